What follows belongs to an exercise in optimizing a design on an open flow for small area and a short achievable clock period; a production flow would make more cautious choices. RTL that was checked went through simulation tests only; none was proved equivalent to the original. Order is by start time. A run may have started before the one above it ended, and the first run may already hold edits. The series may have gaps, and a smaller design here may also do less where the tests do not look. Only the layout flow was run in runs 1 to 6 and 11; the RTL was not checked for function there.

## design/flow/run.sh

```bash
#!/bin/bash
# synth_recipe.tcl (not shown) runs the flow's synth.tcl, then flattens the netlist and writes it again
# the make line also repeats each setting of config.mk as NAME=value (left out here)
make -C /OpenROAD-flow-scripts/flow DESIGN_CONFIG=/design/flow/config.mk WORK_HOME=/design/flow/orfs CLKGATE_MAP_FILE= SYNTH_SCRIPT=/design/flow/synth_recipe.tcl finish
```

## design/flow/config.mk

```make
export PLATFORM = sky130hd
export DESIGN_NAME = cic_decim
export DESIGN_NICKNAME = cic_decim
export VERILOG_FILES = /design/flow/design.v
export SDC_FILE = /design/flow/constraint.sdc
export NUM_CORES = 4
export LEC_CHECK = 0
export ABC_CLOCK_PERIOD_IN_PS = 2000
export CAP_MARGIN = 20
export CORE_MARGIN = 2
export CORE_UTILIZATION = 40
export SETUP_SLACK_MARGIN = 1.8
export SLEW_MARGIN = 20
```

## design/flow/constraint.sdc

```tcl
create_clock -name core_clock -period 4.0 [get_ports {clk_i}]
set_input_delay 0.8000 -clock core_clock [delete_from_list [all_inputs] [get_ports {clk_i}]]
set_output_delay 0.8000 -clock core_clock [all_outputs]
set_load 0.01 [all_outputs]
```

## design/flow/design.v

```verilog
module cic_decim
  (
    input             clk_i,
    input             rst_i,
    input             en_i,
    input      [15:0] data_i,
    output     [15:0] data_o,
    input             act_i,
    input             act_out_i,
    output            val_o
  );
  localparam W = 51;
  reg        rst_r, en_r, act_r, ao_r;
  reg [15:0] din_r;
  always @(posedge clk_i) begin
    rst_r <= rst_i;
    en_r  <= en_i;
    act_r <= act_i;
    ao_r  <= act_out_i;
    din_r <= data_i;
  end
  reg [W-1:0] i0, i1, i2, i3, i4;
  reg         a0, a1, a2, a3, a4;
  reg [W-1:0] d00, d01, d10, d11, d20, d21, d30, d31, d40, d41;
  reg [W-1:0] p0, p1, p2, p3;
  reg [15:0]  p4;
  reg         c0, c1, c2, c3;
  reg         vint;
  wire          g   = en_r & act_r;
  wire          upd = en_r & ao_r & a4;
  wire [W-1:0]  xin = {{(W-16){din_r[15]}}, din_r};
  always @(posedge clk_i) begin
    if (rst_r) begin
      i0 <= 0; i1 <= 0; i2 <= 0; i3 <= 0; i4 <= 0;
    end else begin
      i0 <= i0 + ({W{g}} & xin);
      i1 <= i1 + ({W{g}} & i0);
      i2 <= i2 + ({W{g}} & i1);
      i3 <= i3 + ({W{g}} & i2);
      i4 <= i4 + ({W{g}} & i3);
    end
  end
  always @(posedge clk_i) begin
    if (rst_r) begin
      a0 <= 1'b0; a1 <= 1'b0; a2 <= 1'b0; a3 <= 1'b0; a4 <= 1'b0;
    end else if (g) begin
      a0 <= 1'b1; a1 <= a0; a2 <= a1; a3 <= a2; a4 <= a3;
    end else if (en_r & ao_r) begin
      a4 <= 1'b0;
    end
  end
  wire [W-1:0] s0 = i4 - d01;
  wire [W-1:0] s1 = p0 - d11;
  wire [W-1:0] s2 = p1 - d21;
  wire [W-1:0] s3 = p2 - d31;
  wire [W-1:0] s4 = p3 - d41;
  always @(posedge clk_i) begin
    if (rst_r) begin
      d00 <= 0; d01 <= 0; d10 <= 0; d11 <= 0; d20 <= 0;
      d21 <= 0; d30 <= 0; d31 <= 0; d40 <= 0; d41 <= 0;
      p0 <= 0; p1 <= 0; p2 <= 0; p3 <= 0;
      c0 <= 1'b0; c1 <= 1'b0; c2 <= 1'b0; c3 <= 1'b0;
    end else if (upd) begin
      d00 <= i4; d01 <= d00;
      d10 <= p0; d11 <= d10;
      d20 <= p1; d21 <= d20;
      d30 <= p2; d31 <= d30;
      d40 <= p3; d41 <= d40;
      p0 <= s0; p1 <= s1; p2 <= s2; p3 <= s3;
      c0 <= 1'b1; c1 <= c0; c2 <= c1; c3 <= c2;
    end
  end
  wire [15:0] p4_cur  = rst_r ? 16'd0 : upd ? s4[W-1:W-16] : p4;
  wire        val_cur = rst_r ? 1'b0 : en_r ? (upd & c3) : vint;
  always @(posedge clk_i) begin
    p4   <= p4_cur;
    vint <= val_cur;
  end
  reg [15:0] dout;
  reg        vout;
  always @(posedge clk_i) begin
    if (rst_i) begin
      dout <= 16'd0;
      vout <= 1'b0;
    end else if (en_i) begin
      dout <= p4_cur;
      vout <= val_cur;
    end
  end
  assign data_o = dout;
  assign val_o  = vout;
endmodule
```

==> results.rst, run 1 <==
.. list-table::
   :header-rows: 1

   * - Metric
     - Value
   * - Run status
     - timing/DRC/antenna clean
   * - Remaining max-slew budget at the tightest pin
     - 0.234
   * - Sinks on the clock net
     - 1032
   * - Die Span Y
     - 397 µm
   * - Largest clock skew in the final design
     - 55.1 ps
   * - Number of global-route vias before repair
     - 59100
   * - IO Port Bufs
     - 37
   * - Finish-stage setup viols
     - 0
   * - Final max-slew violation count
     - 0
   * - Global-route wire length before repair
     - 323000 µm
   * - WL met2
     - 117000 µm
   * - Sum of met3 wire segment lengths after detailed routing
     - 13700 µm
   * - Rows
     - 144
   * - Detailed-router iteration count before antenna repair
     - 8
   * - Highest metal layer with signal wires
     - met4
   * - Global placer's final weighted congestion
     - 0.866
   * - Initial Utilization
     - 0.402
   * - H-Tree Level Count
     - 3
   * - Transition at the pin with the smallest max-transition slack
     - 1150 ps
   * - Maximum number of pins on one net before global-route repair
     - 134
   * - Share of synthesized area occupied by flip-flops and latches
     - 0.335
   * - Startpoint Class
     - flip-flop
   * - Clock buffers created by TritonCTS
     - 115
   * - Area of the die
     - 157000 µm²
   * - Reg2reg path depth
     - 14
   * - Cells after synthesis
     - 8241
   * - Filler Cell Count
     - 12200
   * - Number of buffers added to fix hold violations after cts
     - 0
   * - FFs w/ async S/R, synth
     - 0
   * - Hold depth
     - 2
   * - Top delay family on crit path
     - compound AO/OA/AOI/OAI gates
   * - Critical path depth in cells
     - 14
   * - Share of the synthesized area in the top cell type
     - 0.335
   * - Final ANT Viol Nets
     - 0
   * - Total routing resource utilization after global routing
     - 0.251
   * - Dominant synthesized flop cell
     - sky130_fd_sc_hd__dfxtp_1
   * - Upper clock frequency limit
     - 276 MHz
   * - Synthesized netlist net count
     - 8735
   * - Total half-perimeter wirelength after legalization and detailed placement
     - 124000 µm
   * - Peak fanout along the critical path
     - 8
   * - Fraction of layout cells with a size suffix above 1
     - 0.388
   * - Most common cell in the netlist
     - sky130_fd_sc_hd__nand2_1
   * - Longest Clk Path Bufs
     - 3
   * - Cell-by-cell listing of the critical path
     - buf_16 -> and3_4 -> ha_4 -> inv_2 -> fa_2 -> nor2b_4 -> o31a_1 -> o21ai_2 -> nand4_1 -> or4b_4 -> a211oi_4 -> a21boi_2 -> o21a_1 -> a311o_1
   * - Category of the most critical setup path
     - reg -> reg
   * - Antenna Cells
     - 0
   * - Total congestion overflow after global routing
     - 0
   * - Die extent in x
     - 397 µm
   * - Number of synthesized flops with an enable pin
     - 0
   * - WP buf/inv
     - 2
   * - Cell chosen for the clock root
     - sky130_fd_sc_hd__clkbuf_16
   * - Slowest cell on the critical path
     - sky130_fd_sc_hd__or4b_4
   * - Detail-routed via count per cell
     - 5.85
   * - Clock insertion delay at the later pin of the skew report
     - 790 ps
   * - I/O pin count
     - 38
   * - Area Overhead vs Synth
     - 53.1%
   * - Commonest cells post-synth
     - 1636 x sky130_fd_sc_hd__nand2_1, 1113 x sky130_fd_sc_hd__a21oi_1, 1032 x sky130_fd_sc_hd__dfxtp_1, 534 x sky130_fd_sc_hd__nor2_1, 464 x sky130_fd_sc_hd__ha_1
   * - Cell Area, Synth
     - 61700 µm²
   * - Post-DR wirelength/cell
     - 21.9 µm
   * - Most area-hungry cell type in the Yosys netlist
     - sky130_fd_sc_hd__dfxtp_1
   * - Fin. Hold Viols
     - 0
   * - Clock-pin slew on the worst setup and hold paths
     - 60 ps
   * - M1 wire length
     - 99400 µm
   * - Drt initial violations
     - 4718
   * - WP data required
     - 4630 ps
   * - Period Utilization, post-route
     - 0.905
   * - Net count reported at finish
     - 9398
   * - Arrival time at the worst endpoint
     - 4250 ps
   * - Drt total wl
     - 241000 µm
   * - Antenna violations before repair
     - 2
   * - Delay of the slowest cell on the worst path
     - 510 ps
   * - Final-layout setup total negative slack
     - 0 ps
   * - Total number of vias
     - 64600
   * - CTS tree
     - yes
   * - Yosys reg bits
     - 1032
   * - Count of maximum capacitance violations
     - 0
   * - Minimum clock period after layout
     - 3620 ps
   * - Setup crit end kind
     - flip-flop
   * - Top area cells in the synthesized netlist
     - sky130_fd_sc_hd__dfxtp_1 33%, sky130_fd_sc_hd__nand2_1 9.9%, sky130_fd_sc_hd__ha_1 9.4%
   * - Setup repair after global routing missed its margin
     - true
   * - Distinct cell type count after synthesis
     - 101
   * - DRC violations left
     - 0
   * - CORE AREA
     - 154000 µm²
   * - Class of the tightest hold or removal check
     - reg -> reg
   * - Average cell area after synthesis
     - 7.49 µm²
   * - Synth warnings
     - 1
[stage by stage]
stage / instances / area, µm² / setup slack (ps) / hold WS, ps / utilization
finish: 11000 / 94500 / 378 / 422 / 0.615
detailed placement: 9916 / 65700 / 142 / 435 / 0.427
global route: 11000 / 94500 / 216 / 424 / 0.615
floorplan: 8241 / 64100 / 616 / 425 / -
CTS: 10600 / 82400 / 478 / 422 / 0.536
global placement: 9916 / 65700 / 184 / 428 / 0.427
[registers in the layout, summed over array words and instances, names as in the netlist, 51 cells and up]
| name | flops |
|---|---|
| d31 | 51 |
| p2 | 51 |
| p1 | 51 |
| p3 | 51 |
| d21 | 51 |
| i0 | 51 |
| d01 | 51 |
| i3 | 51 |
| d30 | 51 |
| p0 | 51 |
| d40 | 51 |
| d11 | 51 |
| d00 | 51 |
| d41 | 51 |
| i1 | 51 |
| d20 | 51 |
| i4 | 51 |
| d10 | 51 |
| i2 | 51 |
[tightest hold or removal path, stage by stage (launching register included)]
cell	delay (ps)
sky130_fd_sc_hd__dfxtp_1	310
sky130_fd_sc_hd__nand2_2	50
sky130_fd_sc_hd__a21oi_1	40
[worst paths after layout]
check | slack [ps] | from | to
min | 420 | d00[48] | d01[48]
min reg2reg | 420 | d00[48] | d01[48]
max reg2reg | 380 | en_r | i4[46]
max | 380 | en_r | i4[46]
[cell families after synthesis]
family          count (synthesis)  share of synthesized area
simple gates                 3149                      0.229
buf+inv                       854                     0.0521
xor+xnor                      382                     0.0542
compound gates               2313                      0.227
mux                            38                    0.00632
fa+ha+maj                     473                     0.0970
flops                        1032                      0.335
[layout make-up]
cell class / instances / area, µm² / share of cell area
Clock buffer: 153 / 3260 / 0.0345
Clock inverter: 63 / 908 / 0.00961
Inverter: 380 / 1430 / 0.0152
Multi-Input combinational cell: 6358 / 51300 / 0.542
Sequential cell: 1032 / 20800 / 0.221
Tap cell: 2044 / 2560 / 0.0271
Timing Repair Buffer: 1017 / 14200 / 0.151
[repair_timing]
| item | CTS | global route |
|---|---|---|
| resized for setup | 1500 | 1826 |
| gates cloned | 109 | 117 |
| pin swaps | 529 | 660 |
| setup buffers | 385 | 304 |
| setup endpoints to repair | 1000 | 988 |
[metal layers]
metal  track usage  vias to the layer above
li1              -                    30200
met1         0.319                    31600
met2         0.440                     2191
met4        0.0830                        0
met5             0                        -
met3        0.0283                      695
[cell usage in the layout (no fill, tap or decap), types with 99 or more instances in the layout]
cell and n:
sky130_fd_sc_hd__nand2_1 1024, sky130_fd_sc_hd__dfxtp_1 922, sky130_fd_sc_hd__a21oi_1 650, sky130_fd_sc_hd__nor2_1 478
sky130_fd_sc_hd__a21oi_2 430, sky130_fd_sc_hd__buf_4 412, sky130_fd_sc_hd__nand2_4 347, sky130_fd_sc_hd__inv_1 339
sky130_fd_sc_hd__nand2_2 262, sky130_fd_sc_hd__a21o_1 219, sky130_fd_sc_hd__ha_1 213, sky130_fd_sc_hd__buf_6 208
sky130_fd_sc_hd__clkbuf_16 199, sky130_fd_sc_hd__ha_4 197, sky130_fd_sc_hd__and3_1 192, sky130_fd_sc_hd__xnor2_1 154
sky130_fd_sc_hd__xor2_1 142, sky130_fd_sc_hd__buf_16 132, sky130_fd_sc_hd__o21ai_0 125, sky130_fd_sc_hd__nand3_1 115
sky130_fd_sc_hd__buf_12 110, sky130_fd_sc_hd__o21ai_1 108, sky130_fd_sc_hd__o21ai_2 99
Power of run 1 is not shown: the default activity estimate is doubtful for this run.
==> inputs of run 2 (changes only) <==
--- a/design/flow/config.mk
+++ b/design/flow/config.mk
@@ -6,8 +6,6 @@
 export NUM_CORES = 4
 export LEC_CHECK = 0
-export ABC_CLOCK_PERIOD_IN_PS = 2000
 export CAP_MARGIN = 20
 export CORE_MARGIN = 2
 export CORE_UTILIZATION = 40
-export SETUP_SLACK_MARGIN = 1.8
 export SLEW_MARGIN = 20
==> run 2 against run 1 <==
Compared with the run above: still clean; setup slack worse by 310 ps; clock skew increased by 40 ps; clock-buffer cell count grew 14; critical path depth grew 1; via count fell by 14%; critical path type unchanged.
==> results.rst, run 2 <==
.. list-table::
   :header-rows: 1

   * - Metric
     - Value
   * - WP buf/inv
     - 3
   * - Global-route wire length before repair
     - 271000 µm
   * - Synth warnings
     - 1
   * - Global placer's final weighted congestion
     - 0.917
   * - Fin. Hold Viols
     - 0
   * - Number of global-route vias before repair
     - 52700
   * - Commonest cells post-synth
     - 1636 x sky130_fd_sc_hd__nand2_1, 1113 x sky130_fd_sc_hd__a21oi_1, 1032 x sky130_fd_sc_hd__dfxtp_1, 534 x sky130_fd_sc_hd__nor2_1, 464 x sky130_fd_sc_hd__ha_1
   * - Post-DR wirelength/cell
     - 16.2 µm
   * - Total half-perimeter wirelength after legalization and detailed placement
     - 122000 µm
   * - Hold depth
     - 2
   * - Setup repair after global routing missed its margin
     - true
   * - Cell-by-cell listing of the critical path
     - buf_2 -> and3_1 -> ha_1 -> nor2b_1 -> o2111ai_1 -> a21bo_2 -> nand3b_4 -> o311ai_4 -> a2111oi_2 -> buf_4 -> or4_1 -> a31oi_2 -> buf_4 -> o21bai_1 -> mux2_2
   * - Longest Clk Path Bufs
     - 3
   * - H-Tree Level Count
     - 3
   * - Peak fanout along the critical path
     - 9
   * - Run status
     - timing/DRC/antenna clean
   * - Most area-hungry cell type in the Yosys netlist
     - sky130_fd_sc_hd__dfxtp_1
   * - Clock insertion delay at the later pin of the skew report
     - 780 ps
   * - Transition at the pin with the smallest max-transition slack
     - 911 ps
   * - WP data required
     - 4610 ps
   * - WHS
     - 397 ps
   * - Area share of fa/ha/maj cells after synthesis
     - 0.0970
   * - Final max-slew violation count
     - 0
   * - Dominant synthesized flop cell
     - sky130_fd_sc_hd__dfxtp_1
   * - Largest clock skew in the final design
     - 94.7 ps
   * - Top area cells in the synthesized netlist
     - sky130_fd_sc_hd__dfxtp_1 33%, sky130_fd_sc_hd__nand2_1 9.9%, sky130_fd_sc_hd__ha_1 9.4%
   * - Cells after synthesis
     - 8241
   * - IO Port Bufs
     - 37
   * - Synthesized netlist net count
     - 8735
   * - Initial Utilization
     - 0.402
   * - Dominant combinational cell family by area after synthesis
     - simple AND/OR/NAND/NOR gates
   * - Die extent in x
     - 397 µm
   * - Share of the synthesized area in compound gates (AO/OA/AOI/OAI)
     - 0.227
   * - Clock buffers created by TritonCTS
     - 117
   * - Leading cell types in the layout, fill and taps excluded
     - 1635 x sky130_fd_sc_hd__nand2_1, 1112 x sky130_fd_sc_hd__a21oi_1, 1029 x sky130_fd_sc_hd__dfxtp_1
   * - Slowest cell on the critical path
     - sky130_fd_sc_hd__or4_1
   * - Period Utilization, post-route
     - 0.982
   * - Area of the die
     - 157000 µm²
   * - Die Span Y
     - 397 µm
   * - Antenna Cells
     - 0
   * - Drt initial violations
     - 3045
   * - Top delay family on crit path
     - compound AO/OA/AOI/OAI gates
   * - Number of synthesized flops with an enable pin
     - 0
   * - Arrival time at the worst endpoint
     - 4540 ps
   * - Startpoint Class
     - flip-flop
   * - Category of the most critical setup path
     - reg -> reg
   * - Parity-gate share of the synthesized area counting xor and xnor cells
     - 0.0542
   * - Final design area excluding fillers
     - 68900 µm²
   * - Fraction of layout cells with a size suffix above 1
     - 0.0601
   * - Cell Area, Synth
     - 61700 µm²
   * - Cell chosen for the clock root
     - sky130_fd_sc_hd__clkbuf_16
   * - Critical path depth in cells
     - 15
   * - Area Overhead vs Synth
     - 11.6%
   * - Count of maximum capacitance violations
     - 0
   * - Net count reported at finish
     - 8609
   * - Leading cell type in the layout, fill and taps excluded
     - sky130_fd_sc_hd__nand2_1
   * - Upper clock frequency limit
     - 255 MHz
   * - Final ANT Viol Nets
     - 0
   * - Reg2reg path depth
     - 15
   * - FFs w/ async S/R, synth
     - 0
   * - CTS tree
     - yes
   * - Drt total wl
     - 167000 µm
   * - Share of cell area taken by muxes after synthesis
     - 0.00632
   * - Detailed-router iteration count before antenna repair
     - 6
   * - Class of the tightest hold or removal check
     - reg -> reg
   * - Share of the synthesized area in the top cell type
     - 0.335
   * - Sinks on the clock net
     - 1032
   * - Finish-stage setup viols
     - 0
   * - Distinct cell type count after synthesis
     - 101
   * - Most common cell in the netlist
     - sky130_fd_sc_hd__nand2_1
   * - Simple-Gate Fraction of Synth Area
     - 0.229
   * - Antenna violations before repair
     - 1
   * - Total number of vias
     - 55400
   * - Share of synthesized area occupied by flip-flops and latches
     - 0.335
   * - CORE AREA
     - 154000 µm²
   * - Clock-pin slew on the worst setup and hold paths
     - 60 ps
   * - Crit-path most repeated cell
     - sky130_fd_sc_hd__buf_4
   * - Total congestion overflow after global routing
     - 0
   * - I/O pin count
     - 38
   * - Setup crit end kind
     - flip-flop
   * - Rows
     - 144
   * - Yosys reg bits
     - 1032
   * - Remaining max-slew budget at the tightest pin
     - 0.391
   * - Area after DPL
     - 64500 µm²
   * - Average cell area after synthesis
     - 7.49 µm²
   * - Final-layout setup total negative slack
     - 0 ps
   * - Maximum number of pins on one net before global-route repair
     - 145
   * - Detail-routed via count per cell
     - 5.40
   * - Filler Cell Count
     - 15500
   * - Total routing resource utilization after global routing
     - 0.206
   * - DRC violations left
     - 0
   * - Delay of the slowest cell on the worst path
     - 550 ps
   * - Minimum clock period after layout
     - 3930 ps
-- run 2: cell counts after synthesis --
Identical to the previous run, type by type.
-- run 2: kinds of logic after synthesis --
group / Yosys count
DFF: 1032
AOI/OAI and AO/OA: 2313
and+or+nand+nor: 3149
muxes: 38
xor gates and xnor gates: 382
adders and majority gates: 473
buffers and inverters: 854
-- run 2: cell type report --
type,instances,area [µm²],area share
Multi-Input combinational cell,6355,38000,0.552
Inverter,380,1430,0.0207
Tap cell,2044,2560,0.0371
Clock buffer,167,3420,0.0496
Timing Repair Buffer,229,2120,0.0308
Clock inverter,51,678,0.00984
Sequential cell,1032,20700,0.300
-- run 2: tightest hold or removal path: cells and delay by family (launching register included) --
| kind | cells | cell delay (ps) |
|---|---|---|
| simple gates | 1 | 50 |
| compound gates | 1 | 50 |
| flops | 1 | 310 |
-- run 2: through the flow --
step,util,setup slack [ps],instances
finish,0.448,71.2,10300
global route,0.448,-91.4,10300
CTS,0.447,0.256,10200
detailed placement,0.420,-159,10000
global placement,0.420,-231,10000
floorplan,-,150,8241
-- run 2: worst paths after layout --
| path | start | to | slack (ps) |
|---|---|---|---|
| hold reg to reg | d30[0] | d31[0] | 400 |
| hold / removal | d30[0] | d31[0] | 400 |
| setup / recovery | act_r | i3[44] | 70 |
| setup reg to reg | act_r | i3[44] | 70 |
-- run 2: what timing repair did --
item / CTS / global route
setup endpoints to repair: 10 / 53
setup buffers: 0 / 10
gates resized for setup: 8 / 37
pin swaps: 1 / 12
cloned: 0 / 1
hold buffers: 0 / 0
-- run 2: routing by layer --
layer / track usage / routed length [µm] / vias to the layer above
li1: - / - / 28400
met2: 0.367 / 81100 / 953
met5: 0 / 0 / -
met4: 0.0852 / 7280 / 0
met1: 0.251 / 73000 / 25700
met3: 0.0226 / 5270 / 330
Power of run 2 is not shown: the default activity estimate is doubtful for this run.
==> inputs of run 3 (changes only) <==
==> design/flow/design.v (replaced) <==
module cic_decim
  (
    input             clk_i,
    input             rst_i,
    input             en_i,
    input      [15:0] data_i,
    output     [15:0] data_o,
    input             act_i,
    input             act_out_i,
    output            val_o
  );
  localparam W  = 51;
  localparam H  = 25;           
  localparam WH = W - H;        
  wire g   = en_i & act_i;
  reg  a0, a1, a2, a3, a4;
  wire upd = en_i & act_out_i & a4;
  wire [H-1:0] xl = {{(H-16){data_i[15]}}, data_i};
  reg  [H-1:0] li0, li1, li2, li3, li4;
  wire [H:0]   si0 = {1'b0, li0} + {1'b0, {H{g}} & xl};
  wire [H:0]   si1 = {1'b0, li1} + {1'b0, {H{g}} & li0};
  wire [H:0]   si2 = {1'b0, li2} + {1'b0, {H{g}} & li1};
  wire [H:0]   si3 = {1'b0, li3} + {1'b0, {H{g}} & li2};
  wire [H:0]   si4 = {1'b0, li4} + {1'b0, {H{g}} & li3};
  always @(posedge clk_i) begin
    if (rst_i) begin
      li0 <= 0; li1 <= 0; li2 <= 0; li3 <= 0; li4 <= 0;
    end else begin
      li0 <= si0[H-1:0]; li1 <= si1[H-1:0]; li2 <= si2[H-1:0];
      li3 <= si3[H-1:0]; li4 <= si4[H-1:0];
    end
  end
  always @(posedge clk_i) begin
    if (rst_i) begin
      a0 <= 1'b0; a1 <= 1'b0; a2 <= 1'b0; a3 <= 1'b0; a4 <= 1'b0;
    end else if (g) begin
      a0 <= 1'b1; a1 <= a0; a2 <= a1; a3 <= a2; a4 <= a3;
    end else if (en_i & act_out_i) begin
      a4 <= 1'b0;
    end
  end
  reg  [H-1:0] ld00, ld01, ld10, ld11, ld20, ld21, ld30, ld31, ld40, ld41;
  reg  [H-1:0] lp0, lp1, lp2, lp3;
  reg          c0, c1, c2, c3, vint;
  wire [H:0]   sc0 = {1'b0, li4} + {1'b0, ~ld01} + 1'b1;
  wire [H:0]   sc1 = {1'b0, lp0} + {1'b0, ~ld11} + 1'b1;
  wire [H:0]   sc2 = {1'b0, lp1} + {1'b0, ~ld21} + 1'b1;
  wire [H:0]   sc3 = {1'b0, lp2} + {1'b0, ~ld31} + 1'b1;
  wire [H:0]   sc4 = {1'b0, lp3} + {1'b0, ~ld41} + 1'b1;
  always @(posedge clk_i) begin
    if (rst_i) begin
      ld00 <= 0; ld01 <= 0; ld10 <= 0; ld11 <= 0; ld20 <= 0;
      ld21 <= 0; ld30 <= 0; ld31 <= 0; ld40 <= 0; ld41 <= 0;
      lp0 <= 0; lp1 <= 0; lp2 <= 0; lp3 <= 0;
      c0 <= 1'b0; c1 <= 1'b0; c2 <= 1'b0; c3 <= 1'b0;
    end else if (upd) begin
      ld00 <= li4; ld01 <= ld00;
      ld10 <= lp0; ld11 <= ld10;
      ld20 <= lp1; ld21 <= ld20;
      ld30 <= lp2; ld31 <= ld30;
      ld40 <= lp3; ld41 <= ld40;
      lp0 <= sc0[H-1:0]; lp1 <= sc1[H-1:0];
      lp2 <= sc2[H-1:0]; lp3 <= sc3[H-1:0];
      c0 <= 1'b1; c1 <= c0; c2 <= c1; c3 <= c2;
    end
  end
  always @(posedge clk_i) begin
    if (rst_i)     vint <= 1'b0;
    else if (en_i) vint <= upd & c3;
  end
  reg rst_r, g_r, upd_r, sgn_r;
  reg ki0, ki1, ki2, ki3, ki4, kc0, kc1, kc2, kc3, kc4;
  always @(posedge clk_i) begin
    rst_r <= rst_i;
    g_r   <= g;
    upd_r <= upd;
    sgn_r <= data_i[15];
    ki0 <= si0[H]; ki1 <= si1[H]; ki2 <= si2[H]; ki3 <= si3[H]; ki4 <= si4[H];
    kc0 <= sc0[H]; kc1 <= sc1[H]; kc2 <= sc2[H]; kc3 <= sc3[H]; kc4 <= sc4[H];
  end
  reg  [WH-1:0] hi0, hi1, hi2, hi3, hi4;
  always @(posedge clk_i) begin
    if (rst_r) begin
      hi0 <= 0; hi1 <= 0; hi2 <= 0; hi3 <= 0; hi4 <= 0;
    end else begin
      hi0 <= hi0 + ({WH{g_r & sgn_r}}) + ki0;
      hi1 <= hi1 + ({WH{g_r}} & hi0) + ki1;
      hi2 <= hi2 + ({WH{g_r}} & hi1) + ki2;
      hi3 <= hi3 + ({WH{g_r}} & hi2) + ki3;
      hi4 <= hi4 + ({WH{g_r}} & hi3) + ki4;
    end
  end
  reg  [WH-1:0] hd00, hd01, hd10, hd11, hd20, hd21, hd30, hd31, hd40, hd41;
  reg  [WH-1:0] hp0, hp1, hp2, hp3;
  reg  [15:0]   hp4;
  wire [WH-1:0] hs4 = hp3 + ~hd41 + kc4;
  always @(posedge clk_i) begin
    if (rst_r) begin
      hd00 <= 0; hd01 <= 0; hd10 <= 0; hd11 <= 0; hd20 <= 0;
      hd21 <= 0; hd30 <= 0; hd31 <= 0; hd40 <= 0; hd41 <= 0;
      hp0 <= 0; hp1 <= 0; hp2 <= 0; hp3 <= 0;
    end else if (upd_r) begin
      hd00 <= hi4; hd01 <= hd00;
      hd10 <= hp0; hd11 <= hd10;
      hd20 <= hp1; hd21 <= hd20;
      hd30 <= hp2; hd31 <= hd30;
      hd40 <= hp3; hd41 <= hd40;
      hp0 <= hi4 + ~hd01 + kc0;
      hp1 <= hp0 + ~hd11 + kc1;
      hp2 <= hp1 + ~hd21 + kc2;
      hp3 <= hp2 + ~hd31 + kc3;
    end
  end
  wire [15:0] p4_cur = rst_r ? 16'd0 : upd_r ? hs4[WH-1:WH-16] : hp4;
  always @(posedge clk_i) hp4 <= p4_cur;
  reg [15:0] dout;
  reg        vout;
  always @(posedge clk_i) begin
    if (rst_i) begin
      dout <= 16'd0;
      vout <= 1'b0;
    end else if (en_i) begin
      dout <= p4_cur;
      vout <= vint;
    end
  end
  assign data_o = dout;
  assign val_o  = vout;
endmodule
==> run 3 against run 2 <==
Compared with the run above: register-to-register slack gained 280 ps; critical path depth shrank 1; clock skew shrank 54 ps; final area shrank 8.1%; area after synthesis shrank 7.9%; clock-buffer cell count shrank 1; utilization is essentially flat; global-route usage shrank 4.3 points; synthesized cell count shrank 16%; sequential share of layout area grew 2.4 points; flip-flop and latch count shrank 6; non-clock buffer count shrank 87; highest routed layer unchanged.
==> results.rst, run 3 <==
.. list-table::
   :header-rows: 1

   * - Metric
     - Value
   * - Run status
     - timing/DRC/antenna clean
   * - Sinks on the clock net
     - 1026
   * - Share of the synthesized area in compound gates (AO/OA/AOI/OAI)
     - 0.174
   * - Longest Clk Path Bufs
     - 3
   * - Area Overhead vs Synth
     - 11.4%
   * - Upper clock frequency limit
     - 274 MHz
   * - Detailed-router iteration count before antenna repair
     - 5
   * - Commonest cells post-synth
     - 1026 x sky130_fd_sc_hd__dfxtp_1, 863 x sky130_fd_sc_hd__nand2_1, 790 x sky130_fd_sc_hd__nor2_1, 666 x sky130_fd_sc_hd__a21oi_1, 490 x sky130_fd_sc_hd__ha_1
   * - Startpoint Class
     - flip-flop
   * - Simple-Gate Fraction of Synth Area
     - 0.194
   * - Area of the die
     - 145000 µm²
   * - Cell Area, Synth
     - 56800 µm²
   * - Leading cell types in the layout, fill and taps excluded
     - 1023 x sky130_fd_sc_hd__dfxtp_1, 863 x sky130_fd_sc_hd__nand2_1, 790 x sky130_fd_sc_hd__nor2_1
   * - Slowest cell on the critical path
     - sky130_fd_sc_hd__a311oi_1
   * - Total congestion overflow after global routing
     - 0
   * - Worst-case register-to-register setup slack
     - 350 ps
   * - Rows
     - 138
   * - Transition at the pin with the smallest max-transition slack
     - 1080 ps
   * - Class of the tightest hold or removal check
     - in -> reg
   * - Hold depth
     - 2
   * - Cells after synthesis
     - 6911
   * - FFs w/ async S/R, synth
     - 0
   * - CTS tree
     - yes
   * - Die extent in x
     - 381 µm
   * - Drt initial violations
     - 2371
   * - Final ANT Viol Nets
     - 0
   * - Clock buffers created by TritonCTS
     - 113
   * - Finish-stage setup viols
     - 0
   * - Detail-routed via count per cell
     - 5.12
   * - Share of synthesized area occupied by flip-flops and latches
     - 0.361
   * - Cell-by-cell listing of the critical path
     - inv_1 -> fa_1 -> inv_1 -> fa_1 -> nor2b_1 -> o21a_1 -> o21ai_1 -> a21oi_1 -> a311oi_1 -> o31ai_1 -> buf_4 -> a41oi_1 -> mux2_1 -> a311o_1
   * - Area share of fa/ha/maj cells after synthesis
     - 0.117
   * - DRC violations left
     - 0
   * - Cell chosen for the clock root
     - sky130_fd_sc_hd__clkbuf_16
   * - H-Tree Level Count
     - 3
   * - Final max-slew violation count
     - 0
   * - Synthesized netlist net count
     - 7449
   * - Average cell area after synthesis
     - 8.22 µm²
   * - Fraction of layout cells with a size suffix above 1
     - 0.0487
   * - Number of synthesized flops with an enable pin
     - 0
   * - Parity-gate share of the synthesized area counting xor and xnor cells
     - 0.0505
   * - Die Span Y
     - 381 µm
   * - Number of gates resized after CTS
     - 0
   * - Yosys reg bits
     - 1026
   * - End-of-flow core utilization
     - 0.448
   * - Post-DR wirelength/cell
     - 13.6 µm
   * - Number of buffers added to fix hold violations after cts
     - 0
   * - Maximum number of pins on one net before global-route repair
     - 194
   * - WP data required
     - 4600 ps
   * - CORE AREA
     - 141000 µm²
   * - Initial Utilization
     - 0.402
   * - Clock insertion delay at the later pin of the skew report
     - 740 ps
   * - Most area-hungry cell type in the Yosys netlist
     - sky130_fd_sc_hd__dfxtp_1
   * - Fin. Hold Viols
     - 0
   * - Share of the synthesized area in the top cell type
     - 0.361
   * - Peak fanout along the critical path
     - 4
   * - Net count reported at finish
     - 7403
   * - Drt total wl
     - 121000 µm
   * - Share of cell area taken by muxes after synthesis
     - 0.0577
   * - Minimum clock period after layout
     - 3650 ps
   * - Setup crit end kind
     - flip-flop
   * - Global-route wire length before repair
     - 206000 µm
   * - Arrival time at the worst endpoint
     - 4250 ps
   * - Filler Cell Count
     - 14100
   * - Clock-pin slew on the worst setup and hold paths
     - 60 ps
   * - Remaining max-slew budget at the tightest pin
     - 0.277
   * - Total number of vias
     - 45300
   * - Top area cells in the synthesized netlist
     - sky130_fd_sc_hd__dfxtp_1 36%, sky130_fd_sc_hd__ha_1 11%, sky130_fd_sc_hd__a21oi_1 5.9%
   * - Setup repair after global routing missed its margin
     - false
   * - Category of the most critical setup path
     - reg -> reg
   * - Period Utilization, post-route
     - 0.911
   * - Distinct cell type count after synthesis
     - 78
   * - Global placer's final weighted congestion
     - 0.825
   * - Count of maximum capacitance violations
     - 0
   * - Reg2reg path depth
     - 14
   * - Leading cell type in the layout, fill and taps excluded
     - sky130_fd_sc_hd__dfxtp_1
   * - Most common cell in the netlist
     - sky130_fd_sc_hd__dfxtp_1
   * - I/O pin count
     - 38
   * - Delay of the slowest cell on the worst path
     - 620 ps
   * - Antenna violations before repair
     - 1
   * - Number of global-route vias before repair
     - 43100
   * - Synth warnings
     - 1
   * - Total half-perimeter wirelength after legalization and detailed placement
     - 85300 µm
   * - Total routing resource utilization after global routing
     - 0.163
   * - IO Port Bufs
     - 37
   * - Largest clock skew in the final design
     - 40.4 ps
   * - Setup Buffers After CTS
     - 0
   * - Dominant combinational cell family by area after synthesis
     - simple AND/OR/NAND/NOR gates
   * - Dominant synthesized flop cell
     - sky130_fd_sc_hd__dfxtp_1
-- run 3: layout make-up --
cell class	instances	area, µm²	share of cell area
antenna	1	2.50	0.0000395
clock buffer	166	3310	0.0523
clock inverter	41	587	0.00927
inverter	373	1410	0.0222
multi-input combinational	5209	33800	0.533
sequential	1026	20500	0.324
tap	1890	2360	0.0373
timing repair buffer	142	1340	0.0212
-- run 3: worst max-delay path: cells and delay by family (launching register included) --
kind | cells | cell delay (ps)
and+or+nand+nor | 1 | 60
muxes | 1 | 350
adders and majority gates | 2 | 630
DFF | 1 | 320
buffers and inverters | 3 | 320
AOI/OAI and AO/OA | 7 | 1820
-- run 3: kinds of logic after synthesis --
logic type / count (synthesis)
xor gates and xnor gates: 328
DFF: 1026
muxes: 327
buffers and inverters: 676
adders and majority gates: 517
AOI/OAI and AO/OA: 1597
and+or+nand+nor: 2440
-- run 3: through the flow --
step / hold WS (ps) / setup WS (ps) / instances / area [µm²] / setup TNS [ps]
6_report: 422 / 354 / 8848 / 63300 / 0
5_1_grt: 401 / 121 / 8847 / 63300 / 0
4_1_cts: 384 / 317 / 8847 / 63300 / 0
3_5_place_dp: 442 / -128 / 8640 / 59400 / -316
3_3_place_gp: 435 / -165 / 8640 / 59400 / -205
2_1_floorplan: 432 / 98.7 / 6911 / 56800 / 0
-- run 3: metal layers --
metal  vias up  wire [µm]  track usage
li1      23900          -            -
met1     20800      57700        0.210
met2       470      56600        0.284
met3       182       3510       0.0227
met4         0       2870       0.0461
met5         -          0            0
-- run 3: path summary, 6_finish.rpt --
check | endpoint | from
max | hp1[22] | hd11[0]
min | vout | rst_i
max reg2reg | hp1[22] | hd11[0]
min reg2reg | ld11[6] | ld10[6]
Power of run 3 is not shown: the default activity estimate is doubtful for this run.
==> inputs of run 4 (changes only) <==
==> design/flow/design.v (replaced) <==
module cic_slice #(parameter WS = 17)
  (
    input               clk,
    input               rst,       
    input               g,         
    input               upd,       
    input      [WS-1:0] x,         
    input      [4:0]    ki,        
    input      [4:0]    kc,        
    output     [4:0]    ko_i,      
    output     [4:0]    ko_c,      
    output     [WS-1:0] q_p2, q_p3, q_d31, q_d40, q_d41
  );
  reg  [WS-1:0] i0, i1, i2, i3, i4;
  wire [WS-1:0] gm = {WS{g}};
  wire [WS:0]   si0 = {1'b0, i0} + {1'b0, gm & x}  + ki[0];
  wire [WS:0]   si1 = {1'b0, i1} + {1'b0, gm & i0} + ki[1];
  wire [WS:0]   si2 = {1'b0, i2} + {1'b0, gm & i1} + ki[2];
  wire [WS:0]   si3 = {1'b0, i3} + {1'b0, gm & i2} + ki[3];
  wire [WS:0]   si4 = {1'b0, i4} + {1'b0, gm & i3} + ki[4];
  always @(posedge clk) begin
    if (rst) begin
      i0 <= 0; i1 <= 0; i2 <= 0; i3 <= 0; i4 <= 0;
    end else begin
      i0 <= si0[WS-1:0]; i1 <= si1[WS-1:0]; i2 <= si2[WS-1:0];
      i3 <= si3[WS-1:0]; i4 <= si4[WS-1:0];
    end
  end
  reg  [WS-1:0] d00, d01, d10, d11, d20, d21, d30, d31, d40, d41;
  reg  [WS-1:0] p0, p1, p2, p3;
  wire [WS:0]   sc0 = {1'b0, i4} + {1'b0, ~d01} + kc[0];
  wire [WS:0]   sc1 = {1'b0, p0} + {1'b0, ~d11} + kc[1];
  wire [WS:0]   sc2 = {1'b0, p1} + {1'b0, ~d21} + kc[2];
  wire [WS:0]   sc3 = {1'b0, p2} + {1'b0, ~d31} + kc[3];
  wire [WS:0]   sc4 = {1'b0, p3} + {1'b0, ~d41} + kc[4];
  always @(posedge clk) begin
    if (rst) begin
      d00 <= 0; d01 <= 0; d10 <= 0; d11 <= 0; d20 <= 0;
      d21 <= 0; d30 <= 0; d31 <= 0; d40 <= 0; d41 <= 0;
      p0 <= 0; p1 <= 0; p2 <= 0; p3 <= 0;
    end else if (upd) begin
      d00 <= i4; d01 <= d00;
      d10 <= p0; d11 <= d10;
      d20 <= p1; d21 <= d20;
      d30 <= p2; d31 <= d30;
      d40 <= p3; d41 <= d40;
      p0 <= sc0[WS-1:0]; p1 <= sc1[WS-1:0];
      p2 <= sc2[WS-1:0]; p3 <= sc3[WS-1:0];
    end
  end
  assign ko_i  = {si4[WS], si3[WS], si2[WS], si1[WS], si0[WS]};
  assign ko_c  = {sc4[WS], sc3[WS], sc2[WS], sc1[WS], sc0[WS]};
  assign q_p2  = p2;
  assign q_p3  = p3;
  assign q_d31 = d31;
  assign q_d40 = d40;
  assign q_d41 = d41;
endmodule
module cic_decim
  (
    input             clk_i,
    input             rst_i,
    input             en_i,
    input      [15:0] data_i,
    output     [15:0] data_o,
    input             act_i,
    input             act_out_i,
    output            val_o
  );
  localparam WS = 17;
  wire g   = en_i & act_i;
  reg  a0, a1, a2, a3, a4;
  wire upd = en_i & act_out_i & a4;
  reg  c0, c1, c2, c3, vint;
  always @(posedge clk_i) begin
    if (rst_i) begin
      a0 <= 1'b0; a1 <= 1'b0; a2 <= 1'b0; a3 <= 1'b0; a4 <= 1'b0;
    end else if (g) begin
      a0 <= 1'b1; a1 <= a0; a2 <= a1; a3 <= a2; a4 <= a3;
    end else if (en_i & act_out_i) begin
      a4 <= 1'b0;
    end
  end
  always @(posedge clk_i) begin
    if (rst_i) begin
      c0 <= 1'b0; c1 <= 1'b0; c2 <= 1'b0; c3 <= 1'b0;
    end else if (upd) begin
      c0 <= 1'b1; c1 <= c0; c2 <= c1; c3 <= c2;
    end
  end
  always @(posedge clk_i) begin
    if (rst_i)     vint <= 1'b0;
    else if (en_i) vint <= upd & c3;
  end
  reg rst_1, g_1, upd_1, sgn_1;
  reg rst_2, g_2, upd_2, sgn_2;
  always @(posedge clk_i) begin
    rst_1 <= rst_i; g_1 <= g;   upd_1 <= upd;   sgn_1 <= data_i[15];
    rst_2 <= rst_1; g_2 <= g_1; upd_2 <= upd_1; sgn_2 <= sgn_1;
  end
  wire [4:0]    koi_a, koc_a, koi_b, koc_b, koi_c, koc_c;
  reg  [4:0]    kri_a, krc_a, kri_b, krc_b;
  wire [WS-1:0] a_p2, a_p3, a_d31, a_d40, a_d41;
  wire [WS-1:0] b_p2, b_p3, b_d31, b_d40, b_d41;
  wire [WS-1:0] c_p2, c_p3, c_d31, c_d40, c_d41;
  cic_slice #(WS) sa (
    .clk(clk_i), .rst(rst_i), .g(g), .upd(upd),
    .x({data_i[15], data_i}), .ki(5'b00000), .kc(5'b11111),
    .ko_i(koi_a), .ko_c(koc_a),
    .q_p2(a_p2), .q_p3(a_p3), .q_d31(a_d31), .q_d40(a_d40), .q_d41(a_d41));
  cic_slice #(WS) sb (
    .clk(clk_i), .rst(rst_1), .g(g_1), .upd(upd_1),
    .x({WS{sgn_1}}), .ki(kri_a), .kc(krc_a),
    .ko_i(koi_b), .ko_c(koc_b),
    .q_p2(b_p2), .q_p3(b_p3), .q_d31(b_d31), .q_d40(b_d40), .q_d41(b_d41));
  cic_slice #(WS) sc (
    .clk(clk_i), .rst(rst_2), .g(g_2), .upd(upd_2),
    .x({WS{sgn_2}}), .ki(kri_b), .kc(krc_b),
    .ko_i(koi_c), .ko_c(koc_c),
    .q_p2(c_p2), .q_p3(c_p3), .q_d31(c_d31), .q_d40(c_d40), .q_d41(c_d41));
  always @(posedge clk_i) begin
    kri_a <= koi_a; krc_a <= koc_a;
    kri_b <= koi_b; krc_b <= koc_b;
  end
  wire       kb4_now = koc_b[4];     
  wire       kb3_old = krc_b[3];     
  wire       kb4_old = krc_b[4];     
  reg  [15:0] p4c;                   
  wire [WS-1:0] z_sum = c_p3 + ~c_d41 + kb4_old;
  wire [15:0]   z     = rst_2 ? 16'd0 : upd_2 ? z_sum[WS-1:1] : p4c;
  wire [WS-1:0] t_a  = c_p2;
  wire [WS-1:0] t_b  = ~c_d31;
  wire [WS-1:0] t_c  = ~c_d40;
  wire [WS-1:0] cs_s = t_a ^ t_b ^ t_c;
  wire [WS-1:0] cs_c = {(t_a[WS-2:0] & t_b[WS-2:0]) | (t_a[WS-2:0] & t_c[WS-2:0]) |
                        (t_b[WS-2:0] & t_c[WS-2:0]), kb3_old};
  wire [WS-1:0] u_a  = upd_2 ? cs_s : c_p3;
  wire [WS-1:0] u_b  = upd_2 ? cs_c : ~c_d41;
  wire [WS-1:0] y0   = u_a + u_b;
  wire [WS-1:0] y1   = u_a + u_b + 1'b1;
  wire [15:0]   y    = rst_2 ? 16'd0 :
                       kb4_now ? y1[WS-1:1] : y0[WS-1:1];
  wire [15:0] p4_now = rst_1 ? 16'd0 : upd_1 ? y : z;
  always @(posedge clk_i) p4c <= z;
  reg [15:0] dout;
  reg        vout;
  always @(posedge clk_i) begin
    if (rst_i) begin
      dout <= 16'd0;
      vout <= 1'b0;
    end else if (en_i) begin
      dout <= p4_now;
      vout <= vint;
    end
  end
  assign data_o = dout;
  assign val_o  = vout;
endmodule
==> run 4 against run 3 <==
Compared with the run above: still clean on timing, DRC and antenna; synthesized cell count fell by 1.2%; critical path depth fell by 1; area after synthesis rose by 1.3%; final area rose by 1.3%; hold slack got worse by 57 ps; critical endpoint is now dout[6]; largest cell class unchanged.
==> results.rst, run 4 <==
.. list-table::
   :header-rows: 1

   * - Metric
     - Value
   * - Run status
     - timing/DRC/antenna clean
   * - WP buf/inv
     - 1
   * - Total routing resource utilization after global routing
     - 0.157
   * - Cell-by-cell listing of the critical path
     - inv_1 -> fa_1 -> a21oi_1 -> ha_1 -> fa_1 -> a21o_1 -> a21oi_1 -> xnor2_1 -> and3_1 -> nand4_1 -> or3_1 -> a41oi_1 -> o21ai_1
   * - Drt total wl
     - 117000 µm
   * - Peak fanout along the critical path
     - 7
   * - WHS
     - 366 ps
   * - Global placer's final weighted congestion
     - 0.856
   * - Area of the die
     - 147000 µm²
   * - Top area cells in the synthesized netlist
     - sky130_fd_sc_hd__dfxtp_1 36%, sky130_fd_sc_hd__ha_1 11%, sky130_fd_sc_hd__mux2i_1 7.3%
   * - Final max-slew violation count
     - 0
   * - Fin. Hold Viols
     - 0
   * - R2r endpoint
     - dout[6]
   * - Category of the most critical setup path
     - reg -> reg
   * - CTS tree
     - yes
   * - Synthesized netlist net count
     - 7407
   * - Cells after synthesis
     - 6825
   * - Top delay family on crit path
     - adder cells
   * - Class of the tightest hold or removal check
     - reg -> reg
   * - Leading cell type in the layout, fill and taps excluded
     - sky130_fd_sc_hd__dfxtp_1
   * - Slowest cell on the critical path
     - sky130_fd_sc_hd__fa_1
   * - Cell Area, Synth
     - 57600 µm²
   * - Delay of the slowest cell on the worst path
     - 540 ps
   * - Area Overhead vs Synth
     - 11.5%
   * - Fraction of layout cells with a size suffix above 1
     - 0.0481
   * - Number of synthesized flops with an enable pin
     - 0
   * - Pre-CTS setup slack
     - 57.5 ps
   * - Clock insertion delay at the later pin of the skew report
     - 730 ps
   * - Die Span Y
     - 383 µm
   * - Share of the synthesized area in the top cell type
     - 0.362
   * - Terminating pin of the worst hold path
     - sgn_2
   * - Final ANT Viol Nets
     - 0
   * - Upper clock frequency limit
     - 258 MHz
   * - FFs w/ async S/R, synth
     - 0
   * - R2r startpoint
     - sc.p2[0]
   * - WP data required
     - 4620 ps
   * - Crit path setup slack, layout
     - 131 ps
   * - Transition at the pin with the smallest max-transition slack
     - 963 ps
   * - Antenna violations before repair
     - 1
   * - Share of synthesized area occupied by flip-flops and latches
     - 0.362
   * - Remaining max-slew budget at the tightest pin
     - 0.358
   * - Longest Clk Path Bufs
     - 3
   * - Die extent in x
     - 383 µm
   * - Startpoint Class
     - flip-flop
   * - Most area-hungry cell type in the Yosys netlist
     - sky130_fd_sc_hd__dfxtp_1
   * - Largest clock skew in the final design
     - 34.2 ps
   * - Dominant synthesized flop cell
     - sky130_fd_sc_hd__dfxtp_1
   * - Setup crit end kind
     - flip-flop
   * - Minimum clock period after layout
     - 3870 ps
   * - Drt initial violations
     - 2210
   * - Period Utilization, post-route
     - 0.967
   * - Count of maximum capacitance violations
     - 0
   * - Synth warnings
     - 2
   * - Initial Utilization
     - 0.402
   * - Clock buffers created by TritonCTS
     - 117
   * - Net count reported at finish
     - 7337
   * - Most common cell in the netlist
     - sky130_fd_sc_hd__dfxtp_1
   * - Global-route wire length before repair
     - 200000 µm
   * - Filler Cell Count
     - 14100
   * - Number of buffers added to fix hold violations after cts
     - 0
   * - Commonest cells post-synth
     - 1040 x sky130_fd_sc_hd__dfxtp_1, 799 x sky130_fd_sc_hd__nor2_1, 729 x sky130_fd_sc_hd__nand2_1, 498 x sky130_fd_sc_hd__ha_1, 492 x sky130_fd_sc_hd__a21oi_1
   * - Final cell count without fillers
     - 8760
   * - Cell chosen for the clock root
     - sky130_fd_sc_hd__clkbuf_16
   * - Post-DR wirelength/cell
     - 13.4 µm
   * - Leading cell types in the layout, fill and taps excluded
     - 1034 x sky130_fd_sc_hd__dfxtp_1, 799 x sky130_fd_sc_hd__nor2_1, 729 x sky130_fd_sc_hd__nand2_1
   * - I/O pin count
     - 38
   * - Detailed-router iteration count before antenna repair
     - 6
   * - Finish-stage setup viols
     - 0
   * - Maximum number of pins on one net before global-route repair
     - 211
   * - Hold depth
     - 0
   * - Reg2reg path depth
     - 13
   * - Detail-routed via count per cell
     - 5.15
   * - Start point of the worst min-delay path
     - sgn_1
   * - Worst-case register-to-register setup slack
     - 130 ps
   * - Antenna Cells
     - 0
   * - Arrival time at the worst endpoint
     - 4480 ps
   * - Total half-perimeter wirelength after legalization and detailed placement
     - 81200 µm
   * - H-Tree Level Count
     - 3
   * - Rows
     - 139
   * - Average cell area after synthesis
     - 8.43 µm²
   * - Total congestion overflow after global routing
     - 0
   * - Yosys reg bits
     - 1040
   * - CORE AREA
     - 143000 µm²
   * - Sinks on the clock net
     - 1040
   * - Distinct cell type count after synthesis
     - 85
   * - Number of global-route vias before repair
     - 42500
   * - Total number of vias
     - 45100
   * - Number of placed instances with taps included
     - 8538
   * - Clock-pin slew on the worst setup and hold paths
     - 60 ps
   * - IO Port Bufs
     - 37
   * - DRC violations left
     - 0
[run 4: changes by cell type after synthesis, moves of 45 or more]
cell,before,now
sky130_fd_sc_hd__nor3_1,106,187
sky130_fd_sc_hd__xor2_1,147,101
sky130_fd_sc_hd__o21a_1,81,36
sky130_fd_sc_hd__a21oi_1,666,492
sky130_fd_sc_hd__inv_1,372,463
sky130_fd_sc_hd__nand2_1,863,729
sky130_fd_sc_hd__mux2i_1,320,417
[run 4: timing repair]
action,CTS,global route
resized for setup,0,5
endpoints found under the hold margin,0,0
endpoints found under the setup margin,0,3
setup buffers,0,1
[run 4: worst max path at each step]
| stage | from | to | slack (ps) | cells past startpoint |
|---|---|---|---|---|
| after floorplan | upd_2 | dout[15] | 30 | 16 |
| after global placement | sc.p2[0] | dout[15] | 120 | 14 |
| after detailed placement | en_i | sa.i1[16] | 60 | 15 |
| after CTS | sc.p2[0] | dout[14] | 50 | 14 |
| after global routing | sc.p2[0] | dout[6] | -10 | 13 |
| final | sc.p2[0] | dout[6] | 130 | 13 |
[run 4: layout make-up]
class | instances | area [µm²] | share of cell area
well taps | 1903 | 2380 | 0.0371
clock inverters | 47 | 747 | 0.0116
multi-input cells | 5031 | 33900 | 0.529
clock buffers | 174 | 3460 | 0.0540
inverters | 466 | 1750 | 0.0273
repair buffers | 99 | 1040 | 0.0163
flip-flops and latches | 1040 | 20800 | 0.325
[run 4: cells by family (layout without fill, tap and decap cells)]
| logic type | count (synthesis) | count (layout) | share of synthesized area |
|---|---|---|---|
| multiplexers | 423 | 423 | 0.0737 |
| XOR/XNOR | 302 | 302 | 0.0461 |
| flip-flops | 1040 | 1040 | 0.362 |
| AO/OA/AOI/OAI | 1301 | 1301 | 0.145 |
| buffers and inverters | 754 | 786 | 0.0492 |
| adder cells (fa/ha/maj) | 561 | 561 | 0.130 |
| AND/OR/NAND/NOR | 2444 | 2444 | 0.194 |
[run 4: layer usage]
layer  GRT usage  vias to the layer above  share of wire
li1            -                    23400              -
met1       0.205                    21000           0.48
met2       0.269                      471           0.47
met3      0.0236                      172          0.030
met4      0.0405                        0          0.023
met5           0                        -              0
[run 4: metrics by stage]
stage | util | setup TNS [ps] | cell area (µm²)
floorplan | - | 0 | 57600
global placement | 0.419 | 0 | 59900
detailed placement | 0.419 | 0 | 59900
CTS | 0.448 | 0 | 64100
global route | 0.448 | -10.2 | 64200
finish | 0.448 | 0 | 64200
Power of run 4 is not shown: the default activity estimate is doubtful for this run.
==> inputs of run 5 (changes only) <==
--- a/design/flow/config.mk
+++ b/design/flow/config.mk
@@ -9,3 +9,4 @@
 export CORE_MARGIN = 2
 export CORE_UTILIZATION = 40
+export SETUP_SLACK_MARGIN = 1.0
 export SLEW_MARGIN = 20
==> run 5 against run 4 <==
Compared with the run above: sequential share of layout area shrank 0.92 points; clock-buffer cell count shrank 10; cell count grew 0.73%; synthesized cell count is the same; critical path type unchanged; highest routed layer unchanged.
==> results.rst, run 5 <==
.. list-table::
   :header-rows: 1

   * - Metric
     - Value
   * - Run status
     - timing/DRC/antenna clean
   * - Setup repair after global routing missed its margin
     - true
   * - WP data required
     - 4610 ps
   * - Synthesized netlist net count
     - 7407
   * - I/O pin count
     - 38
   * - Longest Clk Path Bufs
     - 3
   * - Distinct cell type count after synthesis
     - 85
   * - Area Overhead vs Synth
     - 14.9%
   * - Net count reported at finish
     - 7402
   * - Fraction of layout cells with a size suffix above 1
     - 0.0906
   * - Total routing resource utilization after global routing
     - 0.160
   * - Detail-routed via count per cell
     - 5.16
   * - Synth warnings
     - 2
   * - Largest clock skew in the final design
     - 51.9 ps
   * - Delay of the slowest cell on the worst path
     - 560 ps
   * - Cell-by-cell listing of the critical path
     - fa_1 -> a21oi_2 -> ha_2 -> fa_2 -> a21o_4 -> a221oi_4 -> xnor2_2 -> nand3_2 -> a211oi_4 -> nand4_1 -> nor2_1 -> xnor2_1 -> a221o_1
   * - Remaining max-slew budget at the tightest pin
     - 0.314
   * - Clock-pin slew on the worst setup and hold paths
     - 60 ps
   * - Leading cell types in the layout, fill and taps excluded
     - 1025 x sky130_fd_sc_hd__dfxtp_1, 797 x sky130_fd_sc_hd__nor2_1, 719 x sky130_fd_sc_hd__nand2_1
   * - Leading cell type in the layout, fill and taps excluded
     - sky130_fd_sc_hd__dfxtp_1
   * - Global-route wire length before repair
     - 205000 µm
   * - Slowest cell on the critical path
     - sky130_fd_sc_hd__fa_1
   * - Share of synthesized area occupied by flip-flops and latches
     - 0.362
   * - Clock insertion delay at the later pin of the skew report
     - 740 ps
   * - Yosys reg bits
     - 1040
   * - Category of the most critical setup path
     - reg -> reg
   * - Total half-perimeter wirelength after legalization and detailed placement
     - 82000 µm
   * - Total number of vias
     - 45500
   * - Cells after synthesis
     - 6825
   * - Final max-slew violation count
     - 0
   * - Die Span Y
     - 383 µm
   * - Commonest cells post-synth
     - 1040 x sky130_fd_sc_hd__dfxtp_1, 799 x sky130_fd_sc_hd__nor2_1, 729 x sky130_fd_sc_hd__nand2_1, 498 x sky130_fd_sc_hd__ha_1, 492 x sky130_fd_sc_hd__a21oi_1
   * - Post-DR wirelength/cell
     - 13.7 µm
   * - Transition at the pin with the smallest max-transition slack
     - 1020 ps
   * - CORE AREA
     - 143000 µm²
   * - Startpoint Class
     - flip-flop
   * - Detailed-router iteration count before antenna repair
     - 5
   * - Number of synthesized flops with an enable pin
     - 0
   * - Antenna violations before repair
     - 1
   * - Global placer's final weighted congestion
     - 0.857
   * - Sinks on the clock net
     - 1040
   * - Initial Utilization
     - 0.402
   * - Number of placed instances with taps included
     - 8540
   * - Cell chosen for the clock root
     - sky130_fd_sc_hd__clkbuf_16
   * - FFs w/ async S/R, synth
     - 0
   * - Drt initial violations
     - 2081
   * - Upper clock frequency limit
     - 284 MHz
   * - Top area cells in the synthesized netlist
     - sky130_fd_sc_hd__dfxtp_1 36%, sky130_fd_sc_hd__ha_1 11%, sky130_fd_sc_hd__mux2i_1 7.3%
   * - Clock buffers created by TritonCTS
     - 116
   * - Rows
     - 139
   * - Class of the tightest hold or removal check
     - reg -> reg
   * - DRC violations left
     - 0
   * - Antenna Cells
     - 0
   * - H-Tree Level Count
     - 3
   * - Final ANT Viol Nets
     - 0
   * - Total congestion overflow after global routing
     - 0
   * - Peak fanout along the critical path
     - 4
   * - Number of global-route vias before repair
     - 43300
   * - Share of the synthesized area in the top cell type
     - 0.362
   * - Fin. Hold Viols
     - 0
   * - Filler Cell Count
     - 13800
   * - Minimum clock period after layout
     - 3520 ps
   * - Area of the die
     - 147000 µm²
   * - End-of-flow core utilization
     - 0.462
   * - Maximum number of pins on one net before global-route repair
     - 170
   * - Count of maximum capacitance violations
     - 0
   * - Final-layout setup total negative slack
     - 0 ps
   * - Most common cell in the netlist
     - sky130_fd_sc_hd__dfxtp_1
   * - Arrival time at the worst endpoint
     - 4130 ps
   * - Die extent in x
     - 383 µm
   * - Dominant synthesized flop cell
     - sky130_fd_sc_hd__dfxtp_1
   * - CTS tree
     - yes
   * - IO Port Bufs
     - 37
   * - Final cell count without fillers
     - 8824
   * - Setup crit end kind
     - flip-flop
   * - Number of buffers added to fix hold violations after cts
     - 0
   * - Finish-stage setup viols
     - 0
   * - Average cell area after synthesis
     - 8.43 µm²
   * - Cell Area, Synth
     - 57600 µm²
   * - Period Utilization, post-route
     - 0.880
   * - Most area-hungry cell type in the Yosys netlist
     - sky130_fd_sc_hd__dfxtp_1
   * - Drt total wl
     - 121000 µm
## run 5: area by class of cell
class	count	area [µm²]	area share
Clock buffer	164	3380	0.0512
Clock inverter	55	902	0.0136
Inverter	466	1760	0.0266
Multi-Input combinational cell	5031	35200	0.533
Sequential cell	1040	20900	0.315
Tap cell	1903	2380	0.0360
Timing Repair Buffer	165	1610	0.0244
## run 5: stage by stage
| step | setup slack [ps] | cell area [µm²] | hold slack, ps |
|---|---|---|---|
| finish | 478 | 66100 | 412 |
| global route | 314 | 66100 | 422 |
| CTS | 587 | 65000 | 408 |
| detailed placement | 268 | 60200 | 442 |
| global placement | 393 | 60200 | 435 |
| floorplan | 676 | 58100 | 331 |
## run 5: routing by layer
layer / vias up / wire length [µm] / GRT usage
met4: 0 / 2950 / 0.0424
met3: 181 / 3710 / 0.0239
met1: 21300 / 57500 / 0.208
li1: 23500 / - / -
met2: 485 / 57100 / 0.277
met5: - / 0 / 0
## run 5: cell families (layout without fill, tap and decap cells)
kind of cell,Yosys count,count (layout),share of synthesized area
buffers and inverters,754,850,0.0492
and+or+nand+nor,2444,2444,0.194
adders and majority gates,561,561,0.130
muxes,423,423,0.0737
AOI/OAI and AO/OA,1301,1301,0.145
xor gates and xnor gates,302,302,0.0461
DFF,1040,1040,0.362
## run 5: final timing paths
path,endpoint,cells after the start,slack [ps],from
worst max-delay path,dout[13],13,480,sc.d40[0]
worst min-delay path,sgn_2,0,410,sgn_1
worst max register to register,dout[13],13,480,sc.d40[0]
worst min register to register,sgn_2,0,410,sgn_1
## run 5: critical path, delay by kind of cell, from the launching register on
| kind | cells | cell delay (ps) |
|---|---|---|
| adder cells (fa/ha/maj) | 3 | 1160 |
| XOR/XNOR | 2 | 260 |
| AO/OA/AOI/OAI | 5 | 1150 |
| AND/OR/NAND/NOR | 3 | 550 |
| flip-flops | 1 | 330 |
## run 5: repair_timing
action / CTS / global route
cloned: 0 / 1
pin swaps: 38 / 92
setup endpoints to repair: 117 / 155
hold endpoints to repair: 0 / 0
setup buffers: 22 / 41
gates resized for setup: 90 / 184
Power of run 5 is not shown: the default activity estimate is doubtful for this run.
==> inputs of run 6 (changes only) <==
--- a/design/flow/config.mk
+++ b/design/flow/config.mk
@@ -9,4 +9,4 @@
 export CORE_MARGIN = 2
 export CORE_UTILIZATION = 40
-export SETUP_SLACK_MARGIN = 1.0
+export SETUP_SLACK_MARGIN = 1.4
 export SLEW_MARGIN = 20
==> run 6 against run 5 <==
Compared with the run above: still clean on timing, DRC and antenna; die area unchanged; via count up 2.4%; final area increased by 6.2%; sequential share of layout area decreased by 1.8 points; clock-buffer cell count is 1 lower; routed wire length up 5.0%; hold slack gained 29 ps; flip-flop and latch count unchanged; critical path type unchanged; largest cell class unchanged; highest routed layer unchanged.
==> results.rst, run 6 <==
.. list-table::
   :header-rows: 1

   * - Metric
     - Value
   * - Most common cell in the netlist
     - sky130_fd_sc_hd__dfxtp_1
   * - Slowest cell on the critical path
     - sky130_fd_sc_hd__fa_1
   * - Initial Utilization
     - 0.402
   * - Detailed-router iteration count before antenna repair
     - 5
   * - R2r endpoint
     - dout[13]
   * - Dominant synthesized flop cell
     - sky130_fd_sc_hd__dfxtp_1
   * - Share of synthesized area occupied by flip-flops and latches
     - 0.362
   * - Distinct cell type count after synthesis
     - 85
   * - Top delay family on crit path
     - compound AO/OA/AOI/OAI gates
   * - Post-DR wirelength/cell
     - 14.1 µm
   * - Area after DPL
     - 60400 µm²
   * - Top area cells in the synthesized netlist
     - sky130_fd_sc_hd__dfxtp_1 36%, sky130_fd_sc_hd__ha_1 11%, sky130_fd_sc_hd__mux2i_1 7.3%
   * - Yosys reg bits
     - 1040
   * - Share of the synthesized area in the top cell type
     - 0.362
   * - Setup repair after global routing missed its margin
     - true
   * - Number of placed instances with taps included
     - 8540
   * - Start point of the worst min-delay path
     - sa.d00[4]
   * - DRC violations left
     - 0
   * - Commonest cells post-synth
     - 1040 x sky130_fd_sc_hd__dfxtp_1, 799 x sky130_fd_sc_hd__nor2_1, 729 x sky130_fd_sc_hd__nand2_1, 498 x sky130_fd_sc_hd__ha_1, 492 x sky130_fd_sc_hd__a21oi_1
   * - Run status
     - timing/DRC/antenna clean
   * - Total half-perimeter wirelength after legalization and detailed placement
     - 81600 µm
   * - Leading cell type in the layout, fill and taps excluded
     - sky130_fd_sc_hd__dfxtp_1
   * - Class of the tightest hold or removal check
     - reg -> reg
   * - I/O pin count
     - 38
   * - Finish-stage setup viols
     - 0
   * - Longest Clk Path Bufs
     - 3
   * - WP buf/inv
     - 2
   * - Global-route wire length before repair
     - 210000 µm
   * - Hold depth
     - 2
   * - H-Tree Level Count
     - 3
   * - Die extent in x
     - 383 µm
   * - End-of-flow core utilization
     - 0.491
   * - Period Utilization, post-route
     - 0.874
   * - Minimum clock period after layout
     - 3500 ps
   * - Arrival time at the worst endpoint
     - 4110 ps
   * - Reg2reg path depth
     - 14
   * - CORE AREA
     - 143000 µm²
   * - Cells after synthesis
     - 6825
   * - Upper clock frequency limit
     - 286 MHz
   * - Final max-slew violation count
     - 0
   * - Peak fanout along the critical path
     - 5
   * - Terminating pin of the worst hold path
     - sa.d01[4]
   * - Fin. Hold Viols
     - 0
   * - Remaining max-slew budget at the tightest pin
     - 0.338
   * - FFs w/ async S/R, synth
     - 0
   * - Antenna Cells
     - 0
   * - R2r startpoint
     - sc.d31[9]
   * - Net count reported at finish
     - 7579
   * - Worst-case register-to-register setup slack
     - 500 ps
   * - Most area-hungry cell type in the Yosys netlist
     - sky130_fd_sc_hd__dfxtp_1
   * - Average cell area after synthesis
     - 8.43 µm²
   * - Category of the most critical setup path
     - reg -> reg
   * - Area Overhead vs Synth
     - 22.0%
   * - Transition at the pin with the smallest max-transition slack
     - 994 ps
   * - Rows
     - 139
   * - Number of buffers added to fix hold violations after cts
     - 0
   * - Clock insertion delay at the later pin of the skew report
     - 730 ps
   * - Number of synthesized flops with an enable pin
     - 0
   * - IO Port Bufs
     - 37
   * - Cell-by-cell listing of the critical path
     - inv_1 -> fa_1 -> nand2_1 -> nand2_1 -> ha_2 -> inv_2 -> or3_1 -> a222oi_1 -> a31oi_2 -> a211oi_4 -> nand4_1 -> nor2_1 -> xnor2_1 -> a221o_1
   * - Crit-path most repeated cell
     - sky130_fd_sc_hd__nand2_1
   * - Delay of the slowest cell on the worst path
     - 460 ps
   * - Startpoint Class
     - flip-flop
   * - Drt initial violations
     - 1889
   * - Total number of vias
     - 46600
   * - Total routing resource utilization after global routing
     - 0.165
   * - Count of maximum capacitance violations
     - 0
   * - Cell Area, Synth
     - 57600 µm²
   * - Number of global-route vias before repair
     - 44000
   * - Largest clock skew in the final design
     - 41.8 ps
   * - Leading cell types in the layout, fill and taps excluded
     - 985 x sky130_fd_sc_hd__dfxtp_1, 793 x sky130_fd_sc_hd__nor2_1, 710 x sky130_fd_sc_hd__nand2_1
   * - Clock buffers created by TritonCTS
     - 118
   * - Area of the die
     - 147000 µm²
   * - Final ANT Viol Nets
     - 0
   * - Drt total wl
     - 127000 µm
   * - Cell chosen for the clock root
     - sky130_fd_sc_hd__clkbuf_16
   * - Final cell count without fillers
     - 9002
   * - Setup crit end kind
     - flip-flop
   * - Sinks on the clock net
     - 1040
   * - Die Span Y
     - 383 µm
   * - Clock-pin slew on the worst setup and hold paths
     - 60 ps
   * - Detail-routed via count per cell
     - 5.18
   * - Final design area excluding fillers
     - 70200 µm²
   * - Total congestion overflow after global routing
     - 0
   * - WP data required
     - 4610 ps
   * - CTS tree
     - yes
   * - Antenna violations before repair
     - 1
   * - Final-layout setup total negative slack
     - 0 ps
   * - Fraction of layout cells with a size suffix above 1
     - 0.169
   * - Synthesized netlist net count
     - 7407
   * - Global placer's final weighted congestion
     - 0.849
   * - Synth warnings
     - 2
   * - Maximum number of pins on one net before global-route repair
     - 206
run 6: cell counts after synthesis:
Identical to the previous run, type by type.
run 6: worst max path at each step:
stage / startpoint / endpoint / slack [ps] / cells past startpoint
5_1_grt: sc.d31[8] / dout[13] / 300 / 14
6_report: sc.d31[9] / dout[13] / 500 / 14
3_5_place_dp: en_i / sa.i4[16] / 330 / 15
2_1_floorplan: upd_2 / dout[13] / 680 / 17
4_1_cts: sc.d31[5] / dout[13] / 560 / 14
3_3_place_gp: en_i / sa.i4[16] / 390 / 15
run 6: cell families after synthesis:
group | Yosys count | share of synthesized area
xor gates and xnor gates | 302 | 0.0461
DFF | 1040 | 0.362
muxes | 423 | 0.0737
AOI/OAI and AO/OA | 1301 | 0.145
and+or+nand+nor | 2444 | 0.194
adders and majority gates | 561 | 0.130
buffers and inverters | 754 | 0.0492
run 6: worst min-delay path, delay by kind of cell, from the launching register on:
family           cells  cell delay [ps]
flip-flops           1              310
AO/OA/AOI/OAI        1               50
AND/OR/NAND/NOR      1               50
run 6: what timing repair did:
action / 4_1_cts / 5_1_grt
endpoints found under the setup margin: 208 / 211
setup buffers: 120 / 109
pin swaps: 250 / 312
cloned: 7 / 3
resized for setup: 388 / 419
run 6: routing by layer:
metal  vias up  share of wire  GRT usage
met5         -              0          0
met2       487           0.48      0.284
met3       188          0.031     0.0259
met1     22000           0.46      0.213
li1      23900              -          -
met4         0          0.023     0.0452
run 6: metrics by stage:
stage / worst slack, ps / hold slack [ps]
6_report: 503 / 441
5_1_grt: 296 / 414
3_5_place_dp: 327 / 443
4_1_cts: 559 / 446
3_3_place_gp: 393 / 435
2_1_floorplan: 676 / 350
run 6: cell type report:
| type | count | area (µm²) |
|---|---|---|
| clock inverters | 59 | 832 |
| well taps | 1903 | 2380 |
| multi-input cells | 5031 | 37500 |
| clock buffers | 163 | 3440 |
| repair buffers | 340 | 3420 |
| fillers | 13400 | 72900 |
| inverters | 466 | 1770 |
| flip-flops and latches | 1040 | 20900 |
Power of run 6 is not shown: the default activity estimate is doubtful for this run.
==> inputs of run 7 (changes only) <==
--- a/design/flow/design.v
+++ b/design/flow/design.v
@@ -13,25 +13,24 @@
   );
   reg  [WS-1:0] i0, i1, i2, i3, i4;
-  wire [WS-1:0] gm = {WS{g}};
-  wire [WS:0]   si0 = {1'b0, i0} + {1'b0, gm & x}  + ki[0];
-  wire [WS:0]   si1 = {1'b0, i1} + {1'b0, gm & i0} + ki[1];
-  wire [WS:0]   si2 = {1'b0, i2} + {1'b0, gm & i1} + ki[2];
-  wire [WS:0]   si3 = {1'b0, i3} + {1'b0, gm & i2} + ki[3];
-  wire [WS:0]   si4 = {1'b0, i4} + {1'b0, gm & i3} + ki[4];
+  wire [WS+1:0] si0 = {1'b0, i0, 1'b1} + {1'b0, x,  ki[0]};
+  wire [WS+1:0] si1 = {1'b0, i1, 1'b1} + {1'b0, i0, ki[1]};
+  wire [WS+1:0] si2 = {1'b0, i2, 1'b1} + {1'b0, i1, ki[2]};
+  wire [WS+1:0] si3 = {1'b0, i3, 1'b1} + {1'b0, i2, ki[3]};
+  wire [WS+1:0] si4 = {1'b0, i4, 1'b1} + {1'b0, i3, ki[4]};
   always @(posedge clk) begin
     if (rst) begin
       i0 <= 0; i1 <= 0; i2 <= 0; i3 <= 0; i4 <= 0;
-    end else begin
-      i0 <= si0[WS-1:0]; i1 <= si1[WS-1:0]; i2 <= si2[WS-1:0];
-      i3 <= si3[WS-1:0]; i4 <= si4[WS-1:0];
+    end else if (g) begin
+      i0 <= si0[WS:1]; i1 <= si1[WS:1]; i2 <= si2[WS:1];
+      i3 <= si3[WS:1]; i4 <= si4[WS:1];
     end
   end
   reg  [WS-1:0] d00, d01, d10, d11, d20, d21, d30, d31, d40, d41;
   reg  [WS-1:0] p0, p1, p2, p3;
-  wire [WS:0]   sc0 = {1'b0, i4} + {1'b0, ~d01} + kc[0];
-  wire [WS:0]   sc1 = {1'b0, p0} + {1'b0, ~d11} + kc[1];
-  wire [WS:0]   sc2 = {1'b0, p1} + {1'b0, ~d21} + kc[2];
-  wire [WS:0]   sc3 = {1'b0, p2} + {1'b0, ~d31} + kc[3];
-  wire [WS:0]   sc4 = {1'b0, p3} + {1'b0, ~d41} + kc[4];
+  wire [WS+1:0] sc0 = {1'b0, i4, 1'b1} + {1'b0, ~d01, kc[0]};
+  wire [WS+1:0] sc1 = {1'b0, p0, 1'b1} + {1'b0, ~d11, kc[1]};
+  wire [WS+1:0] sc2 = {1'b0, p1, 1'b1} + {1'b0, ~d21, kc[2]};
+  wire [WS+1:0] sc3 = {1'b0, p2, 1'b1} + {1'b0, ~d31, kc[3]};
+  wire [WS+1:0] sc4 = {1'b0, p3, 1'b1} + {1'b0, ~d41, kc[4]};
   always @(posedge clk) begin
     if (rst) begin
@@ -45,10 +44,10 @@
       d30 <= p2; d31 <= d30;
       d40 <= p3; d41 <= d40;
-      p0 <= sc0[WS-1:0]; p1 <= sc1[WS-1:0];
-      p2 <= sc2[WS-1:0]; p3 <= sc3[WS-1:0];
+      p0 <= sc0[WS:1]; p1 <= sc1[WS:1];
+      p2 <= sc2[WS:1]; p3 <= sc3[WS:1];
     end
   end
-  assign ko_i  = {si4[WS], si3[WS], si2[WS], si1[WS], si0[WS]};
-  assign ko_c  = {sc4[WS], sc3[WS], sc2[WS], sc1[WS], sc0[WS]};
+  assign ko_i  = {si4[WS+1], si3[WS+1], si2[WS+1], si1[WS+1], si0[WS+1]};
+  assign ko_c  = {sc4[WS+1], sc3[WS+1], sc2[WS+1], sc1[WS+1], sc0[WS+1]};
   assign q_p2  = p2;
   assign q_p3  = p3;
@@ -127,5 +126,6 @@
   wire       kb4_old = krc_b[4];     
   reg  [15:0] p4c;                   
-  wire [WS-1:0] z_sum = c_p3 + ~c_d41 + kb4_old;
+  wire [WS+1:0] z_t   = {1'b0, c_p3, 1'b1} + {1'b0, ~c_d41, kb4_old};
+  wire [WS-1:0] z_sum = z_t[WS:1];
   wire [15:0]   z     = rst_2 ? 16'd0 : upd_2 ? z_sum[WS-1:1] : p4c;
   wire [WS-1:0] t_a  = c_p2;
@@ -138,5 +138,6 @@
   wire [WS-1:0] u_b  = upd_2 ? cs_c : ~c_d41;
   wire [WS-1:0] y0   = u_a + u_b;
-  wire [WS-1:0] y1   = u_a + u_b + 1'b1;
+  wire [WS+1:0] y1_t = {1'b0, u_a, 1'b1} + {1'b0, u_b, 1'b1};
+  wire [WS-1:0] y1   = y1_t[WS:1];
   wire [15:0]   y    = rst_2 ? 16'd0 :
                        kb4_now ? y1[WS-1:1] : y0[WS-1:1];
--- a/design/flow/config.mk
+++ b/design/flow/config.mk
@@ -9,4 +9,3 @@
 export CORE_MARGIN = 2
 export CORE_UTILIZATION = 40
-export SETUP_SLACK_MARGIN = 1.4
 export SLEW_MARGIN = 20
==> run 7 against run 6 <==
Compared with the run above: area after synthesis is essentially flat; first-iteration DRC count grew 7.5%; routed wire length is 8.6% lower; clock-buffer cell count down 6; die area hardly changed; flip-flop and latch count unchanged; critical path type unchanged; non-clock buffer count fell by 242.
==> results.rst, run 7 <==
.. list-table::
   :header-rows: 1

   * - Metric
     - Value
   * - Run status
     - timing/DRC/antenna clean
   * - Global-route wire length before repair
     - 200000 µm
   * - Total congestion overflow after global routing
     - 0
   * - WP data required
     - 4630 ps
   * - CTS tree
     - yes
   * - Initial Utilization
     - 0.402
   * - Maximum number of pins on one net before global-route repair
     - 128
   * - Dominant synthesized flop cell
     - sky130_fd_sc_hd__dfxtp_1
   * - Transition at the pin with the smallest max-transition slack
     - 1030 ps
   * - Number of gates resized after CTS
     - 0
   * - Most common cell in the netlist
     - sky130_fd_sc_hd__dfxtp_1
   * - Area of the die
     - 147000 µm²
   * - Clock insertion delay at the later pin of the skew report
     - 760 ps
   * - Pre-CTS setup slack
     - 158 ps
   * - Number of buffers added to fix hold violations after cts
     - 0
   * - Final design area excluding fillers
     - 63900 µm²
   * - Filler Cell Count
     - 14100
   * - Share of the synthesized area in the top cell type
     - 0.362
   * - Area after DPL
     - 59800 µm²
   * - Area Overhead vs Synth
     - 11.1%
   * - I/O pin count
     - 38
   * - Distinct cell type count after synthesis
     - 72
   * - Peak fanout along the critical path
     - 41
   * - Average cell area after synthesis
     - 8.42 µm²
   * - H-Tree Level Count
     - 3
   * - Category of the most critical setup path
     - reg -> reg
   * - Yosys reg bits
     - 1040
   * - FFs w/ async S/R, synth
     - 0
   * - Period Utilization, post-route
     - 0.879
   * - Commonest cells post-synth
     - 1040 x sky130_fd_sc_hd__dfxtp_1, 845 x sky130_fd_sc_hd__nand2_1, 797 x sky130_fd_sc_hd__nor2_1, 615 x sky130_fd_sc_hd__a21oi_1, 514 x sky130_fd_sc_hd__ha_1
   * - Largest clock skew in the final design
     - 66.1 ps
   * - Longest Clk Path Bufs
     - 3
   * - Rows
     - 139
   * - Total half-perimeter wirelength after legalization and detailed placement
     - 79200 µm
   * - Final ANT Viol Nets
     - 0
   * - Total number of vias
     - 44900
   * - Setup repair after global routing missed its margin
     - false
   * - Share of synthesized area occupied by flip-flops and latches
     - 0.362
   * - Cell chosen for the clock root
     - sky130_fd_sc_hd__clkbuf_16
   * - Remaining max-slew budget at the tightest pin
     - 0.310
   * - Die extent in x
     - 383 µm
   * - Cells after synthesis
     - 6832
   * - Detail-routed via count per cell
     - 5.12
   * - Minimum clock period after layout
     - 3520 ps
   * - Synthesized netlist net count
     - 7412
   * - Post-DR wirelength/cell
     - 13.3 µm
   * - IO Port Bufs
     - 37
   * - Finish-stage setup viols
     - 0
   * - Die Span Y
     - 383 µm
   * - Global placer's final weighted congestion
     - 0.810
   * - Final max-slew violation count
     - 0
   * - Most area-hungry cell type in the Yosys netlist
     - sky130_fd_sc_hd__dfxtp_1
   * - Top area cells in the synthesized netlist
     - sky130_fd_sc_hd__dfxtp_1 36%, sky130_fd_sc_hd__ha_1 11%, sky130_fd_sc_hd__mux2i_1 8.9%
   * - Clock-pin slew on the worst setup and hold paths
     - 60 ps
   * - Antenna violations before repair
     - 0
   * - Net count reported at finish
     - 7330
   * - Class of the tightest hold or removal check
     - reg -> reg
   * - Leading cell types in the layout, fill and taps excluded
     - 1034 x sky130_fd_sc_hd__dfxtp_1, 844 x sky130_fd_sc_hd__nand2_1, 797 x sky130_fd_sc_hd__nor2_1
   * - Upper clock frequency limit
     - 284 MHz
   * - Antenna Cells
     - 0
   * - Detailed-router iteration count before antenna repair
     - 5
   * - DRC violations left
     - 0
   * - Synth warnings
     - 2
   * - Number of global-route vias before repair
     - 42600
   * - Clock buffers created by TritonCTS
     - 113
   * - Setup Buffers After CTS
     - 0
   * - Total routing resource utilization after global routing
     - 0.156
   * - Startpoint Class
     - flip-flop
   * - Sinks on the clock net
     - 1040
   * - Fraction of layout cells with a size suffix above 1
     - 0.0467
   * - Drt total wl
     - 116000 µm
   * - End-of-flow core utilization
     - 0.446
   * - Leading cell type in the layout, fill and taps excluded
     - sky130_fd_sc_hd__dfxtp_1
   * - Number of synthesized flops with an enable pin
     - 0
   * - CORE AREA
     - 143000 µm²
   * - Setup crit end kind
     - flip-flop
   * - Crit path setup slack, layout
     - 484 ps
   * - Count of maximum capacitance violations
     - 0
   * - Cell Area, Synth
     - 57500 µm²
   * - Arrival time at the worst endpoint
     - 4150 ps
   * - Drt initial violations
     - 2030
   * - Fin. Hold Viols
     - 0
   * - Final-layout setup total negative slack
     - 0 ps
[run 7: cell types whose count changed after synthesis, moves of 22 or more]
cell | before | now
sky130_fd_sc_hd__nand2_1 | 729 | 845
sky130_fd_sc_hd__nor2b_1 | 87 | 65
sky130_fd_sc_hd__mux2i_1 | 417 | 513
sky130_fd_sc_hd__nor3_1 | 187 | 128
sky130_fd_sc_hd__and2_1 | 151 | 22
sky130_fd_sc_hd__inv_1 | 463 | 417
sky130_fd_sc_hd__a21oi_1 | 492 | 615
sky130_fd_sc_hd__and3_1 | 139 | 58
sky130_fd_sc_hd__o21ai_1 | 33 | 2
sky130_fd_sc_hd__a31oi_1 | 38 | 81
[run 7: cells by family after synthesis]
kind of cell               Yosys count  share of synthesized area
and+or+nand+nor                   2249                      0.171
adders and majority gates          559                      0.127
DFF                               1040                      0.362
buffers and inverters              717                     0.0468
AOI/OAI and AO/OA                 1421                      0.153
muxes                              526                     0.0918
xor gates and xnor gates           320                     0.0487
[run 7: worst paths after layout]
path               from    endpoint  slack (ps)  depth (start not counted)
max               upd_2    dout[15]         480                         13
min reg2reg  sa.d00[14]  sa.d01[14]         410                          2
max reg2reg       upd_2    dout[15]         480                         13
min          sa.d00[14]  sa.d01[14]         410                          2
[run 7: per-layer routing]
metal	wire (µm)	global-route usage	vias to the layer above
li1	-	-	23500
met1	56500	0.202	20900
met2	54700	0.273	352
met3	2890	0.0231	143
met4	2220	0.0383	0
met5	0	0	-
[run 7: stage by stage]
| stage | hold WS [ps] | instances |
|---|---|---|
| floorplan | 329 | 6832 |
| global placement | 436 | 8538 |
| detailed placement | 443 | 8538 |
| CTS | 389 | 8754 |
| global route | 420 | 8754 |
| finish | 408 | 8754 |
[run 7: cell type report]
| cell class | instances | area, µm² | share of cell area |
|---|---|---|---|
| clock buffers | 157 | 3290 | 0.0516 |
| clock inverters | 59 | 749 | 0.0117 |
| inverters | 422 | 1590 | 0.0249 |
| multi-input cells | 5075 | 34000 | 0.533 |
| flip-flops and latches | 1040 | 20800 | 0.326 |
| well taps | 1903 | 2380 | 0.0373 |
| repair buffers | 98 | 996 | 0.0156 |
[run 7: worst max-delay path, cell delays in order (launching register included)]
cell                       delay (ps)
sky130_fd_sc_hd__dfxtp_4          690
sky130_fd_sc_hd__buf_4            290
sky130_fd_sc_hd__nand2b_1         150
sky130_fd_sc_hd__nand2_1           80
sky130_fd_sc_hd__ha_1             380
sky130_fd_sc_hd__a21oi_1          160
sky130_fd_sc_hd__nor2b_1           50
sky130_fd_sc_hd__o21ai_0          160
sky130_fd_sc_hd__nand2_1           70
sky130_fd_sc_hd__a21oi_1          350
sky130_fd_sc_hd__o21ai_0          210
sky130_fd_sc_hd__o41ai_1          390
sky130_fd_sc_hd__mux2i_1          130
sky130_fd_sc_hd__a211o_1          270
Power of run 7 is not shown: the default activity estimate is doubtful for this run.
==> inputs of run 8 (changes only) <==
--- a/design/flow/config.mk
+++ b/design/flow/config.mk
@@ -9,3 +9,4 @@
 export CORE_MARGIN = 2
 export CORE_UTILIZATION = 40
+export SETUP_SLACK_MARGIN = 1.5
 export SLEW_MARGIN = 20
==> run 8 against run 7 <==
Compared with the run above: final area rose by 9.1%; utilization rose by 4.1 points; area after synthesis did not move; die area did not move.
==> results.rst, run 8 <==
.. list-table::
   :header-rows: 1

   * - Metric
     - Value
   * - Upper clock frequency limit
     - 333 MHz
   * - Arrival time at the worst endpoint
     - 3630 ps
   * - Total half-perimeter wirelength after legalization and detailed placement
     - 79400 µm
   * - Yosys reg bits
     - 1040
   * - Most area-hungry cell type in the Yosys netlist
     - sky130_fd_sc_hd__dfxtp_1
   * - Cell-by-cell listing of the critical path
     - ha_4 -> a211oi_4 -> o21bai_2 -> o41a_4 -> a2111o_1 -> and4_4 -> o32a_4 -> a21oi_2 -> xor2_1 -> o21ai_1 -> a211o_1
   * - Cells after synthesis
     - 6832
   * - Antenna violations before repair
     - 1
   * - Clock-pin slew on the worst setup and hold paths
     - 60 ps
   * - Period Utilization, post-route
     - 0.751
   * - Cell chosen for the clock root
     - sky130_fd_sc_hd__clkbuf_16
   * - Final max-slew violation count
     - 0
   * - Rows
     - 139
   * - Number of global-route vias before repair
     - 43800
   * - Leading cell type in the layout, fill and taps excluded
     - sky130_fd_sc_hd__dfxtp_1
   * - Synth warnings
     - 2
   * - Number of buffers added to fix hold violations after cts
     - 0
   * - Sinks on the clock net
     - 1040
   * - Startpoint Class
     - flip-flop
   * - Peak fanout along the critical path
     - 4
   * - Pre-CTS setup slack
     - 430 ps
   * - WHS
     - 387 ps
   * - Most common cell in the netlist
     - sky130_fd_sc_hd__dfxtp_1
   * - Distinct cell type count after synthesis
     - 72
   * - Run status
     - timing/DRC/antenna clean
   * - Drt total wl
     - 125000 µm
   * - Final ANT Viol Nets
     - 0
   * - Commonest cells post-synth
     - 1040 x sky130_fd_sc_hd__dfxtp_1, 845 x sky130_fd_sc_hd__nand2_1, 797 x sky130_fd_sc_hd__nor2_1, 615 x sky130_fd_sc_hd__a21oi_1, 514 x sky130_fd_sc_hd__ha_1
   * - Clock buffers created by TritonCTS
     - 115
   * - IO Port Bufs
     - 37
   * - Delay of the slowest cell on the worst path
     - 420 ps
   * - Maximum number of pins on one net before global-route repair
     - 202
   * - Cell Area, Synth
     - 57500 µm²
   * - Final-layout setup total negative slack
     - 0 ps
   * - Remaining max-slew budget at the tightest pin
     - 0.289
   * - WP buf/inv
     - 0
   * - CTS tree
     - yes
   * - Class of the tightest hold or removal check
     - in -> reg
   * - Transition at the pin with the smallest max-transition slack
     - 1070 ps
   * - Longest Clk Path Bufs
     - 3
   * - Number of synthesized flops with an enable pin
     - 0
   * - Fraction of layout cells with a size suffix above 1
     - 0.170
   * - Die Span Y
     - 383 µm
   * - Area of the die
     - 147000 µm²
   * - WP data required
     - 4630 ps
   * - Minimum clock period after layout
     - 3010 ps
   * - Total congestion overflow after global routing
     - 0
   * - Finish-stage setup viols
     - 0
   * - Share of the synthesized area in the top cell type
     - 0.362
   * - H-Tree Level Count
     - 3
   * - Detailed-router iteration count before antenna repair
     - 5
   * - DRC violations left
     - 0
   * - Area Overhead vs Synth
     - 21.2%
   * - Setup repair after global routing missed its margin
     - true
   * - Total routing resource utilization after global routing
     - 0.162
   * - Synthesized netlist net count
     - 7412
   * - Top area cells in the synthesized netlist
     - sky130_fd_sc_hd__dfxtp_1 36%, sky130_fd_sc_hd__ha_1 11%, sky130_fd_sc_hd__mux2i_1 8.9%
   * - Detail-routed via count per cell
     - 5.16
   * - Slowest cell on the critical path
     - sky130_fd_sc_hd__a2111o_1
   * - Clock insertion delay at the later pin of the skew report
     - 750 ps
   * - Die extent in x
     - 383 µm
   * - Leading cell types in the layout, fill and taps excluded
     - 947 x sky130_fd_sc_hd__dfxtp_1, 835 x sky130_fd_sc_hd__nand2_1, 793 x sky130_fd_sc_hd__nor2_1
   * - Net count reported at finish
     - 7624
   * - Global-route wire length before repair
     - 207000 µm
   * - Global placer's final weighted congestion
     - 0.811
   * - Post-DR wirelength/cell
     - 13.8 µm
   * - I/O pin count
     - 38
   * - Category of the most critical setup path
     - reg -> reg
   * - Largest clock skew in the final design
     - 47.3 ps
   * - Antenna Cells
     - 0
   * - Total number of vias
     - 46700
   * - Dominant synthesized flop cell
     - sky130_fd_sc_hd__dfxtp_1
   * - Initial Utilization
     - 0.402
   * - Count of maximum capacitance violations
     - 0
   * - FFs w/ async S/R, synth
     - 0
   * - Average cell area after synthesis
     - 8.42 µm²
   * - Drt initial violations
     - 1943
   * - Setup crit end kind
     - flip-flop
   * - Share of synthesized area occupied by flip-flops and latches
     - 0.362
   * - Top delay family on crit path
     - compound AO/OA/AOI/OAI gates
   * - Fin. Hold Viols
     - 0
   * - CORE AREA
     - 143000 µm²
   * - Crit path setup slack, layout
     - 994 ps
[run 8: cell families (layout without fill, tap and decap cells)]
logic type	after synthesis	count (layout)	synth area share
fa+ha+maj	559	559	0.127
compound gates	1421	1421	0.153
flops	1040	1040	0.362
simple gates	2249	2249	0.171
mux	526	526	0.0918
xor+xnor	320	320	0.0487
buf+inv	717	1028	0.0468
[run 8: cell type report]
type / instances / area, µm²
clock buffers: 154 / 3330
clock inverters: 62 / 752
fillers: 13400 / 73400
inverters: 422 / 1620
multi-input cells: 5075 / 37200
flip-flops and latches: 1040 / 21000
well taps: 1903 / 2380
repair buffers: 390 / 3390
[run 8: what timing repair did]
| item | CTS | global route |
|---|---|---|
| buffers inserted | 177 | 126 |
| hold endpoints to repair | 0 | 0 |
| gates resized for setup | 436 | 388 |
| endpoints found under the setup margin | 218 | 209 |
| pin swaps | 303 | 409 |
[run 8: final timing paths]
| check | cells after the start | slack (ps) | to | from |
|---|---|---|---|---|
| setup reg to reg | 11 | 990 | dout[15] | sc.p3[0] |
| setup / recovery | 11 | 990 | dout[15] | sc.p3[0] |
| hold reg to reg | 2 | 420 | sa.d01[5] | sa.d00[5] |
| hold / removal | 2 | 390 | sa.p0[8] | rst_i |
[run 8: worst register-to-register path, delay by kind of cell (launching register included)]
family	cells	cell delay, ps
AO/OA/AOI/OAI	8	1970
flip-flops	1	390
XOR/XNOR	1	150
AND/OR/NAND/NOR	1	180
adder cells (fa/ha/maj)	1	230
[run 8: per-stage QoR]
step / util / cell area [µm²] / std cells
finish: 0.487 / 69700 / 9046
global route: 0.487 / 69700 / 9046
CTS: 0.468 / 67000 / 8920
detailed placement: 0.419 / 60000 / 8527
global placement: 0.419 / 60000 / 8527
floorplan: - / 57900 / 6832
[run 8: routing by layer]
layer / GRT usage / routed length [µm]
met1: 0.207 / 58300
met2: 0.282 / 60100
met3: 0.0259 / 3520
met4: 0.0457 / 2880
met5: 0 / 0
Power of run 8 is not shown: the default activity estimate is doubtful for this run.
==> inputs of run 9 (changes only) <==
--- a/design/flow/config.mk
+++ b/design/flow/config.mk
@@ -9,4 +9,4 @@
 export CORE_MARGIN = 2
 export CORE_UTILIZATION = 40
-export SETUP_SLACK_MARGIN = 1.5
+export SETUP_SLACK_MARGIN = 2.0
 export SLEW_MARGIN = 20
==> run 9 against run 8 <==
Compared with the run above: cell count up 1.5%; via count up 1.2%; first-iteration DRC count down 0.87%.
==> results.rst, run 9 <==
.. list-table::
   :header-rows: 1

   * - Metric
     - Value
   * - Cells after synthesis
     - 6832
   * - Total congestion overflow after global routing
     - 0
   * - Share of the synthesized area in compound gates (AO/OA/AOI/OAI)
     - 0.153
   * - Total half-perimeter wirelength after legalization and detailed placement
     - 78700 µm
   * - Drt initial violations
     - 1926
   * - Leading cell types in the layout, fill and taps excluded
     - 931 x sky130_fd_sc_hd__dfxtp_1, 834 x sky130_fd_sc_hd__nand2_1, 787 x sky130_fd_sc_hd__nor2_1
   * - Dominant combinational cell family by area after synthesis
     - simple AND/OR/NAND/NOR gates
   * - Number of global-route vias before repair
     - 44900
   * - Global-route wire length before repair
     - 211000 µm
   * - Parity-gate share of the synthesized area counting xor and xnor cells
     - 0.0487
   * - Area Overhead vs Synth
     - 26.4%
   * - Share of cell area taken by muxes after synthesis
     - 0.0918
   * - Antenna Cells
     - 0
   * - Synth warnings
     - 2
   * - Final max-slew violation count
     - 0
   * - Finish-stage setup viols
     - 0
   * - Antenna violations before repair
     - 2
   * - FFs w/ async S/R, synth
     - 0
   * - Drt total wl
     - 127000 µm
   * - IO Port Bufs
     - 37
   * - CTS tree
     - yes
   * - Largest clock skew in the final design
     - 18.2 ps
   * - Area of the die
     - 147000 µm²
   * - Fraction of layout cells with a size suffix above 1
     - 0.217
   * - Maximum number of pins on one net before global-route repair
     - 161
   * - Fin. Hold Viols
     - 0
   * - Rows
     - 139
   * - I/O pin count
     - 38
   * - Total routing resource utilization after global routing
     - 0.165
   * - Synthesized netlist net count
     - 7412
   * - Area share of fa/ha/maj cells after synthesis
     - 0.127
   * - Average cell area after synthesis
     - 8.42 µm²
   * - Cell chosen for the clock root
     - sky130_fd_sc_hd__clkbuf_16
   * - Filler Cell Count
     - 13200
   * - Number of placed instances with taps included
     - 8526
   * - Detail-routed via count per cell
     - 5.15
   * - Run status
     - timing/DRC/antenna clean
   * - WHS
     - 413 ps
   * - Initial Utilization
     - 0.402
   * - Die extent in x
     - 383 µm
   * - Remaining max-slew budget at the tightest pin
     - 0.451
   * - Clock buffers created by TritonCTS
     - 113
   * - Dominant synthesized flop cell
     - sky130_fd_sc_hd__dfxtp_1
   * - Cell-by-cell listing of the critical path
     - inv_2 -> ha_4 -> a211oi_4 -> o21bai_2 -> o41a_4 -> a2111o_1 -> and4_4 -> o32a_4 -> a21oi_2 -> xor2_1 -> o21ai_1 -> a211o_1
   * - Peak fanout along the critical path
     - 3
   * - Top area cells in the synthesized netlist
     - sky130_fd_sc_hd__dfxtp_1 36%, sky130_fd_sc_hd__ha_1 11%, sky130_fd_sc_hd__mux2i_1 8.9%
   * - Yosys reg bits
     - 1040
   * - Upper clock frequency limit
     - 325 MHz
   * - Final-layout setup total negative slack
     - 0 ps
   * - Simple-Gate Fraction of Synth Area
     - 0.171
   * - Final ANT Viol Nets
     - 0
   * - Distinct cell type count after synthesis
     - 72
   * - Arrival time at the worst endpoint
     - 3680 ps
   * - Category of the most critical setup path
     - reg -> reg
   * - Slowest cell on the critical path
     - sky130_fd_sc_hd__a2111o_1
   * - Transition at the pin with the smallest max-transition slack
     - 817 ps
   * - Commonest cells post-synth
     - 1040 x sky130_fd_sc_hd__dfxtp_1, 845 x sky130_fd_sc_hd__nand2_1, 797 x sky130_fd_sc_hd__nor2_1, 615 x sky130_fd_sc_hd__a21oi_1, 514 x sky130_fd_sc_hd__ha_1
   * - Number of synthesized flops with an enable pin
     - 0
   * - Most area-hungry cell type in the Yosys netlist
     - sky130_fd_sc_hd__dfxtp_1
   * - Share of the synthesized area in the top cell type
     - 0.362
   * - Share of synthesized area occupied by flip-flops and latches
     - 0.362
   * - WP data required
     - 4610 ps
   * - Number of buffers added to fix hold violations after cts
     - 0
   * - Net count reported at finish
     - 7762
   * - Setup crit end kind
     - flip-flop
   * - Most common cell in the netlist
     - sky130_fd_sc_hd__dfxtp_1
   * - Final cell count without fillers
     - 9181
   * - Total number of vias
     - 47300
   * - Setup repair after global routing missed its margin
     - true
   * - Clock-pin slew on the worst setup and hold paths
     - 60 ps
   * - Startpoint Class
     - flip-flop
   * - CORE AREA
     - 143000 µm²
   * - Clock insertion delay at the later pin of the skew report
     - 720 ps
   * - Period Utilization, post-route
     - 0.769
   * - Cell Area, Synth
     - 57500 µm²
   * - H-Tree Level Count
     - 3
   * - Delay of the slowest cell on the worst path
     - 410 ps
   * - Leading cell type in the layout, fill and taps excluded
     - sky130_fd_sc_hd__dfxtp_1
   * - Count of maximum capacitance violations
     - 0
   * - Minimum clock period after layout
     - 3080 ps
   * - Die Span Y
     - 383 µm
   * - Post-DR wirelength/cell
     - 13.9 µm
   * - Sinks on the clock net
     - 1040
   * - Detailed-router iteration count before antenna repair
     - 7
   * - Class of the tightest hold or removal check
     - in -> reg
   * - DRC violations left
     - 0
   * - Longest Clk Path Bufs
     - 3
   * - Global placer's final weighted congestion
     - 0.811
==> run 9: kinds of logic after synthesis <==
family	after synthesis
and+or+nand+nor	2249
AOI/OAI and AO/OA	1421
DFF	1040
buffers and inverters	717
adders and majority gates	559
muxes	526
xor gates and xnor gates	320
==> run 9: repair_timing <==
action                     CTS  global route
resized for setup          563           407
pin swaps                  463           414
cloned                       3             0
setup endpoints to repair  694           447
buffers inserted           293           148
==> run 9: worst paths after layout <==
check,endpoint,startpoint,cells past startpoint,slack (ps)
max,dout[15],sc.d41[0],12,920
min,rst_1,rst_i,1,410
min reg2reg,sa.d11[1],sa.d10[1],2,450
max reg2reg,dout[15],sc.d41[0],12,920
==> run 9: layout make-up <==
type / instances / area [µm²] / area share
tap: 1903 / 2380 / 0.0328
timing repair buffer: 530 / 5040 / 0.0694
clock inverter: 45 / 637 / 0.00876
clock buffer: 166 / 3300 / 0.0454
sequential: 1040 / 21100 / 0.290
multi-input combinational: 5075 / 38600 / 0.531
inverter: 422 / 1640 / 0.0226
==> run 9: layer usage <==
metal	global-route usage	share of wire
met3	0.0240	0.026
met4	0.0431	0.023
met1	0.208	0.46
met5	0	0.000079
met2	0.293	0.50
==> run 9: critical path, delay by kind of cell (launching register included) <==
| kind | cells | cell delay [ps] |
|---|---|---|
| XOR/XNOR | 1 | 160 |
| buffers and inverters | 1 | 60 |
| adder cells (fa/ha/maj) | 1 | 220 |
| AND/OR/NAND/NOR | 1 | 180 |
| AO/OA/AOI/OAI | 8 | 1980 |
| flip-flops | 1 | 340 |
==> run 9: stage by stage <==
stage          utilization  cell area [µm²]  worst slack [ps]
2_1_floorplan            -            59000               993
3_3_place_gp         0.427            61100               386
3_5_place_dp         0.427            61100               385
4_1_cts              0.487            69700               942
5_1_grt              0.508            72700               803
6_report             0.508            72700               924
Power of run 9 is not shown: the default activity estimate is doubtful for this run.
==> inputs of run 10 (changes only) <==
--- a/design/flow/config.mk
+++ b/design/flow/config.mk
@@ -9,4 +9,4 @@
 export CORE_MARGIN = 2
 export CORE_UTILIZATION = 40
-export SETUP_SLACK_MARGIN = 2.0
+export SETUP_SLACK_MARGIN = 1.0
 export SLEW_MARGIN = 20
==> run 10 against run 9 <==
Compared with the run above: largest cell class unchanged; maximum frequency is 1.4% higher; critical path type unchanged; setup slack better by 42 ps; area after synthesis stayed put; highest routed layer is now met4; register-to-register slack better by 40 ps.
==> results.rst, run 10 <==
.. list-table::
   :header-rows: 1

   * - Metric
     - Value
   * - Run status
     - timing/DRC/antenna clean
   * - Distinct cell type count after synthesis
     - 72
   * - Synth warnings
     - 2
   * - Cell Area, Synth
     - 57500 µm²
   * - Count of maximum capacitance violations
     - 0
   * - Finish-stage setup viols
     - 0
   * - I/O pin count
     - 38
   * - Synthesized netlist net count
     - 7412
   * - Share of the synthesized area in the top cell type
     - 0.362
   * - Post-DR wirelength/cell
     - 13.4 µm
   * - Cell chosen for the clock root
     - sky130_fd_sc_hd__clkbuf_16
   * - Dominant synthesized flop cell
     - sky130_fd_sc_hd__dfxtp_1
   * - Global-route wire length before repair
     - 198000 µm
   * - Net count reported at finish
     - 7372
   * - End-of-flow core utilization
     - 0.456
   * - Die extent in x
     - 383 µm
   * - Number of global-route vias before repair
     - 42200
   * - Minimum clock period after layout
     - 3030 ps
   * - Share of synthesized area occupied by flip-flops and latches
     - 0.362
   * - Class of the tightest hold or removal check
     - in -> reg
   * - IO Port Bufs
     - 37
   * - Clock insertion delay at the later pin of the skew report
     - 760 ps
   * - Leading cell type in the layout, fill and taps excluded
     - sky130_fd_sc_hd__dfxtp_1
   * - Initial Utilization
     - 0.402
   * - Final max-slew violation count
     - 0
   * - Longest Clk Path Bufs
     - 3
   * - Global placer's final weighted congestion
     - 0.816
   * - Drt total wl
     - 118000 µm
   * - WP data required
     - 4630 ps
   * - Category of the most critical setup path
     - reg -> reg
   * - Total number of vias
     - 45200
   * - Total congestion overflow after global routing
     - 0
   * - Die Span Y
     - 383 µm
   * - Top area cells in the synthesized netlist
     - sky130_fd_sc_hd__dfxtp_1 36%, sky130_fd_sc_hd__ha_1 11%, sky130_fd_sc_hd__mux2i_1 8.9%
   * - Total half-perimeter wirelength after legalization and detailed placement
     - 78000 µm
   * - Yosys reg bits
     - 1040
   * - Average cell area after synthesis
     - 8.42 µm²
   * - Setup crit end kind
     - flip-flop
   * - DRC violations left
     - 0
   * - Antenna Cells
     - 0
   * - Most common cell in the netlist
     - sky130_fd_sc_hd__dfxtp_1
   * - Final cell count without fillers
     - 8791
   * - Detail-routed via count per cell
     - 5.14
   * - Most area-hungry cell type in the Yosys netlist
     - sky130_fd_sc_hd__dfxtp_1
   * - Drt initial violations
     - 1913
   * - Number of buffers added to fix hold violations after cts
     - 0
   * - CTS tree
     - yes
   * - Upper clock frequency limit
     - 330 MHz
   * - Filler Cell Count
     - 13900
   * - Area Overhead vs Synth
     - 13.4%
   * - Antenna violations before repair
     - 0
   * - Area of the die
     - 147000 µm²
   * - CORE AREA
     - 143000 µm²
   * - Total routing resource utilization after global routing
     - 0.155
   * - Clock-pin slew on the worst setup and hold paths
     - 60 ps
   * - Number of synthesized flops with an enable pin
     - 0
   * - Setup repair after global routing missed its margin
     - true
   * - Worst-case register-to-register setup slack
     - 970 ps
   * - Detailed-router iteration count before antenna repair
     - 7
   * - Final ANT Viol Nets
     - 0
   * - Leading cell types in the layout, fill and taps excluded
     - 1006 x sky130_fd_sc_hd__dfxtp_1, 843 x sky130_fd_sc_hd__nand2_1, 796 x sky130_fd_sc_hd__nor2_1
   * - Peak fanout along the critical path
     - 3
   * - Fraction of layout cells with a size suffix above 1
     - 0.0775
   * - Startpoint Class
     - flip-flop
   * - Clock buffers created by TritonCTS
     - 115
   * - Commonest cells post-synth
     - 1040 x sky130_fd_sc_hd__dfxtp_1, 845 x sky130_fd_sc_hd__nand2_1, 797 x sky130_fd_sc_hd__nor2_1, 615 x sky130_fd_sc_hd__a21oi_1, 514 x sky130_fd_sc_hd__ha_1
   * - Maximum number of pins on one net before global-route repair
     - 184
   * - Transition at the pin with the smallest max-transition slack
     - 962 ps
   * - Largest clock skew in the final design
     - 56.1 ps
   * - FFs w/ async S/R, synth
     - 0
   * - Sinks on the clock net
     - 1040
   * - Final-layout setup total negative slack
     - 0 ps
   * - Remaining max-slew budget at the tightest pin
     - 0.359
   * - Period Utilization, post-route
     - 0.758
   * - Cells after synthesis
     - 6832
   * - H-Tree Level Count
     - 3
   * - Fin. Hold Viols
     - 0
   * - Arrival time at the worst endpoint
     - 3670 ps
   * - Number of placed instances with taps included
     - 8529
   * - Rows
     - 139
[run 10: metal layers]
layer | wire (µm) | global-route usage | up-vias
met5 | 0 | 0 | -
met4 | 2770 | 0.0427 | 0
met3 | 3610 | 0.0258 | 157
met2 | 55200 | 0.265 | 377
met1 | 56200 | 0.199 | 21100
li1 | - | - | 23600
[run 10: metrics by stage]
| step | hold WS [ps] | setup WS [ps] | area, µm² |
|---|---|---|---|
| 6_report | 358 | 966 | 65200 |
| 5_1_grt | 301 | 840 | 65200 |
| 4_1_cts | 285 | 963 | 64200 |
| 3_5_place_dp | 445 | 279 | 59900 |
| 3_3_place_gp | 435 | 215 | 59900 |
| 2_1_floorplan | 329 | 926 | 57700 |
[run 10: worst paths after layout]
path | start | end | depth (start not counted)
max reg2reg | sc.d41[0] | dout[15] | 12
min reg2reg | sa.d00[14] | sa.d01[14] | 2
max | sc.d41[0] | dout[15] | 12
min | rst_i | rst_1 | 1
[run 10: worst max-delay path, stage by stage, from the launching register on]
cell and delay, ps:
sky130_fd_sc_hd__dfxtp_2 340, sky130_fd_sc_hd__inv_2 50, sky130_fd_sc_hd__ha_4 220, sky130_fd_sc_hd__a211oi_4 230, sky130_fd_sc_hd__o21bai_2 140, sky130_fd_sc_hd__o41a_4 380
sky130_fd_sc_hd__a2111o_1 420, sky130_fd_sc_hd__and4_4 180, sky130_fd_sc_hd__o32a_4 330, sky130_fd_sc_hd__a21oi_2 130, sky130_fd_sc_hd__xor2_1 150, sky130_fd_sc_hd__o21ai_1 100
sky130_fd_sc_hd__a211o_1 270
[run 10: kinds of logic after synthesis]
group,Yosys count,synth area share
multiplexers,526,0.0918
AND/OR/NAND/NOR,2249,0.171
flip-flops,1040,0.362
XOR/XNOR,320,0.0487
buffers and inverters,717,0.0468
adder cells (fa/ha/maj),559,0.127
AO/OA/AOI/OAI,1421,0.153
[run 10: timing repair]
item,4_1_cts,5_1_grt
pin swaps,24,88
setup endpoints to repair,37,91
buffers inserted,16,32
gates resized for setup,58,195
gates cloned,0,1
[run 10: area by class of cell]
cell class | instances | area [µm²] | share of cell area
Clock buffer | 164 | 3330 | 0.0511
Clock inverter | 49 | 701 | 0.0107
Inverter | 422 | 1590 | 0.0244
Multi-Input combinational cell | 5075 | 34900 | 0.536
Sequential cell | 1040 | 20900 | 0.320
Tap cell | 1903 | 2380 | 0.0365
Timing Repair Buffer | 138 | 1370 | 0.0211
Power of run 10 is not shown: the default activity estimate is doubtful for this run.
==> inputs of run 11 (changes only) <==
--- a/design/flow/design.v
+++ b/design/flow/design.v
@@ -126,7 +126,8 @@
   wire       kb4_old = krc_b[4];     
   reg  [15:0] p4c;                   
-  wire [WS+1:0] z_t   = {1'b0, c_p3, 1'b1} + {1'b0, ~c_d41, kb4_old};
-  wire [WS-1:0] z_sum = z_t[WS:1];
-  wire [15:0]   z     = rst_2 ? 16'd0 : upd_2 ? z_sum[WS-1:1] : p4c;
+  wire [WS+1:0] a0_t = {1'b0, c_p3, 1'b1} + {1'b0, ~c_d41, 1'b0};
+  wire [WS+1:0] a1_t = {1'b0, c_p3, 1'b1} + {1'b0, ~c_d41, 1'b1};
+  wire [15:0]   ra0   = a0_t[WS:2];
+  wire [15:0]   ra1   = a1_t[WS:2];
   wire [WS-1:0] t_a  = c_p2;
   wire [WS-1:0] t_b  = ~c_d31;
@@ -135,11 +136,11 @@
   wire [WS-1:0] cs_c = {(t_a[WS-2:0] & t_b[WS-2:0]) | (t_a[WS-2:0] & t_c[WS-2:0]) |
                         (t_b[WS-2:0] & t_c[WS-2:0]), kb3_old};
-  wire [WS-1:0] u_a  = upd_2 ? cs_s : c_p3;
-  wire [WS-1:0] u_b  = upd_2 ? cs_c : ~c_d41;
-  wire [WS-1:0] y0   = u_a + u_b;
-  wire [WS+1:0] y1_t = {1'b0, u_a, 1'b1} + {1'b0, u_b, 1'b1};
-  wire [WS-1:0] y1   = y1_t[WS:1];
+  wire [WS+1:0] b0_t = {1'b0, cs_s, 1'b1} + {1'b0, cs_c, 1'b0};
+  wire [WS+1:0] b1_t = {1'b0, cs_s, 1'b1} + {1'b0, cs_c, 1'b1};
+  wire [15:0]   rb0   = b0_t[WS:2];
+  wire [15:0]   rb1   = b1_t[WS:2];
+  wire [15:0]   z    = rst_2 ? 16'd0 : upd_2 ? (kb4_old ? ra1 : ra0) : p4c;
   wire [15:0]   y    = rst_2 ? 16'd0 :
-                       kb4_now ? y1[WS-1:1] : y0[WS-1:1];
+                       upd_2 ? (kb4_now ? rb1 : rb0) : (kb4_now ? ra1 : ra0);
   wire [15:0] p4_now = rst_1 ? 16'd0 : upd_1 ? y : z;
   always @(posedge clk_i) p4c <= z;
--- a/design/flow/config.mk
+++ b/design/flow/config.mk
@@ -9,4 +9,4 @@
 export CORE_MARGIN = 2
 export CORE_UTILIZATION = 40
-export SETUP_SLACK_MARGIN = 1.0
+export SETUP_SLACK_MARGIN = 1.2
 export SLEW_MARGIN = 20
==> run 11 against run 10 <==
Compared with the run above: first-iteration DRC count up 23%; largest cell class unchanged; die area up 4.0%; global-route usage up 1.2 points; non-clock buffer count up 22; critical path type unchanged; clock skew up 10 ps; highest routed layer unchanged; via count up 7.7%.
==> results.rst, run 11 <==
.. list-table::
   :header-rows: 1

   * - Metric
     - Value
   * - Run status
     - timing/DRC/antenna clean
   * - Number of global-route vias before repair
     - 44800
   * - Fraction of layout cells with a size suffix above 1
     - 0.0953
   * - Peak fanout along the critical path
     - 4
   * - Final max-slew violation count
     - 0
   * - Commonest cells post-synth
     - 1040 x sky130_fd_sc_hd__dfxtp_1, 886 x sky130_fd_sc_hd__nor2_1, 802 x sky130_fd_sc_hd__nand2_1, 588 x sky130_fd_sc_hd__a21oi_1, 513 x sky130_fd_sc_hd__ha_1
   * - FFs w/ async S/R, synth
     - 0
   * - Synth warnings
     - 2
   * - Most common cell in the netlist
     - sky130_fd_sc_hd__dfxtp_1
   * - CORE AREA
     - 148000 µm²
   * - Total congestion overflow after global routing
     - 0
   * - Cell-by-cell listing of the critical path
     - inv_2 -> fa_1 -> nand2b_4 -> fa_2 -> nor2b_4 -> a41o_1 -> a311oi_4 -> nor3_4 -> nand3b_1 -> mux2_4 -> o211ai_1
   * - Setup crit end kind
     - flip-flop
   * - Global placer's final weighted congestion
     - 0.893
   * - Sinks on the clock net
     - 1040
   * - Cell chosen for the clock root
     - sky130_fd_sc_hd__clkbuf_16
   * - Drt initial violations
     - 2353
   * - Setup repair after global routing missed its margin
     - true
   * - Global-route wire length before repair
     - 219000 µm
   * - Maximum number of pins on one net before global-route repair
     - 184
   * - WP buf/inv
     - 1
   * - Class of the tightest hold or removal check
     - in -> reg
   * - Distinct cell type count after synthesis
     - 88
   * - Net count reported at finish
     - 7742
   * - Initial Utilization
     - 0.404
   * - Worst-case register-to-register setup slack
     - 1050 ps
   * - Longest Clk Path Bufs
     - 3
   * - Antenna Cells
     - 0
   * - WP data required
     - 4630 ps
   * - Pre-CTS setup slack
     - 474 ps
   * - Arrival time at the worst endpoint
     - 3580 ps
   * - Fin. Hold Viols
     - 0
   * - Cells after synthesis
     - 7201
   * - Clock buffers created by TritonCTS
     - 115
   * - Total number of vias
     - 48700
   * - Post-DR wirelength/cell
     - 14.3 µm
   * - Die Span Y
     - 391 µm
   * - Final-layout setup total negative slack
     - 0 ps
   * - Number of buffers added to fix hold violations after cts
     - 0
   * - Total routing resource utilization after global routing
     - 0.167
   * - Total half-perimeter wirelength after legalization and detailed placement
     - 88200 µm
   * - H-Tree Level Count
     - 3
   * - Dominant synthesized flop cell
     - sky130_fd_sc_hd__dfxtp_1
   * - Rows
     - 141
   * - Final ANT Viol Nets
     - 0
   * - Finish-stage setup viols
     - 0
   * - Die extent in x
     - 391 µm
   * - Detailed-router iteration count before antenna repair
     - 6
   * - Crit path setup slack, layout
     - 1050 ps
   * - DRC violations left
     - 0
   * - Filler Cell Count
     - 14500
   * - Leading cell type in the layout, fill and taps excluded
     - sky130_fd_sc_hd__dfxtp_1
   * - Largest clock skew in the final design
     - 66.2 ps
   * - Minimum clock period after layout
     - 2950 ps
   * - Transition at the pin with the smallest max-transition slack
     - 1170 ps
   * - Clock-pin slew on the worst setup and hold paths
     - 60 ps
   * - Category of the most critical setup path
     - reg -> reg
   * - Yosys reg bits
     - 1040
   * - Area Overhead vs Synth
     - 14.2%
   * - Top delay family on crit path
     - adder cells
   * - Leading cell types in the layout, fill and taps excluded
     - 993 x sky130_fd_sc_hd__dfxtp_1, 884 x sky130_fd_sc_hd__nor2_1, 801 x sky130_fd_sc_hd__nand2_1
   * - Share of synthesized area occupied by flip-flops and latches
     - 0.348
   * - Top area cells in the synthesized netlist
     - sky130_fd_sc_hd__dfxtp_1 35%, sky130_fd_sc_hd__ha_1 11%, sky130_fd_sc_hd__mux2i_1 8.5%
   * - Detail-routed via count per cell
     - 5.30
   * - Register Area
     - 20900 µm²
   * - Multi-input logic area
     - 37800 µm²
   * - Period Utilization, post-route
     - 0.737
   * - Most area-hungry cell type in the Yosys netlist
     - sky130_fd_sc_hd__dfxtp_1
   * - Antenna violations before repair
     - 1
   * - Number of synthesized flops with an enable pin
     - 0
   * - CTS tree
     - yes
   * - IO Port Bufs
     - 37
   * - Remaining max-slew budget at the tightest pin
     - 0.223
   * - Synthesized netlist net count
     - 7782
   * - Count of maximum capacitance violations
     - 0
   * - Slowest cell on the critical path
     - sky130_fd_sc_hd__fa_1
   * - Area of the die
     - 153000 µm²
   * - I/O pin count
     - 38
   * - Drt total wl
     - 132000 µm
   * - Upper clock frequency limit
     - 339 MHz
   * - Startpoint Class
     - flip-flop
   * - Average cell area after synthesis
     - 8.31 µm²
   * - Share of the synthesized area in the top cell type
     - 0.348
   * - Clock insertion delay at the later pin of the skew report
     - 770 ps
   * - Delay of the slowest cell on the worst path
     - 490 ps
   * - Cell Area, Synth
     - 59900 µm²
## run 11: cell count changes in the layout (fill, tap and decap cells not counted), sizes merged, moves of 23 or more
cell	before	now
nand3	115	178
a21oi	616	590
buf	101	124
nor3	128	179
a211oi	60	100
o21a	31	65
o21ai	198	232
nand2	845	802
xor2	113	81
xnor2	207	230
nor2	797	886
## run 11: through the flow
| step | cells | hold WS (ps) | cell area, µm² | utilization |
|---|---|---|---|---|
| 6_report | 9191 | 268 | 68400 | 0.461 |
| 5_1_grt | 9191 | 213 | 68400 | 0.461 |
| 4_1_cts | 9143 | 199 | 67000 | 0.452 |
| 3_5_place_dp | 8893 | 442 | 62000 | 0.418 |
| 3_3_place_gp | 8893 | 435 | 62000 | 0.418 |
| 2_1_floorplan | 7201 | 329 | 59900 | - |
## run 11: area by class of cell
class                           count  area share
Sequential cell                  1040       0.306
Clock buffer                      159      0.0483
Multi-Input combinational cell   5414       0.553
Inverter                          430      0.0238
Timing Repair Buffer              160      0.0214
Tap cell                         1930      0.0353
Clock inverter                     58      0.0123
## run 11: layer usage
| layer | GRT usage | vias up | routed length [µm] |
|---|---|---|---|
| met2 | 0.275 | 535 | 60400 |
| met3 | 0.0251 | 190 | 3990 |
| li1 | - | 25200 | - |
| met5 | 0 | - | 0 |
| met1 | 0.226 | 22800 | 64500 |
| met4 | 0.0444 | 0 | 2890 |
## run 11: worst paths after layout
path,from,endpoint,cells past startpoint
hold / removal,rst_i,rst_1,1
setup reg to reg,sc.p2[0],dout[9],11
setup / recovery,sc.p2[0],dout[9],11
hold reg to reg,sa.i4[0],sa.d00[0],2
## run 11: cell families after synthesis
kind of cell,synth area share
simple gates,0.180
compound gates,0.170
flops,0.348
buf+inv,0.0469
fa+ha+maj,0.123
mux,0.0863
xor+xnor,0.0455
## run 11: timing repair
item / CTS / global route
setup endpoints to repair: 63 / 118
setup buffers: 33 / 47
pin swaps: 78 / 151
gates resized for setup: 153 / 258
Power of run 11 is not shown: the default activity estimate is doubtful for this run.
==> inputs of run 12 (changes only) <==
--- a/design/flow/design.v
+++ b/design/flow/design.v
@@ -126,8 +126,7 @@
   wire       kb4_old = krc_b[4];     
   reg  [15:0] p4c;                   
-  wire [WS+1:0] a0_t = {1'b0, c_p3, 1'b1} + {1'b0, ~c_d41, 1'b0};
-  wire [WS+1:0] a1_t = {1'b0, c_p3, 1'b1} + {1'b0, ~c_d41, 1'b1};
-  wire [15:0]   ra0   = a0_t[WS:2];
-  wire [15:0]   ra1   = a1_t[WS:2];
+  wire [WS+1:0] z_t   = {1'b0, c_p3, 1'b1} + {1'b0, ~c_d41, kb4_old};
+  wire [WS-1:0] z_sum = z_t[WS:1];
+  wire [15:0]   z     = rst_2 ? 16'd0 : upd_2 ? z_sum[WS-1:1] : p4c;
   wire [WS-1:0] t_a  = c_p2;
   wire [WS-1:0] t_b  = ~c_d31;
@@ -136,11 +135,11 @@
   wire [WS-1:0] cs_c = {(t_a[WS-2:0] & t_b[WS-2:0]) | (t_a[WS-2:0] & t_c[WS-2:0]) |
                         (t_b[WS-2:0] & t_c[WS-2:0]), kb3_old};
-  wire [WS+1:0] b0_t = {1'b0, cs_s, 1'b1} + {1'b0, cs_c, 1'b0};
-  wire [WS+1:0] b1_t = {1'b0, cs_s, 1'b1} + {1'b0, cs_c, 1'b1};
-  wire [15:0]   rb0   = b0_t[WS:2];
-  wire [15:0]   rb1   = b1_t[WS:2];
-  wire [15:0]   z    = rst_2 ? 16'd0 : upd_2 ? (kb4_old ? ra1 : ra0) : p4c;
+  wire [WS-1:0] u_a  = upd_2 ? cs_s : c_p3;
+  wire [WS-1:0] u_b  = upd_2 ? cs_c : ~c_d41;
+  wire [WS-1:0] y0   = u_a + u_b;
+  wire [WS+1:0] y1_t = {1'b0, u_a, 1'b1} + {1'b0, u_b, 1'b1};
+  wire [WS-1:0] y1   = y1_t[WS:1];
   wire [15:0]   y    = rst_2 ? 16'd0 :
-                       upd_2 ? (kb4_now ? rb1 : rb0) : (kb4_now ? ra1 : ra0);
+                       kb4_now ? y1[WS-1:1] : y0[WS-1:1];
   wire [15:0] p4_now = rst_1 ? 16'd0 : upd_1 ? y : z;
   always @(posedge clk_i) p4c <= z;
--- a/design/flow/config.mk
+++ b/design/flow/config.mk
@@ -8,5 +8,5 @@
 export CAP_MARGIN = 20
 export CORE_MARGIN = 2
-export CORE_UTILIZATION = 40
-export SETUP_SLACK_MARGIN = 1.2
+export CORE_UTILIZATION = 55
+export SETUP_SLACK_MARGIN = 1.0
 export SLEW_MARGIN = 20
==> run 12 against run 11 <==
Compared with the run above: routed wire length shrank 8.5%; critical path depth grew 1; hold slack better by 180 ps; sequential share of layout area up 1.8 points; first-iteration DRC count is 6.9% higher; critical path type unchanged; highest routed layer unchanged.
==> results.rst, run 12 <==
.. list-table::
   :header-rows: 1

   * - Metric
     - Value
   * - Class of the tightest hold or removal check
     - reg -> reg
   * - Antenna Cells
     - 0
   * - Setup crit end kind
     - flip-flop
   * - Setup repair after global routing missed its margin
     - true
   * - Yosys reg bits
     - 1040
   * - Net count reported at finish
     - 7379
   * - Distinct cell type count after synthesis
     - 72
   * - Rows
     - 118
   * - Period Utilization, post-route
     - 0.791
   * - Detailed-router iteration count before antenna repair
     - 5
   * - Leading cell types in the layout, fill and taps excluded
     - 1010 x sky130_fd_sc_hd__dfxtp_1, 843 x sky130_fd_sc_hd__nand2_1, 796 x sky130_fd_sc_hd__nor2_1
   * - WP data required
     - 4590 ps
   * - Post-DR wirelength/cell
     - 14.6 µm
   * - Remaining max-slew budget at the tightest pin
     - 0.325
   * - Detail-routed via count per cell
     - 5.44
   * - Average cell area after synthesis
     - 8.42 µm²
   * - H-Tree Level Count
     - 3
   * - Most common cell in the netlist
     - sky130_fd_sc_hd__dfxtp_1
   * - Start point of the worst min-delay path
     - sa.d30[9]
   * - Fin. Hold Viols
     - 0
   * - Final max-slew violation count
     - 0
   * - Minimum clock period after layout
     - 3160 ps
   * - CORE AREA
     - 104000 µm²
   * - Leading cell type in the layout, fill and taps excluded
     - sky130_fd_sc_hd__dfxtp_1
   * - Category of the most critical setup path
     - reg -> reg
   * - Multi-input logic area
     - 35000 µm²
   * - Filler Cell Count
     - 9311
   * - End-of-flow core utilization
     - 0.623
   * - Area Overhead vs Synth
     - 12.2%
   * - Die extent in x
     - 327 µm
   * - Register Area
     - 20900 µm²
   * - Clock insertion delay at the later pin of the skew report
     - 700 ps
   * - Dominant combinational cell family by area after synthesis
     - simple AND/OR/NAND/NOR gates
   * - Global-route wire length before repair
     - 201000 µm
   * - Area of the die
     - 107000 µm²
   * - I/O pin count
     - 38
   * - Clock buffers created by TritonCTS
     - 115
   * - Arrival time at the worst endpoint
     - 3750 ps
   * - Total half-perimeter wirelength after legalization and detailed placement
     - 81000 µm
   * - R2r startpoint
     - sc.d41[0]
   * - Area share of fa/ha/maj cells after synthesis
     - 0.127
   * - Final-layout setup total negative slack
     - 0 ps
   * - Crit path setup slack, layout
     - 836 ps
   * - Run status
     - timing/DRC/antenna clean
   * - Count of maximum capacitance violations
     - 0
   * - Clock-pin slew on the worst setup and hold paths
     - 60 ps
   * - Fraction of layout cells with a size suffix above 1
     - 0.0790
   * - Top area cells in the synthesized netlist
     - sky130_fd_sc_hd__dfxtp_1 36%, sky130_fd_sc_hd__ha_1 11%, sky130_fd_sc_hd__mux2i_1 8.9%
   * - Upper clock frequency limit
     - 316 MHz
   * - Synthesized netlist net count
     - 7412
   * - Antenna violations before repair
     - 5
   * - CP startpoint
     - sc.d41[0]
   * - Startpoint Class
     - flip-flop
   * - Share of the synthesized area in compound gates (AO/OA/AOI/OAI)
     - 0.153
   * - Simple-Gate Fraction of Synth Area
     - 0.171
   * - Final ANT Viol Nets
     - 0
   * - Cell Area, Synth
     - 57500 µm²
   * - Most area-hungry cell type in the Yosys netlist
     - sky130_fd_sc_hd__dfxtp_1
   * - Share of cell area taken by muxes after synthesis
     - 0.0918
   * - Peak fanout along the critical path
     - 4
   * - Die Span Y
     - 327 µm
   * - Drt initial violations
     - 2515
   * - Finish-stage setup viols
     - 0
   * - Parity-gate share of the synthesized area counting xor and xnor cells
     - 0.0487
   * - Maximum number of pins on one net before global-route repair
     - 204
   * - DRC violations left
     - 0
   * - WHS
     - 446 ps
   * - CTS tree
     - yes
   * - Dominant synthesized flop cell
     - sky130_fd_sc_hd__dfxtp_1
   * - Synth warnings
     - 2
   * - Longest Clk Path Bufs
     - 3
   * - Number of synthesized flops with an enable pin
     - 0
   * - IO Port Bufs
     - 37
   * - Pre-CTS setup slack
     - 311 ps
   * - FFs w/ async S/R, synth
     - 0
   * - Global placer's final weighted congestion
     - 0.809
   * - Largest clock skew in the final design
     - 26.4 ps
   * - Transition at the pin with the smallest max-transition slack
     - 1010 ps
   * - Total number of vias
     - 45000
   * - Commonest cells post-synth
     - 1040 x sky130_fd_sc_hd__dfxtp_1, 845 x sky130_fd_sc_hd__nand2_1, 797 x sky130_fd_sc_hd__nor2_1, 615 x sky130_fd_sc_hd__a21oi_1, 514 x sky130_fd_sc_hd__ha_1
   * - Share of synthesized area occupied by flip-flops and latches
     - 0.362
   * - Drt total wl
     - 121000 µm
   * - Total congestion overflow after global routing
     - 0
   * - Total routing resource utilization after global routing
     - 0.218
   * - Number of buffers added to fix hold violations after cts
     - 0
   * - Cells after synthesis
     - 6832
   * - Sinks on the clock net
     - 1040
   * - Cell chosen for the clock root
     - sky130_fd_sc_hd__clkbuf_16
   * - Initial Utilization
     - 0.555
   * - Number of global-route vias before repair
     - 41600
   * - Share of the synthesized area in the top cell type
     - 0.362
[run 12: changes by cell type after synthesis, moves of 34 or more]
cell,change
sky130_fd_sc_hd__o21a_1,-34
sky130_fd_sc_hd__nand3_1,-63
sky130_fd_sc_hd__a211oi_1,-39
sky130_fd_sc_hd__nand2_1,+43
sky130_fd_sc_hd__nor2_1,-89
sky130_fd_sc_hd__nor3_1,-48
[run 12: per-layer routing]
| layer | share of wire | vias to the layer above | global-route usage | wire length [µm] |
|---|---|---|---|---|
| li1 | - | 23600 | - | - |
| met1 | 0.51 | 20800 | 0.309 | 61300 |
| met2 | 0.45 | 438 | 0.353 | 54100 |
| met3 | 0.026 | 141 | 0.0261 | 3080 |
| met4 | 0.017 | 0 | 0.0465 | 2090 |
| met5 | 0 | - | 0 | 0 |
[run 12: final cells by class]
| class | count | area share |
|---|---|---|
| multi-input combinational | 5075 | 0.543 |
| clock inverter | 48 | 0.00960 |
| clock buffer | 160 | 0.0515 |
| sequential | 1040 | 0.324 |
| tap | 1380 | 0.0268 |
| timing repair buffer | 145 | 0.0214 |
| inverter | 422 | 0.0247 |
[run 12: final timing paths]
kind,end,slack [ps],cells after the start
max,dout[15],840,12
min,sa.d31[9],450,2
max reg2reg,dout[15],840,12
min reg2reg,sa.d31[9],450,2
[run 12: kinds of logic (layout without fill, tap and decap cells)]
group / after synthesis / in the layout
and+or+nand+nor: 2249 / 2249
adders and majority gates: 559 / 559
DFF: 1040 / 1040
AOI/OAI and AO/OA: 1421 / 1421
xor gates and xnor gates: 320 / 320
buffers and inverters: 717 / 775
muxes: 526 / 526
[run 12: critical path: stages (launching register included)]
cell,delay (ps)
sky130_fd_sc_hd__dfxtp_2,340
sky130_fd_sc_hd__inv_2,50
sky130_fd_sc_hd__ha_4,220
sky130_fd_sc_hd__a211oi_4,280
sky130_fd_sc_hd__o21bai_4,110
sky130_fd_sc_hd__o41a_4,400
sky130_fd_sc_hd__a2111o_1,450
sky130_fd_sc_hd__and4_4,190
sky130_fd_sc_hd__o32a_4,330
sky130_fd_sc_hd__a21oi_2,130
sky130_fd_sc_hd__xor2_1,200
sky130_fd_sc_hd__o21ai_2,90
sky130_fd_sc_hd__a211o_1,260
[run 12: per-stage QoR]
step           cell area, µm²  instances
4_1_cts                 63600       8235
3_5_place_dp            59200       8010
5_1_grt                 64500       8270
2_1_floorplan           57700       6832
6_report                64500       8270
3_3_place_gp            59200       8010
[run 12: timing repair]
item                                    4_1_cts  5_1_grt
endpoints found under the setup margin       45       98
pin swaps                                    32       83
cloned                                        0        1
setup buffers                                17       34
resized for setup                            86      184
hold endpoints to repair                      0        0
Power of run 12 is not shown: the default activity estimate is doubtful for this run.
==> inputs of run 13 (changes only) <==
--- a/design/flow/config.mk
+++ b/design/flow/config.mk
@@ -8,5 +8,5 @@
 export CAP_MARGIN = 20
 export CORE_MARGIN = 2
-export CORE_UTILIZATION = 55
+export CORE_UTILIZATION = 70
 export SETUP_SLACK_MARGIN = 1.0
 export SLEW_MARGIN = 20
==> run 13 against run 12 <==
Compared with the run above: routed wire length grew 1.4%; critical path type unchanged; still clean on timing, DRC and antenna; via count increased by 2.7%; non-clock buffer count shrank 7; highest routed layer is now met5.
==> results.rst, run 13 <==
.. list-table::
   :header-rows: 1

   * - Metric
     - Value
   * - Leading cell type in the layout, fill and taps excluded
     - sky130_fd_sc_hd__dfxtp_1
   * - Transition at the pin with the smallest max-transition slack
     - 1070 ps
   * - Setup repair after global routing missed its margin
     - true
   * - Clock buffers created by TritonCTS
     - 106
   * - Total congestion overflow after global routing
     - 0
   * - R2r startpoint
     - sc.p3[0]
   * - FFs w/ async S/R, synth
     - 0
   * - Net count reported at finish
     - 7363
   * - Minimum clock period after layout
     - 3120 ps
   * - Category of the most critical setup path
     - reg -> reg
   * - H-Tree Level Count
     - 3
   * - Distinct cell type count after synthesis
     - 72
   * - Setup crit end kind
     - flip-flop
   * - Drt initial violations
     - 2531
   * - Most common cell in the netlist
     - sky130_fd_sc_hd__dfxtp_1
   * - Final cell count without fillers
     - 7944
   * - Start point of the worst min-delay path
     - sa.d40[13]
   * - Number of buffers added to fix hold violations after cts
     - 0
   * - Total routing resource utilization after global routing
     - 0.278
   * - Synth warnings
     - 2
   * - Synthesized netlist net count
     - 7412
   * - Initial Utilization
     - 0.704
   * - Total half-perimeter wirelength after legalization and detailed placement
     - 82200 µm
   * - Die extent in x
     - 291 µm
   * - Top area cells in the synthesized netlist
     - sky130_fd_sc_hd__dfxtp_1 36%, sky130_fd_sc_hd__ha_1 11%, sky130_fd_sc_hd__mux2i_1 8.9%
   * - Area Overhead vs Synth
     - 10.9%
   * - Final ANT Viol Nets
     - 0
   * - CP startpoint
     - sc.p3[0]
   * - Startpoint Class
     - flip-flop
   * - Most area-hungry cell type in the Yosys netlist
     - sky130_fd_sc_hd__dfxtp_1
   * - Cell Area, Synth
     - 57500 µm²
   * - Detail-routed via count per cell
     - 5.82
   * - Post-DR wirelength/cell
     - 15.4 µm
   * - Period Utilization, post-route
     - 0.779
   * - Final max-slew violation count
     - 0
   * - Average cell area after synthesis
     - 8.42 µm²
   * - CTS tree
     - yes
   * - Leading cell types in the layout, fill and taps excluded
     - 996 x sky130_fd_sc_hd__dfxtp_1, 842 x sky130_fd_sc_hd__nand2_1, 794 x sky130_fd_sc_hd__nor2_1
   * - Number of placed instances with taps included
     - 7701
   * - I/O pin count
     - 38
   * - Reg2reg path depth
     - 11
   * - Upper clock frequency limit
     - 321 MHz
   * - Longest Clk Path Bufs
     - 3
   * - Cells after synthesis
     - 6832
   * - Share of the synthesized area in the top cell type
     - 0.362
   * - Clock-pin slew on the worst setup and hold paths
     - 60 ps
   * - Pre-CTS setup slack
     - 290 ps
   * - Hold depth
     - 2
   * - Class of the tightest hold or removal check
     - reg -> reg
   * - DRC violations left
     - 0
   * - Die Span Y
     - 291 µm
   * - Remaining max-slew budget at the tightest pin
     - 0.285
   * - Maximum number of pins on one net before global-route repair
     - 160
   * - Cell chosen for the clock root
     - sky130_fd_sc_hd__clkbuf_16
   * - WP data required
     - 4560 ps
   * - Fin. Hold Viols
     - 0
   * - Run status
     - timing/DRC/antenna clean
   * - End-of-flow core utilization
     - 0.781
   * - Antenna violations before repair
     - 6
   * - Drt total wl
     - 122000 µm
   * - Count of maximum capacitance violations
     - 0
   * - Largest clock skew in the final design
     - 24.1 ps
   * - Peak fanout along the critical path
     - 4
   * - Share of synthesized area occupied by flip-flops and latches
     - 0.362
   * - Final-layout setup total negative slack
     - 0 ps
   * - Global-route wire length before repair
     - 203000 µm
   * - Commonest cells post-synth
     - 1040 x sky130_fd_sc_hd__dfxtp_1, 845 x sky130_fd_sc_hd__nand2_1, 797 x sky130_fd_sc_hd__nor2_1, 615 x sky130_fd_sc_hd__a21oi_1, 514 x sky130_fd_sc_hd__ha_1
   * - Clock insertion delay at the later pin of the skew report
     - 670 ps
   * - Number of global-route vias before repair
     - 43200
   * - IO Port Bufs
     - 37
   * - Fraction of layout cells with a size suffix above 1
     - 0.0781
   * - Rows
     - 105
   * - Arrival time at the worst endpoint
     - 3680 ps
   * - Number of synthesized flops with an enable pin
     - 0
   * - Finish-stage setup viols
     - 0
   * - CORE AREA
     - 81700 µm²
   * - Sinks on the clock net
     - 1040
   * - Crit path setup slack, layout
     - 883 ps
   * - Detailed-router iteration count before antenna repair
     - 6
   * - Area of the die
     - 84500 µm²
   * - Global placer's final weighted congestion
     - 0.853
   * - Yosys reg bits
     - 1040
   * - Dominant synthesized flop cell
     - sky130_fd_sc_hd__dfxtp_1
   * - Total number of vias
     - 46200
## run 13: cell counts after synthesis
Identical to the previous run, type by type.
## run 13: area by class of cell
class | count | area, µm²
clock buffer | 142 | 3020
clock inverter | 56 | 674
tap | 1070 | 1340
sequential | 1040 | 20900
antenna | 1 | 2.50
timing repair buffer | 138 | 1350
multi-input combinational | 5075 | 34900
inverter | 422 | 1590
fill | 5927 | 17900
## run 13: cell families (layout without fill, tap and decap cells)
kind of cell | Yosys count | after routing | synth area share
AND/OR/NAND/NOR | 2249 | 2249 | 0.171
AO/OA/AOI/OAI | 1421 | 1421 | 0.153
flip-flops | 1040 | 1040 | 0.362
buffers and inverters | 717 | 758 | 0.0468
adder cells (fa/ha/maj) | 559 | 559 | 0.127
multiplexers | 526 | 526 | 0.0918
XOR/XNOR | 320 | 320 | 0.0487
other | 0 | 1 | 0
## run 13: critical path, cell delays in order (launching register included)
cell and delay, ps:
sky130_fd_sc_hd__dfxtp_2 410, sky130_fd_sc_hd__ha_4 230, sky130_fd_sc_hd__a211oi_4 210, sky130_fd_sc_hd__o21bai_2 120, sky130_fd_sc_hd__o41a_4 380, sky130_fd_sc_hd__a2111o_1 440, sky130_fd_sc_hd__and4_4 190, sky130_fd_sc_hd__o32a_4 320
sky130_fd_sc_hd__a21oi_2 130, sky130_fd_sc_hd__xor2_1 200, sky130_fd_sc_hd__o21ai_2 90, sky130_fd_sc_hd__a211o_1 270
## run 13: layer usage
| metal | GRT usage | wire [µm] | vias to the layer above |
|---|---|---|---|
| li1 | - | - | 23600 |
| met1 | 0.368 | 56500 | 21800 |
| met2 | 0.475 | 58300 | 653 |
| met3 | 0.0405 | 4820 | 175 |
| met4 | 0.0718 | 2520 | 8 |
| met5 | 0 | 56 | - |
## run 13: timing repair
item	4_1_cts	5_1_grt
endpoints found under the setup margin	53	92
pin swaps	33	92
resized for setup	80	197
endpoints found under the hold margin	0	0
gates cloned	1	0
buffers inserted	15	28
## run 13: worst paths after layout
kind                              endpoint  slack (ps)
worst max register to register    dout[15]         880
worst min-delay path            sa.d41[13]         430
worst max-delay path              dout[15]         880
worst min register to register  sa.d41[13]         430
## run 13: per-stage QoR
stage,hold slack [ps],instance area [µm²]
CTS,431,63000
detailed placement,442,58800
global route,452,63800
global placement,435,58800
floorplan,329,57700
finish,428,63800
Power of run 13 is not shown: the default activity estimate is doubtful for this run.
==> inputs of run 14 (changes only) <==
--- a/design/flow/design.v
+++ b/design/flow/design.v
@@ -10,4 +10,5 @@
     output     [4:0]    ko_i,      
     output     [4:0]    ko_c,      
+    output     [WS-1:0] q_p1, q_d21, q_d30,
     output     [WS-1:0] q_p2, q_p3, q_d31, q_d40, q_d41
   );
@@ -50,4 +51,7 @@
   assign ko_i  = {si4[WS+1], si3[WS+1], si2[WS+1], si1[WS+1], si0[WS+1]};
   assign ko_c  = {sc4[WS+1], sc3[WS+1], sc2[WS+1], sc1[WS+1], sc0[WS+1]};
+  assign q_p1  = p1;
+  assign q_d21 = d21;
+  assign q_d30 = d30;
   assign q_p2  = p2;
   assign q_p3  = p3;
@@ -103,8 +107,10 @@
   wire [WS-1:0] b_p2, b_p3, b_d31, b_d40, b_d41;
   wire [WS-1:0] c_p2, c_p3, c_d31, c_d40, c_d41;
+  wire [WS-1:0] a_p1, a_d21, a_d30, b_p1, b_d21, b_d30, c_p1, c_d21, c_d30;
   cic_slice #(WS) sa (
     .clk(clk_i), .rst(rst_i), .g(g), .upd(upd),
     .x({data_i[15], data_i}), .ki(5'b00000), .kc(5'b11111),
     .ko_i(koi_a), .ko_c(koc_a),
+    .q_p1(a_p1), .q_d21(a_d21), .q_d30(a_d30),
     .q_p2(a_p2), .q_p3(a_p3), .q_d31(a_d31), .q_d40(a_d40), .q_d41(a_d41));
   cic_slice #(WS) sb (
@@ -112,4 +118,5 @@
     .x({WS{sgn_1}}), .ki(kri_a), .kc(krc_a),
     .ko_i(koi_b), .ko_c(koc_b),
+    .q_p1(b_p1), .q_d21(b_d21), .q_d30(b_d30),
     .q_p2(b_p2), .q_p3(b_p3), .q_d31(b_d31), .q_d40(b_d40), .q_d41(b_d41));
   cic_slice #(WS) sc (
@@ -117,4 +124,5 @@
     .x({WS{sgn_2}}), .ki(kri_b), .kc(krc_b),
     .ko_i(koi_c), .ko_c(koc_c),
+    .q_p1(c_p1), .q_d21(c_d21), .q_d30(c_d30),
     .q_p2(c_p2), .q_p3(c_p3), .q_d31(c_d31), .q_d40(c_d40), .q_d41(c_d41));
   always @(posedge clk_i) begin
@@ -126,20 +134,47 @@
   wire       kb4_old = krc_b[4];     
   reg  [15:0] p4c;                   
-  wire [WS+1:0] z_t   = {1'b0, c_p3, 1'b1} + {1'b0, ~c_d41, kb4_old};
-  wire [WS-1:0] z_sum = z_t[WS:1];
-  wire [15:0]   z     = rst_2 ? 16'd0 : upd_2 ? z_sum[WS-1:1] : p4c;
-  wire [WS-1:0] t_a  = c_p2;
-  wire [WS-1:0] t_b  = ~c_d31;
-  wire [WS-1:0] t_c  = ~c_d40;
-  wire [WS-1:0] cs_s = t_a ^ t_b ^ t_c;
-  wire [WS-1:0] cs_c = {(t_a[WS-2:0] & t_b[WS-2:0]) | (t_a[WS-2:0] & t_c[WS-2:0]) |
-                        (t_b[WS-2:0] & t_c[WS-2:0]), kb3_old};
-  wire [WS-1:0] u_a  = upd_2 ? cs_s : c_p3;
-  wire [WS-1:0] u_b  = upd_2 ? cs_c : ~c_d41;
-  wire [WS-1:0] y0   = u_a + u_b;
-  wire [WS+1:0] y1_t = {1'b0, u_a, 1'b1} + {1'b0, u_b, 1'b1};
-  wire [WS-1:0] y1   = y1_t[WS:1];
+  wire [WS+1:0] a0_t = {1'b0, c_p3, 1'b1} + {1'b0, ~c_d41, 1'b0};
+  wire [WS+1:0] a1_t = {1'b0, c_p3, 1'b1} + {1'b0, ~c_d41, 1'b1};
+  wire [15:0]   ra0   = a0_t[WS:2];
+  wire [15:0]   ra1   = a1_t[WS:2];
+  wire          kc2   = krc_b[2];      
+  wire [WS-1:0] f_a   = c_p1;
+  wire [WS-1:0] f_b   = ~c_d21;
+  wire [WS-1:0] f_c   = ~c_d30;
+  wire [WS-1:0] f_d   = ~c_p3;
+  wire [WS-1:0] f1_s  = f_a ^ f_b ^ f_c;
+  wire [WS-1:0] f1_m  = {(f_a[WS-2:0] & f_b[WS-2:0]) | (f_a[WS-2:0] & f_c[WS-2:0]) |
+                         (f_b[WS-2:0] & f_c[WS-2:0]), kc2};
+  wire [WS-1:0] f2_s  = f1_s ^ f1_m ^ f_d;
+  wire [WS-2:0] f2_m  = (f1_s[WS-2:0] & f1_m[WS-2:0]) | (f1_s[WS-2:0] & f_d[WS-2:0]) |
+                        (f1_m[WS-2:0] & f_d[WS-2:0]);
+  wire [WS-1:0] t_a   = c_p2;
+  wire [WS-1:0] t_b   = ~c_d31;
+  wire [WS-1:0] t_c   = ~c_d40;
+  wire [WS-1:0] t_s   = t_a ^ t_b ^ t_c;
+  wire [WS-2:0] t_m   = (t_a[WS-2:0] & t_b[WS-2:0]) | (t_a[WS-2:0] & t_c[WS-2:0]) |
+                        (t_b[WS-2:0] & t_c[WS-2:0]);
+  reg  [WS-1:0] cs_s;
+  reg  [WS-2:0] cs_m;
+  always @(posedge clk_i) begin
+    if (rst_2) begin
+      cs_s <= {WS{1'b0}};
+      cs_m <= {(WS-1){1'b1}};
+    end else if (upd_2) begin
+      cs_s <= f2_s;
+      cs_m <= f2_m;
+    end else begin
+      cs_s <= t_s;
+      cs_m <= t_m;
+    end
+  end
+  wire [WS-1:0] cs_c = {cs_m, kb3_old};
+  wire [WS+1:0] b0_t = {1'b0, cs_s, 1'b1} + {1'b0, cs_c, 1'b0};
+  wire [WS+1:0] b1_t = {1'b0, cs_s, 1'b1} + {1'b0, cs_c, 1'b1};
+  wire [15:0]   rb0   = b0_t[WS:2];
+  wire [15:0]   rb1   = b1_t[WS:2];
+  wire [15:0]   z    = rst_2 ? 16'd0 : upd_2 ? (kb4_old ? ra1 : ra0) : p4c;
   wire [15:0]   y    = rst_2 ? 16'd0 :
-                       kb4_now ? y1[WS-1:1] : y0[WS-1:1];
+                       upd_2 ? (kb4_now ? rb1 : rb0) : (kb4_now ? ra1 : ra0);
   wire [15:0] p4_now = rst_1 ? 16'd0 : upd_1 ? y : z;
   always @(posedge clk_i) p4c <= z;
--- a/design/flow/config.mk
+++ b/design/flow/config.mk
@@ -8,5 +8,5 @@
 export CAP_MARGIN = 20
 export CORE_MARGIN = 2
-export CORE_UTILIZATION = 70
+export CORE_UTILIZATION = 40
 export SETUP_SLACK_MARGIN = 1.0
 export SLEW_MARGIN = 20
==> run 14 against run 13 <==
Compared with the run above: still clean; register-to-register slack worse by 30 ps; maximum frequency down 0.99%; clock-buffer cell count up 27.
==> results.rst, run 14 <==
.. list-table::
   :header-rows: 1

   * - Metric
     - Value
   * - Most common cell in the netlist
     - sky130_fd_sc_hd__dfxtp_1
   * - Worst-case register-to-register setup slack
     - 850 ps
   * - Post-DR wirelength/cell
     - 14.3 µm
   * - Fin. Hold Viols
     - 0
   * - Total routing resource utilization after global routing
     - 0.169
   * - Multi-input logic area
     - 37400 µm²
   * - R2r startpoint
     - sb.d41[12]
   * - Count of maximum capacitance violations
     - 0
   * - I/O pin count
     - 38
   * - Remaining max-slew budget at the tightest pin
     - 0.302
   * - CTS tree
     - yes
   * - Clock-pin slew on the worst setup and hold paths
     - 60 ps
   * - Yosys reg bits
     - 1073
   * - Drt total wl
     - 135000 µm
   * - Number of global-route vias before repair
     - 46600
   * - Total congestion overflow after global routing
     - 0
   * - Area of the die
     - 156000 µm²
   * - Average cell area after synthesis
     - 8.30 µm²
   * - Sinks on the clock net
     - 1073
   * - Synthesized netlist net count
     - 7988
   * - Reg2reg path depth
     - 13
   * - FFs w/ async S/R, synth
     - 0
   * - Top area cells in the synthesized netlist
     - sky130_fd_sc_hd__dfxtp_1 35%, sky130_fd_sc_hd__ha_1 10%, sky130_fd_sc_hd__mux2i_1 7.9%
   * - Net count reported at finish
     - 7922
   * - Initial Utilization
     - 0.403
   * - Leading cell type in the layout, fill and taps excluded
     - sky130_fd_sc_hd__dfxtp_1
   * - Most area-hungry cell type in the Yosys netlist
     - sky130_fd_sc_hd__dfxtp_1
   * - Register Area
     - 21500 µm²
   * - Area Overhead vs Synth
     - 12.7%
   * - Cell chosen for the clock root
     - sky130_fd_sc_hd__clkbuf_16
   * - Global-route wire length before repair
     - 229000 µm
   * - Share of synthesized area occupied by flip-flops and latches
     - 0.351
   * - Setup crit end kind
     - flip-flop
   * - Drt initial violations
     - 2561
   * - Antenna Cells
     - 0
   * - Filler Cell Count
     - 14900
   * - WP data required
     - 4610 ps
   * - Longest Clk Path Bufs
     - 3
   * - Arrival time at the worst endpoint
     - 3760 ps
   * - Final ANT Viol Nets
     - 0
   * - Terminating pin of the worst hold path
     - sa.d31[9]
   * - Clock buffers created by TritonCTS
     - 119
   * - Dominant synthesized flop cell
     - sky130_fd_sc_hd__dfxtp_1
   * - Total number of vias
     - 49200
   * - DRC violations left
     - 0
   * - Number of buffers added to fix hold violations after cts
     - 0
   * - Die Span Y
     - 395 µm
   * - Antenna violations before repair
     - 0
   * - R2r endpoint
     - dout[10]
   * - Setup repair after global routing missed its margin
     - true
   * - Commonest cells post-synth
     - 1073 x sky130_fd_sc_hd__dfxtp_1, 897 x sky130_fd_sc_hd__nor2_1, 815 x sky130_fd_sc_hd__nand2_1, 652 x sky130_fd_sc_hd__a21oi_1
   * - Finish-stage setup viols
     - 0
   * - Largest clock skew in the final design
     - 31.3 ps
   * - Synth warnings
     - 2
   * - Detailed-router iteration count before antenna repair
     - 6
   * - Distinct cell type count after synthesis
     - 87
   * - H-Tree Level Count
     - 3
   * - Clock insertion delay at the later pin of the skew report
     - 740 ps
   * - Number of synthesized flops with an enable pin
     - 0
   * - Run status
     - timing/DRC/antenna clean
   * - CORE AREA
     - 152000 µm²
   * - Startpoint Class
     - flip-flop
   * - Fraction of layout cells with a size suffix above 1
     - 0.0753
   * - Period Utilization, post-route
     - 0.787
   * - Class of the tightest hold or removal check
     - reg -> reg
   * - Hold depth
     - 2
   * - IO Port Bufs
     - 37
   * - Share of the synthesized area in the top cell type
     - 0.351
   * - Final max-slew violation count
     - 0
   * - Upper clock frequency limit
     - 318 MHz
   * - Pre-CTS setup slack
     - 222 ps
   * - Maximum number of pins on one net before global-route repair
     - 180
   * - Cell Area, Synth
     - 61200 µm²
   * - Transition at the pin with the smallest max-transition slack
     - 1050 ps
   * - Final-layout setup total negative slack
     - 0 ps
   * - Cells after synthesis
     - 7375
   * - Die extent in x
     - 395 µm
   * - Leading cell types in the layout, fill and taps excluded
     - 1040 x sky130_fd_sc_hd__dfxtp_1, 896 x sky130_fd_sc_hd__nor2_1, 814 x sky130_fd_sc_hd__nand2_1
   * - Crit path setup slack, layout
     - 852 ps
   * - Peak fanout along the critical path
     - 6
   * - Rows
     - 143
   * - Start point of the worst min-delay path
     - sa.d30[9]
   * - Detail-routed via count per cell
     - 5.22
   * - Total half-perimeter wirelength after legalization and detailed placement
     - 92400 µm
   * - Global placer's final weighted congestion
     - 0.869
   * - Minimum clock period after layout
     - 3150 ps
   * - Category of the most critical setup path
     - reg -> reg
run 14: cell type report:
cell class,instances,share of cell area
multi-input combinational,5450,0.543
tap,2030,0.0368
sequential,1073,0.312
timing repair buffer,146,0.0207
clock inverter,52,0.00884
clock buffer,169,0.0500
inverter,519,0.0283
run 14: metrics by stage:
step	instance area [µm²]	hold WS, ps	util	instances
2_1_floorplan	61200	350	-	7375
3_3_place_gp	63600	435	0.419	9175
3_5_place_dp	63600	445	0.419	9175
4_1_cts	68100	372	0.448	9410
5_1_grt	68900	409	0.454	9439
6_report	68900	441	0.454	9439
run 14: cell families after synthesis:
family	share of synthesized area
compound gates	0.167
xor+xnor	0.0414
fa+ha+maj	0.131
buf+inv	0.0524
flops	0.351
mux	0.0818
simple gates	0.176
run 14: worst max path at each step:
stage | startpoint | to | slack [ps] | cells past startpoint
floorplan | data_i[0] | sa.i0[16] | 1040 | 13
global placement | data_i[0] | sa.i0[16] | 140 | 14
detailed placement | data_i[0] | sa.i0[16] | 220 | 14
CTS | sc.p3[6] | dout[10] | 890 | 10
global route | sb.d41[6] | dout[10] | 690 | 13
finish | sb.d41[12] | dout[10] | 850 | 13
run 14: per-layer routing:
layer  track usage  up-vias  share of wire  routed length [µm]
li1              -    25500              -                   -
met1         0.222    23000           0.47               64200
met2         0.290      546           0.47               63900
met3        0.0235      186          0.032                4340
met4        0.0440        0          0.022                3010
met5             0        -              0                   0
run 14: critical path: stages (launching register included):
cell                        delay (ps)
sky130_fd_sc_hd__dfxtp_1           320
sky130_fd_sc_hd__inv_1              70
sky130_fd_sc_hd__ha_4              220
sky130_fd_sc_hd__and4_1            210
sky130_fd_sc_hd__a21o_1            170
sky130_fd_sc_hd__o21ai_2           220
sky130_fd_sc_hd__o211ai_4          180
sky130_fd_sc_hd__buf_4             180
sky130_fd_sc_hd__o2111ai_2         200
sky130_fd_sc_hd__a31oi_2           150
sky130_fd_sc_hd__or4_4             480
sky130_fd_sc_hd__a31oi_4           230
sky130_fd_sc_hd__o41ai_1            80
sky130_fd_sc_hd__or3_1             310
run 14: timing repair:
action / 4_1_cts / 5_1_grt
resized for setup: 88 / 212
setup buffers: 14 / 29
endpoints found under the setup margin: 52 / 129
hold endpoints to repair: 0 / 0
pin swaps: 30 / 93
Power of run 14 is not shown: the default activity estimate is doubtful for this run.
==> inputs of run 15 (changes only) <==
--- a/design/flow/config.mk
+++ b/design/flow/config.mk
@@ -9,4 +9,4 @@
 export CORE_MARGIN = 2
 export CORE_UTILIZATION = 40
-export SETUP_SLACK_MARGIN = 1.0
+export SETUP_SLACK_MARGIN = 1.3
 export SLEW_MARGIN = 20
==> run 15 against run 14 <==
Compared with the run above: hold slack lost 49 ps; global-route usage rose by 0.35 points; utilization grew 1.9 points; routed wire length is 3.6% higher; cell count increased by 1.8%; non-clock buffer count increased by 160; die area is the same; area after synthesis unchanged; setup slack got worse by 7.9 ps; flip-flop and latch count stayed put; register-to-register slack about the same; clock skew increased by 23 ps; critical path type unchanged; critical endpoint is now dout[13]; largest cell class unchanged.
==> results.rst, run 15 <==
.. list-table::
   :header-rows: 1

   * - Metric
     - Value
   * - Area of the die
     - 156000 µm²
   * - Cell Area, Synth
     - 61200 µm²
   * - H-Tree Level Count
     - 3
   * - Upper clock frequency limit
     - 317 MHz
   * - Number of synthesized flops with an enable pin
     - 0
   * - Detailed-router iteration count before antenna repair
     - 7
   * - Maximum number of pins on one net before global-route repair
     - 181
   * - Synthesized netlist net count
     - 7988
   * - Transition at the pin with the smallest max-transition slack
     - 981 ps
   * - Minimum clock period after layout
     - 3160 ps
   * - Share of the synthesized area in the top cell type
     - 0.351
   * - Clock insertion delay at the later pin of the skew report
     - 750 ps
   * - WP data required
     - 4650 ps
   * - Fin. Hold Viols
     - 0
   * - Category of the most critical setup path
     - reg -> reg
   * - Period Utilization, post-route
     - 0.789
   * - WHS
     - 391 ps
   * - Global-route wire length before repair
     - 233000 µm
   * - Crit-path most repeated cell
     - sky130_fd_sc_hd__a211oi_4
   * - Global placer's final weighted congestion
     - 0.876
   * - I/O pin count
     - 38
   * - Number of buffers added to fix hold violations after cts
     - 0
   * - Share of synthesized area occupied by flip-flops and latches
     - 0.351
   * - Arrival time at the worst endpoint
     - 3810 ps
   * - Final-layout setup total negative slack
     - 0 ps
   * - Net count reported at finish
     - 8084
   * - Average cell area after synthesis
     - 8.30 µm²
   * - Class of the tightest hold or removal check
     - in -> reg
   * - Leading cell types in the layout, fill and taps excluded
     - 1011 x sky130_fd_sc_hd__dfxtp_1, 894 x sky130_fd_sc_hd__nor2_1, 812 x sky130_fd_sc_hd__nand2_1
   * - Yosys reg bits
     - 1073
   * - Slowest cell on the critical path
     - sky130_fd_sc_hd__or4_1
   * - Area Overhead vs Synth
     - 17.5%
   * - Die extent in x
     - 395 µm
   * - Commonest cells post-synth
     - 1073 x sky130_fd_sc_hd__dfxtp_1, 897 x sky130_fd_sc_hd__nor2_1, 815 x sky130_fd_sc_hd__nand2_1, 652 x sky130_fd_sc_hd__a21oi_1
   * - Total half-perimeter wirelength after legalization and detailed placement
     - 92600 µm
   * - Cell-by-cell listing of the critical path
     - inv_2 -> ha_4 -> a21oi_1 -> o21ai_1 -> a211oi_4 -> o211ai_4 -> buf_12 -> buf_6 -> a211oi_4 -> o21ba_4 -> a311o_2 -> o22ai_4 -> or4_1 -> nand3_1
   * - Most area-hungry cell type in the Yosys netlist
     - sky130_fd_sc_hd__dfxtp_1
   * - Share of the synthesized area in compound gates (AO/OA/AOI/OAI)
     - 0.167
   * - Remaining max-slew budget at the tightest pin
     - 0.346
   * - Drt total wl
     - 140000 µm
   * - Antenna violations before repair
     - 1
   * - Drt initial violations
     - 2381
   * - Share of cell area taken by muxes after synthesis
     - 0.0818
   * - Delay of the slowest cell on the worst path
     - 480 ps
   * - Dominant synthesized flop cell
     - sky130_fd_sc_hd__dfxtp_1
   * - Startpoint Class
     - flip-flop
   * - Top area cells in the synthesized netlist
     - sky130_fd_sc_hd__dfxtp_1 35%, sky130_fd_sc_hd__ha_1 10%, sky130_fd_sc_hd__mux2i_1 7.9%
   * - Leading cell type in the layout, fill and taps excluded
     - sky130_fd_sc_hd__dfxtp_1
   * - Count of maximum capacitance violations
     - 0
   * - Number of global-route vias before repair
     - 48000
   * - Finish-stage setup viols
     - 0
   * - Cell chosen for the clock root
     - sky130_fd_sc_hd__clkbuf_16
   * - Total routing resource utilization after global routing
     - 0.173
   * - CTS tree
     - yes
   * - Total number of vias
     - 50400
   * - Final ANT Viol Nets
     - 0
   * - Post-DR wirelength/cell
     - 14.6 µm
   * - Setup crit end kind
     - flip-flop
   * - DRC violations left
     - 0
   * - Final max-slew violation count
     - 0
   * - Area share of fa/ha/maj cells after synthesis
     - 0.131
   * - Longest Clk Path Bufs
     - 3
   * - Synth warnings
     - 2
   * - Clock-pin slew on the worst setup and hold paths
     - 60 ps
   * - Clock buffers created by TritonCTS
     - 121
   * - Rows
     - 143
   * - IO Port Bufs
     - 37
   * - CORE AREA
     - 152000 µm²
   * - Initial Utilization
     - 0.403
   * - FFs w/ async S/R, synth
     - 0
   * - Simple-Gate Fraction of Synth Area
     - 0.176
   * - Total congestion overflow after global routing
     - 0
   * - Detail-routed via count per cell
     - 5.24
   * - Setup repair after global routing missed its margin
     - true
   * - Fraction of layout cells with a size suffix above 1
     - 0.134
   * - Distinct cell type count after synthesis
     - 87
   * - Peak fanout along the critical path
     - 4
   * - Run status
     - timing/DRC/antenna clean
   * - Dominant combinational cell family by area after synthesis
     - simple AND/OR/NAND/NOR gates
   * - Die Span Y
     - 395 µm
   * - Largest clock skew in the final design
     - 54.4 ps
   * - Sinks on the clock net
     - 1073
   * - Cells after synthesis
     - 7375
   * - Most common cell in the netlist
     - sky130_fd_sc_hd__dfxtp_1
   * - Parity-gate share of the synthesized area counting xor and xnor cells
     - 0.0414
[run 15: changes by cell type in the layout (fill, tap and decap cells not counted), sizes merged, moves of 4 or more]
cell,before,now
clkinvlp,6,12
buf,110,270
clkdlybuf4s50,36,32
clkbuf,169,165
clkinv,32,36
[run 15: cell families after synthesis]
group	Yosys count
and+or+nand+nor	2461
muxes	497
AOI/OAI and AO/OA	1610
buffers and inverters	852
xor gates and xnor gates	289
adders and majority gates	593
DFF	1073
[run 15: worst max-delay path: cells and delay by family (launching register included)]
kind	cells	cell delay (ps)
fa+ha+maj	1	210
compound gates	8	1620
flops	1	330
simple gates	2	570
buf+inv	3	330
[run 15: area by class of cell]
class / count / area (µm²)
Sequential cell: 1073 / 21600
Inverter: 519 / 1970
Timing Repair Buffer: 306 / 2680
Antenna cell: 3 / 7.51
Tap cell: 2030 / 2540
Clock inverter: 60 / 689
Fill cell: 14500 / 80000
Clock buffer: 165 / 3480
Multi-Input combinational cell: 5450 / 38900
[run 15: repair_timing]
action | in CTS | in global routing
endpoints found under the setup margin | 174 | 190
buffers inserted | 143 | 68
gates resized for setup | 358 | 362
pin swaps | 187 | 310
[run 15: metrics by stage]
stage	area, µm²	utilization	cells	setup WS [ps]
global placement	63600	0.418	9167	328
global route	71900	0.473	9604	731
CTS	70000	0.461	9535	814
finish	71900	0.473	9606	844
floorplan	61300	-	7375	1130
detailed placement	63600	0.418	9167	291
[run 15: path summary, 6_finish.rpt]
check / startpoint / end / slack [ps] / cells past startpoint
worst max-delay path: sb.d41[6] / dout[13] / 840 / 14
worst min-delay path: rst_i / dout[5] / 390 / 2
worst max register to register: sb.d41[6] / dout[13] / 840 / 14
worst min register to register: sa.d10[1] / sa.d11[1] / 450 / 2
[run 15: layer usage]
| layer | up-vias | track usage | wire (µm) |
|---|---|---|---|
| li1 | 25800 | - | - |
| met5 | - | 0 | 0 |
| met2 | 552 | 0.303 | 68400 |
| met1 | 23900 | 0.223 | 65200 |
| met3 | 179 | 0.0243 | 4130 |
| met4 | 0 | 0.0392 | 2660 |
Power of run 15 is not shown: the default activity estimate is doubtful for this run.
==> inputs of run 16 (changes only) <==
==> design/flow/flow/run.sh (new file) <==
#!/bin/bash
# The standard layout (standard.sh), except that synthesis maps the logic with
# ABC under a delay target (flow/abc_map.script) instead of ORFS's default ABC
# script.  Everything else in synthesis is the standard script
# (synth_recipe.tcl: synth -nofsm -noshare, flatten, renames), so the registers
# are the standard synthesis's.
set -euo pipefail
here=$(pwd)
export MY_ABC_SCRIPT=$here/flow/abc_map.script

# ORFS's synth.tcl with only the abc call's script changed (and its -D dropped)
sed 's|log_cmd abc {\*}\$abc_args$|set abc_args [lreplace $abc_args 1 1 $::env(MY_ABC_SCRIPT)]; set di [lsearch $abc_args -D]; if {$di >= 0} { set abc_args [lreplace $abc_args $di [expr {$di+1}]] }; log_cmd abc {*}$abc_args|' \
  "$FLOW_HOME/scripts/synth.tcl" > my_orfs_synth.tcl
grep -q MY_ABC_SCRIPT my_orfs_synth.tcl

# The standard flow's synthesis script, sourcing the changed synth.tcl
sed "s|source \$::env(SCRIPTS_DIR)/synth.tcl|source $here/my_orfs_synth.tcl|" synth_recipe.tcl > my_synth.tcl
grep -q my_orfs_synth.tcl my_synth.tcl

# The standard layout, with that synthesis script
sed "s|SYNTH_SCRIPT=[^ ]*|SYNTH_SCRIPT=$here/my_synth.tcl|" standard.sh > my_standard.sh
grep -q my_synth.tcl my_standard.sh

bash my_standard.sh > make.log 2>&1
==> design/flow/flow/abc_map.script (new file) <==
strash
dch -f
map -D 1200
topo
buffer -p
upsize -D 1200
dnsize -D 1200
stime -p
==> design/flow/standard.sh (new file) <==
#!/bin/bash
# synth_recipe.tcl (not shown) runs the flow's synth.tcl, then flattens the netlist and writes it again
# the make line also repeats each setting of config.mk as NAME=value (left out here)
make -C /OpenROAD-flow-scripts/flow DESIGN_CONFIG=/design/flow/config.mk WORK_HOME=/design/flow/orfs CLKGATE_MAP_FILE= SYNTH_SCRIPT=/design/flow/synth_recipe.tcl "${@:-finish}"
--- a/design/flow/config.mk
+++ b/design/flow/config.mk
@@ -9,4 +9,4 @@
 export CORE_MARGIN = 2
 export CORE_UTILIZATION = 40
-export SETUP_SLACK_MARGIN = 1.3
+export SETUP_SLACK_MARGIN = 1.0
 export SLEW_MARGIN = 20
removed: design/flow/run.sh
==> run 16 against run 15 <==
Compared with the run above: via count down 4.2%; area after synthesis down 3.7%; critical path type unchanged; critical endpoint is now dout[10]; routed wire length down 6.8%.
==> results.rst, run 16 <==
.. list-table::
   :header-rows: 1

   * - Metric
     - Value
   * - Detail-routed via count per cell
     - 5.15
   * - Area share of fa/ha/maj cells after synthesis
     - 0.136
   * - Cell-by-cell listing of the critical path
     - ha_1 -> a21oi_1 -> o21ai_1 -> a21oi_2 -> o21ai_0 -> nand2_1 -> nand3_1 -> nand3_1 -> nand2_1 -> o22ai_1 -> nand2_1 -> a21oi_1
   * - Crit-path most repeated cell
     - sky130_fd_sc_hd__nand2_1
   * - Cells after synthesis
     - 7530
   * - Die extent in x
     - 388 µm
   * - Share of the synthesized area in compound gates (AO/OA/AOI/OAI)
     - 0.264
   * - Total congestion overflow after global routing
     - 0
   * - Setup crit end kind
     - flip-flop
   * - Final ANT Viol Nets
     - 0
   * - Post-DR wirelength/cell
     - 13.9 µm
   * - Run status
     - timing/DRC/antenna clean
   * - Leading cell types in the layout, fill and taps excluded
     - 1347 x sky130_fd_sc_hd__a21oi_1, 1066 x sky130_fd_sc_hd__dfxtp_1, 944 x sky130_fd_sc_hd__o21ai_0
   * - Category of the most critical setup path
     - reg -> reg
   * - Share of synthesized area occupied by flip-flops and latches
     - 0.365
   * - Number of synthesized flops with an enable pin
     - 0
   * - Clock-pin slew on the worst setup and hold paths
     - 60 ps
   * - Upper clock frequency limit
     - 351 MHz
   * - Yosys reg bits
     - 1073
   * - Arrival time at the worst endpoint
     - 3490 ps
   * - I/O pin count
     - 38
   * - Final max-slew violation count
     - 0
   * - Die Span Y
     - 388 µm
   * - Area Overhead vs Synth
     - 9.70%
   * - Share of the synthesized area in the top cell type
     - 0.365
   * - CTS tree
     - yes
   * - Synth warnings
     - 2
   * - Commonest cells post-synth
     - 1347 x sky130_fd_sc_hd__a21oi_1, 1073 x sky130_fd_sc_hd__dfxtp_1, 944 x sky130_fd_sc_hd__o21ai_0, 816 x sky130_fd_sc_hd__nand2_1, 755 x sky130_fd_sc_hd__inv_1
   * - Clock insertion delay at the later pin of the skew report
     - 720 ps
   * - Remaining max-slew budget at the tightest pin
     - 0.263
   * - Distinct cell type count after synthesis
     - 72
   * - Period Utilization, post-route
     - 0.712
   * - Final-layout setup total negative slack
     - 0 ps
   * - Dominant combinational cell family by area after synthesis
     - compound AO/OA/AOI/OAI gates
   * - Detailed-router iteration count before antenna repair
     - 5
   * - Minimum clock period after layout
     - 2850 ps
   * - Total number of vias
     - 48300
   * - Final design area excluding fillers
     - 64600 µm²
   * - Antenna Cells
     - 0
   * - Count of maximum capacitance violations
     - 0
   * - Parity-gate share of the synthesized area counting xor and xnor cells
     - 0.0569
   * - IO Port Bufs
     - 37
   * - Sinks on the clock net
     - 1073
   * - CORE AREA
     - 146000 µm²
   * - Area of the die
     - 150000 µm²
   * - Fraction of layout cells with a size suffix above 1
     - 0.0499
   * - DRC violations left
     - 0
   * - Drt total wl
     - 131000 µm
   * - Net count reported at finish
     - 7980
   * - Peak fanout along the critical path
     - 6
   * - Class of the tightest hold or removal check
     - reg -> reg
   * - Antenna violations before repair
     - 0
   * - Clock buffers created by TritonCTS
     - 114
   * - Cell chosen for the clock root
     - sky130_fd_sc_hd__clkbuf_16
   * - Initial Utilization
     - 0.404
   * - Slowest cell on the critical path
     - sky130_fd_sc_hd__dfxtp_1
   * - Leading cell type in the layout, fill and taps excluded
     - sky130_fd_sc_hd__a21oi_1
   * - Global placer's final weighted congestion
     - 0.883
   * - Startpoint Class
     - flip-flop
   * - WP data required
     - 4640 ps
   * - Fin. Hold Viols
     - 0
   * - Most common cell in the netlist
     - sky130_fd_sc_hd__a21oi_1
   * - Average cell area after synthesis
     - 7.82 µm²
   * - Delay of the slowest cell on the worst path
     - 440 ps
   * - Synthesized netlist net count
     - 8143
   * - Rows
     - 140
   * - Setup repair after global routing missed its margin
     - false
   * - Area after DPL
     - 60800 µm²
   * - Drt initial violations
     - 2631
   * - Transition at the pin with the smallest max-transition slack
     - 1110 ps
   * - Number of global-route vias before repair
     - 45200
   * - H-Tree Level Count
     - 3
   * - Most area-hungry cell type in the Yosys netlist
     - sky130_fd_sc_hd__dfxtp_1
   * - Largest clock skew in the final design
     - 27.1 ps
   * - Longest Clk Path Bufs
     - 3
   * - Top area cells in the synthesized netlist
     - sky130_fd_sc_hd__dfxtp_1 36%, sky130_fd_sc_hd__a21oi_1 11%, sky130_fd_sc_hd__ha_1 11%
   * - Simple-Gate Fraction of Synth Area
     - 0.106
   * - Dominant synthesized flop cell
     - sky130_fd_sc_hd__dfxtp_1
   * - Final cell count without fillers
     - 9375
   * - Total half-perimeter wirelength after legalization and detailed placement
     - 89900 µm
   * - Cell Area, Synth
     - 58900 µm²
   * - Number of buffers added to fix hold violations after cts
     - 0
   * - Share of cell area taken by muxes after synthesis
     - 0
   * - FFs w/ async S/R, synth
     - 0
   * - Finish-stage setup viols
     - 0
   * - Global-route wire length before repair
     - 220000 µm
   * - Number of placed instances with taps included
     - 9164
   * - Maximum number of pins on one net before global-route repair
     - 260
   * - Total routing resource utilization after global routing
     - 0.170
   * - End-of-flow core utilization
     - 0.443
run 16: changes by cell type in the layout (fill, tap and decap cells not counted), sizes merged, moves of 52 or more:
cell and change:
buf -227, a21o -149, or3 -64, nor2b -56
inv +239, nor3 -142, nor2 -461, and3 -52
o21ai +815, a21oi +710, mux2i -486, xor2 +208
xnor2 -114
run 16: routing by layer:
layer | global-route usage | up-vias | share of wire
met5 | 0 | - | 0
met4 | 0.0486 | 0 | 0.025
met3 | 0.0227 | 215 | 0.031
met2 | 0.285 | 541 | 0.46
met1 | 0.228 | 22000 | 0.49
li1 | - | 25500 | -
run 16: critical path: cells and delay by family (launching register included):
kind,cells,cell delay (ps)
AO/OA/AOI/OAI,6,1460
AND/OR/NAND/NOR,5,490
flip-flops,1,440
adder cells (fa/ha/maj),1,400
run 16: area by class of cell:
| cell class | count | area, µm² |
|---|---|---|
| clock buffers | 171 | 3430 |
| clock inverters | 36 | 363 |
| fillers | 14500 | 81300 |
| inverters | 762 | 2900 |
| multi-input cells | 5337 | 33200 |
| flip-flops and latches | 1073 | 21500 |
| well taps | 1917 | 2400 |
| repair buffers | 79 | 843 |
run 16: worst paths after layout:
path                   from         to  slack [ps]  depth (start not counted)
setup / recovery   sc.p3[6]   dout[10]        1150                         12
hold / removal    sa.d30[0]  sa.d30[0]         450                          2
setup reg to reg   sc.p3[6]   dout[10]        1150                         12
hold reg to reg   sa.d30[0]  sa.d30[0]         450                          2
run 16: repair_timing:
action / 4_1_cts / 5_1_grt
buffers inserted: 0 / 4
pin swaps: 0 / 1
resized for setup: 1 / 2
setup endpoints to repair: 9 / 9
hold endpoints to repair: 0 / 0
run 16: kinds of logic after synthesis:
logic type	Yosys count
AND/OR/NAND/NOR	1535
XOR/XNOR	383
flip-flops	1073
adder cells (fa/ha/maj)	592
buffers and inverters	1120
AO/OA/AOI/OAI	2827
run 16: stage by stage:
step                      hold WS [ps]  worst slack [ps]
after global routing               469              1030
final                              452              1150
after CTS                          456              1160
after detailed placement           447               701
after floorplan                    329              1380
after global placement             438               694
Power of run 16 is not shown: the default activity estimate is doubtful for this run.
==> inputs of run 17 (changes only) <==
==> design/flow/design.v: back to that of run 7 <==
==> run 17 against run 16 <==
Compared with the run above: still clean on timing, DRC and antenna; routed wire length fell by 4.8%; final area fell by 3.4%; utilization rose by 0.53 points; maximum frequency fell by 1.6%; setup slack got worse by 45 ps; hold slack improved by 1.1 ps; clock skew rose by 21 ps; die area fell by 4.8%; critical path type unchanged.
==> results.rst, run 17 <==
.. list-table::
   :header-rows: 1

   * - Metric
     - Value
   * - Yosys reg bits
     - 1040
   * - Number of buffers added to fix hold violations after cts
     - 0
   * - Startpoint Class
     - flip-flop
   * - H-Tree Level Count
     - 3
   * - I/O pin count
     - 38
   * - Clock insertion delay at the later pin of the skew report
     - 750 ps
   * - Leading cell type in the layout, fill and taps excluded
     - sky130_fd_sc_hd__a21oi_1
   * - Detail-routed via count per cell
     - 5.14
   * - Final max-slew violation count
     - 0
   * - Remaining max-slew budget at the tightest pin
     - 0.305
   * - Synth warnings
     - 2
   * - Finish-stage setup viols
     - 0
   * - WP data required
     - 4630 ps
   * - Drt total wl
     - 125000 µm
   * - Final cell count without fillers
     - 9081
   * - Minimum clock period after layout
     - 2890 ps
   * - Commonest cells post-synth
     - 1308 x sky130_fd_sc_hd__a21oi_1, 1040 x sky130_fd_sc_hd__dfxtp_1, 950 x sky130_fd_sc_hd__o21ai_0, 839 x sky130_fd_sc_hd__nand2_1, 683 x sky130_fd_sc_hd__inv_1
   * - Detailed-router iteration count before antenna repair
     - 5
   * - DRC violations left
     - 0
   * - Upper clock frequency limit
     - 345 MHz
   * - Cell chosen for the clock root
     - sky130_fd_sc_hd__clkbuf_16
   * - Number of synthesized flops with an enable pin
     - 0
   * - Final-layout setup total negative slack
     - 0 ps
   * - CORE AREA
     - 139000 µm²
   * - Total number of vias
     - 46700
   * - Cell Area, Synth
     - 56000 µm²
   * - Setup repair after global routing missed its margin
     - true
   * - Global-route wire length before repair
     - 210000 µm
   * - Share of the synthesized area in the top cell type
     - 0.372
   * - Die extent in x
     - 378 µm
   * - Class of the tightest hold or removal check
     - reg -> reg
   * - Number of placed instances with taps included
     - 8855
   * - Total congestion overflow after global routing
     - 0
   * - Most common cell in the netlist
     - sky130_fd_sc_hd__a21oi_1
   * - Area Overhead vs Synth
     - 11.5%
   * - Total half-perimeter wirelength after legalization and detailed placement
     - 84100 µm
   * - Number of global-route vias before repair
     - 43700
   * - End-of-flow core utilization
     - 0.448
   * - Most area-hungry cell type in the Yosys netlist
     - sky130_fd_sc_hd__dfxtp_1
   * - Total routing resource utilization after global routing
     - 0.171
   * - Multi-input logic area
     - 31500 µm²
   * - Setup crit end kind
     - flip-flop
   * - WHS
     - 453 ps
   * - Net count reported at finish
     - 7687
   * - Longest Clk Path Bufs
     - 3
   * - Leading cell types in the layout, fill and taps excluded
     - 1297 x sky130_fd_sc_hd__a21oi_1, 1033 x sky130_fd_sc_hd__dfxtp_1, 938 x sky130_fd_sc_hd__o21ai_0
   * - Sinks on the clock net
     - 1040
   * - Run status
     - timing/DRC/antenna clean
   * - IO Port Bufs
     - 37
   * - Filler Cell Count
     - 13800
   * - Clock-pin slew on the worst setup and hold paths
     - 60 ps
   * - Fraction of layout cells with a size suffix above 1
     - 0.0458
   * - Largest clock skew in the final design
     - 48.1 ps
   * - Dominant synthesized flop cell
     - sky130_fd_sc_hd__dfxtp_1
   * - Register Area
     - 20800 µm²
   * - Arrival time at the worst endpoint
     - 3520 ps
   * - Category of the most critical setup path
     - reg -> reg
   * - Count of maximum capacitance violations
     - 0
   * - Fin. Hold Viols
     - 0
   * - Transition at the pin with the smallest max-transition slack
     - 1040 ps
   * - Global placer's final weighted congestion
     - 0.882
   * - Drt initial violations
     - 2509
   * - FFs w/ async S/R, synth
     - 0
   * - Final ANT Viol Nets
     - 0
   * - Initial Utilization
     - 0.402
   * - Die Span Y
     - 378 µm
   * - Maximum number of pins on one net before global-route repair
     - 255
   * - Period Utilization, post-route
     - 0.724
   * - Top area cells in the synthesized netlist
     - sky130_fd_sc_hd__dfxtp_1 37%, sky130_fd_sc_hd__a21oi_1 12%, sky130_fd_sc_hd__ha_1 11%
   * - Rows
     - 137
   * - Synthesized netlist net count
     - 7821
   * - Antenna Cells
     - 0
   * - Clock buffers created by TritonCTS
     - 117
   * - Peak fanout along the critical path
     - 5
   * - Antenna violations before repair
     - 3
   * - Cells after synthesis
     - 7241
   * - Average cell area after synthesis
     - 7.74 µm²
   * - Share of synthesized area occupied by flip-flops and latches
     - 0.372
   * - Post-DR wirelength/cell
     - 13.7 µm
   * - Area of the die
     - 143000 µm²
   * - Distinct cell type count after synthesis
     - 59
   * - CTS tree
     - yes
## run 17: changes by cell type after synthesis, moves of 34 or more
cell	before	now
sky130_fd_sc_hd__a21oi_1	1347	1308
sky130_fd_sc_hd__xor2_1	285	243
sky130_fd_sc_hd__o21ai_1	81	36
sky130_fd_sc_hd__nor2_1	431	466
sky130_fd_sc_hd__nand3_1	197	141
sky130_fd_sc_hd__fa_1	79	45
sky130_fd_sc_hd__inv_1	755	683
## run 17: repair_timing
action	4_1_cts	5_1_grt
gates cloned	0	3
setup endpoints to repair	13	15
gates resized for setup	15	61
setup buffers	0	6
pin swaps	0	8
## run 17: cell type report
cell class,count,area share
Timing Repair Buffer,89,0.0156
Clock inverter,43,0.0117
Sequential cell,1040,0.334
Clock buffer,174,0.0545
Inverter,686,0.0420
Tap cell,1876,0.0376
Multi-Input combinational cell,5173,0.505
## run 17: worst paths after layout
check	to	cells past startpoint	slack, ps	start
worst min-delay path	sa.d41[0]	2	450	sa.d41[0]
worst max-delay path	dout[5]	13	1110	sc.d31[0]
worst min register to register	sa.d41[0]	2	450	sa.d41[0]
worst max register to register	dout[5]	13	1110	sc.d31[0]
## run 17: cell families after synthesis
| family | count (synthesis) | share of synthesized area |
|---|---|---|
| AOI/OAI and AO/OA | 2698 | 0.260 |
| xor gates and xnor gates | 370 | 0.0578 |
| adders and majority gates | 559 | 0.131 |
| buffers and inverters | 1028 | 0.0693 |
| DFF | 1040 | 0.372 |
| and+or+nand+nor | 1546 | 0.111 |
## run 17: layer usage
| metal | up-vias | share of wire | track usage |
|---|---|---|---|
| li1 | 24600 | - | - |
| met1 | 21400 | 0.49 | 0.226 |
| met2 | 440 | 0.46 | 0.291 |
| met3 | 177 | 0.028 | 0.0236 |
| met4 | 2 | 0.024 | 0.0458 |
| met5 | - | 0.00010 | 0 |
## run 17: worst max-delay path: stages (launching register included)
cell                       delay (ps)
sky130_fd_sc_hd__dfxtp_1          300
sky130_fd_sc_hd__inv_1             90
sky130_fd_sc_hd__fa_1             510
sky130_fd_sc_hd__nand2_1           80
sky130_fd_sc_hd__a21boi_1         140
sky130_fd_sc_hd__nand2_1          100
sky130_fd_sc_hd__inv_1             80
sky130_fd_sc_hd__fa_2             450
sky130_fd_sc_hd__o21ai_1          340
sky130_fd_sc_hd__and2_1           200
sky130_fd_sc_hd__o21ai_2           60
sky130_fd_sc_hd__a32o_1           240
sky130_fd_sc_hd__a22oi_1          140
sky130_fd_sc_hd__nor2_1            50
## run 17: stage by stage
step	worst slack, ps	instance area [µm²]
2_1_floorplan	986	56000
3_3_place_gp	511	58000
3_5_place_dp	525	58000
4_1_cts	946	62100
5_1_grt	869	62500
6_report	1110	62500
Power of run 17 is not shown: the default activity estimate is doubtful for this run.
==> inputs of run 18 (changes only) <==
--- a/design/flow/config.mk
+++ b/design/flow/config.mk
@@ -9,4 +9,4 @@
 export CORE_MARGIN = 2
 export CORE_UTILIZATION = 40
-export SETUP_SLACK_MARGIN = 1.0
+export SETUP_SLACK_MARGIN = 1.5
 export SLEW_MARGIN = 20
==> run 18 against run 17 <==
Compared with the run above: still clean; die area stayed put; critical path depth is 1 higher; clock-buffer cell count is 13 lower; setup slack better by 73 ps; flip-flop and latch count stayed put; hold slack worse by 2.3 ps; area after synthesis stayed put; critical path type unchanged; highest routed layer is now met4.
==> results.rst, run 18 <==
.. list-table::
   :header-rows: 1

   * - Metric
     - Value
   * - Remaining max-slew budget at the tightest pin
     - 0.353
   * - Filler Cell Count
     - 13700
   * - H-Tree Level Count
     - 3
   * - Most common cell in the netlist
     - sky130_fd_sc_hd__a21oi_1
   * - Drt total wl
     - 126000 µm
   * - Run status
     - timing/DRC/antenna clean
   * - Number of buffers added to fix hold violations after cts
     - 0
   * - Area Overhead vs Synth
     - 15.2%
   * - Antenna Cells
     - 0
   * - Rows
     - 137
   * - Share of synthesized area occupied by flip-flops and latches
     - 0.372
   * - Worst-case register-to-register setup slack
     - 1180 ps
   * - DRC violations left
     - 0
   * - Maximum number of pins on one net before global-route repair
     - 255
   * - Setup crit end kind
     - flip-flop
   * - Setup repair after global routing missed its margin
     - true
   * - Initial Utilization
     - 0.402
   * - Startpoint Class
     - flip-flop
   * - Period Utilization, post-route
     - 0.705
   * - Top area cells in the synthesized netlist
     - sky130_fd_sc_hd__dfxtp_1 37%, sky130_fd_sc_hd__a21oi_1 12%, sky130_fd_sc_hd__ha_1 11%
   * - Detail-routed via count per cell
     - 5.17
   * - Global-route wire length before repair
     - 213000 µm
   * - Count of maximum capacitance violations
     - 0
   * - Post-DR wirelength/cell
     - 13.8 µm
   * - Detailed-router iteration count before antenna repair
     - 5
   * - Distinct cell type count after synthesis
     - 59
   * - Total number of vias
     - 47400
   * - Antenna violations before repair
     - 0
   * - Reg2reg path depth
     - 14
   * - Class of the tightest hold or removal check
     - reg -> reg
   * - CP startpoint
     - sc.p2[0]
   * - Minimum clock period after layout
     - 2820 ps
   * - Cell chosen for the clock root
     - sky130_fd_sc_hd__clkbuf_16
   * - Transition at the pin with the smallest max-transition slack
     - 970 ps
   * - Dominant synthesized flop cell
     - sky130_fd_sc_hd__dfxtp_1
   * - CTS tree
     - yes
   * - Clock-pin slew on the worst setup and hold paths
     - 60 ps
   * - Cell Area, Synth
     - 56000 µm²
   * - Share of the synthesized area in the top cell type
     - 0.372
   * - R2r startpoint
     - sc.p2[0]
   * - Total congestion overflow after global routing
     - 0
   * - Total half-perimeter wirelength after legalization and detailed placement
     - 82400 µm
   * - Number of global-route vias before repair
     - 44200
   * - Leading cell type in the layout, fill and taps excluded
     - sky130_fd_sc_hd__a21oi_1
   * - Fin. Hold Viols
     - 0
   * - Number of synthesized flops with an enable pin
     - 0
   * - Clock insertion delay at the later pin of the skew report
     - 740 ps
   * - Yosys reg bits
     - 1040
   * - Die extent in x
     - 378 µm
   * - R2r endpoint
     - dout[11]
   * - Leading cell types in the layout, fill and taps excluded
     - 1250 x sky130_fd_sc_hd__a21oi_1, 1003 x sky130_fd_sc_hd__dfxtp_1, 885 x sky130_fd_sc_hd__o21ai_0
   * - Peak fanout along the critical path
     - 4
   * - Area of the die
     - 143000 µm²
   * - Most area-hungry cell type in the Yosys netlist
     - sky130_fd_sc_hd__dfxtp_1
   * - CORE AREA
     - 139000 µm²
   * - Upper clock frequency limit
     - 354 MHz
   * - Multi-input logic area
     - 32900 µm²
   * - Longest Clk Path Bufs
     - 3
   * - Final ANT Viol Nets
     - 0
   * - IO Port Bufs
     - 37
   * - Final max-slew violation count
     - 0
   * - Total routing resource utilization after global routing
     - 0.172
   * - Sinks on the clock net
     - 1040
   * - Synthesized netlist net count
     - 7821
   * - Net count reported at finish
     - 7765
   * - Die Span Y
     - 378 µm
   * - Clock buffers created by TritonCTS
     - 114
   * - Synth warnings
     - 2
   * - Final-layout setup total negative slack
     - 0 ps
   * - Cells after synthesis
     - 7241
   * - WP data required
     - 4660 ps
   * - Commonest cells post-synth
     - 1308 x sky130_fd_sc_hd__a21oi_1, 1040 x sky130_fd_sc_hd__dfxtp_1, 950 x sky130_fd_sc_hd__o21ai_0, 839 x sky130_fd_sc_hd__nand2_1, 683 x sky130_fd_sc_hd__inv_1
   * - Largest clock skew in the final design
     - 37.2 ps
   * - Finish-stage setup viols
     - 0
   * - Fraction of layout cells with a size suffix above 1
     - 0.0954
   * - I/O pin count
     - 38
   * - Capturing element of the worst setup path
     - dout[11]
   * - FFs w/ async S/R, synth
     - 0
   * - Average cell area after synthesis
     - 7.74 µm²
   * - Drt initial violations
     - 2432
   * - Global placer's final weighted congestion
     - 0.903
   * - Arrival time at the worst endpoint
     - 3480 ps
   * - Register Area
     - 20900 µm²
   * - Category of the most critical setup path
     - reg -> reg
[run 18: what timing repair did]
| action | 4_1_cts | 5_1_grt |
|---|---|---|
| gates resized for setup | 139 | 260 |
| setup endpoints to repair | 59 | 141 |
| buffers inserted | 36 | 54 |
| gates cloned | 3 | 0 |
| pin swaps | 68 | 118 |
[run 18: how the worst min path moves through the flow]
| stage | startpoint | end | slack, ps | depth (start not counted) |
|---|---|---|---|---|
| after floorplan | g_1 | g_2 | 330 | 0 |
| after global routing | sc.d10[10] | sc.d10[10] | 470 | 2 |
| after global placement | sa.d10[0] | sa.d10[0] | 440 | 2 |
| final | sa.d30[0] | sa.d30[0] | 450 | 2 |
| after detailed placement | sa.d30[0] | sa.d30[0] | 450 | 2 |
| after CTS | sa.d30[0] | sa.d30[0] | 460 | 2 |
[run 18: final cells by class]
cell class	count	share of cell area
clock buffers	161	0.0521
clock inverters	52	0.0127
inverters	686	0.0408
multi-input cells	5173	0.509
flip-flops and latches	1040	0.323
well taps	1876	0.0364
repair buffers	169	0.0253
repair inverters	1	0.000136
[run 18: cells by family after synthesis]
logic type      after synthesis  synth area share
compound gates             2698             0.260
simple gates               1546             0.111
flops                      1040             0.372
buf+inv                    1028            0.0693
fa+ha+maj                   559             0.131
xor+xnor                    370            0.0578
[run 18: stage by stage]
stage / utilization / hold slack, ps / setup slack [ps] / cells / cell area (µm²)
after CTS: 0.453 / 456 / 1170 / 9104 / 63100
final: 0.463 / 451 / 1180 / 9158 / 64600
after global routing: 0.463 / 470 / 1050 / 9158 / 64600
after floorplan: - / 329 / 1420 / 7241 / 56400
after detailed placement: 0.418 / 447 / 725 / 8852 / 58200
after global placement: 0.418 / 439 / 689 / 8852 / 58200
[run 18: worst max-delay path, stage by stage, from the launching register on]
cell                        delay, ps
sky130_fd_sc_hd__dfxtp_4          350
sky130_fd_sc_hd__fa_1             550
sky130_fd_sc_hd__nand2_2           70
sky130_fd_sc_hd__a21boi_4         140
sky130_fd_sc_hd__nand2_2          100
sky130_fd_sc_hd__inv_2             50
sky130_fd_sc_hd__fa_2             390
sky130_fd_sc_hd__o21ai_4          220
sky130_fd_sc_hd__a21o_1           170
sky130_fd_sc_hd__nor2_1            40
sky130_fd_sc_hd__o21ai_1          170
sky130_fd_sc_hd__o2111ai_2        170
sky130_fd_sc_hd__nand2_1          140
sky130_fd_sc_hd__a22oi_2           60
sky130_fd_sc_hd__nor2_1           110
[run 18: routing by layer]
layer,up-vias,track usage,routed length (µm)
li1,24800,-,-
met4,0,0.0448,2760
met3,187,0.0245,3460
met2,461,0.289,58000
met1,21900,0.231,61800
met5,-,0,0
Power of run 18 is not shown: the default activity estimate is doubtful for this run.
==> inputs of run 19 (changes only) <==
==> design/flow/design.v: back to that of run 14 <==
==> run 19 against run 18 <==
Compared with the run above: setup slack better by 390 ps; cell count is 3.4% higher; flip-flop and latch count up 33; first-iteration DRC count grew 4.7%; sequential share of layout area is 0.097 points lower; register-to-register slack improved by 390 ps; non-clock buffer count decreased by 14; clock skew up 1.7 ps; utilization decreased by 0.52 points; critical path type unchanged; clock-buffer cell count is 2 higher; routed wire length rose by 5.7%; critical endpoint is now dout[13].
==> results.rst, run 19 <==
.. list-table::
   :header-rows: 1

   * - Metric
     - Value
   * - Run status
     - timing/DRC/antenna clean
   * - M1 wire length
     - 64000 µm
   * - Final ANT Viol Nets
     - 0
   * - Maximum number of pins on one net before global-route repair
     - 260
   * - Top area cells in the synthesized netlist
     - sky130_fd_sc_hd__dfxtp_1 36%, sky130_fd_sc_hd__a21oi_1 11%, sky130_fd_sc_hd__ha_1 11%
   * - Final-layout setup total negative slack
     - 0 ps
   * - Global placer's final weighted congestion
     - 0.886
   * - Fin. Hold Viols
     - 0
   * - Longest Clk Path Bufs
     - 3
   * - Category of the most critical setup path
     - reg -> reg
   * - Sum of met3 wire segment lengths after detailed routing
     - 4110 µm
   * - Number of global-route vias before repair
     - 45900
   * - Number of synthesized flops with an enable pin
     - 0
   * - Share of synthesized area occupied by flip-flops and latches
     - 0.365
   * - FFs w/ async S/R, synth
     - 0
   * - Die Span Y
     - 388 µm
   * - Hold depth
     - 2
   * - Dominant synthesized flop cell
     - sky130_fd_sc_hd__dfxtp_1
   * - I/O pin count
     - 38
   * - Share of the synthesized area in the top cell type
     - 0.365
   * - Yosys reg bits
     - 1073
   * - Peak fanout along the critical path
     - 4
   * - Setup repair after global routing missed its margin
     - true
   * - Initial Utilization
     - 0.404
   * - Detail-routed via count per cell
     - 5.17
   * - Final cell count without fillers
     - 9469
   * - DRC violations left
     - 0
   * - Leading cell types in the layout, fill and taps excluded
     - 1301 x sky130_fd_sc_hd__a21oi_1, 1039 x sky130_fd_sc_hd__dfxtp_1, 933 x sky130_fd_sc_hd__o21ai_0
   * - Area of the die
     - 150000 µm²
   * - Leading cell type in the layout, fill and taps excluded
     - sky130_fd_sc_hd__a21oi_1
   * - Final max-slew violation count
     - 0
   * - Upper clock frequency limit
     - 412 MHz
   * - Total congestion overflow after global routing
     - 0
   * - Most area-hungry cell type in the Yosys netlist
     - sky130_fd_sc_hd__dfxtp_1
   * - Clock buffers created by TritonCTS
     - 116
   * - Setup crit end kind
     - flip-flop
   * - Cell Area, Synth
     - 58900 µm²
   * - Final design area excluding fillers
     - 66900 µm²
   * - H-Tree Level Count
     - 3
   * - Cells after synthesis
     - 7530
   * - Die extent in x
     - 388 µm
   * - WP data required
     - 4590 ps
   * - WL met2
     - 62100 µm
   * - R2r startpoint
     - sc.p3[0]
   * - CTS tree
     - yes
   * - Crit-path most repeated cell
     - sky130_fd_sc_hd__nand3_1
   * - Global-route wire length before repair
     - 221000 µm
   * - Total number of vias
     - 48900
   * - Post-DR wirelength/cell
     - 14.1 µm
   * - Total routing resource utilization after global routing
     - 0.171
   * - Remaining max-slew budget at the tightest pin
     - 0.367
   * - Finish-stage setup viols
     - 0
   * - Net count reported at finish
     - 8062
   * - Drt total wl
     - 133000 µm
   * - Filler Cell Count
     - 14200
   * - Delay of the slowest cell on the worst path
     - 400 ps
   * - R2r endpoint
     - dout[13]
   * - Register Area
     - 21600 µm²
   * - Transition at the pin with the smallest max-transition slack
     - 950 ps
   * - Clock insertion delay at the later pin of the skew report
     - 740 ps
   * - Slowest cell on the critical path
     - sky130_fd_sc_hd__dfxtp_1
   * - Clock-pin slew on the worst setup and hold paths
     - 60 ps
   * - Sinks on the clock net
     - 1073
   * - Most common cell in the netlist
     - sky130_fd_sc_hd__a21oi_1
   * - Startpoint Class
     - flip-flop
   * - Cell-by-cell listing of the critical path
     - inv_2 -> nor2_2 -> fa_2 -> inv_1 -> o211ai_1 -> nand2_1 -> nand3_1 -> nand2_1 -> nand3_1 -> nand3_1 -> nand3_1 -> o22ai_1 -> a22oi_1 -> nor2_1
   * - Start point of the worst min-delay path
     - sa.d41[13]
   * - Worst-case register-to-register setup slack
     - 1570 ps
   * - Drt initial violations
     - 2546
   * - Area Overhead vs Synth
     - 13.5%
   * - Period Utilization, post-route
     - 0.607
   * - Rows
     - 140
   * - Detailed-router iteration count before antenna repair
     - 6
   * - Commonest cells post-synth
     - 1347 x sky130_fd_sc_hd__a21oi_1, 1073 x sky130_fd_sc_hd__dfxtp_1, 944 x sky130_fd_sc_hd__o21ai_0, 816 x sky130_fd_sc_hd__nand2_1, 755 x sky130_fd_sc_hd__inv_1
   * - IO Port Bufs
     - 37
   * - Synth warnings
     - 2
   * - Highest metal layer with signal wires
     - met4
   * - Class of the tightest hold or removal check
     - reg -> reg
   * - Average cell area after synthesis
     - 7.82 µm²
   * - Cell chosen for the clock root
     - sky130_fd_sc_hd__clkbuf_16
   * - WHS
     - 452 ps
   * - Synthesized netlist net count
     - 8143
   * - Minimum clock period after layout
     - 2430 ps
   * - Largest clock skew in the final design
     - 38.9 ps
   * - Antenna violations before repair
     - 7
   * - Area after DPL
     - 60800 µm²
   * - Arrival time at the worst endpoint
     - 3020 ps
   * - CORE AREA
     - 146000 µm²
   * - Distinct cell type count after synthesis
     - 72
   * - Reg2reg path depth
     - 14
   * - Total half-perimeter wirelength after legalization and detailed placement
     - 89500 µm
   * - Fraction of layout cells with a size suffix above 1
     - 0.0915
   * - Multi-input logic area
     - 34400 µm²
   * - Terminating pin of the worst hold path
     - sa.d41[13]
   * - Number of placed instances with taps included
     - 9162
   * - Count of maximum capacitance violations
     - 0
[run 19: cell count changes after synthesis, moves of 27 or more]
cell	before	now
sky130_fd_sc_hd__nor2_1	466	431
sky130_fd_sc_hd__a21oi_1	1308	1347
sky130_fd_sc_hd__o21ai_2	28	55
sky130_fd_sc_hd__xor2_1	243	285
sky130_fd_sc_hd__fa_1	45	79
sky130_fd_sc_hd__inv_1	683	755
sky130_fd_sc_hd__dfxtp_1	1040	1073
sky130_fd_sc_hd__nand3_1	141	197
sky130_fd_sc_hd__o21ai_1	36	81
sky130_fd_sc_hd__xnor2_1	127	98
[run 19: final cells by class]
| cell class | instances | share of cell area |
|---|---|---|
| antenna | 1 | 0.0000374 |
| multi-input combinational | 5341 | 0.515 |
| clock buffer | 163 | 0.0507 |
| sequential | 1073 | 0.322 |
| inverter | 762 | 0.0433 |
| timing repair buffer | 155 | 0.0220 |
| tap | 1917 | 0.0359 |
| clock inverter | 57 | 0.0109 |
[run 19: logic make-up after synthesis]
family | after synthesis | share of synthesized area
flip-flops | 1073 | 0.365
adder cells (fa/ha/maj) | 592 | 0.136
AO/OA/AOI/OAI | 2827 | 0.264
AND/OR/NAND/NOR | 1535 | 0.106
XOR/XNOR | 383 | 0.0569
buffers and inverters | 1120 | 0.0724
[run 19: worst max-delay path by stage]
stage	startpoint	end	slack (ps)	depth (start not counted)
after floorplan	data_i[0]	sa.i0[16]	1480	12
after global placement	data_i[0]	sa.i0[16]	790	13
after detailed placement	data_i[0]	sa.i0[16]	800	13
after CTS	sb.d41[12]	dout[4]	1480	14
after global routing	sc.d41[8]	dout[9]	1430	13
final	sc.p3[0]	dout[13]	1570	14
[run 19: per-layer routing]
layer	vias up	GRT usage
met5	-	0
met4	0	0.0438
met3	213	0.0235
met2	553	0.290
met1	22400	0.227
li1	25700	-
[run 19: per-stage QoR]
stage | utilization | setup WS [ps]
finish | 0.458 | 1570
global route | 0.458 | 1430
CTS | 0.448 | 1480
detailed placement | 0.417 | 801
global placement | 0.417 | 795
floorplan | - | 1480
[run 19: critical path: cells and delay by family, from the launching register on]
kind | cells | cell delay (ps)
adders and majority gates | 1 | 270
buffers and inverters | 2 | 190
and+or+nand+nor | 8 | 840
AOI/OAI and AO/OA | 3 | 580
DFF | 1 | 400
[run 19: repair_timing]
action / 4_1_cts / 5_1_grt
setup buffers: 18 / 64
gates resized for setup: 76 / 237
hold buffers: 0 / 0
gates cloned: 2 / 2
endpoints found under the setup margin: 52 / 101
pin swaps: 19 / 104
Power of run 19 is not shown: the default activity estimate is doubtful for this run.
==> inputs of run 20 (changes only) <==
--- a/design/flow/config.mk
+++ b/design/flow/config.mk
@@ -9,4 +9,4 @@
 export CORE_MARGIN = 2
 export CORE_UTILIZATION = 40
-export SETUP_SLACK_MARGIN = 1.5
+export SETUP_SLACK_MARGIN = 1.9
 export SLEW_MARGIN = 20
==> run 20 against run 19 <==
Compared with the run above: still clean on timing, DRC and antenna; register-to-register slack improved by 90 ps; final area increased by 12%; flip-flop and latch count unchanged; setup slack improved by 88 ps; utilization increased by 5.3 points; critical path depth increased by 1; area after synthesis unchanged; die area unchanged; first-iteration DRC count increased by 0.27%; maximum frequency increased by 3.8%.
==> results.rst, run 20 <==
.. list-table::
   :header-rows: 1

   * - Metric
     - Value
   * - Most common cell in the netlist
     - sky130_fd_sc_hd__a21oi_1
   * - Share of the synthesized area in the top cell type
     - 0.365
   * - Total routing resource utilization after global routing
     - 0.180
   * - Cell Area, Synth
     - 58900 µm²
   * - WL met2
     - 70600 µm
   * - Dominant combinational cell family by area after synthesis
     - compound AO/OA/AOI/OAI gates
   * - Distinct cell type count after synthesis
     - 72
   * - Slowest cell on the critical path
     - sky130_fd_sc_hd__dfxtp_1
   * - Register Area
     - 21900 µm²
   * - Maximum number of pins on one net before global-route repair
     - 260
   * - Drt initial violations
     - 2553
   * - Leading cell type in the layout, fill and taps excluded
     - sky130_fd_sc_hd__a21oi_1
   * - H-Tree Level Count
     - 3
   * - Average cell area after synthesis
     - 7.82 µm²
   * - Post-DR wirelength/cell
     - 14.9 µm
   * - Commonest cells post-synth
     - 1347 x sky130_fd_sc_hd__a21oi_1, 1073 x sky130_fd_sc_hd__dfxtp_1, 944 x sky130_fd_sc_hd__o21ai_0, 816 x sky130_fd_sc_hd__nand2_1, 755 x sky130_fd_sc_hd__inv_1
   * - Antenna violations before repair
     - 2
   * - Class of the tightest hold or removal check
     - reg -> reg
   * - DRC violations left
     - 0
   * - Number of placed instances with taps included
     - 9158
   * - Arrival time at the worst endpoint
     - 3030 ps
   * - Global-route wire length before repair
     - 233000 µm
   * - Share of synthesized area occupied by flip-flops and latches
     - 0.365
   * - Detailed-router iteration count before antenna repair
     - 6
   * - Sum of met3 wire segment lengths after detailed routing
     - 4630 µm
   * - Most area-hungry cell type in the Yosys netlist
     - sky130_fd_sc_hd__dfxtp_1
   * - Fin. Hold Viols
     - 0
   * - WHS
     - 439 ps
   * - Period Utilization, post-route
     - 0.585
   * - Peak fanout along the critical path
     - 7
   * - Final-layout setup total negative slack
     - 0 ps
   * - Total half-perimeter wirelength after legalization and detailed placement
     - 88300 µm
   * - Finish-stage setup viols
     - 0
   * - Clock insertion delay at the later pin of the skew report
     - 750 ps
   * - Initial Utilization
     - 0.404
   * - Highest metal layer with signal wires
     - met4
   * - Yosys reg bits
     - 1073
   * - Simple-Gate Fraction of Synth Area
     - 0.106
   * - Detail-routed via count per cell
     - 5.24
   * - Synthesized netlist net count
     - 8143
   * - Final cell count without fillers
     - 9784
   * - Number of buffers added to fix hold violations after cts
     - 0
   * - Transition at the pin with the smallest max-transition slack
     - 1090 ps
   * - M1 wire length
     - 66400 µm
   * - Clock buffers created by TritonCTS
     - 116
   * - Drt total wl
     - 145000 µm
   * - CTS tree
     - yes
   * - Filler Cell Count
     - 13200
   * - FFs w/ async S/R, synth
     - 0
   * - Rows
     - 140
   * - Minimum clock period after layout
     - 2340 ps
   * - Sinks on the clock net
     - 1073
   * - Die extent in x
     - 388 µm
   * - Upper clock frequency limit
     - 427 MHz
   * - Cell-by-cell listing of the critical path
     - ha_4 -> nand2_4 -> nor3_4 -> nand2_2 -> buf_6 -> a31o_4 -> buf_12 -> nand2_8 -> buf_4 -> nand3_2 -> nand3_2 -> nand2_2 -> o21ai_2 -> nand2_1 -> a21oi_2
   * - Dominant synthesized flop cell
     - sky130_fd_sc_hd__dfxtp_1
   * - Clock-pin slew on the worst setup and hold paths
     - 70 ps
   * - Setup repair after global routing missed its margin
     - true
   * - CORE AREA
     - 146000 µm²
   * - Setup crit end kind
     - flip-flop
   * - Top area cells in the synthesized netlist
     - sky130_fd_sc_hd__dfxtp_1 36%, sky130_fd_sc_hd__a21oi_1 11%, sky130_fd_sc_hd__ha_1 11%
   * - Synth warnings
     - 2
   * - Net count reported at finish
     - 8385
   * - Count of maximum capacitance violations
     - 0
   * - Largest clock skew in the final design
     - 38.5 ps
   * - Category of the most critical setup path
     - reg -> reg
   * - Final max-slew violation count
     - 0
   * - Leading cell types in the layout, fill and taps excluded
     - 1195 x sky130_fd_sc_hd__a21oi_1, 894 x sky130_fd_sc_hd__o21ai_0, 884 x sky130_fd_sc_hd__dfxtp_1
   * - Startpoint Class
     - flip-flop
   * - WP data required
     - 4690 ps
   * - IO Port Bufs
     - 37
   * - Area of the die
     - 150000 µm²
   * - Delay of the slowest cell on the worst path
     - 350 ps
   * - Cell chosen for the clock root
     - sky130_fd_sc_hd__clkbuf_16
   * - Run status
     - timing/DRC/antenna clean
   * - Longest Clk Path Bufs
     - 3
   * - Cells after synthesis
     - 7530
   * - Multi-input logic area
     - 39200 µm²
   * - Number of synthesized flops with an enable pin
     - 0
   * - Share of cell area taken by muxes after synthesis
     - 0
   * - Die Span Y
     - 388 µm
   * - Share of the synthesized area in compound gates (AO/OA/AOI/OAI)
     - 0.264
   * - Total congestion overflow after global routing
     - 0
   * - Number of global-route vias before repair
     - 48400
   * - I/O pin count
     - 38
   * - Remaining max-slew budget at the tightest pin
     - 0.276
   * - Final ANT Viol Nets
     - 0
   * - Total number of vias
     - 51300
   * - Fraction of layout cells with a size suffix above 1
     - 0.233
   * - Area Overhead vs Synth
     - 26.5%
   * - End-of-flow core utilization
     - 0.511
   * - Area share of fa/ha/maj cells after synthesis
     - 0.136
   * - Parity-gate share of the synthesized area counting xor and xnor cells
     - 0.0569
   * - Global placer's final weighted congestion
     - 0.866
## run 20: routing by layer
layer | up-vias | global-route usage
li1 | 26300 | -
met1 | 24000 | 0.229
met2 | 673 | 0.316
met3 | 264 | 0.0244
met4 | 0 | 0.0519
met5 | - | 0
## run 20: final timing paths
check | from | endpoint | slack, ps | depth (start not counted)
max | sb.p3[3] | dout[12] | 1660 | 15
min | sc.d00[16] | sc.d01[16] | 440 | 2
min reg2reg | sc.d00[16] | sc.d01[16] | 440 | 2
max reg2reg | sb.p3[3] | dout[12] | 1660 | 15
## run 20: what timing repair did
item / CTS / global route
cloned: 5 / 4
setup endpoints to repair: 235 / 474
resized for setup: 896 / 619
buffers inserted: 230 / 174
pin swaps: 333 / 467
## run 20: kinds of logic after synthesis
| family | after synthesis |
|---|---|
| buf+inv | 1120 |
| fa+ha+maj | 592 |
| flops | 1073 |
| xor+xnor | 383 |
| simple gates | 1535 |
| compound gates | 2827 |
## run 20: metrics by stage
step | cell area (µm²) | worst slack (ps)
2_1_floorplan | 59100 | 1530
3_3_place_gp | 60900 | 790
3_5_place_dp | 60900 | 812
4_1_cts | 70400 | 1620
5_1_grt | 74600 | 1520
6_report | 74600 | 1660
## run 20: layout make-up
| type | instances | area share |
|---|---|---|
| sequential | 1073 | 0.293 |
| timing repair buffer | 478 | 0.0551 |
| inverter | 762 | 0.0397 |
| tap | 1917 | 0.0322 |
| clock inverter | 39 | 0.00817 |
| clock buffer | 173 | 0.0462 |
| antenna | 1 | 0.0000336 |
| multi-input combinational | 5341 | 0.525 |
## run 20: critical path: cells and delay by family, from the launching register on
kind / cells / cell delay [ps]
AOI/OAI and AO/OA: 3 / 520
DFF: 1 / 350
buffers and inverters: 3 / 400
adders and majority gates: 1 / 280
and+or+nand+nor: 8 / 740
Power of run 20 is not shown: the default activity estimate is doubtful for this run.
==> inputs of run 21 (changes only) <==
==> design/flow/flow/abc_map.script (replaced) <==
strash
dch -f
map -D 1000
topo
buffer -p
upsize -D 1000
dnsize -D 1000
stime -p
--- a/design/flow/config.mk
+++ b/design/flow/config.mk
@@ -9,4 +9,4 @@
 export CORE_MARGIN = 2
 export CORE_UTILIZATION = 40
-export SETUP_SLACK_MARGIN = 1.9
+export SETUP_SLACK_MARGIN = 1.5
 export SLEW_MARGIN = 20
==> run 21 against run 20 <==
Compared with the run above: still clean on timing, DRC and antenna; first-iteration DRC count rose by 0.67%; flip-flop and latch count did not move; register-to-register slack got worse by 50 ps; routed wire length fell by 0.42%; critical path type is now reg -> out; critical endpoint is now data_o[10]; highest routed layer is now met5.
==> results.rst, run 21 <==
.. list-table::
   :header-rows: 1

   * - Metric
     - Value
   * - Commonest cells post-synth
     - 1417 x sky130_fd_sc_hd__a21oi_1, 1073 x sky130_fd_sc_hd__dfxtp_1, 1009 x sky130_fd_sc_hd__o21ai_0, 966 x sky130_fd_sc_hd__nand2_1, 854 x sky130_fd_sc_hd__inv_1
   * - Initial Utilization
     - 0.404
   * - DRC violations left
     - 0
   * - Clock-pin slew on the worst setup and hold paths
     - 60 ps
   * - Share of synthesized area occupied by flip-flops and latches
     - 0.354
   * - CORE AREA
     - 150000 µm²
   * - Maximum number of pins on one net before global-route repair
     - 259
   * - Final ANT Viol Nets
     - 0
   * - Area Overhead vs Synth
     - 11.9%
   * - Total number of vias
     - 51500
   * - Share of cell area taken by muxes after synthesis
     - 0
   * - Filler Cell Count
     - 15100
   * - Largest clock skew in the final design
     - 86.6 ps
   * - Leading cell types in the layout, fill and taps excluded
     - 1395 x sky130_fd_sc_hd__a21oi_1, 1047 x sky130_fd_sc_hd__dfxtp_1, 988 x sky130_fd_sc_hd__o21ai_0
   * - Sinks on the clock net
     - 1073
   * - Fraction of layout cells with a size suffix above 1
     - 0.0683
   * - Yosys reg bits
     - 1073
   * - Arrival time at the worst endpoint
     - 1630 ps
   * - Die extent in x
     - 394 µm
   * - Category of the most critical setup path
     - reg -> out
   * - Average cell area after synthesis
     - 7.61 µm²
   * - Share of the synthesized area in compound gates (AO/OA/AOI/OAI)
     - 0.258
   * - Drt initial violations
     - 2570
   * - Fin. Hold Viols
     - 0
   * - I/O pin count
     - 38
   * - Synthesized netlist net count
     - 8593
   * - Leading cell type in the layout, fill and taps excluded
     - sky130_fd_sc_hd__a21oi_1
   * - Final max-slew violation count
     - 0
   * - Area of the die
     - 155000 µm²
   * - IO Port Bufs
     - 37
   * - Dominant synthesized flop cell
     - sky130_fd_sc_hd__dfxtp_1
   * - Cell Area, Synth
     - 60700 µm²
   * - WP buf/inv
     - 1
   * - Period Utilization, post-route
     - 0.607
   * - Most common cell in the netlist
     - sky130_fd_sc_hd__a21oi_1
   * - Worst-case register-to-register setup slack
     - 1610 ps
   * - Number of global-route vias before repair
     - 48500
   * - Detail-routed via count per cell
     - 5.16
   * - Total congestion overflow after global routing
     - 0
   * - Die Span Y
     - 394 µm
   * - Finish-stage setup viols
     - 0
   * - Terminating pin of the worst hold path
     - sa.d41[0]
   * - Rows
     - 142
   * - Cells after synthesis
     - 7980
   * - Longest Clk Path Bufs
     - 3
   * - Multi-input logic area
     - 35400 µm²
   * - Total half-perimeter wirelength after legalization and detailed placement
     - 101000 µm
   * - Global-route wire length before repair
     - 240000 µm
   * - Drt total wl
     - 145000 µm
   * - Top area cells in the synthesized netlist
     - sky130_fd_sc_hd__dfxtp_1 35%, sky130_fd_sc_hd__a21oi_1 12%, sky130_fd_sc_hd__ha_1 11%
   * - R2r startpoint
     - cs_s[8]
   * - Setup crit end kind
     - primary output
   * - R2r endpoint
     - dout[12]
   * - Count of maximum capacitance violations
     - 0
   * - Area share of fa/ha/maj cells after synthesis
     - 0.132
   * - Register Area
     - 21500 µm²
   * - Top delay family on crit path
     - buffers and inverters
   * - Number of synthesized flops with an enable pin
     - 0
   * - Total routing resource utilization after global routing
     - 0.181
   * - Slowest cell on the critical path
     - sky130_fd_sc_hd__clkdlybuf4s50_1
   * - Number of buffers added to fix hold violations after cts
     - 0
   * - Class of the tightest hold or removal check
     - reg -> reg
   * - Distinct cell type count after synthesis
     - 63
   * - Transition at the pin with the smallest max-transition slack
     - 1050 ps
   * - Remaining max-slew budget at the tightest pin
     - 0.299
   * - Parity-gate share of the synthesized area counting xor and xnor cells
     - 0.0575
   * - FFs w/ async S/R, synth
     - 0
   * - Simple-Gate Fraction of Synth Area
     - 0.122
   * - Net count reported at finish
     - 8462
   * - Cell-by-cell listing of the critical path
     - clkdlybuf4s50_1
   * - H-Tree Level Count
     - 3
   * - Detailed-router iteration count before antenna repair
     - 5
   * - Hold depth
     - 2
   * - Most area-hungry cell type in the Yosys netlist
     - sky130_fd_sc_hd__dfxtp_1
   * - Startpoint Class
     - flip-flop
   * - Reg2reg path depth
     - 11
   * - Clock insertion delay at the later pin of the skew report
     - 790 ps
   * - Global placer's final weighted congestion
     - 0.866
   * - Minimum clock period after layout
     - 2430 ps
   * - Upper clock frequency limit
     - 412 MHz
   * - Delay of the slowest cell on the worst path
     - 540 ps
   * - Clock buffers created by TritonCTS
     - 117
   * - Synth warnings
     - 2
   * - Share of the synthesized area in the top cell type
     - 0.354
   * - Cell chosen for the clock root
     - sky130_fd_sc_hd__clkbuf_16
   * - Final-layout setup total negative slack
     - 0 ps
   * - Post-DR wirelength/cell
     - 14.5 µm
   * - WP data required
     - 3200 ps
   * - Run status
     - timing/DRC/antenna clean
   * - Setup repair after global routing missed its margin
     - true
   * - Dominant combinational cell family by area after synthesis
     - compound AO/OA/AOI/OAI gates
   * - Antenna violations before repair
     - 2
   * - Peak fanout along the critical path
     - 2
   * - Start point of the worst min-delay path
     - sa.d41[0]
   * - CTS tree
     - yes
-- run 21: changes by cell type after synthesis, moves of 17 or more --
cell,change
sky130_fd_sc_hd__o211ai_1,-22
sky130_fd_sc_hd__o221ai_1,+21
sky130_fd_sc_hd__a211oi_1,-17
sky130_fd_sc_hd__inv_1,+99
sky130_fd_sc_hd__xor2_1,+31
sky130_fd_sc_hd__nor3_1,+22
sky130_fd_sc_hd__o21ai_1,-33
sky130_fd_sc_hd__nand4_1,+39
sky130_fd_sc_hd__nor2_1,+32
sky130_fd_sc_hd__o21ai_0,+65
sky130_fd_sc_hd__nand2_1,+150
sky130_fd_sc_hd__clkbuf_1,+18
sky130_fd_sc_hd__a21oi_1,+70
-- run 21: timing repair --
action,4_1_cts,5_1_grt
setup buffers,6,30
endpoints found under the setup margin,47,81
hold endpoints to repair,0,0
gates resized for setup,57,173
pin swaps,6,42
gates cloned,1,1
-- run 21: area by class of cell --
class | count | share of cell area
clock inverters | 47 | 0.0109
flip-flops and latches | 1073 | 0.317
well taps | 2016 | 0.0371
inverters | 857 | 0.0480
diodes | 1 | 0.0000368
repair buffers | 113 | 0.0162
multi-input cells | 5687 | 0.521
clock buffers | 172 | 0.0503
-- run 21: how the worst max path moves through the flow --
stage                    start    endpoint  cells past startpoint  slack [ps]
floorplan            data_i[0]   sa.i0[16]                     11        1500
global placement     data_i[0]   sa.i0[16]                     12         770
detailed placement   data_i[0]   sa.i0[16]                     12         760
CTS                 sb.d41[16]     dout[6]                     13        1480
global route             sgn_1   sb.i0[15]                     14        1440
finish                dout[10]  data_o[10]                      1        1570
-- run 21: metrics by stage --
stage                     setup slack (ps)   util  cell area (µm²)  cells  hold WS, ps
after global routing                  1440  0.452            67900   9965          469
after CTS                             1480  0.446            67000   9934          453
after global placement                 765  0.417            62700   9708          434
after detailed placement               762  0.417            62700   9708          444
after floorplan                       1500      -            60700   7980          329
final                                 1570  0.452            67900   9966          450
-- run 21: kinds of logic (layout without fill, tap and decap cells) --
group / Yosys count / after routing
AO/OA/AOI/OAI: 2891 / 2892
AND/OR/NAND/NOR: 1803 / 1804
buffers and inverters: 1222 / 1189
flip-flops: 1073 / 1073
adder cells (fa/ha/maj): 592 / 592
XOR/XNOR: 399 / 399
other: 0 / 1
-- run 21: per-layer routing --
metal  wire length, µm  track usage  up-vias
met1             68100        0.236    23600
met5                 7            0        -
met3              5380       0.0296      217
met2             67900        0.309      639
li1                  -            -    27100
met4              3350       0.0484        2
Power of run 21 is not shown: the default activity estimate is doubtful for this run.
==> inputs of run 22 (changes only) <==
==> design/flow/flow/abc_map.script (replaced) <==
strash
dch -f
map -D 1400
topo
buffer -p
upsize -D 1400
dnsize -D 1400
stime -p
==> run 22 against run 21 <==
Compared with the run above: via count is 6.7% lower; critical path depth is 14 higher; maximum frequency is 8.7% lower; global-route usage is 0.85 points lower; area after synthesis is 5.1% lower; die area is 5.0% lower; sequential share of layout area is 0.37 points higher; critical endpoint is now dout[8].
==> results.rst, run 22 <==
.. list-table::
   :header-rows: 1

   * - Metric
     - Value
   * - Arrival time at the worst endpoint
     - 3250 ps
   * - Most area-hungry cell type in the Yosys netlist
     - sky130_fd_sc_hd__dfxtp_1
   * - Filler Cell Count
     - 14100
   * - Share of synthesized area occupied by flip-flops and latches
     - 0.373
   * - Sinks on the clock net
     - 1073
   * - Top area cells in the synthesized netlist
     - sky130_fd_sc_hd__dfxtp_1 37%, sky130_fd_sc_hd__a21oi_1 12%, sky130_fd_sc_hd__ha_1 11%
   * - WP data required
     - 4590 ps
   * - Detail-routed via count per cell
     - 5.14
   * - Antenna violations before repair
     - 0
   * - Final max-slew violation count
     - 0
   * - Cells after synthesis
     - 7357
   * - WHS
     - 454 ps
   * - Multi-input logic area
     - 34600 µm²
   * - Finish-stage setup viols
     - 0
   * - Number of synthesized flops with an enable pin
     - 0
   * - H-Tree Level Count
     - 3
   * - I/O pin count
     - 38
   * - Clock buffers created by TritonCTS
     - 117
   * - Start point of the worst min-delay path
     - sa.d10[0]
   * - Area Overhead vs Synth
     - 17.0%
   * - CTS tree
     - yes
   * - Run status
     - timing/DRC/antenna clean
   * - Fraction of layout cells with a size suffix above 1
     - 0.127
   * - Total half-perimeter wirelength after legalization and detailed placement
     - 85300 µm
   * - Longest Clk Path Bufs
     - 3
   * - Startpoint Class
     - flip-flop
   * - DRC violations left
     - 0
   * - Drt total wl
     - 132000 µm
   * - Final ANT Viol Nets
     - 0
   * - Global-route wire length before repair
     - 218000 µm
   * - Cell chosen for the clock root
     - sky130_fd_sc_hd__clkbuf_16
   * - Drt initial violations
     - 2389
   * - Fin. Hold Viols
     - 0
   * - Minimum clock period after layout
     - 2660 ps
   * - Area of the die
     - 147000 µm²
   * - Setup crit end kind
     - flip-flop
   * - Met1 Usage GRT
     - 0.225
   * - Detailed-router iteration count before antenna repair
     - 6
   * - Clock-pin slew on the worst setup and hold paths
     - 60 ps
   * - Class of the tightest hold or removal check
     - reg -> reg
   * - Total number of vias
     - 48000
   * - Share of the synthesized area in the top cell type
     - 0.373
   * - Clock insertion delay at the later pin of the skew report
     - 740 ps
   * - Net count reported at finish
     - 7942
   * - CP startpoint
     - sb.p3[10]
   * - Final-layout setup total negative slack
     - 0 ps
   * - Peak fanout along the critical path
     - 6
   * - R2r startpoint
     - sb.p3[10]
   * - Count of maximum capacitance violations
     - 0
   * - Synth warnings
     - 2
   * - Total routing resource utilization after global routing
     - 0.173
   * - Transition at the pin with the smallest max-transition slack
     - 1030 ps
   * - Upper clock frequency limit
     - 376 MHz
   * - Setup repair after global routing missed its margin
     - true
   * - Post-DR wirelength/cell
     - 14.2 µm
   * - Total congestion overflow after global routing
     - 0
   * - Category of the most critical setup path
     - reg -> reg
   * - GR Layer Usage met3
     - 0.0223
   * - Leading cell types in the layout, fill and taps excluded
     - 1250 x sky130_fd_sc_hd__a21oi_1, 988 x sky130_fd_sc_hd__dfxtp_1, 900 x sky130_fd_sc_hd__o21ai_0
   * - Die extent in x
     - 384 µm
   * - Largest clock skew in the final design
     - 42.8 ps
   * - Period Utilization, post-route
     - 0.665
   * - IO Port Bufs
     - 37
   * - Remaining max-slew budget at the tightest pin
     - 0.310
   * - Rows
     - 139
   * - Synthesized netlist net count
     - 7970
   * - Met2 capacity usage during global routing
     - 0.298
   * - Global placer's final weighted congestion
     - 0.857
   * - Register Area
     - 21600 µm²
   * - Cell Area, Synth
     - 57600 µm²
   * - CORE AREA
     - 143000 µm²
   * - FFs w/ async S/R, synth
     - 0
   * - Distinct cell type count after synthesis
     - 52
   * - Leading cell type in the layout, fill and taps excluded
     - sky130_fd_sc_hd__a21oi_1
   * - Average cell area after synthesis
     - 7.84 µm²
   * - Dominant synthesized flop cell
     - sky130_fd_sc_hd__dfxtp_1
   * - Die Span Y
     - 384 µm
   * - Initial Utilization
     - 0.402
   * - Number of global-route vias before repair
     - 44900
   * - Most crowded layer after global routing
     - met2
   * - Number of buffers added to fix hold violations after cts
     - 0
   * - Commonest cells post-synth
     - 1326 x sky130_fd_sc_hd__a21oi_1, 1073 x sky130_fd_sc_hd__dfxtp_1, 974 x sky130_fd_sc_hd__o21ai_0, 780 x sky130_fd_sc_hd__nand2_1, 753 x sky130_fd_sc_hd__inv_1
   * - Most common cell in the netlist
     - sky130_fd_sc_hd__a21oi_1
   * - Maximum number of pins on one net before global-route repair
     - 255
   * - Yosys reg bits
     - 1073
run 22: changes by cell type in the layout (fill, tap and decap cells not counted), sizes merged, moves of 29 or more:
cell,change
inv,-99
xnor2,+34
nand2,-184
o31ai,-29
nor2,-46
o21ai,-59
buf,+100
a21oi,-108
a21boi,-35
a211oi,+30
nand4,-55
run 22: worst max-delay path: stages (launching register included):
cell                       delay [ps]
sky130_fd_sc_hd__dfxtp_2          340
sky130_fd_sc_hd__ha_4             240
sky130_fd_sc_hd__a21o_1           180
sky130_fd_sc_hd__a221oi_4         270
sky130_fd_sc_hd__o221ai_2         150
sky130_fd_sc_hd__nor2_4           280
sky130_fd_sc_hd__buf_6            170
sky130_fd_sc_hd__buf_6            120
sky130_fd_sc_hd__buf_16           130
sky130_fd_sc_hd__nand2_1           60
sky130_fd_sc_hd__o21ai_2           60
sky130_fd_sc_hd__o21ai_0           90
sky130_fd_sc_hd__a21oi_1          170
sky130_fd_sc_hd__o22ai_1          100
sky130_fd_sc_hd__nand2_1          120
sky130_fd_sc_hd__a21oi_1           60
run 22: worst paths after layout:
path | to | slack [ps] | cells past startpoint
setup / recovery | dout[8] | 1340 | 15
hold / removal | sa.d10[0] | 450 | 2
setup reg to reg | dout[8] | 1340 | 15
hold reg to reg | sa.d10[0] | 450 | 2
run 22: area by class of cell:
cell class / count / share of cell area
sequential: 1073 / 0.321
multi-input combinational: 5166 / 0.513
clock buffer: 166 / 0.0506
timing repair buffer: 214 / 0.0294
inverter: 756 / 0.0428
timing repair inverter: 1 / 0.000111
clock inverter: 52 / 0.00774
antenna: 2 / 0.0000742
tap: 1903 / 0.0353
run 22: per-layer routing:
layer  share of wire  vias to the layer above  wire length (µm)
met2            0.48                      520             63300
met1            0.47                    22300             62100
li1                -                    25000                 -
met4           0.027                        0              3580
met3           0.026                      192              3440
met5               0                        -                 0
run 22: timing repair:
action	4_1_cts	5_1_grt
buffers inserted	32	103
resized for setup	242	474
pin swaps	62	223
cloned	4	1
setup endpoints to repair	107	123
run 22: cell families after synthesis:
logic type               Yosys count  share of synthesized area
AO/OA/AOI/OAI                   2680                      0.248
adder cells (fa/ha/maj)          592                      0.139
XOR/XNOR                         423                     0.0643
flip-flops                      1073                      0.373
AND/OR/NAND/NOR                 1471                      0.103
buffers and inverters           1118                     0.0732
run 22: through the flow:
step,setup slack [ps],std cells,util,instance area (µm²)
6_report,1340,9333,0.471,67400
5_1_grt,1180,9331,0.470,67400
4_1_cts,1310,9227,0.451,64700
2_1_floorplan,1400,7357,-,57700
3_5_place_dp,670,8973,0.416,59600
3_3_place_gp,648,8973,0.416,59600
Power of run 22 is not shown: the default activity estimate is doubtful for this run.
==> inputs of run 23 (changes only) <==
==> design/flow/flow/abc_map.script (replaced) <==
strash
dch -f
map -D 1200
topo
buffer -p
upsize -D 1200
dnsize -D 1200
stime -p
--- a/design/flow/config.mk
+++ b/design/flow/config.mk
@@ -9,4 +9,6 @@
 export CORE_MARGIN = 2
 export CORE_UTILIZATION = 40
+export CTS_CLUSTER_DIAMETER = 80
+export CTS_CLUSTER_SIZE = 24
 export SETUP_SLACK_MARGIN = 1.5
 export SLEW_MARGIN = 20
==> run 23 against run 22 <==
Compared with the run above: still clean on timing, DRC and antenna; final area is 4.2% lower; non-clock buffer count fell by 63; critical path depth down 4.
==> results.rst, run 23 <==
.. list-table::
   :header-rows: 1

   * - Metric
     - Value
   * - Antenna violations before repair
     - 6
   * - Top area cells in the synthesized netlist
     - sky130_fd_sc_hd__dfxtp_1 36%, sky130_fd_sc_hd__a21oi_1 11%, sky130_fd_sc_hd__ha_1 11%
   * - Clock insertion delay at the later pin of the skew report
     - 700 ps
   * - Global-route wire length before repair
     - 219000 µm
   * - Initial Utilization
     - 0.404
   * - Clock-pin slew on the worst setup and hold paths
     - 90 ps
   * - Global placer's final weighted congestion
     - 0.886
   * - Yosys reg bits
     - 1073
   * - Synth warnings
     - 2
   * - CTS tree
     - yes
   * - Setup crit end kind
     - flip-flop
   * - Average cell area after synthesis
     - 7.82 µm²
   * - Minimum clock period after layout
     - 2450 ps
   * - Cell chosen for the clock root
     - sky130_fd_sc_hd__clkbuf_16
   * - Setup repair after global routing missed its margin
     - true
   * - Commonest cells post-synth
     - 1347 x sky130_fd_sc_hd__a21oi_1, 1073 x sky130_fd_sc_hd__dfxtp_1, 944 x sky130_fd_sc_hd__o21ai_0, 816 x sky130_fd_sc_hd__nand2_1, 755 x sky130_fd_sc_hd__inv_1
   * - Fin. Hold Viols
     - 0
   * - CORE AREA
     - 146000 µm²
   * - Die Span Y
     - 388 µm
   * - Final design area excluding fillers
     - 64600 µm²
   * - FFs w/ async S/R, synth
     - 0
   * - Sinks on the clock net
     - 1073
   * - Pre-CTS setup slack
     - 801 ps
   * - DRC violations left
     - 0
   * - Area of the die
     - 150000 µm²
   * - Category of the most critical setup path
     - reg -> reg
   * - Period Utilization, post-route
     - 0.612
   * - IO Port Bufs
     - 37
   * - Final max-slew violation count
     - 0
   * - Detail-routed via count per cell
     - 5.19
   * - Total congestion overflow after global routing
     - 0
   * - Finish-stage setup viols
     - 0
   * - Drt total wl
     - 131000 µm
   * - Longest Clk Path Bufs
     - 3
   * - Rows
     - 140
   * - Run status
     - timing/DRC/antenna clean
   * - Upper clock frequency limit
     - 408 MHz
   * - Net count reported at finish
     - 7998
   * - M1 wire length
     - 64200 µm
   * - Cell-by-cell listing of the critical path
     - ha_1 -> nand2_1 -> o21ai_1 -> o21bai_1 -> nand2_1 -> a21oi_1 -> o21ai_0 -> a21oi_1 -> o22ai_1 -> a22oi_1 -> nor2_1
   * - Number of synthesized flops with an enable pin
     - 0
   * - Synthesized netlist net count
     - 8143
   * - WL met2
     - 61800 µm
   * - Leading cell type in the layout, fill and taps excluded
     - sky130_fd_sc_hd__a21oi_1
   * - Cells after synthesis
     - 7530
   * - Maximum number of pins on one net before global-route repair
     - 260
   * - Area Overhead vs Synth
     - 9.68%
   * - Leading cell types in the layout, fill and taps excluded
     - 1300 x sky130_fd_sc_hd__a21oi_1, 1031 x sky130_fd_sc_hd__dfxtp_1, 934 x sky130_fd_sc_hd__o21ai_0
   * - Count of maximum capacitance violations
     - 0
   * - Number of global-route vias before repair
     - 45400
   * - Total routing resource utilization after global routing
     - 0.168
   * - WHS
     - 457 ps
   * - Remaining max-slew budget at the tightest pin
     - 0.329
   * - Top delay family on crit path
     - compound AO/OA/AOI/OAI gates
   * - Crit path setup slack, layout
     - 1550 ps
   * - Arrival time at the worst endpoint
     - 3010 ps
   * - Dominant synthesized flop cell
     - sky130_fd_sc_hd__dfxtp_1
   * - Startpoint Class
     - flip-flop
   * - I/O pin count
     - 38
   * - Share of synthesized area occupied by flip-flops and latches
     - 0.365
   * - Peak fanout along the critical path
     - 6
   * - Total number of vias
     - 48400
   * - Final ANT Viol Nets
     - 0
   * - Drt initial violations
     - 2596
   * - Transition at the pin with the smallest max-transition slack
     - 1010 ps
   * - Most area-hungry cell type in the Yosys netlist
     - sky130_fd_sc_hd__dfxtp_1
   * - WP data required
     - 4560 ps
   * - Cell Area, Synth
     - 58900 µm²
   * - Clock buffers created by TritonCTS
     - 58
   * - Most common cell in the netlist
     - sky130_fd_sc_hd__a21oi_1
   * - Sum of met3 wire segment lengths after detailed routing
     - 3110 µm
   * - WP buf/inv
     - 0
   * - Die extent in x
     - 388 µm
   * - Distinct cell type count after synthesis
     - 72
   * - Final-layout setup total negative slack
     - 0 ps
   * - Delay of the slowest cell on the worst path
     - 400 ps
   * - Detailed-router iteration count before antenna repair
     - 6
   * - H-Tree Level Count
     - 2
   * - Share of the synthesized area in the top cell type
     - 0.365
   * - Class of the tightest hold or removal check
     - reg -> reg
   * - Slowest cell on the critical path
     - sky130_fd_sc_hd__ha_1
   * - Fraction of layout cells with a size suffix above 1
     - 0.0783
   * - Post-DR wirelength/cell
     - 14.1 µm
   * - Largest clock skew in the final design
     - 29.2 ps
   * - Total half-perimeter wirelength after legalization and detailed placement
     - 89500 µm
   * - Highest metal layer with signal wires
     - met4
   * - Area after DPL
     - 60800 µm²
## run 23: final cells by class
class / count / area (µm²)
clock inverters: 24 / 282
repair buffers: 151 / 1470
well taps: 1917 / 2400
flip-flops and latches: 1073 / 21600
fillers: 14400 / 81300
clock buffers: 72 / 1620
multi-input cells: 5339 / 34400
inverters: 762 / 2900
diodes: 1 / 2.50
## run 23: layer usage
| layer | track usage | vias up |
|---|---|---|
| li1 | - | 25500 |
| met1 | 0.225 | 22300 |
| met2 | 0.291 | 444 |
| met3 | 0.0158 | 147 |
| met4 | 0.0388 | 0 |
| met5 | 0 | - |
## run 23: cell families (layout without fill, tap and decap cells)
logic type	Yosys count	count (layout)	synth area share
AO/OA/AOI/OAI	2827	2827	0.264
AND/OR/NAND/NOR	1535	1537	0.106
buffers and inverters	1120	1009	0.0724
flip-flops	1073	1073	0.365
adder cells (fa/ha/maj)	592	592	0.136
XOR/XNOR	383	383	0.0569
other	0	1	0
## run 23: worst min-delay path: stages, from the launching register on
cell and delay (ps):
sky130_fd_sc_hd__dfxtp_1 310, sky130_fd_sc_hd__inv_1 60, sky130_fd_sc_hd__a21oi_1 50
## run 23: per-stage QoR
stage,instances,utilization
floorplan,7530,-
global placement,9162,0.417
detailed placement,9162,0.417
CTS,9281,0.433
global route,9338,0.443
finish,9339,0.443
## run 23: final timing paths
check,cells after the start,startpoint,slack [ps],end
max,11,cs_m[4],1550,dout[13]
min,2,sa.d41[13],460,sa.d41[13]
min reg2reg,2,sa.d41[13],460,sa.d41[13]
max reg2reg,11,cs_m[4],1550,dout[13]
## run 23: what timing repair did
item / 4_1_cts / 5_1_grt
pin swaps: 21 / 93
gates cloned: 2 / 0
setup buffers: 21 / 57
resized for setup: 74 / 251
setup endpoints to repair: 52 / 102
hold buffers: 0 / 0
Power of run 23 is not shown: the default activity estimate is doubtful for this run.
==> inputs of run 24 (changes only) <==
--- a/design/flow/config.mk
+++ b/design/flow/config.mk
@@ -9,6 +9,6 @@
 export CORE_MARGIN = 2
 export CORE_UTILIZATION = 40
-export CTS_CLUSTER_DIAMETER = 80
-export CTS_CLUSTER_SIZE = 24
-export SETUP_SLACK_MARGIN = 1.5
+export CTS_CLUSTER_DIAMETER = 100
+export CTS_CLUSTER_SIZE = 30
+export SETUP_SLACK_MARGIN = 1.7
 export SLEW_MARGIN = 20
==> run 24 against run 23 <==
Compared with the run above: final area up 5.3%; register-to-register slack barely moved; still clean on timing, DRC and antenna; highest routed layer is now met5; critical path type unchanged; largest cell class unchanged; critical endpoint is now sa.p0[16]; synthesized cell count stayed put; non-clock buffer count increased by 150; setup slack better by 3.8 ps; critical path depth is 1 higher; cell count increased by 1.3%.
==> results.rst, run 24 <==
.. list-table::
   :header-rows: 1

   * - Metric
     - Value
   * - Detail-routed via count per cell
     - 5.20
   * - Upper clock frequency limit
     - 409 MHz
   * - Rows
     - 140
   * - Number of synthesized flops with an enable pin
     - 0
   * - Cell-by-cell listing of the critical path
     - inv_4 -> ha_4 -> fa_2 -> o21ai_4 -> a31oi_4 -> o21ai_2 -> a21boi_2 -> o21ai_2 -> nand4_1 -> o311ai_4 -> o21a_1 -> a21oi_1
   * - CP startpoint
     - sa.i4[0]
   * - Class of the tightest hold or removal check
     - reg -> reg
   * - Area of the die
     - 150000 µm²
   * - Start point of the worst min-delay path
     - sa.d41[5]
   * - H-Tree Level Count
     - 2
   * - Top area cells in the synthesized netlist
     - sky130_fd_sc_hd__dfxtp_1 36%, sky130_fd_sc_hd__a21oi_1 11%, sky130_fd_sc_hd__ha_1 11%
   * - WHS
     - 461 ps
   * - Post-DR wirelength/cell
     - 14.3 µm
   * - Drt initial violations
     - 2602
   * - Most common cell in the netlist
     - sky130_fd_sc_hd__a21oi_1
   * - Distinct cell type count after synthesis
     - 72
   * - Delay of the slowest cell on the worst path
     - 420 ps
   * - Commonest cells post-synth
     - 1347 x sky130_fd_sc_hd__a21oi_1, 1073 x sky130_fd_sc_hd__dfxtp_1, 944 x sky130_fd_sc_hd__o21ai_0, 816 x sky130_fd_sc_hd__nand2_1, 755 x sky130_fd_sc_hd__inv_1
   * - Leading cell type in the layout, fill and taps excluded
     - sky130_fd_sc_hd__a21oi_1
   * - Final max-slew violation count
     - 0
   * - Die extent in x
     - 388 µm
   * - Largest clock skew in the final design
     - 55.6 ps
   * - Yosys reg bits
     - 1073
   * - R2r startpoint
     - sa.i4[0]
   * - Total number of vias
     - 49200
   * - Finish-stage setup viols
     - 0
   * - I/O pin count
     - 38
   * - Transition at the pin with the smallest max-transition slack
     - 1200 ps
   * - Top delay family on crit path
     - compound AO/OA/AOI/OAI gates
   * - Total routing resource utilization after global routing
     - 0.168
   * - Global-route wire length before repair
     - 218000 µm
   * - Run status
     - timing/DRC/antenna clean
   * - Average cell area after synthesis
     - 7.82 µm²
   * - End-of-flow core utilization
     - 0.467
   * - Total congestion overflow after global routing
     - 0
   * - FFs w/ async S/R, synth
     - 0
   * - Setup repair after global routing missed its margin
     - true
   * - Startpoint Class
     - flip-flop
   * - Net count reported at finish
     - 8136
   * - Die Span Y
     - 388 µm
   * - Area Overhead vs Synth
     - 15.5%
   * - Number of global-route vias before repair
     - 45500
   * - WP buf/inv
     - 1
   * - Period Utilization, post-route
     - 0.611
   * - Final design area excluding fillers
     - 68100 µm²
   * - Remaining max-slew budget at the tightest pin
     - 0.198
   * - Terminating pin of the worst hold path
     - sa.d41[5]
   * - Sinks on the clock net
     - 1073
   * - Final ANT Viol Nets
     - 0
   * - Number of buffers added to fix hold violations after cts
     - 0
   * - Detailed-router iteration count before antenna repair
     - 7
   * - Initial Utilization
     - 0.404
   * - Setup crit end kind
     - flip-flop
   * - Peak fanout along the critical path
     - 3
   * - Synth warnings
     - 2
   * - Count of maximum capacitance violations
     - 0
   * - DRC violations left
     - 0
   * - Longest Clk Path Bufs
     - 3
   * - Dominant synthesized flop cell
     - sky130_fd_sc_hd__dfxtp_1
   * - WP data required
     - 4590 ps
   * - Antenna violations before repair
     - 9
   * - Area after DPL
     - 60900 µm²
   * - Clock insertion delay at the later pin of the skew report
     - 690 ps
   * - Global placer's final weighted congestion
     - 0.876
   * - Slowest cell on the critical path
     - sky130_fd_sc_hd__fa_2
   * - Total half-perimeter wirelength after legalization and detailed placement
     - 88900 µm
   * - Fraction of layout cells with a size suffix above 1
     - 0.152
   * - Hold depth
     - 2
   * - Reg2reg path depth
     - 12
   * - Clock buffers created by TritonCTS
     - 46
   * - R2r endpoint
     - sa.p0[16]
   * - Synthesized netlist net count
     - 8143
   * - Leading cell types in the layout, fill and taps excluded
     - 1231 x sky130_fd_sc_hd__a21oi_1, 940 x sky130_fd_sc_hd__dfxtp_1, 916 x sky130_fd_sc_hd__o21ai_0
   * - Share of synthesized area occupied by flip-flops and latches
     - 0.365
   * - Final-layout setup total negative slack
     - 0 ps
   * - Worst-case register-to-register setup slack
     - 1550 ps
   * - Category of the most critical setup path
     - reg -> reg
   * - Drt total wl
     - 135000 µm
   * - IO Port Bufs
     - 37
   * - Clock-pin slew on the worst setup and hold paths
     - 120 ps
   * - Minimum clock period after layout
     - 2450 ps
   * - Maximum number of pins on one net before global-route repair
     - 228
   * - Most area-hungry cell type in the Yosys netlist
     - sky130_fd_sc_hd__dfxtp_1
   * - CORE AREA
     - 146000 µm²
   * - Cell chosen for the clock root
     - sky130_fd_sc_hd__clkbuf_16
   * - Cells after synthesis
     - 7530
   * - Share of the synthesized area in the top cell type
     - 0.365
   * - Crit-path most repeated cell
     - sky130_fd_sc_hd__o21ai_2
   * - Fin. Hold Viols
     - 0
   * - CTS tree
     - yes
   * - Cell Area, Synth
     - 58900 µm²
   * - Arrival time at the worst endpoint
     - 3040 ps
## run 24: how the worst max path moves through the flow
stage / cells after the start / end
2_1_floorplan: 12 / sa.i0[16]
3_3_place_gp: 13 / sa.i0[16]
3_5_place_dp: 13 / sa.i0[16]
4_1_cts: 12 / sa.p0[16]
5_1_grt: 16 / dout[15]
6_report: 12 / sa.p0[16]
## run 24: logic make-up after synthesis
| group | synth area share |
|---|---|
| xor gates and xnor gates | 0.0569 |
| DFF | 0.365 |
| AOI/OAI and AO/OA | 0.264 |
| and+or+nand+nor | 0.106 |
| buffers and inverters | 0.0724 |
| adders and majority gates | 0.136 |
## run 24: cell type report
class,count,area [µm²]
fill,14200,77800
multi-input combinational,5339,36700
sequential,1073,21700
inverter,762,2920
timing repair buffer,301,2810
tap,1917,2400
clock buffer,52,1210
clock inverter,16,298
antenna,2,5.00
## run 24: what timing repair did
item,in CTS,in global routing
gates cloned,4,0
buffers inserted,94,134
setup endpoints to repair,138,146
pin swaps,169,274
resized for setup,414,502
## run 24: per-layer routing
layer,GRT usage,part of all wire,up-vias
li1,-,-,25800
met1,0.221,0.47,22700
met2,0.291,0.47,544
met3,0.0185,0.031,169
met4,0.0468,0.026,6
met5,0,0.00028,-
## run 24: worst reg2reg max path: cells and delay by family, from the launching register on
kind                       cells  cell delay (ps)
AOI/OAI and AO/OA              8             1180
adders and majority gates      2              570
DFF                            1              380
and+or+nand+nor                1              180
buffers and inverters          1               40
## run 24: per-stage QoR
| stage | setup slack, ps | std cells |
|---|---|---|
| CTS | 1560 | 9326 |
| floorplan | 1530 | 7530 |
| finish | 1550 | 9462 |
| global route | 1480 | 9461 |
| global placement | 789 | 9160 |
| detailed placement | 824 | 9160 |
Power of run 24 is not shown: the default activity estimate is doubtful for this run.
==> inputs of run 25 (changes only) <==
--- a/design/flow/config.mk
+++ b/design/flow/config.mk
@@ -11,4 +11,4 @@
 export CTS_CLUSTER_DIAMETER = 100
 export CTS_CLUSTER_SIZE = 30
-export SETUP_SLACK_MARGIN = 1.7
+export SETUP_SLACK_MARGIN = 1.5
 export SLEW_MARGIN = 20
==> run 25 against run 24 <==
Compared with the run above: sequential share of layout area rose by 1.7 points; final area down 5.6%; hold slack got worse by 1.8 ps; die area unchanged; via count decreased by 1.9%; utilization down 2.6 points; critical endpoint is now dout[0]; largest cell class unchanged.
==> results.rst, run 25 <==
.. list-table::
   :header-rows: 1

   * - Metric
     - Value
   * - Run status
     - timing/DRC/antenna clean
   * - Fraction of layout cells with a size suffix above 1
     - 0.0764
   * - Area after DPL
     - 60800 µm²
   * - Count of maximum capacitance violations
     - 0
   * - Detailed-router iteration count before antenna repair
     - 5
   * - Cell Area, Synth
     - 58900 µm²
   * - Startpoint Class
     - flip-flop
   * - Filler Cell Count
     - 14500
   * - Peak fanout along the critical path
     - 6
   * - Maximum number of pins on one net before global-route repair
     - 260
   * - Share of the synthesized area in the top cell type
     - 0.365
   * - Post-DR wirelength/cell
     - 14.1 µm
   * - Fin. Hold Viols
     - 0
   * - Total congestion overflow after global routing
     - 0
   * - Longest Clk Path Bufs
     - 3
   * - IO Port Bufs
     - 37
   * - Total half-perimeter wirelength after legalization and detailed placement
     - 89500 µm
   * - Delay of the slowest cell on the worst path
     - 330 ps
   * - Number of placed instances with taps included
     - 9162
   * - Transition at the pin with the smallest max-transition slack
     - 1040 ps
   * - Synthesized netlist net count
     - 8143
   * - Number of synthesized flops with an enable pin
     - 0
   * - Total number of vias
     - 48300
   * - Arrival time at the worst endpoint
     - 2940 ps
   * - WP buf/inv
     - 4
   * - CTS tree
     - yes
   * - Register Area
     - 21600 µm²
   * - Cell chosen for the clock root
     - sky130_fd_sc_hd__clkbuf_16
   * - Pre-CTS setup slack
     - 801 ps
   * - Die Span Y
     - 388 µm
   * - Final-layout setup total negative slack
     - 0 ps
   * - Finish-stage setup viols
     - 0
   * - Top area cells in the synthesized netlist
     - sky130_fd_sc_hd__dfxtp_1 36%, sky130_fd_sc_hd__a21oi_1 11%, sky130_fd_sc_hd__ha_1 11%
   * - Final cell count without fillers
     - 9315
   * - I/O pin count
     - 38
   * - Class of the tightest hold or removal check
     - reg -> reg
   * - Crit path setup slack, layout
     - 1610 ps
   * - H-Tree Level Count
     - 2
   * - Most area-hungry cell type in the Yosys netlist
     - sky130_fd_sc_hd__dfxtp_1
   * - DRC violations left
     - 0
   * - Drt initial violations
     - 2666
   * - FFs w/ async S/R, synth
     - 0
   * - Yosys reg bits
     - 1073
   * - Slowest cell on the critical path
     - sky130_fd_sc_hd__dfxtp_1
   * - Dominant synthesized flop cell
     - sky130_fd_sc_hd__dfxtp_1
   * - Clock insertion delay at the later pin of the skew report
     - 680 ps
   * - Clock buffers created by TritonCTS
     - 45
   * - Global-route wire length before repair
     - 218000 µm
   * - Detail-routed via count per cell
     - 5.18
   * - Area Overhead vs Synth
     - 9.04%
   * - Drt total wl
     - 131000 µm
   * - Final ANT Viol Nets
     - 0
   * - Remaining max-slew budget at the tightest pin
     - 0.308
   * - Number of global-route vias before repair
     - 45300
   * - Die extent in x
     - 388 µm
   * - Global placer's final weighted congestion
     - 0.886
   * - Setup repair after global routing missed its margin
     - true
   * - WP data required
     - 4540 ps
   * - Multi-input logic area
     - 34400 µm²
   * - Final max-slew violation count
     - 0
   * - Leading cell type in the layout, fill and taps excluded
     - sky130_fd_sc_hd__a21oi_1
   * - Clock-pin slew on the worst setup and hold paths
     - 110 ps
   * - Share of synthesized area occupied by flip-flops and latches
     - 0.365
   * - Cells after synthesis
     - 7530
   * - Commonest cells post-synth
     - 1347 x sky130_fd_sc_hd__a21oi_1, 1073 x sky130_fd_sc_hd__dfxtp_1, 944 x sky130_fd_sc_hd__o21ai_0, 816 x sky130_fd_sc_hd__nand2_1, 755 x sky130_fd_sc_hd__inv_1
   * - Final design area excluding fillers
     - 64200 µm²
   * - Cell-by-cell listing of the critical path
     - inv_1 -> ha_1 -> and2_0 -> and3_4 -> nand2_2 -> a31oi_4 -> buf_12 -> nor2_4 -> buf_6 -> buf_4 -> nand2_1 -> nand3_1 -> a32o_1 -> nand2_1 -> a21oi_1
   * - CORE AREA
     - 146000 µm²
   * - Number of buffers added to fix hold violations after cts
     - 0
   * - Crit-path most repeated cell
     - sky130_fd_sc_hd__nand2_1
   * - Average cell area after synthesis
     - 7.82 µm²
   * - Area of the die
     - 150000 µm²
   * - Upper clock frequency limit
     - 418 MHz
   * - Net count reported at finish
     - 7986
   * - Sinks on the clock net
     - 1073
   * - Leading cell types in the layout, fill and taps excluded
     - 1298 x sky130_fd_sc_hd__a21oi_1, 1027 x sky130_fd_sc_hd__dfxtp_1, 936 x sky130_fd_sc_hd__o21ai_0
   * - Minimum clock period after layout
     - 2390 ps
   * - Initial Utilization
     - 0.404
   * - Period Utilization, post-route
     - 0.598
   * - Distinct cell type count after synthesis
     - 72
   * - Setup crit end kind
     - flip-flop
   * - Largest clock skew in the final design
     - 21.4 ps
   * - Most common cell in the netlist
     - sky130_fd_sc_hd__a21oi_1
   * - Antenna violations before repair
     - 7
   * - Total routing resource utilization after global routing
     - 0.168
   * - Rows
     - 140
   * - Top delay family on crit path
     - simple AND/OR/NAND/NOR gates
   * - Category of the most critical setup path
     - reg -> reg
   * - Synth warnings
     - 2
[run 25: cell counts after synthesis]
Identical to the previous run, type by type.
[run 25: layout make-up]
type,instances,area share
multi-input combinational,5339,0.536
sequential,1073,0.336
inverter,762,0.0452
tap,1917,0.0373
timing repair buffer,152,0.0228
clock buffer,53,0.0191
clock inverter,18,0.00413
antenna,1,0.0000390
[run 25: final timing paths]
path / startpoint / to / slack, ps / cells past startpoint
min reg2reg: sa.d41[13] / sa.d41[13] / 460 / 2
max reg2reg: sb.d41[15] / dout[0] / 1610 / 15
max: sb.d41[15] / dout[0] / 1610 / 15
min: sa.d41[13] / sa.d41[13] / 460 / 2
[run 25: worst register-to-register path, cell delays in order, from the launching register on]
cell and delay, ps:
sky130_fd_sc_hd__dfxtp_1 330, sky130_fd_sc_hd__inv_1 50, sky130_fd_sc_hd__ha_1 280, sky130_fd_sc_hd__and2_0 140, sky130_fd_sc_hd__and3_4 200, sky130_fd_sc_hd__nand2_2 90, sky130_fd_sc_hd__a31oi_4 190, sky130_fd_sc_hd__buf_12 150
sky130_fd_sc_hd__nor2_4 60, sky130_fd_sc_hd__buf_6 130, sky130_fd_sc_hd__buf_4 140, sky130_fd_sc_hd__nand2_1 50, sky130_fd_sc_hd__nand3_1 70, sky130_fd_sc_hd__a32o_1 300, sky130_fd_sc_hd__nand2_1 60, sky130_fd_sc_hd__a21oi_1 50
[run 25: metrics by stage]
step	hold WS, ps	utilization
2_1_floorplan	329	-
3_3_place_gp	438	0.417
3_5_place_dp	448	0.417
4_1_cts	465	0.430
5_1_grt	477	0.440
6_report	460	0.440
[run 25: metal layers]
layer	global-route usage	wire length, µm	up-vias
met5	0	8	-
met4	0.0381	2320	2
met3	0.0153	3430	130
met2	0.290	61400	477
met1	0.225	63900	22200
li1	-	-	25500
[run 25: cell families after synthesis]
family / share of synthesized area
buffers and inverters: 0.0724
adder cells (fa/ha/maj): 0.136
XOR/XNOR: 0.0569
AO/OA/AOI/OAI: 0.264
flip-flops: 0.365
AND/OR/NAND/NOR: 0.106
[run 25: timing repair]
| item | in CTS | in global routing |
|---|---|---|
| cloned | 2 | 0 |
| endpoints found under the setup margin | 52 | 113 |
| gates resized for setup | 74 | 255 |
| pin swaps | 21 | 94 |
| setup buffers | 23 | 56 |
Power of run 25 is not shown: the default activity estimate is doubtful for this run.
==> inputs of run 26 (changes only) <==
--- a/design/flow/config.mk
+++ b/design/flow/config.mk
@@ -8,5 +8,5 @@
 export CAP_MARGIN = 20
 export CORE_MARGIN = 2
-export CORE_UTILIZATION = 40
+export CORE_UTILIZATION = 55
 export CTS_CLUSTER_DIAMETER = 100
 export CTS_CLUSTER_SIZE = 30
==> run 26 against run 25 <==
Compared with the run above: still clean; routed wire length down 0.48%; clock-buffer cell count grew 3; area after synthesis stayed put; final area is 0.71% lower; cell count shrank 5.5%; sequential share of layout area is 0.22 points higher; register-to-register slack got worse by 90 ps; setup slack lost 86 ps; global-route usage up 6.4 points; flip-flop and latch count stayed put; critical path depth is 1 lower; clock skew is 2.3 ps higher.
==> results.rst, run 26 <==
.. list-table::
   :header-rows: 1

   * - Metric
     - Value
   * - Run status
     - timing/DRC/antenna clean
   * - Period Utilization, post-route
     - 0.619
   * - Fin. Hold Viols
     - 0
   * - Share of synthesized area occupied by flip-flops and latches
     - 0.365
   * - Number of synthesized flops with an enable pin
     - 0
   * - Clock buffers created by TritonCTS
     - 47
   * - Global placer's final weighted congestion
     - 0.884
   * - CORE AREA
     - 107000 µm²
   * - Die extent in x
     - 331 µm
   * - Net count reported at finish
     - 7988
   * - Reg2reg path depth
     - 14
   * - Most common cell in the netlist
     - sky130_fd_sc_hd__a21oi_1
   * - Yosys reg bits
     - 1073
   * - Pre-CTS setup slack
     - 707 ps
   * - Area after DPL
     - 60200 µm²
   * - Crit-path most repeated cell
     - sky130_fd_sc_hd__nand2_1
   * - WP data required
     - 4600 ps
   * - CTS tree
     - yes
   * - End-of-flow core utilization
     - 0.598
   * - Number of global-route vias before repair
     - 44800
   * - Average cell area after synthesis
     - 7.82 µm²
   * - Filler Cell Count
     - 9926
   * - Drt initial violations
     - 2659
   * - Most area-hungry cell type in the Yosys netlist
     - sky130_fd_sc_hd__dfxtp_1
   * - Leading cell types in the layout, fill and taps excluded
     - 1305 x sky130_fd_sc_hd__a21oi_1, 1028 x sky130_fd_sc_hd__dfxtp_1, 934 x sky130_fd_sc_hd__o21ai_0
   * - Slowest cell on the critical path
     - sky130_fd_sc_hd__dfxtp_1
   * - Share of the synthesized area in compound gates (AO/OA/AOI/OAI)
     - 0.264
   * - Crit path setup slack, layout
     - 1520 ps
   * - Finish-stage setup viols
     - 0
   * - Antenna Cells
     - 0
   * - Dominant synthesized flop cell
     - sky130_fd_sc_hd__dfxtp_1
   * - Synth warnings
     - 2
   * - Post-DR wirelength/cell
     - 14.8 µm
   * - Clock insertion delay at the later pin of the skew report
     - 680 ps
   * - Detailed-router iteration count before antenna repair
     - 5
   * - I/O pin count
     - 38
   * - Initial Utilization
     - 0.553
   * - Maximum number of pins on one net before global-route repair
     - 260
   * - DRC violations left
     - 0
   * - Rows
     - 120
   * - Antenna violations before repair
     - 0
   * - Simple-Gate Fraction of Synth Area
     - 0.106
   * - Setup repair after global routing missed its margin
     - true
   * - Total routing resource utilization after global routing
     - 0.232
   * - Setup crit end kind
     - flip-flop
   * - Sinks on the clock net
     - 1073
   * - Area Overhead vs Synth
     - 8.26%
   * - Parity-gate share of the synthesized area counting xor and xnor cells
     - 0.0569
   * - Peak fanout along the critical path
     - 6
   * - Commonest cells post-synth
     - 1347 x sky130_fd_sc_hd__a21oi_1, 1073 x sky130_fd_sc_hd__dfxtp_1, 944 x sky130_fd_sc_hd__o21ai_0, 816 x sky130_fd_sc_hd__nand2_1, 755 x sky130_fd_sc_hd__inv_1
   * - Cells after synthesis
     - 7530
   * - Final max-slew violation count
     - 0
   * - Number of buffers added to fix hold violations after cts
     - 0
   * - Longest Clk Path Bufs
     - 3
   * - H-Tree Level Count
     - 2
   * - Top area cells in the synthesized netlist
     - sky130_fd_sc_hd__dfxtp_1 36%, sky130_fd_sc_hd__a21oi_1 11%, sky130_fd_sc_hd__ha_1 11%
   * - Arrival time at the worst endpoint
     - 3080 ps
   * - Cell Area, Synth
     - 58900 µm²
   * - Cell-by-cell listing of the critical path
     - inv_1 -> ha_4 -> nand2_1 -> nor2_2 -> nand2_2 -> a31oi_4 -> nor2_4 -> buf_12 -> buf_4 -> o311ai_1 -> nand2_1 -> o22ai_1 -> a22oi_1 -> nor2_1
   * - Class of the tightest hold or removal check
     - reg -> reg
   * - Count of maximum capacitance violations
     - 0
   * - Detail-routed via count per cell
     - 5.50
   * - IO Port Bufs
     - 37
   * - Leading cell type in the layout, fill and taps excluded
     - sky130_fd_sc_hd__a21oi_1
   * - Final ANT Viol Nets
     - 0
   * - Share of the synthesized area in the top cell type
     - 0.365
   * - Hold depth
     - 2
   * - Total congestion overflow after global routing
     - 0
   * - Share of cell area taken by muxes after synthesis
     - 0
   * - Category of the most critical setup path
     - reg -> reg
   * - Remaining max-slew budget at the tightest pin
     - 0.281
   * - Drt total wl
     - 130000 µm
   * - Area of the die
     - 110000 µm²
   * - Startpoint Class
     - flip-flop
   * - Total half-perimeter wirelength after legalization and detailed placement
     - 89700 µm
   * - Global-route wire length before repair
     - 220000 µm
   * - FFs w/ async S/R, synth
     - 0
   * - Largest clock skew in the final design
     - 23.7 ps
   * - Cell chosen for the clock root
     - sky130_fd_sc_hd__clkbuf_16
   * - Delay of the slowest cell on the worst path
     - 330 ps
   * - Area share of fa/ha/maj cells after synthesis
     - 0.136
   * - Minimum clock period after layout
     - 2480 ps
   * - Transition at the pin with the smallest max-transition slack
     - 1080 ps
   * - Final design area excluding fillers
     - 63800 µm²
   * - Synthesized netlist net count
     - 8143
   * - Die Span Y
     - 331 µm
   * - Final-layout setup total negative slack
     - 0 ps
   * - Upper clock frequency limit
     - 404 MHz
   * - Total number of vias
     - 48400
   * - Distinct cell type count after synthesis
     - 72
   * - Clock-pin slew on the worst setup and hold paths
     - 120 ps
   * - Dominant combinational cell family by area after synthesis
     - compound AO/OA/AOI/OAI gates
   * - Fraction of layout cells with a size suffix above 1
     - 0.0766
-- run 26: per-stage QoR --
| stage | std cells | hold slack [ps] |
|---|---|---|
| floorplan | 7530 | 329 |
| global placement | 8653 | 439 |
| detailed placement | 8653 | 447 |
| global route | 8806 | 477 |
| finish | 8806 | 459 |
| CTS | 8747 | 464 |
-- run 26: cell families (layout without fill, tap and decap cells) --
logic type                 after synthesis  in the layout
adders and majority gates              592            592
and+or+nand+nor                       1535           1535
DFF                                   1073           1073
AOI/OAI and AO/OA                     2827           2827
buffers and inverters                 1120            993
xor gates and xnor gates               383            383
-- run 26: cell type report --
class,count,area [µm²],share of cell area
Multi-Input combinational cell,5337,34500,0.540
Inverter,762,2910,0.0456
Clock buffer,56,1290,0.0203
Sequential cell,1073,21600,0.338
Timing Repair Buffer,154,1520,0.0238
Tap cell,1403,1760,0.0275
Clock inverter,21,277,0.00433
-- run 26: timing repair --
item | 4_1_cts | 5_1_grt
gates cloned | 0 | 2
resized for setup | 82 | 240
setup endpoints to repair | 52 | 98
buffers inserted | 17 | 57
pin swaps | 27 | 82
-- run 26: path summary, 6_finish.rpt --
path,slack [ps],start,endpoint
worst min-delay path,460,sc.d00[16],sc.d01[16]
worst max-delay path,1520,sb.d41[8],dout[11]
worst max register to register,1520,sb.d41[8],dout[11]
worst min register to register,460,sc.d00[16],sc.d01[16]
-- run 26: worst max-delay path: cells and delay by family, from the launching register on --
| kind | cells | cell delay, ps |
|---|---|---|
| simple gates | 6 | 630 |
| buf+inv | 3 | 370 |
| flops | 1 | 330 |
| fa+ha+maj | 1 | 270 |
| compound gates | 4 | 790 |
-- run 26: per-layer routing --
| metal | vias to the layer above | part of all wire | GRT usage |
|---|---|---|---|
| met5 | - | 0 | 0 |
| met3 | 134 | 0.028 | 0.0219 |
| li1 | 25500 | - | - |
| met2 | 547 | 0.45 | 0.382 |
| met4 | 0 | 0.019 | 0.0495 |
| met1 | 22200 | 0.50 | 0.329 |
Power of run 26 is not shown: the default activity estimate is doubtful for this run.
==> inputs of run 27 (changes only) <==
--- a/design/flow/flow/run.sh
+++ b/design/flow/flow/run.sh
@@ -2,7 +2,8 @@
 # The standard layout (standard.sh), except that synthesis maps the logic with
 # ABC under a delay target (flow/abc_map.script) instead of ORFS's default ABC
-# script.  Everything else in synthesis is the standard script
-# (synth_recipe.tcl: synth -nofsm -noshare, flatten, renames), so the registers
-# are the standard synthesis's.
+# script, and leaves the adders to ABC too (no full/half-adder cell extraction).
+# Everything else in synthesis is the standard script (synth_recipe.tcl:
+# synth -nofsm -noshare, flatten, renames), so the registers are the standard
+# synthesis's.
 set -euo pipefail
 here=$(pwd)
@@ -11,6 +12,9 @@
 # ORFS's synth.tcl with only the abc call's script changed (and its -D dropped)
 sed 's|log_cmd abc {\*}\$abc_args$|set abc_args [lreplace $abc_args 1 1 $::env(MY_ABC_SCRIPT)]; set di [lsearch $abc_args -D]; if {$di >= 0} { set abc_args [lreplace $abc_args $di [expr {$di+1}]] }; log_cmd abc {*}$abc_args|' \
-  "$FLOW_HOME/scripts/synth.tcl" > my_orfs_synth.tcl
+  "$FLOW_HOME/scripts/synth.tcl" > my_orfs_synth0.tcl
+# leave the adders' logic to ABC as well: no full/half-adder cell extraction
+sed 's/^  extract_fa {\*}\[dont_use_extract_fa_args\]$/  # extract_fa skipped/' my_orfs_synth0.tcl > my_orfs_synth.tcl
 grep -q MY_ABC_SCRIPT my_orfs_synth.tcl
+grep -q "extract_fa skipped" my_orfs_synth.tcl
 
 # The standard flow's synthesis script, sourcing the changed synth.tcl
==> design/flow/flow/abc_map.script (replaced) <==
strash
dch -f
map -D 1600
topo
buffer -p
upsize -D 1600
dnsize -D 1600
stime -p
--- a/design/flow/config.mk
+++ b/design/flow/config.mk
@@ -8,5 +8,5 @@
 export CAP_MARGIN = 20
 export CORE_MARGIN = 2
-export CORE_UTILIZATION = 55
+export CORE_UTILIZATION = 40
 export CTS_CLUSTER_DIAMETER = 100
 export CTS_CLUSTER_SIZE = 30
==> run 27 against run 26 <==
Compared with the run above: clock-buffer cell count unchanged; setup slack got worse by 280 ps; flip-flop and latch count is the same; final area rose by 3.1%; hold slack got worse by 15 ps; global-route usage fell by 4.6 points; sequential share of layout area shrank 0.97 points; still clean; first-iteration DRC count increased by 14%; utilization down 15 points.
==> results.rst, run 27 <==
.. list-table::
   :header-rows: 1

   * - Metric
     - Value
   * - Clock-pin slew on the worst setup and hold paths
     - 120 ps
   * - Register Area
     - 21600 µm²
   * - Die Span Y
     - 389 µm
   * - Minimum clock period after layout
     - 2760 ps
   * - Global-route wire length before repair
     - 245000 µm
   * - CORE AREA
     - 147000 µm²
   * - Yosys reg bits
     - 1073
   * - FFs w/ async S/R, synth
     - 0
   * - Dominant synthesized flop cell
     - sky130_fd_sc_hd__dfxtp_1
   * - Total congestion overflow after global routing
     - 0
   * - R2r startpoint
     - sb.p3[15]
   * - Post-DR wirelength/cell
     - 13.6 µm
   * - Clock insertion delay at the later pin of the skew report
     - 690 ps
   * - Total half-perimeter wirelength after legalization and detailed placement
     - 99000 µm
   * - Terminating pin of the worst hold path
     - sb.d41[6]
   * - Setup repair after global routing missed its margin
     - true
   * - Average cell area after synthesis
     - 6.64 µm²
   * - I/O pin count
     - 38
   * - Final ANT Viol Nets
     - 0
   * - Largest clock skew in the final design
     - 32.1 ps
   * - Number of synthesized flops with an enable pin
     - 0
   * - Most common cell in the netlist
     - sky130_fd_sc_hd__nor2_1
   * - Number of buffers added to fix hold violations after cts
     - 0
   * - R2r endpoint
     - dout[5]
   * - Longest Clk Path Bufs
     - 3
   * - Startpoint Class
     - flip-flop
   * - Maximum number of pins on one net before global-route repair
     - 202
   * - Run status
     - timing/DRC/antenna clean
   * - Leading cell types in the layout, fill and taps excluded
     - 1673 x sky130_fd_sc_hd__nor2_1, 1099 x sky130_fd_sc_hd__a21oi_1, 1090 x sky130_fd_sc_hd__inv_1
   * - Leading cell type in the layout, fill and taps excluded
     - sky130_fd_sc_hd__nor2_1
   * - Antenna violations before repair
     - 0
   * - Sinks on the clock net
     - 1073
   * - Cell chosen for the clock root
     - sky130_fd_sc_hd__clkbuf_16
   * - Finish-stage setup viols
     - 0
   * - Clock buffers created by TritonCTS
     - 46
   * - Upper clock frequency limit
     - 363 MHz
   * - Class of the tightest hold or removal check
     - reg -> reg
   * - Final max-slew violation count
     - 0
   * - Initial Utilization
     - 0.402
   * - Area of the die
     - 151000 µm²
   * - Remaining max-slew budget at the tightest pin
     - 0.311
   * - Commonest cells post-synth
     - 1777 x sky130_fd_sc_hd__nor2_1, 1155 x sky130_fd_sc_hd__a21oi_1, 1115 x sky130_fd_sc_hd__inv_1, 1083 x sky130_fd_sc_hd__nand2_1, 1073 x sky130_fd_sc_hd__dfxtp_1
   * - Distinct cell type count after synthesis
     - 78
   * - WP data required
     - 4550 ps
   * - Most area-hungry cell type in the Yosys netlist
     - sky130_fd_sc_hd__dfxtp_1
   * - H-Tree Level Count
     - 2
   * - Final-layout setup total negative slack
     - 0 ps
   * - Count of maximum capacitance violations
     - 0
   * - Synthesized netlist net count
     - 8941
   * - Worst-case register-to-register setup slack
     - 1240 ps
   * - Cells after synthesis
     - 8920
   * - DRC violations left
     - 0
   * - Reg2reg path depth
     - 17
   * - Net count reported at finish
     - 8848
   * - Rows
     - 141
   * - Hold depth
     - 2
   * - IO Port Bufs
     - 37
   * - Detail-routed via count per cell
     - 5.15
   * - Transition at the pin with the smallest max-transition slack
     - 1030 ps
   * - Share of the synthesized area in the top cell type
     - 0.363
   * - Detailed-router iteration count before antenna repair
     - 8
   * - Cell Area, Synth
     - 59200 µm²
   * - CTS tree
     - yes
   * - Die extent in x
     - 389 µm
   * - Top area cells in the synthesized netlist
     - sky130_fd_sc_hd__dfxtp_1 36%, sky130_fd_sc_hd__nor2_1 11%, sky130_fd_sc_hd__a21oi_1 9.8%
   * - Fraction of layout cells with a size suffix above 1
     - 0.0950
   * - Drt initial violations
     - 3019
   * - Peak fanout along the critical path
     - 5
   * - Area Overhead vs Synth
     - 11.0%
   * - Period Utilization, post-route
     - 0.689
   * - Total routing resource utilization after global routing
     - 0.185
   * - Share of synthesized area occupied by flip-flops and latches
     - 0.363
   * - Fin. Hold Viols
     - 0
   * - Global placer's final weighted congestion
     - 0.882
   * - Setup crit end kind
     - flip-flop
   * - Total number of vias
     - 55500
   * - Multi-input logic area
     - 33900 µm²
   * - Arrival time at the worst endpoint
     - 3310 ps
   * - Synth warnings
     - 2
   * - Start point of the worst min-delay path
     - sb.d40[6]
   * - Number of global-route vias before repair
     - 51600
   * - Category of the most critical setup path
     - reg -> reg
   * - Antenna Cells
     - 0
   * - Filler Cell Count
     - 15100
   * - Drt total wl
     - 146000 µm
==> run 27: what timing repair did <==
| item | in CTS | in global routing |
|---|---|---|
| resized for setup | 135 | 452 |
| setup buffers | 46 | 87 |
| gates cloned | 5 | 1 |
| endpoints found under the setup margin | 58 | 164 |
| pin swaps | 37 | 139 |
==> run 27: how the worst max path moves through the flow <==
stage / startpoint / to / slack, ps / depth (start not counted)
floorplan: data_i[0] / sa.i0[15] / 1530 / 14
global placement: data_i[0] / sa.i0[15] / 370 / 15
detailed placement: data_i[0] / sa.i0[15] / 450 / 15
CTS: krc_b[3] / dout[15] / 1390 / 13
global route: sb.d41[16] / dout[3] / 1140 / 17
finish: sb.p3[15] / dout[5] / 1240 / 17
==> run 27: per-stage QoR <==
stage          hold WS [ps]  setup slack (ps)  instances  area [µm²]   util
6_report                444              1240      10800       65800  0.446
5_1_grt                 464              1140      10800       65800  0.446
3_5_place_dp            446               455      10600       61200  0.415
2_1_floorplan           329              1530       8920       59200      -
4_1_cts                 446              1390      10700       63500  0.431
3_3_place_gp            440               370      10600       61200  0.415
==> run 27: kinds of logic (layout without fill, tap and decap cells) <==
family / Yosys count / count (layout) / synth area share
AO/OA/AOI/OAI: 2707 / 2707 / 0.262
XOR/XNOR: 458 / 458 / 0.0677
adder cells (fa/ha/maj): 1 / 1 / 0.000169
buffers and inverters: 1496 / 1421 / 0.0955
flip-flops: 1073 / 1073 / 0.363
AND/OR/NAND/NOR: 3185 / 3190 / 0.212
==> run 27: layout make-up <==
type / count / share of cell area
clock inverter: 15 / 0.00369
inverter: 1134 / 0.0656
tap: 1930 / 0.0367
timing repair buffer: 216 / 0.0304
multi-input combinational: 6356 / 0.516
sequential: 1073 / 0.328
clock buffer: 56 / 0.0194
==> run 27: routing by layer <==
metal / vias to the layer above / global-route usage / share of wire
li1: 29100 / - / -
met2: 655 / 0.326 / 0.47
met3: 124 / 0.0148 / 0.027
met5: - / 0 / 0
met4: 0 / 0.0339 / 0.015
met1: 25600 / 0.249 / 0.48
==> run 27: worst max-delay path, stage by stage (launching register included) <==
cell and delay [ps]:
sky130_fd_sc_hd__dfxtp_2 360, sky130_fd_sc_hd__inv_2 40, sky130_fd_sc_hd__or2_1 240, sky130_fd_sc_hd__nand3_2 110, sky130_fd_sc_hd__nor2_4 50, sky130_fd_sc_hd__a211oi_4 320, sky130_fd_sc_hd__o21ai_4 160, sky130_fd_sc_hd__buf_6 150
sky130_fd_sc_hd__buf_6 100, sky130_fd_sc_hd__nor2_4 250, sky130_fd_sc_hd__buf_4 170, sky130_fd_sc_hd__nand2_2 40, sky130_fd_sc_hd__o21ai_0 70, sky130_fd_sc_hd__nand2_1 90, sky130_fd_sc_hd__a21oi_2 160, sky130_fd_sc_hd__o21ai_1 90
sky130_fd_sc_hd__o211ai_1 140, sky130_fd_sc_hd__a21oi_1 80
Power of run 27 is not shown: the default activity estimate is doubtful for this run.
==> inputs of run 28 (changes only) <==
==> design/flow/flow/abc_map.script (replaced) <==
strash
dch -f
map -D 1800
topo
buffer -p
upsize -D 1800
dnsize -D 1800
stime -p
==> run 28 against run 27 <==
Compared with the run above: clock-buffer cell count up 5; setup slack lost 64 ps; critical path depth grew 1; routed wire length down 2.7%; sequential share of layout area fell by 0.73 points; final area is 2.9% higher; die area shrank 2.9%; cell count is 2.2% lower; maximum frequency fell by 2.3%; flip-flop and latch count stayed put; via count shrank 3.1%; hold slack worse by 0.56 ps; largest cell class unchanged.
==> results.rst, run 28 <==
.. list-table::
   :header-rows: 1

   * - Metric
     - Value
   * - Drt total wl
     - 143000 µm
   * - Peak fanout along the critical path
     - 11
   * - Cells after synthesis
     - 8504
   * - Leading cell types in the layout, fill and taps excluded
     - 1526 x sky130_fd_sc_hd__nor2_1, 1013 x sky130_fd_sc_hd__a21oi_1, 1002 x sky130_fd_sc_hd__inv_1
   * - Final ANT Viol Nets
     - 0
   * - Setup crit end kind
     - flip-flop
   * - Commonest cells post-synth
     - 1693 x sky130_fd_sc_hd__nor2_1, 1083 x sky130_fd_sc_hd__a21oi_1, 1073 x sky130_fd_sc_hd__dfxtp_1, 1054 x sky130_fd_sc_hd__inv_1, 982 x sky130_fd_sc_hd__nand2_1
   * - Highest metal layer with signal wires
     - met4
   * - FFs w/ async S/R, synth
     - 0
   * - Run status
     - timing/DRC/antenna clean
   * - Drt initial violations
     - 2796
   * - Crit-path most repeated cell
     - sky130_fd_sc_hd__a21oi_2
   * - Antenna violations before repair
     - 0
   * - Maximum number of pins on one net before global-route repair
     - 251
   * - Rows
     - 139
   * - Total half-perimeter wirelength after legalization and detailed placement
     - 91100 µm
   * - M1 wire length
     - 67400 µm
   * - Share of synthesized area occupied by flip-flops and latches
     - 0.374
   * - Category of the most critical setup path
     - reg -> reg
   * - Average cell area after synthesis
     - 6.76 µm²
   * - Fraction of layout cells with a size suffix above 1
     - 0.158
   * - WP data required
     - 4570 ps
   * - Global-route wire length before repair
     - 234000 µm
   * - Post-DR wirelength/cell
     - 13.5 µm
   * - Transition at the pin with the smallest max-transition slack
     - 1100 ps
   * - Total routing resource utilization after global routing
     - 0.183
   * - Most common cell in the netlist
     - sky130_fd_sc_hd__nor2_1
   * - Total number of vias
     - 53800
   * - Total congestion overflow after global routing
     - 0
   * - Arrival time at the worst endpoint
     - 3400 ps
   * - Final max-slew violation count
     - 0
   * - Final-layout setup total negative slack
     - 0 ps
   * - CTS tree
     - yes
   * - Top delay family on crit path
     - simple AND/OR/NAND/NOR gates
   * - Class of the tightest hold or removal check
     - reg -> reg
   * - Global placer's final weighted congestion
     - 0.869
   * - Synthesized netlist net count
     - 8525
   * - Minimum clock period after layout
     - 2820 ps
   * - Sinks on the clock net
     - 1073
   * - Leading cell type in the layout, fill and taps excluded
     - sky130_fd_sc_hd__nor2_1
   * - Dominant synthesized flop cell
     - sky130_fd_sc_hd__dfxtp_1
   * - Number of buffers added to fix hold violations after cts
     - 0
   * - Sum of met3 wire segment lengths after detailed routing
     - 3400 µm
   * - Top area cells in the synthesized netlist
     - sky130_fd_sc_hd__dfxtp_1 37%, sky130_fd_sc_hd__nor2_1 11%, sky130_fd_sc_hd__a21oi_1 9.4%
   * - Delay of the slowest cell on the worst path
     - 350 ps
   * - Die Span Y
     - 383 µm
   * - Finish-stage setup viols
     - 0
   * - Net count reported at finish
     - 8634
   * - Area after DPL
     - 59400 µm²
   * - CORE AREA
     - 143000 µm²
   * - Upper clock frequency limit
     - 354 MHz
   * - Clock insertion delay at the later pin of the skew report
     - 710 ps
   * - I/O pin count
     - 38
   * - Initial Utilization
     - 0.402
   * - Period Utilization, post-route
     - 0.705
   * - Yosys reg bits
     - 1073
   * - Largest clock skew in the final design
     - 56.2 ps
   * - Detail-routed via count per cell
     - 5.10
   * - Antenna Cells
     - 0
   * - Filler Cell Count
     - 14300
   * - Area Overhead vs Synth
     - 17.7%
   * - Clock-pin slew on the worst setup and hold paths
     - 120 ps
   * - Cell-by-cell listing of the critical path
     - inv_2 -> or2_2 -> nand3b_1 -> buf_4 -> nor2_1 -> nor3_2 -> a21oi_2 -> nor2_2 -> buf_12 -> buf_4 -> nand2_1 -> o21ai_4 -> a21oi_2 -> or2_0 -> a21oi_2 -> o22ai_1 -> a22oi_1 -> nor2_1
   * - Cell chosen for the clock root
     - sky130_fd_sc_hd__clkbuf_16
   * - Slowest cell on the critical path
     - sky130_fd_sc_hd__dfxtp_2
   * - Count of maximum capacitance violations
     - 0
   * - IO Port Bufs
     - 37
   * - Longest Clk Path Bufs
     - 3
   * - Number of synthesized flops with an enable pin
     - 0
   * - Area of the die
     - 147000 µm²
   * - WL met2
     - 69500 µm
   * - Share of the synthesized area in the top cell type
     - 0.374
   * - Remaining max-slew budget at the tightest pin
     - 0.270
   * - Distinct cell type count after synthesis
     - 82
   * - Final design area excluding fillers
     - 67700 µm²
   * - WP buf/inv
     - 4
   * - Setup repair after global routing missed its margin
     - true
   * - Synth warnings
     - 2
   * - Fin. Hold Viols
     - 0
   * - Clock buffers created by TritonCTS
     - 50
   * - Most area-hungry cell type in the Yosys netlist
     - sky130_fd_sc_hd__dfxtp_1
   * - Number of global-route vias before repair
     - 49900
   * - Startpoint Class
     - flip-flop
   * - Die extent in x
     - 383 µm
   * - DRC violations left
     - 0
   * - Cell Area, Synth
     - 57500 µm²
   * - H-Tree Level Count
     - 2
   * - Detailed-router iteration count before antenna repair
     - 6
-- run 28: changes by cell type in the layout (fill, tap and decap cells not counted), moves of 45 or more --
| cell | previous run | this run |
|---|---|---|
| sky130_fd_sc_hd__inv_1 | 1090 | 1002 |
| sky130_fd_sc_hd__dfxtp_1 | 1010 | 965 |
| sky130_fd_sc_hd__nand2_2 | 41 | 110 |
| sky130_fd_sc_hd__nor2_4 | 26 | 79 |
| sky130_fd_sc_hd__a21oi_1 | 1099 | 1013 |
| sky130_fd_sc_hd__nor2_1 | 1673 | 1526 |
| sky130_fd_sc_hd__buf_4 | 147 | 335 |
| sky130_fd_sc_hd__nand2_1 | 1042 | 865 |
-- run 28: worst register-to-register path, cell delays in order, from the launching register on --
cell	delay (ps)
sky130_fd_sc_hd__dfxtp_2	350
sky130_fd_sc_hd__inv_2	40
sky130_fd_sc_hd__or2_2	280
sky130_fd_sc_hd__nand3b_1	170
sky130_fd_sc_hd__buf_4	140
sky130_fd_sc_hd__nor2_1	40
sky130_fd_sc_hd__nor3_2	170
sky130_fd_sc_hd__a21oi_2	100
sky130_fd_sc_hd__nor2_2	170
sky130_fd_sc_hd__buf_12	170
sky130_fd_sc_hd__buf_4	140
sky130_fd_sc_hd__nand2_1	80
sky130_fd_sc_hd__o21ai_4	100
sky130_fd_sc_hd__a21oi_2	70
sky130_fd_sc_hd__or2_0	210
sky130_fd_sc_hd__a21oi_2	120
sky130_fd_sc_hd__o22ai_1	100
sky130_fd_sc_hd__a22oi_1	190
sky130_fd_sc_hd__nor2_1	50
-- run 28: metrics by stage --
stage               utilization  hold slack (ps)  setup slack (ps)  std cells
floorplan                     -              329              1430       8504
global placement          0.415              443               296      10100
detailed placement        0.415              447               380      10100
CTS                       0.444              446              1250      10300
global route              0.473              438               976      10500
finish                    0.473              444              1180      10500
-- run 28: worst paths after layout --
kind / start / cells after the start / slack [ps] / end
worst max-delay path: sb.p3[7] / 18 / 1180 / dout[9]
worst min-delay path: sa.d40[6] / 2 / 440 / sa.d41[6]
worst max register to register: sb.p3[7] / 18 / 1180 / dout[9]
worst min register to register: sa.d40[6] / 2 / 440 / sa.d41[6]
-- run 28: area by class of cell --
| type | instances | area, µm² | share of cell area |
|---|---|---|---|
| clock buffers | 61 | 1390 | 0.0205 |
| clock inverters | 20 | 332 | 0.00490 |
| inverters | 1063 | 4080 | 0.0603 |
| multi-input cells | 6008 | 34200 | 0.505 |
| flip-flops and latches | 1073 | 21700 | 0.321 |
| well taps | 1903 | 2380 | 0.0352 |
| repair buffers | 417 | 3580 | 0.0529 |
-- run 28: timing repair --
item                                   in CTS  in global routing
resized for setup                         412                688
setup endpoints to repair                 140                172
endpoints found under the hold margin       0                  0
setup buffers                             128                203
cloned                                      1                  1
pin swaps                                 151                361
-- run 28: cell families (layout without fill, tap and decap cells) --
| group | count (synthesis) | after routing | share of synthesized area |
|---|---|---|---|
| and+or+nand+nor | 2999 | 2999 | 0.206 |
| AOI/OAI and AO/OA | 2527 | 2527 | 0.253 |
| buffers and inverters | 1423 | 1561 | 0.0940 |
| DFF | 1073 | 1073 | 0.374 |
| xor gates and xnor gates | 479 | 479 | 0.0731 |
| adders and majority gates | 2 | 2 | 0.000370 |
| muxes | 1 | 1 | 0.000174 |
-- run 28: routing by layer --
layer,vias to the layer above,global-route usage
met5,-,0
li1,28200,-
met4,0,0.0398
met1,24900,0.238
met3,128,0.0168
met2,529,0.325
Power of run 28 is not shown: the default activity estimate is doubtful for this run.
==> inputs of run 29 (changes only) <==
==> design/flow/design.v (replaced) <==
module cic_slice #(parameter WS = 17)
  (
    input               clk,
    input               rst,       
    input               g,         
    input               upd,       
    input      [WS-1:0] x,         
    input      [4:0]    ki,        
    input      [4:0]    kc,        
    output     [4:0]    ko_i,      
    output     [4:0]    ko_c,      
    output     [WS-1:0] q_p2, q_p3, q_d31, q_d40, q_d41
  );
  reg  [WS-1:0] i0, i1, i2, i3, i4;
  wire [WS+1:0] si0 = {1'b0, i0, 1'b1} + {1'b0, x,  ki[0]};
  wire [WS+1:0] si1 = {1'b0, i1, 1'b1} + {1'b0, i0, ki[1]};
  wire [WS+1:0] si2 = {1'b0, i2, 1'b1} + {1'b0, i1, ki[2]};
  wire [WS+1:0] si3 = {1'b0, i3, 1'b1} + {1'b0, i2, ki[3]};
  wire [WS+1:0] si4 = {1'b0, i4, 1'b1} + {1'b0, i3, ki[4]};
  always @(posedge clk) begin
    if (rst) begin
      i0 <= 0; i1 <= 0; i2 <= 0; i3 <= 0; i4 <= 0;
    end else if (g) begin
      i0 <= si0[WS:1]; i1 <= si1[WS:1]; i2 <= si2[WS:1];
      i3 <= si3[WS:1]; i4 <= si4[WS:1];
    end
  end
  reg  [WS-1:0] d00, d01, d10, d11, d20, d21, d30, d31, d40, d41;
  reg  [WS-1:0] p0, p1, p2, p3;
  wire [WS+1:0] sc0 = {1'b0, i4, 1'b1} + {1'b0, ~d01, kc[0]};
  wire [WS+1:0] sc1 = {1'b0, p0, 1'b1} + {1'b0, ~d11, kc[1]};
  wire [WS+1:0] sc2 = {1'b0, p1, 1'b1} + {1'b0, ~d21, kc[2]};
  wire [WS+1:0] sc3 = {1'b0, p2, 1'b1} + {1'b0, ~d31, kc[3]};
  wire [WS+1:0] sc4 = {1'b0, p3, 1'b1} + {1'b0, ~d41, kc[4]};
  always @(posedge clk) begin
    if (rst) begin
      d00 <= 0; d01 <= 0; d10 <= 0; d11 <= 0; d20 <= 0;
      d21 <= 0; d30 <= 0; d31 <= 0; d40 <= 0; d41 <= 0;
      p0 <= 0; p1 <= 0; p2 <= 0; p3 <= 0;
    end else if (upd) begin
      d00 <= i4; d01 <= d00;
      d10 <= p0; d11 <= d10;
      d20 <= p1; d21 <= d20;
      d30 <= p2; d31 <= d30;
      d40 <= p3; d41 <= d40;
      p0 <= sc0[WS:1]; p1 <= sc1[WS:1];
      p2 <= sc2[WS:1]; p3 <= sc3[WS:1];
    end
  end
  assign ko_i  = {si4[WS+1], si3[WS+1], si2[WS+1], si1[WS+1], si0[WS+1]};
  assign ko_c  = {sc4[WS+1], sc3[WS+1], sc2[WS+1], sc1[WS+1], sc0[WS+1]};
  assign q_p2  = p2;
  assign q_p3  = p3;
  assign q_d31 = d31;
  assign q_d40 = d40;
  assign q_d41 = d41;
endmodule
module cic_decim
  (
    input             clk_i,
    input             rst_i,
    input             en_i,
    input      [15:0] data_i,
    output     [15:0] data_o,
    input             act_i,
    input             act_out_i,
    output            val_o
  );
  localparam WA = 25;           
  localparam WB = 26;           
  wire g   = en_i & act_i;
  reg  a0, a1, a2, a3, a4;
  wire upd = en_i & act_out_i & a4;
  reg  c0, c1, c2, c3, vint;
  always @(posedge clk_i) begin
    if (rst_i) begin
      a0 <= 1'b0; a1 <= 1'b0; a2 <= 1'b0; a3 <= 1'b0; a4 <= 1'b0;
    end else if (g) begin
      a0 <= 1'b1; a1 <= a0; a2 <= a1; a3 <= a2; a4 <= a3;
    end else if (en_i & act_out_i) begin
      a4 <= 1'b0;
    end
  end
  always @(posedge clk_i) begin
    if (rst_i) begin
      c0 <= 1'b0; c1 <= 1'b0; c2 <= 1'b0; c3 <= 1'b0;
    end else if (upd) begin
      c0 <= 1'b1; c1 <= c0; c2 <= c1; c3 <= c2;
    end
  end
  always @(posedge clk_i) begin
    if (rst_i)     vint <= 1'b0;
    else if (en_i) vint <= upd & c3;
  end
  reg rst_1, g_1, upd_1, sgn_1;
  always @(posedge clk_i) begin
    rst_1 <= rst_i; g_1 <= g; upd_1 <= upd; sgn_1 <= data_i[15];
  end
  wire [4:0]    koi_a, koc_a, koi_b, koc_b;
  reg  [4:0]    kri_a, krc_a;
  wire [WA-1:0] a_p2, a_p3, a_d31, a_d40, a_d41;
  wire [WB-1:0] b_p2, b_p3, b_d31, b_d40, b_d41;
  cic_slice #(WA) sa (
    .clk(clk_i), .rst(rst_i), .g(g), .upd(upd),
    .x({{(WA-16){data_i[15]}}, data_i}), .ki(5'b00000), .kc(5'b11111),
    .ko_i(koi_a), .ko_c(koc_a),
    .q_p2(a_p2), .q_p3(a_p3), .q_d31(a_d31), .q_d40(a_d40), .q_d41(a_d41));
  cic_slice #(WB) sb (
    .clk(clk_i), .rst(rst_1), .g(g_1), .upd(upd_1),
    .x({WB{sgn_1}}), .ki(kri_a), .kc(krc_a),
    .ko_i(koi_b), .ko_c(koc_b),
    .q_p2(b_p2), .q_p3(b_p3), .q_d31(b_d31), .q_d40(b_d40), .q_d41(b_d41));
  always @(posedge clk_i) begin
    kri_a <= koi_a; krc_a <= koc_a;
  end
  reg  [15:0]   p4b;
  wire [WB+1:0] s4_t   = {1'b0, b_p3, 1'b1} + {1'b0, ~b_d41, krc_a[4]};
  wire [15:0]   p4_now = rst_1 ? 16'd0 : upd_1 ? s4_t[WB:WB-15] : p4b;
  always @(posedge clk_i) p4b <= p4_now;
  reg [15:0] dout;
  reg        vout;
  always @(posedge clk_i) begin
    if (rst_i) begin
      dout <= 16'd0;
      vout <= 1'b0;
    end else if (en_i) begin
      dout <= p4_now;
      vout <= vint;
    end
  end
  assign data_o = dout;
  assign val_o  = vout;
endmodule
==> design/flow/flow/abc_map.script (replaced) <==
strash
dch -f
map -D 1600
topo
buffer -p
upsize -D 1600
dnsize -D 1600
stime -p
==> run 29 against run 28 <==
Compared with the run above: synthesized cell count up 3.6%; critical path type unchanged; critical endpoint is now sb.i0[25]; sequential share of layout area up 0.27 points; highest routed layer unchanged; global-route usage rose by 2.2 points.
==> results.rst, run 29 <==
.. list-table::
   :header-rows: 1

   * - Metric
     - Value
   * - Period Utilization, post-route
     - 0.618
   * - Total half-perimeter wirelength after legalization and detailed placement
     - 113000 µm
   * - Setup repair after global routing missed its margin
     - true
   * - Global placer's final weighted congestion
     - 0.911
   * - Final ANT Viol Nets
     - 0
   * - Category of the most critical setup path
     - reg -> reg
   * - Number of global-route vias before repair
     - 50700
   * - Clock buffers created by TritonCTS
     - 50
   * - Total routing resource utilization after global routing
     - 0.205
   * - Hold depth
     - 1
   * - CTS tree
     - yes
   * - Longest Clk Path Bufs
     - 3
   * - Share of synthesized area occupied by flip-flops and latches
     - 0.357
   * - Detailed-router iteration count before antenna repair
     - 6
   * - Critical path depth in cells
     - 14
   * - Remaining max-slew budget at the tightest pin
     - 0.322
   * - Antenna Cells
     - 0
   * - Net count reported at finish
     - 8695
   * - Top area cells in the synthesized netlist
     - sky130_fd_sc_hd__dfxtp_1 36%, sky130_fd_sc_hd__nor2_1 13%, sky130_fd_sc_hd__a21oi_1 11%
   * - Clock insertion delay at the later pin of the skew report
     - 720 ps
   * - WP data required
     - 4620 ps
   * - Synthesized netlist net count
     - 8833
   * - Maximum number of pins on one net before global-route repair
     - 227
   * - H-Tree Level Count
     - 2
   * - Fin. Hold Viols
     - 0
   * - Total congestion overflow after global routing
     - 0
   * - Fraction of layout cells with a size suffix above 1
     - 0.0774
   * - Total number of vias
     - 55200
   * - WP buf/inv
     - 2
   * - IO Port Bufs
     - 37
   * - Die extent in x
     - 383 µm
   * - Dominant synthesized flop cell
     - sky130_fd_sc_hd__dfxtp_1
   * - Run status
     - timing/DRC/antenna clean
   * - Sinks on the clock net
     - 1026
   * - DRC violations left
     - 0
   * - Upper clock frequency limit
     - 405 MHz
   * - Most common cell in the netlist
     - sky130_fd_sc_hd__nor2_1
   * - Filler Cell Count
     - 15000
   * - Count of maximum capacitance violations
     - 0
   * - Drt initial violations
     - 3310
   * - Area of the die
     - 147000 µm²
   * - Die Span Y
     - 383 µm
   * - Cell Area, Synth
     - 57500 µm²
   * - Leading cell type in the layout, fill and taps excluded
     - sky130_fd_sc_hd__nor2_1
   * - Share of the synthesized area in the top cell type
     - 0.357
   * - Detail-routed via count per cell
     - 5.21
   * - Largest clock skew in the final design
     - 54.1 ps
   * - Reg2reg path depth
     - 14
   * - Delay of the slowest cell on the worst path
     - 440 ps
   * - Final max-slew violation count
     - 0
   * - Drt total wl
     - 158000 µm
   * - Clock-pin slew on the worst setup and hold paths
     - 120 ps
   * - Finish-stage setup viols
     - 0
   * - I/O pin count
     - 38
   * - Yosys reg bits
     - 1026
   * - Slowest cell on the critical path
     - sky130_fd_sc_hd__dfxtp_4
   * - Final-layout setup total negative slack
     - 0 ps
   * - Cells after synthesis
     - 8812
   * - FFs w/ async S/R, synth
     - 0
   * - Rows
     - 139
   * - Peak fanout along the critical path
     - 22
   * - Minimum clock period after layout
     - 2470 ps
   * - Number of synthesized flops with an enable pin
     - 0
   * - Area Overhead vs Synth
     - 10.8%
   * - Antenna violations before repair
     - 1
   * - Distinct cell type count after synthesis
     - 63
   * - Arrival time at the worst endpoint
     - 3090 ps
   * - Class of the tightest hold or removal check
     - in -> reg
   * - Cell chosen for the clock root
     - sky130_fd_sc_hd__clkbuf_16
   * - Global-route wire length before repair
     - 256000 µm
   * - Leading cell types in the layout, fill and taps excluded
     - 1825 x sky130_fd_sc_hd__nor2_1, 1183 x sky130_fd_sc_hd__a21oi_1, 982 x sky130_fd_sc_hd__dfxtp_1
   * - Most area-hungry cell type in the Yosys netlist
     - sky130_fd_sc_hd__dfxtp_1
   * - Top delay family on crit path
     - compound AO/OA/AOI/OAI gates
   * - Register Area
     - 20600 µm²
   * - Initial Utilization
     - 0.402
   * - Transition at the pin with the smallest max-transition slack
     - 1020 ps
   * - Setup crit end kind
     - flip-flop
   * - CORE AREA
     - 143000 µm²
   * - Synth warnings
     - 3
   * - Average cell area after synthesis
     - 6.53 µm²
   * - Post-DR wirelength/cell
     - 14.8 µm
   * - Startpoint Class
     - flip-flop
   * - Multi-input logic area
     - 33700 µm²
   * - Commonest cells post-synth
     - 1943 x sky130_fd_sc_hd__nor2_1, 1242 x sky130_fd_sc_hd__a21oi_1, 1026 x sky130_fd_sc_hd__dfxtp_1, 991 x sky130_fd_sc_hd__inv_1, 974 x sky130_fd_sc_hd__nand2_1
   * - Cell-by-cell listing of the critical path
     - buf_12 -> inv_12 -> nor2_4 -> nor2_2 -> a311o_1 -> a21o_1 -> a21oi_2 -> nor3_2 -> a21o_1 -> a21oi_2 -> a21oi_1 -> o21ai_1 -> o21ai_1 -> a21oi_1
-- run 29: cell types whose count changed after synthesis, moves of 15 or more --
cell,previous run,this run
sky130_fd_sc_hd__a211oi_1,218,243
sky130_fd_sc_hd__a21oi_1,1083,1242
sky130_fd_sc_hd__a22oi_1,19,4
sky130_fd_sc_hd__dfxtp_1,1073,1026
sky130_fd_sc_hd__inv_1,1054,991
sky130_fd_sc_hd__nand3_1,180,147
sky130_fd_sc_hd__nor2_1,1693,1943
sky130_fd_sc_hd__nor3_1,38,71
sky130_fd_sc_hd__o211ai_1,58,16
sky130_fd_sc_hd__o21ai_0,773,930
sky130_fd_sc_hd__o21ai_2,25,6
sky130_fd_sc_hd__or2_2,26,2
sky130_fd_sc_hd__xnor2_1,149,202
sky130_fd_sc_hd__xor2_1,329,219
-- run 29: path summary, 6_finish.rpt --
| check | from | endpoint | slack (ps) |
|---|---|---|---|
| max | sgn_1 | sb.i0[25] | 1530 |
| min | rst_i | rst_1 | 280 |
| max reg2reg | sgn_1 | sb.i0[25] | 1530 |
| min reg2reg | sb.d40[9] | sb.d41[9] | 430 |
-- run 29: cell type report --
class,instances,area share
repair buffers,154,0.0233
inverters,1002,0.0599
clock buffers,55,0.0201
multi-input cells,6440,0.529
clock inverters,29,0.00703
flip-flops and latches,1026,0.324
well taps,1903,0.0374
-- run 29: kinds of logic (layout without fill, tap and decap cells) --
family,after synthesis,in the layout,synth area share
AOI/OAI and AO/OA,2805,2805,0.272
and+or+nand+nor,3214,3214,0.218
DFF,1026,1026,0.357
buffers and inverters,1346,1240,0.0887
xor gates and xnor gates,421,421,0.0641
-- run 29: stage by stage --
step                      hold slack [ps]  instances  instance area [µm²]  setup slack, ps   util
after floorplan                       430       8812                57500             1500      -
final                                 279      10600                63700             1530  0.445
after CTS                             228      10500                61800             1470  0.432
after detailed placement              447      10500                59500              557  0.416
after global routing                  234      10600                63700             1380  0.445
after global placement                440      10500                59500              555  0.416
-- run 29: routing by layer --
layer  vias up  GRT usage  wire, µm
met5         -          0         0
met4         0     0.0404      2730
met3       164     0.0308      6720
met2       799      0.329     69600
met1     25300      0.291     78500
li1      28900          -         -
-- run 29: timing repair --
action / 4_1_cts / 5_1_grt
setup buffers: 14 / 60
hold buffers: 0 / 0
gates cloned: 1 / 0
endpoints found under the setup margin: 121 / 201
gates resized for setup: 115 / 413
pin swaps: 25 / 126
Power of run 29 is not shown: the default activity estimate is doubtful for this run.
==> inputs of run 30 (changes only) <==
==> design/flow/flow/abc_map.script (replaced) <==
strash
dch -f
map -D 1400
topo
buffer -p
upsize -D 1400
dnsize -D 1400
stime -p
==> run 30 against run 29 <==
Compared with the run above: routed wire length up 0.49%; sequential share of layout area grew 0.38 points; first-iteration DRC count up 16%; setup slack better by 8.3 ps; hold slack better by 180 ps; highest routed layer is now met5; still clean on timing, DRC and antenna; critical path depth fell by 13; die area increased by 0.70%.
==> results.rst, run 30 <==
.. list-table::
   :header-rows: 1

   * - Metric
     - Value
   * - Final max-slew violation count
     - 0
   * - Reg2reg path depth
     - 10
   * - Slowest cell on the critical path
     - sky130_fd_sc_hd__dfxtp_2
   * - Most crowded layer after global routing
     - met2
   * - Number of global-route vias before repair
     - 51200
   * - Area of the die
     - 148000 µm²
   * - Finish-stage setup viols
     - 0
   * - Run status
     - timing/DRC/antenna clean
   * - Critical path depth in cells
     - 1
   * - Drt initial violations
     - 3839
   * - CTS tree
     - yes
   * - Top delay family on crit path
     - flip-flops
   * - Clock insertion delay at the later pin of the skew report
     - 700 ps
   * - Number of placed instances with taps included
     - 10500
   * - Fin. Hold Viols
     - 0
   * - Area Overhead vs Synth
     - 8.48%
   * - Detailed-router iteration count before antenna repair
     - 6
   * - Filler Cell Count
     - 15100
   * - Cell chosen for the clock root
     - sky130_fd_sc_hd__clkbuf_16
   * - Leading cell type in the layout, fill and taps excluded
     - sky130_fd_sc_hd__nor2_1
   * - Largest clock skew in the final design
     - 42.6 ps
   * - Die extent in x
     - 385 µm
   * - Global placer's final weighted congestion
     - 0.890
   * - Most common cell in the netlist
     - sky130_fd_sc_hd__nor2_1
   * - Distinct cell type count after synthesis
     - 64
   * - IO Port Bufs
     - 37
   * - Maximum number of pins on one net before global-route repair
     - 223
   * - Cell Area, Synth
     - 57900 µm²
   * - Detail-routed via count per cell
     - 5.24
   * - Fraction of layout cells with a size suffix above 1
     - 0.0542
   * - Period Utilization, post-route
     - 0.615
   * - FFs w/ async S/R, synth
     - 0
   * - Share of synthesized area occupied by flip-flops and latches
     - 0.354
   * - H-Tree Level Count
     - 2
   * - I/O pin count
     - 38
   * - Number of buffers added to fix hold violations after cts
     - 0
   * - Crit path setup slack, layout
     - 1540 ps
   * - WP data required
     - 3200 ps
   * - Sinks on the clock net
     - 1026
   * - Post-DR wirelength/cell
     - 14.9 µm
   * - Class of the tightest hold or removal check
     - reg -> reg
   * - Rows
     - 139
   * - Clock buffers created by TritonCTS
     - 48
   * - Total number of vias
     - 55600
   * - Leading cell types in the layout, fill and taps excluded
     - 1865 x sky130_fd_sc_hd__nor2_1, 1118 x sky130_fd_sc_hd__a21oi_1, 1084 x sky130_fd_sc_hd__o21ai_0
   * - Hold depth
     - 1
   * - Upper clock frequency limit
     - 406 MHz
   * - Arrival time at the worst endpoint
     - 1660 ps
   * - WP buf/inv
     - 1
   * - Share of the synthesized area in the top cell type
     - 0.354
   * - Number of synthesized flops with an enable pin
     - 0
   * - Final-layout setup total negative slack
     - 0 ps
   * - Transition at the pin with the smallest max-transition slack
     - 1070 ps
   * - Pre-CTS setup slack
     - 691 ps
   * - Most area-hungry cell type in the Yosys netlist
     - sky130_fd_sc_hd__dfxtp_1
   * - Dominant synthesized flop cell
     - sky130_fd_sc_hd__dfxtp_1
   * - Met1 Usage GRT
     - 0.303
   * - Startpoint Class
     - flip-flop
   * - Cell-by-cell listing of the critical path
     - dlygate4sd2_1
   * - Count of maximum capacitance violations
     - 0
   * - Synth warnings
     - 3
   * - Drt total wl
     - 158000 µm
   * - Initial Utilization
     - 0.403
   * - Total half-perimeter wirelength after legalization and detailed placement
     - 115000 µm
   * - Remaining max-slew budget at the tightest pin
     - 0.286
   * - DRC violations left
     - 0
   * - CORE AREA
     - 144000 µm²
   * - Commonest cells post-synth
     - 1928 x sky130_fd_sc_hd__nor2_1, 1166 x sky130_fd_sc_hd__a21oi_1, 1112 x sky130_fd_sc_hd__o21ai_0, 1026 x sky130_fd_sc_hd__dfxtp_1, 1010 x sky130_fd_sc_hd__inv_1
   * - Final cell count without fillers
     - 10600
   * - WHS
     - 456 ps
   * - Delay of the slowest cell on the worst path
     - 480 ps
   * - Antenna Cells
     - 0
   * - Category of the most critical setup path
     - reg -> out
   * - Met2 capacity usage during global routing
     - 0.332
   * - Total routing resource utilization after global routing
     - 0.207
   * - GR Layer Usage met3
     - 0.0180
   * - Final ANT Viol Nets
     - 0
   * - Global-route wire length before repair
     - 260000 µm
   * - Clock-pin slew on the worst setup and hold paths
     - 110 ps
   * - Net count reported at finish
     - 8713
   * - Setup repair after global routing missed its margin
     - true
   * - Synthesized netlist net count
     - 8892
   * - Cells after synthesis
     - 8871
   * - Setup crit end kind
     - primary output
   * - Minimum clock period after layout
     - 2460 ps
   * - Die Span Y
     - 385 µm
   * - Antenna violations before repair
     - 4
   * - Yosys reg bits
     - 1026
   * - Peak fanout along the critical path
     - 2
   * - Longest Clk Path Bufs
     - 3
   * - Total congestion overflow after global routing
     - 0
   * - Average cell area after synthesis
     - 6.53 µm²
   * - Top area cells in the synthesized netlist
     - sky130_fd_sc_hd__dfxtp_1 35%, sky130_fd_sc_hd__nor2_1 12%, sky130_fd_sc_hd__a21oi_1 10%
==> run 30: changes by cell type after synthesis, sizes merged, moves of 23 or more <==
| cell | previous run | this run |
|---|---|---|
| o21ai | 1006 | 1184 |
| nand2 | 974 | 874 |
| a21oi | 1253 | 1173 |
| xnor2 | 202 | 174 |
| nand3 | 147 | 123 |
| nand4 | 19 | 43 |
| xor2 | 219 | 243 |
| a21o | 18 | 41 |
==> run 30: layout make-up <==
cell class | count | area [µm²] | share of cell area
Clock inverter | 27 | 394 | 0.00627
Timing Repair Buffer | 111 | 1080 | 0.0172
Inverter | 1026 | 3890 | 0.0619
Multi-Input combinational cell | 6479 | 33300 | 0.530
Sequential cell | 1026 | 20600 | 0.328
Tap cell | 1903 | 2380 | 0.0379
Clock buffer | 51 | 1210 | 0.0193
==> run 30: per-stage QoR <==
stage / area [µm²] / utilization
after floorplan: 57900 / -
after global placement: 59900 / 0.417
after detailed placement: 59900 / 0.417
after CTS: 61700 / 0.430
after global routing: 62900 / 0.438
final: 62900 / 0.438
==> run 30: cells by family after synthesis <==
logic type | count (synthesis) | synth area share
buf+inv | 1366 | 0.0891
xor+xnor | 417 | 0.0630
flops | 1026 | 0.354
compound gates | 2954 | 0.283
simple gates | 3108 | 0.211
==> run 30: final timing paths <==
check / startpoint / slack (ps) / endpoint
setup / recovery: dout[11] / 1540 / data_o[11]
hold / removal: sa.d21[24] / 460 / krc_a[2]
setup reg to reg: sa.p0[4] / 1590 / sa.p1[24]
hold reg to reg: sa.d21[24] / 460 / krc_a[2]
==> run 30: repair_timing <==
action | CTS | global route
gates resized for setup | 65 | 269
hold endpoints to repair | 0 | 0
pin swaps | 3 | 39
endpoints found under the setup margin | 64 | 180
setup buffers | 5 | 25
==> run 30: per-layer routing <==
metal  share of wire  wire (µm)  vias to the layer above
met5        0.000082         13                        -
met4           0.017       2700                        2
met3           0.037       5900                      128
met2            0.44      69300                      876
met1            0.51      80300                    25500
li1                -          -                    29100
Power of run 30 is not shown: the default activity estimate is doubtful for this run.
==> inputs of run 31 (changes only) <==
==> design/flow/flow/run.sh (replaced) <==
#!/bin/bash
# The standard layout (standard.sh), except that synthesis maps the logic with
# ABC under a delay target (flow/abc_map.script) instead of ORFS's default ABC
# script.  Everything else in synthesis is the standard script
# (synth_recipe.tcl: synth -nofsm -noshare, flatten, renames), so the registers
# are the standard synthesis's.
set -euo pipefail
here=$(pwd)
export MY_ABC_SCRIPT=$here/flow/abc_map.script

# ORFS's synth.tcl with only the abc call's script changed (and its -D dropped)
sed 's|log_cmd abc {\*}\$abc_args$|set abc_args [lreplace $abc_args 1 1 $::env(MY_ABC_SCRIPT)]; set di [lsearch $abc_args -D]; if {$di >= 0} { set abc_args [lreplace $abc_args $di [expr {$di+1}]] }; log_cmd abc {*}$abc_args|' \
  "$FLOW_HOME/scripts/synth.tcl" > my_orfs_synth.tcl
grep -q MY_ABC_SCRIPT my_orfs_synth.tcl

# The standard flow's synthesis script, sourcing the changed synth.tcl
sed "s|source \$::env(SCRIPTS_DIR)/synth.tcl|source $here/my_orfs_synth.tcl|" synth_recipe.tcl > my_synth.tcl
grep -q my_orfs_synth.tcl my_synth.tcl

# The standard layout, with that synthesis script
sed "s|SYNTH_SCRIPT=[^ ]*|SYNTH_SCRIPT=$here/my_synth.tcl|" standard.sh > my_standard.sh
grep -q my_synth.tcl my_standard.sh

bash my_standard.sh > make.log 2>&1
==> design/flow/flow/abc_map.script (replaced) <==
strash
dch -f
map -D 1200
topo
buffer -p
upsize -D 1200
dnsize -D 1200
stime -p
--- a/design/flow/config.mk
+++ b/design/flow/config.mk
@@ -11,4 +11,4 @@
 export CTS_CLUSTER_DIAMETER = 100
 export CTS_CLUSTER_SIZE = 30
-export SETUP_SLACK_MARGIN = 1.5
+export SETUP_SLACK_MARGIN = 1.7
 export SLEW_MARGIN = 20
==> run 31 against run 30 <==
Compared with the run above: maximum frequency grew 2.5%; synthesized cell count decreased by 14%; still clean on timing, DRC and antenna; area after synthesis decreased by 0.59%; clock-buffer cell count rose by 1; flip-flop and latch count unchanged; routed wire length decreased by 6.9%; setup slack better by 61 ps; critical endpoint is now sa.p0[24]; utilization rose by 2.5 points.
==> results.rst, run 31 <==
.. list-table::
   :header-rows: 1

   * - Metric
     - Value
   * - Synthesized netlist net count
     - 8148
   * - Cell-by-cell listing of the critical path
     - inv_2 -> ha_4 -> inv_2 -> fa_2 -> a31oi_4 -> o21ai_2 -> a21o_1 -> a31oi_4 -> o221ai_2 -> xor2_1 -> a21oi_1
   * - Final ANT Viol Nets
     - 0
   * - Filler Cell Count
     - 14200
   * - Minimum clock period after layout
     - 2400 ps
   * - Net count reported at finish
     - 8114
   * - Run status
     - timing/DRC/antenna clean
   * - Synth warnings
     - 3
   * - Commonest cells post-synth
     - 1342 x sky130_fd_sc_hd__a21oi_1, 1095 x sky130_fd_sc_hd__o21ai_0, 1026 x sky130_fd_sc_hd__dfxtp_1, 893 x sky130_fd_sc_hd__nand2_1, 628 x sky130_fd_sc_hd__nor2_1
   * - Finish-stage setup viols
     - 0
   * - Global placer's final weighted congestion
     - 0.879
   * - Cells after synthesis
     - 7610
   * - Count of maximum capacitance violations
     - 0
   * - Most common cell in the netlist
     - sky130_fd_sc_hd__a21oi_1
   * - Top delay family on crit path
     - compound AO/OA/AOI/OAI gates
   * - WHS
     - 408 ps
   * - H-Tree Level Count
     - 2
   * - I/O pin count
     - 38
   * - Drt total wl
     - 147000 µm
   * - WP data required
     - 4560 ps
   * - Longest Clk Path Bufs
     - 3
   * - Top area cells in the synthesized netlist
     - sky130_fd_sc_hd__dfxtp_1 36%, sky130_fd_sc_hd__a21oi_1 12%, sky130_fd_sc_hd__ha_1 11%
   * - Die extent in x
     - 383 µm
   * - Final max-slew violation count
     - 0
   * - Total number of vias
     - 50700
   * - Share of synthesized area occupied by flip-flops and latches
     - 0.357
   * - Antenna violations before repair
     - 1
   * - Transition at the pin with the smallest max-transition slack
     - 870 ps
   * - Average cell area after synthesis
     - 7.57 µm²
   * - Detail-routed via count per cell
     - 5.33
   * - Clock buffers created by TritonCTS
     - 47
   * - Slowest cell on the critical path
     - sky130_fd_sc_hd__fa_2
   * - Post-DR wirelength/cell
     - 15.5 µm
   * - Setup crit end kind
     - flip-flop
   * - Initial Utilization
     - 0.402
   * - Category of the most critical setup path
     - reg -> reg
   * - Die Span Y
     - 383 µm
   * - Area Overhead vs Synth
     - 15.0%
   * - Cell chosen for the clock root
     - sky130_fd_sc_hd__clkbuf_16
   * - Fraction of layout cells with a size suffix above 1
     - 0.125
   * - Clock-pin slew on the worst setup and hold paths
     - 110 ps
   * - Final-layout setup total negative slack
     - 0 ps
   * - Largest clock skew in the final design
     - 60.9 ps
   * - CTS tree
     - yes
   * - Startpoint Class
     - flip-flop
   * - Dominant synthesized flop cell
     - sky130_fd_sc_hd__dfxtp_1
   * - Share of the synthesized area in the top cell type
     - 0.357
   * - Sinks on the clock net
     - 1026
   * - Arrival time at the worst endpoint
     - 2970 ps
   * - IO Port Bufs
     - 37
   * - Total congestion overflow after global routing
     - 0
   * - Number of synthesized flops with an enable pin
     - 0
   * - Period Utilization, post-route
     - 0.600
   * - Final cell count without fillers
     - 9508
   * - Yosys reg bits
     - 1026
   * - Upper clock frequency limit
     - 417 MHz
   * - Number of placed instances with taps included
     - 9260
   * - Fin. Hold Viols
     - 0
   * - Remaining max-slew budget at the tightest pin
     - 0.420
   * - Delay of the slowest cell on the worst path
     - 410 ps
   * - CORE AREA
     - 143000 µm²
   * - Cell Area, Synth
     - 57600 µm²
   * - Area of the die
     - 147000 µm²
   * - Number of global-route vias before repair
     - 47000
   * - Distinct cell type count after synthesis
     - 65
   * - Rows
     - 139
   * - Most area-hungry cell type in the Yosys netlist
     - sky130_fd_sc_hd__dfxtp_1
   * - FFs w/ async S/R, synth
     - 0
   * - Drt initial violations
     - 3088
   * - Clock insertion delay at the later pin of the skew report
     - 690 ps
   * - Detailed-router iteration count before antenna repair
     - 6
   * - Total half-perimeter wirelength after legalization and detailed placement
     - 102000 µm
   * - Maximum number of pins on one net before global-route repair
     - 186
   * - Leading cell type in the layout, fill and taps excluded
     - sky130_fd_sc_hd__a21oi_1
   * - Leading cell types in the layout, fill and taps excluded
     - 1242 x sky130_fd_sc_hd__a21oi_1, 1037 x sky130_fd_sc_hd__o21ai_0, 941 x sky130_fd_sc_hd__dfxtp_1
   * - Global-route wire length before repair
     - 237000 µm
   * - Class of the tightest hold or removal check
     - in -> reg
   * - Setup repair after global routing missed its margin
     - true
   * - Peak fanout along the critical path
     - 3
   * - Antenna Cells
     - 0
   * - WP buf/inv
     - 2
   * - Total routing resource utilization after global routing
     - 0.188
   * - DRC violations left
     - 0
==> run 31: cell types whose count changed after synthesis, sizes merged, moves of 19 or more <==
cell / previous run / this run
o21ai: 1184 / 1158
ha: 0 / 499
o22ai: 29 / 1
nand2: 874 / 903
nand4: 43 / 105
nor2: 1941 / 629
a21oi: 1173 / 1366
xor2: 243 / 221
a221oi: 32 / 2
xnor2: 174 / 193
a211oi: 240 / 34
inv: 1023 / 559
a21o: 41 / 70
==> run 31: metrics by stage <==
stage           util  setup slack (ps)  cell area [µm²]
6_report       0.462              1600            66300
5_1_grt        0.462              1510            66300
4_1_cts        0.441              1520            63200
3_5_place_dp   0.418               724            59900
3_3_place_gp   0.418               675            59900
2_1_floorplan      -              1620            57700
==> run 31: path summary, 6_finish.rpt <==
| kind | startpoint | to | slack (ps) | depth (start not counted) |
|---|---|---|---|---|
| worst max-delay path | sa.i4[0] | sa.p0[24] | 1600 | 11 |
| worst min register to register | sa.d21[15] | sa.d21[15] | 460 | 2 |
| worst max register to register | sa.i4[0] | sa.p0[24] | 1600 | 11 |
| worst min-delay path | data_i[15] | sgn_1 | 410 | 1 |
==> run 31: final cells by class <==
class | count | area [µm²] | share of cell area
clock buffer | 52 | 1250 | 0.0188
tap | 1903 | 2380 | 0.0359
multi-input combinational | 5693 | 37100 | 0.559
inverter | 559 | 2150 | 0.0325
clock inverter | 26 | 358 | 0.00540
sequential | 1026 | 20700 | 0.312
timing repair buffer | 249 | 2370 | 0.0358
==> run 31: logic make-up (layout without fill, tap and decap cells) <==
kind of cell	count (synthesis)	after routing	synth area share
buf+inv	891	886	0.0582
compound gates	2915	2915	0.276
fa+ha+maj	517	517	0.115
simple gates	1847	1847	0.131
flops	1026	1026	0.357
xor+xnor	414	414	0.0630
==> run 31: metal layers <==
metal / wire (µm) / share of wire / GRT usage / vias to the layer above
li1: - / - / - / 26300
met1: 72800 / 0.49 / 0.262 / 23700
met2: 68000 / 0.46 / 0.314 / 520
met3: 3780 / 0.026 / 0.0178 / 127
met4: 2710 / 0.018 / 0.0412 / 0
met5: 0 / 0 / 0 / -
==> run 31: what timing repair did <==
action,in CTS,in global routing
pin swaps,106,220
setup buffers,75,91
cloned,1,3
endpoints found under the setup margin,225,478
hold buffers,0,0
gates resized for setup,295,490
Power of run 31 is not shown: the default activity estimate is doubtful for this run.
==> inputs of run 32 (changes only) <==
--- a/design/flow/flow/run.sh
+++ b/design/flow/flow/run.sh
@@ -2,7 +2,8 @@
 # The standard layout (standard.sh), except that synthesis maps the logic with
 # ABC under a delay target (flow/abc_map.script) instead of ORFS's default ABC
-# script.  Everything else in synthesis is the standard script
-# (synth_recipe.tcl: synth -nofsm -noshare, flatten, renames), so the registers
-# are the standard synthesis's.
+# script, and leaves the adders to ABC too (no full/half-adder cell extraction).
+# Everything else in synthesis is the standard script (synth_recipe.tcl:
+# synth -nofsm -noshare, flatten, renames), so the registers are the standard
+# synthesis's.
 set -euo pipefail
 here=$(pwd)
@@ -11,6 +12,9 @@
 # ORFS's synth.tcl with only the abc call's script changed (and its -D dropped)
 sed 's|log_cmd abc {\*}\$abc_args$|set abc_args [lreplace $abc_args 1 1 $::env(MY_ABC_SCRIPT)]; set di [lsearch $abc_args -D]; if {$di >= 0} { set abc_args [lreplace $abc_args $di [expr {$di+1}]] }; log_cmd abc {*}$abc_args|' \
-  "$FLOW_HOME/scripts/synth.tcl" > my_orfs_synth.tcl
+  "$FLOW_HOME/scripts/synth.tcl" > my_orfs_synth0.tcl
+# leave the adders' logic to ABC as well: no full/half-adder cell extraction
+sed 's/^  extract_fa {\*}\[dont_use_extract_fa_args\]$/  # extract_fa skipped/' my_orfs_synth0.tcl > my_orfs_synth.tcl
 grep -q MY_ABC_SCRIPT my_orfs_synth.tcl
+grep -q "extract_fa skipped" my_orfs_synth.tcl
 
 # The standard flow's synthesis script, sourcing the changed synth.tcl
==> design/flow/flow/abc_map.script (replaced) <==
strash
dch -f
map -D 1400
topo
buffer -p
upsize -D 1400
dnsize -D 1400
stime -p
==> run 32 against run 31 <==
Compared with the run above: setup slack improved by 17 ps; non-clock buffer count decreased by 14; die area increased by 0.59%; global-route usage grew 2.6 points; critical path depth decreased by 2; critical endpoint is now sb.i0[24]; via count increased by 12%.
==> results.rst, run 32 <==
.. list-table::
   :header-rows: 1

   * - Metric
     - Value
   * - Register Area
     - 20800 µm²
   * - Clock buffers created by TritonCTS
     - 49
   * - Maximum number of pins on one net before global-route repair
     - 178
   * - CP startpoint
     - sgn_1
   * - Minimum clock period after layout
     - 2380 ps
   * - Most area-hungry cell type in the Yosys netlist
     - sky130_fd_sc_hd__dfxtp_1
   * - CTS tree
     - yes
   * - Final max-slew violation count
     - 0
   * - Total number of vias
     - 56900
   * - Cells after synthesis
     - 8871
   * - Count of maximum capacitance violations
     - 0
   * - Capturing element of the worst setup path
     - sb.i0[24]
   * - Reg2reg path depth
     - 9
   * - Detail-routed via count per cell
     - 5.29
   * - Die extent in x
     - 385 µm
   * - Post-DR wirelength/cell
     - 15.5 µm
   * - Setup crit end kind
     - flip-flop
   * - Global-route wire length before repair
     - 268000 µm
   * - Top area cells in the synthesized netlist
     - sky130_fd_sc_hd__dfxtp_1 35%, sky130_fd_sc_hd__nor2_1 12%, sky130_fd_sc_hd__a21oi_1 10%
   * - Clock-pin slew on the worst setup and hold paths
     - 120 ps
   * - Multi-input logic area
     - 35600 µm²
   * - Worst-case register-to-register setup slack
     - 1620 ps
   * - Setup repair after global routing missed its margin
     - true
   * - WP data required
     - 4560 ps
   * - Leading cell types in the layout, fill and taps excluded
     - 1653 x sky130_fd_sc_hd__nor2_1, 1055 x sky130_fd_sc_hd__a21oi_1, 1016 x sky130_fd_sc_hd__o21ai_0
   * - Dominant synthesized flop cell
     - sky130_fd_sc_hd__dfxtp_1
   * - Share of cell area taken by muxes after synthesis
     - 0
   * - Clock insertion delay at the later pin of the skew report
     - 710 ps
   * - Startpoint Class
     - flip-flop
   * - CORE AREA
     - 144000 µm²
   * - Fraction of layout cells with a size suffix above 1
     - 0.134
   * - Final-layout setup total negative slack
     - 0 ps
   * - Detailed-router iteration count before antenna repair
     - 6
   * - Number of global-route vias before repair
     - 52200
   * - Dominant combinational cell family by area after synthesis
     - compound AO/OA/AOI/OAI gates
   * - Initial Utilization
     - 0.403
   * - Total routing resource utilization after global routing
     - 0.214
   * - Class of the tightest hold or removal check
     - reg -> reg
   * - GR Layer Usage met3
     - 0.0236
   * - Fin. Hold Viols
     - 0
   * - Filler Cell Count
     - 14900
   * - Simple-Gate Fraction of Synth Area
     - 0.211
   * - Period Utilization, post-route
     - 0.596
   * - Total half-perimeter wirelength after legalization and detailed placement
     - 117000 µm
   * - Total congestion overflow after global routing
     - 0
   * - Number of buffers added to fix hold violations after cts
     - 0
   * - Remaining max-slew budget at the tightest pin
     - 0.378
   * - Longest Clk Path Bufs
     - 3
   * - Met1 Usage GRT
     - 0.310
   * - R2r startpoint
     - sgn_1
   * - Share of synthesized area occupied by flip-flops and latches
     - 0.354
   * - Share of the synthesized area in compound gates (AO/OA/AOI/OAI)
     - 0.283
   * - H-Tree Level Count
     - 2
   * - DRC violations left
     - 0
   * - Net count reported at finish
     - 8838
   * - Synth warnings
     - 3
   * - Run status
     - timing/DRC/antenna clean
   * - Area of the die
     - 148000 µm²
   * - Sinks on the clock net
     - 1026
   * - Distinct cell type count after synthesis
     - 64
   * - Hold depth
     - 2
   * - Area share of fa/ha/maj cells after synthesis
     - 0
   * - Start point of the worst min-delay path
     - sa.d30[20]
   * - Cell Area, Synth
     - 57900 µm²
   * - Area after DPL
     - 60000 µm²
   * - Arrival time at the worst endpoint
     - 2940 ps
   * - Synthesized netlist net count
     - 8892
   * - Category of the most critical setup path
     - reg -> reg
   * - Most common cell in the netlist
     - sky130_fd_sc_hd__nor2_1
   * - Yosys reg bits
     - 1026
   * - Area Overhead vs Synth
     - 15.0%
   * - Peak fanout along the critical path
     - 6
   * - Drt initial violations
     - 4117
   * - Transition at the pin with the smallest max-transition slack
     - 934 ps
   * - Final design area excluding fillers
     - 66600 µm²
   * - R2r endpoint
     - sb.i0[24]
   * - FFs w/ async S/R, synth
     - 0
   * - Leading cell type in the layout, fill and taps excluded
     - sky130_fd_sc_hd__nor2_1
   * - Cell chosen for the clock root
     - sky130_fd_sc_hd__clkbuf_16
   * - Average cell area after synthesis
     - 6.53 µm²
   * - Share of the synthesized area in the top cell type
     - 0.354
   * - I/O pin count
     - 38
   * - Rows
     - 139
   * - Commonest cells post-synth
     - 1928 x sky130_fd_sc_hd__nor2_1, 1166 x sky130_fd_sc_hd__a21oi_1, 1112 x sky130_fd_sc_hd__o21ai_0, 1026 x sky130_fd_sc_hd__dfxtp_1, 1010 x sky130_fd_sc_hd__inv_1
   * - IO Port Bufs
     - 37
   * - Antenna violations before repair
     - 7
   * - Number of synthesized flops with an enable pin
     - 0
   * - Final ANT Viol Nets
     - 0
   * - Drt total wl
     - 167000 µm
   * - Finish-stage setup viols
     - 0
   * - Parity-gate share of the synthesized area counting xor and xnor cells
     - 0.0630
   * - Upper clock frequency limit
     - 419 MHz
   * - Die Span Y
     - 385 µm
   * - Met2 capacity usage during global routing
     - 0.341
   * - Most crowded layer after global routing
     - met2
   * - Largest clock skew in the final design
     - 46.7 ps
   * - Global placer's final weighted congestion
     - 0.880
[run 32: kinds of logic (layout without fill, tap and decap cells)]
family	Yosys count	after routing
AND/OR/NAND/NOR	3108	3108
AO/OA/AOI/OAI	2954	2954
buffers and inverters	1366	1344
flip-flops	1026	1026
XOR/XNOR	417	417
other	0	2
[run 32: per-layer routing]
| layer | vias to the layer above | routed length (µm) | share of wire |
|---|---|---|---|
| li1 | 29400 | - | - |
| met4 | 2 | 2760 | 0.017 |
| met5 | - | 11 | 0.000066 |
| met1 | 26500 | 83100 | 0.50 |
| met3 | 131 | 6290 | 0.038 |
| met2 | 860 | 74800 | 0.45 |
[run 32: final cells by class]
| cell class | instances | share of cell area |
|---|---|---|
| diodes | 2 | 0.0000751 |
| repair buffers | 235 | 0.0332 |
| inverters | 1026 | 0.0587 |
| clock buffers | 57 | 0.0199 |
| flip-flops and latches | 1026 | 0.312 |
| clock inverters | 26 | 0.00541 |
| multi-input cells | 6479 | 0.535 |
| well taps | 1903 | 0.0357 |
[run 32: through the flow]
stage / utilization / hold WS (ps) / setup slack, ps / instances
after floorplan: - / 426 / 1650 / 8871
after global placement: 0.418 / 440 / 809 / 10500
after detailed placement: 0.418 / 446 / 763 / 10500
after CTS: 0.439 / 463 / 1550 / 10600
after global routing: 0.464 / 476 / 1520 / 10800
final: 0.464 / 457 / 1620 / 10800
[run 32: worst min-delay path by stage]
stage | endpoint | slack [ps]
detailed placement | sa.d20[20] | 450
floorplan | krc_a[2] | 430
CTS | sa.d10[24] | 460
global placement | sa.d40[5] | 440
finish | sa.d31[20] | 460
global route | sa.i0[0] | 480
[run 32: worst max-delay path, cell delays in order (launching register included)]
cell and delay [ps]:
sky130_fd_sc_hd__dfxtp_4 510, sky130_fd_sc_hd__buf_12 150, sky130_fd_sc_hd__buf_12 110, sky130_fd_sc_hd__nor2_1 90, sky130_fd_sc_hd__nor4_4 360, sky130_fd_sc_hd__nand2_1 160, sky130_fd_sc_hd__or4_4 450, sky130_fd_sc_hd__o21ai_4 200
sky130_fd_sc_hd__xnor2_2 120, sky130_fd_sc_hd__a21oi_1 70
[run 32: timing repair]
action	in CTS	in global routing
setup endpoints to repair	223	516
buffers inserted	32	114
pin swaps	53	189
resized for setup	348	821
hold endpoints to repair	0	0
cloned	4	0
Power of run 32 is not shown: the default activity estimate is doubtful for this run.
==> inputs of run 33 (changes only) <==
==> design/flow/flow/run.sh (replaced) <==
#!/bin/bash
# The standard layout (standard.sh), except that synthesis maps the logic with
# ABC under a delay target (flow/abc_map.script) instead of ORFS's default ABC
# script.  Everything else in synthesis is the standard script
# (synth_recipe.tcl: synth -nofsm -noshare, flatten, renames), so the registers
# are the standard synthesis's.
set -euo pipefail
here=$(pwd)
export MY_ABC_SCRIPT=$here/flow/abc_map.script

# ORFS's synth.tcl with only the abc call's script changed (and its -D dropped)
sed 's|log_cmd abc {\*}\$abc_args$|set abc_args [lreplace $abc_args 1 1 $::env(MY_ABC_SCRIPT)]; set di [lsearch $abc_args -D]; if {$di >= 0} { set abc_args [lreplace $abc_args $di [expr {$di+1}]] }; log_cmd abc {*}$abc_args|' \
  "$FLOW_HOME/scripts/synth.tcl" > my_orfs_synth.tcl
grep -q MY_ABC_SCRIPT my_orfs_synth.tcl

# The standard flow's synthesis script, sourcing the changed synth.tcl
sed "s|source \$::env(SCRIPTS_DIR)/synth.tcl|source $here/my_orfs_synth.tcl|" synth_recipe.tcl > my_synth.tcl
grep -q my_orfs_synth.tcl my_synth.tcl

# The standard layout, with that synthesis script
sed "s|SYNTH_SCRIPT=[^ ]*|SYNTH_SCRIPT=$here/my_synth.tcl|" standard.sh > my_standard.sh
grep -q my_synth.tcl my_standard.sh

bash my_standard.sh > make.log 2>&1
==> design/flow/flow/abc_map.script (replaced) <==
strash
dch -f
map -D 1200
topo
buffer -p
upsize -D 1200
dnsize -D 1200
stime -p
--- a/design/flow/config.mk
+++ b/design/flow/config.mk
@@ -11,4 +11,4 @@
 export CTS_CLUSTER_DIAMETER = 100
 export CTS_CLUSTER_SIZE = 30
-export SETUP_SLACK_MARGIN = 1.7
+export SETUP_SLACK_MARGIN = 1.5
 export SLEW_MARGIN = 20
==> run 33 against run 32 <==
Compared with the run above: still clean; final area shrank 6.0%; hold slack lost 44 ps; non-clock buffer count shrank 104; clock-buffer cell count shrank 3; critical path depth shrank 1; area after synthesis shrank 0.59%; cell count shrank 13%.
==> results.rst, run 33 <==
.. list-table::
   :header-rows: 1

   * - Metric
     - Value
   * - Run status
     - timing/DRC/antenna clean
   * - CORE AREA
     - 143000 µm²
   * - Dominant synthesized flop cell
     - sky130_fd_sc_hd__dfxtp_1
   * - H-Tree Level Count
     - 2
   * - Initial Utilization
     - 0.402
   * - Class of the tightest hold or removal check
     - in -> reg
   * - Clock-pin slew on the worst setup and hold paths
     - 110 ps
   * - Longest Clk Path Bufs
     - 3
   * - Setup crit end kind
     - flip-flop
   * - Detailed-router iteration count before antenna repair
     - 5
   * - Pre-CTS setup slack
     - 640 ps
   * - Number of global-route vias before repair
     - 46700
   * - Category of the most critical setup path
     - reg -> reg
   * - Sinks on the clock net
     - 1026
   * - Rows
     - 139
   * - Leading cell types in the layout, fill and taps excluded
     - 1309 x sky130_fd_sc_hd__a21oi_1, 1084 x sky130_fd_sc_hd__o21ai_0, 1001 x sky130_fd_sc_hd__dfxtp_1
   * - Die Span Y
     - 383 µm
   * - Period Utilization, post-route
     - 0.608
   * - Most area-hungry cell type in the Yosys netlist
     - sky130_fd_sc_hd__dfxtp_1
   * - Upper clock frequency limit
     - 411 MHz
   * - Total number of vias
     - 49700
   * - Cells after synthesis
     - 7610
   * - Minimum clock period after layout
     - 2430 ps
   * - Worst-case register-to-register setup slack
     - 1570 ps
   * - Clock buffers created by TritonCTS
     - 47
   * - Synth warnings
     - 3
   * - I/O pin count
     - 38
   * - Clock insertion delay at the later pin of the skew report
     - 690 ps
   * - WP data required
     - 4590 ps
   * - Area Overhead vs Synth
     - 8.68%
   * - IO Port Bufs
     - 37
   * - Final ANT Viol Nets
     - 0
   * - Final design area excluding fillers
     - 62600 µm²
   * - Share of the synthesized area in the top cell type
     - 0.357
   * - Distinct cell type count after synthesis
     - 65
   * - Die extent in x
     - 383 µm
   * - Number of buffers added to fix hold violations after cts
     - 0
   * - Transition at the pin with the smallest max-transition slack
     - 973 ps
   * - Share of synthesized area occupied by flip-flops and latches
     - 0.357
   * - Most common cell in the netlist
     - sky130_fd_sc_hd__a21oi_1
   * - Cell chosen for the clock root
     - sky130_fd_sc_hd__clkbuf_16
   * - Largest clock skew in the final design
     - 60.1 ps
   * - Remaining max-slew budget at the tightest pin
     - 0.351
   * - Drt total wl
     - 142000 µm
   * - Finish-stage setup viols
     - 0
   * - Global-route wire length before repair
     - 236000 µm
   * - Antenna violations before repair
     - 2
   * - Net count reported at finish
     - 7996
   * - Startpoint Class
     - flip-flop
   * - Setup repair after global routing missed its margin
     - true
   * - Arrival time at the worst endpoint
     - 3020 ps
   * - Peak fanout along the critical path
     - 5
   * - Maximum number of pins on one net before global-route repair
     - 182
   * - Drt initial violations
     - 2826
   * - Fin. Hold Viols
     - 0
   * - Cell Area, Synth
     - 57600 µm²
   * - Average cell area after synthesis
     - 7.57 µm²
   * - Area after DPL
     - 59600 µm²
   * - FFs w/ async S/R, synth
     - 0
   * - Leading cell type in the layout, fill and taps excluded
     - sky130_fd_sc_hd__a21oi_1
   * - Commonest cells post-synth
     - 1342 x sky130_fd_sc_hd__a21oi_1, 1095 x sky130_fd_sc_hd__o21ai_0, 1026 x sky130_fd_sc_hd__dfxtp_1, 893 x sky130_fd_sc_hd__nand2_1, 628 x sky130_fd_sc_hd__nor2_1
   * - DRC violations left
     - 0
   * - Number of synthesized flops with an enable pin
     - 0
   * - Synthesized netlist net count
     - 8148
   * - CTS tree
     - yes
   * - Filler Cell Count
     - 14600
   * - Count of maximum capacitance violations
     - 0
   * - Yosys reg bits
     - 1026
   * - Global placer's final weighted congestion
     - 0.865
   * - Fraction of layout cells with a size suffix above 1
     - 0.0608
   * - Area of the die
     - 147000 µm²
   * - Final-layout setup total negative slack
     - 0 ps
   * - Total congestion overflow after global routing
     - 0
   * - Total routing resource utilization after global routing
     - 0.187
   * - Crit path setup slack, layout
     - 1570 ps
   * - Total half-perimeter wirelength after legalization and detailed placement
     - 103000 µm
   * - Final max-slew violation count
     - 0
   * - Top area cells in the synthesized netlist
     - sky130_fd_sc_hd__dfxtp_1 36%, sky130_fd_sc_hd__a21oi_1 12%, sky130_fd_sc_hd__ha_1 11%
   * - Detail-routed via count per cell
     - 5.30
   * - Post-DR wirelength/cell
     - 15.2 µm
[run 33: path summary, 6_finish.rpt]
kind	from	to	cells after the start
setup / recovery	sa.p2[17]	sa.p3[24]	8
hold / removal	data_i[15]	sgn_1	1
setup reg to reg	sa.p2[17]	sa.p3[24]	8
hold reg to reg	sa.d00[0]	sa.d01[0]	2
[run 33: cells by family after synthesis]
group                      synth area share
buffers and inverters                0.0582
xor gates and xnor gates             0.0630
and+or+nand+nor                       0.131
DFF                                   0.357
adders and majority gates             0.115
AOI/OAI and AO/OA                     0.276
[run 33: worst max-delay path, cell delays in order, from the launching register on]
cell	delay, ps
sky130_fd_sc_hd__dfxtp_1	360
sky130_fd_sc_hd__ha_1	370
sky130_fd_sc_hd__a21o_1	220
sky130_fd_sc_hd__a31oi_1	230
sky130_fd_sc_hd__nor2_1	80
sky130_fd_sc_hd__a2111oi_1	560
sky130_fd_sc_hd__o41ai_4	200
sky130_fd_sc_hd__xor2_1	180
sky130_fd_sc_hd__a21oi_1	130
[run 33: through the flow]
| step | util | cells | hold WS, ps |
|---|---|---|---|
| 2_1_floorplan | - | 7610 | 430 |
| 3_3_place_gp | 0.416 | 9259 | 440 |
| 3_5_place_dp | 0.416 | 9259 | 448 |
| 4_1_cts | 0.430 | 9350 | 439 |
| 5_1_grt | 0.437 | 9388 | 389 |
| 6_report | 0.437 | 9390 | 413 |
[run 33: repair_timing]
item / 4_1_cts / 5_1_grt
pin swaps: 32 / 73
setup endpoints to repair: 49 / 163
setup buffers: 15 / 38
resized for setup: 70 / 161
[run 33: cell type report]
cell class                      count  area, µm²  share of cell area
Tap cell                         1903       2380              0.0380
Sequential cell                  1026      20600               0.329
Inverter                          559       2140              0.0342
Clock inverter                     22        315             0.00504
Antenna cell                        2       5.00           0.0000799
Multi-Input combinational cell   5693      34700               0.554
Timing Repair Buffer              131       1250              0.0199
Clock buffer                       54       1240              0.0199
[run 33: layer usage]
metal,wire length (µm),share of wire,up-vias,global-route usage
met5,0,0,-,0
met4,2230,0.016,0,0.0335
met3,3400,0.024,114,0.0197
met2,65600,0.46,451,0.314
met1,71000,0.50,23100,0.261
li1,-,-,26100,-
Power of run 33 is not shown: the default activity estimate is doubtful for this run.
==> inputs of run 34 (changes only) <==
==> design/flow/flow/abc_map.script (replaced) <==
strash
dch -f
map -D 1000
topo
buffer -p
upsize -D 1000
dnsize -D 1000
stime -p
==> run 34 against run 33 <==
Compared with the run above: non-clock buffer count down 42; clock-buffer cell count up 3; utilization down 0.28 points; synthesized cell count grew 6.7%; via count rose by 9.2%; first-iteration DRC count increased by 25%.
==> results.rst, run 34 <==
.. list-table::
   :header-rows: 1

   * - Metric
     - Value
   * - H-Tree Level Count
     - 2
   * - FFs w/ async S/R, synth
     - 0
   * - Total routing resource utilization after global routing
     - 0.204
   * - Clock-pin slew on the worst setup and hold paths
     - 120 ps
   * - Peak fanout along the critical path
     - 4
   * - Class of the tightest hold or removal check
     - in -> reg
   * - Net count reported at finish
     - 8454
   * - Period Utilization, post-route
     - 0.611
   * - Drt initial violations
     - 3531
   * - Initial Utilization
     - 0.404
   * - Global-route wire length before repair
     - 263000 µm
   * - Largest clock skew in the final design
     - 57.6 ps
   * - IO Port Bufs
     - 37
   * - Commonest cells post-synth
     - 1308 x sky130_fd_sc_hd__a21oi_1, 1154 x sky130_fd_sc_hd__o21ai_0, 1033 x sky130_fd_sc_hd__nand2_1, 1026 x sky130_fd_sc_hd__dfxtp_1, 713 x sky130_fd_sc_hd__inv_1
   * - Delay of the slowest cell on the worst path
     - 380 ps
   * - Remaining max-slew budget at the tightest pin
     - 0.377
   * - Start point of the worst min-delay path
     - data_i[15]
   * - Final max-slew violation count
     - 0
   * - Fin. Hold Viols
     - 0
   * - Setup repair after global routing missed its margin
     - true
   * - Total congestion overflow after global routing
     - 0
   * - Run status
     - timing/DRC/antenna clean
   * - Upper clock frequency limit
     - 409 MHz
   * - Arrival time at the worst endpoint
     - 3010 ps
   * - Minimum clock period after layout
     - 2450 ps
   * - R2r startpoint
     - sa.d31[5]
   * - Leading cell types in the layout, fill and taps excluded
     - 1283 x sky130_fd_sc_hd__a21oi_1, 1140 x sky130_fd_sc_hd__o21ai_0, 1032 x sky130_fd_sc_hd__nand2_1
   * - Cells after synthesis
     - 8117
   * - WP data required
     - 4570 ps
   * - Finish-stage setup viols
     - 0
   * - Die extent in x
     - 391 µm
   * - Sinks on the clock net
     - 1026
   * - Slowest cell on the critical path
     - sky130_fd_sc_hd__ha_1
   * - Top area cells in the synthesized netlist
     - sky130_fd_sc_hd__dfxtp_1 34%, sky130_fd_sc_hd__a21oi_1 11%, sky130_fd_sc_hd__ha_1 10%
   * - CP startpoint
     - sa.d31[5]
   * - I/O pin count
     - 38
   * - Number of synthesized flops with an enable pin
     - 0
   * - Number of global-route vias before repair
     - 49900
   * - Category of the most critical setup path
     - reg -> reg
   * - Dominant synthesized flop cell
     - sky130_fd_sc_hd__dfxtp_1
   * - Post-DR wirelength/cell
     - 16.3 µm
   * - Share of the synthesized area in the top cell type
     - 0.343
   * - Transition at the pin with the smallest max-transition slack
     - 934 ps
   * - Total number of vias
     - 54300
   * - Fraction of layout cells with a size suffix above 1
     - 0.0440
   * - Detailed-router iteration count before antenna repair
     - 8
   * - Area Overhead vs Synth
     - 7.49%
   * - Drt total wl
     - 161000 µm
   * - Count of maximum capacitance violations
     - 0
   * - CTS tree
     - yes
   * - Cell Area, Synth
     - 59800 µm²
   * - Global placer's final weighted congestion
     - 0.917
   * - Most area-hungry cell type in the Yosys netlist
     - sky130_fd_sc_hd__dfxtp_1
   * - Total half-perimeter wirelength after legalization and detailed placement
     - 118000 µm
   * - Clock buffers created by TritonCTS
     - 49
   * - Clock insertion delay at the later pin of the skew report
     - 710 ps
   * - Yosys reg bits
     - 1026
   * - Most common cell in the netlist
     - sky130_fd_sc_hd__a21oi_1
   * - Synth warnings
     - 3
   * - CORE AREA
     - 148000 µm²
   * - Synthesized netlist net count
     - 8655
   * - Final ANT Viol Nets
     - 0
   * - Cell-by-cell listing of the critical path
     - inv_1 -> ha_1 -> inv_1 -> nor2_1 -> nand3_1 -> nor2_1 -> nand2_1 -> o221ai_2 -> nand3_1 -> nand2_1 -> a21oi_1 -> o21bai_2
   * - Startpoint Class
     - flip-flop
   * - Die Span Y
     - 391 µm
   * - Share of synthesized area occupied by flip-flops and latches
     - 0.343
   * - Cell chosen for the clock root
     - sky130_fd_sc_hd__clkbuf_16
   * - Leading cell type in the layout, fill and taps excluded
     - sky130_fd_sc_hd__a21oi_1
   * - Antenna violations before repair
     - 2
   * - DRC violations left
     - 0
   * - Setup crit end kind
     - flip-flop
   * - Average cell area after synthesis
     - 7.37 µm²
   * - Maximum number of pins on one net before global-route repair
     - 201
   * - Longest Clk Path Bufs
     - 3
   * - Rows
     - 141
   * - Final-layout setup total negative slack
     - 0 ps
   * - Area of the die
     - 153000 µm²
   * - Detail-routed via count per cell
     - 5.50
   * - Distinct cell type count after synthesis
     - 65
   * - Number of buffers added to fix hold violations after cts
     - 0
## run 34: final cells by class
type | instances | area, µm²
Tap cell | 1930 | 2410
Timing Repair Buffer | 89 | 1030
Sequential cell | 1026 | 20600
Multi-Input combinational cell | 6035 | 35800
Inverter | 715 | 2720
Antenna cell | 1 | 2.50
Fill cell | 15200 | 83900
Clock buffer | 57 | 1320
Clock inverter | 25 | 459
## run 34: kinds of logic (layout without fill, tap and decap cells)
logic type      count (synthesis)  count (layout)  share of synthesized area
compound gates               3139            3139                      0.295
buf+inv                      1056             886                     0.0668
simple gates                 2129            2129                      0.148
fa+ha+maj                     517             517                      0.110
flops                        1026            1026                      0.343
other cells                     0               1                          0
xor+xnor                      250             250                     0.0366
## run 34: critical path, delay by kind of cell (launching register included)
kind            cells  cell delay, ps
simple gates        6             810
compound gates      3             610
flops               1             330
buf+inv             2             180
fa+ha+maj           1             380
## run 34: through the flow
step                hold slack, ps  utilization  instance area, µm²  setup slack, ps  cells
global placement               439        0.418               62000              484   9783
global route                   368        0.434               64300             1440   9877
CTS                            464        0.431               63800             1410   9867
detailed placement             448        0.418               62000              527   9783
floorplan                      430            -               59900             1530   8117
finish                         386        0.434               64300             1550   9878
## run 34: routing by layer
layer / global-route usage / part of all wire / vias up
li1: - / - / 28000
met5: 0 / 0 / -
met4: 0.0366 / 0.017 / 0
met1: 0.290 / 0.49 / 25400
met3: 0.0187 / 0.034 / 130
met2: 0.337 / 0.46 / 763
## run 34: repair_timing
item / 4_1_cts / 5_1_grt
endpoints found under the setup margin: 43 / 99
setup buffers: 2 / 10
pin swaps: 1 / 15
resized for setup: 32 / 98
## run 34: worst paths after layout
check / endpoint / slack, ps / cells after the start
worst max-delay path: krc_a[3] / 1550 / 12
worst min-delay path: sgn_1 / 390 / 1
worst max register to register: krc_a[3] / 1550 / 12
worst min register to register: sa.d31[23] / 460 / 2
Power of run 34 is not shown: the default activity estimate is doubtful for this run.
==> inputs of run 35 (changes only) <==
==> design/flow/flow/abc_map.script (replaced) <==
strash
dch -f
map -D 1200
topo
buffer -p
upsize -D 1200
dnsize -D 1200
stime -p
--- a/design/flow/config.mk
+++ b/design/flow/config.mk
@@ -11,4 +11,4 @@
 export CTS_CLUSTER_DIAMETER = 100
 export CTS_CLUSTER_SIZE = 30
-export SETUP_SLACK_MARGIN = 1.5
+export SETUP_SLACK_MARGIN = 1.6
 export SLEW_MARGIN = 20
==> run 35 against run 34 <==
Compared with the run above: via count is 7.9% lower; critical path depth decreased by 1; die area is 3.7% lower; synthesized cell count fell by 6.2%; still clean; first-iteration DRC count is 15% lower; cell count shrank 4.5%; maximum frequency up 2.0%.
==> results.rst, run 35 <==
.. list-table::
   :header-rows: 1

   * - Metric
     - Value
   * - Net count reported at finish
     - 8044
   * - Maximum number of pins on one net before global-route repair
     - 204
   * - Initial Utilization
     - 0.402
   * - Final ANT Viol Nets
     - 0
   * - Dominant synthesized flop cell
     - sky130_fd_sc_hd__dfxtp_1
   * - Detailed-router iteration count before antenna repair
     - 5
   * - Drt initial violations
     - 2993
   * - Startpoint Class
     - flip-flop
   * - Share of the synthesized area in the top cell type
     - 0.357
   * - CORE AREA
     - 143000 µm²
   * - Count of maximum capacitance violations
     - 0
   * - Average cell area after synthesis
     - 7.57 µm²
   * - Top area cells in the synthesized netlist
     - sky130_fd_sc_hd__dfxtp_1 36%, sky130_fd_sc_hd__a21oi_1 12%, sky130_fd_sc_hd__ha_1 11%
   * - Cell chosen for the clock root
     - sky130_fd_sc_hd__clkbuf_16
   * - Upper clock frequency limit
     - 417 MHz
   * - Run status
     - timing/DRC/antenna clean
   * - Minimum clock period after layout
     - 2400 ps
   * - Clock-pin slew on the worst setup and hold paths
     - 110 ps
   * - R2r startpoint
     - sa.p0[0]
   * - Antenna violations before repair
     - 4
   * - Yosys reg bits
     - 1026
   * - Multi-input logic area
     - 35500 µm²
   * - Global placer's final weighted congestion
     - 0.876
   * - WP data required
     - 4600 ps
   * - CTS tree
     - yes
   * - Class of the tightest hold or removal check
     - in -> reg
   * - Fin. Hold Viols
     - 0
   * - Final cell count without fillers
     - 9438
   * - Die extent in x
     - 383 µm
   * - Total routing resource utilization after global routing
     - 0.188
   * - Finish-stage setup viols
     - 0
   * - Register Area
     - 20600 µm²
   * - Number of placed instances with taps included
     - 9258
   * - Area Overhead vs Synth
     - 11.1%
   * - Peak fanout along the critical path
     - 3
   * - Total half-perimeter wirelength after legalization and detailed placement
     - 103000 µm
   * - Largest clock skew in the final design
     - 73.4 ps
   * - FFs w/ async S/R, synth
     - 0
   * - Longest Clk Path Bufs
     - 3
   * - Leading cell types in the layout, fill and taps excluded
     - 1284 x sky130_fd_sc_hd__a21oi_1, 1062 x sky130_fd_sc_hd__o21ai_0, 981 x sky130_fd_sc_hd__dfxtp_1
   * - Distinct cell type count after synthesis
     - 65
   * - Start point of the worst min-delay path
     - data_i[15]
   * - Transition at the pin with the smallest max-transition slack
     - 1060 ps
   * - Sinks on the clock net
     - 1026
   * - Final-layout setup total negative slack
     - 0 ps
   * - Cell Area, Synth
     - 57600 µm²
   * - Most common cell in the netlist
     - sky130_fd_sc_hd__a21oi_1
   * - Post-DR wirelength/cell
     - 15.3 µm
   * - Commonest cells post-synth
     - 1342 x sky130_fd_sc_hd__a21oi_1, 1095 x sky130_fd_sc_hd__o21ai_0, 1026 x sky130_fd_sc_hd__dfxtp_1, 893 x sky130_fd_sc_hd__nand2_1, 628 x sky130_fd_sc_hd__nor2_1
   * - Setup crit end kind
     - flip-flop
   * - DRC violations left
     - 0
   * - Drt total wl
     - 145000 µm
   * - Total congestion overflow after global routing
     - 0
   * - Most area-hungry cell type in the Yosys netlist
     - sky130_fd_sc_hd__dfxtp_1
   * - Detail-routed via count per cell
     - 5.30
   * - Clock buffers created by TritonCTS
     - 47
   * - Die Span Y
     - 383 µm
   * - CP startpoint
     - sa.p0[0]
   * - Filler Cell Count
     - 14500
   * - Share of synthesized area occupied by flip-flops and latches
     - 0.357
   * - Final max-slew violation count
     - 0
   * - Synthesized netlist net count
     - 8148
   * - Synth warnings
     - 3
   * - Category of the most critical setup path
     - reg -> reg
   * - Area of the die
     - 147000 µm²
   * - Global-route wire length before repair
     - 237000 µm
   * - Number of global-route vias before repair
     - 46600
   * - H-Tree Level Count
     - 2
   * - Fraction of layout cells with a size suffix above 1
     - 0.0860
   * - I/O pin count
     - 38
   * - Setup repair after global routing missed its margin
     - true
   * - Rows
     - 139
   * - Clock insertion delay at the later pin of the skew report
     - 710 ps
   * - Leading cell type in the layout, fill and taps excluded
     - sky130_fd_sc_hd__a21oi_1
   * - IO Port Bufs
     - 37
   * - Number of synthesized flops with an enable pin
     - 0
   * - Remaining max-slew budget at the tightest pin
     - 0.287
   * - Period Utilization, post-route
     - 0.599
   * - Cells after synthesis
     - 7610
   * - Total number of vias
     - 50000
   * - Arrival time at the worst endpoint
     - 3000 ps
## run 35: changes by cell type after synthesis, moves of 34 or more
| cell | before | now |
|---|---|---|
| sky130_fd_sc_hd__inv_1 | 713 | 559 |
| sky130_fd_sc_hd__nand2_1 | 1033 | 893 |
| sky130_fd_sc_hd__xnor2_1 | 88 | 193 |
| sky130_fd_sc_hd__o211ai_1 | 93 | 25 |
| sky130_fd_sc_hd__nand3_1 | 178 | 114 |
| sky130_fd_sc_hd__a21oi_1 | 1308 | 1342 |
| sky130_fd_sc_hd__nand4_1 | 140 | 105 |
| sky130_fd_sc_hd__o21ai_0 | 1154 | 1095 |
| sky130_fd_sc_hd__xor2_1 | 162 | 221 |
| sky130_fd_sc_hd__a31oi_1 | 160 | 71 |
## run 35: timing repair
item,CTS,global route
resized for setup,158,302
pin swaps,60,139
cloned,0,3
setup buffers,42,57
endpoints found under the setup margin,198,229
hold buffers,0,0
## run 35: path summary, 6_finish.rpt
check | endpoint | slack (ps) | cells after the start
worst min-delay path | sgn_1 | 410 | 1
worst max register to register | sa.p1[22] | 1600 | 11
worst min register to register | sa.d20[0] | 460 | 2
worst max-delay path | sa.p1[22] | 1600 | 11
## run 35: layout make-up
class                   count  share of cell area
diodes                      1           0.0000391
clock buffers              54              0.0191
clock inverters            23             0.00534
inverters                 559              0.0335
multi-input cells        5693               0.555
flip-flops and latches   1026               0.322
well taps                1903              0.0372
repair buffers            179              0.0275
## run 35: metal layers
layer	vias up	global-route usage	share of wire
met5	-	0	0
met4	0	0.0358	0.017
met3	129	0.0187	0.026
met2	538	0.312	0.45
met1	23200	0.265	0.50
li1	26200	-	-
## run 35: cell families (layout without fill, tap and decap cells)
kind of cell | count (synthesis) | in the layout | share of synthesized area
adders and majority gates | 517 | 517 | 0.115
and+or+nand+nor | 1847 | 1847 | 0.131
xor gates and xnor gates | 414 | 414 | 0.0630
other | 0 | 1 | 0
buffers and inverters | 891 | 815 | 0.0582
DFF | 1026 | 1026 | 0.357
AOI/OAI and AO/OA | 2915 | 2915 | 0.276
## run 35: through the flow
stage	worst slack (ps)	hold WS [ps]	instance area (µm²)	util
6_report	1600	413	64000	0.447
3_5_place_dp	557	447	59700	0.417
3_3_place_gp	612	438	59700	0.417
5_1_grt	1490	391	64000	0.447
2_1_floorplan	1540	430	57600	-
4_1_cts	1560	460	62300	0.434
## run 35: critical path: stages, from the launching register on
cell                      delay (ps)
sky130_fd_sc_hd__dfxtp_2         350
sky130_fd_sc_hd__inv_2            40
sky130_fd_sc_hd__ha_4            150
sky130_fd_sc_hd__fa_2            340
sky130_fd_sc_hd__o211a_1         280
sky130_fd_sc_hd__o21ai_4         190
sky130_fd_sc_hd__a41oi_2         170
sky130_fd_sc_hd__o21ai_2         250
sky130_fd_sc_hd__nand3_1         120
sky130_fd_sc_hd__nand4_1         130
sky130_fd_sc_hd__xor2_2          200
sky130_fd_sc_hd__a21oi_1          80
Power of run 35 is not shown: the default activity estimate is doubtful for this run.
==> inputs of run 36 (changes only) <==
--- a/design/flow/config.mk
+++ b/design/flow/config.mk
@@ -11,4 +11,4 @@
 export CTS_CLUSTER_DIAMETER = 100
 export CTS_CLUSTER_SIZE = 30
-export SETUP_SLACK_MARGIN = 1.6
+export SETUP_SLACK_MARGIN = 1.4
 export SLEW_MARGIN = 20
==> run 36 against run 35 <==
Compared with the run above: first-iteration DRC count decreased by 3.9%; critical path depth decreased by 10; routed wire length decreased by 2.9%; still clean; cell count decreased by 0.88%; synthesized cell count unchanged; critical path type is now reg -> out; via count decreased by 0.37%; register-to-register slack got worse by 90 ps; highest routed layer is now met5; flip-flop and latch count unchanged; setup slack got worse by 140 ps.
==> results.rst, run 36 <==
.. list-table::
   :header-rows: 1

   * - Metric
     - Value
   * - Run status
     - timing/DRC/antenna clean
   * - Average cell area after synthesis
     - 7.57 µm²
   * - Final ANT Viol Nets
     - 0
   * - Setup repair after global routing missed its margin
     - true
   * - Fraction of layout cells with a size suffix above 1
     - 0.0444
   * - Top delay family on crit path
     - buffers and inverters
   * - Area Overhead vs Synth
     - 7.56%
   * - Crit path setup slack, layout
     - 1470 ps
   * - FFs w/ async S/R, synth
     - 0
   * - Final max-slew violation count
     - 0
   * - IO Port Bufs
     - 37
   * - Share of synthesized area occupied by flip-flops and latches
     - 0.357
   * - Clock buffers created by TritonCTS
     - 47
   * - Sinks on the clock net
     - 1026
   * - R2r startpoint
     - sa.p2[0]
   * - Post-DR wirelength/cell
     - 15.0 µm
   * - Most common cell in the netlist
     - sky130_fd_sc_hd__a21oi_1
   * - Delay of the slowest cell on the worst path
     - 730 ps
   * - Total routing resource utilization after global routing
     - 0.185
   * - Start point of the worst min-delay path
     - sa.d30[0]
   * - R2r endpoint
     - sa.p3[22]
   * - Global placer's final weighted congestion
     - 0.893
   * - Drt total wl
     - 141000 µm
   * - Peak fanout along the critical path
     - 2
   * - Leading cell types in the layout, fill and taps excluded
     - 1327 x sky130_fd_sc_hd__a21oi_1, 1089 x sky130_fd_sc_hd__o21ai_0, 1011 x sky130_fd_sc_hd__dfxtp_1
   * - DRC violations left
     - 0
   * - Pre-CTS setup slack
     - 517 ps
   * - Drt initial violations
     - 2876
   * - Transition at the pin with the smallest max-transition slack
     - 1060 ps
   * - Period Utilization, post-route
     - 0.634
   * - Worst-case register-to-register setup slack
     - 1510 ps
   * - Antenna violations before repair
     - 5
   * - Longest Clk Path Bufs
     - 3
   * - Capturing element of the worst setup path
     - val_o
   * - Commonest cells post-synth
     - 1342 x sky130_fd_sc_hd__a21oi_1, 1095 x sky130_fd_sc_hd__o21ai_0, 1026 x sky130_fd_sc_hd__dfxtp_1, 893 x sky130_fd_sc_hd__nand2_1, 628 x sky130_fd_sc_hd__nor2_1
   * - Clock insertion delay at the later pin of the skew report
     - 700 ps
   * - WHS
     - 447 ps
   * - Final design area excluding fillers
     - 62000 µm²
   * - I/O pin count
     - 38
   * - Category of the most critical setup path
     - reg -> out
   * - Synth warnings
     - 3
   * - CORE AREA
     - 143000 µm²
   * - Maximum number of pins on one net before global-route repair
     - 212
   * - Upper clock frequency limit
     - 395 MHz
   * - Area after DPL
     - 59700 µm²
   * - Die extent in x
     - 383 µm
   * - Area of the die
     - 147000 µm²
   * - Dominant synthesized flop cell
     - sky130_fd_sc_hd__dfxtp_1
   * - Synthesized netlist net count
     - 8148
   * - Die Span Y
     - 383 µm
   * - Finish-stage setup viols
     - 0
   * - Most area-hungry cell type in the Yosys netlist
     - sky130_fd_sc_hd__dfxtp_1
   * - Leading cell type in the layout, fill and taps excluded
     - sky130_fd_sc_hd__a21oi_1
   * - Number of global-route vias before repair
     - 46300
   * - Fin. Hold Viols
     - 0
   * - Cells after synthesis
     - 7610
   * - Largest clock skew in the final design
     - 77.1 ps
   * - WP data required
     - 3200 ps
   * - Minimum clock period after layout
     - 2530 ps
   * - Cell-by-cell listing of the critical path
     - clkdlybuf4s50_1
   * - Distinct cell type count after synthesis
     - 65
   * - Clock-pin slew on the worst setup and hold paths
     - 110 ps
   * - Remaining max-slew budget at the tightest pin
     - 0.293
   * - H-Tree Level Count
     - 2
   * - Cell Area, Synth
     - 57600 µm²
   * - Total number of vias
     - 49800
   * - Initial Utilization
     - 0.402
   * - CP startpoint
     - vout
   * - Net count reported at finish
     - 7959
   * - Final-layout setup total negative slack
     - 0 ps
   * - Reg2reg path depth
     - 12
   * - Setup crit end kind
     - primary output
   * - Startpoint Class
     - flip-flop
   * - Rows
     - 139
   * - Top area cells in the synthesized netlist
     - sky130_fd_sc_hd__dfxtp_1 36%, sky130_fd_sc_hd__a21oi_1 12%, sky130_fd_sc_hd__ha_1 11%
   * - Total half-perimeter wirelength after legalization and detailed placement
     - 103000 µm
   * - Cell chosen for the clock root
     - sky130_fd_sc_hd__clkbuf_16
   * - Global-route wire length before repair
     - 234000 µm
   * - Slowest cell on the critical path
     - sky130_fd_sc_hd__clkdlybuf4s50_1
   * - Total congestion overflow after global routing
     - 0
   * - WP buf/inv
     - 1
   * - Share of the synthesized area in the top cell type
     - 0.357
   * - Detailed-router iteration count before antenna repair
     - 6
   * - Number of synthesized flops with an enable pin
     - 0
   * - CTS tree
     - yes
   * - Detail-routed via count per cell
     - 5.33
   * - Count of maximum capacitance violations
     - 0
   * - Arrival time at the worst endpoint
     - 1730 ps
   * - Class of the tightest hold or removal check
     - reg -> reg
   * - Critical path depth in cells
     - 1
   * - Yosys reg bits
     - 1026
==> run 36: cell count changes in the layout (fill, tap and decap cells not counted), sizes merged, moves of 2 or more <==
cell / before / now
diode: 1 / 3
buf: 139 / 57
dlygate4sd2: 17 / 0
clkdlybuf4s50: 17 / 36
bufinv: 0 / 2
clkbuf: 58 / 51
==> run 36: area by class of cell <==
cell class | instances | area, µm²
inverters | 559 | 2140
multi-input cells | 5693 | 34200
repair buffers | 94 | 1040
well taps | 1903 | 2380
flip-flops and latches | 1026 | 20600
diodes | 3 | 7.51
fillers | 14800 | 81400
clock inverters | 26 | 367
clock buffers | 51 | 1210
==> run 36: how the worst min path moves through the flow <==
stage                     cells past startpoint    endpoint
after floorplan                               2   sa.d00[0]
after global placement                        2   sa.d10[0]
after detailed placement                      2   sa.d20[0]
after CTS                                     2  sb.d20[16]
after global routing                          2   sa.d31[0]
final                                         2   sa.d31[0]
==> run 36: cells by family (layout without fill, tap and decap cells) <==
| kind of cell | after synthesis | in the layout | synth area share |
|---|---|---|---|
| buffers and inverters | 891 | 730 | 0.0582 |
| AND/OR/NAND/NOR | 1847 | 1847 | 0.131 |
| XOR/XNOR | 414 | 414 | 0.0630 |
| adder cells (fa/ha/maj) | 517 | 517 | 0.115 |
| other | 0 | 3 | 0 |
| AO/OA/AOI/OAI | 2915 | 2915 | 0.276 |
| flip-flops | 1026 | 1026 | 0.357 |
==> run 36: metrics by stage <==
stage                     instances  utilization
after floorplan                7610            -
after global routing           9352        0.432
after CTS                      9336        0.428
after detailed placement       9257        0.416
final                          9355        0.432
after global placement         9257        0.416
==> run 36: metal layers <==
layer	wire length, µm	track usage	vias to the layer above
met5	26	0	-
met1	70400	0.261	23100
met4	2170	0.0320	4
met2	64300	0.310	515
met3	3790	0.0176	130
li1	-	-	26100
==> run 36: timing repair <==
item	CTS	global route
gates cloned	0	0
gates resized for setup	25	94
pin swaps	7	35
endpoints found under the setup margin	20	74
hold buffers	0	0
buffers inserted	2	15
Power of run 36 is not shown: the default activity estimate is doubtful for this run.

-- what the ideal ports hide --
Ports are ideal in the flow. The routed layouts listed here were re-timed in OpenROAD. Step 1 sets driving cells, clkbuf_16 on the clock port and buf_2 on the other inputs (assumed; they add their load-dependent delay and slew). Step 2 also shifts input and output timing later by t, the mid clock arrival at the registers, as if the neighbouring blocks saw the same clock. Slacks: ideal / step 1 / step 2; pairs: ideal / step 1.
run	t, ns	setup slack, ns	hold WS [ns]	clock arrival spread, ns	cell pins on the clock port's net
run 1	0.847	0.378 / 0.378 / 0.378	0.422 / 0.406 / 0.422	0.065 / 0.064	1
run 2	0.815	0.071 / 0.071 / 0.071	0.397 / 0.397 / 0.397	0.100 / 0.100	1
run 3	0.794	0.354 / 0.354 / -0.103	0.422 / 0.393 / 0.432	0.042 / 0.042	1
run 4	0.788	0.131 / 0.131 / 0.063	0.366 / 0.366 / 0.366	0.034 / 0.034	1
run 5	0.785	0.478 / 0.478 / 0.399	0.412 / 0.412 / 0.412	0.058 / 0.057	1
run 6	0.778	0.503 / 0.503 / 0.503	0.441 / 0.441 / 0.441	0.044 / 0.044	1
run 7	0.796	0.484 / 0.484 / 0.095	0.408 / 0.405 / 0.408	0.070 / 0.070	1
run 8	0.798	0.994 / 0.994 / 0.807	0.387 / 0.355 / 0.423	0.049 / 0.049	1
run 9	0.788	0.924 / 0.924 / 0.753	0.413 / 0.380 / 0.447	0.024 / 0.024	1
run 10	0.802	0.966 / 0.966 / 0.343	0.358 / 0.332 / 0.414	0.059 / 0.059	1
run 11	0.813	1.051 / 1.051 / 0.605	0.268 / 0.233 / 0.436	0.068 / 0.068	1
run 12	0.758	0.836 / 0.836 / 0.409	0.446 / 0.446 / 0.446	0.029 / 0.029	1
run 13	0.726	0.883 / 0.883 / 0.487	0.428 / 0.428 / 0.428	0.026 / 0.025	1
run 14	0.801	0.852 / 0.852 / 0.367	0.441 / 0.441 / 0.441	0.037 / 0.037	1
run 15	0.809	0.844 / 0.844 / 0.672	0.391 / 0.383 / 0.445	0.062 / 0.063	1
run 16	0.790	1.151 / 1.151 / 0.725	0.452 / 0.452 / 0.452	0.027 / 0.027	1
run 17	0.804	1.105 / 1.105 / 0.537	0.453 / 0.453 / 0.453	0.059 / 0.059	1
run 18	0.801	1.179 / 1.179 / 0.883	0.451 / 0.451 / 0.451	0.038 / 0.038	1
run 19	0.796	1.572 / 1.517 / 0.875	0.452 / 0.443 / 0.452	0.039 / 0.039	1
run 20	0.810	1.660 / 1.660 / 1.023	0.439 / 0.439 / 0.439	0.041 / 0.041	1
run 21	0.816	1.571 / 1.502 / 0.833	0.450 / 0.450 / 0.450	0.088 / 0.088	1
run 22	0.788	1.339 / 1.339 / 0.870	0.454 / 0.454 / 0.454	0.046 / 0.045	1
run 23	0.764	1.551 / 1.545 / 0.853	0.457 / 0.457 / 0.457	0.033 / 0.033	1
run 24	0.742	1.555 / 1.555 / 1.051	0.461 / 0.461 / 0.461	0.056 / 0.056	1
run 25	0.746	1.609 / 1.547 / 0.962	0.460 / 0.460 / 0.460	0.028 / 0.029	1
run 26	0.746	1.523 / 1.488 / 0.943	0.459 / 0.459 / 0.459	0.029 / 0.029	1
run 27	0.748	1.243 / 1.243 / 1.003	0.444 / 0.444 / 0.444	0.035 / 0.035	1
run 28	0.751	1.179 / 1.179 / 0.935	0.444 / 0.435 / 0.444	0.056 / 0.056	1
run 29	0.762	1.530 / 1.528 / 0.845	0.279 / 0.237 / 0.430	0.054 / 0.055	1
run 30	0.754	1.538 / 1.461 / 0.741	0.456 / 0.456 / 0.456	0.048 / 0.047	1
run 31	0.746	1.599 / 1.599 / 1.065	0.408 / 0.361 / 0.460	0.067 / 0.067	1
run 32	0.770	1.616 / 1.616 / 1.068	0.457 / 0.457 / 0.457	0.057 / 0.057	1
run 33	0.754	1.570 / 1.493 / 0.882	0.413 / 0.379 / 0.437	0.069 / 0.069	1
run 34	0.756	1.554 / 1.519 / 0.853	0.386 / 0.343 / 0.460	0.058 / 0.057	1
run 35	0.759	1.603 / 1.603 / 0.924	0.413 / 0.352 / 0.459	0.077 / 0.078	1
run 36	0.736	1.466 / 1.386 / 0.792	0.447 / 0.447 / 0.447	0.077 / 0.078	1
With both steps, setup timing fails in run 3, where it was met with ideal ports. The setup slack of run 30, which loses most, moves by -0.077 ns with the drivers and by -0.797 ns with both steps.
